This is an optimization exercise on Yosys and OpenROAD, whose aim is small area, a short achievable clock period and few clock cycles per item, not a production implementation.
Where RTL was checked, it was by simulation tests only, not by an equivalence proof against the original.
Order is by start time. A run may have started before the one above it ended, and the first run may already hold edits.
Not every run is shown, and edits may drop behaviour that the tests do not exercise.
Only the layout flow was run in runs 2 to 4, 6, 7, 9, 11 to 15, 18, 19, 21 to 37, 42 to 44, 46 to 52, 54 to 58 and 60 to 68; the RTL was not checked for function there.
Power figures rest on the tool's default switching activity, not on a simulated workload.

==> design.v <==
module assignment (
    input logic clk,
    input logic NRST,
    input logic start,
    input logic [10:0] A,
    input logic [10:0] B,
    output logic [20:0] result,
    output logic ready
);
    logic [10:0] a_value;
    logic [10:0] b_value;
    int b_dec_value;
    logic [20:0] mul_value;
    logic [11:0] bcd;
    logic [10:0] binary_round_0;
    logic [10:0] binary_round_1;
    logic [10:0] binary_round_2;
    logic [20:0] accumlator;
    logic [1:0] state;
    always_ff @(posedge clk or negedge NRST) begin 
        if (NRST == 0) begin 
            result <= 0;
            ready <= 0;
            a_value <= 0;
            b_value <= 0;
            b_dec_value <= 0;
            mul_value <= 0;
            binary_round_0 <= 0;
            binary_round_1 <= 0;
            binary_round_2 <= 0;
            accumlator <= 0;
            state <= 0;
        end else if (start == 1) begin
            if (state == 0) begin 
                ready <= 0;
                accumlator <= 0;
                a_value <= A;
                b_value <= B;
                b_dec_value <= B; 
                state <= 1;
            end else if (state == 1) begin 
                binary_round_0 <= b_dec_value % 10; 
                binary_round_1 <= (b_dec_value / 10) % 10;
                binary_round_2 <= (b_dec_value / 100) % 10;
                mul_value <= $unsigned(a_value) * $unsigned(b_dec_value % 10);
                accumlator <= accumlator + $unsigned(a_value) * $unsigned(b_dec_value % 10);
                state <= 2;
            end else if (state == 2) begin 
                mul_value <= $unsigned(a_value) * $unsigned(binary_round_1) * 10;
                accumlator <= accumlator + $unsigned(a_value) * $unsigned(binary_round_1) * 10;
                state <= 3;
            end else if (state == 3) begin 
                mul_value <= $unsigned(a_value) * $unsigned(binary_round_2) * 100;
                accumlator <= accumlator + $unsigned(a_value) * $unsigned(binary_round_2) * 100;
                result <= accumlator + $unsigned(a_value) * $unsigned(binary_round_2) * 100;
                ready <= 1;
                state <= 0;
            end 
        end 
    end 
endmodule
==> run.sh <==
#!/bin/bash
# synth_recipe.tcl (not shown) runs the flow's synth.tcl, then flattens the netlist and writes it again
# the make line also repeats each setting of config.mk as NAME=value (left out here)
make -C /OpenROAD-flow-scripts/flow DESIGN_CONFIG=/design/flow/config.mk WORK_HOME=/design/flow/orfs CLKGATE_MAP_FILE= SYNTH_SCRIPT=/design/flow/synth_recipe.tcl finish
==> config.mk <==
export PLATFORM = sky130hd
export DESIGN_NAME = assignment
export DESIGN_NICKNAME = assignment
export VERILOG_FILES = /design/flow/design.v
export SDC_FILE = /design/flow/constraint.sdc
export NUM_CORES = 4
export LEC_CHECK = 0
export CAP_MARGIN = 20
export CORE_MARGIN = 2
export CORE_UTILIZATION = 40
export SLEW_MARGIN = 20
==> constraint.sdc <==
create_clock -name core_clock -period 12.5 [get_ports {clk}]
set_input_delay 2.5000 -clock core_clock [delete_from_list [all_inputs] [get_ports {clk}]]
set_output_delay 2.5000 -clock core_clock [all_outputs]
set_load 0.01 [all_outputs]
==> results.yml, run 1 <==
outcome:
  status: "no timing/DRC/antenna violations"
sta:
  finalSetupViolations: 0
  fin_crit_sh: 0.932
  timing.final.crit_period_ps: 11650
  timing.final.ws_setup_ps: 846
  finClkSkew_ps: 17.8
  worstMarginPinSlew_ps: 937
  max_freq_ghz: 0.0858
  hold_violations: 0
  relSlewSlack: 0.370
  drv_slew: 0
  hold_slack_ps: 481
finish:
  final_cells: 3608
  insertedDiodeCount: 0
  layout-drive-gt1-share: 0.0568
  fin_nets: 3434
  fillerInstances: 5917
  syn_to_final_growth_pct: 5.75
worst_setup_path:
  end_kind: "flop"
  start_kind: "flop"
  critical_path.max_stage_delay_ps: 530
  critPathArrivalTime_ps: 11900
  path_class: "reg -> reg"
  worstPathMaxFanout: 13
  crit_path_top_delay_cell: "fa_1"
  cp.required_ps: 12750
grt:
  grt_max_degree: 54
  grt_overflow: 0
  antenna_found_initial: 0
  first_global_vias: 20300
  grt_use_total: 0.208
  grt_pass1_wl_mm: 105
detailed_routing:
  wl_per_cell_um: 17.5
  drcViolationCount: 0
  ant_nets: 0
  dr.pass1.iters: 6
  via_per_inst: 5.43
  initialDrtViolationCount: 1319
  vias: 19600
  totalWireLength_mm: 63.0
clock_network:
  cts.sinks: 89
  cts_buffer_depth: 2
  clk_pin_slew_ps: 70
  worst_skew_pair.late_latency_ps: 400
  cts_tree: "done"
  hold_buffers: 0
  cts_root_buf: "clkbuf_16"
  htree_levels: 3
  numCtsBuffers: 9
job:
  maxCapViolCount: 0
hold_path:
  min_path_type: "reg -> reg"
logic_synthesis:
  synth_edf_count: 0
  muxShareOfSynthArea: 0.0166
  synth_compound_area_frac: 0.162
  synth_area_leaders: "fa_1 (26%), ha_1 (14%), dfrtp_1 (9.3%)"
  ys_seq_area_frac: 0.0927
  yosys.area.top_type: "fa_1"
  yosys.area_share.simple: 0.170
  synth-seq-cells: 89
  ys.flop_type: "dfrtp_1"
  synthAdderAreaFrac: 0.401
  syn_area_per_cell_um2: 8.31
  synth_top_family_by_area: "adder cells"
  ys_async_sr_fraction: 1.00
  yosys_warnings: 1
  post_synth_xor_area_fraction: 0.0575
  netlist_area_um2: 24000
  synthCells: 2893
  synth_top_area_share: 0.260
  synth.distinct_cells: 116
place:
  hpwl_mm: 50.7
  dp_slack_ps: 574
  portBuffers: 46
  dp_cells: 3591
  gp_congestion: 0.891
die:
  coreArea_um2: 59200
  ios: 47
  std_cell_rows: 89
  initial_core_util: 0.406
  die_h_um: 249
  die_w_um: 249
  dieArea_um2: 62100
==> cells in the final DEF, fill, tap and decap left out, types with 12 or more instances in the layout <==
cell type,synthesis,routed
mux2_2,27,27
xnor2_1,125,124
nor3_1,28,27
a21o_1,26,26
o211ai_1,12,12
nand2b_1,29,29
a211oi_1,25,25
a21boi_0,13,13
xor2_1,27,27
and2_1,154,154
inv_1,452,452
nand3_1,29,29
a21oi_1,154,153
nand2_1,383,383
nor2_1,117,117
o21ai_0,126,126
o21bai_1,39,39
dfrtp_1,89,89
a31oi_1,19,19
nor2b_1,12,12
clkdlybuf4s50_1,0,45
o21ai_1,15,15
buf_4,2,36
a22o_1,17,17
ha_1,267,267
fa_1,312,312
==> cell type report <==
class | count | area, µm² | share of cell area
flip-flops and latches | 89 | 2230 | 0.0876
inverters | 460 | 1730 | 0.0681
clock buffers | 11 | 253 | 0.00994
well taps | 773 | 967 | 0.0381
repair buffers | 81 | 721 | 0.0284
multi-input cells | 2189 | 19400 | 0.764
clock inverters | 5 | 86.3 | 0.00340
==> cells by family after synthesis <==
| logic type | count (synthesis) |
|---|---|
| XOR/XNOR | 154 |
| flip-flops | 89 |
| AND/OR/NAND/NOR | 836 |
| adder cells (fa/ha/maj) | 584 |
| AO/OA/AOI/OAI | 580 |
| multiplexers | 35 |
| buffers and inverters | 615 |
==> worst max-delay path, delay by kind of cell (launching register included) <==
kind / cells / cell delay, ps
xor gates and xnor gates: 4 / 760
AOI/OAI and AO/OA: 20 / 4130
DFF: 1 / 410
muxes: 1 / 330
and+or+nand+nor: 13 / 2240
buffers and inverters: 9 / 920
adders and majority gates: 7 / 2690
==> flip-flops by register name, summed over array words and instances (netlist names) <==
| name | cells |
|---|---|
| binary_round_1 | 11 |
| a_value | 11 |
| state | 2 |
| b_dec_value | 11 |
| result | 21 |
| ready | 1 |
| binary_round_2 | 11 |
| accumlator | 21 |
==> worst paths after layout <==
path	start	endpoint	slack [ps]	cells after the start
max	b_dec_value[8]$_DFFE_PN0P_	accumlator[20]$_DFFE_PN0P_	850	54
min reg2reg	result[7]$_DFFE_PN0P_	result[7]$_DFFE_PN0P_	480	2
max reg2reg	b_dec_value[8]$_DFFE_PN0P_	accumlator[20]$_DFFE_PN0P_	850	54
min in group asynchronous	NRST	result[2]$_DFFE_PN0P_	2190	1
max in group asynchronous	NRST	b_dec_value[6]$_DFFE_PN0P_	9230	2
min	result[7]$_DFFE_PN0P_	result[7]$_DFFE_PN0P_	480	2
==> per-stage QoR <==
step	setup TNS, ps	cell area [µm²]	util
after floorplan	0	24000	-
after global placement	0	25100	0.423
after detailed placement	0	25100	0.423
after CTS	0	25400	0.429
after global routing	-11.7	25400	0.429
final	0	25400	0.429
==> synthesized netlist by cell type, drive strengths merged, types with 10 or more instances <==
cell type  number
nor2b          12
a21o           27
mux2           28
fa            312
inv           459
dfrtp          89
nand3          31
xnor2         126
o22ai          10
nand2b         29
o21bai         39
o21ai         145
nand2         385
o211ai         16
a211oi         27
a21boi         15
o31a           11
a21oi         158
a31oi          20
ha            267
nor2          120
buf            36
nor3           33
xor2           27
clkbuf        119
o31ai          19
and2          154
or3            10
nor4           12
a22o           17
==> what timing repair did <==
| item | 4_1_cts | 5_1_grt |
|---|---|---|
| setup endpoints to repair | 0 | 2 |
| resized for setup | 0 | 3 |
| buffers inserted | 0 | 1 |
| hold endpoints to repair | 0 | 0 |
==> metal layers <==
layer  wire length, µm  part of all wire  track usage
met5                 0                 0            0
met4              1490             0.024       0.0585
met3              2760             0.044       0.0234
met2             30200              0.48        0.358
met1             28600              0.45        0.276
Testbench counts, summed over its fixed seeds: cycles 6,400, items 1,600.
Power of run 1 is not shown: default switching activity piles up to over one toggle a cycle in this logic, so the estimate is an artifact.
==> inputs of run 2 (changes only) <==
==> design.v (replaced) <==
module assignment (
    input logic clk,
    input logic NRST,
    input logic start,
    input logic [10:0] A,
    input logic [10:0] B,
    output logic [20:0] result,
    output logic ready
);
    logic        busy;
    logic        accept;
    logic [10:0] a_value;
    logic [9:0]  b_mod;
    logic [9:0]  b_mod_next;
    assign accept = start & ~busy;
    always_comb begin
        if (B >= 11'd2000)      b_mod_next = 10'(B - 11'd2000);
        else if (B >= 11'd1000) b_mod_next = 10'(B - 11'd1000);
        else                    b_mod_next = B[9:0];
    end
    always_ff @(posedge clk) begin
        if (accept) begin
            a_value <= A;
            b_mod   <= b_mod_next;
        end
    end
    always_ff @(posedge clk) begin
        result <= a_value * b_mod;
    end
    always_ff @(posedge clk or negedge NRST) begin
        if (!NRST) begin
            busy  <= 1'b0;
            ready <= 1'b0;
        end else begin
            busy  <= accept;
            ready <= busy | (ready & ~start);
        end
    end
endmodule
==> results.yml, run 2 <==
outcome:
  status: "no timing/DRC/antenna violations"
logic_synthesis:
  ys_async_sr_fraction: 0.0455
  ys.flop_type: "edfxtp_1"
  synth-seq-cells: 44
  synthMostInstantiatedCell: "inv_1"
  yosys_warnings: 1
  synth_area_leaders: "fa_1 (27%), ha_1 (15%), edfxtp_1 (12%)"
  synth_edf_count: 21
  synth_top_area_share: 0.268
  synth.distinct_cells: 50
  ys_seq_area_frac: 0.211
  netlist_area_um2: 5220
  syn_area_per_cell_um2: 9.82
  synthCells: 532
  netlist_top_cells_count: "inv_1 (75), and2_1 (70), fa_1 (70), ha_1 (62), nand2_1 (62)"
  yosys.area.top_type: "fa_1"
sta:
  timing.final.crit_period_ps: 5160
  drv_slew: 0
  finalSetupViolations: 0
  tns_ps: 0
  finClkSkew_ps: 11.0
  max_freq_ghz: 0.194
  hold_slack_ps: 478
  hold_violations: 0
  fin_crit_sh: 0.413
  grt_setup_unrepaired: "false"
  timing.final.ws_setup_ps: 7340
  relSlewSlack: 0.314
  worstMarginPinSlew_ps: 1030
finish:
  fin_area_um2: 5970
  insertedDiodeCount: 0
  layout-drive-gt1-share: 0.0426
  fillerInstances: 1255
  syn_to_final_growth_pct: 14.3
  fin_nets: 719
  largest_reg_flops: 21
  final_cell_mix: "inv_1 (75), and2_1 (70), fa_1 (70)"
  largest_register: "result"
  final_cells: 735
  multiInputGateArea_um2: 3750
  ff_latch_area_um2: 1100
  final_common_cell: "inv_1"
  utilization: 0.471
grt:
  grt_use_total: 0.163
  met2_usage: 0.269
  antenna_found_initial: 0
  grt_max_degree: 23
  use_met3: 0.0343
  grt_pass1_wl_mm: 18.2
  grt_overflow: 0
  grt_busiest_layer: "met2"
  first_global_vias: 3793
  use_met1: 0.213
die:
  coreArea_um2: 12700
  ios: 47
  die_w_um: 118
  dieArea_um2: 14000
  std_cell_rows: 41
  die_h_um: 118
  initial_core_util: 0.412
detailed_routing:
  drcViolationCount: 0
  initialDrtViolationCount: 134
  vias: 3668
  wl_per_cell_um: 14.7
  ant_nets: 0
  dr.pass1.iters: 4
  via_per_inst: 4.99
  totalWireLength_mm: 10.8
worst_setup_path:
  path_class: "reg -> reg"
  start_kind: "flop"
  worstPathMaxFanout: 11
  critPathArrivalTime_ps: 5320
  cp.required_ps: 12660
  end_kind: "flop"
clock_network:
  cts_resized: 0
  worst_skew_pair.late_latency_ps: 300
  cts_tree: "done"
  post-cts-setup-buffers: 0
  cts_root_buf: "clkbuf_16"
  cts_buffer_depth: 2
  cts.sinks: 44
  htree_levels: 2
  numCtsBuffers: 5
  clk_pin_slew_ps: 70
  hold_buffers: 0
hold_path:
  min_path_type: "reg -> reg"
pwr:
  totalPowerFinal_mw: 1.29
  ir_drop_mv: 0.103
  power_density_nw_per_um2: 217
  leakage_nw: 2.82
place:
  hpwl_mm: 8.95
  dp_slack_ps: 7390
  gp_congestion: 0.871
  portBuffers: 46
  dp_cells: 727
  dpl_cell_area_um2: 5810
job:
  maxCapViolCount: 0
[run 2: power breakdown]
part	total, mW	internal (mW)	switching [mW]
Sequential	0.218	0.200	0.0186
Clock	0.152	0.0939	0.0578
Combinational	0.925	0.394	0.531
[run 2: cell type report]
class,count,share of cell area
clock inverters,3,0.00712
repair buffers,46,0.0771
clock buffers,5,0.0209
inverters,75,0.0471
multi-input cells,390,0.627
well taps,172,0.0360
flip-flops and latches,44,0.184
[run 2: worst paths after layout]
check | cells past startpoint | from | to | slack [ps]
max | 17 | b_mod[3]$_DFFE_PP_ | result[18]$_DFF_P_ | 7340
min | 1 | busy$_DFF_PN0_ | ready$_DFF_PN0_ | 480
max reg2reg | 17 | b_mod[3]$_DFFE_PP_ | result[18]$_DFF_P_ | 7340
min reg2reg | 1 | busy$_DFF_PN0_ | ready$_DFF_PN0_ | 480
max in group asynchronous | 1 | NRST | ready$_DFF_PN0_ | 10020
min in group asynchronous | 1 | NRST | busy$_DFF_PN0_ | 2360
[run 2: critical path, cell delays in order (launching register included)]
cell      delay [ps]
edfxtp_1         630
nand2_1          140
fa_1             550
inv_1             50
fa_1             490
inv_1             50
fa_1             470
inv_1             60
fa_1             530
inv_1             60
fa_1             530
inv_1             40
ha_1             340
nand2_1          140
o21ai_0          180
a21oi_1          100
o311ai_1         520
xor2_1           140
[run 2: routing by layer]
layer	up-vias	share of wire
li1	1773	-
met1	1800	0.43
met2	85	0.50
met3	10	0.051
met4	0	0.014
met5	-	0
[run 2: cells by family after synthesis]
group,after synthesis,share of synthesized area
buffers and inverters,98,0.0723
DFF,44,0.211
muxes,4,0.00766
xor gates and xnor gates,19,0.0319
adders and majority gates,132,0.417
AOI/OAI and AO/OA,70,0.0958
and+or+nand+nor,165,0.165
--- run 3: outline of the changes from run 2 ---
design.v: 39 -> 582 lines; modules unchanged: 0
  assignment: edited, 39 -> 582 lines, shown in part
==> module assignment, changes in run 3, first 43 of 552 lines <==
@@ -14,2 +14,273 @@
     logic [9:0]  b_mod_next;
+    logic [20:0] row0, row1;
+    logic pp_0_0;
+    logic pp_0_1;
+    logic pp_0_2;
+    logic pp_0_3;
+    logic pp_0_4;
+    logic pp_0_5;
+    logic pp_0_6;
+    logic pp_0_7;
+    logic pp_0_8;
+    logic pp_0_9;
+    logic pp_1_0;
+    logic pp_1_1;
+    logic pp_1_2;
+    logic pp_1_3;
+    logic pp_1_4;
+    logic pp_1_5;
+    logic pp_1_6;
+    logic pp_1_7;
+    logic pp_1_8;
+    logic pp_1_9;
+    logic pp_2_0;
+    logic pp_2_1;
+    logic pp_2_2;
+    logic pp_2_3;
+    logic pp_2_4;
+    logic pp_2_5;
+    logic pp_2_6;
+    logic pp_2_7;
+    logic pp_2_8;
+    logic pp_2_9;
+    logic pp_3_0;
+    logic pp_3_1;
+    logic pp_3_2;
+    logic pp_3_3;
+    logic pp_3_4;
+    logic pp_3_5;
+    logic pp_3_6;
+    logic pp_3_7;
+    logic pp_3_8;
+    logic pp_3_9;
==> results.yml, run 3 <==
outcome:
  status: "no timing/DRC/antenna violations"
worst_setup_path:
  path_class: "reg -> reg"
  crit_start: "b_mod[2]$_DFFE_PP_"
  crit_chain: "and2_1, fa_1, fa_1, fa_1, fa_1, inv_1, fa_1, inv_1, fa_1, fa_1, inv_1, fa_1, nor4bb_2, a41oi_1, o22ai_1, a21boi_1, xnor2_1"
  crit_path_end: "result[18]$_DFF_P_"
  worstPathMaxFanout: 11
  critical_path.max_stage_delay_ps: 550
  end_kind: "flop"
  critPathArrivalTime_ps: 5670
  rrSetupSlack_ps: 7010
  start_kind: "flop"
  rr_startpoint: "b_mod[2]$_DFFE_PP_"
  rr_endpoint: "result[18]$_DFF_P_"
  cpMostUsedCell: "fa_1"
  crit_path_top_delay_cell: "edfxtp_1"
  cp_top_family: "adder cells"
  reg2regPathDepth: 17
  worstSetupPathDepth: 17
  cp.required_ps: 12680
grt:
  use_met1: 0.208
  grt_max_degree: 23
  first_global_vias: 3372
  grt_overflow: 0
  antenna_found_initial: 0
  grt_busiest_layer: "met2"
  grt_use_total: 0.161
clock_network:
  post-cts-setup-buffers: 0
  hold_buffers: 0
  htree_levels: 2
  cts_buffer_depth: 2
  clk_pin_slew_ps: 60
  cts_tree: "done"
  cts.sinks: 44
  cts_root_buf: "clkbuf_16"
  cts_resized: 0
detailed_routing:
  totalWireLength_mm: 9.31
  route.met3.wl_um: 268
  drcViolationCount: 0
  dr.pass1.iters: 4
  wl_met1_mm: 3.97
  vias: 3118
  ant_nets: 0
  via_per_inst: 4.96
  met2_length_mm: 4.88
  initialDrtViolationCount: 128
  wl_per_cell_um: 14.8
finish:
  fin_nets: 607
  fillerInstances: 1088
  insertedDiodeCount: 0
  fin_area_um2: 5350
  largest_reg_flops: 21
  largest_register: "result"
  syn_to_final_growth_pct: 16.1
  final_cell_mix: "fa_1 (80), and2_1 (77), inv_1 (70)"
  final_common_cell: "fa_1"
sta:
  timing.final.crit_period_ps: 5490
  worstMarginPinSlew_ps: 465
  fin_crit_sh: 0.439
  relSlewSlack: 0.686
  tns_ps: 0
  max_freq_ghz: 0.182
  drv_slew: 0
  finalSetupViolations: 0
  grt_setup_unrepaired: "false"
pwr:
  top_power_group: "combinational logic"
  p_sw_mw: 0.385
  power_density_nw_per_um2: 181
  comb_power_mw: 0.599
  combPwrFrac: 0.617
  seq_power_mw: 0.215
  clockPowerShare: 0.161
  power_clock_mw: 0.156
  swShare: 0.396
  intPower_mw: 0.586
job:
  maxCapViolCount: 0
logic_synthesis:
  netlist_top_cells_count: "fa_1 (80), and2_1 (77), inv_1 (70), nand2_1 (41)"
  synth_area_leaders: "fa_1 (35%), edfxtp_1 (14%), and2_1 (10%)"
  ys_seq_area_frac: 0.239
  yosys.area.top_type: "fa_1"
  ys.flop_type: "edfxtp_1"
  netlist_area_um2: 4610
  synth_top_area_share: 0.347
  synth-seq-cells: 44
  yosys_warnings: 1
  syn_area_per_cell_um2: 10.2
  synth_edf_count: 21
  ys_async_sr_fraction: 0.0455
  synthMostInstantiatedCell: "fa_1"
  synthCells: 450
die:
  initial_core_util: 0.407
  coreArea_um2: 11300
  std_cell_rows: 39
  ios: 47
  die_w_um: 111
  dieArea_um2: 12400
  die_h_um: 111
place:
  hpwl_mm: 7.49
  portBuffers: 46
  dpl_cell_area_um2: 5180
  gp_congestion: 0.841
  dp_cells: 621
hold_path:
  min_path_type: "reg -> reg"
==> run 3: worst min-delay path by stage <==
| stage | from | endpoint | cells past startpoint | slack, ps |
|---|---|---|---|---|
| 2_1_floorplan | busy$_DFF_PN0_ | ready$_DFF_PN0_ | 1 | 430 |
| 3_3_place_gp | busy$_DFF_PN0_ | ready$_DFF_PN0_ | 1 | 440 |
| 3_5_place_dp | busy$_DFF_PN0_ | ready$_DFF_PN0_ | 1 | 460 |
| 4_1_cts | busy$_DFF_PN0_ | ready$_DFF_PN0_ | 1 | 470 |
| 5_1_grt | busy$_DFF_PN0_ | ready$_DFF_PN0_ | 1 | 510 |
| 6_report | busy$_DFF_PN0_ | ready$_DFF_PN0_ | 1 | 470 |
==> run 3: final cells by class <==
class                   instances  area (µm²)  share of cell area
flip-flops and latches         44        1100               0.206
repair buffers                 47         468              0.0874
clock inverters                 3        46.3             0.00865
multi-input cells             316        3170               0.592
clock buffers                   5         125              0.0234
well taps                     143         179              0.0334
inverters                      71         267              0.0498
==> run 3: logic make-up (layout without fill, tap and decap cells) <==
group | after synthesis | after routing | share of synthesized area
buf+inv | 90 | 126 | 0.0744
xor+xnor | 18 | 18 | 0.0342
flops | 44 | 44 | 0.239
mux | 3 | 3 | 0.00760
fa+ha+maj | 98 | 98 | 0.396
simple gates | 155 | 155 | 0.185
compound gates | 42 | 42 | 0.0646
==> run 3: stage by stage <==
step | util | total power [mW] | hold slack (ps) | setup WS (ps)
after detailed placement | 0.458 | 0.826 | 456 | 7000
after floorplan | - | 0.654 | 429 | 7550
final | 0.473 | 0.970 | 465 | 7010
after global routing | 0.473 | 1.07 | 513 | 6700
after CTS | 0.473 | 0.989 | 470 | 6990
after global placement | 0.458 | 0.811 | 440 | 7160
--- run 4: outline of the changes from run 3 ---
design.v: 582 -> 582 lines; modules unchanged: 0
  assignment: edited, 582 -> 582 lines, shown in part
==> module assignment, changes in run 4, first 20 of 230 lines <==
@@ -297,112 +297,112 @@
     end
-    assign pp_0_0 = a_value[0] & b_mod[0];
-    assign pp_0_1 = a_value[0] & b_mod[1];
-    assign pp_0_2 = a_value[0] & b_mod[2];
-    assign pp_0_3 = a_value[0] & b_mod[3];
-    assign pp_0_4 = a_value[0] & b_mod[4];
-    assign pp_0_5 = a_value[0] & b_mod[5];
-    assign pp_0_6 = a_value[0] & b_mod[6];
-    assign pp_0_7 = a_value[0] & b_mod[7];
-    assign pp_0_8 = a_value[0] & b_mod[8];
-    assign pp_0_9 = a_value[0] & b_mod[9];
-    assign pp_1_0 = a_value[1] & b_mod[0];
-    assign pp_1_1 = a_value[1] & b_mod[1];
-    assign pp_1_2 = a_value[1] & b_mod[2];
-    assign pp_1_3 = a_value[1] & b_mod[3];
-    assign pp_1_4 = a_value[1] & b_mod[4];
-    assign pp_1_5 = a_value[1] & b_mod[5];
-    assign pp_1_6 = a_value[1] & b_mod[6];
-    assign pp_1_7 = a_value[1] & b_mod[7];
==> results.yml, run 4 <==
finish:
  final_cell_mix: "inv_1 (85), fa_1 (80), and2_1 (78)"
  final_common_cell: "inv_1"
  largest_reg_flops: 21
  final_cells: 634
  layout-drive-gt1-share: 0.0305
  fillerInstances: 1060
  syn_to_final_growth_pct: 16.9
  fin_nets: 612
  largest_register: "result"
clock_network:
  htree_levels: 2
  numCtsBuffers: 5
  cts_buffer_depth: 2
  cts_tree: "done"
  cts_resized: 0
  post-cts-setup-buffers: 0
  hold_buffers: 0
  clk_pin_slew_ps: 70
  worst_skew_pair.late_latency_ps: 300
logic_synthesis:
  netlist_area_um2: 4580
  synth_compound_area_frac: 0.0528
  synthMostInstantiatedCell: "inv_1"
  syn_area_per_cell_um2: 10.1
  synthCells: 451
  ys.flop_type: "edfxtp_1"
  synthAdderAreaFrac: 0.396
  synth_top_family_by_area: "adder cells"
  synth.distinct_cells: 44
  synth_top_area_share: 0.350
  muxShareOfSynthArea: 0.00219
  synth_edf_count: 21
  yosys_warnings: 1
  yosys.area.top_type: "fa_1"
worst_setup_path:
  crit_chain: "and2_1, fa_1, fa_1, fa_1, inv_1, fa_1, inv_1, fa_1, inv_1, fa_1, inv_1, fa_1, inv_1, fa_1, inv_1, ha_1, and3b_1, and4_1, a221oi_1, a21oi_1, xor2_1"
  rr_endpoint: "result[19]$_DFF_P_"
  critical_path.max_stage_delay_ps: 530
  cpMostUsedCell: "fa_1"
  worst-path-buf-inv: 6
  rrSetupSlack_ps: 7190
  start_kind: "flop"
  path_class: "reg -> reg"
  reg2regPathDepth: 21
  crit_path_top_delay_cell: "edfxtp_1"
  worstSetupPathDepth: 21
  end_kind: "flop"
die:
  std_cell_rows: 39
  die_h_um: 111
  dieArea_um2: 12300
sta:
  drv_slew: 0
  fin_crit_sh: 0.424
  grt_setup_unrepaired: "false"
  finalSetupViolations: 0
  tns_ps: 0
  hold_violations: 0
pwr:
  seqPwrFrac: 0.222
  combPwrFrac: 0.616
  clockPowerShare: 0.161
  ir_drop_mv: 0.105
  power_density_nw_per_um2: 181
  p_sw_mw: 0.379
  intPower_mw: 0.587
hold_path:
  min_path_cells: 1
  min_path_type: "reg -> reg"
place:
  portBuffers: 46
  gp_congestion: 0.856
grt:
  grt_overflow: 0
  grt_max_degree: 23
  first_global_vias: 3316
job:
  maxCapViolCount: 0
detailed_routing:
  wl_per_cell_um: 14.2
  ant_nets: 0
outcome:
  status: "no timing/DRC/antenna violations"
==> run 4: cell count changes after synthesis, moves of 3 or more <==
cell and change:
inv_1 +15, nand2b_1 -4, xor2_1 +4, and3b_1 +3, xnor2_1 -3
==> run 4: per-stage QoR <==
stage / setup slack [ps] / power [mW] / hold slack, ps / utilization / instance area [µm²]
4_1_cts: 7180 / 0.977 / 481 / 0.473 / 5330
3_3_place_gp: 7300 / 0.807 / 459 / 0.458 / 5160
2_1_floorplan: 7590 / 0.656 / 429 / - / 4580
5_1_grt: 6850 / 1.07 / 492 / 0.475 / 5350
6_report: 7190 / 0.966 / 474 / 0.475 / 5350
3_5_place_dp: 7210 / 0.818 / 466 / 0.458 / 5160
==> run 4: routing by layer <==
layer  up-vias  GRT usage  wire length [µm]
met2        86      0.258              4290
met1      1525      0.212              4140
met3        18     0.0246               337
li1       1454          -                 -
met5         -          0                 0
met4         0     0.0592               255
==> run 4: layout make-up <==
type                            count  area [µm²]  share of cell area
Clock buffer                        5         125              0.0234
Inverter                           85         319              0.0596
Multi-Input combinational cell    307        3100               0.580
Sequential cell                    44        1100               0.206
Timing Repair Buffer               47         475              0.0889
Clock inverter                      3        46.3             0.00865
Tap cell                          143         179              0.0335
==> run 4: worst register-to-register path, delay by kind of cell (launching register included) <==
family | cells | cell delay (ps)
xor+xnor | 1 | 170
compound gates | 2 | 640
simple gates | 3 | 670
flops | 1 | 530
fa+ha+maj | 9 | 2810
buf+inv | 6 | 390
==> run 4: power groups by stage <==
stage	Sequential [mW]	Clock (mW)	Combinational (mW)
global placement	0.218	0	0.589
global route	0.218	0.165	0.685
CTS	0.215	0.160	0.602
floorplan	0.225	0	0.430
finish	0.215	0.156	0.595
detailed placement	0.219	0	0.599
## Run 5: large edit since run 4, in outline
design.v: 582 -> 530 lines; modules unchanged: 0
  fa_cell: new, 10 lines, not shown
  ha_cell: new, 9 lines
  hai_cell: new, 9 lines
  assignment: edited, 582 -> 502 lines, shown in part
==> module ha_cell as of run 5 <==
module ha_cell (
    input  logic a,
    input  logic b,
    output logic s,
    output logic co
);
    assign s  = a ^ b;
    assign co = a & b;
endmodule
==> module hai_cell as of run 5 <==
module hai_cell (
    input  logic a,
    input  logic b,
    output logic s,
    output logic co
);
    assign s  = ~(a ^ b);
    assign co = a | b;
endmodule
==> module assignment as of run 5, first 14 of 502 lines <==
module assignment (
    input logic clk,
    input logic NRST,
    input logic start,
    input logic [10:0] A,
    input logic [10:0] B,
    output logic [20:0] result,
    output logic ready
);
    logic        busy;
    logic        accept;
    logic [10:0] a_value;
    logic [9:0]  b_mod;
    logic [9:0]  b_mod_next;
--- a/config.mk
+++ b/config.mk
@@ -11 +11,3 @@
 export SLEW_MARGIN = 20
+export SYNTH_HIERARCHICAL = 1
+export SYNTH_MINIMUM_KEEP_SIZE = 0
==> results.yml, run 5 <==
outcome:
  status: "no timing/DRC/antenna violations"
worst_setup_path:
  critPathArrivalTime_ps: 4900
  end_kind: "flop"
  worstSetupPathDepth: 13
  crit_path_end: "result[18]$_DFF_P_"
  rrSetupSlack_ps: 7780
  rr_startpoint: "b_mod[0]$_DFFE_PP_"
  rr_endpoint: "result[18]$_DFF_P_"
  critical_path.max_stage_delay_ps: 570
  crit_start: "b_mod[0]$_DFFE_PP_"
  worstPathMaxFanout: 11
  path_class: "reg -> reg"
  crit_path_top_delay_cell: "edfxtp_1"
  cpMostUsedCell: "fa_1"
  cp_top_family: "adder cells"
  start_kind: "flop"
sta:
  timing.final.crit_period_ps: 4720
  max_freq_ghz: 0.212
  finalSetupViolations: 0
  hold_violations: 0
  relSlewSlack: 0.645
  tns_ps: 0
  fin_crit_sh: 0.378
  drv_slew: 0
detailed_routing:
  ant_nets: 0
  totalWireLength_mm: 9.41
  wl_per_cell_um: 14.2
  via_per_inst: 4.95
  vias: 3284
finish:
  ff_latch_area_um2: 1100
  nonClockBufferCount: 47
  largest_register: "result"
  nClkBuffers: 5
  fin_area_um2: 5330
  nMultiInputCombCells: 340
  n_sequential_cell: 44
  syn_to_final_growth_pct: 16.0
  fin_nets: 650
  multi_input_area_share: 0.583
  insertedDiodeCount: 0
  final_cells: 663
  multiInputGateArea_um2: 3100
  largestClassByArea: "multi-input gates"
  fillerInstances: 1094
  buf_share: 0.0878
  final_common_cell: "nand2_1"
  layout-drive-gt1-share: 0.0269
die:
  nWellTaps: 143
  ios: 47
  initial_core_util: 0.406
  die_w_um: 111
  std_cell_rows: 39
  dieArea_um2: 12400
grt:
  grt_pass1_wl_mm: 16.2
  grt_overflow: 0
  grt_use_total: 0.163
  first_global_vias: 3458
  antenna_found_initial: 0
place:
  gp_congestion: 0.842
  hpwl_mm: 7.25
  dp_cells: 655
  dpl_cell_area_um2: 5160
  portBuffers: 46
hold_path:
  min_path_type: "reg -> reg"
  hold_start: "busy$_DFF_PN0_"
  min_path_cells: 1
  worstHoldEndpoint: "ready$_DFF_PN0_"
clock_network:
  cts_root_buf: "clkbuf_16"
  cts.sinks: 44
  numCtsBuffers: 5
  cts_resized: 0
  post-cts-setup-buffers: 0
  htree_levels: 2
  hold_buffers: 0
  cts_buffer_depth: 2
  cts_tree: "done"
logic_synthesis:
  synth-seq-cells: 44
  ys_async_sr_fraction: 0.0455
  synthAdderAreaFrac: 0.409
  synthMostInstantiatedCell: "nand2_1"
  syn_area_per_cell_um2: 9.43
  post_synth_xor_area_fraction: 0.0362
  netlist_area_um2: 4590
  ys_seq_area_frac: 0.240
  synthCells: 487
  synth_top_area_share: 0.314
  synth_top_family_by_area: "adder cells"
  synth_compound_area_frac: 0.0875
  synth_edf_count: 21
  synth_area_leaders: "fa_1 (31%), edfxtp_1 (14%), nand2_1 (9.7%)"
  yosys.area_share.simple: 0.139
  yosys.area.top_type: "fa_1"
  ys.flop_type: "edfxtp_1"
  yosys_warnings: 7
  muxShareOfSynthArea: 0.00436
pwr:
  seqPwrFrac: 0.214
  swShare: 0.416
  combPwrFrac: 0.632
  intPower_mw: 0.592
  ir_drop_mv: 0.123
  p_sw_mw: 0.422
job:
  maxCapViolCount: 0
[run 5: routing by layer]
layer / vias up / routed length (µm) / track usage
met5: - / 0 / 0
met4: 0 / 125 / 0.0453
met3: 10 / 481 / 0.0268
met2: 88 / 4630 / 0.285
met1: 1604 / 4170 / 0.210
li1: 1582 / - / -
[run 5: power by group through the flow]
stage / Sequential [mW] / Clock (mW) / Combinational [mW]
floorplan: 0.224 / 0 / 0.468
global placement: 0.220 / 0 / 0.636
detailed placement: 0.220 / 0 / 0.644
CTS: 0.217 / 0.162 / 0.647
global route: 0.221 / 0.169 / 0.729
finish: 0.216 / 0.157 / 0.641
[run 5: per-stage QoR]
step | utilization | hold slack, ps | power (mW) | worst slack, ps
CTS | 0.471 | 468 | 1.03 | 7800
finish | 0.471 | 460 | 1.01 | 7780
global route | 0.471 | 488 | 1.12 | 7530
floorplan | - | 429 | 0.692 | 8070
detailed placement | 0.455 | 453 | 0.864 | 7810
global placement | 0.455 | 435 | 0.856 | 7890
[run 5: modules after synthesis, one instance, submodules excluded]
module | area (µm²) | copies in the design | flip-flops and latches | cells
hai_cell | 27.5 | 9 | 0 | 5
fa_cell | 20.0 | 71 | 0 | 1
assignment | 2920 | 1 | 44 | 371
[run 5: worst register-to-register path, delay by kind of cell (launching register included)]
| kind | cells | cell delay, ps |
|---|---|---|
| compound gates | 3 | 760 |
| flops | 1 | 570 |
| fa+ha+maj | 6 | 2750 |
| simple gates | 3 | 510 |
| buf+inv | 1 | 40 |
Testbench counts for the RTL of run 5, summed over its fixed seeds: cycles 3,200, items 1,600.
--- run 6: outline of the changes from run 5 ---
design.v: 530 -> 530 lines; modules unchanged: 3
  assignment: edited, 502 -> 502 lines, shown in part
==> module assignment as of run 6, first 42 of 502 lines <==
module assignment (
    input logic clk,
    input logic NRST,
    input logic start,
    input logic [10:0] A,
    input logic [10:0] B,
    output logic [20:0] result,
    output logic ready
);
    logic        busy;
    logic        accept;
    logic [10:0] a_value;
    logic [9:0]  b_mod;
    logic [9:0]  b_mod_next;
    logic [20:0] row0, row1;
    logic pp_0_0;
    logic pp_0_1;
    logic pp_0_2;
    logic pp_0_3;
    logic pp_0_4;
    logic pp_0_5;
    logic pp_0_6;
    logic pp_0_7;
    logic pp_0_8;
    logic pp_0_9;
    logic pp_1_0;
    logic pp_1_1;
    logic pp_1_2;
    logic pp_1_3;
    logic pp_1_4;
    logic pp_1_5;
    logic pp_1_6;
    logic pp_1_7;
    logic pp_1_8;
    logic pp_1_9;
    logic pp_2_0;
    logic pp_2_1;
    logic pp_2_2;
    logic pp_2_3;
    logic pp_2_4;
    logic pp_2_5;
    logic pp_2_6;
==> results.yml, run 6 <==
worst_setup_path:
  path_class: "reg -> reg"
  cp.required_ps: 12680
  reg2regPathDepth: 13
  start_kind: "flop"
  worstPathMaxFanout: 10
  end_kind: "flop"
  critPathArrivalTime_ps: 4830
pwr:
  p_sw_mw: 0.426
  comb_power_mw: 0.659
  totalPowerFinal_mw: 1.03
  power_clock_mw: 0.154
  clockPowerShare: 0.150
  seq_power_mw: 0.215
  intPower_mw: 0.601
  top_power_group: "combinational logic"
  seqPwrFrac: 0.209
  ir_drop_mv: 0.108
  swShare: 0.415
  leakage_nw: 2.29
  combPwrFrac: 0.642
die:
  coreArea_um2: 11300
  initial_core_util: 0.406
  ios: 47
  die_w_um: 111
  dieArea_um2: 12300
logic_synthesis:
  synthAdderAreaFrac: 0.410
  netlist_top_cells_count: "and2_1 (112), fa_1 (72), ha_1 (34), dfxtp_1 (21), edfxtp_1 (21)"
  synth_area_leaders: "fa_1 (31%), and2_1 (15%), edfxtp_1 (14%)"
  yosys_warnings: 7
  yosys.area_share.simple: 0.212
  synth_top_area_share: 0.315
  syn_area_per_cell_um2: 11.0
  synthMostInstantiatedCell: "and2_1"
  synth_edf_count: 21
  muxShareOfSynthArea: 0
  netlist_area_um2: 4580
  synth_compound_area_frac: 0.0809
  ys_seq_area_frac: 0.240
  synth_top_family_by_area: "adder cells"
  yosys.area.top_type: "fa_1"
  synth.distinct_cells: 41
  ys.flop_type: "edfxtp_1"
  synthCells: 416
  ys_async_sr_fraction: 0.0455
finish:
  fin_area_um2: 5350
  largest_reg_flops: 21
  layout-drive-gt1-share: 0.0349
  insertedDiodeCount: 0
  fin_nets: 588
  final_cell_mix: "and2_1 (112), fa_1 (72), clkdlybuf4s50_1 (46)"
  final_common_cell: "and2_1"
  largest_register: "result"
  final_cells: 601
detailed_routing:
  dr.pass1.iters: 4
  initialDrtViolationCount: 128
  met2_length_mm: 4.81
  wl_per_cell_um: 16.3
  ant_nets: 0
  totalWireLength_mm: 9.77
  top_layer: "met4"
  wl_met1_mm: 4.49
  vias: 3082
  route.met3.wl_um: 258
  drcViolationCount: 0
grt:
  use_met3: 0.0224
  grt_max_degree: 23
  grt_busiest_layer: "met2"
  met2_usage: 0.291
  antenna_found_initial: 0
  use_met1: 0.225
  grt_overflow: 0
  first_global_vias: 3390
  grt_use_total: 0.172
  grt_pass1_wl_mm: 17.0
clock_network:
  clk_pin_slew_ps: 70
  cts_tree: "done"
  numCtsBuffers: 5
  cts_root_buf: "clkbuf_16"
  htree_levels: 2
  cts.sinks: 44
  hold_buffers: 0
  cts_buffer_depth: 2
  post-cts-setup-buffers: 0
  worst_skew_pair.late_latency_ps: 290
place:
  portBuffers: 46
  hpwl_mm: 7.75
  dpl_cell_area_um2: 5170
  dp_cells: 593
  gp_congestion: 0.848
sta:
  drv_slew: 0
  grt_setup_unrepaired: "false"
  timing.final.crit_period_ps: 4650
  finalSetupViolations: 0
  hold_violations: 0
  tns_ps: 0
  finClkSkew_ps: 5.80
  fin_crit_sh: 0.372
  worstMarginPinSlew_ps: 1030
job:
  maxCapViolCount: 0
outcome:
  status: "no timing/DRC/antenna violations"
hold_path:
  min_path_type: "reg -> reg"
  min_path_cells: 1
run 6: cell types whose count changed in the layout (fill, tap and decap cells not counted), sizes merged, moves of 4 or more:
| cell | before | now |
|---|---|---|
| a21boi | 4 | 0 |
| and2 | 7 | 112 |
| inv | 82 | 11 |
| nand2 | 119 | 16 |
| nor2 | 9 | 17 |
| nor2b | 0 | 4 |
| o21bai | 0 | 4 |
run 6: layout make-up:
class                   count  area, µm²
clock buffers               5        125
well taps                 143        179
multi-input cells         350       3400
inverters                  10       37.5
repair buffers             46        460
clock inverters             3       46.3
fillers                  1049       5930
flip-flops and latches     44       1100
run 6: per-module statistics from Yosys, one instance, submodules excluded:
module | cells inside | flops+latches | cell area (µm²)
ha_cell | 1 | 0 | 12.5
fa_cell | 1 | 0 | 20.0
assignment | 336 | 44 | 3050
run 6: worst paths after layout:
check                                      to             startpoint
max in group asynchronous      busy$_DFF_PN0_                   NRST
hold reg to reg               ready$_DFF_PN0_         busy$_DFF_PN0_
min in group asynchronous     ready$_DFF_PN0_                   NRST
hold / removal                ready$_DFF_PN0_         busy$_DFF_PN0_
setup / recovery           result[20]$_DFF_P_  a_value[10]$_DFFE_PP_
setup reg to reg           result[20]$_DFF_P_  a_value[10]$_DFFE_PP_
run 6: critical path, stage by stage, from the launching register on:
cell and delay, ps:
edfxtp_1 510, and2_1 240, fa_1 440, fa_1 510, fa_1 440, fa_1 510, fa_1 410, ha_1 380
nand2_1 120, nor2_1 50, a211oi_1 280, o221ai_1 150, a21o_1 200, a221o_1 290
run 6: stage by stage:
step	utilization	hold WS, ps	worst slack (ps)
final	0.474	481	7850
after CTS	0.474	486	7860
after global placement	0.459	456	7900
after global routing	0.474	514	7640
after floorplan	-	429	8110
after detailed placement	0.459	471	7800
## Run 7: large edit since run 6, in outline
design.v: 530 -> 530 lines; modules unchanged: 3
  assignment: edited, 502 -> 502 lines, shown in part
==> module assignment as of run 7, first 42 of 502 lines <==
module assignment (
    input logic clk,
    input logic NRST,
    input logic start,
    input logic [10:0] A,
    input logic [10:0] B,
    output logic [20:0] result,
    output logic ready
);
    logic        busy;
    logic        accept;
    logic [10:0] a_value;
    logic [9:0]  b_mod;
    logic [9:0]  b_mod_next;
    logic [20:0] row0, row1;
    logic pp_0_0;
    logic pp_0_1;
    logic pp_0_2;
    logic pp_0_3;
    logic pp_0_4;
    logic pp_0_5;
    logic pp_0_6;
    logic pp_0_7;
    logic pp_0_8;
    logic pp_0_9;
    logic pp_1_0;
    logic pp_1_1;
    logic pp_1_2;
    logic pp_1_3;
    logic pp_1_4;
    logic pp_1_5;
    logic pp_1_6;
    logic pp_1_7;
    logic pp_1_8;
    logic pp_1_9;
    logic pp_2_0;
    logic pp_2_1;
    logic pp_2_2;
    logic pp_2_3;
    logic pp_2_4;
    logic pp_2_5;
    logic pp_2_6;
==> results.yml, run 7 <==
worst_setup_path:
  reg2regPathDepth: 13
  worstPathMaxFanout: 11
  start_kind: "flop"
  cp.required_ps: 12720
  critPathArrivalTime_ps: 4980
  path_class: "reg -> reg"
  critical_path.max_stage_delay_ps: 580
  cp_top_family: "adder cells"
  crit_path_top_delay_cell: "edfxtp_1"
  cpMostUsedCell: "fa_1"
  worstSetupPathDepth: 13
  end_kind: "flop"
logic_synthesis:
  synth_area_leaders: "fa_1 (32%), edfxtp_1 (14%), nand2_1 (9.7%)"
  ys_seq_area_frac: 0.244
  netlist_top_cells_count: "nand2_1 (116), fa_1 (72), inv_1 (47), ha_1 (34)"
  synthMostInstantiatedCell: "nand2_1"
  yosys_warnings: 7
  synth_top_area_share: 0.320
  synth_edf_count: 21
  ys_async_sr_fraction: 0.0455
  synth.distinct_cells: 48
  synth-seq-cells: 44
  syn_area_per_cell_um2: 9.88
  yosys.area.top_type: "fa_1"
grt:
  first_global_vias: 3547
  use_met3: 0.0282
  grt_pass1_wl_mm: 16.5
  grt_overflow: 0
  grt_busiest_layer: "met2"
  antenna_found_initial: 0
  use_met1: 0.222
  grt_use_total: 0.178
sta:
  hold_slack_ps: 465
  worstMarginPinSlew_ps: 496
  hold_violations: 0
  finalSetupViolations: 0
  timing.final.crit_period_ps: 4760
  max_freq_ghz: 0.210
  tns_ps: 0
  relSlewSlack: 0.669
  grt_setup_unrepaired: "false"
  finClkSkew_ps: 8.71
  fin_crit_sh: 0.381
detailed_routing:
  ant_nets: 0
  totalWireLength_mm: 9.83
  dr.pass1.iters: 4
  wl_per_cell_um: 15.6
  vias: 3306
  drcViolationCount: 0
  initialDrtViolationCount: 173
  met2_length_mm: 5.25
  via_per_inst: 5.25
  wl_met1_mm: 3.99
  top_layer: "met4"
  route.met3.wl_um: 469
die:
  std_cell_rows: 38
  coreArea_um2: 10900
  ios: 47
  initial_core_util: 0.412
  dieArea_um2: 12100
  die_w_um: 110
  die_h_um: 110
clock_network:
  post-cts-setup-buffers: 0
  cts_tree: "done"
  clk_pin_slew_ps: 70
  cts.sinks: 44
  numCtsBuffers: 5
  hold_buffers: 0
  htree_levels: 2
  worst_skew_pair.late_latency_ps: 290
  cts_root_buf: "clkbuf_16"
  cts_resized: 0
finish:
  final_common_cell: "nand2_1"
  utilization: 0.477
  fin_nets: 620
  largest_register: "result"
  fillerInstances: 1053
  final_cells: 630
  layout-drive-gt1-share: 0.0306
  syn_to_final_growth_pct: 15.7
hold_path:
  min_path_cells: 1
  min_path_type: "reg -> reg"
pwr:
  comb_power_mw: 0.777
  ir_drop_mv: 0.154
  seqPwrFrac: 0.195
  top_power_group: "combinational logic"
  combPwrFrac: 0.688
  power_clock_mw: 0.132
  p_sw_mw: 0.498
  intPower_mw: 0.632
  clockPowerShare: 0.117
  leakage_nw: 2.12
  seq_power_mw: 0.221
  swShare: 0.441
  power_density_nw_per_um2: 217
place:
  dpl_cell_area_um2: 5070
  portBuffers: 46
  hpwl_mm: 7.60
  gp_congestion: 0.880
  dp_slack_ps: 7620
outcome:
  status: "no timing/DRC/antenna violations"
job:
  maxCapViolCount: 0
run 7: cell count changes in the layout (fill, tap and decap cells not counted), moves of 4 or more:
cell | before | now
o21ai_1 | 0 | 4
and2_1 | 112 | 3
o21ai_0 | 9 | 4
o21a_1 | 0 | 4
inv_1 | 10 | 47
nor2_1 | 16 | 12
nand2_1 | 15 | 116
run 7: cell families (layout without fill, tap and decap cells):
family	after synthesis	after routing	share of synthesized area
AND/OR/NAND/NOR	154	154	0.142
adder cells (fa/ha/maj)	107	107	0.417
buffers and inverters	68	102	0.0567
AO/OA/AOI/OAI	62	62	0.0986
flip-flops	44	44	0.244
XOR/XNOR	19	19	0.0369
multiplexers	2	2	0.00444
run 7: layout make-up:
class / instances / area (µm²) / share of cell area
Tap cell: 140 / 175 / 0.0336
Multi-Input combinational cell: 344 / 3150 / 0.604
Clock inverter: 3 / 18.8 / 0.00360
Clock buffer: 5 / 125 / 0.0240
Sequential cell: 44 / 1100 / 0.211
Timing Repair Buffer: 47 / 468 / 0.0898
Inverter: 47 / 176 / 0.0338
run 7: final timing paths:
kind	to	slack, ps	from
setup / recovery	result[18]$_DFF_P_	7740	b_mod[0]$_DFFE_PP_
hold / removal	ready$_DFF_PN0_	470	busy$_DFF_PN0_
setup reg to reg	result[18]$_DFF_P_	7740	b_mod[0]$_DFFE_PP_
hold reg to reg	ready$_DFF_PN0_	470	busy$_DFF_PN0_
max in group asynchronous	ready$_DFF_PN0_	10020	NRST
min in group asynchronous	busy$_DFF_PN0_	2370	NRST
run 7: modules after synthesis (local to each module, per instance):
module,copies in the design,flip-flops and latches,cells inside,cell area (µm²)
assignment,1,44,340,2840
fa_cell,71,0,1,20.0
hai_cell,9,0,5,27.5
==> inputs of run 8 (changes only) <==
--- a/design.v
+++ b/design.v
@@ -515,6 +515,6 @@
     fa_cell u_fa71 (.a(pp_10_8), .b(pp_9_9), .ci(c126), .s(s159), .co(c160));
-    assign row0 = {1'b1, pp_10_9, s159, s157, s155, s153, s151, c148, c146, c144, c142, c140, c138, c136, c134, c132, c130, c128, pp_2_0, pp_0_1, pp_0_0};
-    assign row1 = {1'b1, c160, c158, c156, c154, c152, c150, s149, s147, s145, s143, s141, s139, s137, s135, s133, s131, s129, s127, pp_1_0, 1'b1};
+    assign row0 = {1'b0, ~pp_10_9, ~s159, ~s157, ~s155, ~s153, ~s151, ~c148, ~c146, ~c144, ~c142, ~c140, ~c138, ~c136, ~c134, ~c132, ~c130, ~c128, ~pp_2_0, ~pp_0_1, ~pp_0_0};
+    assign row1 = {1'b0, ~c160, ~c158, ~c156, ~c154, ~c152, ~c150, ~s149, ~s147, ~s145, ~s143, ~s141, ~s139, ~s137, ~s135, ~s133, ~s131, ~s129, ~s127, ~pp_1_0, 1'b0};
     always_ff @(posedge clk) begin
-        result <= ~(row0 + row1 + 21'd1);
+        result <= row0 + row1;
     end
==> flow/run.sh (new file) <==
#!/bin/bash
# The standard layout (standard.sh: ORFS synthesis to final layout),
# with smaller port buffers and no clock-tree dummy loads.
set -euo pipefail
export BUFFER_PORTS_ARGS="-buffer_cell ${PORT_BUF:-sky130_fd_sc_hd__buf_1}"
export CTS_ARGS="-sink_clustering_enable -repair_clock_nets -dont_use_dummy_load"
bash standard.sh > standard.log 2>&1
==> standard.sh (new file) <==
#!/bin/bash
# synth_recipe.tcl (not shown) runs the flow's synth.tcl, then flattens the netlist and writes it again
# the make line also repeats each setting of config.mk as NAME=value (left out here)
make -C /OpenROAD-flow-scripts/flow DESIGN_CONFIG=/design/flow/config.mk WORK_HOME=/design/flow/orfs CLKGATE_MAP_FILE= SYNTH_SCRIPT=/design/flow/synth_recipe.tcl "${@:-finish}"
removed: run.sh
==> results.yml, run 8 <==
worst_setup_path:
  worstSetupPathDepth: 13
  crit_path_top_delay_cell: "edfxtp_1"
  cpMostUsedCell: "fa_1"
  crit_chain: "nand2_1, fa_1, fa_1, fa_1, fa_1, fa_1, inv_1, ha_1, and2_2, and3_1, a31oi_1, o21ai_1, o311a_1"
  reg2regPathDepth: 13
  start_kind: "flop"
  end_kind: "flop"
  worst-path-buf-inv: 1
  crit_path_end: "result[18]$_DFF_P_"
  rrSetupSlack_ps: 7840
  path_class: "reg -> reg"
  critPathArrivalTime_ps: 4830
  rr_endpoint: "result[18]$_DFF_P_"
  critical_path.max_stage_delay_ps: 550
  crit_start: "b_mod[0]$_DFFE_PP_"
  cp_top_family: "adder cells"
  worstPathMaxFanout: 11
  rr_startpoint: "b_mod[0]$_DFFE_PP_"
  cp.required_ps: 12680
finish:
  ff_latch_area_um2: 1100
  insertedDiodeCount: 0
  largest_reg_flops: 21
  fin_nets: 650
  multiInputGateArea_um2: 3100
  syn_to_final_growth_pct: 8.75
  final_common_cell: "nand2_1"
  largest_register: "result"
  layout-drive-gt1-share: 0.0213
  fillerInstances: 1131
  final_cell_mix: "nand2_1 (119), inv_1 (81), fa_1 (72)"
die:
  die_h_um: 111
  dieArea_um2: 12400
  coreArea_um2: 11300
  initial_core_util: 0.406
  ios: 47
  std_cell_rows: 39
  die_w_um: 111
detailed_routing:
  ant_nets: 0
  dr.pass1.iters: 4
  via_per_inst: 5.07
  totalWireLength_mm: 9.95
  drcViolationCount: 0
  wl_per_cell_um: 15.1
  initialDrtViolationCount: 158
  vias: 3346
clock_network:
  cts_buffer_depth: 2
  cts_root_buf: "clkbuf_16"
  clk_pin_slew_ps: 70
  cts_resized: 0
  numCtsBuffers: 5
  worst_skew_pair.late_latency_ps: 290
  cts.sinks: 44
  htree_levels: 2
  post-cts-setup-buffers: 0
  hold_buffers: 0
  cts_tree: "done"
logic_synthesis:
  synthMostInstantiatedCell: "nand2_1"
  yosys.area.top_type: "fa_1"
  ys_async_sr_fraction: 0.0455
  synth_top_area_share: 0.314
  synth.distinct_cells: 43
  synth_edf_count: 21
  netlist_area_um2: 4590
  syn_area_per_cell_um2: 9.43
  synthCells: 487
  ys.flop_type: "edfxtp_1"
  ys_seq_area_frac: 0.240
  synth_area_leaders: "fa_1 (31%), edfxtp_1 (14%), nand2_1 (9.7%)"
  yosys_warnings: 7
  netlist_top_cells_count: "nand2_1 (119), inv_1 (81), fa_1 (72), ha_1 (34), clkbuf_1 (22)"
  synth-seq-cells: 44
hold_path:
  hold_start: "busy$_DFF_PN0_"
  min_path_cells: 1
  worstHoldEndpoint: "ready$_DFF_PN0_"
  min_path_type: "reg -> reg"
sta:
  tns_ps: 0
  fin_crit_sh: 0.373
  worstMarginPinSlew_ps: 544
  drv_slew: 0
  grt_setup_unrepaired: "false"
  hold_slack_ps: 456
  relSlewSlack: 0.633
  max_freq_ghz: 0.215
  finClkSkew_ps: 13.3
  finalSetupViolations: 0
  hold_violations: 0
  timing.final.crit_period_ps: 4660
job:
  maxCapViolCount: 0
grt:
  grt_pass1_wl_mm: 17.3
  grt_max_degree: 23
  grt_use_total: 0.174
  antenna_found_initial: 0
  grt_overflow: 0
  first_global_vias: 3608
outcome:
  status: "no timing/DRC/antenna violations"
pwr:
  ir_drop_mv: 0.122
  power_density_nw_per_um2: 191
  leakage_nw: 2.23
place:
  portBuffers: 46
  hpwl_mm: 7.76
  gp_congestion: 0.834
## run 8: cell families after synthesis
family,synth area share
compound gates,0.0875
simple gates,0.139
buf+inv,0.0842
mux,0.00436
flops,0.240
fa+ha+maj,0.409
xor+xnor,0.0362
## run 8: per-stage QoR
| step | worst slack (ps) | power (mW) | instances | area (µm²) | util |
|---|---|---|---|---|---|
| floorplan | 8070 | 0.692 | 487 | 4590 | - |
| global placement | 7970 | 0.817 | 655 | 4870 | 0.430 |
| detailed placement | 7870 | 0.834 | 655 | 4870 | 0.430 |
| CTS | 7860 | 0.967 | 660 | 4990 | 0.441 |
| global route | 7620 | 1.06 | 660 | 4990 | 0.441 |
| finish | 7840 | 0.954 | 660 | 4990 | 0.441 |
## run 8: where the power goes
| part | switching, mW | internal, mW |
|---|---|---|
| sequential | 0.0202 | 0.196 |
| combinational | 0.352 | 0.261 |
| clock | 0.0545 | 0.0708 |
| total | 0.426 | 0.528 |
## run 8: routing by layer
layer | GRT usage | share of wire | vias to the layer above
met2 | 0.311 | 0.51 | 92
li1 | - | - | 1583
met4 | 0.0477 | 0.012 | 0
met1 | 0.220 | 0.42 | 1661
met3 | 0.0257 | 0.052 | 10
met5 | 0 | 0 | -
## run 8: Yosys stat by module (local to each module, per instance)
module      cells  copies in the design  flip-flops and latches
assignment    371                     1                      44
fa_cell         1                    71                       0
hai_cell        5                     9                       0
## run 8: layout make-up
cell class              count  share of cell area
inverters                  81              0.0609
repair buffers             47              0.0361
well taps                 143              0.0358
flip-flops and latches     44               0.220
multi-input cells         340               0.622
clock buffers               5              0.0251
Testbench counts for the RTL of run 8, summed over its fixed seeds: cycles 3,200, items 1,600.
## Run 9: large edit since run 8, in outline
design.v: 530 -> 549 lines; modules unchanged: 2
  assignment: edited, 502 -> 530 lines, shown in part
  removed: hai_cell
==> module assignment, changes in run 9, first 21 of 307 lines <==
@@ -286,7 +286,8 @@
     assign accept = start & ~busy;
-    always_comb begin
-        if (B >= 11'd2000)      b_mod_next = 10'(B - 11'd2000);
-        else if (B >= 11'd1000) b_mod_next = 10'(B - 11'd1000);
-        else                    b_mod_next = B[9:0];
-    end
+    logic       b_ge_1000, b_ge_2000;
+    logic [6:0] b_add;
+    assign b_ge_1000 = B >= 11'd1000;
+    assign b_ge_2000 = B >= 11'd2000;
+    assign b_add = b_ge_2000 ? 7'd6 : (b_ge_1000 ? 7'd3 : 7'd0);
+    assign b_mod_next = {7'(B[9:3] + b_add), B[2:0]};
     always_ff @(posedge clk) begin
@@ -297,121 +298,121 @@
     end
-    assign pp_0_0 = ~(a_value[0] & b_mod[0]);
-    assign pp_0_1 = ~(a_value[0] & b_mod[1]);
-    assign pp_0_2 = ~(a_value[0] & b_mod[2]);
-    assign pp_0_3 = ~(a_value[0] & b_mod[3]);
-    assign pp_0_4 = ~(a_value[0] & b_mod[4]);
==> results.yml, run 9 <==
pwr:
  p_sw_mw: 0.325
  top_power_group: "combinational logic"
  clockPowerShare: 0.144
  totalPowerFinal_mw: 0.837
  combPwrFrac: 0.568
  swShare: 0.388
  power_clock_mw: 0.121
  seq_power_mw: 0.240
  seqPwrFrac: 0.287
  leakage_nw: 2.17
  ir_drop_mv: 0.123
  power_density_nw_per_um2: 169
  comb_power_mw: 0.475
  intPower_mw: 0.512
die:
  initial_core_util: 0.405
  std_cell_rows: 39
  dieArea_um2: 12300
  die_w_um: 111
  die_h_um: 111
  ios: 47
  coreArea_um2: 11300
grt:
  grt_use_total: 0.151
  first_global_vias: 3223
  antenna_found_initial: 0
  grt_max_degree: 23
  grt_pass1_wl_mm: 14.8
  grt_overflow: 0
finish:
  largest_reg_flops: 21
  final_common_cell: "and2_1"
  layout-drive-gt1-share: 0.0191
  final_cells: 562
  syn_to_final_growth_pct: 8.47
  final_cell_mix: "and2_1 (110), fa_1 (76), buf_1 (46)"
  largest_register: "sum_q"
  utilization: 0.439
  fin_nets: 559
  insertedDiodeCount: 0
  fin_area_um2: 4950
  fillerInstances: 1056
detailed_routing:
  vias: 2755
  wl_per_cell_um: 14.5
  dr.pass1.iters: 4
  via_per_inst: 4.90
  ant_nets: 0
  drcViolationCount: 0
  initialDrtViolationCount: 64
  totalWireLength_mm: 8.17
worst_setup_path:
  start_kind: "input port"
  worstPathMaxFanout: 4
  critical_path.max_stage_delay_ps: 410
  path_class: "in -> reg"
  crit_chain: "buf_1, nand4_1, o21ai_0, o31ai_1, ha_1, fa_1, a21o_1, nand2_1, nor2_1, xor2_1"
  critPathArrivalTime_ps: 4270
  crit_path_top_delay_cell: "fa_1"
  end_kind: "flop"
  cp.required_ps: 12540
logic_synthesis:
  yosys.area.top_type: "fa_1"
  synth.distinct_cells: 27
  synth_top_area_share: 0.333
  synthMostInstantiatedCell: "and2_1"
  synth-seq-cells: 49
  ys_seq_area_frac: 0.263
  synth_area_leaders: "fa_1 (33%), and2_1 (15%), edfxtp_1 (14%)"
  synth_edf_count: 21
  netlist_top_cells_count: "and2_1 (110), fa_1 (76), ha_1 (37), dfxtp_1 (26), edfxtp_1 (21)"
  netlist_area_um2: 4570
  synthCells: 385
  ys_async_sr_fraction: 0.0408
  syn_area_per_cell_um2: 11.9
  ys.flop_type: "dfxtp_1"
  yosys_warnings: 7
clock_network:
  clk_pin_slew_ps: 70
  worst_skew_pair.late_latency_ps: 290
  htree_levels: 2
  cts.sinks: 49
  numCtsBuffers: 5
  cts_tree: "done"
  cts_buffer_depth: 2
  cts_root_buf: "clkbuf_16"
  post-cts-setup-buffers: 0
  cts_resized: 0
  hold_buffers: 0
place:
  gp_congestion: 0.777
  dp_slack_ps: 7960
  portBuffers: 46
  dp_cells: 557
  hpwl_mm: 6.46
  dpl_cell_area_um2: 4830
sta:
  finalSetupViolations: 0
  worstMarginPinSlew_ps: 403
  grt_setup_unrepaired: "false"
  relSlewSlack: 0.731
  hold_slack_ps: 462
  tns_ps: 0
  timing.final.crit_period_ps: 4230
  drv_slew: 0
  max_freq_ghz: 0.237
  finClkSkew_ps: 25.9
  timing.final.ws_setup_ps: 8270
  fin_crit_sh: 0.338
  hold_violations: 0
job:
  maxCapViolCount: 0
outcome:
  status: "no timing/DRC/antenna violations"
hold_path:
  min_path_type: "reg -> reg"
## run 9: cell type report
type / count / area [µm²] / share of cell area
repair buffers: 47 / 180 / 0.0364
multi-input cells: 304 / 3210 / 0.649
well taps: 143 / 179 / 0.0361
flip-flops and latches: 49 / 1200 / 0.243
inverters: 14 / 52.6 / 0.0106
clock buffers: 5 / 125 / 0.0253
## run 9: critical path, delay by kind of cell
family                     cells  cell delay [ps]
AOI/OAI and AO/OA              3              490
xor gates and xnor gates       1              140
adders and majority gates      2              620
buffers and inverters          1              160
and+or+nand+nor                3              360
## run 9: logic make-up after synthesis
group,share of synthesized area
AOI/OAI and AO/OA,0.0485
xor gates and xnor gates,0.0422
adders and majority gates,0.435
buffers and inverters,0.0329
DFF,0.263
and+or+nand+nor,0.179
## run 9: routing by layer
metal / vias up / GRT usage / routed length, µm / share of wire
met3: 17 / 0.0262 / 230 / 0.028
met2: 43 / 0.275 / 4130 / 0.51
met4: 0 / 0.0583 / 215 / 0.026
li1: 1300 / - / - / -
met1: 1395 / 0.177 / 3600 / 0.44
met5: - / 0 / 0 / 0
## run 9: per-module statistics from Yosys (local to each module, per instance)
module / flip-flops and latches / cells inside / copies in the design
assignment: 49 / 305 / 1
fa_cell: 0 / 1 / 71
ha_cell: 0 / 1 / 9
## run 9: final timing paths
path	startpoint	end	slack, ps	cells after the start
max	B[6]	b_mod[9]$_DFFE_PP_	8270	10
min	busy$_DFF_PN0_	ready$_DFF_PN0_	460	1
max reg2reg	b_mod[9]$_DFFE_PP_	gen_q[1]$_DFF_P_	8530	11
min reg2reg	busy$_DFF_PN0_	ready$_DFF_PN0_	460	1
max in group asynchronous	NRST	ready$_DFF_PN0_	10410	1
min in group asynchronous	NRST	busy$_DFF_PN0_	1970	1
--- run 10: outline of the changes from run 9 ---
design.v: 549 -> 540 lines; modules unchanged: 1
  assignment: edited, 530 -> 530 lines, shown in part
  removed: ha_cell
==> module assignment as of run 10, first 32 of 530 lines <==
module assignment (
    input logic clk,
    input logic NRST,
    input logic start,
    input logic [10:0] A,
    input logic [10:0] B,
    output logic [20:0] result,
    output logic ready
);
    logic        busy;
    logic        accept;
    logic [10:0] a_value;
    logic [9:0]  b_mod;
    logic [9:0]  b_mod_next;
    logic [20:0] row0, row1;
    logic pp_0_0;
    logic pp_0_1;
    logic pp_0_2;
    logic pp_0_3;
    logic pp_0_4;
    logic pp_0_5;
    logic pp_0_6;
    logic pp_0_7;
    logic pp_0_8;
    logic pp_0_9;
    logic pp_1_0;
    logic pp_1_1;
    logic pp_1_2;
    logic pp_1_3;
    logic pp_1_4;
    logic pp_1_5;
    logic pp_1_6;
--- a/flow/run.sh
+++ b/flow/run.sh
@@ -6,2 +6,3 @@
 export CTS_ARGS="-sink_clustering_enable -repair_clock_nets -dont_use_dummy_load"
+export SETUP_SLACK_MARGIN=9
 bash standard.sh > standard.log 2>&1
==> results.yml, run 10 <==
outcome:
  status: "no timing/DRC/antenna violations"
hold_path:
  worstHoldEndpoint: "ready$_DFF_PN0_"
  hold_start: "ready$_DFF_PN0_"
  min_path_type: "reg -> reg"
logic_synthesis:
  synthCells: 400
  ys_async_sr_fraction: 0.0408
  synthMostInstantiatedCell: "nand2_1"
  yosys.area.top_type: "fa_1"
  synth_top_area_share: 0.386
  netlist_area_um2: 4410
  ys_seq_area_frac: 0.272
  ys.flop_type: "dfxtp_1"
  synth_edf_count: 21
  synth-seq-cells: 49
  yosys_warnings: 7
  synth.distinct_cells: 29
  netlist_top_cells_count: "nand2_1 (113), fa_1 (85), ha_1 (28), dfxtp_1 (26)"
  syn_area_per_cell_um2: 11.0
sta:
  max_freq_ghz: 0.245
  finClkSkew_ps: 40.3
  grt_setup_unrepaired: "true"
  timing.final.crit_period_ps: 4090
  tns_ps: 0
  relSlewSlack: 0.605
  hold_slack_ps: 498
  fin_crit_sh: 0.327
worst_setup_path:
  worst-path-buf-inv: 1
  worstSetupPathDepth: 6
  cp.required_ps: 10000
  cp_top_family: "compound AO/OA/AOI/OAI gates"
  crit_path_end: "result[19]"
  critical_path.max_stage_delay_ps: 330
  start_kind: "flop"
  end_kind: "output port"
  rr_endpoint: "gen_q[1]$_DFF_P_"
  worstPathMaxFanout: 2
  rr_startpoint: "b_mod[9]$_DFFE_PP_"
  crit_start: "gen_q[0]$_DFF_P_"
  crit_chain: "a21o_1, a21o_1, ha_4, ha_4, xor2_2, buf_2"
  rrSetupSlack_ps: 8690
  crit_path_top_delay_cell: "dfxtp_2"
  reg2regPathDepth: 10
  critPathArrivalTime_ps: 1590
grt:
  grt_max_degree: 23
  met2_usage: 0.316
  use_met3: 0.0424
  grt_pass1_wl_mm: 15.8
  use_met1: 0.208
  grt_busiest_layer: "met2"
  first_global_vias: 3465
  grt_overflow: 0
  antenna_found_initial: 0
  grt_use_total: 0.176
place:
  hpwl_mm: 6.35
  portBuffers: 46
  dpl_cell_area_um2: 4780
  gp_congestion: 0.805
finish:
  layout-drive-gt1-share: 0.291
  largest_register: "sum_q"
  fin_nets: 631
  syn_to_final_growth_pct: 27.7
  insertedDiodeCount: 0
  final_cell_mix: "nand2_1 (107), fa_1 (69), buf_4 (51)"
  largest_reg_flops: 21
  fin_area_um2: 5630
  final_common_cell: "nand2_1"
detailed_routing:
  initialDrtViolationCount: 135
  ant_nets: 0
  met2_length_mm: 4.93
  wl_met1_mm: 3.75
  totalWireLength_mm: 9.39
  vias: 3084
  route.met3.wl_um: 615
  drcViolationCount: 0
  via_per_inst: 4.89
  top_layer: "met4"
  dr.pass1.iters: 4
  wl_per_cell_um: 14.9
die:
  std_cell_rows: 38
  initial_core_util: 0.409
  die_h_um: 109
  die_w_um: 109
  coreArea_um2: 10800
  ios: 47
  dieArea_um2: 11900
pwr:
  p_sw_mw: 0.452
  power_density_nw_per_um2: 198
  ir_drop_mv: 0.170
  leakage_nw: 2.25
  seqPwrFrac: 0.226
  combPwrFrac: 0.697
  clockPowerShare: 0.077
  intPower_mw: 0.665
  swShare: 0.405
clock_network:
  cts_buffer_depth: 2
  clk_pin_slew_ps: 110
  cts_tree: "done"
  hold_buffers: 0
  htree_levels: 2
  worst_skew_pair.late_latency_ps: 320
  cts_root_buf: "clkbuf_8"
job:
  maxCapViolCount: 0
run 10: cell types whose count changed after synthesis, sizes merged, moves of 4 or more:
cell / delta
xnor2: -5
and2: -107
fa: +9
ha: -9
inv: +4
xor2: +5
clkbuf: +11
nand2: +108
run 10: stage by stage:
step | setup slack [ps] | util | total power, mW | instances
finish | 8410 | 0.522 | 1.12 | 631
global route | 8340 | 0.522 | 1.25 | 631
CTS | 8400 | 0.508 | 1.09 | 625
detailed placement | 8110 | 0.443 | 0.902 | 565
global placement | 8180 | 0.443 | 0.892 | 565
floorplan | 8410 | - | 0.778 | 408
run 10: power groups by stage:
stage	sequential, mW	clock [mW]	combinational [mW]
after floorplan	0.240	0	0.538
after global routing	0.256	0.0963	0.894
after global placement	0.256	0	0.636
after detailed placement	0.257	0	0.646
after CTS	0.251	0.0909	0.751
final	0.252	0.0865	0.778
run 10: what timing repair did:
action / CTS / global route
pin swaps: 30 / 24
buffers inserted: 55 / 6
hold endpoints to repair: 0 / 0
resized for setup: 65 / 22
setup endpoints to repair: 31 / 31
run 10: Yosys stat by module, one instance, submodules excluded:
| module | cells | copies in the design |
|---|---|---|
| assignment | 320 | 1 |
| fa_cell | 1 | 80 |
run 10: layout make-up:
cell class / count / area, µm²
flip-flops and latches: 49 / 1200
well taps: 140 / 175
multi-input cells: 312 / 3340
clock buffers: 5 / 68.8
fillers: 943 / 5160
inverters: 18 / 67.6
repair buffers: 107 / 778
run 10: cell families (layout without fill, tap and decap cells):
family	Yosys count	in the layout	synth area share
DFF	49	49	0.272
AOI/OAI and AO/OA	35	35	0.0511
and+or+nand+nor	133	133	0.120
adders and majority gates	113	113	0.465
xor gates and xnor gates	22	22	0.0437
buffers and inverters	47	130	0.0468
other	1	9	0.000850
Testbench counts for the RTL of run 10, summed over its fixed seeds: cycles 3,200, items 1,600.
==> inputs of run 11 (changes only) <==
--- a/design.v
+++ b/design.v
@@ -297,7 +297,9 @@
     logic       b_ge_1000, b_ge_2000;
-    logic [6:0] b_add;
+    logic [6:0] b_plus3, b_plus6;
     assign b_ge_1000 = B >= 11'd1000;
     assign b_ge_2000 = B >= 11'd2000;
-    assign b_add = b_ge_2000 ? 7'd6 : (b_ge_1000 ? 7'd3 : 7'd0);
-    assign b_mod_next = {7'(B[9:3] + b_add), B[2:0]};
+    assign b_plus3 = B[9:3] + 7'd3;
+    assign b_plus6 = B[9:3] + 7'd6;
+    assign b_mod_next[2:0] = B[2:0];
+    assign b_mod_next[9:3] = b_ge_2000 ? b_plus6 : (b_ge_1000 ? b_plus3 : B[9:3]);
     always_ff @(posedge clk) begin
@@ -516,6 +518,6 @@
         gen_q[1] <= blk1[5];
-        prop_q[1] <= &(row0[12:8] ^ row1[12:8]);
+        prop_q[1] <= &blk1[4:0];
         sum_q[16:13] <= blk2[3:0];
         gen_q[2] <= blk2[4];
-        prop_q[2] <= &(row0[16:13] ^ row1[16:13]);
+        prop_q[2] <= &blk2[3:0];
         sum_q[20:17] <= blk3[3:0];
@@ -527,5 +529,15 @@
     assign result[7:0] = sum_q[7:0];
-    assign result[12:8] = sum_q[12:8] + 5'(cin[1]);
-    assign result[16:13] = sum_q[16:13] + 4'(cin[2]);
-    assign result[20:17] = sum_q[20:17] + 4'(cin[3]);
+    assign result[8] = sum_q[8] ^ cin[1];
+    assign result[9] = sum_q[9] ^ (cin[1] & (&sum_q[8:8]));
+    assign result[10] = sum_q[10] ^ (cin[1] & (&sum_q[9:8]));
+    assign result[11] = sum_q[11] ^ (cin[1] & (&sum_q[10:8]));
+    assign result[12] = sum_q[12] ^ (cin[1] & (&sum_q[11:8]));
+    assign result[13] = sum_q[13] ^ cin[2];
+    assign result[14] = sum_q[14] ^ (cin[2] & (&sum_q[13:13]));
+    assign result[15] = sum_q[15] ^ (cin[2] & (&sum_q[14:13]));
+    assign result[16] = sum_q[16] ^ (cin[2] & (&sum_q[15:13]));
+    assign result[17] = sum_q[17] ^ cin[3];
+    assign result[18] = sum_q[18] ^ (cin[3] & (&sum_q[17:17]));
+    assign result[19] = sum_q[19] ^ (cin[3] & (&sum_q[18:17]));
+    assign result[20] = sum_q[20] ^ (cin[3] & (&sum_q[19:17]));
     always_ff @(posedge clk or negedge NRST) begin
--- a/flow/run.sh
+++ b/flow/run.sh
@@ -6,3 +6,2 @@
 export CTS_ARGS="-sink_clustering_enable -repair_clock_nets -dont_use_dummy_load"
-export SETUP_SLACK_MARGIN=9
 bash standard.sh > standard.log 2>&1
==> results.yml, run 11 <==
outcome:
  status: "no timing/DRC/antenna violations"
sta:
  finalSetupViolations: 0
  timing.final.ws_setup_ps: 8320
  max_freq_ghz: 0.239
  fin_crit_sh: 0.335
  hold_violations: 0
  grt_setup_unrepaired: "false"
  relSlewSlack: 0.582
  timing.final.crit_period_ps: 4180
  finClkSkew_ps: 24.0
  drv_slew: 0
  tns_ps: 0
  worstMarginPinSlew_ps: 626
detailed_routing:
  via_per_inst: 5.03
  ant_nets: 0
  wl_per_cell_um: 14.6
  initialDrtViolationCount: 142
  vias: 3056
  totalWireLength_mm: 8.84
  drcViolationCount: 0
  dr.pass1.iters: 4
grt:
  grt_use_total: 0.160
  grt_max_degree: 23
  antenna_found_initial: 0
  first_global_vias: 3425
  grt_pass1_wl_mm: 16.0
  grt_overflow: 0
worst_setup_path:
  crit_path_end: "prop_q[1]$_DFF_P_"
  start_kind: "flop"
  rr_startpoint: "b_mod[9]$_DFFE_PP_"
  worstSetupPathDepth: 11
  worstPathMaxFanout: 11
  path_class: "reg -> reg"
  critical_path.max_stage_delay_ps: 620
  crit_chain: "nand2_1, fa_1, fa_1, fa_1, fa_1, fa_1, ha_1, a21o_1, a21oi_1, xor2_1, and3_1"
  crit_path_top_delay_cell: "edfxtp_1"
  worst-path-buf-inv: 0
  crit_start: "b_mod[9]$_DFFE_PP_"
  end_kind: "flop"
  critPathArrivalTime_ps: 4400
  rrSetupSlack_ps: 8320
  reg2regPathDepth: 11
  cp.required_ps: 12720
  rr_endpoint: "prop_q[1]$_DFF_P_"
  cpMostUsedCell: "fa_1"
hold_path:
  min_path_cells: 1
  hold_start: "busy$_DFF_PN0_"
  worstHoldEndpoint: "ready$_DFF_PN0_"
  min_path_type: "reg -> reg"
finish:
  syn_to_final_growth_pct: 7.79
  fillerInstances: 1108
  largest_register: "sum_q"
  final_common_cell: "nand2_1"
  utilization: 0.438
  ff_latch_area_um2: 1200
  insertedDiodeCount: 0
  multiInputGateArea_um2: 3210
  fin_nets: 602
  fin_area_um2: 4980
logic_synthesis:
  synth_edf_count: 21
  synth_top_area_share: 0.364
  muxShareOfSynthArea: 0.00677
  synth_area_leaders: "fa_1 (36%), edfxtp_1 (14%), dfxtp_1 (11%)"
  ys.flop_type: "dfxtp_1"
  synthAdderAreaFrac: 0.439
  synth.distinct_cells: 43
  syn_area_per_cell_um2: 10.6
  synth_compound_area_frac: 0.0612
  post_synth_xor_area_fraction: 0.0379
  yosys.area_share.simple: 0.143
  synth-seq-cells: 49
  netlist_area_um2: 4620
  synth_top_family_by_area: "adder cells"
  synthMostInstantiatedCell: "nand2_1"
  yosys_warnings: 7
  ys_async_sr_fraction: 0.0408
  netlist_top_cells_count: "nand2_1 (114), fa_1 (84), ha_1 (27), dfxtp_1 (26), inv_1 (23)"
  ys_seq_area_frac: 0.260
  synthCells: 435
clock_network:
  htree_levels: 2
  cts_root_buf: "clkbuf_16"
  clk_pin_slew_ps: 70
  cts_tree: "done"
  cts_buffer_depth: 2
  post-cts-setup-buffers: 0
  hold_buffers: 0
  numCtsBuffers: 5
die:
  die_h_um: 112
  die_w_um: 112
  std_cell_rows: 39
  dieArea_um2: 12400
  initial_core_util: 0.407
  ios: 47
  coreArea_um2: 11400
place:
  gp_congestion: 0.836
  dp_slack_ps: 8280
  hpwl_mm: 6.94
  dpl_cell_area_um2: 4860
job:
  maxCapViolCount: 0
pwr:
  power_density_nw_per_um2: 189
  ir_drop_mv: 0.101
  leakage_nw: 1.96
[run 11: cell types whose count changed after synthesis, sizes merged, moves of 3 or more]
cell    delta
nor2       +6
a21o       -3
nand3      -3
o21bai     -3
inv        +5
and3       +6
[run 11: logic make-up after synthesis]
family	after synthesis
mux	3
buf+inv	54
xor+xnor	20
flops	49
other cells	1
compound gates	42
fa+ha+maj	112
simple gates	154
[run 11: layout make-up]
cell class                 count  area share
timing repair buffer          47      0.0362
clock buffer                   5      0.0251
tap                          143      0.0359
inverter                      23      0.0173
sequential                    49       0.241
multi-input combinational    340       0.644
[run 11: per-layer routing]
metal	vias up	GRT usage	part of all wire
li1	1432	-	-
met1	1542	0.206	0.43
met2	71	0.280	0.51
met5	-	0	0
met4	0	0.0502	0.015
met3	11	0.0234	0.044
[run 11: power breakdown]
| part | switching (mW) | leakage, nW | internal, mW |
|---|---|---|---|
| sequential | 0.0311 | 0.443 | 0.220 |
| clock | 0.0548 | 0.0616 | 0.0708 |
| combinational | 0.300 | 1.46 | 0.264 |
| total | 0.386 | 1.96 | 0.555 |
[run 11: modules after synthesis (local to each module, per instance)]
module	area (µm²)	cells
fa_cell	20.0	1
assignment	3020	355
[run 11: per-stage QoR]
stage / hold WS, ps / power (mW) / std cells
final: 464 / 0.941 / 607
after global routing: 494 / 1.06 / 607
after CTS: 469 / 0.960 / 607
after detailed placement: 453 / 0.831 / 602
after global placement: 435 / 0.821 / 602
after floorplan: 429 / 0.707 / 443
==> inputs of run 12 (changes only) <==
--- a/design.v
+++ b/design.v
@@ -305,6 +305,4 @@
     always_ff @(posedge clk) begin
-        if (accept) begin
-            a_value <= A;
-            b_mod   <= b_mod_next;
-        end
+        a_value <= (A & {11{accept}}) | (a_value & {11{~accept}});
+        b_mod   <= (b_mod_next & {10{accept}}) | (b_mod & {10{~accept}});
     end
==> results.yml, run 12 <==
outcome:
  status: "no timing/DRC/antenna violations"
die:
  initial_core_util: 0.408
  std_cell_rows: 39
  coreArea_um2: 11300
  ios: 47
  die_w_um: 111
  dieArea_um2: 12400
  die_h_um: 111
pwr:
  leakage_nw: 1.94
  totalPowerFinal_mw: 0.946
  ir_drop_mv: 0.132
  p_sw_mw: 0.388
  intPower_mw: 0.558
  clockPowerShare: 0.134
  combPwrFrac: 0.602
  power_clock_mw: 0.126
  seq_power_mw: 0.250
  seqPwrFrac: 0.264
  top_power_group: "combinational logic"
  comb_power_mw: 0.570
  power_density_nw_per_um2: 190
  swShare: 0.410
detailed_routing:
  totalWireLength_mm: 8.76
  via_per_inst: 5.10
  wl_per_cell_um: 14.6
  met2_length_mm: 4.49
  initialDrtViolationCount: 161
  ant_nets: 0
  wl_met1_mm: 3.76
  dr.pass1.iters: 4
  top_layer: "met4"
  route.met3.wl_um: 382
  drcViolationCount: 0
  vias: 3062
worst_setup_path:
  worstPathMaxFanout: 11
  end_kind: "flop"
  path_class: "reg -> reg"
  start_kind: "flop"
  cp.required_ps: 12720
  critPathArrivalTime_ps: 4460
clock_network:
  post-cts-setup-buffers: 0
  cts_buffer_depth: 2
  htree_levels: 2
  cts_resized: 0
  hold_buffers: 0
  cts_root_buf: "clkbuf_16"
  cts_tree: "done"
  clk_pin_slew_ps: 70
  numCtsBuffers: 5
  cts.sinks: 49
  worst_skew_pair.late_latency_ps: 290
grt:
  grt_use_total: 0.155
  antenna_found_initial: 0
  grt_busiest_layer: "met2"
  grt_overflow: 0
  use_met1: 0.196
  grt_pass1_wl_mm: 15.5
  met2_usage: 0.277
  use_met3: 0.0305
  first_global_vias: 3315
  grt_max_degree: 23
logic_synthesis:
  post_synth_xor_area_fraction: 0.0417
  synth_edf_count: 21
  synth.distinct_cells: 43
  ys.flop_type: "dfxtp_1"
  synthCells: 429
  synth_area_leaders: "fa_1 (36%), edfxtp_1 (14%), dfxtp_1 (11%)"
  muxShareOfSynthArea: 0.00244
  ys_seq_area_frac: 0.260
  syn_area_per_cell_um2: 10.8
  ys_async_sr_fraction: 0.0408
  yosys.area.top_type: "fa_1"
  synth_top_area_share: 0.364
  yosys.area_share.simple: 0.132
  yosys_warnings: 7
  synthMostInstantiatedCell: "nand2_1"
  netlist_top_cells_count: "nand2_1 (112), fa_1 (84), ha_1 (27), dfxtp_1 (26), inv_1 (26)"
  synth_top_family_by_area: "adder cells"
  synth_compound_area_frac: 0.0688
  synth-seq-cells: 49
  synthAdderAreaFrac: 0.437
  netlist_area_um2: 4620
place:
  gp_congestion: 0.861
  dpl_cell_area_um2: 4840
  portBuffers: 46
  hpwl_mm: 6.73
sta:
  drv_slew: 0
  timing.final.crit_period_ps: 4240
  hold_slack_ps: 456
  grt_setup_unrepaired: "false"
  finClkSkew_ps: 21.0
  hold_violations: 0
  max_freq_ghz: 0.236
  finalSetupViolations: 0
  fin_crit_sh: 0.339
  tns_ps: 0
finish:
  final_common_cell: "nand2_1"
  fin_nets: 595
  syn_to_final_growth_pct: 7.56
  fin_area_um2: 4970
  final_cell_mix: "nand2_1 (112), fa_1 (84), buf_1 (46)"
  insertedDiodeCount: 0
  layout-drive-gt1-share: 0.0263
hold_path:
  min_path_type: "reg -> reg"
job:
  maxCapViolCount: 0
run 12: changes by cell type in the layout (fill, tap and decap cells not counted), moves of 2 or more:
cell / change
a21o_1: +2
mux2i_1: -2
o21ai_0: -2
xnor2_1: +2
nand2_1: -2
nor2_1: -7
a21oi_1: +2
nor3_1: +2
inv_1: +3
nor2b_1: -3
and3_1: -2
run 12: path summary, 6_finish.rpt:
path / from / to / slack, ps / cells past startpoint
worst max register to register: flop / prop_q[1]$_DFF_P_ / 8260 / 11
worst max-delay path: flop / prop_q[1]$_DFF_P_ / 8260 / 11
worst min register to register: busy$_DFF_PN0_ / ready$_DFF_PN0_ / 460 / 1
min in group asynchronous: NRST / ready$_DFF_PN0_ / 1970 / 1
worst min-delay path: busy$_DFF_PN0_ / ready$_DFF_PN0_ / 460 / 1
max in group asynchronous: NRST / busy$_DFF_PN0_ / 10410 / 1
run 12: per-stage QoR:
step / worst slack (ps) / util / std cells
floorplan: 8530 / - / 437
global placement: 8260 / 0.428 / 595
detailed placement: 8100 / 0.428 / 595
CTS: 8250 / 0.439 / 600
global route: 8020 / 0.439 / 600
finish: 8260 / 0.439 / 600
run 12: cell type report:
cell class | count | area [µm²]
clock buffers | 5 | 125
fillers | 1099 | 6350
inverters | 26 | 97.6
multi-input cells | 330 | 3180
flip-flops and latches | 49 | 1200
well taps | 143 | 179
repair buffers | 47 | 180
run 12: Yosys stat by module (local to each module, per instance):
module,flip-flops and latches,cells inside
assignment,49,349
fa_cell,0,1
run 12: worst max-delay path, cell delays in order (launching register included):
cell and delay, ps:
edfxtp_1 600, nand2_1 150, fa_1 580, fa_1 460, fa_1 400, fa_1 510
fa_1 410, ha_1 330, a21o_1 190, a21oi_1 160, xor2_1 200, and3_1 180
==> inputs of run 13 (changes only) <==
--- a/design.v
+++ b/design.v
@@ -510,3 +510,2 @@
     logic [2:0] gen_q;
-    logic [2:1] prop_q;
     always_ff @(posedge clk) begin
@@ -516,8 +515,9 @@
         gen_q[1] <= blk1[5];
-        prop_q[1] <= &blk1[4:0];
         sum_q[16:13] <= blk2[3:0];
         gen_q[2] <= blk2[4];
-        prop_q[2] <= &blk2[3:0];
         sum_q[20:17] <= blk3[3:0];
     end
+    logic [2:1] prop_q;
+    assign prop_q[1] = &sum_q[12:8];
+    assign prop_q[2] = &sum_q[16:13];
     logic [3:1] cin;
==> results.yml, run 13 <==
hold_path:
  min_path_type: "reg -> reg"
place:
  gp_congestion: 0.826
  portBuffers: 46
  dp_cells: 586
  dp_slack_ps: 8350
  dpl_cell_area_um2: 4800
  hpwl_mm: 6.73
die:
  die_h_um: 111
  ios: 47
  die_w_um: 111
  std_cell_rows: 39
  coreArea_um2: 11300
  dieArea_um2: 12300
  initial_core_util: 0.405
worst_setup_path:
  critical_path.max_stage_delay_ps: 310
  start_kind: "flop"
  cp.required_ps: 10000
  critPathArrivalTime_ps: 1850
  crit_chain: "and4_4, a31o_4, a41oi_4, inv_1, ha_1, xor2_1, buf_1"
  worst-path-buf-inv: 2
  cp_top_family: "compound AO/OA/AOI/OAI gates"
  crit_path_top_delay_cell: "dfxtp_1"
  rrSetupSlack_ps: 8430
  path_class: "reg -> out"
  worstPathMaxFanout: 3
  end_kind: "output port"
sta:
  timing.final.ws_setup_ps: 8150
  finalSetupViolations: 0
  tns_ps: 0
  worstMarginPinSlew_ps: 612
  timing.final.crit_period_ps: 4350
  max_freq_ghz: 0.230
  grt_setup_unrepaired: "false"
  drv_slew: 0
  hold_violations: 0
  relSlewSlack: 0.591
  fin_crit_sh: 0.348
  hold_slack_ps: 488
  finClkSkew_ps: 20.0
logic_synthesis:
  synth-seq-cells: 47
  syn_area_per_cell_um2: 10.9
  netlist_top_cells_count: "nand2_1 (112), fa_1 (84), ha_1 (27), dfxtp_1 (24), inv_1 (22)"
  netlist_area_um2: 4560
  synth_area_leaders: "fa_1 (37%), edfxtp_1 (14%), dfxtp_1 (11%)"
  synthCells: 419
  synth.distinct_cells: 44
  ys_async_sr_fraction: 0.0426
  ys_seq_area_frac: 0.254
  yosys.area.top_type: "fa_1"
  yosys_warnings: 7
  synth_edf_count: 21
  ys.flop_type: "dfxtp_1"
  synth_top_area_share: 0.368
  synthMostInstantiatedCell: "nand2_1"
clock_network:
  post-cts-setup-buffers: 0
  cts_root_buf: "clkbuf_16"
  numCtsBuffers: 5
  cts_resized: 0
  hold_buffers: 0
  clk_pin_slew_ps: 70
  cts.sinks: 47
  worst_skew_pair.late_latency_ps: 290
  cts_buffer_depth: 2
  cts_tree: "done"
  htree_levels: 2
finish:
  final_cells: 591
  fin_area_um2: 4930
  utilization: 0.438
  insertedDiodeCount: 0
  final_cell_mix: "nand2_1 (112), fa_1 (84), buf_1 (46)"
  final_common_cell: "nand2_1"
  fin_nets: 586
  syn_to_final_growth_pct: 8.11
  layout-drive-gt1-share: 0.0357
job:
  maxCapViolCount: 0
grt:
  first_global_vias: 3249
  grt_pass1_wl_mm: 15.3
  grt_overflow: 0
  antenna_found_initial: 0
  grt_use_total: 0.154
  grt_max_degree: 23
pwr:
  leakage_nw: 1.92
  power_density_nw_per_um2: 186
  ir_drop_mv: 0.0892
  totalPowerFinal_mw: 0.918
detailed_routing:
  initialDrtViolationCount: 132
  totalWireLength_mm: 8.57
  via_per_inst: 5.03
  ant_nets: 0
  drcViolationCount: 0
  dr.pass1.iters: 5
  wl_per_cell_um: 14.5
  vias: 2971
outcome:
  status: "no timing/DRC/antenna violations"
run 13: cell families after synthesis:
group,Yosys count,synth area share
AO/OA/AOI/OAI,38,0.0652
other,1,0.000822
AND/OR/NAND/NOR,144,0.135
flip-flops,47,0.254
XOR/XNOR,22,0.0422
adder cells (fa/ha/maj),111,0.442
buffers and inverters,52,0.0496
multiplexers,4,0.00987
run 13: path summary, 6_finish.rpt:
check                           depth (start not counted)               end               from
worst max-delay path                                    7        result[18]  sum_q[10]$_DFF_P_
worst min-delay path                                    1   ready$_DFF_PN0_    ready$_DFF_PN0_
worst max register to register                         12  gen_q[2]$_DFF_P_               flop
worst min register to register                          1   ready$_DFF_PN0_    ready$_DFF_PN0_
max in group asynchronous                               1   ready$_DFF_PN0_               NRST
min in group asynchronous                               1    busy$_DFF_PN0_               NRST
run 13: power by group:
part | total [mW] | internal, mW | switching (mW)
clock | 0.122 | 0.0706 | 0.0511
combinational | 0.549 | 0.264 | 0.285
sequential | 0.247 | 0.213 | 0.0344
run 13: cell type report:
| class | instances | area, µm² |
|---|---|---|
| clock buffers | 5 | 125 |
| fillers | 1070 | 6340 |
| inverters | 22 | 82.6 |
| multi-input cells | 328 | 3210 |
| flip-flops and latches | 47 | 1160 |
| well taps | 143 | 179 |
| repair buffers | 46 | 173 |
run 13: per-layer routing:
| layer | up-vias | share of wire | global-route usage |
|---|---|---|---|
| li1 | 1389 | - | - |
| met4 | 0 | 0.015 | 0.0425 |
| met2 | 73 | 0.51 | 0.274 |
| met5 | - | 0 | 0 |
| met1 | 1500 | 0.43 | 0.191 |
| met3 | 9 | 0.049 | 0.0323 |
run 13: modules after synthesis (local to each module, per instance):
module / cells inside / flops+latches
assignment: 339 / 47
fa_cell: 1 / 0
==> inputs of run 14 (changes only) <==
--- a/config.mk
+++ b/config.mk
@@ -7,2 +7,3 @@
 export LEC_CHECK = 0
+export ABC_CLOCK_PERIOD_IN_PS = 3000
 export CAP_MARGIN = 20
==> results.yml, run 14 <==
finish:
  layout-drive-gt1-share: 0.0357
  insertedDiodeCount: 0
  final_common_cell: "nand2_1"
  final_cell_mix: "nand2_1 (112), fa_1 (84), buf_1 (46)"
  syn_to_final_growth_pct: 8.11
  fin_nets: 586
  fillerInstances: 1070
sta:
  tns_ps: 0
  relSlewSlack: 0.591
  max_freq_ghz: 0.230
  finClkSkew_ps: 20.0
  finalSetupViolations: 0
  timing.final.ws_setup_ps: 8150
  grt_setup_unrepaired: "false"
  drv_slew: 0
  fin_crit_sh: 0.348
  timing.final.crit_period_ps: 4350
  hold_violations: 0
  worstMarginPinSlew_ps: 612
  hold_slack_ps: 488
clock_network:
  cts_buffer_depth: 2
  clk_pin_slew_ps: 70
  cts_root_buf: "clkbuf_16"
  numCtsBuffers: 5
  cts_resized: 0
  hold_buffers: 0
  cts_tree: "done"
  post-cts-setup-buffers: 0
  cts.sinks: 47
  worst_skew_pair.late_latency_ps: 290
  htree_levels: 2
detailed_routing:
  initialDrtViolationCount: 132
  route.met3.wl_um: 420
  totalWireLength_mm: 8.57
  wl_met1_mm: 3.69
  top_layer: "met4"
  dr.pass1.iters: 5
  via_per_inst: 5.03
  vias: 2971
  drcViolationCount: 0
  met2_length_mm: 4.33
  wl_per_cell_um: 14.5
  ant_nets: 0
pwr:
  ir_drop_mv: 0.0892
  leakage_nw: 1.92
  power_density_nw_per_um2: 186
logic_synthesis:
  yosys.area.top_type: "fa_1"
  synth-seq-cells: 47
  synth_area_leaders: "fa_1 (37%), edfxtp_1 (14%), dfxtp_1 (11%)"
  synthMostInstantiatedCell: "nand2_1"
  ys.flop_type: "dfxtp_1"
  ys_seq_area_frac: 0.254
  synth.distinct_cells: 44
  yosys_warnings: 7
  netlist_area_um2: 4560
  synthCells: 419
  synth_top_area_share: 0.368
  syn_area_per_cell_um2: 10.9
  synth_edf_count: 21
  netlist_top_cells_count: "nand2_1 (112), fa_1 (84), ha_1 (27), dfxtp_1 (24), inv_1 (22)"
  ys_async_sr_fraction: 0.0426
grt:
  antenna_found_initial: 0
  use_met3: 0.0323
  met2_usage: 0.274
  use_met1: 0.191
  grt_max_degree: 23
  grt_overflow: 0
  first_global_vias: 3249
  grt_pass1_wl_mm: 15.3
  grt_busiest_layer: "met2"
  grt_use_total: 0.154
worst_setup_path:
  crit_chain: "and4_4, a31o_4, a41oi_4, inv_1, ha_1, xor2_1, buf_1"
  start_kind: "flop"
  cp.required_ps: 10000
  worst-path-buf-inv: 2
  critical_path.max_stage_delay_ps: 310
  worstPathMaxFanout: 3
  crit_path_top_delay_cell: "dfxtp_1"
  end_kind: "output port"
  cp_top_family: "compound AO/OA/AOI/OAI gates"
  critPathArrivalTime_ps: 1850
  path_class: "reg -> out"
die:
  ios: 47
  initial_core_util: 0.405
  coreArea_um2: 11300
  std_cell_rows: 39
  dieArea_um2: 12300
  die_h_um: 111
  die_w_um: 111
place:
  dp_slack_ps: 8350
  hpwl_mm: 6.73
  portBuffers: 46
  gp_congestion: 0.826
outcome:
  status: "no timing/DRC/antenna violations"
hold_path:
  min_path_type: "reg -> reg"
job:
  maxCapViolCount: 0
-- run 14: where the power goes --
part           total, mW  leakage, nW  internal (mW)  switching [mW]
Combinational      0.549         1.43          0.264           0.285
Clock              0.122       0.0616         0.0706          0.0511
Sequential         0.247        0.426          0.213          0.0344
Total              0.918         1.92          0.547           0.371
-- run 14: per-stage QoR --
step	cells	util	power, mW	cell area [µm²]
after detailed placement	586	0.426	0.812	4800
after floorplan	427	-	0.696	4590
after CTS	591	0.437	0.940	4930
final	591	0.438	0.918	4930
after global placement	586	0.426	0.802	4800
after global routing	591	0.438	1.03	4930
-- run 14: cell families after synthesis --
group           share of synthesized area
compound gates                     0.0652
simple gates                        0.135
other cells                      0.000822
flops                               0.254
buf+inv                            0.0496
mux                               0.00987
xor+xnor                           0.0422
fa+ha+maj                           0.442
-- run 14: modules after synthesis, one instance, submodules excluded --
module / cells / times used
fa_cell: 1 / 80
assignment: 339 / 1
-- run 14: path summary, 6_finish.rpt --
check / from / end / slack (ps) / cells after the start
setup / recovery: sum_q[10]$_DFF_P_ / result[18] / 8150 / 7
hold / removal: ready$_DFF_PN0_ / ready$_DFF_PN0_ / 490 / 1
setup reg to reg: flop / gen_q[2]$_DFF_P_ / 8430 / 12
hold reg to reg: ready$_DFF_PN0_ / ready$_DFF_PN0_ / 490 / 1
max in group asynchronous: NRST / ready$_DFF_PN0_ / 10410 / 1
min in group asynchronous: NRST / busy$_DFF_PN0_ / 1970 / 1
-- run 14: layout make-up --
class / instances / area [µm²] / area share
Clock buffer: 5 / 125 / 0.0254
Inverter: 22 / 82.6 / 0.0167
Timing Repair Buffer: 46 / 173 / 0.0350
Tap cell: 143 / 179 / 0.0363
Sequential cell: 47 / 1160 / 0.235
Multi-Input combinational cell: 328 / 3210 / 0.651
==> inputs of run 15 (changes only) <==
--- a/design.v
+++ b/design.v
@@ -305,4 +305,6 @@
     always_ff @(posedge clk) begin
-        a_value <= (A & {11{accept}}) | (a_value & {11{~accept}});
-        b_mod   <= (b_mod_next & {10{accept}}) | (b_mod & {10{~accept}});
+        if (accept) begin
+            a_value <= A;
+            b_mod   <= b_mod_next;
+        end
     end
@@ -510,2 +512,3 @@
     logic [2:0] gen_q;
+    logic [2:1] prop_q;
     always_ff @(posedge clk) begin
@@ -515,9 +518,8 @@
         gen_q[1] <= blk1[5];
+        prop_q[1] <= &blk1[4:0];
         sum_q[16:13] <= blk2[3:0];
         gen_q[2] <= blk2[4];
+        prop_q[2] <= &blk2[3:0];
         sum_q[20:17] <= blk3[3:0];
     end
-    logic [2:1] prop_q;
-    assign prop_q[1] = &sum_q[12:8];
-    assign prop_q[2] = &sum_q[16:13];
     logic [3:1] cin;
==> results.yml, run 15 <==
worst_setup_path:
  cp.required_ps: 12720
  end_kind: "flop"
  worstSetupPathDepth: 11
  worstPathMaxFanout: 11
  crit_path_top_delay_cell: "edfxtp_1"
  crit_chain: "nand2_1, fa_1, fa_1, fa_1, fa_1, fa_1, ha_1, a21o_1, a21oi_1, xor2_1, and3_1"
  start_kind: "flop"
  worst-path-buf-inv: 0
  cpMostUsedCell: "fa_1"
  critPathArrivalTime_ps: 4400
  critical_path.max_stage_delay_ps: 620
  cp_top_family: "adder cells"
  path_class: "reg -> reg"
  rr_startpoint: "b_mod[9]$_DFFE_PP_"
  crit_path_end: "prop_q[1]$_DFF_P_"
  rr_endpoint: "prop_q[1]$_DFF_P_"
  reg2regPathDepth: 11
  crit_start: "b_mod[9]$_DFFE_PP_"
clock_network:
  cts_root_buf: "clkbuf_16"
  htree_levels: 2
  cts.sinks: 49
  clk_pin_slew_ps: 70
  cts_buffer_depth: 2
  cts_resized: 0
  cts_tree: "done"
sta:
  max_freq_ghz: 0.239
  finClkSkew_ps: 24.0
  fin_crit_sh: 0.335
  hold_violations: 0
  tns_ps: 0
  grt_setup_unrepaired: "false"
  worstMarginPinSlew_ps: 626
  timing.final.ws_setup_ps: 8320
  hold_slack_ps: 464
  drv_slew: 0
  timing.final.crit_period_ps: 4180
  relSlewSlack: 0.582
  finalSetupViolations: 0
place:
  dpl_cell_area_um2: 4860
  hpwl_mm: 6.94
  dp_cells: 602
  portBuffers: 46
  gp_congestion: 0.836
  dp_slack_ps: 8280
detailed_routing:
  via_per_inst: 5.03
  drcViolationCount: 0
  wl_per_cell_um: 14.6
  dr.pass1.iters: 4
  totalWireLength_mm: 8.84
  vias: 3056
  initialDrtViolationCount: 142
  ant_nets: 0
pwr:
  combPwrFrac: 0.600
  seqPwrFrac: 0.267
  power_density_nw_per_um2: 189
  p_sw_mw: 0.386
  ir_drop_mv: 0.101
  swShare: 0.410
  intPower_mw: 0.555
  totalPowerFinal_mw: 0.941
  clockPowerShare: 0.134
logic_synthesis:
  ys_seq_area_frac: 0.260
  synth_top_area_share: 0.364
  synth-seq-cells: 49
  netlist_top_cells_count: "nand2_1 (114), fa_1 (84), ha_1 (27), dfxtp_1 (26), inv_1 (23)"
  synth.distinct_cells: 43
  netlist_area_um2: 4620
  ys_async_sr_fraction: 0.0408
  syn_area_per_cell_um2: 10.6
  yosys_warnings: 7
  synthMostInstantiatedCell: "nand2_1"
  ys.flop_type: "dfxtp_1"
  yosys.area.top_type: "fa_1"
  synth_edf_count: 21
  synth_area_leaders: "fa_1 (36%), edfxtp_1 (14%), dfxtp_1 (11%)"
finish:
  layout-drive-gt1-share: 0.0194
  fin_nets: 602
  syn_to_final_growth_pct: 7.79
  final_cell_mix: "nand2_1 (114), fa_1 (84), buf_1 (46)"
  largest_reg_flops: 21
  insertedDiodeCount: 0
  utilization: 0.438
  final_common_cell: "nand2_1"
  largest_register: "sum_q"
grt:
  grt_pass1_wl_mm: 16.0
  grt_max_degree: 23
  grt_use_total: 0.160
  grt_overflow: 0
  antenna_found_initial: 0
outcome:
  status: "no timing/DRC/antenna violations"
die:
  std_cell_rows: 39
  dieArea_um2: 12400
  die_w_um: 112
  initial_core_util: 0.407
  coreArea_um2: 11400
  ios: 47
  die_h_um: 112
hold_path:
  min_path_type: "reg -> reg"
  hold_start: "busy$_DFF_PN0_"
  worstHoldEndpoint: "ready$_DFF_PN0_"
  min_path_cells: 1
job:
  maxCapViolCount: 0
[run 15: Yosys stat by module, one instance, submodules excluded]
| module | cells | area (µm²) |
|---|---|---|
| assignment | 355 | 3020 |
| fa_cell | 1 | 20.0 |
[run 15: logic make-up (layout without fill, tap and decap cells)]
| logic type | after synthesis | after routing | share of synthesized area |
|---|---|---|---|
| XOR/XNOR | 20 | 20 | 0.0379 |
| other | 1 | 9 | 0.000811 |
| flip-flops | 49 | 49 | 0.260 |
| AO/OA/AOI/OAI | 42 | 42 | 0.0612 |
| buffers and inverters | 54 | 75 | 0.0520 |
| multiplexers | 3 | 3 | 0.00677 |
| AND/OR/NAND/NOR | 154 | 154 | 0.143 |
| adder cells (fa/ha/maj) | 112 | 112 | 0.439 |
[run 15: power groups by stage]
stage / clock network (mW) / logic [mW] / registers [mW]
3_3_place_gp: 0 / 0.567 / 0.254
3_5_place_dp: 0 / 0.576 / 0.255
6_report: 0.126 / 0.564 / 0.251
5_1_grt: 0.134 / 0.668 / 0.257
2_1_floorplan: 0 / 0.469 / 0.238
4_1_cts: 0.128 / 0.579 / 0.252
[run 15: cell type report]
cell class	instances	area [µm²]
Tap cell	143	179
Timing Repair Buffer	47	180
Clock buffer	5	125
Sequential cell	49	1200
Fill cell	1108	6390
Inverter	23	86.3
Multi-Input combinational cell	340	3210
[run 15: layer usage]
metal  share of wire  wire length (µm)  vias to the layer above  track usage
met2            0.51              4520                       71        0.280
met4           0.015               129                        0       0.0502
met5               0                 0                        -            0
met1            0.43              3800                     1542        0.206
met3           0.044               390                       11       0.0234
li1                -                 -                     1432            -
==> inputs of run 16 (changes only) <==
--- a/design.v
+++ b/design.v
@@ -297,9 +297,7 @@
     logic       b_ge_1000, b_ge_2000;
-    logic [6:0] b_plus3, b_plus6;
+    logic [6:0] b_add;
     assign b_ge_1000 = B >= 11'd1000;
     assign b_ge_2000 = B >= 11'd2000;
-    assign b_plus3 = B[9:3] + 7'd3;
-    assign b_plus6 = B[9:3] + 7'd6;
-    assign b_mod_next[2:0] = B[2:0];
-    assign b_mod_next[9:3] = b_ge_2000 ? b_plus6 : (b_ge_1000 ? b_plus3 : B[9:3]);
+    assign b_add = b_ge_2000 ? 7'd6 : (b_ge_1000 ? 7'd3 : 7'd0);
+    assign b_mod_next = {7'(B[9:3] + b_add), B[2:0]};
     always_ff @(posedge clk) begin
@@ -518,6 +516,6 @@
         gen_q[1] <= blk1[5];
-        prop_q[1] <= &blk1[4:0];
+        prop_q[1] <= &(row0[12:8] ^ row1[12:8]);
         sum_q[16:13] <= blk2[3:0];
         gen_q[2] <= blk2[4];
-        prop_q[2] <= &blk2[3:0];
+        prop_q[2] <= &(row0[16:13] ^ row1[16:13]);
         sum_q[20:17] <= blk3[3:0];
@@ -529,15 +527,5 @@
     assign result[7:0] = sum_q[7:0];
-    assign result[8] = sum_q[8] ^ cin[1];
-    assign result[9] = sum_q[9] ^ (cin[1] & (&sum_q[8:8]));
-    assign result[10] = sum_q[10] ^ (cin[1] & (&sum_q[9:8]));
-    assign result[11] = sum_q[11] ^ (cin[1] & (&sum_q[10:8]));
-    assign result[12] = sum_q[12] ^ (cin[1] & (&sum_q[11:8]));
-    assign result[13] = sum_q[13] ^ cin[2];
-    assign result[14] = sum_q[14] ^ (cin[2] & (&sum_q[13:13]));
-    assign result[15] = sum_q[15] ^ (cin[2] & (&sum_q[14:13]));
-    assign result[16] = sum_q[16] ^ (cin[2] & (&sum_q[15:13]));
-    assign result[17] = sum_q[17] ^ cin[3];
-    assign result[18] = sum_q[18] ^ (cin[3] & (&sum_q[17:17]));
-    assign result[19] = sum_q[19] ^ (cin[3] & (&sum_q[18:17]));
-    assign result[20] = sum_q[20] ^ (cin[3] & (&sum_q[19:17]));
+    assign result[12:8] = sum_q[12:8] + 5'(cin[1]);
+    assign result[16:13] = sum_q[16:13] + 4'(cin[2]);
+    assign result[20:17] = sum_q[20:17] + 4'(cin[3]);
     always_ff @(posedge clk or negedge NRST) begin
--- a/config.mk
+++ b/config.mk
@@ -7,3 +7,2 @@
 export LEC_CHECK = 0
-export ABC_CLOCK_PERIOD_IN_PS = 3000
 export CAP_MARGIN = 20
==> results.yml, run 16 <==
finish:
  utilization: 0.438
  layout-drive-gt1-share: 0.0186
  insertedDiodeCount: 0
  final_cell_mix: "nand2_1 (113), fa_1 (85), buf_1 (46)"
  final_common_cell: "nand2_1"
  fin_nets: 571
  largest_register: "sum_q"
  syn_to_final_growth_pct: 7.15
  largest_reg_flops: 21
  final_cells: 571
  fin_area_um2: 4730
pwr:
  comb_power_mw: 0.583
  clockPowerShare: 0.094
  p_sw_mw: 0.395
  combPwrFrac: 0.635
  swShare: 0.429
  seq_power_mw: 0.249
  seqPwrFrac: 0.271
  totalPowerFinal_mw: 0.919
  power_clock_mw: 0.0863
  ir_drop_mv: 0.106
  power_density_nw_per_um2: 194
  intPower_mw: 0.524
  top_power_group: "combinational logic"
  leakage_nw: 1.84
logic_synthesis:
  yosys.area_share.simple: 0.120
  ys.flop_type: "dfxtp_1"
  ys_seq_area_frac: 0.272
  synth_compound_area_frac: 0.0511
  muxShareOfSynthArea: 0
  synthAdderAreaFrac: 0.465
  synth-seq-cells: 49
  netlist_top_cells_count: "nand2_1 (113), fa_1 (85), ha_1 (28), dfxtp_1 (26)"
  synth_top_area_share: 0.386
  synth_edf_count: 21
  synth.distinct_cells: 29
  synth_top_family_by_area: "adder cells"
  yosys.area.top_type: "fa_1"
  synthCells: 400
  yosys_warnings: 7
  ys_async_sr_fraction: 0.0408
  syn_area_per_cell_um2: 11.0
  synth_area_leaders: "fa_1 (39%), edfxtp_1 (14%), dfxtp_1 (12%)"
  synthMostInstantiatedCell: "nand2_1"
  post_synth_xor_area_fraction: 0.0437
  netlist_area_um2: 4410
clock_network:
  cts.sinks: 49
  worst_skew_pair.late_latency_ps: 310
  hold_buffers: 0
  cts_tree: "done"
  clk_pin_slew_ps: 100
  cts_root_buf: "clkbuf_8"
  numCtsBuffers: 5
  htree_levels: 2
  cts_buffer_depth: 2
  post-cts-setup-buffers: 0
  cts_resized: 0
sta:
  relSlewSlack: 0.652
  finClkSkew_ps: 32.9
  grt_setup_unrepaired: "false"
  finalSetupViolations: 0
  worstMarginPinSlew_ps: 522
  hold_violations: 0
  fin_crit_sh: 0.338
  hold_slack_ps: 461
  drv_slew: 0
  timing.final.ws_setup_ps: 8280
  tns_ps: 0
  max_freq_ghz: 0.237
  timing.final.crit_period_ps: 4220
die:
  std_cell_rows: 38
  dieArea_um2: 11900
  die_w_um: 109
  die_h_um: 109
  coreArea_um2: 10800
  ios: 47
  initial_core_util: 0.409
worst_setup_path:
  end_kind: "output port"
  worstPathMaxFanout: 2
  path_class: "reg -> out"
  cp.required_ps: 10000
  critPathArrivalTime_ps: 1720
  start_kind: "flop"
place:
  dpl_cell_area_um2: 4660
  hpwl_mm: 6.54
  dp_cells: 566
  gp_congestion: 0.815
  dp_slack_ps: 8060
  portBuffers: 46
outcome:
  status: "no timing/DRC/antenna violations"
detailed_routing:
  totalWireLength_mm: 8.33
  initialDrtViolationCount: 114
  met2_length_mm: 4.32
  drcViolationCount: 0
  top_layer: "met4"
  ant_nets: 0
  dr.pass1.iters: 4
  wl_met1_mm: 3.47
  via_per_inst: 5.01
  vias: 2862
  wl_per_cell_um: 14.6
  route.met3.wl_um: 358
grt:
  grt_pass1_wl_mm: 14.4
  grt_max_degree: 23
  grt_use_total: 0.158
  grt_overflow: 0
  antenna_found_initial: 0
  first_global_vias: 3180
hold_path:
  min_path_type: "reg -> reg"
job:
  maxCapViolCount: 0
## run 16: area by class of cell
class,count,area [µm²]
multi-input combinational,312,3030
timing repair buffer,47,180
inverter,18,67.6
sequential,49,1200
fill,1062,6070
tap,140,175
clock buffer,5,68.8
## run 16: path summary, 6_finish.rpt
| check | startpoint | end | slack [ps] | cells past startpoint |
|---|---|---|---|---|
| min in group asynchronous | NRST | busy$_DFF_PN0_ | 1950 | 1 |
| min reg2reg | busy$_DFF_PN0_ | ready$_DFF_PN0_ | 460 | 1 |
| max | gen_q[0]$_DFF_P_ | result[19] | 8280 | 6 |
| min | busy$_DFF_PN0_ | ready$_DFF_PN0_ | 460 | 1 |
| max reg2reg | b_mod[9]$_DFFE_PP_ | sum_q[12]$_DFF_P_ | 8400 | 10 |
| max in group asynchronous | NRST | ready$_DFF_PN0_ | 10430 | 1 |
## run 16: critical path: stages (launching register included)
cell	delay, ps
dfxtp_1	320
a21o_1	220
a21o_1	200
ha_1	200
ha_1	190
xor2_1	150
buf_1	170
## run 16: cells by family (layout without fill, tap and decap cells)
family / after synthesis / count (layout)
and+or+nand+nor: 133 / 133
buffers and inverters: 47 / 70
DFF: 49 / 49
other: 1 / 9
adders and majority gates: 113 / 113
xor gates and xnor gates: 22 / 22
AOI/OAI and AO/OA: 35 / 35
## run 16: metal layers
| layer | track usage | vias to the layer above |
|---|---|---|
| met5 | 0 | - |
| met4 | 0.0531 | 0 |
| met3 | 0.0281 | 20 |
| met2 | 0.283 | 84 |
| met1 | 0.190 | 1452 |
| li1 | - | 1306 |
## run 16: Yosys stat by module (local to each module, per instance)
module,cells,times used,flip-flops and latches
fa_cell,1,80,0
assignment,320,1,49
Testbench counts for the RTL of run 16, summed over its fixed seeds: cycles 3,200, items 1,600.
==> inputs of run 17 (changes only) <==
--- a/flow/run.sh
+++ b/flow/run.sh
@@ -5,3 +5,3 @@
 export BUFFER_PORTS_ARGS="-buffer_cell ${PORT_BUF:-sky130_fd_sc_hd__buf_1}"
-export CTS_ARGS="-sink_clustering_enable -repair_clock_nets -dont_use_dummy_load"
+export CTS_ARGS="-sink_clustering_enable -repair_clock_nets -dont_use_dummy_load -sink_clustering_size 60 -sink_clustering_max_diameter 300 -buf_list sky130_fd_sc_hd__clkbuf_16"
 bash standard.sh > standard.log 2>&1
==> results.yml, run 17 <==
outcome:
  status: "no timing/DRC/antenna violations"
die:
  die_w_um: 109
  coreArea_um2: 10800
  ios: 47
  std_cell_rows: 38
  die_h_um: 109
  dieArea_um2: 11900
  initial_core_util: 0.409
sta:
  hold_violations: 0
  max_freq_ghz: 0.237
  finClkSkew_ps: 21.8
  finalSetupViolations: 0
  hold_slack_ps: 454
  grt_setup_unrepaired: "false"
  tns_ps: 0
  timing.final.crit_period_ps: 4210
  drv_slew: 0
  worstMarginPinSlew_ps: 528
  relSlewSlack: 0.648
  fin_crit_sh: 0.337
logic_synthesis:
  synth.distinct_cells: 29
  synth-seq-cells: 49
  yosys_warnings: 7
  netlist_top_cells_count: "nand2_1 (113), fa_1 (85), ha_1 (28), dfxtp_1 (26)"
  yosys.area.top_type: "fa_1"
  ys_async_sr_fraction: 0.0408
  synth_top_area_share: 0.386
  synth_area_leaders: "fa_1 (39%), edfxtp_1 (14%), dfxtp_1 (12%)"
  synthMostInstantiatedCell: "nand2_1"
  ys_seq_area_frac: 0.272
  synth_edf_count: 21
  netlist_area_um2: 4410
  synthCells: 400
  ys.flop_type: "dfxtp_1"
  syn_area_per_cell_um2: 11.0
worst_setup_path:
  cp_top_family: "compound AO/OA/AOI/OAI gates"
  path_class: "reg -> out"
  crit_path_top_delay_cell: "dfxtp_1"
  end_kind: "output port"
  worst-path-buf-inv: 1
  start_kind: "flop"
  critPathArrivalTime_ps: 1710
  crit_chain: "a21o_1, a21o_1, ha_1, ha_1, xor2_1, buf_1"
  cp.required_ps: 10000
  reg2regPathDepth: 10
  worstPathMaxFanout: 2
  worstSetupPathDepth: 6
  critical_path.max_stage_delay_ps: 320
hold_path:
  min_path_type: "reg -> reg"
  min_path_cells: 1
finish:
  layout-drive-gt1-share: 0.0186
  fin_nets: 571
  largest_reg_flops: 21
  final_common_cell: "nand2_1"
  insertedDiodeCount: 0
  fin_area_um2: 4780
  syn_to_final_growth_pct: 8.43
  largest_register: "sum_q"
  final_cell_mix: "nand2_1 (113), fa_1 (85), buf_1 (46)"
pwr:
  ir_drop_mv: 0.106
  leakage_nw: 1.86
  totalPowerFinal_mw: 0.957
  power_density_nw_per_um2: 200
detailed_routing:
  met2_length_mm: 4.37
  wl_per_cell_um: 14.6
  totalWireLength_mm: 8.33
  top_layer: "met4"
  drcViolationCount: 0
  wl_met1_mm: 3.38
  via_per_inst: 5.01
  vias: 2858
  route.met3.wl_um: 441
  initialDrtViolationCount: 87
  ant_nets: 0
  dr.pass1.iters: 4
clock_network:
  cts_buffer_depth: 2
  htree_levels: 2
  cts_root_buf: "clkbuf_16"
  numCtsBuffers: 5
  cts_tree: "done"
  hold_buffers: 0
  worst_skew_pair.late_latency_ps: 300
  cts.sinks: 49
  clk_pin_slew_ps: 70
  post-cts-setup-buffers: 0
  cts_resized: 0
grt:
  use_met3: 0.0359
  grt_use_total: 0.159
  met2_usage: 0.285
  grt_overflow: 0
  first_global_vias: 3167
  grt_pass1_wl_mm: 14.4
  antenna_found_initial: 0
  grt_busiest_layer: "met2"
  use_met1: 0.190
  grt_max_degree: 23
job:
  maxCapViolCount: 0
place:
  hpwl_mm: 6.54
  portBuffers: 46
  gp_congestion: 0.815
  dpl_cell_area_um2: 4660
## run 17: cell counts after synthesis
No cell type changed its count.
## run 17: cells by family after synthesis
kind of cell,count (synthesis),share of synthesized area
simple gates,133,0.120
other cells,1,0.000850
compound gates,35,0.0511
fa+ha+maj,113,0.465
buf+inv,47,0.0468
xor+xnor,22,0.0437
flops,49,0.272
## run 17: report_power, final
| group | internal [mW] | total [mW] | switching (mW) |
|---|---|---|---|
| Sequential | 0.221 | 0.250 | 0.0291 |
| Clock | 0.0708 | 0.125 | 0.0540 |
| Combinational | 0.268 | 0.583 | 0.315 |
## run 17: worst paths after layout
path,from,end,slack (ps)
max reg2reg,b_mod[9]$_DFFE_PP_,sum_q[12]$_DFF_P_,8430
min in group asynchronous,NRST,busy$_DFF_PN0_,1970
min,busy$_DFF_PN0_,ready$_DFF_PN0_,450
max in group asynchronous,NRST,ready$_DFF_PN0_,10400
max,gen_q[0]$_DFF_P_,result[19],8290
min reg2reg,busy$_DFF_PN0_,ready$_DFF_PN0_,450
## run 17: final cells by class
class	instances	area, µm²
Clock buffer	5	125
Timing Repair Buffer	47	180
Multi-Input combinational cell	312	3030
Tap cell	140	175
Inverter	18	67.6
Sequential cell	49	1200
Fill cell	1051	6010
## run 17: Yosys stat by module (local to each module, per instance)
module      cells inside  area, µm²  flip-flops and latches  times used
fa_cell                1       20.0                       0          80
assignment           320       2810                      49           1
## run 17: through the flow
stage,setup WS (ps),std cells,util
floorplan,8360,408,-
global placement,8180,566,0.431
detailed placement,8060,566,0.431
CTS,8270,571,0.443
global route,8170,571,0.443
finish,8290,571,0.443
==> inputs of run 18 (changes only) <==
--- a/design.v
+++ b/design.v
@@ -500,32 +500,17 @@
     assign row1 = {1'b1, c160, c158, c156, c154, c152, c150, s149, s147, s145, s143, s141, s139, s137, s135, s133, s131, s129, s127, pp_1_0, 1'b1};
-    logic [8:0] blk0;
-    assign blk0 = ~({1'b0, row0[7:0]} + {1'b0, row1[7:0]} + 9'd1);
-    logic [5:0] blk1;
-    assign blk1 = ~({1'b0, row0[12:8]} + {1'b0, row1[12:8]} + 6'd1);
-    logic [4:0] blk2;
-    assign blk2 = ~({1'b0, row0[16:13]} + {1'b0, row1[16:13]} + 5'd1);
-    logic [4:0] blk3;
-    assign blk3 = ~({1'b0, row0[20:17]} + {1'b0, row1[20:17]} + 5'd1);
+    logic [10:0] blk0;
+    assign blk0 = ~({1'b0, row0[9:0]} + {1'b0, row1[9:0]} + 11'd1);
+    logic [11:0] blk1;
+    assign blk1 = ~({1'b0, row0[20:10]} + {1'b0, row1[20:10]} + 12'd1);
     logic [20:0] sum_q;
-    logic [2:0] gen_q;
-    logic [2:1] prop_q;
+    logic [0:0] gen_q;
     always_ff @(posedge clk) begin
-        sum_q[7:0] <= blk0[7:0];
-        gen_q[0] <= blk0[8];
-        sum_q[12:8] <= blk1[4:0];
-        gen_q[1] <= blk1[5];
-        prop_q[1] <= &(row0[12:8] ^ row1[12:8]);
-        sum_q[16:13] <= blk2[3:0];
-        gen_q[2] <= blk2[4];
-        prop_q[2] <= &(row0[16:13] ^ row1[16:13]);
-        sum_q[20:17] <= blk3[3:0];
+        sum_q[9:0] <= blk0[9:0];
+        gen_q[0] <= blk0[10];
+        sum_q[20:10] <= blk1[10:0];
     end
-    logic [3:1] cin;
+    logic [1:1] cin;
     assign cin[1] = gen_q[0];
-    assign cin[2] = gen_q[1] | (prop_q[1] & cin[1]);
-    assign cin[3] = gen_q[2] | (prop_q[2] & cin[2]);
-    assign result[7:0] = sum_q[7:0];
-    assign result[12:8] = sum_q[12:8] + 5'(cin[1]);
-    assign result[16:13] = sum_q[16:13] + 4'(cin[2]);
-    assign result[20:17] = sum_q[20:17] + 4'(cin[3]);
+    assign result[9:0] = sum_q[9:0];
+    assign result[20:10] = sum_q[20:10] + 11'(cin[1]);
     always_ff @(posedge clk or negedge NRST) begin
==> flow/run.sh (replaced) <==
#!/bin/bash
# The standard layout (standard.sh: ORFS synthesis to final layout),
# with smaller port buffers and no clock-tree dummy loads.
set -euo pipefail
export BUFFER_PORTS_ARGS="-buffer_cell ${PORT_BUF:-sky130_fd_sc_hd__buf_1}"
export CTS_ARGS="-sink_clustering_enable -repair_clock_nets -dont_use_dummy_load -buf_list sky130_fd_sc_hd__clkbuf_8"
bash standard.sh > standard.log 2>&1
==> results.yml, run 18 <==
place:
  dp_slack_ps: 8000
  hpwl_mm: 6.64
  portBuffers: 46
  dp_cells: 574
  dpl_cell_area_um2: 4640
  gp_congestion: 0.832
detailed_routing:
  via_per_inst: 5.07
  totalWireLength_mm: 8.53
  initialDrtViolationCount: 147
  wl_per_cell_um: 14.7
  ant_nets: 0
  drcViolationCount: 0
  dr.pass1.iters: 4
  vias: 2938
logic_synthesis:
  yosys_warnings: 7
  synth-seq-cells: 45
  ys_async_sr_fraction: 0.0444
  synth_edf_count: 21
  netlist_top_cells_count: "nand2_1 (115), fa_1 (83), ha_1 (24), dfxtp_1 (22)"
  synth_top_area_share: 0.377
  ys.flop_type: "dfxtp_1"
  synthCells: 410
  syn_area_per_cell_um2: 10.8
  synth.distinct_cells: 38
  yosys.area.top_type: "fa_1"
  synth_area_leaders: "fa_1 (38%), edfxtp_1 (14%), dfxtp_1 (10%)"
  synthMostInstantiatedCell: "nand2_1"
  netlist_area_um2: 4410
  ys_seq_area_frac: 0.254
sta:
  timing.final.ws_setup_ps: 7960
  tns_ps: 0
  hold_slack_ps: 461
  hold_violations: 0
  fin_crit_sh: 0.363
  grt_setup_unrepaired: "false"
  finalSetupViolations: 0
  drv_slew: 0
  timing.final.crit_period_ps: 4540
  finClkSkew_ps: 28.4
  max_freq_ghz: 0.220
finish:
  syn_to_final_growth_pct: 6.80
  final_cell_mix: "nand2_1 (115), fa_1 (83), buf_1 (46)"
  layout-drive-gt1-share: 0.0228
  fin_nets: 573
  largest_register: "sum_q"
  fin_area_um2: 4710
  largest_reg_flops: 21
  final_common_cell: "nand2_1"
  utilization: 0.437
  final_cells: 579
  insertedDiodeCount: 0
pwr:
  totalPowerFinal_mw: 1.01
  power_density_nw_per_um2: 214
  leakage_nw: 1.74
  ir_drop_mv: 0.0982
clock_network:
  cts_tree: "done"
  cts_resized: 0
  numCtsBuffers: 5
  htree_levels: 2
  cts_root_buf: "clkbuf_8"
  cts.sinks: 45
  clk_pin_slew_ps: 90
  hold_buffers: 0
  worst_skew_pair.late_latency_ps: 330
  cts_buffer_depth: 2
  post-cts-setup-buffers: 0
die:
  coreArea_um2: 10800
  ios: 47
  initial_core_util: 0.409
  dieArea_um2: 11900
  die_w_um: 109
  std_cell_rows: 38
  die_h_um: 109
worst_setup_path:
  end_kind: "flop"
  worstPathMaxFanout: 11
  rrSetupSlack_ps: 7960
  critPathArrivalTime_ps: 4750
  path_class: "reg -> reg"
  cp.required_ps: 12710
  start_kind: "flop"
grt:
  grt_use_total: 0.164
  grt_overflow: 0
  first_global_vias: 3129
  antenna_found_initial: 0
  grt_pass1_wl_mm: 14.6
  grt_max_degree: 23
outcome:
  status: "no timing/DRC/antenna violations"
job:
  maxCapViolCount: 0
hold_path:
  min_path_type: "reg -> reg"
## run 18: layer usage
metal  wire [µm]  track usage  share of wire
met1        3510        0.196           0.41
met3         383       0.0299          0.045
met4         125       0.0687          0.015
met5           0            0              0
met2        4510        0.290           0.53
## run 18: logic make-up after synthesis
group,count (synthesis),share of synthesized area
flops,45,0.254
compound gates,42,0.0663
xor+xnor,28,0.0556
buf+inv,39,0.0417
other cells,1,0.000850
simple gates,148,0.137
fa+ha+maj,107,0.445
## run 18: where the power goes
group / switching (mW) / total, mW / internal, mW
sequential: 0.0310 / 0.237 / 0.206
clock: 0.0498 / 0.0859 / 0.0361
combinational: 0.367 / 0.688 / 0.320
total: 0.448 / 1.01 / 0.563
## run 18: worst paths after layout
kind / startpoint / end / cells after the start
max: b_mod[1]$_DFFE_PP_ / sum_q[20]$_DFF_P_ / 13
min: busy$_DFF_PN0_ / ready$_DFF_PN0_ / 1
max reg2reg: b_mod[1]$_DFFE_PP_ / sum_q[20]$_DFF_P_ / 13
min reg2reg: busy$_DFF_PN0_ / ready$_DFF_PN0_ / 1
max in group asynchronous: NRST / ready$_DFF_PN0_ / 1
min in group asynchronous: NRST / busy$_DFF_PN0_ / 1
## run 18: final cells by class
cell class,count,area [µm²]
timing repair buffer,47,180
sequential,45,1120
multi-input combinational,334,3140
clock buffer,5,68.8
tap,140,175
fill,1022,6080
inverter,8,30.0
## run 18: critical path, stage by stage (launching register included)
cell	delay, ps
edfxtp_1	570
nand2_1	140
fa_1	580
fa_1	430
fa_1	530
fa_1	430
fa_1	510
inv_1	60
fa_1	420
nor2b_1	160
o31a_1	190
nor4_1	70
o21bai_1	220
a31oi_1	110
==> inputs of run 19 (changes only) <==
--- a/design.v
+++ b/design.v
@@ -500,17 +500,25 @@
     assign row1 = {1'b1, c160, c158, c156, c154, c152, c150, s149, s147, s145, s143, s141, s139, s137, s135, s133, s131, s129, s127, pp_1_0, 1'b1};
-    logic [10:0] blk0;
-    assign blk0 = ~({1'b0, row0[9:0]} + {1'b0, row1[9:0]} + 11'd1);
-    logic [11:0] blk1;
-    assign blk1 = ~({1'b0, row0[20:10]} + {1'b0, row1[20:10]} + 12'd1);
+    logic [9:0] blk0;
+    assign blk0 = ~({1'b0, row0[8:0]} + {1'b0, row1[8:0]} + 10'd1);
+    logic [6:0] blk1;
+    assign blk1 = ~({1'b0, row0[14:9]} + {1'b0, row1[14:9]} + 7'd1);
+    logic [6:0] blk2;
+    assign blk2 = ~({1'b0, row0[20:15]} + {1'b0, row1[20:15]} + 7'd1);
     logic [20:0] sum_q;
-    logic [0:0] gen_q;
+    logic [1:0] gen_q;
+    logic [1:1] prop_q;
     always_ff @(posedge clk) begin
-        sum_q[9:0] <= blk0[9:0];
-        gen_q[0] <= blk0[10];
-        sum_q[20:10] <= blk1[10:0];
+        sum_q[8:0] <= blk0[8:0];
+        gen_q[0] <= blk0[9];
+        sum_q[14:9] <= blk1[5:0];
+        gen_q[1] <= blk1[6];
+        prop_q[1] <= &(row0[14:9] ^ row1[14:9]);
+        sum_q[20:15] <= blk2[5:0];
     end
-    logic [1:1] cin;
+    logic [2:1] cin;
     assign cin[1] = gen_q[0];
-    assign result[9:0] = sum_q[9:0];
-    assign result[20:10] = sum_q[20:10] + 11'(cin[1]);
+    assign cin[2] = gen_q[1] | (prop_q[1] & cin[1]);
+    assign result[8:0] = sum_q[8:0];
+    assign result[14:9] = sum_q[14:9] + 6'(cin[1]);
+    assign result[20:15] = sum_q[20:15] + 6'(cin[2]);
     always_ff @(posedge clk or negedge NRST) begin
==> results.yml, run 19 <==
detailed_routing:
  totalWireLength_mm: 8.30
  initialDrtViolationCount: 129
  vias: 2891
  wl_met1_mm: 3.34
  wl_per_cell_um: 14.3
  ant_nets: 0
  top_layer: "met4"
  met2_length_mm: 4.31
  route.met3.wl_um: 570
  via_per_inst: 4.99
  dr.pass1.iters: 5
  drcViolationCount: 0
finish:
  syn_to_final_growth_pct: 6.95
  insertedDiodeCount: 0
  utilization: 0.437
  final_cells: 579
  layout-drive-gt1-share: 0.0228
  largest_reg_flops: 21
  fin_area_um2: 4740
  largest_register: "sum_q"
  final_cell_mix: "nand2_1 (113), fa_1 (84), buf_1 (46)"
  fin_nets: 576
  final_common_cell: "nand2_1"
logic_synthesis:
  synthMostInstantiatedCell: "nand2_1"
  ys_seq_area_frac: 0.262
  yosys.area.top_type: "fa_1"
  synth_top_area_share: 0.380
  ys.flop_type: "dfxtp_1"
  synth.distinct_cells: 37
  netlist_area_um2: 4430
  syn_area_per_cell_um2: 10.8
  synth_area_leaders: "fa_1 (38%), edfxtp_1 (14%), dfxtp_1 (11%)"
  synth-seq-cells: 47
  synthCells: 409
  netlist_top_cells_count: "nand2_1 (113), fa_1 (84), ha_1 (26), dfxtp_1 (24)"
  ys_async_sr_fraction: 0.0426
  yosys_warnings: 7
  synth_edf_count: 21
place:
  dpl_cell_area_um2: 4670
  gp_congestion: 0.835
  dp_slack_ps: 7900
  dp_cells: 574
  portBuffers: 46
  hpwl_mm: 6.48
worst_setup_path:
  worstPathMaxFanout: 11
  cp_top_family: "adder cells"
  cp.required_ps: 12720
  crit_chain: "nand2_1, fa_1, fa_1, fa_1, fa_1, fa_1, ha_1, nor2b_1, o21ai_0, a21oi_1, o21a_1, nor2_1"
  crit_path_top_delay_cell: "edfxtp_1"
  cpMostUsedCell: "fa_1"
  worst-path-buf-inv: 0
  end_kind: "flop"
  critical_path.max_stage_delay_ps: 620
  path_class: "reg -> reg"
  critPathArrivalTime_ps: 4640
  start_kind: "flop"
grt:
  grt_busiest_layer: "met2"
  grt_max_degree: 23
  antenna_found_initial: 0
  met2_usage: 0.277
  first_global_vias: 3123
  grt_pass1_wl_mm: 14.4
  use_met3: 0.0281
  grt_overflow: 0
  use_met1: 0.200
  grt_use_total: 0.157
clock_network:
  hold_buffers: 0
  cts_tree: "done"
  cts.sinks: 47
  cts_buffer_depth: 2
  cts_root_buf: "clkbuf_8"
  worst_skew_pair.late_latency_ps: 310
  post-cts-setup-buffers: 0
  numCtsBuffers: 5
  cts_resized: 0
  htree_levels: 2
  clk_pin_slew_ps: 100
hold_path:
  min_path_type: "reg -> reg"
pwr:
  ir_drop_mv: 0.0963
  leakage_nw: 1.81
  power_density_nw_per_um2: 207
  totalPowerFinal_mw: 0.979
sta:
  max_freq_ghz: 0.227
  timing.final.ws_setup_ps: 8090
  finalSetupViolations: 0
  grt_setup_unrepaired: "false"
  finClkSkew_ps: 32.0
  fin_crit_sh: 0.353
  drv_slew: 0
  hold_violations: 0
  tns_ps: 0
  timing.final.crit_period_ps: 4410
  hold_slack_ps: 466
die:
  dieArea_um2: 11900
  die_h_um: 109
  std_cell_rows: 38
  die_w_um: 109
  ios: 47
  coreArea_um2: 10800
  initial_core_util: 0.409
outcome:
  status: "no timing/DRC/antenna violations"
job:
  maxCapViolCount: 0
[run 19: changes by cell type after synthesis, sizes merged, moves of 3 or more]
cell | previous run | this run
inv | 8 | 16
nor2b | 1 | 7
xnor2 | 15 | 11
o21a | 5 | 2
[run 19: cells by family (layout without fill, tap and decap cells)]
logic type / Yosys count / count (layout) / share of synthesized area
AND/OR/NAND/NOR: 151 / 151 / 0.145
adder cells (fa/ha/maj): 110 / 110 / 0.453
flip-flops: 47 / 47 / 0.262
buffers and inverters: 46 / 68 / 0.0466
AO/OA/AOI/OAI: 30 / 30 / 0.0452
XOR/XNOR: 23 / 23 / 0.0455
other: 1 / 9 / 0.000846
multiplexers: 1 / 1 / 0.00226
[run 19: path summary, 6_finish.rpt]
path | start | endpoint | slack, ps | cells past startpoint
max in group asynchronous | NRST | ready$_DFF_PN0_ | 10430 | 1
max reg2reg | b_mod[1]$_DFFE_PP_ | gen_q[1]$_DFF_P_ | 8090 | 12
min | busy$_DFF_PN0_ | ready$_DFF_PN0_ | 470 | 1
min reg2reg | busy$_DFF_PN0_ | ready$_DFF_PN0_ | 470 | 1
max | b_mod[1]$_DFFE_PP_ | gen_q[1]$_DFF_P_ | 8090 | 12
min in group asynchronous | NRST | busy$_DFF_PN0_ | 1950 | 1
[run 19: per-module statistics from Yosys, one instance, submodules excluded]
module	flops+latches	copies in the design
assignment	47	1
fa_cell	0	80
[run 19: area by class of cell]
type,instances,area [µm²]
fill,1022,6100
inverter,16,60.1
timing repair buffer,47,180
tap,140,175
sequential,47,1160
clock buffer,5,68.8
multi-input combinational,324,3090
[run 19: where the power goes]
part           internal [mW]  switching (mW)
Combinational          0.305           0.345
Sequential             0.214          0.0326
Clock                 0.0361          0.0459
==> inputs of run 20 (changes only) <==
--- a/design.v
+++ b/design.v
@@ -500,25 +500,32 @@
     assign row1 = {1'b1, c160, c158, c156, c154, c152, c150, s149, s147, s145, s143, s141, s139, s137, s135, s133, s131, s129, s127, pp_1_0, 1'b1};
-    logic [9:0] blk0;
-    assign blk0 = ~({1'b0, row0[8:0]} + {1'b0, row1[8:0]} + 10'd1);
-    logic [6:0] blk1;
-    assign blk1 = ~({1'b0, row0[14:9]} + {1'b0, row1[14:9]} + 7'd1);
-    logic [6:0] blk2;
-    assign blk2 = ~({1'b0, row0[20:15]} + {1'b0, row1[20:15]} + 7'd1);
+    logic [8:0] blk0;
+    assign blk0 = ~({1'b0, row0[7:0]} + {1'b0, row1[7:0]} + 9'd1);
+    logic [5:0] blk1;
+    assign blk1 = ~({1'b0, row0[12:8]} + {1'b0, row1[12:8]} + 6'd1);
+    logic [4:0] blk2;
+    assign blk2 = ~({1'b0, row0[16:13]} + {1'b0, row1[16:13]} + 5'd1);
+    logic [4:0] blk3;
+    assign blk3 = ~({1'b0, row0[20:17]} + {1'b0, row1[20:17]} + 5'd1);
     logic [20:0] sum_q;
-    logic [1:0] gen_q;
-    logic [1:1] prop_q;
+    logic [2:0] gen_q;
+    logic [2:1] prop_q;
     always_ff @(posedge clk) begin
-        sum_q[8:0] <= blk0[8:0];
-        gen_q[0] <= blk0[9];
-        sum_q[14:9] <= blk1[5:0];
-        gen_q[1] <= blk1[6];
-        prop_q[1] <= &(row0[14:9] ^ row1[14:9]);
-        sum_q[20:15] <= blk2[5:0];
+        sum_q[7:0] <= blk0[7:0];
+        gen_q[0] <= blk0[8];
+        sum_q[12:8] <= blk1[4:0];
+        gen_q[1] <= blk1[5];
+        prop_q[1] <= &(row0[12:8] ^ row1[12:8]);
+        sum_q[16:13] <= blk2[3:0];
+        gen_q[2] <= blk2[4];
+        prop_q[2] <= &(row0[16:13] ^ row1[16:13]);
+        sum_q[20:17] <= blk3[3:0];
     end
-    logic [2:1] cin;
+    logic [3:1] cin;
     assign cin[1] = gen_q[0];
     assign cin[2] = gen_q[1] | (prop_q[1] & cin[1]);
-    assign result[8:0] = sum_q[8:0];
-    assign result[14:9] = sum_q[14:9] + 6'(cin[1]);
-    assign result[20:15] = sum_q[20:15] + 6'(cin[2]);
+    assign cin[3] = gen_q[2] | (prop_q[2] & cin[2]);
+    assign result[7:0] = sum_q[7:0];
+    assign result[12:8] = sum_q[12:8] + 5'(cin[1]);
+    assign result[16:13] = sum_q[16:13] + 4'(cin[2]);
+    assign result[20:17] = sum_q[20:17] + 4'(cin[3]);
     always_ff @(posedge clk or negedge NRST) begin
--- a/flow/run.sh
+++ b/flow/run.sh
@@ -6,2 +6,3 @@
 export CTS_ARGS="-sink_clustering_enable -repair_clock_nets -dont_use_dummy_load -buf_list sky130_fd_sc_hd__clkbuf_8"
+export SETUP_SLACK_MARGIN=8.5
 bash standard.sh > standard.log 2>&1
==> results.yml, run 20 <==
outcome:
  status: "no timing/DRC/antenna violations"
worst_setup_path:
  worst-path-buf-inv: 1
  cp.required_ps: 10000
  critical_path.max_stage_delay_ps: 330
  crit_chain: "a21o_1, a21o_1, ha_4, ha_4, xor2_1, buf_2"
  end_kind: "output port"
  crit_path_top_delay_cell: "dfxtp_2"
  cp_top_family: "compound AO/OA/AOI/OAI gates"
  worstPathMaxFanout: 2
  critPathArrivalTime_ps: 1610
  path_class: "reg -> out"
  start_kind: "flop"
job:
  maxCapViolCount: 0
sta:
  timing.final.ws_setup_ps: 8390
  finalSetupViolations: 0
  timing.final.crit_period_ps: 4110
  finClkSkew_ps: 33.4
  max_freq_ghz: 0.244
  fin_crit_sh: 0.329
  tns_ps: 0
  drv_slew: 0
  hold_violations: 0
  hold_slack_ps: 479
  grt_setup_unrepaired: "true"
detailed_routing:
  via_per_inst: 4.93
  vias: 2975
  totalWireLength_mm: 8.44
  drcViolationCount: 0
  wl_per_cell_um: 14.0
  dr.pass1.iters: 4
  initialDrtViolationCount: 119
  ant_nets: 0
hold_path:
  min_path_type: "reg -> reg"
clock_network:
  cts.sinks: 49
  hold_buffers: 0
  cts_root_buf: "clkbuf_8"
  clk_pin_slew_ps: 100
  cts_tree: "done"
  htree_levels: 2
  cts_resized: 17
  cts_buffer_depth: 2
  worst_skew_pair.late_latency_ps: 320
  numCtsBuffers: 5
  post-cts-setup-buffers: 11
pwr:
  intPower_mw: 0.556
  power_density_nw_per_um2: 190
  clockPowerShare: 0.090
  leakage_nw: 2.03
  ir_drop_mv: 0.106
  swShare: 0.421
  p_sw_mw: 0.405
  combPwrFrac: 0.653
  seqPwrFrac: 0.257
  totalPowerFinal_mw: 0.961
finish:
  fin_area_um2: 5070
  insertedDiodeCount: 0
  fin_nets: 603
  final_cell_mix: "nand2_1 (112), fa_1 (84), buf_1 (34)"
  largest_register: "sum_q"
  final_cells: 603
  fillerInstances: 1027
  final_common_cell: "nand2_1"
  largest_reg_flops: 21
  syn_to_final_growth_pct: 15.0
  utilization: 0.470
  layout-drive-gt1-share: 0.134
logic_synthesis:
  yosys.area.top_type: "fa_1"
  ys_async_sr_fraction: 0.0408
  synth-seq-cells: 49
  netlist_top_cells_count: "nand2_1 (113), fa_1 (85), ha_1 (28), dfxtp_1 (26)"
  synth_top_area_share: 0.386
  ys_seq_area_frac: 0.272
  yosys_warnings: 7
  synthCells: 400
  syn_area_per_cell_um2: 11.0
  synth_area_leaders: "fa_1 (39%), edfxtp_1 (14%), dfxtp_1 (12%)"
  ys.flop_type: "dfxtp_1"
  synth_edf_count: 21
  synth.distinct_cells: 29
  synthMostInstantiatedCell: "nand2_1"
  netlist_area_um2: 4410
grt:
  grt_overflow: 0
  grt_max_degree: 23
  antenna_found_initial: 0
  grt_use_total: 0.158
  first_global_vias: 3146
  grt_pass1_wl_mm: 14.5
die:
  die_w_um: 109
  die_h_um: 109
  std_cell_rows: 38
  dieArea_um2: 11900
  coreArea_um2: 10800
  initial_core_util: 0.409
  ios: 47
place:
  hpwl_mm: 6.32
  gp_congestion: 0.804
  dp_cells: 566
  dpl_cell_area_um2: 4670
  portBuffers: 46
  dp_slack_ps: 8100
==> run 20: final timing paths <==
kind                                      startpoint                end  slack [ps]  cells after the start
worst min-delay path                  busy$_DFF_PN0_    ready$_DFF_PN0_         480                      1
worst min register to register        busy$_DFF_PN0_    ready$_DFF_PN0_         480                      1
worst max-delay path                gen_q[0]$_DFF_P_         result[19]        8390                      6
worst max register to register  a_value[6]$_DFFE_PP_  sum_q[12]$_DFF_P_        8610                     12
max in group asynchronous                       NRST     busy$_DFF_PN0_       10430                      1
min in group asynchronous                       NRST    ready$_DFF_PN0_        1940                      1
==> run 20: power groups by stage <==
stage	clock [mW]	sequential [mW]	combinational [mW]
2_1_floorplan	0	0.236	0.484
3_3_place_gp	0	0.252	0.582
3_5_place_dp	0	0.253	0.595
4_1_cts	0.0907	0.250	0.622
5_1_grt	0.0942	0.252	0.743
6_report	0.0864	0.247	0.627
==> run 20: cell families after synthesis <==
kind of cell / after synthesis / share of synthesized area
adders and majority gates: 113 / 0.465
xor gates and xnor gates: 22 / 0.0437
DFF: 49 / 0.272
and+or+nand+nor: 133 / 0.120
buffers and inverters: 47 / 0.0468
AOI/OAI and AO/OA: 35 / 0.0511
other: 1 / 0.000850
==> run 20: cell type report <==
type,count,area [µm²],area share
multi-input cells,312,3100,0.611
repair buffers,79,458,0.0903
inverters,18,67.6,0.0133
flip-flops and latches,49,1200,0.237
well taps,140,175,0.0346
clock buffers,5,68.8,0.0136
==> run 20: metal layers <==
layer  vias to the layer above  track usage  wire [µm]
li1                       1372            -          -
met1                      1489        0.196       3510
met2                        94        0.283       4330
met3                        20       0.0275        423
met4                         0       0.0421        174
met5                         -            0          0
Testbench counts for the RTL of run 20, summed over its fixed seeds: cycles 3,200, items 1,600.
==> inputs of run 21 (changes only) <==
--- a/design.v
+++ b/design.v
@@ -500,25 +500,30 @@
     assign row1 = {1'b1, c160, c158, c156, c154, c152, c150, s149, s147, s145, s143, s141, s139, s137, s135, s133, s131, s129, s127, pp_1_0, 1'b1};
-    logic [8:0] blk0;
-    assign blk0 = ~({1'b0, row0[7:0]} + {1'b0, row1[7:0]} + 9'd1);
-    logic [5:0] blk1;
-    assign blk1 = ~({1'b0, row0[12:8]} + {1'b0, row1[12:8]} + 6'd1);
+    logic [7:0] blk0;
+    assign blk0 = ~({1'b0, row0[6:0]} + {1'b0, row1[6:0]} + 8'd1);
+    logic [4:0] blk1;
+    assign blk1 = ~({1'b0, row0[10:7]} + {1'b0, row1[10:7]} + 5'd1);
     logic [4:0] blk2;
-    assign blk2 = ~({1'b0, row0[16:13]} + {1'b0, row1[16:13]} + 5'd1);
-    logic [4:0] blk3;
-    assign blk3 = ~({1'b0, row0[20:17]} + {1'b0, row1[20:17]} + 5'd1);
+    assign blk2 = ~({1'b0, row0[14:11]} + {1'b0, row1[14:11]} + 5'd1);
+    logic [3:0] blk3;
+    assign blk3 = ~({1'b0, row0[17:15]} + {1'b0, row1[17:15]} + 4'd1);
+    logic [3:0] blk4;
+    assign blk4 = ~({1'b0, row0[20:18]} + {1'b0, row1[20:18]} + 4'd1);
     logic [20:0] sum_q;
-    logic [2:0] gen_q;
-    logic [2:1] prop_q;
+    logic [3:0] gen_q;
+    logic [3:1] prop_q;
     always_ff @(posedge clk) begin
-        sum_q[7:0] <= blk0[7:0];
-        gen_q[0] <= blk0[8];
-        sum_q[12:8] <= blk1[4:0];
-        gen_q[1] <= blk1[5];
-        prop_q[1] <= &(row0[12:8] ^ row1[12:8]);
-        sum_q[16:13] <= blk2[3:0];
+        sum_q[6:0] <= blk0[6:0];
+        gen_q[0] <= blk0[7];
+        sum_q[10:7] <= blk1[3:0];
+        gen_q[1] <= blk1[4];
+        prop_q[1] <= &(row0[10:7] ^ row1[10:7]);
+        sum_q[14:11] <= blk2[3:0];
         gen_q[2] <= blk2[4];
-        prop_q[2] <= &(row0[16:13] ^ row1[16:13]);
-        sum_q[20:17] <= blk3[3:0];
+        prop_q[2] <= &(row0[14:11] ^ row1[14:11]);
+        sum_q[17:15] <= blk3[2:0];
+        gen_q[3] <= blk3[3];
+        prop_q[3] <= &(row0[17:15] ^ row1[17:15]);
+        sum_q[20:18] <= blk4[2:0];
     end
-    logic [3:1] cin;
+    logic [4:1] cin;
     assign cin[1] = gen_q[0];
@@ -526,6 +531,8 @@
     assign cin[3] = gen_q[2] | (prop_q[2] & cin[2]);
-    assign result[7:0] = sum_q[7:0];
-    assign result[12:8] = sum_q[12:8] + 5'(cin[1]);
-    assign result[16:13] = sum_q[16:13] + 4'(cin[2]);
-    assign result[20:17] = sum_q[20:17] + 4'(cin[3]);
+    assign cin[4] = gen_q[3] | (prop_q[3] & cin[3]);
+    assign result[6:0] = sum_q[6:0];
+    assign result[10:7] = sum_q[10:7] + 4'(cin[1]);
+    assign result[14:11] = sum_q[14:11] + 4'(cin[2]);
+    assign result[17:15] = sum_q[17:15] + 3'(cin[3]);
+    assign result[20:18] = sum_q[20:18] + 3'(cin[4]);
     always_ff @(posedge clk or negedge NRST) begin
--- a/flow/run.sh
+++ b/flow/run.sh
@@ -6,3 +6,2 @@
 export CTS_ARGS="-sink_clustering_enable -repair_clock_nets -dont_use_dummy_load -buf_list sky130_fd_sc_hd__clkbuf_8"
-export SETUP_SLACK_MARGIN=8.5
 bash standard.sh > standard.log 2>&1
==> results.yml, run 21 <==
pwr:
  intPower_mw: 0.523
  leakage_nw: 1.92
  seq_power_mw: 0.256
  totalPowerFinal_mw: 0.898
  ir_drop_mv: 0.0960
  top_power_group: "combinational logic"
  combPwrFrac: 0.616
  seqPwrFrac: 0.285
  comb_power_mw: 0.553
  power_density_nw_per_um2: 188
  power_clock_mw: 0.0895
  p_sw_mw: 0.376
  swShare: 0.418
  clockPowerShare: 0.100
sta:
  hold_violations: 0
  drv_slew: 0
  tns_ps: 0
  max_freq_ghz: 0.226
  grt_setup_unrepaired: "false"
  fin_crit_sh: 0.354
  finalSetupViolations: 0
  hold_slack_ps: 472
  timing.final.crit_period_ps: 4420
  timing.final.ws_setup_ps: 8080
  finClkSkew_ps: 18.3
clock_network:
  worst_skew_pair.late_latency_ps: 310
  cts.sinks: 51
  numCtsBuffers: 5
  clk_pin_slew_ps: 100
  htree_levels: 2
  cts_resized: 0
  cts_tree: "done"
  cts_root_buf: "clkbuf_8"
  post-cts-setup-buffers: 0
logic_synthesis:
  ys_seq_area_frac: 0.279
  netlist_area_um2: 4450
  synth_area_leaders: "fa_1 (39%), edfxtp_1 (14%), dfxtp_1 (13%)"
  synth_top_area_share: 0.387
  yosys.area.top_type: "fa_1"
  netlist_top_cells_count: "nand2_1 (110), fa_1 (86), ha_1 (29), dfxtp_1 (28), inv_1 (27)"
  synth.distinct_cells: 32
  syn_area_per_cell_um2: 11.1
  synthCells: 400
  synth_edf_count: 21
  yosys_warnings: 7
  synthMostInstantiatedCell: "nand2_1"
die:
  ios: 47
  std_cell_rows: 38
  coreArea_um2: 10800
  die_h_um: 110
  initial_core_util: 0.411
  die_w_um: 110
  dieArea_um2: 12000
finish:
  final_cells: 572
  layout-drive-gt1-share: 0.0162
  fin_area_um2: 4780
  ff_latch_area_um2: 1240
  fin_nets: 574
  largest_reg_flops: 21
  fillerInstances: 1047
  insertedDiodeCount: 0
  utilization: 0.441
  syn_to_final_growth_pct: 7.25
  multiInputGateArea_um2: 3010
  final_common_cell: "nand2_1"
detailed_routing:
  initialDrtViolationCount: 114
  route.met3.wl_um: 284
  wl_per_cell_um: 14.2
  vias: 2797
  wl_met1_mm: 3.37
  drcViolationCount: 0
  dr.pass1.iters: 4
  via_per_inst: 4.89
  top_layer: "met4"
  totalWireLength_mm: 8.10
  ant_nets: 0
grt:
  antenna_found_initial: 0
  grt_busiest_layer: "met2"
  met2_usage: 0.291
  first_global_vias: 3176
  grt_pass1_wl_mm: 14.4
  grt_use_total: 0.156
  grt_max_degree: 23
worst_setup_path:
  crit_chain: "a21o_1, a21o_1, a21o_1, ha_1, ha_1, xor2_1, buf_1"
  cpMostUsedCell: "a21o_1"
  worst-path-buf-inv: 1
  end_kind: "output port"
  cp_top_family: "compound AO/OA/AOI/OAI gates"
  path_class: "reg -> out"
  worstPathMaxFanout: 2
  critical_path.max_stage_delay_ps: 330
  start_kind: "flop"
  critPathArrivalTime_ps: 1920
  crit_path_top_delay_cell: "dfxtp_1"
outcome:
  status: "no timing/DRC/antenna violations"
hold_path:
  min_path_type: "reg -> reg"
place:
  gp_congestion: 0.838
  dpl_cell_area_um2: 4710
  hpwl_mm: 6.46
  portBuffers: 46
  dp_slack_ps: 7970
job:
  maxCapViolCount: 0
## run 21: cell types whose count changed after synthesis, moves of 2 or more
cell,change
xnor2_1,-4
nand2_1,-3
nand3_1,-3
o21ai_0,-4
dfxtp_1,+2
inv_1,+9
## run 21: Yosys stat by module, one instance, submodules excluded
module / cell area, µm² / cells / times used
assignment: 2850 / 320 / 1
fa_cell: 20.0 / 1 / 80
## run 21: path summary, 6_finish.rpt
check | from | endpoint | slack [ps] | cells after the start
setup / recovery | gen_q[0]$_DFF_P_ | result[20] | 8080 | 7
hold / removal | busy$_DFF_PN0_ | ready$_DFF_PN0_ | 470 | 1
setup reg to reg | b_mod[9]$_DFFE_PP_ | gen_q[2]$_DFF_P_ | 8330 | 12
hold reg to reg | busy$_DFF_PN0_ | ready$_DFF_PN0_ | 470 | 1
max in group asynchronous | NRST | ready$_DFF_PN0_ | 10420 | 1
min in group asynchronous | NRST | busy$_DFF_PN0_ | 1960 | 1
## run 21: final cells by class
| class | count | share of cell area |
|---|---|---|
| multi-input cells | 302 | 0.630 |
| well taps | 140 | 0.0367 |
| repair buffers | 47 | 0.0377 |
| clock buffers | 5 | 0.0144 |
| inverters | 27 | 0.0212 |
| flip-flops and latches | 51 | 0.260 |
## run 21: worst register-to-register path, cell delays in order (launching register included)
cell and delay, ps:
edfxtp_1 630, nand2_1 140, fa_1 550, fa_1 440, fa_1 530, fa_1 430
fa_1 490, inv_1 40, ha_1 190, fa_1 400, inv_1 70, a21o_1 100
a21oi_1 60
## run 21: cells by family after synthesis
group,after synthesis,share of synthesized area
fa+ha+maj,115,0.468
other cells,1,0.000842
compound gates,31,0.0475
buf+inv,55,0.0523
flops,51,0.279
simple gates,129,0.117
xor+xnor,18,0.0354
--- run 22: outline of the changes from run 21 ---
design.v: 547 -> 559 lines; modules unchanged: 1
  assignment: edited, 537 -> 549 lines, not shown
==> results.yml, run 22 <==
outcome:
  status: "no timing/DRC/antenna violations"
pwr:
  ir_drop_mv: 0.0877
  seq_power_mw: 0.250
  combPwrFrac: 0.621
  swShare: 0.420
  p_sw_mw: 0.368
  totalPowerFinal_mw: 0.877
  top_power_group: "combinational logic"
  leakage_nw: 1.83
  power_clock_mw: 0.0824
  comb_power_mw: 0.545
  intPower_mw: 0.509
  power_density_nw_per_um2: 185
  seqPwrFrac: 0.285
  clockPowerShare: 0.094
hold_path:
  min_path_type: "reg -> reg"
detailed_routing:
  met2_length_mm: 4.39
  route.met3.wl_um: 371
  ant_nets: 0
  vias: 2884
  wl_per_cell_um: 14.5
  totalWireLength_mm: 8.40
  initialDrtViolationCount: 126
  top_layer: "met4"
  via_per_inst: 4.98
  drcViolationCount: 0
  dr.pass1.iters: 4
finish:
  layout-drive-gt1-share: 0.0228
  largest_reg_flops: 21
  buf_share: 0.0380
  insertedDiodeCount: 0
  utilization: 0.437
  syn_to_final_growth_pct: 6.92
  final_cells: 579
  largestClassByArea: "multi-input gates"
  final_cell_mix: "nand2_1 (113), fa_1 (84), buf_1 (46)"
  nMultiInputCombCells: 318
  seq_share: 0.245
  nClkBuffers: 5
  nonClockBufferCount: 47
  multiInputGateArea_um2: 3070
  clk_share: 0.0145
  n_sequential_cell: 47
  fillerInstances: 1033
  largest_register: "sum_q"
  nNonClkInverters: 22
  ff_latch_area_um2: 1160
  fin_area_um2: 4740
  fin_nets: 576
grt:
  grt_pass1_wl_mm: 14.7
  grt_use_total: 0.161
  first_global_vias: 3232
  antenna_found_initial: 0
  grt_overflow: 0
  grt_max_degree: 23
worst_setup_path:
  end_kind: "output port"
  critPathArrivalTime_ps: 1800
  worstPathMaxFanout: 5
  crit_path_top_delay_cell: "dfxtp_1"
  cp.required_ps: 10000
  crit_chain: "nand4_2, o21ai_2, a31o_2, ha_1, xor2_1, buf_1"
  path_class: "reg -> out"
  start_kind: "flop"
  critical_path.max_stage_delay_ps: 370
die:
  ios: 47
  nWellTaps: 140
  coreArea_um2: 10800
  dieArea_um2: 11900
  die_h_um: 109
  initial_core_util: 0.409
  std_cell_rows: 38
sta:
  timing.final.crit_period_ps: 4300
  max_freq_ghz: 0.232
  drv_slew: 0
  timing.final.ws_setup_ps: 8200
  hold_slack_ps: 467
  finalSetupViolations: 0
  hold_violations: 0
  tns_ps: 0
logic_synthesis:
  synth_top_area_share: 0.379
  syn_area_per_cell_um2: 10.8
  yosys.area.top_type: "fa_1"
  yosys_warnings: 7
  synth_area_leaders: "fa_1 (38%), edfxtp_1 (14%), dfxtp_1 (11%)"
  ys_seq_area_frac: 0.262
  ys_async_sr_fraction: 0.0426
  netlist_top_cells_count: "nand2_1 (113), fa_1 (84), ha_1 (26), dfxtp_1 (24)"
  ys.flop_type: "dfxtp_1"
  synthMostInstantiatedCell: "nand2_1"
  synth.distinct_cells: 43
clock_network:
  post-cts-setup-buffers: 0
  cts.sinks: 47
  cts_buffer_depth: 2
  cts_tree: "done"
  clk_pin_slew_ps: 90
  hold_buffers: 0
  cts_root_buf: "clkbuf_8"
  cts_resized: 0
place:
  portBuffers: 46
  dp_slack_ps: 8460
  hpwl_mm: 6.69
job:
  maxCapViolCount: 0
## run 22: worst paths after layout
| kind | slack (ps) | to | depth (start not counted) | startpoint |
|---|---|---|---|---|
| max in group asynchronous | 10410 | busy$_DFF_PN0_ | 1 | NRST |
| max | 8200 | result[18] | 6 | sum_q[10]$_DFF_P_ |
| min in group asynchronous | 1970 | ready$_DFF_PN0_ | 1 | NRST |
| max reg2reg | 8480 | gen_q[2]$_DFF_P_ | 12 | b_mod[1]$_DFFE_PP_ |
| min | 470 | ready$_DFF_PN0_ | 1 | busy$_DFF_PN0_ |
| min reg2reg | 470 | ready$_DFF_PN0_ | 1 | busy$_DFF_PN0_ |
## run 22: metal layers
| metal | vias to the layer above | GRT usage |
|---|---|---|
| li1 | 1347 | - |
| met4 | 0 | 0.0461 |
| met5 | - | 0 |
| met3 | 13 | 0.0185 |
| met1 | 1444 | 0.203 |
| met2 | 80 | 0.290 |
## run 22: cells by family (layout without fill, tap and decap cells)
group	Yosys count	count (layout)	share of synthesized area
AO/OA/AOI/OAI	39	39	0.0624
adder cells (fa/ha/maj)	110	110	0.453
buffers and inverters	53	74	0.0519
flip-flops	47	47	0.262
other	1	9	0.000846
XOR/XNOR	19	19	0.0375
AND/OR/NAND/NOR	141	141	0.133
## run 22: worst max-delay path, delay by kind of cell, from the launching register on
kind / cells / cell delay (ps)
XOR/XNOR: 1 / 140
flip-flops: 1 / 370
buffers and inverters: 1 / 160
adder cells (fa/ha/maj): 1 / 160
AO/OA/AOI/OAI: 2 / 510
AND/OR/NAND/NOR: 1 / 180
## run 22: modules after synthesis (local to each module, per instance)
module,copies in the design,flip-flops and latches,cells inside
assignment,1,47,330
fa_cell,80,0,1
==> inputs of run 23 (changes only) <==
--- a/design.v
+++ b/design.v
@@ -519,2 +519,3 @@
     logic [2:0] gen_q;
+    logic [2:1] prop_q;
     always_ff @(posedge clk) begin
@@ -524,9 +525,8 @@
         gen_q[1] <= blk1[5];
+        prop_q[1] <= &blk1[4:0];
         sum_q[16:13] <= blk2[3:0];
         gen_q[2] <= blk2[4];
+        prop_q[2] <= &blk2[3:0];
         sum_q[20:17] <= blk3[3:0];
     end
-    logic [2:1] prop_q;
-    assign prop_q[1] = &sum_q[12:8];
-    assign prop_q[2] = &sum_q[16:13];
     logic [3:1] cin;
==> results.yml, run 23 <==
pwr:
  ir_drop_mv: 0.127
  clockPowerShare: 0.093
  seqPwrFrac: 0.268
  intPower_mw: 0.537
  totalPowerFinal_mw: 0.935
  swShare: 0.426
  leakage_nw: 1.84
  combPwrFrac: 0.639
grt:
  met2_usage: 0.281
  use_met3: 0.0255
  grt_pass1_wl_mm: 14.7
  grt_max_degree: 23
  antenna_found_initial: 0
  grt_use_total: 0.159
  grt_overflow: 0
  grt_busiest_layer: "met2"
  use_met1: 0.205
logic_synthesis:
  ys_seq_area_frac: 0.269
  syn_area_per_cell_um2: 10.9
  synthAdderAreaFrac: 0.450
  yosys_warnings: 7
  synth.distinct_cells: 42
  ys_async_sr_fraction: 0.0408
  netlist_area_um2: 4460
  synth_top_area_share: 0.377
  yosys.area.top_type: "fa_1"
  synth_compound_area_frac: 0.0460
  synth_area_leaders: "fa_1 (38%), edfxtp_1 (14%), dfxtp_1 (12%)"
  muxShareOfSynthArea: 0.00224
  synthMostInstantiatedCell: "nand2_1"
  synth-seq-cells: 49
  synth_top_family_by_area: "adder cells"
  yosys.area_share.simple: 0.139
place:
  dp_cells: 575
  dp_slack_ps: 8280
  hpwl_mm: 6.59
  portBuffers: 46
  gp_congestion: 0.831
  dpl_cell_area_um2: 4700
clock_network:
  cts_tree: "done"
  cts.sinks: 49
  clk_pin_slew_ps: 100
  cts_buffer_depth: 2
  htree_levels: 2
  numCtsBuffers: 5
  hold_buffers: 0
  cts_resized: 0
  post-cts-setup-buffers: 0
  cts_root_buf: "clkbuf_8"
die:
  die_w_um: 110
  coreArea_um2: 10800
  std_cell_rows: 38
  dieArea_um2: 12000
  die_h_um: 110
  initial_core_util: 0.411
worst_setup_path:
  crit_path_end: "prop_q[2]$_DFF_P_"
  cp.required_ps: 12740
  critPathArrivalTime_ps: 4470
  rr_endpoint: "prop_q[2]$_DFF_P_"
  reg2regPathDepth: 12
  critical_path.max_stage_delay_ps: 570
  cpMostUsedCell: "fa_1"
  start_kind: "flop"
  rrSetupSlack_ps: 8270
  worstPathMaxFanout: 11
  path_class: "reg -> reg"
  end_kind: "flop"
  crit_path_top_delay_cell: "edfxtp_1"
  rr_startpoint: "b_mod[1]$_DFFE_PP_"
  crit_chain: "nand2_1, fa_1, fa_1, fa_1, fa_1, fa_1, inv_1, ha_1, fa_1, xor2_1, nand4b_1, mux2i_1"
  crit_start: "b_mod[1]$_DFFE_PP_"
sta:
  grt_setup_unrepaired: "false"
  max_freq_ghz: 0.237
  hold_violations: 0
  hold_slack_ps: 466
  finClkSkew_ps: 35.1
  tns_ps: 0
  drv_slew: 0
  timing.final.crit_period_ps: 4230
  finalSetupViolations: 0
  fin_crit_sh: 0.338
detailed_routing:
  wl_per_cell_um: 14.2
  initialDrtViolationCount: 131
  dr.pass1.iters: 4
  ant_nets: 0
  vias: 2904
  drcViolationCount: 0
hold_path:
  min_path_type: "reg -> reg"
  hold_start: "busy$_DFF_PN0_"
  min_path_cells: 1
finish:
  fin_nets: 577
  syn_to_final_growth_pct: 6.96
  largest_register: "sum_q"
  layout-drive-gt1-share: 0.0205
  utilization: 0.440
  insertedDiodeCount: 0
  fillerInstances: 1068
  final_cell_mix: "nand2_1 (112), fa_1 (84), buf_1 (46)"
  final_cells: 580
  largest_reg_flops: 21
job:
  maxCapViolCount: 0
outcome:
  status: "no timing/DRC/antenna violations"
## run 23: changes by cell type after synthesis, sizes merged, moves of 2 or more
cell / before / now
o21a: 3 / 0
dfxtp: 24 / 26
nand4b: 0 / 2
and3: 2 / 4
a21oi: 7 / 9
xnor2: 7 / 11
## run 23: area by class of cell
type | instances | area [µm²] | share of cell area
multi-input combinational | 318 | 3070 | 0.643
sequential | 49 | 1200 | 0.252
timing repair buffer | 47 | 180 | 0.0378
tap | 140 | 175 | 0.0367
inverter | 21 | 78.8 | 0.0165
clock buffer | 5 | 68.8 | 0.0144
## run 23: metal layers
metal	wire [µm]	part of all wire	vias to the layer above
met3	378	0.046	10
li1	-	-	1343
met1	3500	0.42	1480
met4	97	0.012	0
met2	4280	0.52	71
met5	0	0	-
## run 23: critical path: cells and delay by family, from the launching register on
| family | cells | cell delay (ps) |
|---|---|---|
| flops | 1 | 570 |
| buf+inv | 1 | 50 |
| fa+ha+maj | 7 | 2910 |
| simple gates | 2 | 270 |
| mux | 1 | 130 |
| xor+xnor | 1 | 250 |
## run 23: power groups by stage
stage / combinational, mW / sequential, mW / clock, mW
floorplan: 0.498 / 0.239 / 0
global placement: 0.596 / 0.255 / 0
detailed placement: 0.609 / 0.255 / 0
CTS: 0.612 / 0.252 / 0.0919
global route: 0.705 / 0.257 / 0.0989
finish: 0.597 / 0.251 / 0.0870
## run 23: modules after synthesis (local to each module, per instance)
module	times used	area [µm²]	flops+latches	cells inside
assignment	1	2860	49	330
fa_cell	80	20.0	0	1
==> inputs of run 24 (changes only) <==
--- a/design.v
+++ b/design.v
@@ -10,2 +10,10 @@
 endmodule
+module operand_select (
+    input  logic        load,
+    input  logic [20:0] d,
+    input  logic [20:0] q,
+    output logic [20:0] y
+);
+    assign y = load ? d : q;
+endmodule
 module assignment (
@@ -311,7 +319,11 @@
     assign b_mod_next[9] = h[6] ^ (b_f & h[3] & h[4] & h[5]);
+    logic [20:0] operands_next;
+    operand_select u_operand_select (
+        .load(accept),
+        .d({A, b_mod_next}),
+        .q({a_value, b_mod}),
+        .y(operands_next)
+    );
     always_ff @(posedge clk) begin
-        if (accept) begin
-            a_value <= A;
-            b_mod   <= b_mod_next;
-        end
+        {a_value, b_mod} <= operands_next;
     end
==> results.yml, run 24 <==
clock_network:
  worst_skew_pair.late_latency_ps: 310
  cts_root_buf: "clkbuf_8"
  numCtsBuffers: 5
  cts_buffer_depth: 2
  post-cts-setup-buffers: 0
  cts_resized: 0
  hold_buffers: 0
  htree_levels: 2
  cts_tree: "done"
  clk_pin_slew_ps: 100
  cts.sinks: 49
logic_synthesis:
  syn_area_per_cell_um2: 10.6
  synthMostInstantiatedCell: "nand2_1"
  synth_edf_count: 0
  yosys_warnings: 7
  ys_async_sr_fraction: 0.0408
  synthCells: 433
  ys.flop_type: "dfxtp_1"
  synth.distinct_cells: 44
  yosys.area.top_type: "fa_1"
  synth-seq-cells: 49
  netlist_area_um2: 4580
  ys_seq_area_frac: 0.216
  synth_top_area_share: 0.367
  synth_area_leaders: "fa_1 (37%), dfxtp_1 (21%), nand2_1 (9.2%)"
  netlist_top_cells_count: "nand2_1 (112), fa_1 (84), dfxtp_1 (47), ha_1 (26)"
finish:
  largest_register: "sum_q"
  ff_latch_area_um2: 991
  insertedDiodeCount: 0
  layout-drive-gt1-share: 0.0672
  multiInputGateArea_um2: 3380
  fillerInstances: 1120
  fin_nets: 598
  final_cell_mix: "nand2_1 (112), fa_1 (84), dfxtp_1 (47)"
  largest_reg_flops: 21
  final_common_cell: "nand2_1"
  syn_to_final_growth_pct: 6.41
  fin_area_um2: 4880
sta:
  hold_violations: 0
  hold_slack_ps: 486
  relSlewSlack: 0.651
  finalSetupViolations: 0
  timing.final.crit_period_ps: 4280
  max_freq_ghz: 0.234
  drv_slew: 0
  grt_setup_unrepaired: "false"
  worstMarginPinSlew_ps: 523
  finClkSkew_ps: 22.0
  fin_crit_sh: 0.342
  tns_ps: 0
place:
  dpl_cell_area_um2: 4810
  gp_congestion: 0.821
  portBuffers: 46
  hpwl_mm: 6.83
outcome:
  status: "no timing/DRC/antenna violations"
detailed_routing:
  vias: 3025
  route.met3.wl_um: 393
  wl_per_cell_um: 14.3
  via_per_inst: 5.01
  met2_length_mm: 4.34
  drcViolationCount: 0
  totalWireLength_mm: 8.63
  ant_nets: 0
  dr.pass1.iters: 4
  top_layer: "met4"
  initialDrtViolationCount: 83
  wl_met1_mm: 3.67
grt:
  grt_overflow: 0
  met2_usage: 0.270
  grt_max_degree: 23
  first_global_vias: 3278
  use_met3: 0.0257
  grt_busiest_layer: "met2"
  antenna_found_initial: 0
  use_met1: 0.184
  grt_use_total: 0.153
  grt_pass1_wl_mm: 15.2
hold_path:
  min_path_type: "reg -> reg"
die:
  coreArea_um2: 11300
  initial_core_util: 0.405
  ios: 47
  dieArea_um2: 12300
  std_cell_rows: 39
  die_w_um: 111
  die_h_um: 111
job:
  maxCapViolCount: 0
worst_setup_path:
  crit_path_top_delay_cell: "dfxtp_1"
  worstPathMaxFanout: 12
  path_class: "reg -> reg"
  end_kind: "flop"
  start_kind: "flop"
  cp_top_family: "adder cells"
  crit_chain: "nand2_1, fa_1, fa_1, fa_1, fa_1, fa_1, inv_1, ha_1, fa_1, xor2_1, nand4_1, mux2i_1"
  critPathArrivalTime_ps: 4510
  worst-path-buf-inv: 1
  cpMostUsedCell: "fa_1"
  cp.required_ps: 12730
  critical_path.max_stage_delay_ps: 580
## run 24: changes by cell type in the layout (fill, tap and decap cells not counted), sizes merged
cell    change
dfxtp      +21
edfxtp     -21
mux2       +21
## run 24: logic make-up (layout without fill, tap and decap cells)
group / Yosys count / in the layout / share of synthesized area
other cells: 1 / 9 / 0.000818
mux: 22 / 22 / 0.0701
compound gates: 31 / 31 / 0.0448
fa+ha+maj: 110 / 110 / 0.438
simple gates: 145 / 145 / 0.135
xor+xnor: 22 / 22 / 0.0420
flops: 49 / 49 / 0.216
buf+inv: 53 / 73 / 0.0535
## run 24: path summary, 6_finish.rpt
check	start	end	slack [ps]	cells past startpoint
setup / recovery	b_mod[1]$_DFF_P_	prop_q[2]$_DFF_P_	8220	12
hold / removal	ready$_DFF_PN0_	ready$_DFF_PN0_	490	1
setup reg to reg	b_mod[1]$_DFF_P_	prop_q[2]$_DFF_P_	8220	12
hold reg to reg	ready$_DFF_PN0_	ready$_DFF_PN0_	490	1
max in group asynchronous	NRST	busy$_DFF_PN0_	10420	1
min in group asynchronous	NRST	ready$_DFF_PN0_	1960	1
## run 24: metrics by stage
| step | setup WS (ps) | util | cells |
|---|---|---|---|
| 6_report | 8220 | 0.431 | 604 |
| 5_1_grt | 8000 | 0.431 | 604 |
| 4_1_cts | 8220 | 0.431 | 604 |
| 3_5_place_dp | 8280 | 0.425 | 599 |
| 3_3_place_gp | 8370 | 0.425 | 599 |
| 2_1_floorplan | 8450 | - | 441 |
## run 24: layout make-up
class	instances	share of cell area
Inverter	21	0.0162
Timing Repair Buffer	47	0.0369
Tap cell	143	0.0367
Clock buffer	5	0.0141
Multi-Input combinational cell	339	0.693
Sequential cell	49	0.203
Power of run 24 is not shown: default switching activity piles up to over one toggle a cycle in this logic, so the estimate is an artifact.
--- run 25: outline of the changes from run 24 ---
design.v: 571 -> 603 lines; modules unchanged: 1
  assignment: edited, 553 -> 593 lines, shown in part
  removed: operand_select
==> module assignment, changes in run 25, first 23 of 109 lines <==
@@ -301,11 +301,7 @@
     assign b_mod_next[9] = h[6] ^ (b_f & h[3] & h[4] & h[5]);
-    logic [20:0] operands_next;
-    operand_select u_operand_select (
-        .load(accept),
-        .d({A, b_mod_next}),
-        .q({a_value, b_mod}),
-        .y(operands_next)
-    );
     always_ff @(posedge clk) begin
-        {a_value, b_mod} <= operands_next;
+        if (accept) begin
+            a_value <= A;
+            b_mod   <= b_mod_next;
+        end
     end
@@ -503,10 +499,34 @@
     assign row1 = {1'b1, c160, c158, c156, c154, c152, c150, s149, s147, s145, s143, s141, s139, s137, s135, s133, s131, s129, s127, pp_1_0, 1'b1};
+    logic [20:0] bit_g, bit_p;
+    assign bit_g = ~(row0 | row1);
+    assign bit_p = row0 ^ row1;
     logic [8:0] blk0;
-    assign blk0 = ~({1'b0, row0[7:0]} + {1'b0, row1[7:0]} + 9'd1);
==> results.yml, run 25 <==
clock_network:
  hold_buffers: 0
  worst_skew_pair.late_latency_ps: 310
  numCtsBuffers: 5
  post-cts-setup-buffers: 0
  cts_root_buf: "clkbuf_8"
  htree_levels: 2
  cts_buffer_depth: 2
  cts.sinks: 49
  clk_pin_slew_ps: 90
  cts_resized: 0
  cts_tree: "done"
logic_synthesis:
  synth-seq-cells: 49
  ys_async_sr_fraction: 0.0408
  yosys.area.top_type: "fa_1"
  yosys_warnings: 7
  synth_area_leaders: "fa_1 (37%), edfxtp_1 (14%), dfxtp_1 (11%)"
  synth.distinct_cells: 35
  synth_edf_count: 21
  netlist_area_um2: 4550
  synthCells: 431
  synthMostInstantiatedCell: "nand2_1"
  syn_area_per_cell_um2: 10.5
  ys_seq_area_frac: 0.264
  synth_top_area_share: 0.370
worst_setup_path:
  worst-path-buf-inv: 2
  worstPathMaxFanout: 4
  rr_startpoint: "b_mod[9]$_DFFE_PP_"
  cp_top_family: "compound AO/OA/AOI/OAI gates"
  rr_endpoint: "gen_q[1]$_DFF_P_"
  critPathArrivalTime_ps: 1680
  reg2regPathDepth: 12
  critical_path.max_stage_delay_ps: 360
  crit_path_end: "result[18]"
  cp.required_ps: 10000
  start_kind: "flop"
  path_class: "reg -> out"
  worstSetupPathDepth: 6
  crit_start: "gen_q[0]$_DFF_P_"
  end_kind: "output port"
  rrSetupSlack_ps: 8390
detailed_routing:
  vias: 2931
  ant_nets: 0
  totalWireLength_mm: 8.28
  met2_length_mm: 4.10
  drcViolationCount: 0
  dr.pass1.iters: 4
  via_per_inst: 4.89
  wl_met1_mm: 3.60
  top_layer: "met4"
  route.met3.wl_um: 414
  initialDrtViolationCount: 121
  wl_per_cell_um: 13.8
sta:
  tns_ps: 0
  hold_violations: 0
  grt_setup_unrepaired: "false"
  drv_slew: 0
  finClkSkew_ps: 27.8
  timing.final.ws_setup_ps: 8320
  fin_crit_sh: 0.335
  timing.final.crit_period_ps: 4180
  finalSetupViolations: 0
  max_freq_ghz: 0.239
finish:
  largest_register: "sum_q"
  fin_nets: 601
  fin_area_um2: 4850
  final_common_cell: "nand2_1"
  syn_to_final_growth_pct: 6.61
  insertedDiodeCount: 0
  final_cell_mix: "nand2_1 (110), fa_1 (84), inv_1 (49)"
  fillerInstances: 1047
  largest_reg_flops: 21
grt:
  antenna_found_initial: 0
  grt_max_degree: 23
  grt_pass1_wl_mm: 14.6
  first_global_vias: 3164
hold_path:
  hold_start: "busy$_DFF_PN0_"
  worstHoldEndpoint: "ready$_DFF_PN0_"
  min_path_cells: 1
  min_path_type: "reg -> reg"
pwr:
  power_density_nw_per_um2: 173
  seqPwrFrac: 0.295
  leakage_nw: 2.03
  combPwrFrac: 0.606
  swShare: 0.416
  totalPowerFinal_mw: 0.838
  clockPowerShare: 0.100
  intPower_mw: 0.490
  ir_drop_mv: 0.0954
job:
  maxCapViolCount: 0
die:
  die_w_um: 111
  coreArea_um2: 11000
  std_cell_rows: 38
  die_h_um: 111
  dieArea_um2: 12200
  initial_core_util: 0.414
  ios: 47
outcome:
  status: "no timing/DRC/antenna violations"
place:
  portBuffers: 46
  dpl_cell_area_um2: 4780
  hpwl_mm: 6.56
  dp_slack_ps: 8410
  gp_congestion: 0.861
==> run 25: power groups by stage <==
stage	Sequential, mW	Clock (mW)	Combinational, mW
finish	0.247	0.0835	0.508
global route	0.253	0.0960	0.604
CTS	0.247	0.0903	0.521
detailed placement	0.251	0	0.518
global placement	0.250	0	0.505
floorplan	0.235	0	0.425
==> run 25: stage by stage <==
stage / hold slack (ps) / cells / utilization
6_report: 466 / 600 / 0.441
5_1_grt: 501 / 600 / 0.441
4_1_cts: 477 / 600 / 0.441
3_5_place_dp: 454 / 595 / 0.435
3_3_place_gp: 436 / 595 / 0.435
2_1_floorplan: 429 / 439 / -
==> run 25: metal layers <==
layer	GRT usage	vias to the layer above
met3	0.0263	14
met1	0.189	1463
li1	-	1362
met2	0.250	92
met5	0	-
met4	0.0517	0
==> run 25: kinds of logic (layout without fill, tap and decap cells) <==
group | after synthesis | after routing | share of synthesized area
flip-flops | 49 | 49 | 0.264
other | 1 | 9 | 0.000825
XOR/XNOR | 21 | 21 | 0.0405
AO/OA/AOI/OAI | 25 | 25 | 0.0394
buffers and inverters | 80 | 101 | 0.0743
AND/OR/NAND/NOR | 141 | 141 | 0.128
adder cells (fa/ha/maj) | 114 | 114 | 0.453
==> run 25: area by class of cell <==
class / count / area, µm² / area share
flip-flops and latches: 49 / 1200 / 0.248
inverters: 49 / 184 / 0.0380
repair buffers: 47 / 180 / 0.0372
multi-input cells: 310 / 3040 / 0.627
well taps: 140 / 175 / 0.0361
clock buffers: 5 / 68.8 / 0.0142
==> run 25: modules after synthesis (local to each module, per instance) <==
module	area [µm²]	copies in the design	flip-flops and latches
assignment	2940	1	49
fa_cell	20.0	80	0
==> inputs of run 26 (changes only) <==
==> design.v: back to that of run 24 <==
--- a/flow/run.sh
+++ b/flow/run.sh
@@ -6,2 +6,3 @@
 export CTS_ARGS="-sink_clustering_enable -repair_clock_nets -dont_use_dummy_load -buf_list sky130_fd_sc_hd__clkbuf_8"
+export SETUP_SLACK_MARGIN=8.7 SETUP_MOVE_SEQUENCE="sizeup,swap" SKIP_GATE_CLONING=1 SKIP_LAST_GASP=1
 bash standard.sh > standard.log 2>&1
==> results.yml, run 26 <==
sta:
  drv_slew: 0
  fin_crit_sh: 0.326
  tns_ps: 0
  hold_violations: 0
  finClkSkew_ps: 23.7
  max_freq_ghz: 0.245
  timing.final.crit_period_ps: 4080
  grt_setup_unrepaired: "true"
  finalSetupViolations: 0
clock_network:
  post-cts-setup-buffers: 0
  cts_tree: "done"
  numCtsBuffers: 5
  hold_buffers: 0
  clk_pin_slew_ps: 90
  cts.sinks: 49
  cts_root_buf: "clkbuf_8"
  worst_skew_pair.late_latency_ps: 310
  htree_levels: 2
  cts_buffer_depth: 2
hold_path:
  hold_start: "busy$_DFF_PN0_"
  min_path_cells: 1
  min_path_type: "reg -> reg"
  worstHoldEndpoint: "ready$_DFF_PN0_"
die:
  die_h_um: 111
  initial_core_util: 0.405
  dieArea_um2: 12300
  ios: 47
  std_cell_rows: 39
  coreArea_um2: 11300
  die_w_um: 111
detailed_routing:
  initialDrtViolationCount: 102
  vias: 3027
  totalWireLength_mm: 8.93
  wl_per_cell_um: 14.8
  drcViolationCount: 0
  ant_nets: 0
  dr.pass1.iters: 5
  via_per_inst: 5.01
finish:
  layout-drive-gt1-share: 0.208
  largest_reg_flops: 21
  fin_nets: 598
  syn_to_final_growth_pct: 12.4
  insertedDiodeCount: 0
  final_cell_mix: "nand2_1 (108), fa_1 (77), buf_1 (36)"
  final_common_cell: "nand2_1"
  fillerInstances: 1110
  largest_register: "sum_q"
  fin_area_um2: 5150
  utilization: 0.455
outcome:
  status: "no timing/DRC/antenna violations"
worst_setup_path:
  rr_endpoint: "prop_q[2]$_DFF_P_"
  reg2regPathDepth: 12
  crit_start: "gen_q[0]$_DFF_P_"
  crit_path_end: "result[18]"
  start_kind: "flop"
  cp.required_ps: 10000
  rr_startpoint: "b_mod[1]$_DFF_P_"
  end_kind: "output port"
  critPathArrivalTime_ps: 1580
  worstPathMaxFanout: 4
  rrSetupSlack_ps: 8550
  path_class: "reg -> out"
logic_synthesis:
  synthMostInstantiatedCell: "nand2_1"
  synth_compound_area_frac: 0.0448
  yosys.area_share.simple: 0.135
  ys_async_sr_fraction: 0.0408
  netlist_area_um2: 4580
  yosys_warnings: 7
  synthCells: 433
  ys_seq_area_frac: 0.216
  synth_top_area_share: 0.367
  yosys.area.top_type: "fa_1"
  post_synth_xor_area_fraction: 0.0420
  synth_top_family_by_area: "adder cells"
  synth-seq-cells: 49
  ys.flop_type: "dfxtp_1"
  synthAdderAreaFrac: 0.438
  netlist_top_cells_count: "nand2_1 (112), fa_1 (84), dfxtp_1 (47), ha_1 (26)"
  synth_edf_count: 0
  synth.distinct_cells: 44
  muxShareOfSynthArea: 0.0701
  synth_area_leaders: "fa_1 (37%), dfxtp_1 (21%), nand2_1 (9.2%)"
  syn_area_per_cell_um2: 10.6
place:
  dpl_cell_area_um2: 4850
  gp_congestion: 0.840
  portBuffers: 46
  hpwl_mm: 6.72
grt:
  antenna_found_initial: 0
  first_global_vias: 3369
  grt_use_total: 0.160
  grt_pass1_wl_mm: 15.9
  grt_overflow: 0
  grt_max_degree: 23
job:
  maxCapViolCount: 0
==> run 26: cell types whose count changed in the layout (fill, tap and decap cells not counted), moves of 8 or more <==
cell and delta:
buf_1 -10, buf_2 +8, dfxtp_4 +19, edfxtp_1 -21
ha_1 -12, inv_1 -31, mux2_4 +20
==> run 26: repair_timing <==
item / CTS / global route
gates resized for setup: 55 / 31
pin swaps: 6 / 25
setup endpoints to repair: 22 / 21
==> run 26: per-stage QoR <==
step	hold slack, ps	setup slack [ps]	std cells
floorplan	429	8550	441
global placement	455	8340	599
detailed placement	475	8250	599
CTS	496	8400	604
global route	530	8340	604
finish	487	8420	604
==> run 26: final cells by class <==
class | count | area (µm²) | share of cell area
Sequential cell | 49 | 1070 | 0.207
Clock buffer | 5 | 68.8 | 0.0134
Tap cell | 143 | 179 | 0.0347
Timing Repair Buffer | 47 | 199 | 0.0386
Inverter | 21 | 78.8 | 0.0153
Multi-Input combinational cell | 339 | 3560 | 0.691
==> run 26: routing by layer <==
metal	share of wire	global-route usage
met2	0.49	0.275
met1	0.44	0.205
met4	0.016	0.0436
met3	0.053	0.0344
met5	0	0
==> run 26: critical path, cell delays in order (launching register included) <==
cell and delay [ps]:
dfxtp_4 370, a21o_4 220, a21oi_4 190, inv_2 60, ha_4 160, xor2_2 140, buf_2 140
==> run 26: Yosys stat by module (local to each module, per instance) <==
module | cell area (µm²) | flops+latches | copies in the design | cells inside
fa_cell | 20.0 | 0 | 80 | 1
operand_select | 334 | 0 | 1 | 23
assignment | 2650 | 49 | 1 | 330
==> run 26: cell families after synthesis <==
logic type	count (synthesis)
muxes	22
buffers and inverters	53
and+or+nand+nor	145
DFF	49
xor gates and xnor gates	22
AOI/OAI and AO/OA	31
other	1
adders and majority gates	110
Power of run 26 is left out: the tool's default activity adds up to more than one toggle a clock period on the data nets, which glitch-free logic cannot reach.
==> inputs of run 27 (changes only) <==
--- a/design.v
+++ b/design.v
@@ -10,10 +10,2 @@
 endmodule
-module operand_select (
-    input  logic        load,
-    input  logic [20:0] d,
-    input  logic [20:0] q,
-    output logic [20:0] y
-);
-    assign y = load ? d : q;
-endmodule
 module assignment (
@@ -319,11 +311,7 @@
     assign b_mod_next[9] = h[6] ^ (b_f & h[3] & h[4] & h[5]);
-    logic [20:0] operands_next;
-    operand_select u_operand_select (
-        .load(accept),
-        .d({A, b_mod_next}),
-        .q({a_value, b_mod}),
-        .y(operands_next)
-    );
     always_ff @(posedge clk) begin
-        {a_value, b_mod} <= operands_next;
+        if (accept) begin
+            a_value <= A;
+            b_mod   <= b_mod_next;
+        end
     end
==> results.yml, run 27 <==
outcome:
  status: "no timing/DRC/antenna violations"
place:
  hpwl_mm: 6.56
  dp_slack_ps: 8350
  gp_congestion: 0.797
  portBuffers: 46
hold_path:
  min_path_type: "reg -> reg"
  worstHoldEndpoint: "ready$_DFF_PN0_"
  hold_start: "busy$_DFF_PN0_"
worst_setup_path:
  critical_path.max_stage_delay_ps: 370
  rr_startpoint: "a_value[10]$_DFFE_PP_"
  worstPathMaxFanout: 4
  reg2regPathDepth: 11
  critPathArrivalTime_ps: 1620
  worst-path-buf-inv: 2
  rrSetupSlack_ps: 8430
  cp_top_family: "compound AO/OA/AOI/OAI gates"
  end_kind: "output port"
  crit_start: "gen_q[0]$_DFF_P_"
  crit_path_end: "result[18]"
  cp.required_ps: 10000
  path_class: "reg -> out"
  start_kind: "flop"
  crit_path_top_delay_cell: "dfxtp_4"
  crit_chain: "a21o_4, a21oi_4, inv_2, ha_4, xor2_1, buf_2"
logic_synthesis:
  synth_area_leaders: "fa_1 (38%), edfxtp_1 (14%), dfxtp_1 (12%)"
  synth.distinct_cells: 42
  synth_top_area_share: 0.377
  syn_area_per_cell_um2: 10.9
  ys.flop_type: "dfxtp_1"
  synthCells: 410
  ys_seq_area_frac: 0.269
  synth-seq-cells: 49
  yosys_warnings: 7
  synthMostInstantiatedCell: "nand2_1"
  netlist_top_cells_count: "nand2_1 (112), fa_1 (84), dfxtp_1 (26), ha_1 (26)"
  netlist_area_um2: 4460
  yosys.area.top_type: "fa_1"
  synth_edf_count: 21
finish:
  fillerInstances: 1016
  syn_to_final_growth_pct: 12.3
  largest_register: "sum_q"
  final_cell_mix: "nand2_1 (101), fa_1 (74), buf_1 (36)"
  fin_nets: 577
  utilization: 0.462
  insertedDiodeCount: 0
  final_common_cell: "nand2_1"
  layout-drive-gt1-share: 0.139
  largest_reg_flops: 21
grt:
  grt_use_total: 0.162
  grt_overflow: 0
  grt_pass1_wl_mm: 14.8
  antenna_found_initial: 0
  use_met3: 0.0296
  use_met1: 0.204
  met2_usage: 0.284
  first_global_vias: 3166
  grt_busiest_layer: "met2"
  grt_max_degree: 23
pwr:
  power_density_nw_per_um2: 207
  leakage_nw: 1.89
  ir_drop_mv: 0.120
sta:
  fin_crit_sh: 0.329
  max_freq_ghz: 0.243
  worstMarginPinSlew_ps: 560
  hold_violations: 0
  grt_setup_unrepaired: "true"
  timing.final.ws_setup_ps: 8380
  relSlewSlack: 0.626
  timing.final.crit_period_ps: 4120
  finalSetupViolations: 0
  drv_slew: 0
  tns_ps: 0
  finClkSkew_ps: 32.2
clock_network:
  cts_tree: "done"
  cts.sinks: 49
  post-cts-setup-buffers: 0
  cts_root_buf: "clkbuf_8"
  clk_pin_slew_ps: 100
  hold_buffers: 0
  htree_levels: 2
  worst_skew_pair.late_latency_ps: 320
  numCtsBuffers: 5
  cts_buffer_depth: 2
detailed_routing:
  totalWireLength_mm: 8.37
  ant_nets: 0
  wl_met1_mm: 3.59
  dr.pass1.iters: 4
  route.met3.wl_um: 417
  top_layer: "met4"
  via_per_inst: 4.96
  drcViolationCount: 0
  initialDrtViolationCount: 128
  vias: 2879
  wl_per_cell_um: 14.4
  met2_length_mm: 4.25
die:
  std_cell_rows: 38
  coreArea_um2: 10800
  dieArea_um2: 12000
  die_w_um: 110
  die_h_um: 110
  initial_core_util: 0.411
job:
  maxCapViolCount: 0
## run 27: changes by cell type in the layout (fill, tap and decap cells not counted), sizes merged
| cell | change |
|---|---|
| dfxtp | -21 |
| edfxtp | +21 |
| mux2 | -21 |
## run 27: metrics by stage
step	cells	power, mW	hold slack [ps]	cell area [µm²]
5_1_grt	580	1.18	501	5010
4_1_cts	579	1.02	482	4910
3_5_place_dp	574	0.868	460	4740
6_report	580	1.04	478	5010
3_3_place_gp	574	0.855	455	4740
2_1_floorplan	418	0.741	447	4570
## run 27: power by group
| part | total (mW) | leakage (nW) | internal, mW | switching (mW) |
|---|---|---|---|---|
| clock network | 0.0849 | 0.0359 | 0.0361 | 0.0487 |
| registers | 0.257 | 0.443 | 0.221 | 0.0361 |
| logic | 0.694 | 1.41 | 0.347 | 0.347 |
| total | 1.04 | 1.89 | 0.605 | 0.431 |
## run 27: logic make-up (layout without fill, tap and decap cells)
logic type      Yosys count  count (layout)  synth area share
compound gates           31              31            0.0460
flops                    49              49             0.269
mux                       1               1           0.00224
simple gates            145             145             0.139
buf+inv                  51              73            0.0499
xor+xnor                 22              22            0.0432
other cells               1               9          0.000841
fa+ha+maj               110             110             0.450
## run 27: cell type report
| type | instances | area (µm²) | area share |
|---|---|---|---|
| Clock buffer | 5 | 68.8 | 0.0137 |
| Tap cell | 140 | 175 | 0.0350 |
| Inverter | 21 | 78.8 | 0.0157 |
| Multi-Input combinational cell | 318 | 3270 | 0.653 |
| Sequential cell | 49 | 1200 | 0.240 |
| Timing Repair Buffer | 47 | 213 | 0.0424 |
## run 27: timing repair
item                       4_1_cts  5_1_grt
resized for setup               28       26
hold endpoints to repair         0        0
setup endpoints to repair       18       21
pin swaps                       18       26
==> inputs of run 28 (changes only) <==
--- a/design.v
+++ b/design.v
@@ -296,17 +296,8 @@
     assign accept = start & ~busy;
-    logic       b_ge_1000, b_ge_2000, b_q1, b_f;
-    logic [6:0] h;
-    assign h = B[9:3];
-    assign b_ge_2000 = B[10] & B[9] & B[8] & B[7] & B[6] & (B[5] | B[4]);
-    assign b_ge_1000 = B[10] | (B[9] & B[8] & B[7] & B[6] & B[5] & (B[4] | B[3]));
-    assign b_q1 = b_ge_1000 & ~b_ge_2000;
-    assign b_f = (b_ge_2000 & (h[1] | h[2])) | (b_q1 & (h[0] | h[1]) & h[2]);
-    assign b_mod_next[2:0] = B[2:0];
-    assign b_mod_next[3] = h[0] ^ b_q1;
-    assign b_mod_next[4] = h[1] ^ (b_ge_2000 | (b_q1 & ~h[0]));
-    assign b_mod_next[5] = h[2] ^ ((b_ge_2000 & ~h[1]) | (b_q1 & (h[0] | h[1])));
-    assign b_mod_next[6] = h[3] ^ b_f;
-    assign b_mod_next[7] = h[4] ^ (b_f & h[3]);
-    assign b_mod_next[8] = h[5] ^ (b_f & h[3] & h[4]);
-    assign b_mod_next[9] = h[6] ^ (b_f & h[3] & h[4] & h[5]);
+    logic       b_ge_1000, b_ge_2000;
+    logic [6:0] b_add;
+    assign b_ge_1000 = B >= 11'd1000;
+    assign b_ge_2000 = B >= 11'd2000;
+    assign b_add = b_ge_2000 ? 7'd6 : (b_ge_1000 ? 7'd3 : 7'd0);
+    assign b_mod_next = {7'(B[9:3] + b_add), B[2:0]};
     always_ff @(posedge clk) begin
@@ -525,6 +516,6 @@
         gen_q[1] <= blk1[5];
-        prop_q[1] <= &blk1[4:0];
+        prop_q[1] <= &(row0[12:8] ^ row1[12:8]);
         sum_q[16:13] <= blk2[3:0];
         gen_q[2] <= blk2[4];
-        prop_q[2] <= &blk2[3:0];
+        prop_q[2] <= &(row0[16:13] ^ row1[16:13]);
         sum_q[20:17] <= blk3[3:0];
@@ -536,15 +527,5 @@
     assign result[7:0] = sum_q[7:0];
-    assign result[8] = sum_q[8] ^ cin[1];
-    assign result[9] = sum_q[9] ^ (cin[1] & (&sum_q[8:8]));
-    assign result[10] = sum_q[10] ^ (cin[1] & (&sum_q[9:8]));
-    assign result[11] = sum_q[11] ^ (cin[1] & (&sum_q[10:8]));
-    assign result[12] = sum_q[12] ^ (cin[1] & (&sum_q[11:8]));
-    assign result[13] = sum_q[13] ^ cin[2];
-    assign result[14] = sum_q[14] ^ (cin[2] & (&sum_q[13:13]));
-    assign result[15] = sum_q[15] ^ (cin[2] & (&sum_q[14:13]));
-    assign result[16] = sum_q[16] ^ (cin[2] & (&sum_q[15:13]));
-    assign result[17] = sum_q[17] ^ cin[3];
-    assign result[18] = sum_q[18] ^ (cin[3] & (&sum_q[17:17]));
-    assign result[19] = sum_q[19] ^ (cin[3] & (&sum_q[18:17]));
-    assign result[20] = sum_q[20] ^ (cin[3] & (&sum_q[19:17]));
+    assign result[12:8] = sum_q[12:8] + 5'(cin[1]);
+    assign result[16:13] = sum_q[16:13] + 4'(cin[2]);
+    assign result[20:17] = sum_q[20:17] + 4'(cin[3]);
     always_ff @(posedge clk or negedge NRST) begin
--- a/flow/run.sh
+++ b/flow/run.sh
@@ -6,3 +6,2 @@
 export CTS_ARGS="-sink_clustering_enable -repair_clock_nets -dont_use_dummy_load -buf_list sky130_fd_sc_hd__clkbuf_8"
-export SETUP_SLACK_MARGIN=8.7 SETUP_MOVE_SEQUENCE="sizeup,swap" SKIP_GATE_CLONING=1 SKIP_LAST_GASP=1
 bash standard.sh > standard.log 2>&1
==> results.yml, run 28 <==
grt:
  grt_overflow: 0
  first_global_vias: 3180
  grt_use_total: 0.158
  grt_max_degree: 23
  antenna_found_initial: 0
  grt_pass1_wl_mm: 14.4
sta:
  relSlewSlack: 0.652
  hold_slack_ps: 461
  grt_setup_unrepaired: "false"
  finalSetupViolations: 0
  timing.final.ws_setup_ps: 8280
  fin_crit_sh: 0.338
  drv_slew: 0
  finClkSkew_ps: 32.9
  timing.final.crit_period_ps: 4220
  worstMarginPinSlew_ps: 522
  tns_ps: 0
  hold_violations: 0
  max_freq_ghz: 0.237
detailed_routing:
  via_per_inst: 5.01
  drcViolationCount: 0
  initialDrtViolationCount: 114
  vias: 2862
  totalWireLength_mm: 8.33
  wl_per_cell_um: 14.6
  dr.pass1.iters: 4
  ant_nets: 0
worst_setup_path:
  path_class: "reg -> out"
  worstPathMaxFanout: 2
  end_kind: "output port"
  critical_path.max_stage_delay_ps: 320
  critPathArrivalTime_ps: 1720
  crit_start: "gen_q[0]$_DFF_P_"
  cp.required_ps: 10000
  crit_path_top_delay_cell: "dfxtp_1"
  rr_startpoint: "b_mod[9]$_DFFE_PP_"
  crit_chain: "a21o_1, a21o_1, ha_1, ha_1, xor2_1, buf_1"
  start_kind: "flop"
clock_network:
  numCtsBuffers: 5
  hold_buffers: 0
  cts_root_buf: "clkbuf_8"
  cts_tree: "done"
  cts.sinks: 49
  clk_pin_slew_ps: 100
  cts_resized: 0
  worst_skew_pair.late_latency_ps: 310
  htree_levels: 2
  cts_buffer_depth: 2
  post-cts-setup-buffers: 0
pwr:
  power_density_nw_per_um2: 194
  ir_drop_mv: 0.106
  totalPowerFinal_mw: 0.919
  leakage_nw: 1.84
logic_synthesis:
  ys_async_sr_fraction: 0.0408
  netlist_top_cells_count: "nand2_1 (113), fa_1 (85), ha_1 (28), dfxtp_1 (26)"
  syn_area_per_cell_um2: 11.0
  synth-seq-cells: 49
  synth_area_leaders: "fa_1 (39%), edfxtp_1 (14%), dfxtp_1 (12%)"
  yosys.area.top_type: "fa_1"
  synthCells: 400
  ys_seq_area_frac: 0.272
  synth_top_area_share: 0.386
  yosys_warnings: 7
  synth_edf_count: 21
  netlist_area_um2: 4410
  synthMostInstantiatedCell: "nand2_1"
  synth.distinct_cells: 29
  ys.flop_type: "dfxtp_1"
finish:
  seq_share: 0.254
  multi_input_area_share: 0.642
  final_common_cell: "nand2_1"
  largest_reg_flops: 21
  nNonClkInverters: 18
  utilization: 0.438
  n_sequential_cell: 49
  multiInputGateArea_um2: 3030
  largestClassByArea: "multi-input gates"
  layout-drive-gt1-share: 0.0186
  syn_to_final_growth_pct: 7.15
  final_cell_mix: "nand2_1 (113), fa_1 (85), buf_1 (46)"
  fin_area_um2: 4730
  ff_latch_area_um2: 1200
  buf_share: 0.0381
  insertedDiodeCount: 0
  fillerInstances: 1062
  fin_nets: 571
  clk_share: 0.0146
  nonClockBufferCount: 47
  largest_register: "sum_q"
  nMultiInputCombCells: 312
  final_cells: 571
  nClkBuffers: 5
die:
  std_cell_rows: 38
  die_w_um: 109
  initial_core_util: 0.409
  die_h_um: 109
  ios: 47
  coreArea_um2: 10800
  dieArea_um2: 11900
  nWellTaps: 140
outcome:
  status: "no timing/DRC/antenna violations"
hold_path:
  hold_start: "busy$_DFF_PN0_"
  min_path_type: "reg -> reg"
place:
  hpwl_mm: 6.54
  portBuffers: 46
  dpl_cell_area_um2: 4660
  dp_slack_ps: 8060
  dp_cells: 566
  gp_congestion: 0.815
job:
  maxCapViolCount: 0
run 28: power breakdown:
part           leakage (nW)  switching [mW]  internal (mW)  total, mW
logic                  1.36           0.315          0.268      0.583
registers             0.442          0.0291          0.220      0.249
clock network        0.0359          0.0501         0.0362     0.0863
run 28: layer usage:
metal  track usage  wire length, µm  vias to the layer above
met1         0.190             3470                     1452
li1              -                -                     1306
met4        0.0531              175                        0
met5             0                0                        -
met2         0.283             4320                       84
met3        0.0281              358                       20
run 28: cell families (layout without fill, tap and decap cells):
| logic type | after synthesis | count (layout) | synth area share |
|---|---|---|---|
| fa+ha+maj | 113 | 113 | 0.465 |
| buf+inv | 47 | 70 | 0.0468 |
| xor+xnor | 22 | 22 | 0.0437 |
| other cells | 1 | 9 | 0.000850 |
| simple gates | 133 | 133 | 0.120 |
| compound gates | 35 | 35 | 0.0511 |
| flops | 49 | 49 | 0.272 |
run 28: worst paths after layout:
path / endpoint / slack, ps / depth (start not counted)
setup / recovery: result[19] / 8280 / 6
hold / removal: ready$_DFF_PN0_ / 460 / 1
setup reg to reg: sum_q[12]$_DFF_P_ / 8400 / 10
hold reg to reg: ready$_DFF_PN0_ / 460 / 1
max in group asynchronous: ready$_DFF_PN0_ / 10430 / 1
min in group asynchronous: busy$_DFF_PN0_ / 1950 / 1
run 28: per-module statistics from Yosys, one instance, submodules excluded:
module	area, µm²	cells inside
assignment	2810	320
fa_cell	20.0	1
run 28: critical path: cells and delay by family (launching register included):
kind,cells,cell delay (ps)
DFF,1,320
AOI/OAI and AO/OA,2,420
adders and majority gates,2,390
xor gates and xnor gates,1,150
buffers and inverters,1,170
--- run 29: outline of the changes from run 28 ---
design.v: 540 -> 540 lines; modules unchanged: 1
  assignment: edited, 530 -> 530 lines, not shown
==> results.yml, run 29 <==
worst_setup_path:
  path_class: "reg -> out"
  start_kind: "flop"
  critPathArrivalTime_ps: 1750
  worstPathMaxFanout: 2
  rrSetupSlack_ps: 8400
  cp.required_ps: 10000
  end_kind: "output port"
  rr_endpoint: "gen_q[2]$_DFF_P_"
  rr_startpoint: "b_mod[9]$_DFFE_PP_"
  reg2regPathDepth: 12
logic_synthesis:
  synth-seq-cells: 49
  yosys.area.top_type: "fa_1"
  ys_seq_area_frac: 0.273
  synth.distinct_cells: 34
  yosys_warnings: 7
  synthMostInstantiatedCell: "nand2_1"
  synthCells: 402
  netlist_top_cells_count: "nand2_1 (112), fa_1 (84), ha_1 (28), dfxtp_1 (26)"
  netlist_area_um2: 4410
  ys.flop_type: "dfxtp_1"
  ys_async_sr_fraction: 0.0408
  synth_area_leaders: "fa_1 (38%), edfxtp_1 (14%), dfxtp_1 (12%)"
  synth_top_area_share: 0.382
  synth_edf_count: 21
  syn_area_per_cell_um2: 11.0
die:
  dieArea_um2: 11900
  die_w_um: 109
  die_h_um: 109
  initial_core_util: 0.408
  ios: 47
  coreArea_um2: 10800
  std_cell_rows: 38
clock_network:
  htree_levels: 2
  cts_buffer_depth: 2
  post-cts-setup-buffers: 0
  worst_skew_pair.late_latency_ps: 310
  clk_pin_slew_ps: 100
  cts.sinks: 49
  hold_buffers: 0
  cts_root_buf: "clkbuf_8"
  numCtsBuffers: 5
  cts_tree: "done"
  cts_resized: 0
sta:
  hold_violations: 0
  drv_slew: 0
  grt_setup_unrepaired: "false"
  tns_ps: 0
  fin_crit_sh: 0.340
  finalSetupViolations: 0
  finClkSkew_ps: 21.4
  timing.final.crit_period_ps: 4250
  max_freq_ghz: 0.235
grt:
  grt_use_total: 0.157
  met2_usage: 0.281
  grt_max_degree: 23
  use_met1: 0.193
  antenna_found_initial: 0
  first_global_vias: 3120
  grt_pass1_wl_mm: 14.4
  grt_overflow: 0
  grt_busiest_layer: "met2"
  use_met3: 0.0269
finish:
  largest_reg_flops: 21
  syn_to_final_growth_pct: 7.07
  fin_nets: 571
  final_cell_mix: "nand2_1 (112), fa_1 (84), buf_1 (46)"
  layout-drive-gt1-share: 0.0208
  multiInputGateArea_um2: 3020
  insertedDiodeCount: 0
  ff_latch_area_um2: 1200
  largest_register: "sum_q"
  utilization: 0.437
  final_common_cell: "nand2_1"
  fin_area_um2: 4720
  fillerInstances: 1043
hold_path:
  hold_start: "busy$_DFF_PN0_"
  min_path_type: "reg -> reg"
  worstHoldEndpoint: "ready$_DFF_PN0_"
  min_path_cells: 1
pwr:
  totalPowerFinal_mw: 0.931
  intPower_mw: 0.530
  seqPwrFrac: 0.267
  power_clock_mw: 0.0879
  seq_power_mw: 0.248
  leakage_nw: 1.84
  top_power_group: "combinational logic"
  ir_drop_mv: 0.122
  comb_power_mw: 0.595
  p_sw_mw: 0.402
  swShare: 0.431
  power_density_nw_per_um2: 197
  combPwrFrac: 0.639
  clockPowerShare: 0.094
detailed_routing:
  vias: 2799
  wl_per_cell_um: 14.0
  totalWireLength_mm: 8.03
  met2_length_mm: 4.24
  initialDrtViolationCount: 104
  ant_nets: 0
  route.met3.wl_um: 306
  top_layer: "met4"
  dr.pass1.iters: 4
  drcViolationCount: 0
  via_per_inst: 4.89
  wl_met1_mm: 3.38
job:
  maxCapViolCount: 0
place:
  gp_congestion: 0.842
  hpwl_mm: 6.32
  dpl_cell_area_um2: 4650
  portBuffers: 46
outcome:
  status: "no timing/DRC/antenna violations"
run 29: cells by family after synthesis:
family / after synthesis / share of synthesized area
simple gates: 140 / 0.131
fa+ha+maj: 112 / 0.461
flops: 49 / 0.273
buf+inv: 48 / 0.0477
compound gates: 32 / 0.0471
xor+xnor: 20 / 0.0398
other cells: 1 / 0.000851
run 29: modules after synthesis (local to each module, per instance):
module	cells inside	times used	area, µm²	flip-flops and latches
fa_cell	1	80	20.0	0
assignment	322	1	2800	49
run 29: cell type report:
class / instances / area share
multi-input cells: 312 / 0.640
clock buffers: 5 / 0.0146
repair buffers: 47 / 0.0382
well taps: 140 / 0.0371
inverters: 19 / 0.0151
flip-flops and latches: 49 / 0.255
run 29: worst max-delay path, cell delays in order, from the launching register on:
cell,delay (ps)
dfxtp_1,330
a21o_1,220
a21o_1,190
ha_1,200
ha_1,200
xor2_1,150
buf_1,170
run 29: per-stage QoR:
step	std cells	hold slack [ps]	setup WS, ps
detailed placement	567	455	8070
global route	572	502	8150
floorplan	409	429	8440
global placement	567	435	8180
finish	572	471	8250
CTS	572	476	8220
run 29: how the worst max path moves through the flow:
stage                     start                  to  slack, ps  cells past startpoint
4_1_cts        gen_q[0]$_DFF_P_          result[19]       8220                      6
2_1_floorplan              B[8]  b_mod[9]$_DFFE_PP_       8440                      8
3_5_place_dp               B[6]  b_mod[9]$_DFFE_PP_       8070                      9
6_report       gen_q[0]$_DFF_P_          result[19]       8250                      6
5_1_grt        gen_q[0]$_DFF_P_          result[19]       8150                      6
3_3_place_gp               B[6]  b_mod[9]$_DFFE_PP_       8180                      9
==> inputs of run 30 (changes only) <==
==> design.v: back to that of run 24 <==
==> flow/run.sh (replaced) <==
#!/bin/bash
# The standard layout (standard.sh: ORFS synthesis to final layout),
# with smaller port buffers, no clock-tree dummy loads, and stronger operand
# flip-flops (flow/post_floorplan.tcl).
set -euo pipefail
here=$(cd "$(dirname "$0")" && pwd)
export BUFFER_PORTS_ARGS="-buffer_cell sky130_fd_sc_hd__buf_1"
export CTS_ARGS="-sink_clustering_enable -repair_clock_nets -dont_use_dummy_load -buf_list sky130_fd_sc_hd__clkbuf_8"
export POST_FLOORPLAN_TCL="$here/post_floorplan.tcl"
export OPERAND_FF_CELL=sky130_fd_sc_hd__dfxtp_4
bash standard.sh > standard.log 2>&1
==> flow/post_floorplan.tcl (new file) <==
# After floorplan: give the operand flip-flops, which drive the partial
# products, a stronger drive (same cell type, larger size).
set block [ord::get_db_block]
foreach inst [$block getInsts] {
  set name [$inst getName]
  set master [[$inst getMaster] getName]
  if {$master eq "sky130_fd_sc_hd__dfxtp_1" &&
      ([string match "a_value*" $name] || [string match "b_mod*" $name])} {
    puts "upsize $name"
    replace_cell $name $::env(OPERAND_FF_CELL)
  }
}
==> results.yml, run 30 <==
detailed_routing:
  dr.pass1.iters: 4
  ant_nets: 0
  vias: 3048
  wl_per_cell_um: 14.3
  via_per_inst: 5.05
  initialDrtViolationCount: 126
  drcViolationCount: 0
  totalWireLength_mm: 8.62
worst_setup_path:
  cp.required_ps: 10000
  crit_chain: "a21o_4, a21oi_2, or3b_1, xnor2_1, buf_1"
  critPathArrivalTime_ps: 1630
  crit_path_top_delay_cell: "dfxtp_1"
  end_kind: "output port"
  path_class: "reg -> out"
  worstPathMaxFanout: 4
  start_kind: "flop"
  critical_path.max_stage_delay_ps: 410
  reg2regPathDepth: 12
finish:
  ff_latch_area_um2: 1070
  nNonClkInverters: 21
  seq_share: 0.216
  syn_to_final_growth_pct: 8.13
  n_sequential_cell: 49
  fin_nets: 598
  nClkBuffers: 5
  insertedDiodeCount: 0
  largest_reg_flops: 21
  nMultiInputCombCells: 339
  final_common_cell: "nand2_1"
  fillerInstances: 1113
  final_cell_mix: "nand2_1 (112), fa_1 (84), buf_1 (46)"
  nonClockBufferCount: 47
  buf_share: 0.0363
  multi_input_area_share: 0.682
  largest_register: "sum_q"
  layout-drive-gt1-share: 0.113
  clk_share: 0.0139
  multiInputGateArea_um2: 3380
  largestClassByArea: "multi-input gates"
sta:
  finClkSkew_ps: 28.9
  tns_ps: 0
  max_freq_ghz: 0.242
  drv_slew: 0
  fin_crit_sh: 0.330
  timing.final.crit_period_ps: 4130
  grt_setup_unrepaired: "false"
  hold_violations: 0
  finalSetupViolations: 0
logic_synthesis:
  netlist_area_um2: 4580
  synth_area_leaders: "fa_1 (37%), dfxtp_1 (21%), nand2_1 (9.2%)"
  ys_async_sr_fraction: 0.0408
  netlist_top_cells_count: "nand2_1 (112), fa_1 (84), dfxtp_1 (47), ha_1 (26)"
  synth_top_area_share: 0.367
  ys.flop_type: "dfxtp_1"
  synthCells: 433
  syn_area_per_cell_um2: 10.6
  synth_edf_count: 0
  synth-seq-cells: 49
  yosys.area.top_type: "fa_1"
  yosys_warnings: 7
  ys_seq_area_frac: 0.216
  synthMostInstantiatedCell: "nand2_1"
  synth.distinct_cells: 44
place:
  hpwl_mm: 6.65
  portBuffers: 46
  gp_congestion: 0.824
grt:
  grt_pass1_wl_mm: 15.3
  grt_use_total: 0.153
  antenna_found_initial: 0
  first_global_vias: 3227
  grt_max_degree: 23
  grt_overflow: 0
clock_network:
  post-cts-setup-buffers: 0
  hold_buffers: 0
  cts_tree: "done"
  htree_levels: 2
  cts_root_buf: "clkbuf_8"
  numCtsBuffers: 5
  worst_skew_pair.late_latency_ps: 310
  cts.sinks: 49
  clk_pin_slew_ps: 90
  cts_resized: 0
  cts_buffer_depth: 2
die:
  nWellTaps: 143
  dieArea_um2: 12300
  std_cell_rows: 39
  die_h_um: 111
  die_w_um: 111
  ios: 47
  initial_core_util: 0.405
  coreArea_um2: 11300
job:
  maxCapViolCount: 0
hold_path:
  min_path_cells: 1
  min_path_type: "reg -> reg"
outcome:
  status: "no timing/DRC/antenna violations"
-- run 30: changes by cell type after synthesis, sizes merged, moves of 3 or more --
cell,change
mux2,+21
edfxtp,-21
dfxtp,+21
a21o,-5
and3,+3
-- run 30: per-stage QoR --
stage	setup WS [ps]	instance area, µm²	hold slack (ps)	utilization	instances
2_1_floorplan	8450	4610	429	-	441
3_3_place_gp	8400	4890	454	0.432	599
3_5_place_dp	8340	4890	477	0.432	599
4_1_cts	8330	4960	499	0.438	604
5_1_grt	8190	4960	515	0.438	604
6_report	8370	4960	492	0.438	604
-- run 30: logic make-up (layout without fill, tap and decap cells) --
group | after synthesis | count (layout) | share of synthesized area
mux | 22 | 22 | 0.0701
compound gates | 31 | 31 | 0.0448
flops | 49 | 49 | 0.216
buf+inv | 53 | 73 | 0.0535
fa+ha+maj | 110 | 110 | 0.438
simple gates | 145 | 145 | 0.135
other cells | 1 | 9 | 0.000818
xor+xnor | 22 | 22 | 0.0420
-- run 30: path summary, 6_finish.rpt --
check,startpoint,to,slack (ps)
worst min register to register,ready$_DFF_PN0_,ready$_DFF_PN0_,490
worst min-delay path,ready$_DFF_PN0_,ready$_DFF_PN0_,490
worst max-delay path,gen_q[0]$_DFF_P_,result[20],8370
worst max register to register,b_mod[1]$_DFF_P_,prop_q[2]$_DFF_P_,8420
min in group asynchronous,NRST,ready$_DFF_PN0_,1960
max in group asynchronous,NRST,busy$_DFF_PN0_,10410
-- run 30: worst max-delay path, delay by kind of cell, from the launching register on --
kind,cells,cell delay [ps]
buf+inv,1,160
xor+xnor,1,140
simple gates,1,390
compound gates,2,240
flops,1,410
-- run 30: per-layer routing --
metal	GRT usage	share of wire
met1	0.197	0.45
met2	0.265	0.50
met3	0.0301	0.044
met4	0.0428	0.011
met5	0	0
Power of run 30 is left out: the tool's default activity adds up to more than one toggle a clock period on the data nets, which glitch-free logic cannot reach.
==> inputs of run 31 (changes only) <==
--- a/design.v
+++ b/design.v
@@ -10,10 +10,2 @@
 endmodule
-module operand_select (
-    input  logic        load,
-    input  logic [20:0] d,
-    input  logic [20:0] q,
-    output logic [20:0] y
-);
-    assign y = load ? d : q;
-endmodule
 module assignment (
@@ -304,26 +296,13 @@
     assign accept = start & ~busy;
-    logic       b_ge_1000, b_ge_2000, b_q1, b_f;
-    logic [6:0] h;
-    assign h = B[9:3];
-    assign b_ge_2000 = B[10] & B[9] & B[8] & B[7] & B[6] & (B[5] | B[4]);
-    assign b_ge_1000 = B[10] | (B[9] & B[8] & B[7] & B[6] & B[5] & (B[4] | B[3]));
-    assign b_q1 = b_ge_1000 & ~b_ge_2000;
-    assign b_f = (b_ge_2000 & (h[1] | h[2])) | (b_q1 & (h[0] | h[1]) & h[2]);
-    assign b_mod_next[2:0] = B[2:0];
-    assign b_mod_next[3] = h[0] ^ b_q1;
-    assign b_mod_next[4] = h[1] ^ (b_ge_2000 | (b_q1 & ~h[0]));
-    assign b_mod_next[5] = h[2] ^ ((b_ge_2000 & ~h[1]) | (b_q1 & (h[0] | h[1])));
-    assign b_mod_next[6] = h[3] ^ b_f;
-    assign b_mod_next[7] = h[4] ^ (b_f & h[3]);
-    assign b_mod_next[8] = h[5] ^ (b_f & h[3] & h[4]);
-    assign b_mod_next[9] = h[6] ^ (b_f & h[3] & h[4] & h[5]);
-    logic [20:0] operands_next;
-    operand_select u_operand_select (
-        .load(accept),
-        .d({A, b_mod_next}),
-        .q({a_value, b_mod}),
-        .y(operands_next)
-    );
+    logic       b_ge_1000, b_ge_2000;
+    logic [6:0] b_add;
+    assign b_ge_1000 = B >= 11'd1000;
+    assign b_ge_2000 = B >= 11'd2000;
+    assign b_add = b_ge_2000 ? 7'd6 : (b_ge_1000 ? 7'd3 : 7'd0);
+    assign b_mod_next = {7'(B[9:3] + b_add), B[2:0]};
     always_ff @(posedge clk) begin
-        {a_value, b_mod} <= operands_next;
+        if (accept) begin
+            a_value <= A;
+            b_mod   <= b_mod_next;
+        end
     end
@@ -523,8 +502,8 @@
     assign blk0 = ~({1'b0, row0[7:0]} + {1'b0, row1[7:0]} + 9'd1);
-    logic [5:0] blk1;
-    assign blk1 = ~({1'b0, row0[12:8]} + {1'b0, row1[12:8]} + 6'd1);
+    logic [4:0] blk1;
+    assign blk1 = ~({1'b0, row0[11:8]} + {1'b0, row1[11:8]} + 5'd1);
     logic [4:0] blk2;
-    assign blk2 = ~({1'b0, row0[16:13]} + {1'b0, row1[16:13]} + 5'd1);
-    logic [4:0] blk3;
-    assign blk3 = ~({1'b0, row0[20:17]} + {1'b0, row1[20:17]} + 5'd1);
+    assign blk2 = ~({1'b0, row0[15:12]} + {1'b0, row1[15:12]} + 5'd1);
+    logic [5:0] blk3;
+    assign blk3 = ~({1'b0, row0[20:16]} + {1'b0, row1[20:16]} + 6'd1);
     logic [20:0] sum_q;
@@ -535,9 +514,9 @@
         gen_q[0] <= blk0[8];
-        sum_q[12:8] <= blk1[4:0];
-        gen_q[1] <= blk1[5];
-        prop_q[1] <= &blk1[4:0];
-        sum_q[16:13] <= blk2[3:0];
+        sum_q[11:8] <= blk1[3:0];
+        gen_q[1] <= blk1[4];
+        prop_q[1] <= &(row0[11:8] ^ row1[11:8]);
+        sum_q[15:12] <= blk2[3:0];
         gen_q[2] <= blk2[4];
-        prop_q[2] <= &blk2[3:0];
-        sum_q[20:17] <= blk3[3:0];
+        prop_q[2] <= &(row0[15:12] ^ row1[15:12]);
+        sum_q[20:16] <= blk3[4:0];
     end
@@ -548,15 +527,5 @@
     assign result[7:0] = sum_q[7:0];
-    assign result[8] = sum_q[8] ^ cin[1];
-    assign result[9] = sum_q[9] ^ (cin[1] & (&sum_q[8:8]));
-    assign result[10] = sum_q[10] ^ (cin[1] & (&sum_q[9:8]));
-    assign result[11] = sum_q[11] ^ (cin[1] & (&sum_q[10:8]));
-    assign result[12] = sum_q[12] ^ (cin[1] & (&sum_q[11:8]));
-    assign result[13] = sum_q[13] ^ cin[2];
-    assign result[14] = sum_q[14] ^ (cin[2] & (&sum_q[13:13]));
-    assign result[15] = sum_q[15] ^ (cin[2] & (&sum_q[14:13]));
-    assign result[16] = sum_q[16] ^ (cin[2] & (&sum_q[15:13]));
-    assign result[17] = sum_q[17] ^ cin[3];
-    assign result[18] = sum_q[18] ^ (cin[3] & (&sum_q[17:17]));
-    assign result[19] = sum_q[19] ^ (cin[3] & (&sum_q[18:17]));
-    assign result[20] = sum_q[20] ^ (cin[3] & (&sum_q[19:17]));
+    assign result[11:8] = sum_q[11:8] + 4'(cin[1]);
+    assign result[15:12] = sum_q[15:12] + 4'(cin[2]);
+    assign result[20:16] = sum_q[20:16] + 5'(cin[3]);
     always_ff @(posedge clk or negedge NRST) begin
==> flow/run.sh (replaced) <==
#!/bin/bash
# The standard layout (standard.sh: ORFS synthesis to final layout),
# with smaller port buffers and no clock-tree dummy loads.
set -euo pipefail
export BUFFER_PORTS_ARGS="-buffer_cell ${PORT_BUF:-sky130_fd_sc_hd__buf_1}"
export CTS_ARGS="-sink_clustering_enable -repair_clock_nets -dont_use_dummy_load -buf_list sky130_fd_sc_hd__clkbuf_8"
bash standard.sh > standard.log 2>&1
removed: flow/post_floorplan.tcl
==> results.yml, run 31 <==
outcome:
  status: "no timing/DRC/antenna violations"
detailed_routing:
  initialDrtViolationCount: 84
  wl_met1_mm: 3.39
  dr.pass1.iters: 4
  top_layer: "met4"
  vias: 2803
  met2_length_mm: 4.22
  wl_per_cell_um: 14.3
  ant_nets: 0
  totalWireLength_mm: 8.12
  via_per_inst: 4.93
  route.met3.wl_um: 364
  drcViolationCount: 0
sta:
  finClkSkew_ps: 28.1
  timing.final.crit_period_ps: 4310
  timing.final.ws_setup_ps: 8190
  grt_setup_unrepaired: "false"
  tns_ps: 0
  finalSetupViolations: 0
  fin_crit_sh: 0.345
  drv_slew: 0
  max_freq_ghz: 0.232
  hold_slack_ps: 474
  hold_violations: 0
pwr:
  totalPowerFinal_mw: 0.891
  power_density_nw_per_um2: 189
  ir_drop_mv: 0.127
  leakage_nw: 1.86
clock_network:
  cts_root_buf: "clkbuf_8"
  post-cts-setup-buffers: 0
  numCtsBuffers: 5
  htree_levels: 2
  hold_buffers: 0
  worst_skew_pair.late_latency_ps: 310
  clk_pin_slew_ps: 110
  cts.sinks: 49
  cts_buffer_depth: 2
  cts_resized: 0
  cts_tree: "done"
logic_synthesis:
  synth-seq-cells: 49
  synth_top_area_share: 0.386
  synth_edf_count: 21
  yosys_warnings: 7
  netlist_area_um2: 4410
  ys.flop_type: "dfxtp_1"
  ys_seq_area_frac: 0.272
  netlist_top_cells_count: "nand2_1 (110), fa_1 (85), ha_1 (28), dfxtp_1 (26)"
  synthCells: 397
  yosys.area.top_type: "fa_1"
  synth.distinct_cells: 29
  syn_area_per_cell_um2: 11.1
  ys_async_sr_fraction: 0.0408
  synthMostInstantiatedCell: "nand2_1"
  synth_area_leaders: "fa_1 (39%), edfxtp_1 (14%), dfxtp_1 (12%)"
grt:
  grt_pass1_wl_mm: 14.8
  antenna_found_initial: 0
  grt_use_total: 0.162
  met2_usage: 0.288
  use_met1: 0.201
  grt_busiest_layer: "met2"
  grt_max_degree: 23
  grt_overflow: 0
  first_global_vias: 3164
  use_met3: 0.0263
finish:
  utilization: 0.438
  fillerInstances: 1043
  largest_register: "sum_q"
  insertedDiodeCount: 0
  layout-drive-gt1-share: 0.0164
  fin_area_um2: 4720
  final_cells: 568
  final_common_cell: "nand2_1"
  final_cell_mix: "nand2_1 (110), fa_1 (85), buf_1 (46)"
  largest_reg_flops: 21
  syn_to_final_growth_pct: 7.15
  fin_nets: 568
job:
  maxCapViolCount: 0
die:
  dieArea_um2: 11900
  die_w_um: 109
  coreArea_um2: 10800
  ios: 47
  initial_core_util: 0.408
  die_h_um: 109
  std_cell_rows: 38
worst_setup_path:
  rr_startpoint: "b_mod[9]$_DFFE_PP_"
  rrSetupSlack_ps: 8400
  path_class: "reg -> out"
  worstPathMaxFanout: 2
  end_kind: "output port"
  cp.required_ps: 10000
  crit_start: "gen_q[0]$_DFF_P_"
  start_kind: "flop"
  critPathArrivalTime_ps: 1810
place:
  portBuffers: 46
  gp_congestion: 0.828
  dp_cells: 563
  hpwl_mm: 6.40
  dpl_cell_area_um2: 4650
  dp_slack_ps: 7980
hold_path:
  hold_start: "busy$_DFF_PN0_"
  min_path_type: "reg -> reg"
[run 31: changes by cell type in the layout (fill, tap and decap cells not counted), sizes merged, moves of 3 or more]
cell and delta:
and3 -4, mux2 -21, xor2 +4, o21ai -4, edfxtp +21, a21o +7, dfxtp -21, nand2b -3
xnor2 -3
[run 31: path summary, 6_finish.rpt]
kind	to	cells past startpoint
setup / recovery	result[20]	7
hold / removal	ready$_DFF_PN0_	1
setup reg to reg	gen_q[2]$_DFF_P_	12
hold reg to reg	ready$_DFF_PN0_	1
max in group asynchronous	busy$_DFF_PN0_	1
min in group asynchronous	ready$_DFF_PN0_	1
[run 31: report_power, final]
group	leakage [nW]	total, mW	switching [mW]	internal [mW]
sequential	0.443	0.252	0.0299	0.222
combinational	1.38	0.552	0.292	0.260
clock	0.0359	0.0870	0.0507	0.0363
total	1.86	0.891	0.373	0.518
[run 31: cells by family after synthesis]
| family | Yosys count | synth area share |
|---|---|---|
| fa+ha+maj | 113 | 0.466 |
| other cells | 1 | 0.000851 |
| xor+xnor | 23 | 0.0457 |
| compound gates | 33 | 0.0494 |
| simple gates | 128 | 0.117 |
| flops | 49 | 0.272 |
| buf+inv | 50 | 0.0494 |
[run 31: per-module statistics from Yosys, one instance, submodules excluded]
module,flip-flops and latches,cells inside
assignment,49,317
fa_cell,0,1
[run 31: cell type report]
type	instances	area, µm²	share of cell area
well taps	140	175	0.0371
inverters	21	78.8	0.0167
clock buffers	5	68.8	0.0146
repair buffers	47	180	0.0381
flip-flops and latches	49	1200	0.254
multi-input cells	306	3020	0.639
[run 31: worst max-delay path, stage by stage (launching register included)]
cell,delay [ps]
dfxtp_1,330
a21o_1,220
a21o_1,200
ha_1,200
ha_1,210
nand3_1,90
xnor2_1,120
buf_1,160
==> inputs of run 32 (changes only) <==
--- a/design.v
+++ b/design.v
@@ -10,2 +10,10 @@
 endmodule
+module operand_select (
+    input  logic        load,
+    input  logic [20:0] d,
+    input  logic [20:0] q,
+    output logic [20:0] y
+);
+    assign y = load ? d : q;
+endmodule
 module assignment (
@@ -296,13 +304,26 @@
     assign accept = start & ~busy;
-    logic       b_ge_1000, b_ge_2000;
-    logic [6:0] b_add;
-    assign b_ge_1000 = B >= 11'd1000;
-    assign b_ge_2000 = B >= 11'd2000;
-    assign b_add = b_ge_2000 ? 7'd6 : (b_ge_1000 ? 7'd3 : 7'd0);
-    assign b_mod_next = {7'(B[9:3] + b_add), B[2:0]};
+    logic       b_ge_1000, b_ge_2000, b_q1, b_f;
+    logic [6:0] h;
+    assign h = B[9:3];
+    assign b_ge_2000 = B[10] & B[9] & B[8] & B[7] & B[6] & (B[5] | B[4]);
+    assign b_ge_1000 = B[10] | (B[9] & B[8] & B[7] & B[6] & B[5] & (B[4] | B[3]));
+    assign b_q1 = b_ge_1000 & ~b_ge_2000;
+    assign b_f = (b_ge_2000 & (h[1] | h[2])) | (b_q1 & (h[0] | h[1]) & h[2]);
+    assign b_mod_next[2:0] = B[2:0];
+    assign b_mod_next[3] = h[0] ^ b_q1;
+    assign b_mod_next[4] = h[1] ^ (b_ge_2000 | (b_q1 & ~h[0]));
+    assign b_mod_next[5] = h[2] ^ ((b_ge_2000 & ~h[1]) | (b_q1 & (h[0] | h[1])));
+    assign b_mod_next[6] = h[3] ^ b_f;
+    assign b_mod_next[7] = h[4] ^ (b_f & h[3]);
+    assign b_mod_next[8] = h[5] ^ (b_f & h[3] & h[4]);
+    assign b_mod_next[9] = h[6] ^ (b_f & h[3] & h[4] & h[5]);
+    logic [20:0] operands_next;
+    operand_select u_operand_select (
+        .load(accept),
+        .d({A, b_mod_next}),
+        .q({a_value, b_mod}),
+        .y(operands_next)
+    );
     always_ff @(posedge clk) begin
-        if (accept) begin
-            a_value <= A;
-            b_mod   <= b_mod_next;
-        end
+        {a_value, b_mod} <= operands_next;
     end
@@ -502,8 +523,8 @@
     assign blk0 = ~({1'b0, row0[7:0]} + {1'b0, row1[7:0]} + 9'd1);
-    logic [4:0] blk1;
-    assign blk1 = ~({1'b0, row0[11:8]} + {1'b0, row1[11:8]} + 5'd1);
+    logic [5:0] blk1;
+    assign blk1 = ~({1'b0, row0[12:8]} + {1'b0, row1[12:8]} + 6'd1);
     logic [4:0] blk2;
-    assign blk2 = ~({1'b0, row0[15:12]} + {1'b0, row1[15:12]} + 5'd1);
-    logic [5:0] blk3;
-    assign blk3 = ~({1'b0, row0[20:16]} + {1'b0, row1[20:16]} + 6'd1);
+    assign blk2 = ~({1'b0, row0[16:13]} + {1'b0, row1[16:13]} + 5'd1);
+    logic [4:0] blk3;
+    assign blk3 = ~({1'b0, row0[20:17]} + {1'b0, row1[20:17]} + 5'd1);
     logic [20:0] sum_q;
@@ -514,9 +535,9 @@
         gen_q[0] <= blk0[8];
-        sum_q[11:8] <= blk1[3:0];
-        gen_q[1] <= blk1[4];
-        prop_q[1] <= &(row0[11:8] ^ row1[11:8]);
-        sum_q[15:12] <= blk2[3:0];
+        sum_q[12:8] <= blk1[4:0];
+        gen_q[1] <= blk1[5];
+        prop_q[1] <= &(row0[12:8] ^ row1[12:8]);
+        sum_q[16:13] <= blk2[3:0];
         gen_q[2] <= blk2[4];
-        prop_q[2] <= &(row0[15:12] ^ row1[15:12]);
-        sum_q[20:16] <= blk3[4:0];
+        prop_q[2] <= &(row0[16:13] ^ row1[16:13]);
+        sum_q[20:17] <= blk3[3:0];
     end
@@ -527,5 +548,5 @@
     assign result[7:0] = sum_q[7:0];
-    assign result[11:8] = sum_q[11:8] + 4'(cin[1]);
-    assign result[15:12] = sum_q[15:12] + 4'(cin[2]);
-    assign result[20:16] = sum_q[20:16] + 5'(cin[3]);
+    assign result[12:8] = sum_q[12:8] + 5'(cin[1]);
+    assign result[16:13] = sum_q[16:13] + 4'(cin[2]);
+    assign result[20:17] = sum_q[20:17] + 4'(cin[3]);
     always_ff @(posedge clk or negedge NRST) begin
==> flow/run.sh (replaced) <==
#!/bin/bash
# The standard layout (standard.sh: ORFS synthesis to final layout),
# with smaller port buffers, no clock-tree dummy loads, and stronger operand
# flip-flops (flow/post_floorplan.tcl).
set -euo pipefail
here=$(cd "$(dirname "$0")" && pwd)
export BUFFER_PORTS_ARGS="-buffer_cell sky130_fd_sc_hd__buf_1"
export CTS_ARGS="-sink_clustering_enable -repair_clock_nets -dont_use_dummy_load -buf_list sky130_fd_sc_hd__clkbuf_8"
export POST_FLOORPLAN_TCL="$here/post_floorplan.tcl"
export OPERAND_FF_CELL=sky130_fd_sc_hd__dfxtp_4
bash standard.sh > standard.log 2>&1
==> flow/post_floorplan.tcl (new file) <==
# After floorplan: give the operand flip-flops, which drive the partial
# products, a stronger drive (same cell type, larger size).
set block [ord::get_db_block]
foreach inst [$block getInsts] {
  set name [$inst getName]
  set master [[$inst getMaster] getName]
  if {$master eq "sky130_fd_sc_hd__dfxtp_1" &&
      ([string match "a_value*" $name] || [string match "b_mod*" $name])} {
    puts "upsize $name"
    replace_cell $name $::env(OPERAND_FF_CELL)
  }
}
==> results.yml, run 32 <==
finish:
  syn_to_final_growth_pct: 7.91
  largest_reg_flops: 21
  fin_nets: 597
  insertedDiodeCount: 0
  final_common_cell: "nand2_1"
  final_cell_mix: "nand2_1 (111), fa_1 (84), buf_1 (46)"
  fillerInstances: 1072
  ff_latch_area_um2: 1070
  multiInputGateArea_um2: 3360
  largest_register: "sum_q"
  utilization: 0.438
  layout-drive-gt1-share: 0.116
clock_network:
  htree_levels: 2
  cts.sinks: 49
  cts_buffer_depth: 2
  numCtsBuffers: 5
  worst_skew_pair.late_latency_ps: 320
  cts_root_buf: "clkbuf_8"
  clk_pin_slew_ps: 110
  cts_resized: 0
  hold_buffers: 0
  cts_tree: "done"
  post-cts-setup-buffers: 0
worst_setup_path:
  rr_startpoint: "b_mod[9]$_DFF_P_"
  end_kind: "output port"
  rrSetupSlack_ps: 8640
  worstPathMaxFanout: 2
  start_kind: "flop"
  cp.required_ps: 10000
  crit_path_end: "result[19]"
  path_class: "reg -> out"
  rr_endpoint: "sum_q[12]$_DFF_P_"
  reg2regPathDepth: 10
  critPathArrivalTime_ps: 1720
  crit_start: "gen_q[0]$_DFF_P_"
detailed_routing:
  via_per_inst: 4.97
  met2_length_mm: 4.27
  wl_met1_mm: 3.72
  vias: 2981
  route.met3.wl_um: 412
  totalWireLength_mm: 8.54
  ant_nets: 0
  top_layer: "met4"
  initialDrtViolationCount: 100
  dr.pass1.iters: 4
  wl_per_cell_um: 14.2
  drcViolationCount: 0
grt:
  met2_usage: 0.265
  grt_busiest_layer: "met2"
  antenna_found_initial: 0
  use_met1: 0.193
  grt_overflow: 0
  first_global_vias: 3136
  grt_use_total: 0.152
  grt_pass1_wl_mm: 15.1
  use_met3: 0.0268
  grt_max_degree: 23
die:
  die_h_um: 111
  ios: 47
  coreArea_um2: 11300
  die_w_um: 111
  dieArea_um2: 12300
  initial_core_util: 0.406
  std_cell_rows: 39
logic_synthesis:
  yosys_warnings: 7
  netlist_area_um2: 4570
  synth_edf_count: 0
  ys_async_sr_fraction: 0.0408
  ys.flop_type: "dfxtp_1"
  yosys.area.top_type: "fa_1"
  synth_area_leaders: "fa_1 (37%), dfxtp_1 (21%), nand2_1 (9.1%)"
  ys_seq_area_frac: 0.217
  netlist_top_cells_count: "nand2_1 (111), fa_1 (84), dfxtp_1 (47), ha_1 (29), clkbuf_1 (21)"
  synthCells: 430
  synth-seq-cells: 49
  syn_area_per_cell_um2: 10.6
  synth.distinct_cells: 40
  synth_top_area_share: 0.368
  synthMostInstantiatedCell: "nand2_1"
sta:
  fin_crit_sh: 0.337
  timing.final.crit_period_ps: 4220
  grt_setup_unrepaired: "false"
  tns_ps: 0
  finalSetupViolations: 0
  hold_violations: 0
  finClkSkew_ps: 36.8
  max_freq_ghz: 0.237
  drv_slew: 0
  hold_slack_ps: 483
job:
  maxCapViolCount: 0
place:
  gp_congestion: 0.821
  portBuffers: 46
  hpwl_mm: 6.65
hold_path:
  worstHoldEndpoint: "ready$_DFF_PN0_"
  hold_start: "busy$_DFF_PN0_"
  min_path_type: "reg -> reg"
  min_path_cells: 1
outcome:
  status: "no timing/DRC/antenna violations"
==> run 32: cell types whose count changed after synthesis, sizes merged, moves of 3 or more <==
cell / change
a21o: -5
buf: +3
dfxtp: +21
edfxtp: -21
mux2: +21
o21ai: +7
xor2: -5
==> run 32: stage by stage <==
step / instance area [µm²] / worst slack [ps] / cells
global route: 4930 / 8200 / 600
detailed placement: 4860 / 8340 / 595
floorplan: 4600 / 8510 / 438
finish: 4930 / 8280 / 600
global placement: 4860 / 8380 / 595
CTS: 4930 / 8270 / 600
==> run 32: area by class of cell <==
cell class | instances | area share
clock buffer | 5 | 0.0139
multi-input combinational | 336 | 0.681
inverter | 20 | 0.0152
timing repair buffer | 47 | 0.0365
tap | 143 | 0.0363
sequential | 49 | 0.217
==> run 32: Yosys stat by module, one instance, submodules excluded <==
module / cell area (µm²) / copies in the design / flip-flops and latches / cells
operand_select: 334 / 1 / 0 / 23
fa_cell: 20.0 / 80 / 0 / 1
assignment: 2640 / 1 / 49 / 327
==> run 32: worst max-delay path, stage by stage, from the launching register on <==
cell,delay [ps]
dfxtp_1,320
a21o_1,220
a21o_1,200
ha_1,190
ha_1,190
xor2_1,130
buf_1,180
==> run 32: kinds of logic (layout without fill, tap and decap cells) <==
family | count (synthesis) | count (layout) | share of synthesized area
AO/OA/AOI/OAI | 36 | 36 | 0.0514
multiplexers | 21 | 21 | 0.0681
other | 1 | 9 | 0.000820
buffers and inverters | 53 | 72 | 0.0553
adder cells (fa/ha/maj) | 113 | 113 | 0.447
XOR/XNOR | 18 | 18 | 0.0345
flip-flops | 49 | 49 | 0.217
AND/OR/NAND/NOR | 139 | 139 | 0.126
Power of run 32 is not shown: the default activity estimate is doubtful for this run.
==> inputs of run 33 (changes only) <==
--- a/design.v
+++ b/design.v
@@ -548,5 +548,35 @@
     assign result[7:0] = sum_q[7:0];
-    assign result[12:8] = sum_q[12:8] + 5'(cin[1]);
-    assign result[16:13] = sum_q[16:13] + 4'(cin[2]);
-    assign result[20:17] = sum_q[20:17] + 4'(cin[3]);
+    assign result[8] = sum_q[8] ^ cin[1];
+    logic ones9;
+    assign ones9 = &sum_q[8:8];
+    assign result[9] = sum_q[9] ^ (ones9 & cin[1]);
+    logic ones10;
+    assign ones10 = &sum_q[9:8];
+    assign result[10] = sum_q[10] ^ (ones10 & cin[1]);
+    logic ones11;
+    assign ones11 = &sum_q[10:8];
+    assign result[11] = sum_q[11] ^ (ones11 & cin[1]);
+    logic ones12;
+    assign ones12 = &sum_q[11:8];
+    assign result[12] = sum_q[12] ^ (ones12 & cin[1]);
+    assign result[13] = sum_q[13] ^ cin[2];
+    logic ones14;
+    assign ones14 = &sum_q[13:13];
+    assign result[14] = sum_q[14] ^ (ones14 & cin[2]);
+    logic ones15;
+    assign ones15 = &sum_q[14:13];
+    assign result[15] = sum_q[15] ^ (ones15 & cin[2]);
+    logic ones16;
+    assign ones16 = &sum_q[15:13];
+    assign result[16] = sum_q[16] ^ (ones16 & cin[2]);
+    assign result[17] = sum_q[17] ^ cin[3];
+    logic ones18;
+    assign ones18 = &sum_q[17:17];
+    assign result[18] = sum_q[18] ^ (ones18 & cin[3]);
+    logic ones19;
+    assign ones19 = &sum_q[18:17];
+    assign result[19] = sum_q[19] ^ (ones19 & cin[3]);
+    logic ones20;
+    assign ones20 = &sum_q[19:17];
+    assign result[20] = sum_q[20] ^ (ones20 & cin[3]);
     always_ff @(posedge clk or negedge NRST) begin
==> results.yml, run 33 <==
outcome:
  status: "no timing/DRC/antenna violations"
worst_setup_path:
  crit_path_end: "result[20]"
  crit_chain: "a21o_4, a21oi_2, or3b_1, xnor2_1, buf_1"
  end_kind: "output port"
  path_class: "reg -> out"
  rr_endpoint: "sum_q[12]$_DFF_P_"
  critPathArrivalTime_ps: 1650
  worstSetupPathDepth: 5
  crit_path_top_delay_cell: "dfxtp_1"
  crit_start: "gen_q[0]$_DFF_P_"
  worstPathMaxFanout: 4
  start_kind: "flop"
  cp.required_ps: 10000
  rr_startpoint: "b_mod[9]$_DFF_P_"
  cp_top_family: "flip-flops"
  critical_path.max_stage_delay_ps: 420
  rrSetupSlack_ps: 8670
  worst-path-buf-inv: 1
  reg2regPathDepth: 10
sta:
  hold_slack_ps: 496
  hold_violations: 0
  timing.final.ws_setup_ps: 8350
  finalSetupViolations: 0
  fin_crit_sh: 0.332
  grt_setup_unrepaired: "false"
  tns_ps: 0
  max_freq_ghz: 0.241
  drv_slew: 0
  finClkSkew_ps: 27.3
  timing.final.crit_period_ps: 4150
grt:
  first_global_vias: 3359
  grt_max_degree: 23
  grt_overflow: 0
  grt_use_total: 0.157
  grt_pass1_wl_mm: 15.7
  antenna_found_initial: 0
logic_synthesis:
  yosys_warnings: 7
  synth_top_area_share: 0.367
  synth_edf_count: 0
  synthCells: 436
  synth_area_leaders: "fa_1 (37%), dfxtp_1 (21%), nand2_1 (9.3%)"
  synth-seq-cells: 49
  ys_async_sr_fraction: 0.0408
  yosys.area.top_type: "fa_1"
  netlist_area_um2: 4580
  synthMostInstantiatedCell: "nand2_1"
  ys_seq_area_frac: 0.216
  netlist_top_cells_count: "nand2_1 (114), fa_1 (84), dfxtp_1 (47), ha_1 (26)"
  ys.flop_type: "dfxtp_1"
  syn_area_per_cell_um2: 10.5
  synth.distinct_cells: 41
detailed_routing:
  route.met3.wl_um: 474
  dr.pass1.iters: 4
  wl_per_cell_um: 14.5
  drcViolationCount: 0
  met2_length_mm: 4.48
  totalWireLength_mm: 8.82
  wl_met1_mm: 3.76
  via_per_inst: 5.13
  initialDrtViolationCount: 84
  vias: 3107
  ant_nets: 0
  top_layer: "met4"
clock_network:
  cts.sinks: 49
  htree_levels: 2
  worst_skew_pair.late_latency_ps: 310
  cts_tree: "done"
  cts_resized: 0
  hold_buffers: 0
  clk_pin_slew_ps: 100
  numCtsBuffers: 5
  cts_root_buf: "clkbuf_8"
  post-cts-setup-buffers: 0
  cts_buffer_depth: 2
finish:
  final_common_cell: "nand2_1"
  final_cells: 606
  insertedDiodeCount: 0
  syn_to_final_growth_pct: 8.06
  utilization: 0.439
  largest_reg_flops: 21
  final_cell_mix: "nand2_1 (114), fa_1 (84), buf_1 (46)"
  fin_nets: 600
  fin_area_um2: 4950
  layout-drive-gt1-share: 0.112
  largest_register: "sum_q"
hold_path:
  min_path_cells: 1
  hold_start: "busy$_DFF_PN0_"
  worstHoldEndpoint: "ready$_DFF_PN0_"
  min_path_type: "reg -> reg"
place:
  dp_slack_ps: 8340
  gp_congestion: 0.811
  portBuffers: 46
  dpl_cell_area_um2: 4880
  hpwl_mm: 6.72
  dp_cells: 601
die:
  ios: 47
  coreArea_um2: 11300
  die_h_um: 111
  std_cell_rows: 39
  initial_core_util: 0.406
  die_w_um: 111
  dieArea_um2: 12300
job:
  maxCapViolCount: 0
-- run 33: cell count changes in the layout (fill, tap and decap cells not counted), sizes merged, moves of 2 or more --
cell	previous run	this run
inv	20	22
nand2	112	114
nor2	6	8
xor2	10	13
ha	29	26
nand3	6	3
-- run 33: per-layer routing --
| metal | vias up | global-route usage |
|---|---|---|
| met2 | 97 | 0.280 |
| met4 | 0 | 0.0383 |
| met3 | 9 | 0.0284 |
| met1 | 1577 | 0.197 |
| met5 | - | 0 |
| li1 | 1424 | - |
-- run 33: cells by family (layout without fill, tap and decap cells) --
logic type | after synthesis | in the layout | share of synthesized area
XOR/XNOR | 21 | 21 | 0.0402
flip-flops | 49 | 49 | 0.216
other | 1 | 9 | 0.000819
buffers and inverters | 55 | 74 | 0.0552
AND/OR/NAND/NOR | 143 | 143 | 0.130
AO/OA/AOI/OAI | 36 | 36 | 0.0508
multiplexers | 21 | 21 | 0.0681
adder cells (fa/ha/maj) | 110 | 110 | 0.438
-- run 33: layout make-up --
cell class / instances / area (µm²)
clock buffers: 5 / 68.8
fillers: 1078 / 6320
inverters: 22 / 82.6
multi-input cells: 340 / 3370
flip-flops and latches: 49 / 1070
well taps: 143 / 179
repair buffers: 47 / 180
-- run 33: worst reg2reg max path, stage by stage (launching register included) --
cell	delay [ps]
dfxtp_4	440
nand2_1	110
fa_1	560
fa_1	450
fa_1	400
fa_1	510
fa_1	410
ha_1	340
a21o_1	200
a21oi_1	160
xor2_1	160
-- run 33: Yosys stat by module, one instance, submodules excluded --
module / area [µm²] / flip-flops and latches / cells inside / copies in the design
fa_cell: 20.0 / 0 / 1 / 80
operand_select: 334 / 0 / 23 / 1
assignment: 2640 / 49 / 333 / 1
Power of run 33 is not shown: the default activity estimate is doubtful for this run.
==> inputs of run 34 (changes only) <==
--- a/config.mk
+++ b/config.mk
@@ -7,2 +7,3 @@
 export LEC_CHECK = 0
+export ABC_CLOCK_PERIOD_IN_PS = 800
 export CAP_MARGIN = 20
==> results.yml, run 34 <==
logic_synthesis:
  synthAdderAreaFrac: 0.438
  yosys.area_share.simple: 0.130
  post_synth_xor_area_fraction: 0.0402
  synth.distinct_cells: 41
  muxShareOfSynthArea: 0.0681
  synth_compound_area_frac: 0.0508
  synth-seq-cells: 49
  syn_area_per_cell_um2: 10.5
  netlist_area_um2: 4580
  ys.flop_type: "dfxtp_1"
  yosys.area.top_type: "fa_1"
  synthMostInstantiatedCell: "nand2_1"
  synth_area_leaders: "fa_1 (37%), dfxtp_1 (21%), nand2_1 (9.3%)"
  netlist_top_cells_count: "nand2_1 (114), fa_1 (84), dfxtp_1 (47), ha_1 (26)"
  synthCells: 436
  ys_seq_area_frac: 0.216
  ys_async_sr_fraction: 0.0408
  synth_top_family_by_area: "adder cells"
  synth_top_area_share: 0.367
  yosys_warnings: 7
  synth_edf_count: 0
grt:
  met2_usage: 0.280
  grt_use_total: 0.157
  grt_overflow: 0
  grt_pass1_wl_mm: 15.7
  first_global_vias: 3359
  use_met3: 0.0284
  antenna_found_initial: 0
  grt_busiest_layer: "met2"
  use_met1: 0.197
  grt_max_degree: 23
place:
  hpwl_mm: 6.72
  portBuffers: 46
  dpl_cell_area_um2: 4880
  gp_congestion: 0.811
detailed_routing:
  dr.pass1.iters: 4
  totalWireLength_mm: 8.82
  initialDrtViolationCount: 84
  ant_nets: 0
  drcViolationCount: 0
  wl_per_cell_um: 14.5
  via_per_inst: 5.13
  vias: 3107
clock_network:
  hold_buffers: 0
  cts_tree: "done"
  cts_resized: 0
  htree_levels: 2
  worst_skew_pair.late_latency_ps: 310
  cts_root_buf: "clkbuf_8"
  numCtsBuffers: 5
  post-cts-setup-buffers: 0
  cts_buffer_depth: 2
  clk_pin_slew_ps: 100
  cts.sinks: 49
worst_setup_path:
  path_class: "reg -> out"
  start_kind: "flop"
  cp.required_ps: 10000
  worstPathMaxFanout: 4
  critical_path.max_stage_delay_ps: 420
  crit_chain: "a21o_4, a21oi_2, or3b_1, xnor2_1, buf_1"
  critPathArrivalTime_ps: 1650
  crit_path_top_delay_cell: "dfxtp_1"
  end_kind: "output port"
sta:
  grt_setup_unrepaired: "false"
  timing.final.crit_period_ps: 4150
  drv_slew: 0
  hold_violations: 0
  fin_crit_sh: 0.332
  finClkSkew_ps: 27.3
  finalSetupViolations: 0
  max_freq_ghz: 0.241
  tns_ps: 0
die:
  ios: 47
  coreArea_um2: 11300
  die_w_um: 111
  die_h_um: 111
  std_cell_rows: 39
  initial_core_util: 0.406
  dieArea_um2: 12300
finish:
  utilization: 0.439
  fillerInstances: 1078
  insertedDiodeCount: 0
  syn_to_final_growth_pct: 8.06
  layout-drive-gt1-share: 0.112
  largest_register: "sum_q"
  fin_area_um2: 4950
  final_common_cell: "nand2_1"
  fin_nets: 600
  final_cell_mix: "nand2_1 (114), fa_1 (84), buf_1 (46)"
  largest_reg_flops: 21
job:
  maxCapViolCount: 0
outcome:
  status: "no timing/DRC/antenna violations"
hold_path:
  min_path_type: "reg -> reg"
## run 34: cell counts in the layout (fill, tap and decap cells not counted)
No cell type changed its count.
## run 34: path summary, 6_finish.rpt
path,from,slack (ps),endpoint,depth (start not counted)
setup / recovery,gen_q[0]$_DFF_P_,8350,result[20],5
hold / removal,busy$_DFF_PN0_,500,ready$_DFF_PN0_,1
setup reg to reg,b_mod[9]$_DFF_P_,8670,sum_q[12]$_DFF_P_,10
hold reg to reg,busy$_DFF_PN0_,500,ready$_DFF_PN0_,1
max in group asynchronous,NRST,10420,busy$_DFF_PN0_,1
min in group asynchronous,NRST,1950,ready$_DFF_PN0_,1
## run 34: Yosys stat by module, one instance, submodules excluded
module	cells	flip-flops and latches
assignment	333	49
operand_select	23	0
fa_cell	1	0
## run 34: worst max-delay path: cells and delay by family, from the launching register on
kind,cells,cell delay [ps]
simple gates,1,390
compound gates,2,250
flops,1,420
xor+xnor,1,140
buf+inv,1,170
## run 34: cell type report
type	instances	area, µm²	area share
sequential	49	1070	0.216
inverter	22	82.6	0.0167
multi-input combinational	340	3370	0.681
timing repair buffer	47	180	0.0364
tap	143	179	0.0362
clock buffer	5	68.8	0.0139
## run 34: per-stage QoR
stage / hold WS [ps] / worst slack (ps) / instances
6_report: 496 / 8350 / 606
5_1_grt: 530 / 8170 / 606
4_1_cts: 500 / 8320 / 606
3_5_place_dp: 478 / 8340 / 601
3_3_place_gp: 454 / 8390 / 601
2_1_floorplan: 429 / 8510 / 444
## run 34: routing by layer
layer / vias to the layer above / part of all wire
met3: 9 / 0.054
met2: 97 / 0.51
met5: - / 0
met4: 0 / 0.011
met1: 1577 / 0.43
li1: 1424 / -
Power of run 34 is not shown: the default activity estimate is doubtful for this run.
==> inputs of run 35 (changes only) <==
--- a/config.mk
+++ b/config.mk
@@ -7,3 +7,3 @@
 export LEC_CHECK = 0
-export ABC_CLOCK_PERIOD_IN_PS = 800
+export ABC_CLOCK_PERIOD_IN_PS = 300
 export CAP_MARGIN = 20
==> results.yml, run 35 <==
worst_setup_path:
  worstPathMaxFanout: 4
  worstSetupPathDepth: 5
  cp.required_ps: 10000
  rr_endpoint: "sum_q[12]$_DFF_P_"
  path_class: "reg -> out"
  reg2regPathDepth: 10
  rr_startpoint: "b_mod[9]$_DFF_P_"
  crit_start: "gen_q[0]$_DFF_P_"
  critPathArrivalTime_ps: 1650
  crit_chain: "a21o_4, a21oi_2, or3b_1, xnor2_1, buf_1"
  worst-path-buf-inv: 1
  end_kind: "output port"
  cp_top_family: "flip-flops"
  crit_path_top_delay_cell: "dfxtp_1"
  critical_path.max_stage_delay_ps: 420
  crit_path_end: "result[20]"
  start_kind: "flop"
  rrSetupSlack_ps: 8670
sta:
  drv_slew: 0
  timing.final.crit_period_ps: 4150
  grt_setup_unrepaired: "false"
  finalSetupViolations: 0
  finClkSkew_ps: 27.3
  tns_ps: 0
  hold_violations: 0
  max_freq_ghz: 0.241
  hold_slack_ps: 496
  fin_crit_sh: 0.332
finish:
  utilization: 0.439
  final_common_cell: "nand2_1"
  insertedDiodeCount: 0
  final_cells: 606
  final_cell_mix: "nand2_1 (114), fa_1 (84), buf_1 (46)"
  largest_register: "sum_q"
  layout-drive-gt1-share: 0.112
  syn_to_final_growth_pct: 8.06
  fin_nets: 600
  largest_reg_flops: 21
die:
  initial_core_util: 0.406
  die_w_um: 111
  dieArea_um2: 12300
  die_h_um: 111
  ios: 47
  std_cell_rows: 39
  coreArea_um2: 11300
logic_synthesis:
  synth-seq-cells: 49
  synthMostInstantiatedCell: "nand2_1"
  yosys_warnings: 7
  yosys.area.top_type: "fa_1"
  ys_seq_area_frac: 0.216
  synthCells: 436
  synth.distinct_cells: 41
  netlist_top_cells_count: "nand2_1 (114), fa_1 (84), dfxtp_1 (47), ha_1 (26)"
  syn_area_per_cell_um2: 10.5
  ys_async_sr_fraction: 0.0408
  synth_area_leaders: "fa_1 (37%), dfxtp_1 (21%), nand2_1 (9.3%)"
  synth_top_area_share: 0.367
  netlist_area_um2: 4580
  synth_edf_count: 0
  ys.flop_type: "dfxtp_1"
clock_network:
  hold_buffers: 0
  cts_root_buf: "clkbuf_8"
  worst_skew_pair.late_latency_ps: 310
  clk_pin_slew_ps: 100
  cts_resized: 0
  cts_buffer_depth: 2
  numCtsBuffers: 5
  post-cts-setup-buffers: 0
  cts_tree: "done"
  htree_levels: 2
  cts.sinks: 49
place:
  gp_congestion: 0.811
  hpwl_mm: 6.72
  portBuffers: 46
  dp_cells: 601
detailed_routing:
  top_layer: "met4"
  wl_per_cell_um: 14.5
  totalWireLength_mm: 8.82
  vias: 3107
  initialDrtViolationCount: 84
  met2_length_mm: 4.48
  route.met3.wl_um: 474
  wl_met1_mm: 3.76
  ant_nets: 0
  drcViolationCount: 0
  via_per_inst: 5.13
  dr.pass1.iters: 4
grt:
  use_met3: 0.0284
  grt_max_degree: 23
  first_global_vias: 3359
  grt_pass1_wl_mm: 15.7
  grt_busiest_layer: "met2"
  use_met1: 0.197
  antenna_found_initial: 0
  grt_overflow: 0
  grt_use_total: 0.157
  met2_usage: 0.280
outcome:
  status: "no timing/DRC/antenna violations"
job:
  maxCapViolCount: 0
hold_path:
  min_path_cells: 1
  min_path_type: "reg -> reg"
[run 35: cell counts after synthesis]
No cell type changed its count.
[run 35: stage by stage]
| stage | setup WS [ps] | cell area (µm²) |
|---|---|---|
| 6_report | 8350 | 4950 |
| 5_1_grt | 8170 | 4950 |
| 4_1_cts | 8320 | 4950 |
| 3_5_place_dp | 8340 | 4880 |
| 3_3_place_gp | 8390 | 4880 |
| 2_1_floorplan | 8510 | 4610 |
[run 35: worst min path at each step]
stage,start,to,slack (ps)
floorplan,busy$_DFF_PN0_,ready$_DFF_PN0_,430
global placement,busy$_DFF_PN0_,ready$_DFF_PN0_,450
detailed placement,busy$_DFF_PN0_,ready$_DFF_PN0_,480
CTS,busy$_DFF_PN0_,ready$_DFF_PN0_,500
global route,ready$_DFF_PN0_,ready$_DFF_PN0_,530
finish,busy$_DFF_PN0_,ready$_DFF_PN0_,500
[run 35: layout make-up]
class | count | area, µm²
clock buffer | 5 | 68.8
fill | 1078 | 6320
inverter | 22 | 82.6
multi-input combinational | 340 | 3370
sequential | 49 | 1070
tap | 143 | 179
timing repair buffer | 47 | 180
[run 35: Yosys stat by module (local to each module, per instance)]
module / area [µm²] / flip-flops and latches
assignment: 2640 / 49
operand_select: 334 / 0
fa_cell: 20.0 / 0
[run 35: logic make-up (layout without fill, tap and decap cells)]
group / after synthesis / after routing / share of synthesized area
other cells: 1 / 9 / 0.000819
xor+xnor: 21 / 21 / 0.0402
flops: 49 / 49 / 0.216
mux: 21 / 21 / 0.0681
buf+inv: 55 / 74 / 0.0552
compound gates: 36 / 36 / 0.0508
fa+ha+maj: 110 / 110 / 0.438
simple gates: 143 / 143 / 0.130
Power of run 35 is not shown: the default activity estimate is doubtful for this run.
==> inputs of run 36 (changes only) <==
--- a/design.v
+++ b/design.v
@@ -521,62 +521,55 @@
     assign row1 = {1'b1, c160, c158, c156, c154, c152, c150, s149, s147, s145, s143, s141, s139, s137, s135, s133, s131, s129, s127, pp_1_0, 1'b1};
-    logic [8:0] blk0;
-    assign blk0 = ~({1'b0, row0[7:0]} + {1'b0, row1[7:0]} + 9'd1);
-    logic [5:0] blk1;
-    assign blk1 = ~({1'b0, row0[12:8]} + {1'b0, row1[12:8]} + 6'd1);
-    logic [4:0] blk2;
-    assign blk2 = ~({1'b0, row0[16:13]} + {1'b0, row1[16:13]} + 5'd1);
-    logic [4:0] blk3;
-    assign blk3 = ~({1'b0, row0[20:17]} + {1'b0, row1[20:17]} + 5'd1);
+    logic [9:0] blk0;
+    assign blk0 = ~({1'b0, row0[8:0]} + {1'b0, row1[8:0]} + 10'd1);
+    logic [6:0] blk1;
+    assign blk1 = ~({1'b0, row0[14:9]} + {1'b0, row1[14:9]} + 7'd1);
+    logic [6:0] blk2;
+    assign blk2 = ~({1'b0, row0[20:15]} + {1'b0, row1[20:15]} + 7'd1);
     logic [20:0] sum_q;
-    logic [2:0] gen_q;
-    logic [2:1] prop_q;
+    logic [1:0] gen_q;
+    logic [1:1] prop_q;
     always_ff @(posedge clk) begin
-        sum_q[7:0] <= blk0[7:0];
-        gen_q[0] <= blk0[8];
-        sum_q[12:8] <= blk1[4:0];
-        gen_q[1] <= blk1[5];
-        prop_q[1] <= &(row0[12:8] ^ row1[12:8]);
-        sum_q[16:13] <= blk2[3:0];
-        gen_q[2] <= blk2[4];
-        prop_q[2] <= &(row0[16:13] ^ row1[16:13]);
-        sum_q[20:17] <= blk3[3:0];
+        sum_q[8:0] <= blk0[8:0];
+        gen_q[0] <= blk0[9];
+        sum_q[14:9] <= blk1[5:0];
+        gen_q[1] <= blk1[6];
+        prop_q[1] <= &(row0[14:9] ^ row1[14:9]);
+        sum_q[20:15] <= blk2[5:0];
     end
-    logic [3:1] cin;
+    logic [2:1] cin;
     assign cin[1] = gen_q[0];
     assign cin[2] = (gen_q[0] & prop_q[1]) | gen_q[1];
-    assign cin[3] = (gen_q[0] & prop_q[1] & prop_q[2]) | (gen_q[1] & prop_q[2]) | gen_q[2];
-    assign result[7:0] = sum_q[7:0];
-    assign result[8] = sum_q[8] ^ cin[1];
-    logic ones9;
-    assign ones9 = &sum_q[8:8];
-    assign result[9] = sum_q[9] ^ (ones9 & cin[1]);
+    assign result[8:0] = sum_q[8:0];
+    assign result[9] = sum_q[9] ^ cin[1];
     logic ones10;
-    assign ones10 = &sum_q[9:8];
+    assign ones10 = &sum_q[9:9];
     assign result[10] = sum_q[10] ^ (ones10 & cin[1]);
     logic ones11;
-    assign ones11 = &sum_q[10:8];
+    assign ones11 = &sum_q[10:9];
     assign result[11] = sum_q[11] ^ (ones11 & cin[1]);
     logic ones12;
-    assign ones12 = &sum_q[11:8];
+    assign ones12 = &sum_q[11:9];
     assign result[12] = sum_q[12] ^ (ones12 & cin[1]);
-    assign result[13] = sum_q[13] ^ cin[2];
+    logic ones13;
+    assign ones13 = &sum_q[12:9];
+    assign result[13] = sum_q[13] ^ (ones13 & cin[1]);
     logic ones14;
-    assign ones14 = &sum_q[13:13];
-    assign result[14] = sum_q[14] ^ (ones14 & cin[2]);
-    logic ones15;
-    assign ones15 = &sum_q[14:13];
-    assign result[15] = sum_q[15] ^ (ones15 & cin[2]);
+    assign ones14 = &sum_q[13:9];
+    assign result[14] = sum_q[14] ^ (ones14 & cin[1]);
+    assign result[15] = sum_q[15] ^ cin[2];
     logic ones16;
-    assign ones16 = &sum_q[15:13];
+    assign ones16 = &sum_q[15:15];
     assign result[16] = sum_q[16] ^ (ones16 & cin[2]);
-    assign result[17] = sum_q[17] ^ cin[3];
+    logic ones17;
+    assign ones17 = &sum_q[16:15];
+    assign result[17] = sum_q[17] ^ (ones17 & cin[2]);
     logic ones18;
-    assign ones18 = &sum_q[17:17];
-    assign result[18] = sum_q[18] ^ (ones18 & cin[3]);
+    assign ones18 = &sum_q[17:15];
+    assign result[18] = sum_q[18] ^ (ones18 & cin[2]);
     logic ones19;
-    assign ones19 = &sum_q[18:17];
-    assign result[19] = sum_q[19] ^ (ones19 & cin[3]);
+    assign ones19 = &sum_q[18:15];
+    assign result[19] = sum_q[19] ^ (ones19 & cin[2]);
     logic ones20;
-    assign ones20 = &sum_q[19:17];
-    assign result[20] = sum_q[20] ^ (ones20 & cin[3]);
+    assign ones20 = &sum_q[19:15];
+    assign result[20] = sum_q[20] ^ (ones20 & cin[2]);
     always_ff @(posedge clk or negedge NRST) begin
--- a/config.mk
+++ b/config.mk
@@ -7,3 +7,2 @@
 export LEC_CHECK = 0
-export ABC_CLOCK_PERIOD_IN_PS = 300
 export CAP_MARGIN = 20
==> results.yml, run 36 <==
logic_synthesis:
  netlist_top_cells_count: "nand2_1 (115), fa_1 (83), dfxtp_1 (45), ha_1 (25)"
  synth-seq-cells: 47
  synth_top_area_share: 0.366
  yosys_warnings: 7
  synth.distinct_cells: 39
  ys.flop_type: "dfxtp_1"
  syn_area_per_cell_um2: 10.5
  synth_area_leaders: "fa_1 (37%), dfxtp_1 (20%), nand2_1 (9.5%)"
  synthMostInstantiatedCell: "nand2_1"
  ys_async_sr_fraction: 0.0426
  yosys.area.top_type: "fa_1"
  netlist_area_um2: 4540
  synthCells: 434
  ys_seq_area_frac: 0.210
  synth_edf_count: 0
place:
  dp_slack_ps: 8320
  hpwl_mm: 6.91
  gp_congestion: 0.815
  portBuffers: 46
  dp_cells: 596
  dpl_cell_area_um2: 4830
clock_network:
  htree_levels: 2
  cts_buffer_depth: 2
  cts_root_buf: "clkbuf_8"
  numCtsBuffers: 5
  clk_pin_slew_ps: 90
  hold_buffers: 0
  worst_skew_pair.late_latency_ps: 310
  cts_resized: 0
  post-cts-setup-buffers: 0
  cts.sinks: 47
  cts_tree: "done"
finish:
  layout-drive-gt1-share: 0.117
  largest_register: "sum_q"
  final_cells: 601
  utilization: 0.448
  insertedDiodeCount: 0
  final_common_cell: "nand2_1"
  final_cell_mix: "nand2_1 (115), fa_1 (83), buf_1 (46)"
  fin_nets: 596
  largest_reg_flops: 21
  fin_area_um2: 4900
  syn_to_final_growth_pct: 7.91
detailed_routing:
  totalWireLength_mm: 8.85
  wl_per_cell_um: 14.7
  initialDrtViolationCount: 166
  drcViolationCount: 0
  dr.pass1.iters: 4
  vias: 3088
  via_per_inst: 5.14
  ant_nets: 0
worst_setup_path:
  worstPathMaxFanout: 12
  critPathArrivalTime_ps: 4390
  end_kind: "flop"
  reg2regPathDepth: 12
  cp.required_ps: 12710
  path_class: "reg -> reg"
  start_kind: "flop"
sta:
  timing.final.crit_period_ps: 4180
  max_freq_ghz: 0.239
  drv_slew: 0
  grt_setup_unrepaired: "false"
  hold_slack_ps: 486
  hold_violations: 0
  timing.final.ws_setup_ps: 8320
  fin_crit_sh: 0.335
  tns_ps: 0
  finClkSkew_ps: 15.5
  finalSetupViolations: 0
outcome:
  status: "no timing/DRC/antenna violations"
die:
  initial_core_util: 0.415
  coreArea_um2: 10900
  die_h_um: 111
  ios: 47
  dieArea_um2: 12200
  std_cell_rows: 38
  die_w_um: 111
grt:
  first_global_vias: 3435
  grt_use_total: 0.159
  grt_max_degree: 23
  grt_pass1_wl_mm: 15.7
  antenna_found_initial: 0
  grt_overflow: 0
hold_path:
  min_path_type: "reg -> reg"
  min_path_cells: 1
job:
  maxCapViolCount: 0
## run 36: path summary, 6_finish.rpt
check                                 start                end  slack (ps)
min in group asynchronous              NRST     busy$_DFF_PN0_        1950
max                        b_mod[9]$_DFF_P_  sum_q[14]$_DFF_P_        8320
max reg2reg                b_mod[9]$_DFF_P_  sum_q[14]$_DFF_P_        8320
max in group asynchronous              NRST    ready$_DFF_PN0_       10420
min reg2reg                  busy$_DFF_PN0_    ready$_DFF_PN0_         490
min                          busy$_DFF_PN0_    ready$_DFF_PN0_         490
## run 36: cell type report
type                       count  area [µm²]
fill                        1058        6040
multi-input combinational    344        3380
sequential                    47        1030
timing repair buffer          47         180
tap                          140         175
clock buffer                   5        68.8
inverter                      18        67.6
## run 36: kinds of logic after synthesis
logic type | Yosys count | share of synthesized area
buffers and inverters | 51 | 0.0538
other | 1 | 0.000826
adder cells (fa/ha/maj) | 108 | 0.435
flip-flops | 47 | 0.210
XOR/XNOR | 21 | 0.0405
AND/OR/NAND/NOR | 150 | 0.139
multiplexers | 23 | 0.0742
AO/OA/AOI/OAI | 33 | 0.0474
## run 36: layer usage
layer	global-route usage	vias to the layer above	share of wire
met4	0.0608	0	0.023
met5	0	-	0
met2	0.292	68	0.53
met1	0.186	1579	0.41
li1	-	1423	-
met3	0.0269	18	0.038
## run 36: critical path, stage by stage (launching register included)
cell and delay [ps]:
dfxtp_4 430, nand2_1 100, fa_1 560, fa_1 440, fa_1 420, fa_1 510, fa_1 430, ha_1 300
nor2b_1 140, o21a_1 180, o21ai_2 140, mux2i_1 100, a2111oi_2 320
## run 36: Yosys stat by module, one instance, submodules excluded
module / times used / flops+latches
assignment: 1 / 47
fa_cell: 80 / 0
operand_select: 1 / 0
Power of run 36 is not shown: default switching activity piles up to over one toggle a cycle in this logic, so the estimate is an artifact.
==> inputs of run 37 (changes only) <==
--- a/design.v
+++ b/design.v
@@ -521,8 +521,8 @@
     assign row1 = {1'b1, c160, c158, c156, c154, c152, c150, s149, s147, s145, s143, s141, s139, s137, s135, s133, s131, s129, s127, pp_1_0, 1'b1};
-    logic [9:0] blk0;
-    assign blk0 = ~({1'b0, row0[8:0]} + {1'b0, row1[8:0]} + 10'd1);
+    logic [8:0] blk0;
+    assign blk0 = ~({1'b0, row0[7:0]} + {1'b0, row1[7:0]} + 9'd1);
     logic [6:0] blk1;
-    assign blk1 = ~({1'b0, row0[14:9]} + {1'b0, row1[14:9]} + 7'd1);
-    logic [6:0] blk2;
-    assign blk2 = ~({1'b0, row0[20:15]} + {1'b0, row1[20:15]} + 7'd1);
+    assign blk1 = ~({1'b0, row0[13:8]} + {1'b0, row1[13:8]} + 7'd1);
+    logic [7:0] blk2;
+    assign blk2 = ~({1'b0, row0[20:14]} + {1'b0, row1[20:14]} + 8'd1);
     logic [20:0] sum_q;
@@ -531,8 +531,8 @@
     always_ff @(posedge clk) begin
-        sum_q[8:0] <= blk0[8:0];
-        gen_q[0] <= blk0[9];
-        sum_q[14:9] <= blk1[5:0];
+        sum_q[7:0] <= blk0[7:0];
+        gen_q[0] <= blk0[8];
+        sum_q[13:8] <= blk1[5:0];
         gen_q[1] <= blk1[6];
-        prop_q[1] <= &(row0[14:9] ^ row1[14:9]);
-        sum_q[20:15] <= blk2[5:0];
+        prop_q[1] <= &(row0[13:8] ^ row1[13:8]);
+        sum_q[20:14] <= blk2[6:0];
     end
@@ -541,34 +541,37 @@
     assign cin[2] = (gen_q[0] & prop_q[1]) | gen_q[1];
-    assign result[8:0] = sum_q[8:0];
-    assign result[9] = sum_q[9] ^ cin[1];
+    assign result[7:0] = sum_q[7:0];
+    assign result[8] = sum_q[8] ^ cin[1];
+    logic ones9;
+    assign ones9 = &sum_q[8:8];
+    assign result[9] = sum_q[9] ^ (ones9 & cin[1]);
     logic ones10;
-    assign ones10 = &sum_q[9:9];
+    assign ones10 = &sum_q[9:8];
     assign result[10] = sum_q[10] ^ (ones10 & cin[1]);
     logic ones11;
-    assign ones11 = &sum_q[10:9];
+    assign ones11 = &sum_q[10:8];
     assign result[11] = sum_q[11] ^ (ones11 & cin[1]);
     logic ones12;
-    assign ones12 = &sum_q[11:9];
+    assign ones12 = &sum_q[11:8];
     assign result[12] = sum_q[12] ^ (ones12 & cin[1]);
     logic ones13;
-    assign ones13 = &sum_q[12:9];
+    assign ones13 = &sum_q[12:8];
     assign result[13] = sum_q[13] ^ (ones13 & cin[1]);
-    logic ones14;
-    assign ones14 = &sum_q[13:9];
-    assign result[14] = sum_q[14] ^ (ones14 & cin[1]);
-    assign result[15] = sum_q[15] ^ cin[2];
+    assign result[14] = sum_q[14] ^ cin[2];
+    logic ones15;
+    assign ones15 = &sum_q[14:14];
+    assign result[15] = sum_q[15] ^ (ones15 & cin[2]);
     logic ones16;
-    assign ones16 = &sum_q[15:15];
+    assign ones16 = &sum_q[15:14];
     assign result[16] = sum_q[16] ^ (ones16 & cin[2]);
     logic ones17;
-    assign ones17 = &sum_q[16:15];
+    assign ones17 = &sum_q[16:14];
     assign result[17] = sum_q[17] ^ (ones17 & cin[2]);
     logic ones18;
-    assign ones18 = &sum_q[17:15];
+    assign ones18 = &sum_q[17:14];
     assign result[18] = sum_q[18] ^ (ones18 & cin[2]);
     logic ones19;
-    assign ones19 = &sum_q[18:15];
+    assign ones19 = &sum_q[18:14];
     assign result[19] = sum_q[19] ^ (ones19 & cin[2]);
     logic ones20;
-    assign ones20 = &sum_q[19:15];
+    assign ones20 = &sum_q[19:14];
     assign result[20] = sum_q[20] ^ (ones20 & cin[2]);
==> results.yml, run 37 <==
logic_synthesis:
  ys.flop_type: "dfxtp_1"
  synth_top_family_by_area: "adder cells"
  ys_seq_area_frac: 0.207
  yosys.area.top_type: "fa_1"
  netlist_top_cells_count: "nand2_1 (118), fa_1 (83), dfxtp_1 (45), ha_1 (25), clkbuf_1 (22)"
  post_synth_xor_area_fraction: 0.0362
  synth_top_area_share: 0.361
  synthMostInstantiatedCell: "nand2_1"
  yosys.area_share.simple: 0.147
  synthAdderAreaFrac: 0.429
  netlist_area_um2: 4600
  muxShareOfSynthArea: 0.0699
  ys_async_sr_fraction: 0.0426
  synth.distinct_cells: 46
  yosys_warnings: 7
  synth_area_leaders: "fa_1 (36%), dfxtp_1 (20%), nand2_1 (9.6%)"
  syn_area_per_cell_um2: 10.2
  synth-seq-cells: 47
  synth_compound_area_frac: 0.0598
  synth_edf_count: 0
  synthCells: 450
detailed_routing:
  initialDrtViolationCount: 108
  via_per_inst: 5.10
  vias: 3160
  ant_nets: 0
  wl_per_cell_um: 14.4
  dr.pass1.iters: 4
  drcViolationCount: 0
  totalWireLength_mm: 8.92
clock_network:
  worst_skew_pair.late_latency_ps: 320
  cts.sinks: 47
  htree_levels: 2
  post-cts-setup-buffers: 0
  hold_buffers: 0
  cts_root_buf: "clkbuf_8"
  numCtsBuffers: 5
  cts_buffer_depth: 2
  cts_tree: "done"
  clk_pin_slew_ps: 90
  cts_resized: 0
sta:
  grt_setup_unrepaired: "false"
  tns_ps: 0
  max_freq_ghz: 0.235
  hold_slack_ps: 484
  fin_crit_sh: 0.341
  finalSetupViolations: 0
  timing.final.crit_period_ps: 4260
  timing.final.ws_setup_ps: 8240
  finClkSkew_ps: 27.4
  hold_violations: 0
  drv_slew: 0
die:
  die_h_um: 111
  ios: 47
  die_w_um: 111
  dieArea_um2: 12400
  initial_core_util: 0.406
  std_cell_rows: 39
  coreArea_um2: 11300
worst_setup_path:
  end_kind: "output port"
  worstPathMaxFanout: 3
  crit_chain: "a21oi_1, nor3_1, nand3_1, xnor2_1, buf_1"
  reg2regPathDepth: 13
  rr_startpoint: "b_mod[1]$_DFF_P_"
  crit_path_top_delay_cell: "dfxtp_1"
  crit_start: "gen_q[0]$_DFF_P_"
  start_kind: "flop"
  worstSetupPathDepth: 5
  critical_path.max_stage_delay_ps: 410
  cp.required_ps: 10000
  path_class: "reg -> out"
  critPathArrivalTime_ps: 1760
  worst-path-buf-inv: 1
  rr_endpoint: "sum_q[20]$_DFF_P_"
  crit_path_end: "result[20]"
  cp_top_family: "simple AND/OR/NAND/NOR gates"
  rrSetupSlack_ps: 8510
grt:
  antenna_found_initial: 0
  grt_overflow: 0
  first_global_vias: 3497
  grt_use_total: 0.159
  grt_pass1_wl_mm: 16.0
  grt_max_degree: 23
finish:
  final_cell_mix: "nand2_1 (118), fa_1 (83), buf_1 (46)"
  insertedDiodeCount: 0
  layout-drive-gt1-share: 0.107
  fillerInstances: 1089
  syn_to_final_growth_pct: 8.02
  ff_latch_area_um2: 1030
  largest_register: "sum_q"
  fin_nets: 612
  final_common_cell: "nand2_1"
  multiInputGateArea_um2: 3450
  largest_reg_flops: 21
  final_cells: 620
hold_path:
  worstHoldEndpoint: "ready$_DFF_PN0_"
  hold_start: "ready$_DFF_PN0_"
  min_path_type: "reg -> reg"
  min_path_cells: 1
outcome:
  status: "no timing/DRC/antenna violations"
place:
  portBuffers: 46
  dp_cells: 615
  dp_slack_ps: 8360
  hpwl_mm: 6.87
  gp_congestion: 0.833
job:
  maxCapViolCount: 0
==> run 37: cell families (layout without fill, tap and decap cells) <==
family          Yosys count  after routing
xor+xnor                 19             19
other cells               1              9
mux                      22             22
buf+inv                  50             69
fa+ha+maj               108            108
flops                    47             47
compound gates           43             43
simple gates            160            160
==> run 37: modules after synthesis (local to each module, per instance) <==
module          times used  flops+latches  cells inside  cell area [µm²]
operand_select           1              0            23              334
fa_cell                 80              0             1             20.0
assignment               1             47           347             2670
==> run 37: worst register-to-register path: cells and delay by family (launching register included) <==
kind,cells,cell delay (ps)
fa+ha+maj,7,2800
buf+inv,1,40
simple gates,3,350
compound gates,2,230
flops,1,440
==> run 37: layer usage <==
| metal | track usage | up-vias | share of wire |
|---|---|---|---|
| met5 | 0 | - | 0 |
| met4 | 0.0576 | 0 | 0.016 |
| met2 | 0.283 | 70 | 0.52 |
| met1 | 0.195 | 1590 | 0.42 |
| li1 | - | 1489 | - |
| met3 | 0.0273 | 11 | 0.042 |
==> run 37: layout make-up <==
type / count / share of cell area
Clock buffer: 5 / 0.0138
Sequential cell: 47 / 0.207
Inverter: 17 / 0.0128
Tap cell: 143 / 0.0360
Timing Repair Buffer: 47 / 0.0362
Multi-Input combinational cell: 361 / 0.694
==> run 37: stage by stage <==
| stage | utilization | instance area (µm²) |
|---|---|---|
| after floorplan | - | 4630 |
| after global placement | 0.433 | 4900 |
| after detailed placement | 0.433 | 4900 |
| after CTS | 0.439 | 4970 |
| after global routing | 0.439 | 4970 |
| final | 0.439 | 4970 |
Power of run 37 is left out for the same reason.
==> inputs of run 38 (changes only) <==
==> design.v: back to that of run 10 <==
==> flow/run.sh (replaced) <==
#!/bin/bash
# The standard layout (standard.sh: ORFS synthesis to final layout),
# with smaller port buffers and no clock-tree dummy loads.
set -euo pipefail
export BUFFER_PORTS_ARGS="-buffer_cell ${PORT_BUF:-sky130_fd_sc_hd__buf_1}"
export CTS_ARGS="-sink_clustering_enable -repair_clock_nets -dont_use_dummy_load -buf_list sky130_fd_sc_hd__clkbuf_8"
bash standard.sh > standard.log 2>&1
--- a/config.mk
+++ b/config.mk
@@ -9,3 +9,3 @@
 export CORE_MARGIN = 2
-export CORE_UTILIZATION = 40
+export CORE_UTILIZATION = 85
 export SLEW_MARGIN = 20
removed: flow/post_floorplan.tcl
==> results.yml, run 38 <==
outcome:
  status: "no timing/DRC/antenna violations"
hold_path:
  worstHoldEndpoint: "ready$_DFF_PN0_"
  hold_start: "busy$_DFF_PN0_"
  min_path_type: "reg -> reg"
  min_path_cells: 1
finish:
  layout-drive-gt1-share: 0.0186
  nonClockBufferCount: 47
  fin_nets: 571
  clk_share: 0.0148
  nNonClkInverters: 18
  largest_reg_flops: 21
  largestClassByArea: "multi-input gates"
  nMultiInputCombCells: 312
  buf_share: 0.0388
  largest_register: "sum_q"
  n_sequential_cell: 49
  final_common_cell: "nand2_1"
  seq_share: 0.259
  fillerInstances: 178
  multiInputGateArea_um2: 3030
  final_cell_mix: "nand2_1 (113), fa_1 (85), buf_1 (46)"
  insertedDiodeCount: 0
  multi_input_area_share: 0.654
  syn_to_final_growth_pct: 5.16
  ff_latch_area_um2: 1200
grt:
  grt_max_degree: 23
  first_global_vias: 3468
  grt_use_total: 0.361
  grt_busiest_layer: "met2"
  use_met3: 0.0640
  use_met1: 0.412
  grt_overflow: 0
  antenna_found_initial: 0
  grt_pass1_wl_mm: 15.7
worst_setup_path:
  worstPathMaxFanout: 2
  reg2regPathDepth: 10
  path_class: "reg -> out"
  critPathArrivalTime_ps: 1800
  rrSetupSlack_ps: 8300
  end_kind: "output port"
  crit_path_end: "result[19]"
  rr_endpoint: "sum_q[12]$_DFF_P_"
  cp.required_ps: 10000
  start_kind: "flop"
logic_synthesis:
  ys_async_sr_fraction: 0.0408
  synthMostInstantiatedCell: "nand2_1"
  yosys.area.top_type: "fa_1"
  synth_edf_count: 21
  syn_area_per_cell_um2: 11.0
  synth.distinct_cells: 29
  yosys_warnings: 7
  synthCells: 400
  netlist_area_um2: 4410
  synth-seq-cells: 49
  ys.flop_type: "dfxtp_1"
  netlist_top_cells_count: "nand2_1 (113), fa_1 (85), ha_1 (28), dfxtp_1 (26)"
detailed_routing:
  initialDrtViolationCount: 394
  wl_met1_mm: 3.14
  top_layer: "met4"
  route.met3.wl_um: 649
  vias: 3085
  dr.pass1.iters: 5
  wl_per_cell_um: 18.7
  totalWireLength_mm: 9.39
  drcViolationCount: 0
  ant_nets: 0
  met2_length_mm: 5.22
  via_per_inst: 6.16
clock_network:
  numCtsBuffers: 5
  cts_root_buf: "clkbuf_8"
  post-cts-setup-buffers: 0
  cts_resized: 0
  cts.sinks: 49
  worst_skew_pair.late_latency_ps: 320
  cts_buffer_depth: 2
  hold_buffers: 0
  htree_levels: 2
  cts_tree: "done"
sta:
  finClkSkew_ps: 36.6
  max_freq_ghz: 0.232
  finalSetupViolations: 0
  grt_setup_unrepaired: "false"
  drv_slew: 0
  tns_ps: 0
  timing.final.crit_period_ps: 4300
pwr:
  leakage_nw: 1.84
  combPwrFrac: 0.649
  totalPowerFinal_mw: 0.955
  swShare: 0.444
  clockPowerShare: 0.088
  intPower_mw: 0.531
die:
  die_w_um: 76.0
  nWellTaps: 70
  ios: 47
  initial_core_util: 0.875
  coreArea_um2: 5040
  dieArea_um2: 5780
  std_cell_rows: 26
place:
  gp_congestion: 0.877
  hpwl_mm: 7.37
  portBuffers: 46
job:
  maxCapViolCount: 0
==> run 38: cell count changes after synthesis, sizes merged, moves of 4 or more <==
| cell | change |
|---|---|
| nor2b | -4 |
| nand2 | -5 |
| dfxtp | -19 |
| mux2 | -21 |
| edfxtp | +21 |
| nor3 | -6 |
| nor2 | -5 |
| o21ai | -7 |
| a21o | +8 |
==> run 38: cell families (layout without fill, tap and decap cells) <==
family | count (synthesis) | count (layout) | synth area share
adders and majority gates | 113 | 113 | 0.465
DFF | 49 | 49 | 0.272
buffers and inverters | 47 | 70 | 0.0468
other | 1 | 9 | 0.000850
xor gates and xnor gates | 22 | 22 | 0.0437
AOI/OAI and AO/OA | 35 | 35 | 0.0511
and+or+nand+nor | 133 | 133 | 0.120
==> run 38: through the flow <==
step                hold slack (ps)  worst slack (ps)  cell area, µm²  utilization  std cells
floorplan                       429              8360            4440            -        408
global placement                436              8180            4570        0.906        496
detailed placement              464              7970            4570        0.906        496
CTS                             488              8210            4640        0.920        501
global route                    502              8100            4640        0.920        501
finish                          485              8200            4640        0.920        501
==> run 38: power groups by stage <==
stage / Sequential [mW] / Combinational, mW / Clock, mW
global route: 0.255 / 0.700 / 0.0905
detailed placement: 0.253 / 0.614 / 0
floorplan: 0.236 / 0.484 / 0
CTS: 0.250 / 0.618 / 0.0850
global placement: 0.250 / 0.561 / 0
finish: 0.251 / 0.620 / 0.0841
==> run 38: critical path: stages, from the launching register on <==
cell and delay (ps):
dfxtp_1 320, a21o_1 210, a21o_1 190, ha_1 190, ha_1 210, xor2_1 210
buf_1 180
==> run 38: Yosys stat by module, one instance, submodules excluded <==
module      cell area (µm²)  copies in the design  flops+latches  cells
assignment             2810                     1             49    320
fa_cell                20.0                    80              0      1
Testbench counts for the RTL of run 38, summed over its fixed seeds: cycles 3,200, items 1,600.
==> inputs of run 39 (changes only) <==
--- a/config.mk
+++ b/config.mk
@@ -9,3 +9,3 @@
 export CORE_MARGIN = 2
-export CORE_UTILIZATION = 85
+export CORE_UTILIZATION = 65
 export SLEW_MARGIN = 20
==> results.yml, run 39 <==
outcome:
  status: "no timing/DRC/antenna violations"
clock_network:
  cts_resized: 0
  cts_root_buf: "clkbuf_8"
  clk_pin_slew_ps: 100
  post-cts-setup-buffers: 0
  cts.sinks: 49
  hold_buffers: 0
  worst_skew_pair.late_latency_ps: 310
  cts_tree: "done"
  cts_buffer_depth: 2
  numCtsBuffers: 5
  htree_levels: 2
hold_path:
  min_path_type: "reg -> reg"
detailed_routing:
  totalWireLength_mm: 7.74
  ant_nets: 0
  met2_length_mm: 4.11
  initialDrtViolationCount: 135
  drcViolationCount: 0
  top_layer: "met4"
  dr.pass1.iters: 4
  route.met3.wl_um: 358
  wl_per_cell_um: 15.1
  vias: 2830
  wl_met1_mm: 3.16
  via_per_inst: 5.54
place:
  portBuffers: 46
  dp_slack_ps: 8100
  hpwl_mm: 6.22
  dp_cells: 506
  dpl_cell_area_um2: 4580
  gp_congestion: 0.865
worst_setup_path:
  worst-path-buf-inv: 1
  path_class: "reg -> out"
  cp.required_ps: 10000
  critPathArrivalTime_ps: 1700
  critical_path.max_stage_delay_ps: 330
  crit_path_top_delay_cell: "dfxtp_1"
  worstPathMaxFanout: 2
  cp_top_family: "compound AO/OA/AOI/OAI gates"
  crit_chain: "a21o_1, a21o_1, ha_1, ha_1, xor2_1, buf_1"
  end_kind: "output port"
  start_kind: "flop"
sta:
  finalSetupViolations: 0
  grt_setup_unrepaired: "false"
  timing.final.ws_setup_ps: 8300
  hold_violations: 0
  drv_slew: 0
  fin_crit_sh: 0.336
  timing.final.crit_period_ps: 4200
  hold_slack_ps: 464
  finClkSkew_ps: 35.1
  tns_ps: 0
  max_freq_ghz: 0.238
finish:
  insertedDiodeCount: 0
  fin_nets: 571
  final_common_cell: "nand2_1"
  final_cell_mix: "nand2_1 (113), fa_1 (85), buf_1 (46)"
  largest_register: "sum_q"
  utilization: 0.696
  fillerInstances: 552
  largest_reg_flops: 21
  layout-drive-gt1-share: 0.0186
  final_cells: 511
  fin_area_um2: 4650
  syn_to_final_growth_pct: 5.45
pwr:
  top_power_group: "combinational logic"
  combPwrFrac: 0.636
  power_density_nw_per_um2: 196
  clockPowerShare: 0.091
  intPower_mw: 0.525
  totalPowerFinal_mw: 0.912
  leakage_nw: 1.84
  ir_drop_mv: 0.120
  p_sw_mw: 0.387
  seqPwrFrac: 0.273
  swShare: 0.424
  comb_power_mw: 0.580
  seq_power_mw: 0.249
  power_clock_mw: 0.0835
die:
  initial_core_util: 0.660
  die_h_um: 86.4
  std_cell_rows: 30
  ios: 47
  dieArea_um2: 7460
  coreArea_um2: 6680
  die_w_um: 86.4
logic_synthesis:
  synthMostInstantiatedCell: "nand2_1"
  synth_area_leaders: "fa_1 (39%), edfxtp_1 (14%), dfxtp_1 (12%)"
  ys_seq_area_frac: 0.272
  synth_edf_count: 21
  ys.flop_type: "dfxtp_1"
  netlist_top_cells_count: "nand2_1 (113), fa_1 (85), ha_1 (28), dfxtp_1 (26)"
  netlist_area_um2: 4410
  synth.distinct_cells: 29
  synth_top_area_share: 0.386
  syn_area_per_cell_um2: 11.0
  yosys.area.top_type: "fa_1"
  synth-seq-cells: 49
  yosys_warnings: 7
  synthCells: 400
  ys_async_sr_fraction: 0.0408
grt:
  antenna_found_initial: 0
  grt_pass1_wl_mm: 13.7
  grt_max_degree: 23
  first_global_vias: 3129
  grt_use_total: 0.237
  grt_overflow: 0
job:
  maxCapViolCount: 0
run 39: cell counts in the layout (fill, tap and decap cells not counted):
No cell type changed its count.
run 39: final cells by class:
cell class	count	area, µm²	area share
flip-flops and latches	49	1200	0.258
repair buffers	47	180	0.0387
multi-input cells	312	3030	0.652
inverters	18	67.6	0.0145
clock buffers	5	68.8	0.0148
well taps	80	100	0.0215
run 39: logic make-up (layout without fill, tap and decap cells):
logic type / count (synthesis) / in the layout / share of synthesized area
flops: 49 / 49 / 0.272
simple gates: 133 / 133 / 0.120
fa+ha+maj: 113 / 113 / 0.465
compound gates: 35 / 35 / 0.0511
buf+inv: 47 / 70 / 0.0468
xor+xnor: 22 / 22 / 0.0437
other cells: 1 / 9 / 0.000850
run 39: worst reg2reg max path: cells and delay by family (launching register included):
family	cells	cell delay, ps
AO/OA/AOI/OAI	2	160
adder cells (fa/ha/maj)	7	2970
buffers and inverters	2	110
flip-flops	1	610
AND/OR/NAND/NOR	1	150
run 39: layer usage:
metal | GRT usage | up-vias
met1 | 0.301 | 1436
met5 | 0 | -
li1 | - | 1304
met2 | 0.427 | 81
met4 | 0.0625 | 0
met3 | 0.0343 | 9
run 39: final timing paths:
kind	cells after the start	from	slack [ps]	to
setup / recovery	6	gen_q[0]$_DFF_P_	8300	result[19]
hold / removal	1	busy$_DFF_PN0_	460	ready$_DFF_PN0_
setup reg to reg	12	b_mod[1]$_DFFE_PP_	8390	gen_q[2]$_DFF_P_
hold reg to reg	1	busy$_DFF_PN0_	460	ready$_DFF_PN0_
max in group asynchronous	1	NRST	10430	busy$_DFF_PN0_
min in group asynchronous	1	NRST	1950	ready$_DFF_PN0_
==> inputs of run 40 (changes only) <==
--- a/config.mk
+++ b/config.mk
@@ -10,2 +10,3 @@
 export CORE_UTILIZATION = 65
+export PLACE_DENSITY = 0.75
 export SLEW_MARGIN = 20
==> results.yml, run 40 <==
place:
  portBuffers: 46
  gp_congestion: 0.819
  dp_cells: 506
  dp_slack_ps: 8060
  dpl_cell_area_um2: 4580
  hpwl_mm: 6.37
finish:
  insertedDiodeCount: 0
  final_cell_mix: "nand2_1 (113), fa_1 (85), buf_1 (46)"
  largest_register: "sum_q"
  final_common_cell: "nand2_1"
  syn_to_final_growth_pct: 5.45
  utilization: 0.696
  fin_area_um2: 4650
  fin_nets: 571
  largest_reg_flops: 21
  layout-drive-gt1-share: 0.0186
  final_cells: 511
detailed_routing:
  drcViolationCount: 0
  via_per_inst: 5.67
  wl_per_cell_um: 15.7
  ant_nets: 0
  totalWireLength_mm: 8.04
  initialDrtViolationCount: 225
  vias: 2899
  dr.pass1.iters: 4
worst_setup_path:
  rrSetupSlack_ps: 8450
  rr_startpoint: "b_mod[9]$_DFFE_PP_"
  crit_chain: "a21o_1, a21o_1, ha_1, ha_1, xor2_1, buf_1"
  cp_top_family: "compound AO/OA/AOI/OAI gates"
  reg2regPathDepth: 10
  rr_endpoint: "sum_q[12]$_DFF_P_"
  end_kind: "output port"
  worstPathMaxFanout: 2
  start_kind: "flop"
  crit_path_top_delay_cell: "dfxtp_1"
  path_class: "reg -> out"
  cp.required_ps: 10000
  critical_path.max_stage_delay_ps: 320
  worst-path-buf-inv: 1
  critPathArrivalTime_ps: 1700
clock_network:
  cts_resized: 0
  cts_buffer_depth: 2
  hold_buffers: 0
  numCtsBuffers: 5
  cts_tree: "done"
  clk_pin_slew_ps: 100
  htree_levels: 2
  cts_root_buf: "clkbuf_8"
  worst_skew_pair.late_latency_ps: 310
  post-cts-setup-buffers: 0
  cts.sinks: 49
sta:
  hold_slack_ps: 475
  fin_crit_sh: 0.336
  drv_slew: 0
  hold_violations: 0
  finClkSkew_ps: 31.1
  max_freq_ghz: 0.238
  timing.final.ws_setup_ps: 8300
  finalSetupViolations: 0
  grt_setup_unrepaired: "false"
  timing.final.crit_period_ps: 4200
  tns_ps: 0
die:
  die_w_um: 86.4
  coreArea_um2: 6680
  ios: 47
  initial_core_util: 0.660
  dieArea_um2: 7460
  die_h_um: 86.4
  std_cell_rows: 30
grt:
  first_global_vias: 3253
  grt_max_degree: 23
  grt_use_total: 0.245
  grt_overflow: 0
  grt_pass1_wl_mm: 14.0
  antenna_found_initial: 0
logic_synthesis:
  synth.distinct_cells: 29
  yosys_warnings: 7
  synth-seq-cells: 49
  synthCells: 400
  synth_edf_count: 21
  netlist_area_um2: 4410
  synth_area_leaders: "fa_1 (39%), edfxtp_1 (14%), dfxtp_1 (12%)"
  syn_area_per_cell_um2: 11.0
  ys_seq_area_frac: 0.272
  synthMostInstantiatedCell: "nand2_1"
  netlist_top_cells_count: "nand2_1 (113), fa_1 (85), ha_1 (28), dfxtp_1 (26)"
  ys_async_sr_fraction: 0.0408
  synth_top_area_share: 0.386
  yosys.area.top_type: "fa_1"
  ys.flop_type: "dfxtp_1"
pwr:
  ir_drop_mv: 0.112
  power_density_nw_per_um2: 198
  leakage_nw: 1.84
  totalPowerFinal_mw: 0.923
hold_path:
  min_path_cells: 1
  hold_start: "busy$_DFF_PN0_"
  worstHoldEndpoint: "ready$_DFF_PN0_"
  min_path_type: "reg -> reg"
job:
  maxCapViolCount: 0
outcome:
  status: "no timing/DRC/antenna violations"
[run 40: cell counts after synthesis]
Identical to the previous run, type by type.
[run 40: cell families after synthesis]
family | Yosys count | synth area share
buf+inv | 47 | 0.0468
compound gates | 35 | 0.0511
simple gates | 133 | 0.120
fa+ha+maj | 113 | 0.465
other cells | 1 | 0.000850
flops | 49 | 0.272
xor+xnor | 22 | 0.0437
[run 40: power by group]
group	total (mW)	internal [mW]	leakage, nW	switching, mW
Clock	0.0847	0.0362	0.0359	0.0485
Combinational	0.589	0.271	1.36	0.319
Sequential	0.249	0.220	0.442	0.0283
[run 40: routing by layer]
layer	GRT usage	vias to the layer above	routed length, µm
met5	0	-	0
met4	0.102	0	203
met3	0.0390	17	475
met2	0.434	107	4200
met1	0.298	1471	3170
li1	-	1304	-
[run 40: how the worst max path moves through the flow]
stage | start | end | cells after the start
finish | gen_q[0]$_DFF_P_ | result[19] | 6
global route | gen_q[0]$_DFF_P_ | result[19] | 6
CTS | gen_q[0]$_DFF_P_ | result[19] | 6
detailed placement | B[4] | b_mod[9]$_DFFE_PP_ | 10
global placement | B[6] | b_mod[9]$_DFFE_PP_ | 9
floorplan | B[3] | b_mod[9]$_DFFE_PP_ | 9
[run 40: final cells by class]
| cell class | count | area (µm²) |
|---|---|---|
| Clock buffer | 5 | 68.8 |
| Tap cell | 80 | 100 |
| Fill cell | 508 | 2030 |
| Timing Repair Buffer | 47 | 180 |
| Inverter | 18 | 67.6 |
| Multi-Input combinational cell | 312 | 3030 |
| Sequential cell | 49 | 1200 |
[run 40: Yosys stat by module, one instance, submodules excluded]
| module | times used | area (µm²) | cells | flops+latches |
|---|---|---|---|---|
| fa_cell | 80 | 20.0 | 1 | 0 |
| assignment | 1 | 2810 | 320 | 49 |
==> inputs of run 41 (changes only) <==
==> flow/run.sh (replaced) <==
#!/bin/bash
# The standard layout (standard.sh: ORFS synthesis to final layout),
# with smaller port buffers and no clock-tree dummy loads.
set -euo pipefail
export BUFFER_PORTS_ARGS="-buffer_cell ${PORT_BUF:-sky130_fd_sc_hd__buf_1}"
export CTS_ARGS="-sink_clustering_enable -repair_clock_nets -dont_use_dummy_load -buf_list sky130_fd_sc_hd__clkbuf_8 -sink_clustering_size 30 -sink_clustering_max_diameter 100"
bash standard.sh > standard.log 2>&1
--- a/config.mk
+++ b/config.mk
@@ -10,3 +10,2 @@
 export CORE_UTILIZATION = 65
-export PLACE_DENSITY = 0.75
 export SLEW_MARGIN = 20
==> results.yml, run 41 <==
sta:
  fin_crit_sh: 0.336
  hold_slack_ps: 464
  finClkSkew_ps: 35.1
  tns_ps: 0
  hold_violations: 0
  grt_setup_unrepaired: "false"
  timing.final.crit_period_ps: 4200
  max_freq_ghz: 0.238
  finalSetupViolations: 0
  drv_slew: 0
detailed_routing:
  via_per_inst: 5.54
  dr.pass1.iters: 4
  wl_per_cell_um: 15.1
  initialDrtViolationCount: 135
  vias: 2830
  ant_nets: 0
  totalWireLength_mm: 7.74
  drcViolationCount: 0
finish:
  final_cells: 511
  final_cell_mix: "nand2_1 (113), fa_1 (85), buf_1 (46)"
  fin_area_um2: 4650
  fillerInstances: 552
  insertedDiodeCount: 0
  largest_reg_flops: 21
  multiInputGateArea_um2: 3030
  largest_register: "sum_q"
  syn_to_final_growth_pct: 5.45
  final_common_cell: "nand2_1"
  layout-drive-gt1-share: 0.0186
  ff_latch_area_um2: 1200
  fin_nets: 571
worst_setup_path:
  rr_endpoint: "gen_q[2]$_DFF_P_"
  rrSetupSlack_ps: 8390
  crit_path_end: "result[19]"
  reg2regPathDepth: 12
  crit_start: "gen_q[0]$_DFF_P_"
  cp.required_ps: 10000
  start_kind: "flop"
  worstPathMaxFanout: 2
  critPathArrivalTime_ps: 1700
  rr_startpoint: "b_mod[1]$_DFFE_PP_"
  path_class: "reg -> out"
  end_kind: "output port"
logic_synthesis:
  ys_seq_area_frac: 0.272
  synth-seq-cells: 49
  syn_area_per_cell_um2: 11.0
  synth_top_area_share: 0.386
  synthCells: 400
  netlist_area_um2: 4410
  ys_async_sr_fraction: 0.0408
  yosys.area.top_type: "fa_1"
  synth_edf_count: 21
  ys.flop_type: "dfxtp_1"
  synthMostInstantiatedCell: "nand2_1"
  yosys_warnings: 7
  synth.distinct_cells: 29
  netlist_top_cells_count: "nand2_1 (113), fa_1 (85), ha_1 (28), dfxtp_1 (26)"
  synth_area_leaders: "fa_1 (39%), edfxtp_1 (14%), dfxtp_1 (12%)"
clock_network:
  cts_root_buf: "clkbuf_8"
  post-cts-setup-buffers: 0
  htree_levels: 2
  cts_resized: 0
  hold_buffers: 0
  cts_buffer_depth: 2
  worst_skew_pair.late_latency_ps: 310
  cts_tree: "done"
  numCtsBuffers: 5
  cts.sinks: 49
  clk_pin_slew_ps: 100
die:
  die_h_um: 86.4
  die_w_um: 86.4
  ios: 47
  std_cell_rows: 30
  dieArea_um2: 7460
  coreArea_um2: 6680
  initial_core_util: 0.660
grt:
  first_global_vias: 3129
  grt_use_total: 0.237
  antenna_found_initial: 0
  grt_max_degree: 23
  grt_pass1_wl_mm: 13.7
  grt_overflow: 0
hold_path:
  hold_start: "busy$_DFF_PN0_"
  worstHoldEndpoint: "ready$_DFF_PN0_"
  min_path_cells: 1
  min_path_type: "reg -> reg"
place:
  dp_cells: 506
  dpl_cell_area_um2: 4580
  hpwl_mm: 6.22
  gp_congestion: 0.865
  portBuffers: 46
pwr:
  leakage_nw: 1.84
  power_density_nw_per_um2: 196
  ir_drop_mv: 0.120
outcome:
  status: "no timing/DRC/antenna violations"
job:
  maxCapViolCount: 0
==> run 41: cell counts in the layout (fill, tap and decap cells not counted) <==
Identical to the previous run, type by type.
==> run 41: final cells by class <==
type                            count  area share
Tap cell                           80      0.0215
Timing Repair Buffer               47      0.0387
Multi-Input combinational cell    312       0.652
Clock buffer                        5      0.0148
Inverter                           18      0.0145
Sequential cell                    49       0.258
==> run 41: kinds of logic (layout without fill, tap and decap cells) <==
group | count (synthesis) | in the layout | share of synthesized area
compound gates | 35 | 35 | 0.0511
xor+xnor | 22 | 22 | 0.0437
fa+ha+maj | 113 | 113 | 0.465
buf+inv | 47 | 70 | 0.0468
flops | 49 | 49 | 0.272
other cells | 1 | 9 | 0.000850
simple gates | 133 | 133 | 0.120
==> run 41: where the power goes <==
part,total [mW],leakage [nW],internal (mW),switching [mW]
logic,0.580,1.36,0.269,0.311
clock network,0.0835,0.0359,0.0362,0.0473
registers,0.249,0.442,0.220,0.0286
total,0.912,1.84,0.525,0.387
==> run 41: critical path, cell delays in order (launching register included) <==
cell     delay, ps
dfxtp_1        330
a21o_1         220
a21o_1         190
ha_1           190
ha_1           190
xor2_1         140
buf_1          160
==> run 41: metrics by stage <==
step           utilization  setup WS, ps  power, mW
2_1_floorplan            -          8360      0.720
3_3_place_gp         0.686          8170      0.823
3_5_place_dp         0.686          8100      0.844
4_1_cts              0.696          8270      0.928
5_1_grt              0.696          8210       1.02
6_report             0.696          8300      0.912
==> run 41: routing by layer <==
metal  vias to the layer above  share of wire  global-route usage
met2                        81           0.53               0.427
li1                       1304              -                   -
met3                         9          0.046              0.0343
met1                      1436           0.41               0.301
met5                         -              0                   0
met4                         0          0.014              0.0625
==> inputs of run 42 (changes only) <==
--- a/design.v
+++ b/design.v
@@ -524,8 +524,38 @@
     assign cin[1] = gen_q[0];
-    assign cin[2] = gen_q[1] | (prop_q[1] & cin[1]);
-    assign cin[3] = gen_q[2] | (prop_q[2] & cin[2]);
+    assign cin[2] = (gen_q[0] & prop_q[1]) | gen_q[1];
+    assign cin[3] = (gen_q[0] & prop_q[1] & prop_q[2]) | (gen_q[1] & prop_q[2]) | gen_q[2];
     assign result[7:0] = sum_q[7:0];
-    assign result[12:8] = sum_q[12:8] + 5'(cin[1]);
-    assign result[16:13] = sum_q[16:13] + 4'(cin[2]);
-    assign result[20:17] = sum_q[20:17] + 4'(cin[3]);
+    assign result[8] = sum_q[8] ^ cin[1];
+    logic ones9;
+    assign ones9 = &sum_q[8:8];
+    assign result[9] = sum_q[9] ^ (ones9 & cin[1]);
+    logic ones10;
+    assign ones10 = &sum_q[9:8];
+    assign result[10] = sum_q[10] ^ (ones10 & cin[1]);
+    logic ones11;
+    assign ones11 = &sum_q[10:8];
+    assign result[11] = sum_q[11] ^ (ones11 & cin[1]);
+    logic ones12;
+    assign ones12 = &sum_q[11:8];
+    assign result[12] = sum_q[12] ^ (ones12 & cin[1]);
+    assign result[13] = sum_q[13] ^ cin[2];
+    logic ones14;
+    assign ones14 = &sum_q[13:13];
+    assign result[14] = sum_q[14] ^ (ones14 & cin[2]);
+    logic ones15;
+    assign ones15 = &sum_q[14:13];
+    assign result[15] = sum_q[15] ^ (ones15 & cin[2]);
+    logic ones16;
+    assign ones16 = &sum_q[15:13];
+    assign result[16] = sum_q[16] ^ (ones16 & cin[2]);
+    assign result[17] = sum_q[17] ^ cin[3];
+    logic ones18;
+    assign ones18 = &sum_q[17:17];
+    assign result[18] = sum_q[18] ^ (ones18 & cin[3]);
+    logic ones19;
+    assign ones19 = &sum_q[18:17];
+    assign result[19] = sum_q[19] ^ (ones19 & cin[3]);
+    logic ones20;
+    assign ones20 = &sum_q[19:17];
+    assign result[20] = sum_q[20] ^ (ones20 & cin[3]);
     always_ff @(posedge clk or negedge NRST) begin
==> flow/run.sh (replaced) <==
#!/bin/bash
# The standard layout (standard.sh: ORFS synthesis to final layout),
# with smaller port buffers and no clock-tree dummy loads.
set -euo pipefail
export BUFFER_PORTS_ARGS="-buffer_cell ${PORT_BUF:-sky130_fd_sc_hd__buf_1}"
export CTS_ARGS="-sink_clustering_enable -repair_clock_nets -dont_use_dummy_load -buf_list sky130_fd_sc_hd__clkbuf_8"
bash standard.sh > standard.log 2>&1
==> results.yml, run 42 <==
detailed_routing:
  dr.pass1.iters: 4
  via_per_inst: 5.48
  drcViolationCount: 0
  ant_nets: 0
  wl_per_cell_um: 14.9
  initialDrtViolationCount: 160
  vias: 2830
  totalWireLength_mm: 7.68
logic_synthesis:
  synth_area_leaders: "fa_1 (38%), edfxtp_1 (14%), dfxtp_1 (12%)"
  ys.flop_type: "dfxtp_1"
  synth_compound_area_frac: 0.0489
  synthMostInstantiatedCell: "nand2_1"
  synthCells: 405
  ys_async_sr_fraction: 0.0408
  synth_top_family_by_area: "adder cells"
  synth_edf_count: 21
  synth-seq-cells: 49
  yosys_warnings: 7
  netlist_area_um2: 4430
  synth_top_area_share: 0.384
  synthAdderAreaFrac: 0.455
  netlist_top_cells_count: "nand2_1 (112), fa_1 (85), dfxtp_1 (26), ha_1 (25)"
  post_synth_xor_area_fraction: 0.0494
  syn_area_per_cell_um2: 10.9
  synth.distinct_cells: 32
  yosys.area.top_type: "fa_1"
  ys_seq_area_frac: 0.271
  yosys.area_share.simple: 0.127
  muxShareOfSynthArea: 0
clock_network:
  numCtsBuffers: 5
  cts_tree: "done"
  cts.sinks: 49
  cts_root_buf: "clkbuf_8"
  post-cts-setup-buffers: 0
  hold_buffers: 0
  clk_pin_slew_ps: 100
  cts_buffer_depth: 2
  worst_skew_pair.late_latency_ps: 310
  htree_levels: 2
  cts_resized: 0
sta:
  fin_crit_sh: 0.336
  drv_slew: 0
  max_freq_ghz: 0.238
  finalSetupViolations: 0
  hold_slack_ps: 471
  tns_ps: 0
  hold_violations: 0
  timing.final.ws_setup_ps: 8300
  finClkSkew_ps: 35.7
  timing.final.crit_period_ps: 4200
  grt_setup_unrepaired: "false"
hold_path:
  hold_start: "busy$_DFF_PN0_"
  min_path_type: "reg -> reg"
  worstHoldEndpoint: "ready$_DFF_PN0_"
  min_path_cells: 1
finish:
  final_cell_mix: "nand2_1 (112), fa_1 (85), buf_1 (46)"
  final_common_cell: "nand2_1"
  largest_reg_flops: 21
  fin_nets: 573
  final_cells: 516
  utilization: 0.699
  layout-drive-gt1-share: 0.0183
  largest_register: "sum_q"
  syn_to_final_growth_pct: 5.42
  fin_area_um2: 4670
  insertedDiodeCount: 0
pwr:
  combPwrFrac: 0.634
  leakage_nw: 1.83
  p_sw_mw: 0.389
  seqPwrFrac: 0.275
  power_density_nw_per_um2: 196
  totalPowerFinal_mw: 0.914
  clockPowerShare: 0.091
  intPower_mw: 0.525
  swShare: 0.426
  ir_drop_mv: 0.116
place:
  dpl_cell_area_um2: 4600
  hpwl_mm: 5.99
  gp_congestion: 0.841
  portBuffers: 46
  dp_slack_ps: 8040
  dp_cells: 511
worst_setup_path:
  worstPathMaxFanout: 4
  end_kind: "output port"
  path_class: "reg -> out"
  cp.required_ps: 10000
  reg2regPathDepth: 12
  rrSetupSlack_ps: 8430
  rr_endpoint: "gen_q[2]$_DFF_P_"
  critPathArrivalTime_ps: 1700
  start_kind: "flop"
  rr_startpoint: "b_mod[1]$_DFFE_PP_"
job:
  maxCapViolCount: 0
grt:
  grt_overflow: 0
  grt_max_degree: 23
  antenna_found_initial: 0
  first_global_vias: 3080
  grt_pass1_wl_mm: 14.0
  grt_use_total: 0.242
outcome:
  status: "no timing/DRC/antenna violations"
die:
  ios: 47
  coreArea_um2: 6680
  initial_core_util: 0.663
  die_w_um: 86.6
  dieArea_um2: 7490
  die_h_um: 86.6
  std_cell_rows: 30
[run 42: Yosys stat by module (local to each module, per instance)]
module	cells inside	copies in the design	cell area, µm²
fa_cell	1	80	20.0
assignment	325	1	2830
[run 42: final cells by class]
class,count,area [µm²]
Multi-Input combinational cell,315,3040
Fill cell,524,2010
Sequential cell,49,1200
Timing Repair Buffer,47,180
Tap cell,80,100
Inverter,20,75.1
Clock buffer,5,68.8
[run 42: power by group through the flow]
| stage | Combinational [mW] | Clock, mW | Sequential [mW] |
|---|---|---|---|
| 3_3_place_gp | 0.571 | 0 | 0.254 |
| 3_5_place_dp | 0.588 | 0 | 0.255 |
| 2_1_floorplan | 0.484 | 0 | 0.239 |
| 6_report | 0.579 | 0.0834 | 0.251 |
| 4_1_cts | 0.590 | 0.0882 | 0.251 |
| 5_1_grt | 0.684 | 0.0922 | 0.257 |
[run 42: metal layers]
layer	routed length [µm]	vias up	global-route usage
met5	0	-	0
met4	89	0	0.0526
met3	328	9	0.0295
met2	4130	74	0.428
met1	3130	1426	0.325
li1	-	1321	-
[run 42: critical path, stage by stage, from the launching register on]
cell     delay [ps]
dfxtp_1         350
a21o_2          230
a21oi_1         250
inv_1            80
ha_1            190
xor2_1          160
buf_1           170
[run 42: how the worst max path moves through the flow]
stage                               to  cells after the start             start
global placement    b_mod[9]$_DFFE_PP_                      9              B[6]
floorplan           b_mod[9]$_DFFE_PP_                      8              B[8]
global route        b_mod[9]$_DFFE_PP_                      9              B[6]
CTS                         result[18]                      6  gen_q[0]$_DFF_P_
finish                      result[18]                      6  gen_q[0]$_DFF_P_
detailed placement  b_mod[9]$_DFFE_PP_                      9              B[6]
==> inputs of run 43 (changes only) <==
--- a/design.v
+++ b/design.v
@@ -296,8 +296,17 @@
     assign accept = start & ~busy;
-    logic       b_ge_1000, b_ge_2000;
-    logic [6:0] b_add;
-    assign b_ge_1000 = B >= 11'd1000;
-    assign b_ge_2000 = B >= 11'd2000;
-    assign b_add = b_ge_2000 ? 7'd6 : (b_ge_1000 ? 7'd3 : 7'd0);
-    assign b_mod_next = {7'(B[9:3] + b_add), B[2:0]};
+    logic       b_ge_1000, b_ge_2000, b_q1, b_f;
+    logic [6:0] h;
+    assign h = B[9:3];
+    assign b_ge_2000 = B[10] & B[9] & B[8] & B[7] & B[6] & (B[5] | B[4]);
+    assign b_ge_1000 = B[10] | (B[9] & B[8] & B[7] & B[6] & B[5] & (B[4] | B[3]));
+    assign b_q1 = b_ge_1000 & ~b_ge_2000;
+    assign b_f = (b_ge_2000 & (h[1] | h[2])) | (b_q1 & (h[0] | h[1]) & h[2]);
+    assign b_mod_next[2:0] = B[2:0];
+    assign b_mod_next[3] = h[0] ^ b_q1;
+    assign b_mod_next[4] = h[1] ^ (b_ge_2000 | (b_q1 & ~h[0]));
+    assign b_mod_next[5] = h[2] ^ ((b_ge_2000 & ~h[1]) | (b_q1 & (h[0] | h[1])));
+    assign b_mod_next[6] = h[3] ^ b_f;
+    assign b_mod_next[7] = h[4] ^ (b_f & h[3]);
+    assign b_mod_next[8] = h[5] ^ (b_f & h[3] & h[4]);
+    assign b_mod_next[9] = h[6] ^ (b_f & h[3] & h[4] & h[5]);
     always_ff @(posedge clk) begin
@@ -511,3 +520,6 @@
     logic [2:1] prop_q;
+    logic [3:1] pre_cin, cin_q;
+    assign pre_cin[3] = (blk0[8] & (&(row0[12:8] ^ row1[12:8])) & (&(row0[16:13] ^ row1[16:13]))) | (blk1[5] & (&(row0[16:13] ^ row1[16:13]))) | blk2[4];
     always_ff @(posedge clk) begin
+        cin_q[3] <= pre_cin[3];
         sum_q[7:0] <= blk0[7:0];
@@ -525,37 +537,7 @@
     assign cin[2] = (gen_q[0] & prop_q[1]) | gen_q[1];
-    assign cin[3] = (gen_q[0] & prop_q[1] & prop_q[2]) | (gen_q[1] & prop_q[2]) | gen_q[2];
+    assign cin[3] = cin_q[3];
     assign result[7:0] = sum_q[7:0];
-    assign result[8] = sum_q[8] ^ cin[1];
-    logic ones9;
-    assign ones9 = &sum_q[8:8];
-    assign result[9] = sum_q[9] ^ (ones9 & cin[1]);
-    logic ones10;
-    assign ones10 = &sum_q[9:8];
-    assign result[10] = sum_q[10] ^ (ones10 & cin[1]);
-    logic ones11;
-    assign ones11 = &sum_q[10:8];
-    assign result[11] = sum_q[11] ^ (ones11 & cin[1]);
-    logic ones12;
-    assign ones12 = &sum_q[11:8];
-    assign result[12] = sum_q[12] ^ (ones12 & cin[1]);
-    assign result[13] = sum_q[13] ^ cin[2];
-    logic ones14;
-    assign ones14 = &sum_q[13:13];
-    assign result[14] = sum_q[14] ^ (ones14 & cin[2]);
-    logic ones15;
-    assign ones15 = &sum_q[14:13];
-    assign result[15] = sum_q[15] ^ (ones15 & cin[2]);
-    logic ones16;
-    assign ones16 = &sum_q[15:13];
-    assign result[16] = sum_q[16] ^ (ones16 & cin[2]);
-    assign result[17] = sum_q[17] ^ cin[3];
-    logic ones18;
-    assign ones18 = &sum_q[17:17];
-    assign result[18] = sum_q[18] ^ (ones18 & cin[3]);
-    logic ones19;
-    assign ones19 = &sum_q[18:17];
-    assign result[19] = sum_q[19] ^ (ones19 & cin[3]);
-    logic ones20;
-    assign ones20 = &sum_q[19:17];
-    assign result[20] = sum_q[20] ^ (ones20 & cin[3]);
+    assign result[12:8] = sum_q[12:8] + 5'(cin[1]);
+    assign result[16:13] = sum_q[16:13] + 4'(cin[2]);
+    assign result[20:17] = sum_q[20:17] + 4'(cin[3]);
     always_ff @(posedge clk or negedge NRST) begin
==> results.yml, run 43 <==
outcome:
  status: "no timing/DRC/antenna violations"
finish:
  fillerInstances: 512
  buf_share: 0.0385
  clk_share: 0.0147
  nonClockBufferCount: 47
  fin_area_um2: 4690
  syn_to_final_growth_pct: 5.20
  layout-drive-gt1-share: 0.0181
  largest_reg_flops: 21
  ff_latch_area_um2: 1180
  final_common_cell: "nand2_1"
  n_sequential_cell: 48
  insertedDiodeCount: 0
  nMultiInputCombCells: 322
  nClkBuffers: 5
  nNonClkInverters: 21
  multiInputGateArea_um2: 3080
  largestClassByArea: "multi-input gates"
  seq_share: 0.252
  multi_input_area_share: 0.657
  final_cell_mix: "nand2_1 (115), fa_1 (84), buf_1 (46)"
  largest_register: "sum_q"
clock_network:
  hold_buffers: 0
  cts.sinks: 48
  post-cts-setup-buffers: 0
  cts_root_buf: "clkbuf_8"
  cts_buffer_depth: 2
  worst_skew_pair.late_latency_ps: 300
  cts_tree: "done"
  htree_levels: 2
  numCtsBuffers: 5
  clk_pin_slew_ps: 90
die:
  std_cell_rows: 30
  nWellTaps: 80
  dieArea_um2: 7530
  die_w_um: 86.8
  ios: 47
  die_h_um: 86.8
  initial_core_util: 0.663
  coreArea_um2: 6720
sta:
  timing.final.crit_period_ps: 4250
  grt_setup_unrepaired: "false"
  drv_slew: 0
  tns_ps: 0
  fin_crit_sh: 0.340
  finalSetupViolations: 0
  finClkSkew_ps: 18.2
logic_synthesis:
  synth.distinct_cells: 40
  ys.flop_type: "dfxtp_1"
  netlist_top_cells_count: "nand2_1 (115), fa_1 (84), ha_1 (29), dfxtp_1 (25), clkbuf_1 (22)"
  ys_async_sr_fraction: 0.0417
  yosys_warnings: 7
  synth_top_area_share: 0.378
  yosys.area.top_type: "fa_1"
  ys_seq_area_frac: 0.265
  netlist_area_um2: 4450
  synthCells: 414
worst_setup_path:
  crit_start: "b_mod[1]$_DFFE_PP_"
  start_kind: "flop"
  crit_chain: "nand2_1, fa_1, fa_1, fa_1, fa_1, fa_1, inv_1, ha_1, fa_1, inv_1, a21o_1, a21oi_1, a211o_1"
  worstSetupPathDepth: 13
  cpMostUsedCell: "fa_1"
  worstPathMaxFanout: 11
  crit_path_end: "cin_q[3]$_DFF_P_"
  path_class: "reg -> reg"
  worst-path-buf-inv: 2
  rr_endpoint: "cin_q[3]$_DFF_P_"
  crit_path_top_delay_cell: "edfxtp_1"
  critical_path.max_stage_delay_ps: 570
  end_kind: "flop"
  rr_startpoint: "b_mod[1]$_DFFE_PP_"
  cp_top_family: "adder cells"
detailed_routing:
  wl_per_cell_um: 15.2
  vias: 2912
  dr.pass1.iters: 4
  drcViolationCount: 0
  totalWireLength_mm: 7.96
  initialDrtViolationCount: 145
  ant_nets: 0
  via_per_inst: 5.57
pwr:
  p_sw_mw: 0.404
  power_density_nw_per_um2: 199
  totalPowerFinal_mw: 0.933
  clockPowerShare: 0.092
  intPower_mw: 0.528
  combPwrFrac: 0.648
  swShare: 0.434
  seqPwrFrac: 0.261
  ir_drop_mv: 0.131
place:
  hpwl_mm: 6.39
  gp_congestion: 0.871
  dpl_cell_area_um2: 4620
  portBuffers: 46
grt:
  antenna_found_initial: 0
  grt_use_total: 0.243
  first_global_vias: 3093
  grt_max_degree: 23
  grt_pass1_wl_mm: 14.0
  grt_overflow: 0
job:
  maxCapViolCount: 0
hold_path:
  min_path_cells: 1
  worstHoldEndpoint: "ready$_DFF_PN0_"
-- run 43: changes by cell type after synthesis, sizes merged, moves of 3 or more --
cell and delta:
nand3 +4, xor2 -7, nand2 +3, o21bai -3, ha +4
-- run 43: per-module statistics from Yosys (local to each module, per instance) --
module	times used	flops+latches	cell area, µm²	cells
assignment	1	48	2850	334
fa_cell	80	0	20.0	1
-- run 43: per-stage QoR --
step                std cells   util  worst slack, ps  hold slack, ps
finish                    523  0.697             8250             473
detailed placement        518  0.687             8260             454
global placement          518  0.687             8380             436
floorplan                 422      -             8410             429
CTS                       523  0.697             8240             476
global route              523  0.697             8020             503
-- run 43: per-layer routing --
metal  wire [µm]  GRT usage
met1        3340      0.321
met5           0          0
met4         146     0.0682
met3         382     0.0362
met2        4100      0.421
-- run 43: cells by family (layout without fill, tap and decap cells) --
| kind of cell | count (synthesis) | after routing | synth area share |
|---|---|---|---|
| and+or+nand+nor | 147 | 147 | 0.137 |
| adders and majority gates | 113 | 113 | 0.459 |
| buffers and inverters | 52 | 73 | 0.0508 |
| DFF | 48 | 48 | 0.265 |
| AOI/OAI and AO/OA | 35 | 35 | 0.0514 |
| xor gates and xnor gates | 17 | 17 | 0.0334 |
| other | 1 | 9 | 0.000842 |
| muxes | 1 | 1 | 0.00253 |
-- run 43: power groups by stage --
stage / sequential (mW) / clock, mW / combinational [mW]
after floorplan: 0.232 / 0 / 0.502
after global placement: 0.246 / 0 / 0.596
after detailed placement: 0.247 / 0 / 0.610
after CTS: 0.243 / 0.0886 / 0.614
after global routing: 0.248 / 0.0931 / 0.709
final: 0.243 / 0.0855 / 0.604
==> inputs of run 44 (changes only) <==
--- a/design.v
+++ b/design.v
@@ -521,5 +521,5 @@
     logic [3:1] pre_cin, cin_q;
-    assign pre_cin[3] = (blk0[8] & (&(row0[12:8] ^ row1[12:8])) & (&(row0[16:13] ^ row1[16:13]))) | (blk1[5] & (&(row0[16:13] ^ row1[16:13]))) | blk2[4];
+    assign pre_cin[2] = (blk0[8] & (&(row0[12:8] ^ row1[12:8]))) | blk1[5];
     always_ff @(posedge clk) begin
-        cin_q[3] <= pre_cin[3];
+        cin_q[2] <= pre_cin[2];
         sum_q[7:0] <= blk0[7:0];
@@ -536,4 +536,4 @@
     assign cin[1] = gen_q[0];
-    assign cin[2] = (gen_q[0] & prop_q[1]) | gen_q[1];
-    assign cin[3] = cin_q[3];
+    assign cin[2] = cin_q[2];
+    assign cin[3] = (gen_q[2] | (prop_q[2] & cin_q[2]));
     assign result[7:0] = sum_q[7:0];
==> results.yml, run 44 <==
detailed_routing:
  ant_nets: 0
  vias: 2916
  initialDrtViolationCount: 114
  totalWireLength_mm: 8.22
  drcViolationCount: 0
  wl_per_cell_um: 15.8
  dr.pass1.iters: 5
  via_per_inst: 5.60
pwr:
  p_sw_mw: 0.391
  leakage_nw: 1.85
  ir_drop_mv: 0.119
  intPower_mw: 0.528
  comb_power_mw: 0.592
  power_clock_mw: 0.0836
  top_power_group: "combinational logic"
  combPwrFrac: 0.644
  seqPwrFrac: 0.265
  swShare: 0.426
  seq_power_mw: 0.243
  power_density_nw_per_um2: 197
  clockPowerShare: 0.091
logic_synthesis:
  muxShareOfSynthArea: 0
  synth_top_family_by_area: "adder cells"
  post_synth_xor_area_fraction: 0.0316
  synth_area_leaders: "fa_1 (38%), edfxtp_1 (14%), dfxtp_1 (11%)"
  ys.flop_type: "dfxtp_1"
  synth_edf_count: 21
  netlist_area_um2: 4430
  synthMostInstantiatedCell: "nand2_1"
  syn_area_per_cell_um2: 10.8
  synth_top_area_share: 0.379
  yosys.area.top_type: "fa_1"
  synth-seq-cells: 48
  synthCells: 411
  netlist_top_cells_count: "nand2_1 (115), fa_1 (84), ha_1 (29), dfxtp_1 (25), inv_1 (24)"
  synth_compound_area_frac: 0.0615
  yosys.area_share.simple: 0.126
  ys_seq_area_frac: 0.266
  synth.distinct_cells: 32
  synthAdderAreaFrac: 0.461
  ys_async_sr_fraction: 0.0417
  yosys_warnings: 7
place:
  portBuffers: 46
  hpwl_mm: 6.56
  gp_congestion: 0.941
sta:
  finClkSkew_ps: 18.5
  fin_crit_sh: 0.334
  drv_slew: 0
  grt_setup_unrepaired: "false"
  hold_slack_ps: 475
  timing.final.crit_period_ps: 4170
  finalSetupViolations: 0
  max_freq_ghz: 0.240
  tns_ps: 0
  hold_violations: 0
finish:
  syn_to_final_growth_pct: 5.33
  utilization: 0.699
  largest_reg_flops: 21
  final_common_cell: "nand2_1"
  final_cell_mix: "nand2_1 (115), fa_1 (84), buf_1 (46)"
  layout-drive-gt1-share: 0.0159
  fin_nets: 581
  largest_register: "sum_q"
  insertedDiodeCount: 0
grt:
  grt_use_total: 0.260
  antenna_found_initial: 0
  grt_pass1_wl_mm: 14.6
  grt_max_degree: 23
  first_global_vias: 3190
  grt_overflow: 0
worst_setup_path:
  critical_path.max_stage_delay_ps: 570
  cp_top_family: "adder cells"
  cpMostUsedCell: "fa_1"
  critPathArrivalTime_ps: 4360
  start_kind: "flop"
  end_kind: "flop"
  cp.required_ps: 12680
  worst-path-buf-inv: 0
  crit_path_top_delay_cell: "edfxtp_1"
  crit_chain: "nand2_1, fa_1, fa_1, fa_1, fa_1, fa_1, ha_1, o21a_1, o31a_1, o21ai_0, a32o_1"
  path_class: "reg -> reg"
  worstPathMaxFanout: 11
clock_network:
  post-cts-setup-buffers: 0
  numCtsBuffers: 5
  clk_pin_slew_ps: 90
  cts_resized: 0
  worst_skew_pair.late_latency_ps: 310
  cts_tree: "done"
  cts_root_buf: "clkbuf_8"
  hold_buffers: 0
  cts_buffer_depth: 2
  htree_levels: 2
  cts.sinks: 48
die:
  dieArea_um2: 7500
  coreArea_um2: 6680
  ios: 47
  die_w_um: 86.6
  initial_core_util: 0.663
  die_h_um: 86.6
  std_cell_rows: 30
job:
  maxCapViolCount: 0
outcome:
  status: "no timing/DRC/antenna violations"
hold_path:
  min_path_type: "reg -> reg"
==> run 44: cell types whose count changed after synthesis, moves of 2 or more <==
cell      change
and3_1        -2
o31a_1        +2
and4_1        +2
nand4_1       -2
nand3_1       -2
inv_1         +3
a21oi_1       +3
nand3b_1      -2
==> run 44: final timing paths <==
kind	startpoint	end	slack, ps	cells past startpoint
min in group asynchronous	NRST	busy$_DFF_PN0_	1970	1
max	b_mod[1]$_DFFE_PP_	cin[2]$_DFF_P_	8330	11
min	busy$_DFF_PN0_	ready$_DFF_PN0_	480	1
min reg2reg	busy$_DFF_PN0_	ready$_DFF_PN0_	480	1
max in group asynchronous	NRST	ready$_DFF_PN0_	10400	1
max reg2reg	b_mod[1]$_DFFE_PP_	cin[2]$_DFF_P_	8330	11
==> run 44: through the flow <==
| step | total power [mW] | instances | worst slack, ps | instance area (µm²) |
|---|---|---|---|---|
| 2_1_floorplan | 0.719 | 419 | 8520 | 4460 |
| 3_3_place_gp | 0.824 | 516 | 8490 | 4600 |
| 3_5_place_dp | 0.846 | 516 | 8380 | 4600 |
| 4_1_cts | 0.933 | 521 | 8340 | 4670 |
| 5_1_grt | 1.03 | 521 | 8080 | 4670 |
| 6_report | 0.919 | 521 | 8330 | 4670 |
==> run 44: metal layers <==
metal	wire, µm	GRT usage
met1	3310	0.319
met4	218	0.112
met3	364	0.0419
met2	4320	0.456
met5	0	0
==> run 44: final cells by class <==
class                           count  area, µm²
Clock buffer                        5       68.8
Fill cell                         525       2010
Inverter                           24       90.1
Multi-Input combinational cell    317       3050
Sequential cell                    48       1180
Tap cell                           80        100
Timing Repair Buffer               47        180
==> inputs of run 45 (changes only) <==
--- a/design.v
+++ b/design.v
@@ -520,6 +520,3 @@
     logic [2:1] prop_q;
-    logic [3:1] pre_cin, cin_q;
-    assign pre_cin[2] = (blk0[8] & (&(row0[12:8] ^ row1[12:8]))) | blk1[5];
     always_ff @(posedge clk) begin
-        cin_q[2] <= pre_cin[2];
         sum_q[7:0] <= blk0[7:0];
@@ -536,4 +533,4 @@
     assign cin[1] = gen_q[0];
-    assign cin[2] = cin_q[2];
-    assign cin[3] = (gen_q[2] | (prop_q[2] & cin_q[2]));
+    assign cin[2] = (gen_q[0] & prop_q[1]) | gen_q[1];
+    assign cin[3] = (gen_q[0] & prop_q[1] & prop_q[2]) | (gen_q[1] & prop_q[2]) | gen_q[2];
     assign result[7:0] = sum_q[7:0];
==> results.yml, run 45 <==
job:
  maxCapViolCount: 0
grt:
  grt_overflow: 0
  grt_busiest_layer: "met2"
  antenna_found_initial: 0
  grt_use_total: 0.244
  grt_pass1_wl_mm: 14.0
  first_global_vias: 3038
  met2_usage: 0.431
  grt_max_degree: 23
  use_met1: 0.316
  use_met3: 0.0352
logic_synthesis:
  synth_edf_count: 21
  synthCells: 407
  syn_area_per_cell_um2: 10.9
  netlist_top_cells_count: "nand2_1 (111), fa_1 (84), ha_1 (29), dfxtp_1 (26)"
  yosys.area.top_type: "fa_1"
  ys_async_sr_fraction: 0.0408
  synth.distinct_cells: 39
  synthMostInstantiatedCell: "nand2_1"
  yosys_warnings: 7
  synth-seq-cells: 49
  ys_seq_area_frac: 0.270
  netlist_area_um2: 4450
  ys.flop_type: "dfxtp_1"
  synth_area_leaders: "fa_1 (38%), edfxtp_1 (14%), dfxtp_1 (12%)"
  synth_top_area_share: 0.378
pwr:
  seq_power_mw: 0.247
  combPwrFrac: 0.633
  top_power_group: "combinational logic"
  swShare: 0.429
  comb_power_mw: 0.572
  p_sw_mw: 0.387
  clockPowerShare: 0.093
  ir_drop_mv: 0.125
  leakage_nw: 1.83
  power_clock_mw: 0.0838
  totalPowerFinal_mw: 0.903
  seqPwrFrac: 0.274
  power_density_nw_per_um2: 193
  intPower_mw: 0.515
worst_setup_path:
  cp.required_ps: 10000
  end_kind: "output port"
  start_kind: "flop"
  rr_endpoint: "sum_q[12]$_DFF_P_"
  rrSetupSlack_ps: 8460
  reg2regPathDepth: 10
  path_class: "reg -> out"
  critPathArrivalTime_ps: 1670
  rr_startpoint: "b_mod[9]$_DFFE_PP_"
  worstPathMaxFanout: 2
finish:
  layout-drive-gt1-share: 0.0229
  final_cells: 516
  insertedDiodeCount: 0
  final_cell_mix: "nand2_1 (111), fa_1 (84), buf_1 (46)"
  largest_reg_flops: 21
  largest_register: "sum_q"
  utilization: 0.695
  fin_nets: 576
  syn_to_final_growth_pct: 5.04
  final_common_cell: "nand2_1"
  fillerInstances: 534
clock_network:
  cts_tree: "done"
  worst_skew_pair.late_latency_ps: 310
  cts.sinks: 49
  hold_buffers: 0
  cts_buffer_depth: 2
  post-cts-setup-buffers: 0
  cts_root_buf: "clkbuf_8"
  clk_pin_slew_ps: 100
  numCtsBuffers: 5
  htree_levels: 2
  cts_resized: 0
detailed_routing:
  wl_per_cell_um: 15.4
  route.met3.wl_um: 318
  ant_nets: 0
  drcViolationCount: 0
  totalWireLength_mm: 7.94
  vias: 2859
  top_layer: "met4"
  wl_met1_mm: 3.35
  initialDrtViolationCount: 69
  dr.pass1.iters: 4
  met2_length_mm: 4.14
  via_per_inst: 5.54
die:
  coreArea_um2: 6720
  initial_core_util: 0.662
  die_h_um: 86.7
  std_cell_rows: 30
  ios: 47
  dieArea_um2: 7520
  die_w_um: 86.7
hold_path:
  min_path_type: "reg -> reg"
  worstHoldEndpoint: "ready$_DFF_PN0_"
  min_path_cells: 1
  hold_start: "busy$_DFF_PN0_"
sta:
  timing.final.ws_setup_ps: 8330
  drv_slew: 0
  max_freq_ghz: 0.240
  grt_setup_unrepaired: "false"
  finClkSkew_ps: 31.6
  tns_ps: 0
  timing.final.crit_period_ps: 4170
  fin_crit_sh: 0.334
  hold_violations: 0
  finalSetupViolations: 0
place:
  dp_slack_ps: 8440
  dp_cells: 511
  hpwl_mm: 6.25
  gp_congestion: 0.858
  portBuffers: 46
outcome:
  status: "no timing/DRC/antenna violations"
==> run 45: worst max path at each step <==
stage / from / to / slack [ps] / cells past startpoint
2_1_floorplan: B[9] / b_mod[9]$_DFFE_PP_ / 8620 / 8
3_3_place_gp: B[9] / b_mod[9]$_DFFE_PP_ / 8500 / 8
3_5_place_dp: B[9] / b_mod[9]$_DFFE_PP_ / 8440 / 8
4_1_cts: gen_q[0]$_DFF_P_ / result[19] / 8300 / 6
5_1_grt: gen_q[0]$_DFF_P_ / result[19] / 8220 / 6
6_report: gen_q[0]$_DFF_P_ / result[19] / 8330 / 6
==> run 45: final cells by class <==
class	instances	area [µm²]	area share
Multi-Input combinational cell	315	3050	0.652
Inverter	20	75.1	0.0161
Timing Repair Buffer	47	180	0.0386
Tap cell	80	100	0.0214
Clock buffer	5	68.8	0.0147
Sequential cell	49	1200	0.257
==> run 45: kinds of logic (layout without fill, tap and decap cells) <==
| kind of cell | count (synthesis) | in the layout | share of synthesized area |
|---|---|---|---|
| xor+xnor | 18 | 18 | 0.0354 |
| fa+ha+maj | 113 | 113 | 0.460 |
| compound gates | 36 | 36 | 0.0529 |
| other cells | 1 | 9 | 0.000843 |
| buf+inv | 51 | 72 | 0.0518 |
| simple gates | 139 | 139 | 0.129 |
| flops | 49 | 49 | 0.270 |
==> run 45: stage by stage <==
step                      hold slack, ps  instance area (µm²)
after floorplan                      429                 4480
after global placement               436                 4600
after detailed placement             447                 4600
after CTS                            471                 4670
after global routing                 507                 4670
final                                466                 4670
==> run 45: critical path, cell delays in order (launching register included) <==
cell and delay [ps]:
dfxtp_1 330, a21o_1 210, a21o_1 180, ha_1 190
ha_1 190, xor2_1 120, buf_1 160
Testbench counts for the RTL of run 45, summed over its fixed seeds: cycles 3,200, items 1,600.
==> run 46: too many edits to list; what changed since run 45 <==
design.v: 549 -> 553 lines; modules unchanged: 1
  assignment: edited, 539 -> 543 lines, shown in part
==> module assignment, changes in run 46, first 43 of 245 lines <==
@@ -87,3 +87,2 @@
     logic pp_7_1;
-    logic pp_7_2;
     logic pp_7_3;
@@ -96,4 +95,2 @@
     logic pp_8_0;
-    logic pp_8_1;
-    logic pp_8_2;
     logic pp_8_3;
@@ -105,5 +102,2 @@
     logic pp_8_9;
-    logic pp_9_0;
-    logic pp_9_1;
-    logic pp_9_2;
     logic pp_9_3;
@@ -115,4 +109,2 @@
     logic pp_9_9;
-    logic pp_10_0;
-    logic pp_10_1;
     logic pp_10_2;
@@ -279,8 +271,2 @@
     logic c154;
-    logic s155;
-    logic c156;
-    logic s157;
-    logic c158;
-    logic s159;
-    logic c160;
     assign accept = start & ~busy;
@@ -307,2 +293,31 @@
     end
+    logic ppi_9_0;
+    logic ppi_8_1;
+    logic ppi_7_2;
+    logic ppi_10_0;
+    logic ppi_9_1;
+    logic ppi_8_2;
+    logic ppi_10_1;
+    logic ppi_9_2;
+    logic pre_s9;
+    logic pre_c10;
+    logic pre_s10;
+    logic pre_c11;
==> results.yml, run 46 <==
finish:
  fillerInstances: 505
  final_cell_mix: "nand2_1 (111), fa_1 (84), buf_1 (46)"
  largest_register: "sum_q"
  multiInputGateArea_um2: 3050
  layout-drive-gt1-share: 0.0249
  final_common_cell: "nand2_1"
  utilization: 0.714
  fin_area_um2: 4870
  fin_nets: 582
  final_cells: 538
  syn_to_final_growth_pct: 5.41
  insertedDiodeCount: 0
sta:
  finalSetupViolations: 0
  timing.final.crit_period_ps: 4160
  drv_slew: 0
  grt_setup_unrepaired: "false"
  fin_crit_sh: 0.333
  max_freq_ghz: 0.241
  hold_violations: 0
  hold_slack_ps: 490
  tns_ps: 0
  finClkSkew_ps: 12.3
worst_setup_path:
  end_kind: "output port"
  rr_startpoint: "a_value[6]$_DFFE_PP_"
  rr_endpoint: "sum_q[12]$_DFF_P_"
  crit_start: "gen_q[0]$_DFF_P_"
  start_kind: "flop"
  critPathArrivalTime_ps: 1660
  worst-path-buf-inv: 1
  crit_chain: "a21o_1, a21o_1, ha_1, ha_1, xor2_1, buf_1"
  cp.required_ps: 10000
  worstSetupPathDepth: 6
  critical_path.max_stage_delay_ps: 320
  cp_top_family: "adder cells"
  worstPathMaxFanout: 2
  rrSetupSlack_ps: 8620
  crit_path_end: "result[19]"
  reg2regPathDepth: 12
  crit_path_top_delay_cell: "dfxtp_1"
place:
  gp_congestion: 0.864
  dpl_cell_area_um2: 4810
  portBuffers: 46
  hpwl_mm: 6.64
clock_network:
  hold_buffers: 0
  post-cts-setup-buffers: 0
  cts.sinks: 55
  clk_pin_slew_ps: 90
  cts_tree: "done"
  cts_buffer_depth: 2
  htree_levels: 2
  cts_root_buf: "clkbuf_8"
  worst_skew_pair.late_latency_ps: 310
  cts_resized: 0
die:
  dieArea_um2: 7800
  die_w_um: 88.3
  coreArea_um2: 6830
  ios: 47
  std_cell_rows: 30
  initial_core_util: 0.677
  die_h_um: 88.3
logic_synthesis:
  yosys_warnings: 7
  synth.distinct_cells: 39
  synth_edf_count: 27
  synth_compound_area_frac: 0.0509
  netlist_top_cells_count: "nand2_1 (111), fa_1 (84), ha_1 (29), edfxtp_1 (27), dfxtp_1 (26)"
  muxShareOfSynthArea: 0
  synth_top_area_share: 0.364
  post_synth_xor_area_fraction: 0.0341
  synthAdderAreaFrac: 0.442
  synthCells: 412
  ys_seq_area_frac: 0.299
  synthMostInstantiatedCell: "nand2_1"
  synth_area_leaders: "fa_1 (36%), edfxtp_1 (18%), dfxtp_1 (11%)"
  synth_top_family_by_area: "adder cells"
  ys.flop_type: "edfxtp_1"
  yosys.area_share.simple: 0.124
  synth-seq-cells: 55
  yosys.area.top_type: "fa_1"
detailed_routing:
  via_per_inst: 5.42
  ant_nets: 0
  drcViolationCount: 0
  dr.pass1.iters: 4
  vias: 2918
  initialDrtViolationCount: 173
  wl_per_cell_um: 15.4
  totalWireLength_mm: 8.30
grt:
  met2_usage: 0.400
  grt_use_total: 0.238
  grt_overflow: 0
  grt_max_degree: 29
  use_met3: 0.0485
  first_global_vias: 2987
  antenna_found_initial: 0
  use_met1: 0.326
  grt_pass1_wl_mm: 13.9
  grt_busiest_layer: "met2"
job:
  maxCapViolCount: 0
pwr:
  leakage_nw: 1.88
  power_density_nw_per_um2: 186
hold_path:
  hold_start: "busy$_DFF_PN0_"
  min_path_type: "reg -> reg"
outcome:
  status: "no timing/DRC/antenna violations"
[run 46: area by class of cell]
| cell class | count | share of cell area |
|---|---|---|
| tap | 96 | 0.0246 |
| timing repair buffer | 47 | 0.0370 |
| clock buffer | 5 | 0.0141 |
| multi-input combinational | 315 | 0.626 |
| sequential | 55 | 0.283 |
| inverter | 20 | 0.0154 |
[run 46: worst min-delay path by stage]
stage | slack, ps | cells after the start | end
global route | 510 | 1 | ready$_DFF_PN0_
finish | 490 | 1 | ready$_DFF_PN0_
CTS | 490 | 1 | ready$_DFF_PN0_
detailed placement | 470 | 1 | ready$_DFF_PN0_
floorplan | 430 | 1 | ready$_DFF_PN0_
global placement | 460 | 1 | ready$_DFF_PN0_
[run 46: routing by layer]
layer,vias up,part of all wire
li1,1369,-
met1,1437,0.43
met2,104,0.49
met3,8,0.070
met4,0,0.0093
met5,-,0
[run 46: report_power, final]
group / leakage [nW] / total (mW) / internal, mW / switching (mW)
logic: 1.35 / 0.548 / 0.251 / 0.297
registers: 0.496 / 0.270 / 0.242 / 0.0280
clock network: 0.0359 / 0.0893 / 0.0363 / 0.0530
[run 46: cells by family (layout without fill, tap and decap cells)]
family,Yosys count,count (layout)
AND/OR/NAND/NOR,139,139
adder cells (fa/ha/maj),113,113
flip-flops,55,55
buffers and inverters,50,72
AO/OA/AOI/OAI,36,36
XOR/XNOR,18,18
other,1,9
[run 46: per-module statistics from Yosys (local to each module, per instance)]
| module | flip-flops and latches | copies in the design |
|---|---|---|
| fa_cell | 0 | 80 |
| assignment | 55 | 1 |
[run 46: through the flow]
stage                     power [mW]  worst slack [ps]
after floorplan                0.705              8370
after global placement         0.802              8500
after detailed placement       0.829              8430
after CTS                      0.918              8320
after global routing            1.01              8240
final                          0.907              8340
==> inputs of run 47 (changes only) <==
--- a/design.v
+++ b/design.v
@@ -513,32 +513,25 @@
     assign row1 = {1'b1, c154, c152, c150, c148, s147, s145, s143, s141, s139, s137, s135, s133, s131, s129, s127, s125, s123, s121, pp_1_0, 1'b1};
-    logic [8:0] blk0;
-    assign blk0 = ~({1'b0, row0[7:0]} + {1'b0, row1[7:0]} + 9'd1);
-    logic [5:0] blk1;
-    assign blk1 = ~({1'b0, row0[12:8]} + {1'b0, row1[12:8]} + 6'd1);
-    logic [4:0] blk2;
-    assign blk2 = ~({1'b0, row0[16:13]} + {1'b0, row1[16:13]} + 5'd1);
-    logic [4:0] blk3;
-    assign blk3 = ~({1'b0, row0[20:17]} + {1'b0, row1[20:17]} + 5'd1);
+    logic [9:0] blk0;
+    assign blk0 = ~({1'b0, row0[8:0]} + {1'b0, row1[8:0]} + 10'd1);
+    logic [6:0] blk1;
+    assign blk1 = ~({1'b0, row0[14:9]} + {1'b0, row1[14:9]} + 7'd1);
+    logic [6:0] blk2;
+    assign blk2 = ~({1'b0, row0[20:15]} + {1'b0, row1[20:15]} + 7'd1);
     logic [20:0] sum_q;
-    logic [2:0] gen_q;
-    logic [2:1] prop_q;
+    logic [1:0] gen_q;
+    logic [1:1] prop_q;
     always_ff @(posedge clk) begin
-        sum_q[7:0] <= blk0[7:0];
-        gen_q[0] <= blk0[8];
-        sum_q[12:8] <= blk1[4:0];
-        gen_q[1] <= blk1[5];
-        prop_q[1] <= &(row0[12:8] ^ row1[12:8]);
-        sum_q[16:13] <= blk2[3:0];
-        gen_q[2] <= blk2[4];
-        prop_q[2] <= &(row0[16:13] ^ row1[16:13]);
-        sum_q[20:17] <= blk3[3:0];
+        sum_q[8:0] <= blk0[8:0];
+        gen_q[0] <= blk0[9];
+        sum_q[14:9] <= blk1[5:0];
+        gen_q[1] <= blk1[6];
+        prop_q[1] <= &(row0[14:9] ^ row1[14:9]);
+        sum_q[20:15] <= blk2[5:0];
     end
-    logic [3:1] cin;
+    logic [2:1] cin;
     assign cin[1] = gen_q[0];
     assign cin[2] = (gen_q[0] & prop_q[1]) | gen_q[1];
-    assign cin[3] = (gen_q[0] & prop_q[1] & prop_q[2]) | (gen_q[1] & prop_q[2]) | gen_q[2];
-    assign result[7:0] = sum_q[7:0];
-    assign result[12:8] = sum_q[12:8] + 5'(cin[1]);
-    assign result[16:13] = sum_q[16:13] + 4'(cin[2]);
-    assign result[20:17] = sum_q[20:17] + 4'(cin[3]);
+    assign result[8:0] = sum_q[8:0];
+    assign result[14:9] = sum_q[14:9] + 6'(cin[1]);
+    assign result[20:15] = sum_q[20:15] + 6'(cin[2]);
     always_ff @(posedge clk or negedge NRST) begin
==> results.yml, run 47 <==
outcome:
  status: "no timing/DRC/antenna violations"
place:
  dp_cells: 538
  hpwl_mm: 6.78
  dp_slack_ps: 8430
  dpl_cell_area_um2: 4790
  portBuffers: 46
hold_path:
  worstHoldEndpoint: "ready$_DFF_PN0_"
  min_path_cells: 1
  hold_start: "ready$_DFF_PN0_"
  min_path_type: "reg -> reg"
worst_setup_path:
  worst-path-buf-inv: 1
  critical_path.max_stage_delay_ps: 320
  crit_start: "gen_q[0]$_DFF_P_"
  cpMostUsedCell: "ha_1"
  rrSetupSlack_ps: 8370
  crit_chain: "a21o_1, ha_1, ha_1, nand3_1, xnor2_1, buf_1"
  worstPathMaxFanout: 3
  rr_startpoint: "a_value[6]$_DFFE_PP_"
  cp.required_ps: 10000
  critPathArrivalTime_ps: 1670
  worstSetupPathDepth: 6
  start_kind: "flop"
  rr_endpoint: "gen_q[1]$_DFF_P_"
  crit_path_top_delay_cell: "dfxtp_1"
  cp_top_family: "adder cells"
  path_class: "reg -> out"
grt:
  grt_overflow: 0
  first_global_vias: 3118
  grt_max_degree: 29
  grt_use_total: 0.242
  grt_pass1_wl_mm: 14.3
  antenna_found_initial: 0
detailed_routing:
  via_per_inst: 5.41
  ant_nets: 0
  totalWireLength_mm: 8.26
  vias: 2938
  initialDrtViolationCount: 132
  dr.pass1.iters: 4
  drcViolationCount: 0
  wl_per_cell_um: 15.2
pwr:
  p_sw_mw: 0.407
  seqPwrFrac: 0.280
  clockPowerShare: 0.091
  power_density_nw_per_um2: 197
  totalPowerFinal_mw: 0.957
  ir_drop_mv: 0.123
  intPower_mw: 0.550
  leakage_nw: 1.87
  combPwrFrac: 0.628
  swShare: 0.425
finish:
  fillerInstances: 523
  utilization: 0.711
  final_cell_mix: "nand2_1 (114), fa_1 (83), buf_1 (46)"
  fin_area_um2: 4860
  fin_nets: 584
  largest_register: "sum_q"
  largest_reg_flops: 21
  final_common_cell: "nand2_1"
  insertedDiodeCount: 0
  syn_to_final_growth_pct: 5.46
  layout-drive-gt1-share: 0.0291
sta:
  hold_violations: 0
  hold_slack_ps: 495
  drv_slew: 0
  finClkSkew_ps: 32.4
  fin_crit_sh: 0.333
  timing.final.crit_period_ps: 4170
  finalSetupViolations: 0
  max_freq_ghz: 0.240
  tns_ps: 0
  grt_setup_unrepaired: "false"
  timing.final.ws_setup_ps: 8330
die:
  coreArea_um2: 6830
  initial_core_util: 0.675
  die_w_um: 88.2
  dieArea_um2: 7780
  std_cell_rows: 30
  ios: 47
  die_h_um: 88.2
logic_synthesis:
  ys_async_sr_fraction: 0.0377
  synth.distinct_cells: 39
  ys.flop_type: "edfxtp_1"
  synth_edf_count: 27
  ys_seq_area_frac: 0.291
  yosys.area.top_type: "fa_1"
  synth-seq-cells: 53
  syn_area_per_cell_um2: 11.1
  synth_top_area_share: 0.361
  yosys_warnings: 7
  synth_area_leaders: "fa_1 (36%), edfxtp_1 (18%), dfxtp_1 (10%)"
  netlist_area_um2: 4610
  synthCells: 417
clock_network:
  cts.sinks: 53
  cts_tree: "done"
  hold_buffers: 0
  clk_pin_slew_ps: 110
  numCtsBuffers: 5
  worst_skew_pair.late_latency_ps: 320
  htree_levels: 2
  cts_root_buf: "clkbuf_8"
  post-cts-setup-buffers: 0
job:
  maxCapViolCount: 0
[run 47: cell count changes after synthesis, sizes merged, moves of 3 or more]
cell    previous run  this run
a21o               8         5
nor2b              2         5
nand2b             1         4
nand2            112       115
o21a               0         3
[run 47: power groups by stage]
stage	clock [mW]	combinational, mW	sequential (mW)
after global routing	0.0959	0.698	0.275
final	0.0876	0.601	0.268
after floorplan	0	0.498	0.256
after CTS	0.0898	0.608	0.268
after detailed placement	0	0.604	0.272
after global placement	0	0.587	0.271
[run 47: cells by family (layout without fill, tap and decap cells)]
| kind of cell | count (synthesis) | count (layout) | share of synthesized area |
|---|---|---|---|
| flip-flops | 53 | 53 | 0.291 |
| XOR/XNOR | 19 | 19 | 0.0361 |
| buffers and inverters | 48 | 70 | 0.0472 |
| AND/OR/NAND/NOR | 151 | 151 | 0.139 |
| multiplexers | 2 | 2 | 0.00543 |
| other | 1 | 9 | 0.000814 |
| AO/OA/AOI/OAI | 33 | 33 | 0.0467 |
| adder cells (fa/ha/maj) | 110 | 110 | 0.434 |
[run 47: layer usage]
metal  vias up  global-route usage  wire (µm)
li1       1377                   -          -
met1      1456               0.324       3510
met2        86               0.417       4180
met3        19              0.0396        383
met4         0              0.0647        190
met5         -                   0          0
[run 47: cell type report]
cell class / instances / area [µm²] / share of cell area
Sequential cell: 53 / 1340 / 0.276
Clock buffer: 5 / 68.8 / 0.0142
Multi-Input combinational cell: 324 / 3080 / 0.634
Tap cell: 96 / 120 / 0.0247
Inverter: 18 / 67.6 / 0.0139
Timing Repair Buffer: 47 / 180 / 0.0371
[run 47: modules after synthesis (local to each module, per instance)]
module | flops+latches | cells
assignment | 53 | 337
fa_cell | 0 | 1
==> inputs of run 48 (changes only) <==
--- a/design.v
+++ b/design.v
@@ -513,25 +513,35 @@
     assign row1 = {1'b1, c154, c152, c150, c148, s147, s145, s143, s141, s139, s137, s135, s133, s131, s129, s127, s125, s123, s121, pp_1_0, 1'b1};
-    logic [9:0] blk0;
-    assign blk0 = ~({1'b0, row0[8:0]} + {1'b0, row1[8:0]} + 10'd1);
-    logic [6:0] blk1;
-    assign blk1 = ~({1'b0, row0[14:9]} + {1'b0, row1[14:9]} + 7'd1);
-    logic [6:0] blk2;
-    assign blk2 = ~({1'b0, row0[20:15]} + {1'b0, row1[20:15]} + 7'd1);
+    logic [8:0] blk0;
+    assign blk0 = ~({1'b0, row0[7:0]} + {1'b0, row1[7:0]} + 9'd1);
+    logic [5:0] blk1;
+    assign blk1 = ~({1'b0, row0[12:8]} + {1'b0, row1[12:8]} + 6'd1);
+    logic [4:0] blk2;
+    assign blk2 = ~({1'b0, row0[16:13]} + {1'b0, row1[16:13]} + 5'd1);
+    logic [4:0] blk3;
+    assign blk3 = ~({1'b0, row0[20:17]} + {1'b0, row1[20:17]} + 5'd1);
     logic [20:0] sum_q;
-    logic [1:0] gen_q;
-    logic [1:1] prop_q;
+    logic [2:0] gen_q;
+    logic [2:1] prop_q;
+    logic pre_cin3, cin_q3;
+    assign pre_cin3 = (blk0[8] & (&(row0[12:8] ^ row1[12:8])) & (&(row0[16:13] ^ row1[16:13]))) | (blk1[5] & (&(row0[16:13] ^ row1[16:13]))) | blk2[4];
     always_ff @(posedge clk) begin
-        sum_q[8:0] <= blk0[8:0];
-        gen_q[0] <= blk0[9];
-        sum_q[14:9] <= blk1[5:0];
-        gen_q[1] <= blk1[6];
-        prop_q[1] <= &(row0[14:9] ^ row1[14:9]);
-        sum_q[20:15] <= blk2[5:0];
+        cin_q3 <= pre_cin3;
+        sum_q[7:0] <= blk0[7:0];
+        gen_q[0] <= blk0[8];
+        sum_q[12:8] <= blk1[4:0];
+        gen_q[1] <= blk1[5];
+        prop_q[1] <= &(row0[12:8] ^ row1[12:8]);
+        sum_q[16:13] <= blk2[3:0];
+        gen_q[2] <= blk2[4];
+        prop_q[2] <= &(row0[16:13] ^ row1[16:13]);
+        sum_q[20:17] <= blk3[3:0];
     end
-    logic [2:1] cin;
+    logic [3:1] cin;
     assign cin[1] = gen_q[0];
     assign cin[2] = (gen_q[0] & prop_q[1]) | gen_q[1];
-    assign result[8:0] = sum_q[8:0];
-    assign result[14:9] = sum_q[14:9] + 6'(cin[1]);
-    assign result[20:15] = sum_q[20:15] + 6'(cin[2]);
+    assign cin[3] = cin_q3;
+    assign result[7:0] = sum_q[7:0];
+    assign result[12:8] = sum_q[12:8] + 5'(cin[1]);
+    assign result[16:13] = sum_q[16:13] + 4'(cin[2]);
+    assign result[20:17] = sum_q[20:17] + 4'(cin[3]);
     always_ff @(posedge clk or negedge NRST) begin
==> results.yml, run 48 <==
place:
  gp_congestion: 0.831
  dp_cells: 539
  hpwl_mm: 6.72
  dpl_cell_area_um2: 4840
  portBuffers: 46
  dp_slack_ps: 8480
die:
  die_w_um: 88.7
  ios: 47
  coreArea_um2: 6870
  die_h_um: 88.7
worst_setup_path:
  path_class: "reg -> reg"
  start_kind: "flop"
  cp.required_ps: 12690
  critical_path.max_stage_delay_ps: 630
  rr_startpoint: "a_value[2]$_DFFE_PP_"
  crit_start: "a_value[2]$_DFFE_PP_"
  reg2regPathDepth: 12
  crit_path_top_delay_cell: "edfxtp_1"
  worstPathMaxFanout: 10
  worstSetupPathDepth: 12
  end_kind: "flop"
  cp_top_family: "adder cells"
  critPathArrivalTime_ps: 4190
  crit_chain: "nand2_1, fa_1, fa_1, fa_1, fa_1, inv_1, ha_1, fa_1, inv_1, a21o_1, a21oi_1, a211o_1"
pwr:
  intPower_mw: 0.547
  leakage_nw: 1.93
  ir_drop_mv: 0.0746
  p_sw_mw: 0.402
  combPwrFrac: 0.624
  swShare: 0.423
  power_density_nw_per_um2: 193
  clockPowerShare: 0.095
  seqPwrFrac: 0.281
sta:
  timing.final.crit_period_ps: 3990
  grt_setup_unrepaired: "false"
  max_freq_ghz: 0.250
  hold_violations: 0
  tns_ps: 0
  finClkSkew_ps: 25.9
  timing.final.ws_setup_ps: 8510
  finalSetupViolations: 0
  hold_slack_ps: 516
clock_network:
  numCtsBuffers: 5
  clk_pin_slew_ps: 100
  cts_resized: 0
  post-cts-setup-buffers: 0
  htree_levels: 2
  cts.sinks: 54
  cts_tree: "done"
  cts_root_buf: "clkbuf_8"
  cts_buffer_depth: 2
logic_synthesis:
  synth_top_family_by_area: "adder cells"
  post_synth_xor_area_fraction: 0.0320
  syn_area_per_cell_um2: 11.1
  yosys.area_share.simple: 0.128
  netlist_area_um2: 4660
  synthAdderAreaFrac: 0.439
  synth_edf_count: 27
  synthCells: 418
  synth-seq-cells: 54
  yosys_warnings: 7
  netlist_top_cells_count: "nand2_1 (115), fa_1 (84), ha_1 (29), edfxtp_1 (27), dfxtp_1 (25)"
  synth_area_leaders: "fa_1 (36%), edfxtp_1 (17%), dfxtp_1 (11%)"
  ys_async_sr_fraction: 0.0370
  synthMostInstantiatedCell: "nand2_1"
  synth.distinct_cells: 42
  synth_compound_area_frac: 0.0564
  ys.flop_type: "edfxtp_1"
  synth_top_area_share: 0.361
  ys_seq_area_frac: 0.292
finish:
  final_cell_mix: "nand2_1 (115), fa_1 (84), buf_1 (46)"
  layout-drive-gt1-share: 0.0290
  final_common_cell: "nand2_1"
  syn_to_final_growth_pct: 5.40
  largest_register: "sum_q"
  fillerInstances: 509
  utilization: 0.715
  fin_area_um2: 4910
  final_cells: 544
  fin_nets: 588
  largest_reg_flops: 21
  insertedDiodeCount: 0
detailed_routing:
  via_per_inst: 5.51
  wl_per_cell_um: 15.8
  ant_nets: 0
  top_layer: "met4"
  dr.pass1.iters: 4
  met2_length_mm: 4.20
  route.met3.wl_um: 585
  drcViolationCount: 0
  initialDrtViolationCount: 211
grt:
  first_global_vias: 3064
  grt_use_total: 0.244
  grt_max_degree: 29
  antenna_found_initial: 0
  grt_pass1_wl_mm: 14.3
  grt_overflow: 0
hold_path:
  min_path_cells: 1
  hold_start: "busy$_DFF_PN0_"
  min_path_type: "reg -> reg"
outcome:
  status: "no timing/DRC/antenna violations"
job:
  maxCapViolCount: 0
==> run 48: layout make-up <==
class | instances | area (µm²) | area share
well taps | 96 | 120 | 0.0245
flip-flops and latches | 54 | 1360 | 0.277
multi-input cells | 321 | 3100 | 0.631
clock buffers | 5 | 68.8 | 0.0140
repair buffers | 47 | 180 | 0.0367
inverters | 21 | 78.8 | 0.0161
==> run 48: per-module statistics from Yosys (local to each module, per instance) <==
module      flops+latches  copies in the design  cells inside
assignment             54                     1           338
fa_cell                 0                    80             1
==> run 48: power groups by stage <==
stage	Clock [mW]	Combinational (mW)	Sequential [mW]
finish	0.0905	0.592	0.267
global route	0.0960	0.687	0.272
CTS	0.0923	0.596	0.267
detailed placement	0	0.594	0.271
global placement	0	0.576	0.270
floorplan	0	0.485	0.256
==> run 48: worst paths after layout <==
check / endpoint / slack, ps
max in group asynchronous: ready$_DFF_PN0_ / 10440
worst min-delay path: ready$_DFF_PN0_ / 520
worst max-delay path: cin_q3$_DFF_P_ / 8510
worst max register to register: cin_q3$_DFF_P_ / 8510
min in group asynchronous: busy$_DFF_PN0_ / 1940
worst min register to register: ready$_DFF_PN0_ / 520
==> run 48: cell families after synthesis <==
logic type,after synthesis
compound gates,37
xor+xnor,17
fa+ha+maj,113
buf+inv,51
flops,54
mux,1
other cells,1
simple gates,144
==> run 48: metal layers <==
metal  vias up  GRT usage
li1       1383          -
met3        10     0.0504
met1      1488      0.336
met4         0     0.0496
met2       115      0.410
met5         -          0
==> inputs of run 49 (changes only) <==
--- a/design.v
+++ b/design.v
@@ -524,5 +524,8 @@
     logic [2:1] prop_q;
+    logic pre_cin2, cin_q2;
     logic pre_cin3, cin_q3;
+    assign pre_cin2 = (blk0[8] & (&(row0[12:8] ^ row1[12:8]))) | blk1[5];
     assign pre_cin3 = (blk0[8] & (&(row0[12:8] ^ row1[12:8])) & (&(row0[16:13] ^ row1[16:13]))) | (blk1[5] & (&(row0[16:13] ^ row1[16:13]))) | blk2[4];
     always_ff @(posedge clk) begin
+        cin_q2 <= pre_cin2;
         cin_q3 <= pre_cin3;
@@ -540,3 +543,3 @@
     assign cin[1] = gen_q[0];
-    assign cin[2] = (gen_q[0] & prop_q[1]) | gen_q[1];
+    assign cin[2] = cin_q2;
     assign cin[3] = cin_q3;
==> results.yml, run 49 <==
outcome:
  status: "no timing/DRC/antenna violations"
clock_network:
  post-cts-setup-buffers: 0
  cts.sinks: 53
  hold_buffers: 0
  cts_resized: 0
  clk_pin_slew_ps: 100
  htree_levels: 2
  numCtsBuffers: 5
  cts_buffer_depth: 2
  cts_root_buf: "clkbuf_8"
  worst_skew_pair.late_latency_ps: 320
  cts_tree: "done"
grt:
  grt_overflow: 0
  antenna_found_initial: 0
  grt_use_total: 0.248
  grt_max_degree: 29
  first_global_vias: 3077
  grt_pass1_wl_mm: 14.5
sta:
  fin_crit_sh: 0.321
  timing.final.crit_period_ps: 4010
  timing.final.ws_setup_ps: 8490
  drv_slew: 0
  hold_slack_ps: 491
  finalSetupViolations: 0
  tns_ps: 0
  finClkSkew_ps: 24.2
  hold_violations: 0
  worstMarginPinSlew_ps: 516
  max_freq_ghz: 0.249
  grt_setup_unrepaired: "false"
  relSlewSlack: 0.653
finish:
  final_cells: 541
  multiInputGateArea_um2: 3070
  fin_area_um2: 4860
  largest_reg_flops: 21
  largest_register: "sum_q"
  syn_to_final_growth_pct: 5.60
  fillerInstances: 542
  final_common_cell: "nand2_1"
  insertedDiodeCount: 0
  ff_latch_area_um2: 1340
  layout-drive-gt1-share: 0.0225
  final_cell_mix: "nand2_1 (115), fa_1 (84), buf_1 (46)"
  fin_nets: 585
  utilization: 0.711
logic_synthesis:
  synth.distinct_cells: 39
  synthMostInstantiatedCell: "nand2_1"
  synthCells: 415
  synth_area_leaders: "fa_1 (37%), edfxtp_1 (18%), dfxtp_1 (10%)"
  synth_top_area_share: 0.366
  ys_seq_area_frac: 0.292
  synth_edf_count: 27
  ys_async_sr_fraction: 0.0377
  netlist_area_um2: 4600
  yosys.area.top_type: "fa_1"
  synth-seq-cells: 53
  ys.flop_type: "edfxtp_1"
  yosys_warnings: 7
  netlist_top_cells_count: "nand2_1 (115), fa_1 (84), ha_1 (29), edfxtp_1 (27), dfxtp_1 (24)"
  syn_area_per_cell_um2: 11.1
detailed_routing:
  initialDrtViolationCount: 203
  via_per_inst: 5.47
  vias: 2957
  dr.pass1.iters: 4
  ant_nets: 0
  totalWireLength_mm: 8.55
  drcViolationCount: 0
  wl_per_cell_um: 15.8
die:
  dieArea_um2: 7770
  initial_core_util: 0.673
  coreArea_um2: 6830
  ios: 47
  std_cell_rows: 30
  die_w_um: 88.1
  die_h_um: 88.1
hold_path:
  min_path_cells: 1
  hold_start: "busy$_DFF_PN0_"
  min_path_type: "reg -> reg"
  worstHoldEndpoint: "ready$_DFF_PN0_"
pwr:
  totalPowerFinal_mw: 0.939
  leakage_nw: 1.90
  ir_drop_mv: 0.0728
  power_density_nw_per_um2: 193
worst_setup_path:
  path_class: "reg -> reg"
  end_kind: "flop"
  rr_startpoint: "a_value[3]$_DFFE_PP_"
  rr_endpoint: "cin_q3$_DFF_P_"
  worstPathMaxFanout: 10
  reg2regPathDepth: 12
  critPathArrivalTime_ps: 4170
  rrSetupSlack_ps: 8490
  crit_start: "a_value[3]$_DFFE_PP_"
  crit_path_end: "cin_q3$_DFF_P_"
  start_kind: "flop"
  cp.required_ps: 12660
job:
  maxCapViolCount: 0
place:
  portBuffers: 46
  hpwl_mm: 6.73
  dp_cells: 536
  gp_congestion: 0.840
  dpl_cell_area_um2: 4790
  dp_slack_ps: 8430
[run 49: report_power, final]
| group | switching (mW) | internal, mW |
|---|---|---|
| Clock | 0.0525 | 0.0363 |
| Combinational | 0.319 | 0.269 |
| Sequential | 0.0270 | 0.235 |
| Total | 0.398 | 0.541 |
[run 49: per-module statistics from Yosys, one instance, submodules excluded]
module / flops+latches / area (µm²) / times used / cells
assignment: 53 / 3000 / 1 / 335
fa_cell: 0 / 20.0 / 80 / 1
[run 49: layout make-up]
class / count / area share
well taps: 96 / 0.0247
repair buffers: 47 / 0.0371
multi-input cells: 318 / 0.631
clock buffers: 5 / 0.0142
inverters: 22 / 0.0170
flip-flops and latches: 53 / 0.276
[run 49: cell families (layout without fill, tap and decap cells)]
family / Yosys count / in the layout / share of synthesized area
AND/OR/NAND/NOR: 142 / 142 / 0.127
buffers and inverters: 52 / 74 / 0.0492
XOR/XNOR: 17 / 17 / 0.0324
adder cells (fa/ha/maj): 113 / 113 / 0.444
multiplexers: 1 / 1 / 0.00245
other: 1 / 9 / 0.000815
AO/OA/AOI/OAI: 36 / 36 / 0.0525
flip-flops: 53 / 53 / 0.292
[run 49: metal layers]
layer,track usage,vias up,share of wire
met3,0.0386,7,0.067
met5,0,-,0
met2,0.419,110,0.50
met1,0.348,1470,0.43
met4,0.0523,0,0.0096
li1,-,1370,-
[run 49: worst max-delay path: stages, from the launching register on]
cell	delay, ps
edfxtp_1	600
nand2_1	160
fa_1	530
fa_1	430
fa_1	460
fa_1	520
inv_1	40
ha_1	190
fa_1	400
nor2b_1	130
o21ai_0	90
a32oi_1	180
o31ai_1	120
## Run 50: large edit since run 49, in outline
design.v: 559 -> 549 lines; modules unchanged: 1
  assignment: edited, 549 -> 539 lines, shown in part
==> module assignment, changes in run 50, first 43 of 262 lines <==
@@ -87,2 +87,3 @@
     logic pp_7_1;
+    logic pp_7_2;
     logic pp_7_3;
@@ -95,2 +96,4 @@
     logic pp_8_0;
+    logic pp_8_1;
+    logic pp_8_2;
     logic pp_8_3;
@@ -102,2 +105,5 @@
     logic pp_8_9;
+    logic pp_9_0;
+    logic pp_9_1;
+    logic pp_9_2;
     logic pp_9_3;
@@ -109,2 +115,4 @@
     logic pp_9_9;
+    logic pp_10_0;
+    logic pp_10_1;
     logic pp_10_2;
@@ -271,2 +279,8 @@
     logic c154;
+    logic s155;
+    logic c156;
+    logic s157;
+    logic c158;
+    logic s159;
+    logic c160;
     assign accept = start & ~busy;
@@ -293,31 +307,2 @@
     end
-    logic ppi_9_0;
-    logic ppi_8_1;
-    logic ppi_7_2;
-    logic ppi_10_0;
-    logic ppi_9_1;
-    logic ppi_8_2;
-    logic ppi_10_1;
-    logic ppi_9_2;
-    logic pre_s9;
-    logic pre_c10;
-    logic pre_s10;
-    logic pre_c11;
==> results.yml, run 50 <==
worst_setup_path:
  critical_path.max_stage_delay_ps: 590
  reg2regPathDepth: 13
  end_kind: "flop"
  start_kind: "flop"
  rrSetupSlack_ps: 8190
  cpMostUsedCell: "fa_1"
  cp.required_ps: 12670
  rr_startpoint: "b_mod[6]$_DFFE_PP_"
  critPathArrivalTime_ps: 4490
  crit_start: "b_mod[6]$_DFFE_PP_"
  path_class: "reg -> reg"
  crit_path_end: "sum_q[12]$_DFF_P_"
  worstPathMaxFanout: 11
  crit_path_top_delay_cell: "edfxtp_1"
clock_network:
  numCtsBuffers: 5
  hold_buffers: 0
  post-cts-setup-buffers: 0
  clk_pin_slew_ps: 110
  cts_root_buf: "clkbuf_8"
  worst_skew_pair.late_latency_ps: 320
  cts_tree: "done"
  cts_resized: 0
  htree_levels: 2
  cts.sinks: 49
finish:
  largest_reg_flops: 21
  fin_nets: 557
  final_common_cell: "nand2_1"
  multiInputGateArea_um2: 2920
  ff_latch_area_um2: 1200
  syn_to_final_growth_pct: 4.74
  final_cell_mix: "nand2_1 (114), fa_1 (83), buf_1 (46)"
  largest_register: "sum_q"
  layout-drive-gt1-share: 0.0214
  insertedDiodeCount: 0
  utilization: 0.710
sta:
  finClkSkew_ps: 36.5
  timing.final.crit_period_ps: 4310
  tns_ps: 0
  max_freq_ghz: 0.232
  hold_violations: 0
  fin_crit_sh: 0.345
  finalSetupViolations: 0
  drv_slew: 0
logic_synthesis:
  yosys_warnings: 7
  synth_top_area_share: 0.384
  synth_area_leaders: "fa_1 (38%), edfxtp_1 (15%), dfxtp_1 (12%)"
  ys_seq_area_frac: 0.277
  syn_area_per_cell_um2: 10.9
  ys.flop_type: "dfxtp_1"
  synthCells: 396
  netlist_area_um2: 4330
  synth.distinct_cells: 33
  ys_async_sr_fraction: 0.0408
  synth_edf_count: 21
  synth-seq-cells: 49
  netlist_top_cells_count: "nand2_1 (114), fa_1 (83), dfxtp_1 (26), ha_1 (26)"
  yosys.area.top_type: "fa_1"
grt:
  grt_use_total: 0.233
  grt_overflow: 0
  antenna_found_initial: 0
  grt_pass1_wl_mm: 13.0
  grt_max_degree: 23
  first_global_vias: 2944
detailed_routing:
  totalWireLength_mm: 7.48
  initialDrtViolationCount: 165
  top_layer: "met4"
  dr.pass1.iters: 5
  route.met3.wl_um: 383
  vias: 2751
  wl_met1_mm: 2.94
  wl_per_cell_um: 15.0
  via_per_inst: 5.52
  drcViolationCount: 0
  met2_length_mm: 3.93
  ant_nets: 0
die:
  dieArea_um2: 7330
  initial_core_util: 0.678
  ios: 47
  die_h_um: 85.6
  std_cell_rows: 29
  die_w_um: 85.6
  coreArea_um2: 6390
pwr:
  power_density_nw_per_um2: 198
  seq_power_mw: 0.246
  power_clock_mw: 0.0869
  top_power_group: "combinational logic"
  p_sw_mw: 0.384
  intPower_mw: 0.512
  seqPwrFrac: 0.274
  swShare: 0.429
  comb_power_mw: 0.563
  clockPowerShare: 0.097
  combPwrFrac: 0.629
  leakage_nw: 1.76
hold_path:
  worstHoldEndpoint: "ready$_DFF_PN0_"
  min_path_type: "reg -> reg"
  hold_start: "busy$_DFF_PN0_"
place:
  gp_congestion: 0.910
  hpwl_mm: 6.03
  portBuffers: 46
job:
  maxCapViolCount: 0
outcome:
  status: "no timing/DRC/antenna violations"
## run 50: cell types whose count changed after synthesis, sizes merged, moves of 3 or more
cell / previous run / this run
edfxtp: 27 / 21
ha: 29 / 26
inv: 22 / 19
nor2b: 4 / 1
o31ai: 3 / 0
## run 50: Yosys stat by module, one instance, submodules excluded
module,cells inside,copies in the design
fa_cell,1,80
assignment,316,1
## run 50: cell type report
cell class,instances,area share
sequential,49,0.265
tap,77,0.0212
timing repair buffer,47,0.0397
clock buffer,5,0.0152
inverter,19,0.0157
multi-input combinational,301,0.643
## run 50: cell families (layout without fill, tap and decap cells)
logic type / Yosys count / in the layout / synth area share
other: 1 / 5 / 0.000866
AOI/OAI and AO/OA: 30 / 30 / 0.0442
xor gates and xnor gates: 18 / 18 / 0.0364
buffers and inverters: 50 / 71 / 0.0523
adders and majority gates: 109 / 109 / 0.459
DFF: 49 / 49 / 0.277
and+or+nand+nor: 139 / 139 / 0.130
## run 50: critical path: cells and delay by family (launching register included)
kind / cells / cell delay [ps]
and+or+nand+nor: 1 / 140
adders and majority gates: 7 / 2970
xor gates and xnor gates: 1 / 140
DFF: 1 / 590
AOI/OAI and AO/OA: 2 / 190
buffers and inverters: 2 / 120
## run 50: metal layers
metal | up-vias | GRT usage
met2 | 84 | 0.425
met5 | - | 0
met4 | 0 | 0.0909
li1 | 1282 | -
met1 | 1363 | 0.275
met3 | 22 | 0.0375
## run 50: through the flow
stage                     hold WS (ps)  total power [mW]  std cells  area, µm²  worst slack, ps
final                              468             0.896        498       4530             8190
after global routing               505              1.00        498       4530             7990
after CTS                          472             0.911        498       4530             8190
after detailed placement           447             0.823        493       4470             8240
after global placement             436             0.803        493       4470             8350
after floorplan                    429             0.699        400       4340             8380
--- run 51: outline of the changes from run 50 ---
design.v: 549 -> 549 lines; modules unchanged: 1
  assignment: edited, 539 -> 539 lines, shown in part
==> module assignment, changes in run 51, first 12 of 79 lines <==
@@ -484,25 +484,25 @@
     fa_cell u_fa67 (.a(c100), .b(s101), .ci(c132), .s(s133), .co(c134));
-    fa_cell u_ha1 (.a(c102), .b(s103), .ci(1'b1), .s(s135), .co(c136));
-    fa_cell u_ha2 (.a(c104), .b(s105), .ci(1'b1), .s(s137), .co(c138));
-    fa_cell u_ha3 (.a(c106), .b(s107), .ci(1'b1), .s(s139), .co(c140));
-    fa_cell u_ha4 (.a(c108), .b(s109), .ci(1'b1), .s(s141), .co(c142));
-    fa_cell u_fa68 (.a(s73), .b(c110), .ci(s111), .s(s143), .co(c144));
-    fa_cell u_ha5 (.a(c112), .b(s113), .ci(1'b1), .s(s145), .co(c146));
-    fa_cell u_fa69 (.a(c78), .b(c114), .ci(s115), .s(s147), .co(c148));
-    fa_cell u_fa70 (.a(s85), .b(s117), .ci(c116), .s(s149), .co(c150));
-    fa_cell u_fa71 (.a(c86), .b(s119), .ci(c118), .s(s151), .co(c152));
-    fa_cell u_fa72 (.a(s93), .b(s121), .ci(c120), .s(s153), .co(c154));
==> results.yml, run 51 <==
die:
  coreArea_um2: 6350
  die_w_um: 85.1
  dieArea_um2: 7250
  std_cell_rows: 29
  die_h_um: 85.1
  initial_core_util: 0.674
finish:
  insertedDiodeCount: 0
  final_common_cell: "nand2_1"
  final_cells: 494
  layout-drive-gt1-share: 0.0216
  largest_register: "sum_q"
  syn_to_final_growth_pct: 5.09
  final_cell_mix: "nand2_1 (113), fa_1 (82), buf_1 (46)"
  largest_reg_flops: 21
  fin_nets: 551
  fillerInstances: 463
grt:
  grt_busiest_layer: "met2"
  grt_max_degree: 23
  grt_pass1_wl_mm: 12.8
  use_met3: 0.0418
  use_met1: 0.296
  grt_overflow: 0
  first_global_vias: 2926
  met2_usage: 0.393
  grt_use_total: 0.225
clock_network:
  cts.sinks: 49
  cts_tree: "done"
  cts_buffer_depth: 2
  clk_pin_slew_ps: 100
  cts_root_buf: "clkbuf_8"
  numCtsBuffers: 5
  worst_skew_pair.late_latency_ps: 300
  cts_resized: 0
  post-cts-setup-buffers: 0
  hold_buffers: 0
job:
  maxCapViolCount: 0
pwr:
  seqPwrFrac: 0.289
  totalPowerFinal_mw: 0.853
  swShare: 0.420
  intPower_mw: 0.495
  combPwrFrac: 0.615
  power_clock_mw: 0.0823
  p_sw_mw: 0.358
  power_density_nw_per_um2: 190
  comb_power_mw: 0.524
  leakage_nw: 1.74
  top_power_group: "combinational logic"
  ir_drop_mv: 0.217
  seq_power_mw: 0.246
worst_setup_path:
  worstPathMaxFanout: 11
  critPathArrivalTime_ps: 4560
  rr_endpoint: "sum_q[15]$_DFF_P_"
  rr_startpoint: "b_mod[1]$_DFFE_PP_"
  start_kind: "flop"
  cp.required_ps: 12660
  end_kind: "flop"
  reg2regPathDepth: 13
  crit_start: "b_mod[1]$_DFFE_PP_"
  crit_path_end: "sum_q[15]$_DFF_P_"
  path_class: "reg -> reg"
  rrSetupSlack_ps: 8100
sta:
  fin_crit_sh: 0.352
  max_freq_ghz: 0.227
  drv_slew: 0
  grt_setup_unrepaired: "false"
  timing.final.crit_period_ps: 4400
  hold_violations: 0
detailed_routing:
  met2_length_mm: 3.51
  wl_met1_mm: 3.01
  ant_nets: 0
  vias: 2750
  route.met3.wl_um: 542
  initialDrtViolationCount: 250
  via_per_inst: 5.57
  top_layer: "met4"
  wl_per_cell_um: 14.5
  totalWireLength_mm: 7.17
  drcViolationCount: 0
logic_synthesis:
  synthMostInstantiatedCell: "nand2_1"
  ys.flop_type: "dfxtp_1"
  synth_top_area_share: 0.384
  synthCells: 391
  ys_seq_area_frac: 0.281
  yosys_warnings: 7
  synth.distinct_cells: 33
  synth_area_leaders: "fa_1 (38%), edfxtp_1 (15%), dfxtp_1 (12%)"
  synth_edf_count: 21
  netlist_area_um2: 4280
  synth-seq-cells: 49
  syn_area_per_cell_um2: 10.9
  ys_async_sr_fraction: 0.0408
  yosys.area.top_type: "fa_1"
  netlist_top_cells_count: "nand2_1 (113), fa_1 (82), dfxtp_1 (26), ha_1 (25)"
hold_path:
  min_path_cells: 1
  hold_start: "busy$_DFF_PN0_"
  min_path_type: "reg -> reg"
  worstHoldEndpoint: "ready$_DFF_PN0_"
place:
  hpwl_mm: 5.68
  gp_congestion: 0.870
  dp_cells: 489
  portBuffers: 46
outcome:
  status: "no timing/DRC/antenna violations"
-- run 51: cell types whose count changed after synthesis, sizes merged, moves of 2 or more --
cell / previous run / this run
buf: 9 / 7
inv: 19 / 21
nand2: 115 / 113
nand3: 5 / 8
-- run 51: final cells by class --
cell class | instances | area, µm² | share of cell area
Timing Repair Buffer | 47 | 180 | 0.0401
Multi-Input combinational cell | 295 | 2870 | 0.639
Clock buffer | 5 | 68.8 | 0.0153
Inverter | 21 | 78.8 | 0.0175
Sequential cell | 49 | 1200 | 0.267
Tap cell | 77 | 96.3 | 0.0214
-- run 51: kinds of logic (layout without fill, tap and decap cells) --
family	Yosys count	in the layout	synth area share
simple gates	139	139	0.132
fa+ha+maj	107	107	0.457
flops	49	49	0.281
buf+inv	49	73	0.0500
compound gates	27	27	0.0404
xor+xnor	19	19	0.0389
other cells	1	3	0.000876
-- run 51: critical path, stage by stage, from the launching register on --
cell and delay [ps]:
edfxtp_1 580, nand2_1 140, fa_1 590, fa_1 450
fa_1 550, fa_1 440, fa_1 510, inv_1 40
ha_1 190, fa_1 400, inv_1 70, a21o_1 100
a21oi_1 60, xor2_1 140
-- run 51: per-stage QoR --
| step | util | hold WS [ps] | setup slack, ps | instance area (µm²) |
|---|---|---|---|---|
| 2_1_floorplan | - | 429 | 8260 | 4290 |
| 3_3_place_gp | 0.697 | 438 | 8230 | 4430 |
| 3_5_place_dp | 0.697 | 453 | 8150 | 4430 |
| 4_1_cts | 0.708 | 476 | 8110 | 4500 |
| 5_1_grt | 0.708 | 487 | 7900 | 4500 |
| 6_report | 0.708 | 467 | 8100 | 4500 |
-- run 51: modules after synthesis (local to each module, per instance) --
module	flip-flops and latches	cell area, µm²	cells
fa_cell	0	20.0	1
assignment	49	2680	311
==> inputs of run 52 (changes only) <==
--- a/design.v
+++ b/design.v
@@ -509,10 +509,10 @@
     assign row1 = {1'b1, c160, c158, c156, c154, c152, s151, s149, s147, c144, s143, s141, 1'b1, c136, 1'b1, 1'b1, 1'b1, 1'b1, 1'b1, pp_1_0, 1'b1};
-    logic [6:0] blk0;
-    assign blk0 = ~({1'b0, row0[5:0]} + {1'b0, row1[5:0]} + 7'd1);
+    logic [7:0] blk0;
+    assign blk0 = ~({1'b0, row0[6:0]} + {1'b0, row1[6:0]} + 8'd1);
     logic [5:0] blk1;
-    assign blk1 = ~({1'b0, row0[10:6]} + {1'b0, row1[10:6]} + 6'd1);
+    assign blk1 = ~({1'b0, row0[11:7]} + {1'b0, row1[11:7]} + 6'd1);
     logic [5:0] blk2;
-    assign blk2 = ~({1'b0, row0[15:11]} + {1'b0, row1[15:11]} + 6'd1);
-    logic [5:0] blk3;
-    assign blk3 = ~({1'b0, row0[20:16]} + {1'b0, row1[20:16]} + 6'd1);
+    assign blk2 = ~({1'b0, row0[16:12]} + {1'b0, row1[16:12]} + 6'd1);
+    logic [4:0] blk3;
+    assign blk3 = ~({1'b0, row0[20:17]} + {1'b0, row1[20:17]} + 5'd1);
     logic [20:0] sum_q;
@@ -521,11 +521,11 @@
     always_ff @(posedge clk) begin
-        sum_q[5:0] <= blk0[5:0];
-        gen_q[0] <= blk0[6];
-        sum_q[10:6] <= blk1[4:0];
+        sum_q[6:0] <= blk0[6:0];
+        gen_q[0] <= blk0[7];
+        sum_q[11:7] <= blk1[4:0];
         gen_q[1] <= blk1[5];
-        prop_q[1] <= &(row0[10:6] ^ row1[10:6]);
-        sum_q[15:11] <= blk2[4:0];
+        prop_q[1] <= &(row0[11:7] ^ row1[11:7]);
+        sum_q[16:12] <= blk2[4:0];
         gen_q[2] <= blk2[5];
-        prop_q[2] <= &(row0[15:11] ^ row1[15:11]);
-        sum_q[20:16] <= blk3[4:0];
+        prop_q[2] <= &(row0[16:12] ^ row1[16:12]);
+        sum_q[20:17] <= blk3[3:0];
     end
@@ -535,6 +535,6 @@
     assign cin[3] = (gen_q[0] & prop_q[1] & prop_q[2]) | (gen_q[1] & prop_q[2]) | gen_q[2];
-    assign result[5:0] = sum_q[5:0];
-    assign result[10:6] = sum_q[10:6] + 5'(cin[1]);
-    assign result[15:11] = sum_q[15:11] + 5'(cin[2]);
-    assign result[20:16] = sum_q[20:16] + 5'(cin[3]);
+    assign result[6:0] = sum_q[6:0];
+    assign result[11:7] = sum_q[11:7] + 5'(cin[1]);
+    assign result[16:12] = sum_q[16:12] + 5'(cin[2]);
+    assign result[20:17] = sum_q[20:17] + 4'(cin[3]);
     always_ff @(posedge clk or negedge NRST) begin
==> results.yml, run 52 <==
die:
  initial_core_util: 0.676
  dieArea_um2: 7270
  die_w_um: 85.2
  die_h_um: 85.2
  ios: 47
  coreArea_um2: 6350
  std_cell_rows: 29
pwr:
  top_power_group: "combinational logic"
  seq_power_mw: 0.245
  swShare: 0.421
  intPower_mw: 0.500
  combPwrFrac: 0.622
  seqPwrFrac: 0.284
  power_clock_mw: 0.0813
  totalPowerFinal_mw: 0.863
  leakage_nw: 1.72
  p_sw_mw: 0.363
  power_density_nw_per_um2: 192
  comb_power_mw: 0.537
  ir_drop_mv: 0.262
  clockPowerShare: 0.094
detailed_routing:
  wl_per_cell_um: 14.7
  via_per_inst: 5.54
  route.met3.wl_um: 350
  totalWireLength_mm: 7.24
  wl_met1_mm: 2.91
  top_layer: "met4"
  initialDrtViolationCount: 125
  drcViolationCount: 0
  dr.pass1.iters: 4
  vias: 2733
  met2_length_mm: 3.88
  ant_nets: 0
logic_synthesis:
  synth_edf_count: 21
  ys.flop_type: "dfxtp_1"
  netlist_top_cells_count: "nand2_1 (113), fa_1 (82), dfxtp_1 (26), ha_1 (25)"
  yosys_warnings: 7
  synth.distinct_cells: 37
  muxShareOfSynthArea: 0
  synth_top_family_by_area: "adder cells"
  synth_top_area_share: 0.383
  synthCells: 392
  synthMostInstantiatedCell: "nand2_1"
  synth-seq-cells: 49
  ys_seq_area_frac: 0.280
  yosys.area_share.simple: 0.135
  netlist_area_um2: 4290
  synth_compound_area_frac: 0.0405
  synth_area_leaders: "fa_1 (38%), edfxtp_1 (15%), dfxtp_1 (12%)"
  synthAdderAreaFrac: 0.456
  ys_async_sr_fraction: 0.0408
  yosys.area.top_type: "fa_1"
  post_synth_xor_area_fraction: 0.0388
  syn_area_per_cell_um2: 10.9
place:
  portBuffers: 46
  gp_congestion: 0.883
  hpwl_mm: 5.82
finish:
  layout-drive-gt1-share: 0.0216
  fin_nets: 550
  syn_to_final_growth_pct: 4.78
  utilization: 0.708
  largest_register: "sum_q"
  largest_reg_flops: 21
  final_cell_mix: "nand2_1 (113), fa_1 (82), buf_1 (46)"
  final_common_cell: "nand2_1"
  insertedDiodeCount: 0
  fillerInstances: 464
sta:
  finalSetupViolations: 0
  finClkSkew_ps: 18.7
  drv_slew: 0
  fin_crit_sh: 0.340
  hold_slack_ps: 466
  timing.final.crit_period_ps: 4250
  tns_ps: 0
  grt_setup_unrepaired: "false"
  hold_violations: 0
  max_freq_ghz: 0.235
clock_network:
  cts_buffer_depth: 2
  cts_root_buf: "clkbuf_8"
  cts_resized: 0
  numCtsBuffers: 5
  cts.sinks: 49
  worst_skew_pair.late_latency_ps: 300
  hold_buffers: 0
  htree_levels: 2
  cts_tree: "done"
  clk_pin_slew_ps: 90
  post-cts-setup-buffers: 0
grt:
  grt_pass1_wl_mm: 13.3
  first_global_vias: 2961
  grt_overflow: 0
  antenna_found_initial: 0
  grt_use_total: 0.237
  grt_max_degree: 23
worst_setup_path:
  end_kind: "flop"
  worst-path-buf-inv: 2
  path_class: "reg -> reg"
  crit_chain: "nand2_1, fa_1, fa_1, fa_1, fa_1, fa_1, inv_1, ha_1, fa_1, inv_1, a21o_1, a21oi_1, xor2_1"
  cp_top_family: "adder cells"
  critical_path.max_stage_delay_ps: 580
  critPathArrivalTime_ps: 4420
  cpMostUsedCell: "fa_1"
  start_kind: "flop"
  worstPathMaxFanout: 11
  cp.required_ps: 12670
  crit_path_top_delay_cell: "fa_1"
job:
  maxCapViolCount: 0
hold_path:
  min_path_type: "reg -> reg"
outcome:
  status: "no timing/DRC/antenna violations"
## run 52: cell count changes in the layout (fill, tap and decap cells not counted), moves of 2 or more
cell / change
inv_1: -4
nand3_1: -2
o21ai_0: +3
nor2_1: +2
o21ai_1: -3
## run 52: metal layers
metal  track usage  up-vias
li1              -     1271
met1         0.296     1367
met2         0.427       86
met3        0.0379        9
met4        0.0678        0
met5             0        -
## run 52: cell type report
class,count,area (µm²),share of cell area
multi-input cells,298,2890,0.642
clock buffers,5,68.8,0.0153
well taps,77,96.3,0.0214
repair buffers,47,180,0.0401
flip-flops and latches,49,1200,0.267
inverters,17,63.8,0.0142
## run 52: final timing paths
check	endpoint	cells past startpoint	slack, ps	startpoint
max	sum_q[16]$_DFF_P_	13	8250	b_mod[1]$_DFFE_PP_
min	ready$_DFF_PN0_	1	470	busy$_DFF_PN0_
min reg2reg	ready$_DFF_PN0_	1	470	busy$_DFF_PN0_
min in group asynchronous	busy$_DFF_PN0_	1	1960	NRST
max in group asynchronous	ready$_DFF_PN0_	1	10410	NRST
max reg2reg	sum_q[16]$_DFF_P_	13	8250	b_mod[1]$_DFFE_PP_
## run 52: through the flow
stage	std cells	worst slack, ps	cell area [µm²]
final	493	8250	4500
after global routing	493	8020	4500
after CTS	493	8250	4500
after detailed placement	488	8260	4430
after global placement	488	8290	4430
after floorplan	394	8350	4300
## run 52: worst register-to-register path, cell delays in order (launching register included)
cell	delay (ps)
edfxtp_1	570
nand2_1	140
fa_1	580
fa_1	440
fa_1	490
fa_1	400
fa_1	510
inv_1	40
ha_1	200
fa_1	400
inv_1	70
a21o_1	100
a21oi_1	70
xor2_1	140
==> inputs of run 53 (changes only) <==
--- a/design.v
+++ b/design.v
@@ -509,8 +509,8 @@
     assign row1 = {1'b1, c160, c158, c156, c154, c152, s151, s149, s147, c144, s143, s141, 1'b1, c136, 1'b1, 1'b1, 1'b1, 1'b1, 1'b1, pp_1_0, 1'b1};
-    logic [7:0] blk0;
-    assign blk0 = ~({1'b0, row0[6:0]} + {1'b0, row1[6:0]} + 8'd1);
+    logic [8:0] blk0;
+    assign blk0 = ~({1'b0, row0[7:0]} + {1'b0, row1[7:0]} + 9'd1);
     logic [5:0] blk1;
-    assign blk1 = ~({1'b0, row0[11:7]} + {1'b0, row1[11:7]} + 6'd1);
-    logic [5:0] blk2;
-    assign blk2 = ~({1'b0, row0[16:12]} + {1'b0, row1[16:12]} + 6'd1);
+    assign blk1 = ~({1'b0, row0[12:8]} + {1'b0, row1[12:8]} + 6'd1);
+    logic [4:0] blk2;
+    assign blk2 = ~({1'b0, row0[16:13]} + {1'b0, row1[16:13]} + 5'd1);
     logic [4:0] blk3;
@@ -521,10 +521,10 @@
     always_ff @(posedge clk) begin
-        sum_q[6:0] <= blk0[6:0];
-        gen_q[0] <= blk0[7];
-        sum_q[11:7] <= blk1[4:0];
+        sum_q[7:0] <= blk0[7:0];
+        gen_q[0] <= blk0[8];
+        sum_q[12:8] <= blk1[4:0];
         gen_q[1] <= blk1[5];
-        prop_q[1] <= &(row0[11:7] ^ row1[11:7]);
-        sum_q[16:12] <= blk2[4:0];
-        gen_q[2] <= blk2[5];
-        prop_q[2] <= &(row0[16:12] ^ row1[16:12]);
+        prop_q[1] <= &(row0[12:8] ^ row1[12:8]);
+        sum_q[16:13] <= blk2[3:0];
+        gen_q[2] <= blk2[4];
+        prop_q[2] <= &(row0[16:13] ^ row1[16:13]);
         sum_q[20:17] <= blk3[3:0];
@@ -535,5 +535,5 @@
     assign cin[3] = (gen_q[0] & prop_q[1] & prop_q[2]) | (gen_q[1] & prop_q[2]) | gen_q[2];
-    assign result[6:0] = sum_q[6:0];
-    assign result[11:7] = sum_q[11:7] + 5'(cin[1]);
-    assign result[16:12] = sum_q[16:12] + 5'(cin[2]);
+    assign result[7:0] = sum_q[7:0];
+    assign result[12:8] = sum_q[12:8] + 5'(cin[1]);
+    assign result[16:13] = sum_q[16:13] + 4'(cin[2]);
     assign result[20:17] = sum_q[20:17] + 4'(cin[3]);
==> results.yml, run 53 <==
finish:
  final_common_cell: "nand2_1"
  syn_to_final_growth_pct: 4.63
  largest_reg_flops: 21
  final_cell_mix: "nand2_1 (111), fa_1 (83), buf_1 (46)"
  final_cells: 486
  fin_nets: 543
  layout-drive-gt1-share: 0.0244
  insertedDiodeCount: 0
  fillerInstances: 483
  largest_register: "sum_q"
pwr:
  seq_power_mw: 0.244
  power_density_nw_per_um2: 188
  ir_drop_mv: 0.242
  seqPwrFrac: 0.291
  comb_power_mw: 0.509
  power_clock_mw: 0.0861
  top_power_group: "combinational logic"
  intPower_mw: 0.491
  leakage_nw: 1.72
  combPwrFrac: 0.606
  clockPowerShare: 0.103
  swShare: 0.415
  p_sw_mw: 0.348
worst_setup_path:
  crit_path_end: "gen_q[1]$_DFF_P_"
  start_kind: "flop"
  path_class: "reg -> reg"
  rr_startpoint: "b_mod[9]$_DFFE_PP_"
  end_kind: "flop"
  cp.required_ps: 12690
  rrSetupSlack_ps: 8260
  worstPathMaxFanout: 11
  crit_start: "b_mod[9]$_DFFE_PP_"
  rr_endpoint: "gen_q[1]$_DFF_P_"
  critPathArrivalTime_ps: 4420
  reg2regPathDepth: 12
logic_synthesis:
  synthMostInstantiatedCell: "nand2_1"
  ys.flop_type: "dfxtp_1"
  yosys_warnings: 7
  netlist_area_um2: 4270
  synth_area_leaders: "fa_1 (39%), edfxtp_1 (15%), dfxtp_1 (12%)"
  synth_compound_area_frac: 0.0340
  ys_seq_area_frac: 0.281
  synth-seq-cells: 49
  synthCells: 386
  synthAdderAreaFrac: 0.459
  synth_edf_count: 21
  yosys.area.top_type: "fa_1"
  muxShareOfSynthArea: 0
  yosys.area_share.simple: 0.133
  ys_async_sr_fraction: 0.0408
  netlist_top_cells_count: "nand2_1 (111), fa_1 (83), dfxtp_1 (26), ha_1 (24)"
  syn_area_per_cell_um2: 11.1
  post_synth_xor_area_fraction: 0.0369
  synth_top_area_share: 0.389
  synth_top_family_by_area: "adder cells"
  synth.distinct_cells: 32
detailed_routing:
  ant_nets: 0
  totalWireLength_mm: 7.34
  wl_per_cell_um: 15.1
  vias: 2645
  initialDrtViolationCount: 129
  dr.pass1.iters: 4
  via_per_inst: 5.44
  drcViolationCount: 0
grt:
  grt_max_degree: 23
  first_global_vias: 2827
  grt_pass1_wl_mm: 12.9
  grt_use_total: 0.231
  antenna_found_initial: 0
  grt_overflow: 0
clock_network:
  cts_tree: "done"
  htree_levels: 2
  clk_pin_slew_ps: 100
  cts_root_buf: "clkbuf_8"
  post-cts-setup-buffers: 0
  hold_buffers: 0
  numCtsBuffers: 5
  worst_skew_pair.late_latency_ps: 320
  cts_buffer_depth: 2
  cts_resized: 0
  cts.sinks: 49
place:
  portBuffers: 46
  gp_congestion: 0.864
  dp_cells: 481
  hpwl_mm: 5.87
sta:
  finalSetupViolations: 0
  tns_ps: 0
  drv_slew: 0
  hold_violations: 0
  grt_setup_unrepaired: "false"
  finClkSkew_ps: 23.0
  timing.final.crit_period_ps: 4240
  max_freq_ghz: 0.236
  fin_crit_sh: 0.339
die:
  std_cell_rows: 29
  die_h_um: 85.1
  dieArea_um2: 7240
  coreArea_um2: 6350
  initial_core_util: 0.673
  ios: 47
  die_w_um: 85.1
hold_path:
  worstHoldEndpoint: "ready$_DFF_PN0_"
  hold_start: "busy$_DFF_PN0_"
  min_path_type: "reg -> reg"
  min_path_cells: 1
job:
  maxCapViolCount: 0
outcome:
  status: "no timing/DRC/antenna violations"
==> run 53: cell types whose count changed in the layout (fill, tap and decap cells not counted), sizes merged, moves of 2 or more <==
cell	change
inv	+4
o21ai	-4
nor2	-4
nand2	-3
nand3	+2
a21o	+2
a21oi	+2
a211oi	-2
==> run 53: layout make-up <==
type / count / area [µm²] / area share
Tap cell: 77 / 96.3 / 0.0216
Multi-Input combinational cell: 287 / 2850 / 0.636
Sequential cell: 49 / 1200 / 0.269
Inverter: 21 / 78.8 / 0.0176
Clock buffer: 5 / 68.8 / 0.0154
Timing Repair Buffer: 47 / 180 / 0.0403
==> run 53: Yosys stat by module, one instance, submodules excluded <==
module	cells	area [µm²]	copies in the design
fa_cell	1	20.0	80
assignment	306	2670	1
==> run 53: critical path: stages, from the launching register on <==
cell      delay (ps)
edfxtp_1         550
nand2_1          150
fa_1             580
fa_1             440
fa_1             560
fa_1             440
fa_1             510
inv_1             40
ha_1             200
fa_1             400
inv_1             70
a21o_1           100
a21oi_1           60
==> run 53: through the flow <==
| stage | power (mW) | instance area, µm² | worst slack (ps) | hold slack (ps) | utilization |
|---|---|---|---|---|---|
| finish | 0.839 | 4470 | 8260 | 464 | 0.704 |
| global route | 0.934 | 4470 | 8050 | 491 | 0.704 |
| CTS | 0.853 | 4470 | 8270 | 472 | 0.704 |
| detailed placement | 0.765 | 4400 | 8320 | 449 | 0.693 |
| global placement | 0.749 | 4400 | 8390 | 435 | 0.693 |
| floorplan | 0.653 | 4280 | 8400 | 429 | - |
==> run 53: routing by layer <==
layer	up-vias	part of all wire	track usage
li1	1245	-	-
met1	1329	0.40	0.286
met2	61	0.53	0.410
met3	10	0.045	0.0418
met4	0	0.016	0.0765
met5	-	0	0
Testbench counts for the RTL of run 53, summed over its fixed seeds: cycles 3,200, items 1,600.
==> inputs of run 54 (changes only) <==
--- a/design.v
+++ b/design.v
@@ -494,17 +494,17 @@
     fa_cell u_fa67 (.a(c100), .b(s101), .ci(c132), .s(s133), .co(c134));
-    fa_cell u_fa68 (.a(c102), .b(s103), .ci(c134), .s(s135), .co(c136));
-    fa_cell u_ha1 (.a(c104), .b(s105), .ci(1'b1), .s(s137), .co(c138));
-    fa_cell u_fa69 (.a(c106), .b(s107), .ci(c138), .s(s139), .co(c140));
-    fa_cell u_ha2 (.a(c108), .b(s109), .ci(1'b1), .s(s141), .co(c142));
-    fa_cell u_fa70 (.a(s73), .b(c110), .ci(s111), .s(s143), .co(c144));
-    fa_cell u_ha3 (.a(c112), .b(s113), .ci(1'b1), .s(s145), .co(c146));
-    fa_cell u_fa71 (.a(c78), .b(c114), .ci(s115), .s(s147), .co(c148));
-    fa_cell u_fa72 (.a(s85), .b(s117), .ci(c116), .s(s149), .co(c150));
-    fa_cell u_fa73 (.a(c86), .b(s119), .ci(c118), .s(s151), .co(c152));
-    fa_cell u_fa74 (.a(s93), .b(s121), .ci(c120), .s(s153), .co(c154));
-    fa_cell u_fa75 (.a(c94), .b(s123), .ci(c122), .s(s155), .co(c156));
-    fa_cell u_fa76 (.a(c96), .b(s125), .ci(c124), .s(s157), .co(c158));
-    fa_cell u_fa77 (.a(pp_10_8), .b(pp_9_9), .ci(c126), .s(s159), .co(c160));
+    fa_cell u_ha1 (.a(c102), .b(s103), .ci(1'b1), .s(s135), .co(c136));
+    fa_cell u_fa68 (.a(c104), .b(s105), .ci(c136), .s(s137), .co(c138));
+    fa_cell u_ha2 (.a(c106), .b(s107), .ci(1'b1), .s(s139), .co(c140));
+    fa_cell u_ha3 (.a(c108), .b(s109), .ci(1'b1), .s(s141), .co(c142));
+    fa_cell u_fa69 (.a(s73), .b(c110), .ci(s111), .s(s143), .co(c144));
+    fa_cell u_ha4 (.a(c112), .b(s113), .ci(1'b1), .s(s145), .co(c146));
+    fa_cell u_fa70 (.a(c78), .b(c114), .ci(s115), .s(s147), .co(c148));
+    fa_cell u_fa71 (.a(s85), .b(s117), .ci(c116), .s(s149), .co(c150));
+    fa_cell u_fa72 (.a(c86), .b(s119), .ci(c118), .s(s151), .co(c152));
+    fa_cell u_fa73 (.a(s93), .b(s121), .ci(c120), .s(s153), .co(c154));
+    fa_cell u_fa74 (.a(c94), .b(s123), .ci(c122), .s(s155), .co(c156));
+    fa_cell u_fa75 (.a(c96), .b(s125), .ci(c124), .s(s157), .co(c158));
+    fa_cell u_fa76 (.a(pp_10_8), .b(pp_9_9), .ci(c126), .s(s159), .co(c160));
     assign row0 = {1'b1, pp_10_9, s159, s157, s155, s153, c150, c148, c146, s145, c142, c140, s139, s137, s135, s133, s131, s129, s127, pp_0_1, pp_0_0};
-    assign row1 = {1'b1, c160, c158, c156, c154, c152, s151, s149, s147, c144, s143, s141, 1'b1, c136, 1'b1, 1'b1, 1'b1, 1'b1, 1'b1, pp_1_0, 1'b1};
+    assign row1 = {1'b1, c160, c158, c156, c154, c152, s151, s149, s147, c144, s143, s141, c138, 1'b1, c134, 1'b1, 1'b1, 1'b1, 1'b1, pp_1_0, 1'b1};
     logic [8:0] blk0;
==> results.yml, run 54 <==
logic_synthesis:
  synth_edf_count: 21
  synth_area_leaders: "fa_1 (39%), edfxtp_1 (15%), dfxtp_1 (12%)"
  ys.flop_type: "dfxtp_1"
  ys_seq_area_frac: 0.279
  netlist_area_um2: 4310
  synthMostInstantiatedCell: "nand2_1"
  yosys.area.top_type: "fa_1"
  yosys_warnings: 7
  netlist_top_cells_count: "nand2_1 (112), fa_1 (83), dfxtp_1 (26), ha_1 (25)"
  syn_area_per_cell_um2: 11.0
  ys_async_sr_fraction: 0.0408
  synthCells: 392
  synth_top_area_share: 0.386
  synth-seq-cells: 49
  synth.distinct_cells: 34
die:
  die_w_um: 85.4
  initial_core_util: 0.674
  ios: 47
  dieArea_um2: 7290
  coreArea_um2: 6390
  die_h_um: 85.4
  std_cell_rows: 29
grt:
  grt_use_total: 0.236
  grt_pass1_wl_mm: 13.4
  grt_overflow: 0
  grt_busiest_layer: "met2"
  antenna_found_initial: 0
  grt_max_degree: 23
  use_met3: 0.0340
  met2_usage: 0.435
  use_met1: 0.291
  first_global_vias: 2998
finish:
  final_common_cell: "nand2_1"
  final_cells: 493
  layout-drive-gt1-share: 0.0216
  multiInputGateArea_um2: 2890
  largest_register: "sum_q"
  insertedDiodeCount: 0
  ff_latch_area_um2: 1200
  utilization: 0.706
  final_cell_mix: "nand2_1 (112), fa_1 (83), buf_1 (46)"
  fin_nets: 551
  syn_to_final_growth_pct: 4.68
  fillerInstances: 478
  largest_reg_flops: 21
worst_setup_path:
  worstPathMaxFanout: 11
  crit_path_end: "sum_q[12]$_DFF_P_"
  critPathArrivalTime_ps: 4400
  rr_endpoint: "sum_q[12]$_DFF_P_"
  reg2regPathDepth: 12
  crit_start: "b_mod[9]$_DFFE_PP_"
  rr_startpoint: "b_mod[9]$_DFFE_PP_"
  rrSetupSlack_ps: 8270
  end_kind: "flop"
  start_kind: "flop"
  cp.required_ps: 12670
  path_class: "reg -> reg"
clock_network:
  cts_root_buf: "clkbuf_8"
  cts_resized: 0
  hold_buffers: 0
  numCtsBuffers: 5
  cts.sinks: 49
  cts_tree: "done"
  cts_buffer_depth: 2
  post-cts-setup-buffers: 0
  worst_skew_pair.late_latency_ps: 300
  htree_levels: 2
  clk_pin_slew_ps: 90
job:
  maxCapViolCount: 0
hold_path:
  worstHoldEndpoint: "ready$_DFF_PN0_"
  min_path_cells: 1
  hold_start: "busy$_DFF_PN0_"
  min_path_type: "reg -> reg"
pwr:
  ir_drop_mv: 0.263
  power_density_nw_per_um2: 193
  leakage_nw: 1.74
place:
  gp_congestion: 0.904
  portBuffers: 46
  hpwl_mm: 5.97
  dp_cells: 488
detailed_routing:
  top_layer: "met4"
  via_per_inst: 5.55
  dr.pass1.iters: 4
  ant_nets: 0
  vias: 2734
  drcViolationCount: 0
  met2_length_mm: 3.98
  totalWireLength_mm: 7.40
  initialDrtViolationCount: 179
  route.met3.wl_um: 290
  wl_met1_mm: 2.99
  wl_per_cell_um: 15.0
sta:
  hold_violations: 0
  grt_setup_unrepaired: "false"
  max_freq_ghz: 0.236
  timing.final.crit_period_ps: 4230
  fin_crit_sh: 0.339
  tns_ps: 0
  finClkSkew_ps: 20.0
  drv_slew: 0
  finalSetupViolations: 0
  hold_slack_ps: 465
outcome:
  status: "no timing/DRC/antenna violations"
==> run 54: cell types whose count changed after synthesis, sizes merged, moves of 2 or more <==
cell    previous run  this run
o21ai              4         8
a211oi             0         2
inv               21        19
nand2            111       113
nand3              8         6
nor3               0         2
nor4               2         0
==> run 54: power breakdown <==
group          internal [mW]  switching, mW
logic                  0.251          0.294
clock network         0.0362         0.0466
registers              0.217         0.0258
total                  0.505          0.366
==> run 54: cells by family (layout without fill, tap and decap cells) <==
logic type | count (synthesis) | in the layout | synth area share
and+or+nand+nor | 137 | 137 | 0.129
DFF | 49 | 49 | 0.279
AOI/OAI and AO/OA | 29 | 29 | 0.0433
other | 1 | 4 | 0.000871
buffers and inverters | 50 | 71 | 0.0526
xor gates and xnor gates | 18 | 18 | 0.0366
adders and majority gates | 108 | 108 | 0.458
==> run 54: layout make-up <==
class | instances | area share
inverters | 19 | 0.0158
multi-input cells | 296 | 0.641
well taps | 77 | 0.0214
clock buffers | 5 | 0.0153
repair buffers | 47 | 0.0400
flip-flops and latches | 49 | 0.266
==> run 54: critical path, stage by stage, from the launching register on <==
cell and delay (ps):
edfxtp_1 560, nand2_1 140, fa_1 580, fa_1 440
fa_1 540, fa_1 440, fa_1 550, inv_1 60
fa_1 420, inv_1 70, a21o_1 100, a21oi_1 70
xor2_1 150
==> run 54: Yosys stat by module (local to each module, per instance) <==
module	flops+latches	area, µm²	cells inside	times used
fa_cell	0	20.0	1	80
assignment	49	2710	312	1
==> run 54: per-stage QoR <==
stage	setup slack, ps	instance area [µm²]	total power [mW]
final	8270	4510	0.871
after CTS	8260	4510	0.886
after floorplan	8380	4320	0.686
after detailed placement	8290	4440	0.802
after global placement	8350	4440	0.788
after global routing	8020	4510	0.981
==> inputs of run 55 (changes only) <==
--- a/design.v
+++ b/design.v
@@ -10,2 +10,10 @@
 endmodule
+module operand_select (
+    input  logic        load,
+    input  logic [20:0] d,
+    input  logic [20:0] q,
+    output logic [20:0] y
+);
+    assign y = load ? d : q;
+endmodule
 module assignment (
@@ -311,7 +319,11 @@
     assign b_mod_next[9] = h[6] ^ (b_f & h[3] & h[4] & h[5]);
+    logic [20:0] operands_next;
+    operand_select u_operand_select (
+        .load(accept),
+        .d({A, b_mod_next}),
+        .q({a_value, b_mod}),
+        .y(operands_next)
+    );
     always_ff @(posedge clk) begin
-        if (accept) begin
-            a_value <= A;
-            b_mod   <= b_mod_next;
-        end
+        {a_value, b_mod} <= operands_next;
     end
@@ -494,17 +506,17 @@
     fa_cell u_fa67 (.a(c100), .b(s101), .ci(c132), .s(s133), .co(c134));
-    fa_cell u_ha1 (.a(c102), .b(s103), .ci(1'b1), .s(s135), .co(c136));
-    fa_cell u_fa68 (.a(c104), .b(s105), .ci(c136), .s(s137), .co(c138));
-    fa_cell u_ha2 (.a(c106), .b(s107), .ci(1'b1), .s(s139), .co(c140));
-    fa_cell u_ha3 (.a(c108), .b(s109), .ci(1'b1), .s(s141), .co(c142));
-    fa_cell u_fa69 (.a(s73), .b(c110), .ci(s111), .s(s143), .co(c144));
-    fa_cell u_ha4 (.a(c112), .b(s113), .ci(1'b1), .s(s145), .co(c146));
-    fa_cell u_fa70 (.a(c78), .b(c114), .ci(s115), .s(s147), .co(c148));
-    fa_cell u_fa71 (.a(s85), .b(s117), .ci(c116), .s(s149), .co(c150));
-    fa_cell u_fa72 (.a(c86), .b(s119), .ci(c118), .s(s151), .co(c152));
-    fa_cell u_fa73 (.a(s93), .b(s121), .ci(c120), .s(s153), .co(c154));
-    fa_cell u_fa74 (.a(c94), .b(s123), .ci(c122), .s(s155), .co(c156));
-    fa_cell u_fa75 (.a(c96), .b(s125), .ci(c124), .s(s157), .co(c158));
-    fa_cell u_fa76 (.a(pp_10_8), .b(pp_9_9), .ci(c126), .s(s159), .co(c160));
+    fa_cell u_fa68 (.a(c102), .b(s103), .ci(c134), .s(s135), .co(c136));
+    fa_cell u_ha1 (.a(c104), .b(s105), .ci(1'b1), .s(s137), .co(c138));
+    fa_cell u_fa69 (.a(c106), .b(s107), .ci(c138), .s(s139), .co(c140));
+    fa_cell u_ha2 (.a(c108), .b(s109), .ci(1'b1), .s(s141), .co(c142));
+    fa_cell u_fa70 (.a(s73), .b(c110), .ci(s111), .s(s143), .co(c144));
+    fa_cell u_ha3 (.a(c112), .b(s113), .ci(1'b1), .s(s145), .co(c146));
+    fa_cell u_fa71 (.a(c78), .b(c114), .ci(s115), .s(s147), .co(c148));
+    fa_cell u_fa72 (.a(s85), .b(s117), .ci(c116), .s(s149), .co(c150));
+    fa_cell u_fa73 (.a(c86), .b(s119), .ci(c118), .s(s151), .co(c152));
+    fa_cell u_fa74 (.a(s93), .b(s121), .ci(c120), .s(s153), .co(c154));
+    fa_cell u_fa75 (.a(c94), .b(s123), .ci(c122), .s(s155), .co(c156));
+    fa_cell u_fa76 (.a(c96), .b(s125), .ci(c124), .s(s157), .co(c158));
+    fa_cell u_fa77 (.a(pp_10_8), .b(pp_9_9), .ci(c126), .s(s159), .co(c160));
     assign row0 = {1'b1, pp_10_9, s159, s157, s155, s153, c150, c148, c146, s145, c142, c140, s139, s137, s135, s133, s131, s129, s127, pp_0_1, pp_0_0};
-    assign row1 = {1'b1, c160, c158, c156, c154, c152, s151, s149, s147, c144, s143, s141, c138, 1'b1, c134, 1'b1, 1'b1, 1'b1, 1'b1, pp_1_0, 1'b1};
+    assign row1 = {1'b1, c160, c158, c156, c154, c152, s151, s149, s147, c144, s143, s141, 1'b1, c136, 1'b1, 1'b1, 1'b1, 1'b1, 1'b1, pp_1_0, 1'b1};
     logic [8:0] blk0;
==> flow/run.sh (replaced) <==
#!/bin/bash
# The standard layout (standard.sh: ORFS synthesis to final layout),
# with smaller port buffers, no clock-tree dummy loads, and stronger operand
# flip-flops (flow/post_floorplan.tcl).
set -euo pipefail
here=$(cd "$(dirname "$0")" && pwd)
export BUFFER_PORTS_ARGS="-buffer_cell sky130_fd_sc_hd__buf_1"
export CTS_ARGS="-sink_clustering_enable -repair_clock_nets -dont_use_dummy_load -buf_list sky130_fd_sc_hd__clkbuf_8"
export POST_FLOORPLAN_TCL="$here/post_floorplan.tcl"
export OPERAND_FF_CELL=sky130_fd_sc_hd__dfxtp_4
bash standard.sh > standard.log 2>&1
==> flow/post_floorplan.tcl (new file) <==
# After floorplan: give the operand flip-flops, which drive the partial
# products, a stronger drive (same cell type, larger size).
set block [ord::get_db_block]
foreach inst [$block getInsts] {
  set name [$inst getName]
  set master [[$inst getMaster] getName]
  if {$master eq "sky130_fd_sc_hd__dfxtp_1" &&
      ([string match "a_value*" $name] || [string match "b_mod*" $name])} {
    puts "upsize $name"
    replace_cell $name $::env(OPERAND_FF_CELL)
  }
}
==> results.yml, run 55 <==
place:
  portBuffers: 46
  dp_cells: 502
  gp_congestion: 0.849
  hpwl_mm: 6.13
  dpl_cell_area_um2: 4580
sta:
  fin_crit_sh: 0.337
  max_freq_ghz: 0.238
  finClkSkew_ps: 19.0
  tns_ps: 0
  grt_setup_unrepaired: "false"
  finalSetupViolations: 0
  timing.final.crit_period_ps: 4210
  hold_violations: 0
  drv_slew: 0
hold_path:
  hold_start: "busy$_DFF_PN0_"
  min_path_cells: 1
  min_path_type: "reg -> reg"
  worstHoldEndpoint: "ready$_DFF_PN0_"
grt:
  grt_pass1_wl_mm: 13.9
  first_global_vias: 3070
  grt_use_total: 0.242
  antenna_found_initial: 0
  grt_max_degree: 23
  grt_overflow: 0
die:
  ios: 47
  die_w_um: 86.2
  std_cell_rows: 29
  coreArea_um2: 6460
  initial_core_util: 0.681
  dieArea_um2: 7440
  die_h_um: 86.2
detailed_routing:
  vias: 2841
  drcViolationCount: 0
  dr.pass1.iters: 4
  ant_nets: 0
  totalWireLength_mm: 7.89
  initialDrtViolationCount: 139
  wl_per_cell_um: 15.6
  via_per_inst: 5.60
worst_setup_path:
  crit_path_end: "result[19]"
  critical_path.max_stage_delay_ps: 330
  end_kind: "output port"
  cp_top_family: "compound AO/OA/AOI/OAI gates"
  critPathArrivalTime_ps: 1710
  crit_start: "gen_q[0]$_DFF_P_"
  start_kind: "flop"
  reg2regPathDepth: 12
  path_class: "reg -> out"
  worstPathMaxFanout: 2
  cp.required_ps: 10000
  worst-path-buf-inv: 1
  worstSetupPathDepth: 6
  rr_endpoint: "gen_q[1]$_DFF_P_"
  rr_startpoint: "b_mod[9]$_DFF_P_"
  crit_path_top_delay_cell: "dfxtp_1"
  rrSetupSlack_ps: 8470
  crit_chain: "a21o_1, a21o_1, ha_1, ha_1, xor2_1, buf_1"
finish:
  syn_to_final_growth_pct: 5.83
  ff_latch_area_um2: 1070
  insertedDiodeCount: 0
  multiInputGateArea_um2: 3160
  fin_area_um2: 4650
  final_common_cell: "nand2_1"
  fillerInstances: 502
  layout-drive-gt1-share: 0.123
  largest_reg_flops: 21
  final_cells: 507
  final_cell_mix: "nand2_1 (111), fa_1 (83), buf_1 (46)"
  fin_nets: 564
  largest_register: "sum_q"
clock_network:
  cts_buffer_depth: 2
  clk_pin_slew_ps: 90
  numCtsBuffers: 5
  worst_skew_pair.late_latency_ps: 300
  post-cts-setup-buffers: 0
  hold_buffers: 0
  cts_root_buf: "clkbuf_8"
  cts.sinks: 49
  cts_resized: 0
  cts_tree: "done"
  htree_levels: 2
logic_synthesis:
  ys_seq_area_frac: 0.225
  synth_area_leaders: "fa_1 (38%), dfxtp_1 (21%), nand2_1 (9.5%)"
  ys.flop_type: "dfxtp_1"
  syn_area_per_cell_um2: 10.7
  synth_top_area_share: 0.378
  synth.distinct_cells: 33
  netlist_area_um2: 4400
  synth-seq-cells: 49
  synthMostInstantiatedCell: "nand2_1"
  yosys.area.top_type: "fa_1"
  synth_edf_count: 0
  yosys_warnings: 7
  synthCells: 409
  netlist_top_cells_count: "nand2_1 (111), fa_1 (83), dfxtp_1 (47), ha_1 (24)"
  ys_async_sr_fraction: 0.0408
outcome:
  status: "no timing/DRC/antenna violations"
job:
  maxCapViolCount: 0
## run 55: changes by cell type after synthesis, sizes merged, moves of 2 or more
cell | previous run | this run
edfxtp | 21 | 0
nand3 | 6 | 8
buf | 9 | 11
nand2 | 113 | 111
dfxtp | 26 | 47
mux2 | 0 | 21
nor4 | 0 | 2
inv | 19 | 21
o21ai | 8 | 4
nor3 | 2 | 0
a211oi | 2 | 0
## run 55: cell type report
cell class	count	share of cell area
Clock buffer	5	0.0148
Inverter	21	0.0169
Multi-Input combinational cell	308	0.679
Sequential cell	49	0.230
Tap cell	77	0.0207
Timing Repair Buffer	47	0.0387
## run 55: logic make-up (layout without fill, tap and decap cells)
logic type	count (synthesis)	after routing	synth area share
AND/OR/NAND/NOR	136	136	0.129
adder cells (fa/ha/maj)	107	107	0.446
buffers and inverters	54	73	0.0583
flip-flops	49	49	0.225
AO/OA/AOI/OAI	23	23	0.0330
multiplexers	21	21	0.0709
XOR/XNOR	18	18	0.0359
other	1	3	0.000853
## run 55: per-layer routing
| layer | vias up | wire length, µm | part of all wire | track usage |
|---|---|---|---|---|
| met3 | 18 | 384 | 0.049 | 0.0381 |
| li1 | 1308 | - | - | - |
| met1 | 1426 | 3160 | 0.40 | 0.298 |
| met5 | - | 0 | 0 | 0 |
| met4 | 0 | 187 | 0.024 | 0.0795 |
| met2 | 89 | 4160 | 0.53 | 0.436 |
## run 55: stage by stage
| stage | util | hold WS [ps] | setup WS [ps] |
|---|---|---|---|
| 2_1_floorplan | - | 429 | 8400 |
| 3_3_place_gp | 0.710 | 456 | 8460 |
| 3_5_place_dp | 0.710 | 472 | 8410 |
| 4_1_cts | 0.720 | 493 | 8260 |
| 5_1_grt | 0.720 | 505 | 8160 |
| 6_report | 0.720 | 487 | 8290 |
Power of run 55 is not shown: the default activity estimate is doubtful for this run.
==> inputs of run 56 (changes only) <==
--- a/design.v
+++ b/design.v
@@ -532,3 +532,6 @@
     logic [2:1] prop_q;
+    logic pre_cin2, cin_q2;
+    assign pre_cin2 = (blk0[8] & (&(row0[12:8] ^ row1[12:8]))) | blk1[5];
     always_ff @(posedge clk) begin
+        cin_q2 <= pre_cin2;
         sum_q[7:0] <= blk0[7:0];
@@ -545,4 +548,4 @@
     assign cin[1] = gen_q[0];
-    assign cin[2] = (gen_q[0] & prop_q[1]) | gen_q[1];
-    assign cin[3] = (gen_q[0] & prop_q[1] & prop_q[2]) | (gen_q[1] & prop_q[2]) | gen_q[2];
+    assign cin[2] = cin_q2;
+    assign cin[3] = (gen_q[2] | (prop_q[2] & cin_q2));
     assign result[7:0] = sum_q[7:0];
==> results.yml, run 56 <==
worst_setup_path:
  crit_path_top_delay_cell: "fa_1"
  cp_top_family: "adder cells"
  start_kind: "flop"
  end_kind: "flop"
  crit_chain: "nand2_1, fa_1, fa_1, fa_1, fa_1, fa_1, inv_1, ha_1, fa_1, inv_1, a21o_1, a21oi_1, a31o_1"
  critical_path.max_stage_delay_ps: 570
  cp.required_ps: 12670
  path_class: "reg -> reg"
  worst-path-buf-inv: 2
  worstPathMaxFanout: 12
  cpMostUsedCell: "fa_1"
  critPathArrivalTime_ps: 4410
finish:
  fin_area_um2: 4620
  final_common_cell: "nand2_1"
  multiInputGateArea_um2: 3150
  insertedDiodeCount: 0
  final_cells: 505
  final_cell_mix: "nand2_1 (111), fa_1 (83), buf_1 (46)"
  fillerInstances: 482
  ff_latch_area_um2: 1050
  utilization: 0.720
  layout-drive-gt1-share: 0.119
  syn_to_final_growth_pct: 6.05
  fin_nets: 562
  largest_register: "sum_q"
  largest_reg_flops: 21
clock_network:
  post-cts-setup-buffers: 0
  cts_resized: 0
  clk_pin_slew_ps: 80
  cts_tree: "done"
  cts_buffer_depth: 2
  hold_buffers: 0
  cts_root_buf: "clkbuf_8"
  worst_skew_pair.late_latency_ps: 300
  cts.sinks: 48
  htree_levels: 2
  numCtsBuffers: 5
sta:
  finalSetupViolations: 0
  timing.final.ws_setup_ps: 8270
  drv_slew: 0
  grt_setup_unrepaired: "false"
  fin_crit_sh: 0.339
  max_freq_ghz: 0.236
  tns_ps: 0
  finClkSkew_ps: 24.0
  timing.final.crit_period_ps: 4230
  hold_slack_ps: 490
  hold_violations: 0
die:
  die_h_um: 85.9
  dieArea_um2: 7380
  die_w_um: 85.9
  coreArea_um2: 6420
  std_cell_rows: 29
  ios: 47
  initial_core_util: 0.679
logic_synthesis:
  netlist_top_cells_count: "nand2_1 (111), fa_1 (83), dfxtp_1 (46), ha_1 (24), clkbuf_1 (22)"
  synth.distinct_cells: 31
  synthAdderAreaFrac: 0.450
  synthMostInstantiatedCell: "nand2_1"
  synth_edf_count: 0
  synth-seq-cells: 48
  yosys_warnings: 7
  synth_compound_area_frac: 0.0336
  ys_seq_area_frac: 0.223
  ys_async_sr_fraction: 0.0417
  syn_area_per_cell_um2: 10.7
  post_synth_xor_area_fraction: 0.0362
  yosys.area.top_type: "fa_1"
  synth_area_leaders: "fa_1 (38%), dfxtp_1 (21%), nand2_1 (9.6%)"
  netlist_area_um2: 4360
  synth_top_family_by_area: "adder cells"
  synthCells: 407
  yosys.area_share.simple: 0.128
  ys.flop_type: "dfxtp_1"
  muxShareOfSynthArea: 0.0714
  synth_top_area_share: 0.381
grt:
  grt_use_total: 0.243
  antenna_found_initial: 0
  grt_max_degree: 23
  first_global_vias: 3075
  grt_pass1_wl_mm: 14.0
  grt_overflow: 0
job:
  maxCapViolCount: 0
place:
  hpwl_mm: 5.94
  portBuffers: 46
  gp_congestion: 0.825
  dpl_cell_area_um2: 4560
  dp_cells: 500
  dp_slack_ps: 8290
detailed_routing:
  totalWireLength_mm: 7.56
  ant_nets: 0
  wl_per_cell_um: 15.0
  via_per_inst: 5.55
  dr.pass1.iters: 4
  initialDrtViolationCount: 124
  drcViolationCount: 0
  vias: 2801
hold_path:
  min_path_type: "reg -> reg"
outcome:
  status: "no timing/DRC/antenna violations"
[run 56: cell count changes after synthesis, sizes merged]
cell / before / now
a21o: 8 / 7
dfxtp: 47 / 46
nand3: 8 / 7
a31o: 0 / 1
and4: 2 / 3
nor3b: 1 / 0
[run 56: path summary, 6_finish.rpt]
| check | from | endpoint | slack, ps | depth (start not counted) |
|---|---|---|---|---|
| max | b_mod[9]$_DFF_P_ | cin_q2$_DFF_P_ | 8270 | 13 |
| min | busy$_DFF_PN0_ | ready$_DFF_PN0_ | 490 | 1 |
| max reg2reg | b_mod[9]$_DFF_P_ | cin_q2$_DFF_P_ | 8270 | 13 |
| min reg2reg | busy$_DFF_PN0_ | ready$_DFF_PN0_ | 490 | 1 |
| max in group asynchronous | NRST | ready$_DFF_PN0_ | 10420 | 1 |
| min in group asynchronous | NRST | busy$_DFF_PN0_ | 1960 | 1 |
[run 56: area by class of cell]
class / count / share of cell area
timing repair buffer: 47 / 0.0390
clock buffer: 5 / 0.0149
sequential: 48 / 0.227
inverter: 21 / 0.0170
tap: 77 / 0.0208
multi-input combinational: 307 / 0.681
[run 56: Yosys stat by module, one instance, submodules excluded]
module          flops+latches  cells inside  copies in the design
assignment                 48           304                     1
operand_select              0            23                     1
fa_cell                     0             1                    80
[run 56: routing by layer]
| metal | global-route usage | share of wire | vias to the layer above |
|---|---|---|---|
| met2 | 0.425 | 0.52 | 69 |
| met5 | 0 | 0 | - |
| met3 | 0.0356 | 0.039 | 14 |
| li1 | - | - | 1311 |
| met4 | 0.0678 | 0.017 | 0 |
| met1 | 0.316 | 0.42 | 1407 |
Power of run 56 is not shown: the default activity estimate is doubtful for this run.
==> inputs of run 57 (changes only) <==
--- a/design.v
+++ b/design.v
@@ -10,10 +10,2 @@
 endmodule
-module operand_select (
-    input  logic        load,
-    input  logic [20:0] d,
-    input  logic [20:0] q,
-    output logic [20:0] y
-);
-    assign y = load ? d : q;
-endmodule
 module assignment (
@@ -319,11 +311,7 @@
     assign b_mod_next[9] = h[6] ^ (b_f & h[3] & h[4] & h[5]);
-    logic [20:0] operands_next;
-    operand_select u_operand_select (
-        .load(accept),
-        .d({A, b_mod_next}),
-        .q({a_value, b_mod}),
-        .y(operands_next)
-    );
     always_ff @(posedge clk) begin
-        {a_value, b_mod} <= operands_next;
+        if (accept) begin
+            a_value <= A;
+            b_mod   <= b_mod_next;
+        end
     end
@@ -522,9 +510,9 @@
     logic [8:0] blk0;
-    assign blk0 = ~({1'b0, row0[7:0]} + {1'b0, row1[7:0]} + 9'd1);
+    assign blk0 = {1'b0, ~row0[7:0]} + {1'b0, ~row1[7:0]};
     logic [5:0] blk1;
-    assign blk1 = ~({1'b0, row0[12:8]} + {1'b0, row1[12:8]} + 6'd1);
+    assign blk1 = {1'b0, ~row0[12:8]} + {1'b0, ~row1[12:8]};
     logic [4:0] blk2;
-    assign blk2 = ~({1'b0, row0[16:13]} + {1'b0, row1[16:13]} + 5'd1);
+    assign blk2 = {1'b0, ~row0[16:13]} + {1'b0, ~row1[16:13]};
     logic [4:0] blk3;
-    assign blk3 = ~({1'b0, row0[20:17]} + {1'b0, row1[20:17]} + 5'd1);
+    assign blk3 = {1'b0, ~row0[20:17]} + {1'b0, ~row1[20:17]};
     logic [20:0] sum_q;
@@ -532,6 +520,3 @@
     logic [2:1] prop_q;
-    logic pre_cin2, cin_q2;
-    assign pre_cin2 = (blk0[8] & (&(row0[12:8] ^ row1[12:8]))) | blk1[5];
     always_ff @(posedge clk) begin
-        cin_q2 <= pre_cin2;
         sum_q[7:0] <= blk0[7:0];
@@ -548,4 +533,4 @@
     assign cin[1] = gen_q[0];
-    assign cin[2] = cin_q2;
-    assign cin[3] = (gen_q[2] | (prop_q[2] & cin_q2));
+    assign cin[2] = (gen_q[0] & prop_q[1]) | gen_q[1];
+    assign cin[3] = (gen_q[0] & prop_q[1] & prop_q[2]) | (gen_q[1] & prop_q[2]) | gen_q[2];
     assign result[7:0] = sum_q[7:0];
==> flow/run.sh (replaced) <==
#!/bin/bash
# The standard layout (standard.sh: ORFS synthesis to final layout),
# with smaller port buffers and no clock-tree dummy loads.
set -euo pipefail
export BUFFER_PORTS_ARGS="-buffer_cell ${PORT_BUF:-sky130_fd_sc_hd__buf_1}"
export CTS_ARGS="-sink_clustering_enable -repair_clock_nets -dont_use_dummy_load -buf_list sky130_fd_sc_hd__clkbuf_8"
bash standard.sh > standard.log 2>&1
removed: flow/post_floorplan.tcl
==> results.yml, run 57 <==
outcome:
  status: "no timing/DRC/antenna violations"
grt:
  grt_max_degree: 23
  grt_busiest_layer: "met2"
  met2_usage: 0.403
  grt_use_total: 0.236
  first_global_vias: 2953
  grt_pass1_wl_mm: 13.3
  antenna_found_initial: 0
  use_met1: 0.314
worst_setup_path:
  start_kind: "flop"
  path_class: "reg -> reg"
  cp.required_ps: 12740
  critPathArrivalTime_ps: 4450
  worstPathMaxFanout: 11
  critical_path.max_stage_delay_ps: 580
  crit_chain: "nand2_1, fa_1, fa_1, fa_1, fa_1, fa_1, inv_1, ha_1, inv_1, fa_1, nor2b_1, o21ai_0, nand2b_1"
  worst-path-buf-inv: 2
  end_kind: "flop"
  crit_path_top_delay_cell: "fa_1"
  cpMostUsedCell: "fa_1"
place:
  dp_slack_ps: 8310
  hpwl_mm: 5.89
  portBuffers: 46
  gp_congestion: 0.841
die:
  die_w_um: 85.8
  dieArea_um2: 7360
  coreArea_um2: 6420
  std_cell_rows: 29
  initial_core_util: 0.677
  die_h_um: 85.8
  ios: 47
logic_synthesis:
  ys_seq_area_frac: 0.276
  syn_area_per_cell_um2: 10.8
  synth_top_area_share: 0.382
  ys.flop_type: "dfxtp_1"
  synthCells: 401
  yosys.area.top_type: "fa_1"
  synthMostInstantiatedCell: "nand2_1"
  netlist_area_um2: 4350
  synth-seq-cells: 49
  netlist_top_cells_count: "nand2_1 (108), fa_1 (83), inv_1 (36), dfxtp_1 (26), ha_1 (24)"
  yosys.area_share.simple: 0.132
  synth_edf_count: 21
  synth_top_family_by_area: "adder cells"
  muxShareOfSynthArea: 0.00230
  yosys_warnings: 7
  synth.distinct_cells: 34
  ys_async_sr_fraction: 0.0408
  synthAdderAreaFrac: 0.451
  synth_compound_area_frac: 0.0363
  synth_area_leaders: "fa_1 (38%), edfxtp_1 (15%), dfxtp_1 (12%)"
pwr:
  clockPowerShare: 0.103
  power_clock_mw: 0.0854
  swShare: 0.413
  seq_power_mw: 0.243
  p_sw_mw: 0.343
  comb_power_mw: 0.502
  combPwrFrac: 0.605
  power_density_nw_per_um2: 182
  ir_drop_mv: 0.130
  intPower_mw: 0.487
  seqPwrFrac: 0.292
  leakage_nw: 1.86
finish:
  final_common_cell: "nand2_1"
  fin_nets: 559
  layout-drive-gt1-share: 0.0282
  largest_reg_flops: 21
  syn_to_final_growth_pct: 4.75
  final_cell_mix: "nand2_1 (108), fa_1 (83), buf_1 (46)"
clock_network:
  worst_skew_pair.late_latency_ps: 320
  post-cts-setup-buffers: 0
  cts_resized: 0
  numCtsBuffers: 5
  cts.sinks: 49
  htree_levels: 2
  hold_buffers: 0
  cts_root_buf: "clkbuf_8"
  cts_buffer_depth: 2
  cts_tree: "done"
detailed_routing:
  top_layer: "met4"
  ant_nets: 0
  vias: 2763
  totalWireLength_mm: 7.44
  wl_per_cell_um: 14.8
  drcViolationCount: 0
  wl_met1_mm: 3.10
  route.met3.wl_um: 401
  met2_length_mm: 3.84
  initialDrtViolationCount: 132
  dr.pass1.iters: 18
sta:
  timing.final.crit_period_ps: 4210
  finalSetupViolations: 0
  finClkSkew_ps: 32.5
  grt_setup_unrepaired: "false"
  max_freq_ghz: 0.237
  tns_ps: 0
  drv_slew: 0
  hold_violations: 0
  timing.final.ws_setup_ps: 8290
  fin_crit_sh: 0.337
job:
  maxCapViolCount: 0
hold_path:
  min_path_type: "reg -> reg"
## run 57: cell count changes after synthesis, moves of 4 or more
| cell | change |
|---|---|
| mux2_4 | -20 |
| dfxtp_1 | -20 |
| nand2b_1 | +4 |
| inv_1 | +15 |
| xor2_1 | -4 |
| xnor2_1 | +4 |
| edfxtp_1 | +21 |
## run 57: metrics by stage
step / total power, mW / utilization / hold slack (ps) / std cells / cell area (µm²)
floorplan: 0.652 / - / 429 / 403 / 4350
global placement: 0.738 / 0.698 / 438 / 497 / 4480
detailed placement: 0.759 / 0.698 / 450 / 497 / 4480
CTS: 0.845 / 0.709 / 475 / 502 / 4550
global route: 0.934 / 0.709 / 500 / 502 / 4550
finish: 0.830 / 0.709 / 468 / 502 / 4550
## run 57: worst paths after layout
| path | start | to | slack [ps] | cells past startpoint |
|---|---|---|---|---|
| max | b_mod[9]$_DFFE_PP_ | gen_q[1]$_DFF_P_ | 8290 | 13 |
| min | busy$_DFF_PN0_ | ready$_DFF_PN0_ | 470 | 1 |
| max reg2reg | b_mod[9]$_DFFE_PP_ | gen_q[1]$_DFF_P_ | 8290 | 13 |
| min reg2reg | busy$_DFF_PN0_ | ready$_DFF_PN0_ | 470 | 1 |
| max in group asynchronous | NRST | ready$_DFF_PN0_ | 10440 | 1 |
| min in group asynchronous | NRST | busy$_DFF_PN0_ | 1940 | 1 |
## run 57: area by class of cell
| class | instances | area, µm² |
|---|---|---|
| Inverter | 36 | 135 |
| Fill cell | 497 | 1870 |
| Tap cell | 77 | 96.3 |
| Multi-Input combinational cell | 288 | 2870 |
| Timing Repair Buffer | 47 | 180 |
| Clock buffer | 5 | 68.8 |
| Sequential cell | 49 | 1200 |
==> inputs of run 58 (changes only) <==
--- a/design.v
+++ b/design.v
@@ -510,9 +510,9 @@
     logic [8:0] blk0;
-    assign blk0 = {1'b0, ~row0[7:0]} + {1'b0, ~row1[7:0]};
-    logic [5:0] blk1;
-    assign blk1 = {1'b0, ~row0[12:8]} + {1'b0, ~row1[12:8]};
-    logic [4:0] blk2;
-    assign blk2 = {1'b0, ~row0[16:13]} + {1'b0, ~row1[16:13]};
+    assign blk0 = ~({1'b0, row0[7:0]} + {1'b0, row1[7:0]} + 9'd1);
+    logic [4:0] blk1;
+    assign blk1 = ~({1'b0, row0[11:8]} + {1'b0, row1[11:8]} + 5'd1);
+    logic [5:0] blk2;
+    assign blk2 = ~({1'b0, row0[16:12]} + {1'b0, row1[16:12]} + 6'd1);
     logic [4:0] blk3;
-    assign blk3 = {1'b0, ~row0[20:17]} + {1'b0, ~row1[20:17]};
+    assign blk3 = ~({1'b0, row0[20:17]} + {1'b0, row1[20:17]} + 5'd1);
     logic [20:0] sum_q;
@@ -523,8 +523,8 @@
         gen_q[0] <= blk0[8];
-        sum_q[12:8] <= blk1[4:0];
-        gen_q[1] <= blk1[5];
-        prop_q[1] <= &(row0[12:8] ^ row1[12:8]);
-        sum_q[16:13] <= blk2[3:0];
-        gen_q[2] <= blk2[4];
-        prop_q[2] <= &(row0[16:13] ^ row1[16:13]);
+        sum_q[11:8] <= blk1[3:0];
+        gen_q[1] <= blk1[4];
+        prop_q[1] <= &(row0[11:8] ^ row1[11:8]);
+        sum_q[16:12] <= blk2[4:0];
+        gen_q[2] <= blk2[5];
+        prop_q[2] <= &(row0[16:12] ^ row1[16:12]);
         sum_q[20:17] <= blk3[3:0];
@@ -536,4 +536,4 @@
     assign result[7:0] = sum_q[7:0];
-    assign result[12:8] = sum_q[12:8] + 5'(cin[1]);
-    assign result[16:13] = sum_q[16:13] + 4'(cin[2]);
+    assign result[11:8] = sum_q[11:8] + 4'(cin[1]);
+    assign result[16:12] = sum_q[16:12] + 5'(cin[2]);
     assign result[20:17] = sum_q[20:17] + 4'(cin[3]);
==> results.yml, run 58 <==
logic_synthesis:
  syn_area_per_cell_um2: 11.0
  ys_seq_area_frac: 0.281
  post_synth_xor_area_fraction: 0.0349
  yosys.area.top_type: "fa_1"
  ys.flop_type: "dfxtp_1"
  synth_compound_area_frac: 0.0390
  synthCells: 388
  synth_top_area_share: 0.389
  yosys.area_share.simple: 0.132
  synth-seq-cells: 49
  synthMostInstantiatedCell: "nand2_1"
  synth_top_family_by_area: "adder cells"
  synth_edf_count: 21
  netlist_top_cells_count: "nand2_1 (113), fa_1 (83), dfxtp_1 (26), ha_1 (24)"
  yosys_warnings: 7
  muxShareOfSynthArea: 0
clock_network:
  cts_buffer_depth: 2
  cts.sinks: 49
  hold_buffers: 0
  cts_tree: "done"
  post-cts-setup-buffers: 0
  numCtsBuffers: 5
  clk_pin_slew_ps: 100
  cts_resized: 0
  htree_levels: 2
detailed_routing:
  wl_per_cell_um: 14.8
  drcViolationCount: 0
  initialDrtViolationCount: 139
  via_per_inst: 5.51
  dr.pass1.iters: 4
  totalWireLength_mm: 7.23
worst_setup_path:
  critPathArrivalTime_ps: 4470
  reg2regPathDepth: 13
  rrSetupSlack_ps: 8210
  rr_endpoint: "sum_q[16]$_DFF_P_"
  cp.required_ps: 12670
  cpMostUsedCell: "fa_1"
  crit_start: "b_mod[1]$_DFFE_PP_"
  path_class: "reg -> reg"
  end_kind: "flop"
  crit_path_top_delay_cell: "fa_1"
  critical_path.max_stage_delay_ps: 580
  crit_path_end: "sum_q[16]$_DFF_P_"
  rr_startpoint: "b_mod[1]$_DFFE_PP_"
sta:
  tns_ps: 0
  hold_slack_ps: 465
  hold_violations: 0
  timing.final.crit_period_ps: 4290
  finClkSkew_ps: 24.7
  fin_crit_sh: 0.344
  grt_setup_unrepaired: "false"
  drv_slew: 0
  finalSetupViolations: 0
finish:
  syn_to_final_growth_pct: 4.63
  fin_nets: 545
  largest_reg_flops: 21
  utilization: 0.703
  final_common_cell: "nand2_1"
  multiInputGateArea_um2: 2850
  nClkBuffers: 5
  final_cell_mix: "nand2_1 (113), fa_1 (83), buf_1 (46)"
  seq_share: 0.269
  clk_share: 0.0154
  largest_register: "sum_q"
  fillerInstances: 481
  ff_latch_area_um2: 1200
  n_sequential_cell: 49
  nMultiInputCombCells: 292
  largestClassByArea: "multi-input gates"
  nonClockBufferCount: 47
  multi_input_area_share: 0.639
  layout-drive-gt1-share: 0.0219
  nNonClkInverters: 18
grt:
  first_global_vias: 2920
  grt_overflow: 0
  grt_pass1_wl_mm: 13.0
  antenna_found_initial: 0
  grt_max_degree: 23
pwr:
  clockPowerShare: 0.100
  swShare: 0.417
  totalPowerFinal_mw: 0.843
  ir_drop_mv: 0.196
  power_density_nw_per_um2: 189
  leakage_nw: 1.70
  combPwrFrac: 0.609
hold_path:
  min_path_type: "reg -> reg"
  worstHoldEndpoint: "ready$_DFF_PN0_"
  hold_start: "busy$_DFF_PN0_"
  min_path_cells: 1
job:
  maxCapViolCount: 0
place:
  gp_congestion: 0.906
  hpwl_mm: 5.81
  dpl_cell_area_um2: 4400
  portBuffers: 46
die:
  dieArea_um2: 7230
  ios: 47
  coreArea_um2: 6350
  initial_core_util: 0.672
  std_cell_rows: 29
  nWellTaps: 77
  die_h_um: 85.0
outcome:
  status: "no timing/DRC/antenna violations"
-- run 58: changes by cell type in the layout (fill, tap and decap cells not counted), moves of 2 or more --
cell / delta
a21oi_1: +2
a31oi_1: +2
inv_1: -18
nand2_1: +5
nand2b_1: -4
nor2_1: +3
nor2b_1: -2
nor4_1: +2
o21ai_0: +3
xnor2_1: -3
xor2_1: +2
-- run 58: power groups by stage --
stage	clock network [mW]	logic [mW]	registers (mW)
after floorplan	0	0.426	0.235
after global placement	0	0.511	0.248
after detailed placement	0	0.525	0.250
after CTS	0.0877	0.527	0.246
after global routing	0.0908	0.608	0.250
final	0.0841	0.514	0.246
-- run 58: cell families (layout without fill, tap and decap cells) --
group | Yosys count | after routing
compound gates | 26 | 26
xor+xnor | 17 | 17
fa+ha+maj | 107 | 107
buf+inv | 49 | 70
flops | 49 | 49
other cells | 1 | 3
simple gates | 139 | 139
-- run 58: per-layer routing --
layer  global-route usage  wire length [µm]  vias up  part of all wire
met3               0.0302               219        7             0.030
met2                0.417              3790       65              0.52
met4               0.0519                55        0            0.0076
li1                     -                 -     1257                 -
met1                0.299              3160     1358              0.44
met5                    0                 0        -                 0
-- run 58: stage by stage --
stage	cells	setup WS, ps
CTS	488	8210
finish	488	8210
floorplan	390	8350
global placement	483	8290
global route	488	8030
detailed placement	483	8220
-- run 58: modules after synthesis (local to each module, per instance) --
module,cells,copies in the design,flops+latches,area [µm²]
assignment,308,1,49,2670
fa_cell,1,80,0,20.0
-- run 58: critical path: cells and delay by family (launching register included) --
kind	cells	cell delay, ps
buffers and inverters	2	120
AO/OA/AOI/OAI	2	170
flip-flops	1	570
adder cells (fa/ha/maj)	7	3030
XOR/XNOR	1	140
AND/OR/NAND/NOR	1	150
==> inputs of run 59 (changes only) <==
--- a/design.v
+++ b/design.v
@@ -509,8 +509,8 @@
     assign row1 = {1'b1, c160, c158, c156, c154, c152, s151, s149, s147, c144, s143, s141, 1'b1, c136, 1'b1, 1'b1, 1'b1, 1'b1, 1'b1, pp_1_0, 1'b1};
-    logic [8:0] blk0;
-    assign blk0 = ~({1'b0, row0[7:0]} + {1'b0, row1[7:0]} + 9'd1);
+    logic [9:0] blk0;
+    assign blk0 = ~({1'b0, row0[8:0]} + {1'b0, row1[8:0]} + 10'd1);
     logic [4:0] blk1;
-    assign blk1 = ~({1'b0, row0[11:8]} + {1'b0, row1[11:8]} + 5'd1);
-    logic [5:0] blk2;
-    assign blk2 = ~({1'b0, row0[16:12]} + {1'b0, row1[16:12]} + 6'd1);
+    assign blk1 = ~({1'b0, row0[12:9]} + {1'b0, row1[12:9]} + 5'd1);
+    logic [4:0] blk2;
+    assign blk2 = ~({1'b0, row0[16:13]} + {1'b0, row1[16:13]} + 5'd1);
     logic [4:0] blk3;
@@ -521,10 +521,10 @@
     always_ff @(posedge clk) begin
-        sum_q[7:0] <= blk0[7:0];
-        gen_q[0] <= blk0[8];
-        sum_q[11:8] <= blk1[3:0];
+        sum_q[8:0] <= blk0[8:0];
+        gen_q[0] <= blk0[9];
+        sum_q[12:9] <= blk1[3:0];
         gen_q[1] <= blk1[4];
-        prop_q[1] <= &(row0[11:8] ^ row1[11:8]);
-        sum_q[16:12] <= blk2[4:0];
-        gen_q[2] <= blk2[5];
-        prop_q[2] <= &(row0[16:12] ^ row1[16:12]);
+        prop_q[1] <= &(row0[12:9] ^ row1[12:9]);
+        sum_q[16:13] <= blk2[3:0];
+        gen_q[2] <= blk2[4];
+        prop_q[2] <= &(row0[16:13] ^ row1[16:13]);
         sum_q[20:17] <= blk3[3:0];
@@ -535,5 +535,5 @@
     assign cin[3] = (gen_q[0] & prop_q[1] & prop_q[2]) | (gen_q[1] & prop_q[2]) | gen_q[2];
-    assign result[7:0] = sum_q[7:0];
-    assign result[11:8] = sum_q[11:8] + 4'(cin[1]);
-    assign result[16:12] = sum_q[16:12] + 5'(cin[2]);
+    assign result[8:0] = sum_q[8:0];
+    assign result[12:9] = sum_q[12:9] + 4'(cin[1]);
+    assign result[16:13] = sum_q[16:13] + 4'(cin[2]);
     assign result[20:17] = sum_q[20:17] + 4'(cin[3]);
==> results.yml, run 59 <==
clock_network:
  hold_buffers: 0
  cts_tree: "done"
  clk_pin_slew_ps: 100
  htree_levels: 2
  post-cts-setup-buffers: 0
  cts_buffer_depth: 2
  cts_resized: 0
  worst_skew_pair.late_latency_ps: 310
  numCtsBuffers: 5
  cts.sinks: 49
  cts_root_buf: "clkbuf_8"
pwr:
  leakage_nw: 1.72
  swShare: 0.410
  ir_drop_mv: 0.232
  seq_power_mw: 0.244
  comb_power_mw: 0.512
  seqPwrFrac: 0.291
  combPwrFrac: 0.609
  intPower_mw: 0.495
  p_sw_mw: 0.345
  power_clock_mw: 0.0843
  top_power_group: "combinational logic"
  power_density_nw_per_um2: 188
  clockPowerShare: 0.100
  totalPowerFinal_mw: 0.840
sta:
  timing.final.crit_period_ps: 4230
  tns_ps: 0
  finClkSkew_ps: 32.2
  fin_crit_sh: 0.339
  timing.final.ws_setup_ps: 8270
  drv_slew: 0
  finalSetupViolations: 0
  grt_setup_unrepaired: "false"
  hold_violations: 0
  max_freq_ghz: 0.236
grt:
  grt_overflow: 0
  grt_pass1_wl_mm: 13.2
  antenna_found_initial: 0
  grt_use_total: 0.235
  grt_busiest_layer: "met2"
  met2_usage: 0.411
  use_met3: 0.0399
  grt_max_degree: 23
  use_met1: 0.305
  first_global_vias: 2849
logic_synthesis:
  netlist_top_cells_count: "nand2_1 (111), fa_1 (83), dfxtp_1 (26), ha_1 (24), clkbuf_1 (22)"
  ys.flop_type: "dfxtp_1"
  synthCells: 385
  yosys.area.top_type: "fa_1"
  synth.distinct_cells: 30
  netlist_area_um2: 4260
  syn_area_per_cell_um2: 11.1
  synth_top_area_share: 0.390
  synthMostInstantiatedCell: "nand2_1"
  synth-seq-cells: 49
  synth_area_leaders: "fa_1 (39%), edfxtp_1 (15%), dfxtp_1 (12%)"
  ys_seq_area_frac: 0.282
  yosys_warnings: 7
  synth_edf_count: 21
  ys_async_sr_fraction: 0.0408
die:
  dieArea_um2: 7220
  std_cell_rows: 29
  die_w_um: 85.0
  coreArea_um2: 6350
  ios: 47
  initial_core_util: 0.671
  die_h_um: 85.0
worst_setup_path:
  rr_endpoint: "gen_q[1]$_DFF_P_"
  path_class: "reg -> out"
  crit_path_end: "result[19]"
  reg2regPathDepth: 12
  crit_start: "gen_q[0]$_DFF_P_"
  end_kind: "output port"
  start_kind: "flop"
  worstPathMaxFanout: 2
  cp.required_ps: 10000
  critPathArrivalTime_ps: 1730
  rr_startpoint: "b_mod[9]$_DFFE_PP_"
  rrSetupSlack_ps: 8280
detailed_routing:
  met2_length_mm: 3.89
  via_per_inst: 5.58
  initialDrtViolationCount: 145
  dr.pass1.iters: 4
  top_layer: "met4"
  wl_met1_mm: 2.87
  route.met3.wl_um: 483
  totalWireLength_mm: 7.36
  vias: 2701
  wl_per_cell_um: 15.2
  drcViolationCount: 0
  ant_nets: 0
hold_path:
  min_path_type: "reg -> reg"
place:
  portBuffers: 46
  hpwl_mm: 5.85
  gp_congestion: 0.858
  dp_slack_ps: 8340
finish:
  layout-drive-gt1-share: 0.0197
  syn_to_final_growth_pct: 4.64
  final_cell_mix: "nand2_1 (111), fa_1 (83), buf_1 (46)"
  largest_reg_flops: 21
  insertedDiodeCount: 0
  final_common_cell: "nand2_1"
  largest_register: "sum_q"
  fin_nets: 541
  fillerInstances: 489
job:
  maxCapViolCount: 0
outcome:
  status: "no timing/DRC/antenna violations"
## run 59: worst max-delay path, stage by stage (launching register included)
cell	delay, ps
dfxtp_1	340
a21o_1	230
a21o_1	190
ha_1	190
ha_1	190
xor2_1	130
buf_1	160
## run 59: how the worst min path moves through the flow
stage,from,to,slack [ps],cells after the start
3_3_place_gp,busy$_DFF_PN0_,ready$_DFF_PN0_,440,1
6_report,busy$_DFF_PN0_,ready$_DFF_PN0_,480,1
2_1_floorplan,busy$_DFF_PN0_,ready$_DFF_PN0_,430,1
5_1_grt,busy$_DFF_PN0_,ready$_DFF_PN0_,530,1
3_5_place_dp,busy$_DFF_PN0_,ready$_DFF_PN0_,450,1
4_1_cts,busy$_DFF_PN0_,ready$_DFF_PN0_,490,1
## run 59: area by class of cell
class	count	area (µm²)	share of cell area
multi-input cells	286	2840	0.636
flip-flops and latches	49	1200	0.269
repair buffers	47	180	0.0404
well taps	77	96.3	0.0216
inverters	20	75.1	0.0168
clock buffers	5	68.8	0.0154
## run 59: modules after synthesis (local to each module, per instance)
module	cells	copies in the design
assignment	305	1
fa_cell	1	80
## run 59: logic make-up after synthesis
| kind of cell | synth area share |
|---|---|
| adders and majority gates | 0.460 |
| buffers and inverters | 0.0540 |
| xor gates and xnor gates | 0.0370 |
| DFF | 0.282 |
| other | 0.000880 |
| AOI/OAI and AO/OA | 0.0358 |
| and+or+nand+nor | 0.130 |
## run 59: stage by stage
step / util / std cells / cell area [µm²] / hold slack [ps]
after global placement: 0.691 / 479 / 4390 / 435
final: 0.702 / 484 / 4460 / 481
after floorplan: - / 387 / 4270 / 429
after CTS: 0.702 / 484 / 4460 / 487
after global routing: 0.702 / 484 / 4460 / 528
after detailed placement: 0.691 / 479 / 4390 / 454
Testbench counts for the RTL of run 59, summed over its fixed seeds: cycles 3,200, items 1,600.
==> inputs of run 60 (changes only) <==
--- a/design.v
+++ b/design.v
@@ -519,3 +519,2 @@
     logic [2:0] gen_q;
-    logic [2:1] prop_q;
     always_ff @(posedge clk) begin
@@ -525,8 +524,9 @@
         gen_q[1] <= blk1[4];
-        prop_q[1] <= &(row0[12:9] ^ row1[12:9]);
         sum_q[16:13] <= blk2[3:0];
         gen_q[2] <= blk2[4];
-        prop_q[2] <= &(row0[16:13] ^ row1[16:13]);
         sum_q[20:17] <= blk3[3:0];
     end
+    logic [2:1] prop_q;
+    assign prop_q[1] = &sum_q[12:9];
+    assign prop_q[2] = &sum_q[16:13];
     logic [3:1] cin;
==> results.yml, run 60 <==
pwr:
  power_clock_mw: 0.0846
  comb_power_mw: 0.485
  leakage_nw: 1.70
  swShare: 0.409
  clockPowerShare: 0.105
  power_density_nw_per_um2: 183
  intPower_mw: 0.478
  combPwrFrac: 0.600
  seq_power_mw: 0.239
  ir_drop_mv: 0.237
  top_power_group: "combinational logic"
  seqPwrFrac: 0.295
finish:
  syn_to_final_growth_pct: 4.78
  fillerInstances: 507
  multiInputGateArea_um2: 2840
  ff_latch_area_um2: 1160
  layout-drive-gt1-share: 0.0198
  final_cell_mix: "nand2_1 (113), fa_1 (83), buf_1 (46)"
  fin_nets: 539
  largest_reg_flops: 21
  insertedDiodeCount: 0
  largest_register: "sum_q"
  fin_area_um2: 4420
logic_synthesis:
  netlist_top_cells_count: "nand2_1 (113), fa_1 (83), dfxtp_1 (24), ha_1 (24)"
  syn_area_per_cell_um2: 11.0
  ys_async_sr_fraction: 0.0426
  ys_seq_area_frac: 0.275
  synth_edf_count: 21
  yosys.area.top_type: "fa_1"
  synth-seq-cells: 47
  synth_top_area_share: 0.394
  ys.flop_type: "dfxtp_1"
  synthMostInstantiatedCell: "nand2_1"
  yosys_warnings: 7
  synthCells: 382
  netlist_area_um2: 4220
  synth_area_leaders: "fa_1 (39%), edfxtp_1 (15%), dfxtp_1 (11%)"
  synth.distinct_cells: 31
place:
  dp_slack_ps: 8300
  portBuffers: 46
  dpl_cell_area_um2: 4350
  hpwl_mm: 5.94
  gp_congestion: 0.827
die:
  die_h_um: 84.5
  initial_core_util: 0.668
  coreArea_um2: 6310
  std_cell_rows: 29
  die_w_um: 84.5
  dieArea_um2: 7150
  ios: 47
grt:
  grt_max_degree: 23
  grt_use_total: 0.249
  antenna_found_initial: 0
  grt_pass1_wl_mm: 13.8
  first_global_vias: 3018
  grt_overflow: 0
clock_network:
  cts.sinks: 47
  post-cts-setup-buffers: 0
  numCtsBuffers: 5
  clk_pin_slew_ps: 100
  hold_buffers: 0
  htree_levels: 2
  cts_tree: "done"
  cts_resized: 0
  cts_buffer_depth: 2
  cts_root_buf: "clkbuf_8"
  worst_skew_pair.late_latency_ps: 310
detailed_routing:
  wl_per_cell_um: 15.6
  ant_nets: 0
  via_per_inst: 5.60
  drcViolationCount: 0
  vias: 2700
  initialDrtViolationCount: 116
  dr.pass1.iters: 4
worst_setup_path:
  start_kind: "flop"
  worst-path-buf-inv: 1
  end_kind: "output port"
  critPathArrivalTime_ps: 1880
  worstPathMaxFanout: 2
  reg2regPathDepth: 12
  crit_chain: "and2_1, a41o_1, a21o_1, ha_1, ha_1, xor2_1, buf_1"
  crit_path_top_delay_cell: "dfxtp_1"
  path_class: "reg -> out"
  rr_startpoint: "b_mod[9]$_DFFE_PP_"
  cpMostUsedCell: "ha_1"
  critical_path.max_stage_delay_ps: 310
  rrSetupSlack_ps: 8270
sta:
  max_freq_ghz: 0.228
  finClkSkew_ps: 34.1
  finalSetupViolations: 0
  hold_violations: 0
  timing.final.ws_setup_ps: 8120
  grt_setup_unrepaired: "false"
  tns_ps: 0
  fin_crit_sh: 0.351
  drv_slew: 0
hold_path:
  min_path_cells: 1
  min_path_type: "reg -> reg"
  worstHoldEndpoint: "ready$_DFF_PN0_"
  hold_start: "busy$_DFF_PN0_"
outcome:
  status: "no timing/DRC/antenna violations"
job:
  maxCapViolCount: 0
[run 60: changes by cell type in the layout (fill, tap and decap cells not counted)]
cell,previous run,this run
a211oi_1,1,2
nand2_1,111,113
and2_1,3,4
dfxtp_1,26,24
nand3_1,6,5
nand3b_1,2,1
a21oi_1,7,6
and4_1,3,2
a21o_1,8,7
a41o_1,0,1
[run 60: area by class of cell]
class	instances	area share
Clock buffer	5	0.0156
Inverter	20	0.0170
Multi-Input combinational cell	286	0.642
Sequential cell	47	0.263
Tap cell	77	0.0218
Timing Repair Buffer	47	0.0408
[run 60: through the flow]
stage	util	total power, mW	std cells	hold WS, ps
2_1_floorplan	-	0.643	384	429
3_5_place_dp	0.689	0.741	477	445
6_report	0.700	0.808	482	464
5_1_grt	0.700	0.921	482	498
3_3_place_gp	0.689	0.725	477	434
4_1_cts	0.700	0.828	482	469
[run 60: worst max path at each step]
stage | cells past startpoint | end | slack [ps]
after floorplan | 13 | gen_q[1]$_DFF_P_ | 8410
after global placement | 12 | gen_q[1]$_DFF_P_ | 8390
after detailed placement | 12 | gen_q[1]$_DFF_P_ | 8300
after CTS | 7 | result[19] | 8100
after global routing | 7 | result[19] | 8010
final | 7 | result[19] | 8120
[run 60: metal layers]
layer,up-vias,global-route usage,wire length (µm)
met1,1357,0.307,3000
li1,1236,-,-
met4,0,0.0794,127
met2,95,0.445,3970
met3,12,0.0472,404
met5,-,0,0
[run 60: logic make-up after synthesis]
kind of cell	Yosys count	synth area share
buffers and inverters	51	0.0537
other	1	0.000890
AO/OA/AOI/OAI	24	0.0374
XOR/XNOR	18	0.0374
AND/OR/NAND/NOR	134	0.130
flip-flops	47	0.275
adder cells (fa/ha/maj)	107	0.465
--- run 61: outline of the changes from run 60 ---
design.v: 549 -> 575 lines; modules unchanged: 1
  assignment: edited, 539 -> 565 lines, not shown
==> results.yml, run 61 <==
die:
  ios: 47
  die_h_um: 86.0
  die_w_um: 86.0
  coreArea_um2: 6420
  dieArea_um2: 7400
  std_cell_rows: 29
  initial_core_util: 0.681
logic_synthesis:
  synth_area_leaders: "fa_1 (38%), edfxtp_1 (14%), dfxtp_1 (12%)"
  ys_seq_area_frac: 0.275
  synth.distinct_cells: 32
  yosys_warnings: 7
  synth-seq-cells: 49
  yosys.area.top_type: "fa_1"
  ys_async_sr_fraction: 0.0408
  synthCells: 397
  synth_edf_count: 21
  synthMostInstantiatedCell: "nand2_1"
  netlist_top_cells_count: "nand2_1 (106), fa_1 (84), inv_1 (38), ha_1 (32), dfxtp_1 (26)"
  synth_top_area_share: 0.384
  ys.flop_type: "dfxtp_1"
  syn_area_per_cell_um2: 11.0
  netlist_area_um2: 4370
detailed_routing:
  initialDrtViolationCount: 132
  wl_per_cell_um: 14.4
  drcViolationCount: 0
  dr.pass1.iters: 4
  vias: 2702
  via_per_inst: 5.44
  ant_nets: 0
  totalWireLength_mm: 7.15
job:
  maxCapViolCount: 0
worst_setup_path:
  worstPathMaxFanout: 11
  rr_startpoint: "b_mod[8]$_DFFE_PP_"
  cp.required_ps: 12680
  reg2regPathDepth: 12
  end_kind: "flop"
  crit_start: "b_mod[8]$_DFFE_PP_"
  rrSetupSlack_ps: 8250
  path_class: "reg -> reg"
  critPathArrivalTime_ps: 4430
  crit_path_end: "gen_q[1]$_DFF_P_"
  rr_endpoint: "gen_q[1]$_DFF_P_"
  start_kind: "flop"
clock_network:
  hold_buffers: 0
  worst_skew_pair.late_latency_ps: 310
  clk_pin_slew_ps: 100
  cts.sinks: 49
  cts_buffer_depth: 2
  htree_levels: 2
  cts_root_buf: "clkbuf_8"
  cts_tree: "done"
  cts_resized: 0
  post-cts-setup-buffers: 0
  numCtsBuffers: 5
sta:
  tns_ps: 0
  timing.final.crit_period_ps: 4250
  drv_slew: 0
  grt_setup_unrepaired: "false"
  finClkSkew_ps: 30.3
  fin_crit_sh: 0.340
  hold_slack_ps: 466
  timing.final.ws_setup_ps: 8250
  max_freq_ghz: 0.235
  hold_violations: 0
  finalSetupViolations: 0
finish:
  layout-drive-gt1-share: 0.0262
  utilization: 0.712
  final_cells: 497
  final_common_cell: "nand2_1"
  largest_register: "sum_q"
  syn_to_final_growth_pct: 4.55
  fillerInstances: 488
  largest_reg_flops: 21
  final_cell_mix: "nand2_1 (106), fa_1 (84), buf_1 (46)"
  fin_nets: 563
  fin_area_um2: 4570
  insertedDiodeCount: 0
pwr:
  clockPowerShare: 0.105
  intPower_mw: 0.476
  leakage_nw: 1.90
  swShare: 0.410
  p_sw_mw: 0.331
  seqPwrFrac: 0.299
  ir_drop_mv: 0.115
  combPwrFrac: 0.596
  power_density_nw_per_um2: 176
  totalPowerFinal_mw: 0.807
place:
  hpwl_mm: 5.78
  dpl_cell_area_um2: 4500
  gp_congestion: 0.860
  portBuffers: 46
  dp_slack_ps: 8290
  dp_cells: 492
outcome:
  status: "no timing/DRC/antenna violations"
hold_path:
  worstHoldEndpoint: "ready$_DFF_PN0_"
  hold_start: "busy$_DFF_PN0_"
  min_path_cells: 1
  min_path_type: "reg -> reg"
grt:
  grt_pass1_wl_mm: 13.0
  antenna_found_initial: 0
  grt_max_degree: 23
  first_global_vias: 2960
  grt_use_total: 0.228
  grt_overflow: 0
[run 61: cell count changes after synthesis, sizes merged, moves of 3 or more]
cell,change
inv,+18
nand2,-6
nand2b,+4
a21oi,-5
a21o,-3
xor2,-5
ha,+8
[run 61: logic make-up (layout without fill, tap and decap cells)]
kind of cell | after synthesis | count (layout) | synth area share
buffers and inverters | 69 | 90 | 0.0678
muxes | 1 | 1 | 0.00229
and+or+nand+nor | 130 | 130 | 0.123
xor gates and xnor gates | 13 | 13 | 0.0260
adders and majority gates | 116 | 116 | 0.476
AOI/OAI and AO/OA | 18 | 18 | 0.0295
DFF | 49 | 49 | 0.275
other | 1 | 3 | 0.000857
[run 61: layout make-up]
class | instances | area, µm² | area share
multi-input cells | 281 | 2880 | 0.631
inverters | 38 | 143 | 0.0312
well taps | 77 | 96.3 | 0.0211
repair buffers | 47 | 180 | 0.0394
clock buffers | 5 | 68.8 | 0.0150
flip-flops and latches | 49 | 1200 | 0.263
[run 61: critical path, stage by stage (launching register included)]
cell and delay, ps:
edfxtp_1 570, nand2_1 140, fa_1 500, fa_1 560, fa_1 440, fa_1 400
fa_1 570, inv_1 60, ha_1 290, ha_1 190, o21a_1 190, o21ai_0 150
nand2b_1 70
[run 61: power by group through the flow]
stage	sequential, mW	combinational [mW]	clock, mW
6_report	0.241	0.481	0.0849
5_1_grt	0.246	0.570	0.0935
4_1_cts	0.241	0.494	0.0889
3_5_place_dp	0.245	0.493	0
3_3_place_gp	0.244	0.470	0
2_1_floorplan	0.231	0.401	0
[run 61: routing by layer]
layer	wire [µm]	global-route usage	vias up	part of all wire
met5	0	0	-	0
met4	131	0.0750	0	0.018
met3	371	0.0404	13	0.052
met2	3640	0.387	81	0.51
met1	3010	0.300	1351	0.42
li1	-	-	1257	-
--- run 62: outline of the changes from run 61 ---
design.v: 575 -> 540 lines; modules unchanged: 1
  assignment: edited, 565 -> 530 lines, shown in part
==> module assignment, changes in run 62, first 16 of 65 lines <==
@@ -286,17 +286,8 @@
     assign accept = start & ~busy;
-    logic       b_ge_1000, b_ge_2000, b_q1, b_f;
-    logic [6:0] h;
-    assign h = B[9:3];
-    assign b_ge_2000 = B[10] & B[9] & B[8] & B[7] & B[6] & (B[5] | B[4]);
-    assign b_ge_1000 = B[10] | (B[9] & B[8] & B[7] & B[6] & B[5] & (B[4] | B[3]));
-    assign b_q1 = b_ge_1000 & ~b_ge_2000;
-    assign b_f = (b_ge_2000 & (h[1] | h[2])) | (b_q1 & (h[0] | h[1]) & h[2]);
-    assign b_mod_next[2:0] = B[2:0];
-    assign b_mod_next[3] = h[0] ^ b_q1;
-    assign b_mod_next[4] = h[1] ^ (b_ge_2000 | (b_q1 & ~h[0]));
-    assign b_mod_next[5] = h[2] ^ ((b_ge_2000 & ~h[1]) | (b_q1 & (h[0] | h[1])));
-    assign b_mod_next[6] = h[3] ^ b_f;
-    assign b_mod_next[7] = h[4] ^ (b_f & h[3]);
-    assign b_mod_next[8] = h[5] ^ (b_f & h[3] & h[4]);
==> results.yml, run 62 <==
clock_network:
  cts_buffer_depth: 2
  cts.sinks: 49
  htree_levels: 2
  worst_skew_pair.late_latency_ps: 320
  clk_pin_slew_ps: 100
  cts_resized: 0
  numCtsBuffers: 5
  hold_buffers: 0
  cts_root_buf: "clkbuf_8"
  cts_tree: "done"
  post-cts-setup-buffers: 0
hold_path:
  min_path_type: "reg -> reg"
  min_path_cells: 1
  hold_start: "busy$_DFF_PN0_"
  worstHoldEndpoint: "ready$_DFF_PN0_"
place:
  gp_congestion: 0.829
  hpwl_mm: 5.83
  dp_cells: 476
  portBuffers: 46
grt:
  grt_max_degree: 23
  grt_busiest_layer: "met2"
  use_met1: 0.283
  antenna_found_initial: 0
  grt_use_total: 0.235
  met2_usage: 0.433
  grt_overflow: 0
  first_global_vias: 2861
  grt_pass1_wl_mm: 13.0
  use_met3: 0.0360
detailed_routing:
  vias: 2659
  totalWireLength_mm: 7.31
  met2_length_mm: 4.00
  via_per_inst: 5.53
  ant_nets: 0
  drcViolationCount: 0
  top_layer: "met4"
  initialDrtViolationCount: 163
  route.met3.wl_um: 313
  dr.pass1.iters: 4
  wl_per_cell_um: 15.2
  wl_met1_mm: 2.84
logic_synthesis:
  synth_edf_count: 21
  syn_area_per_cell_um2: 11.3
  netlist_top_cells_count: "nand2_1 (110), fa_1 (84), dfxtp_1 (26), ha_1 (23)"
  synth_area_leaders: "fa_1 (39%), edfxtp_1 (15%), dfxtp_1 (12%)"
  synth.distinct_cells: 28
  yosys.area.top_type: "fa_1"
  ys_async_sr_fraction: 0.0408
  synthCells: 380
  ys_seq_area_frac: 0.281
  netlist_area_um2: 4280
  synth-seq-cells: 49
  synthMostInstantiatedCell: "nand2_1"
  synth_top_area_share: 0.393
  yosys_warnings: 7
  ys.flop_type: "dfxtp_1"
sta:
  finalSetupViolations: 0
  timing.final.crit_period_ps: 4250
  hold_violations: 0
  max_freq_ghz: 0.236
  tns_ps: 0
  hold_slack_ps: 467
  fin_crit_sh: 0.340
  finClkSkew_ps: 22.4
  grt_setup_unrepaired: "false"
  drv_slew: 0
finish:
  final_common_cell: "nand2_1"
  ff_latch_area_um2: 1200
  fillerInstances: 485
  insertedDiodeCount: 0
  multiInputGateArea_um2: 2870
  largest_register: "sum_q"
  fin_nets: 538
  largest_reg_flops: 21
  layout-drive-gt1-share: 0.0272
  syn_to_final_growth_pct: 4.83
  final_cell_mix: "nand2_1 (110), fa_1 (84), buf_1 (46)"
  final_cells: 481
die:
  dieArea_um2: 7250
  ios: 47
  initial_core_util: 0.674
  coreArea_um2: 6350
  std_cell_rows: 29
  die_w_um: 85.1
  die_h_um: 85.1
worst_setup_path:
  reg2regPathDepth: 12
  rr_startpoint: "b_mod[9]$_DFFE_PP_"
  crit_path_end: "gen_q[1]$_DFF_P_"
  rrSetupSlack_ps: 8250
  worstPathMaxFanout: 11
  crit_start: "b_mod[9]$_DFFE_PP_"
  critPathArrivalTime_ps: 4430
  start_kind: "flop"
  path_class: "reg -> reg"
  cp.required_ps: 12690
  rr_endpoint: "gen_q[1]$_DFF_P_"
  end_kind: "flop"
pwr:
  totalPowerFinal_mw: 0.864
  leakage_nw: 1.72
  ir_drop_mv: 0.274
  power_density_nw_per_um2: 193
outcome:
  status: "no timing/DRC/antenna violations"
job:
  maxCapViolCount: 0
==> run 62: changes by cell type after synthesis, sizes merged, moves of 5 or more <==
cell | before | now
a21o | 4 | 10
xor2 | 4 | 10
a21oi | 2 | 7
inv | 38 | 18
ha | 32 | 23
==> run 62: report_power, final <==
group          internal, mW  total [mW]  switching [mW]  leakage [nW]
Combinational         0.254       0.534           0.280          1.24
Sequential            0.219       0.245          0.0263         0.442
Clock                0.0362      0.0849          0.0487        0.0359
Total                 0.509       0.864           0.355          1.72
==> run 62: cell type report <==
class / count / area share
sequential: 49 / 0.268
inverter: 18 / 0.0151
multi-input combinational: 285 / 0.640
timing repair buffer: 47 / 0.0402
clock buffer: 5 / 0.0153
tap: 77 / 0.0215
==> run 62: cell families after synthesis <==
group	share of synthesized area
xor gates and xnor gates	0.0430
and+or+nand+nor	0.128
DFF	0.281
buffers and inverters	0.0500
AOI/OAI and AO/OA	0.0366
other	0.000877
adders and majority gates	0.460
==> run 62: worst max-delay path: stages (launching register included) <==
cell and delay [ps]:
edfxtp_1 590, nand2_1 140, fa_1 580, fa_1 440, fa_1 550, fa_1 440
fa_1 510, inv_1 40, ha_1 200, fa_1 400, inv_1 70, a21o_1 100
a21oi_1 60
==> run 62: per-module statistics from Yosys (local to each module, per instance) <==
module | copies in the design | cells | area, µm² | flip-flops and latches
fa_cell | 80 | 1 | 20.0 | 0
assignment | 1 | 300 | 2680 | 49
==> run 62: through the flow <==
stage	area, µm²	worst slack (ps)	utilization
2_1_floorplan	4290	8400	-
3_3_place_gp	4420	8150	0.695
3_5_place_dp	4420	8040	0.695
4_1_cts	4480	8250	0.706
5_1_grt	4480	8050	0.706
6_report	4480	8250	0.706
==> inputs of run 63 (changes only) <==
--- a/design.v
+++ b/design.v
@@ -296,8 +296,7 @@
     assign accept = start & ~busy;
-    logic       b_ge_1000, b_ge_2000;
-    logic [6:0] b_add;
-    assign b_ge_1000 = B >= 11'd1000;
-    assign b_ge_2000 = B >= 11'd2000;
-    assign b_add = b_ge_2000 ? 7'd6 : (b_ge_1000 ? 7'd3 : 7'd0);
-    assign b_mod_next = {7'(B[9:3] + b_add), B[2:0]};
+    always_comb begin
+        if (B >= 11'd2000)      b_mod_next = 10'(B - 11'd2000);
+        else if (B >= 11'd1000) b_mod_next = 10'(B - 11'd1000);
+        else                    b_mod_next = B[9:0];
+    end
     always_ff @(posedge clk) begin
==> results.yml, run 63 <==
logic_synthesis:
  synth-seq-cells: 49
  post_synth_xor_area_fraction: 0.0373
  ys_seq_area_frac: 0.269
  muxShareOfSynthArea: 0
  synthAdderAreaFrac: 0.446
  yosys.area.top_type: "fa_1"
  synth_top_family_by_area: "adder cells"
  yosys.area_share.simple: 0.134
  synth_top_area_share: 0.373
  syn_area_per_cell_um2: 10.8
  synth.distinct_cells: 39
  synth_edf_count: 21
  synthMostInstantiatedCell: "nand2_1"
  netlist_top_cells_count: "nand2_1 (113), fa_1 (83), dfxtp_1 (26), ha_1 (26), clkbuf_1 (23)"
  netlist_area_um2: 4460
  synth_compound_area_frac: 0.0612
  synth_area_leaders: "fa_1 (37%), edfxtp_1 (14%), dfxtp_1 (12%)"
  ys.flop_type: "dfxtp_1"
  yosys_warnings: 7
  synthCells: 412
finish:
  largest_reg_flops: 21
  fin_area_um2: 4660
  ff_latch_area_um2: 1200
  multiInputGateArea_um2: 3040
  final_common_cell: "nand2_1"
  fillerInstances: 533
  layout-drive-gt1-share: 0.0162
  final_cell_mix: "nand2_1 (113), fa_1 (83), buf_1 (46)"
  final_cells: 513
  utilization: 0.693
  fin_nets: 569
  insertedDiodeCount: 0
place:
  hpwl_mm: 6.41
  dpl_cell_area_um2: 4590
  gp_congestion: 0.873
  dp_slack_ps: 8060
  dp_cells: 508
die:
  die_w_um: 86.8
  std_cell_rows: 30
  coreArea_um2: 6720
  dieArea_um2: 7540
  die_h_um: 86.8
  ios: 47
  initial_core_util: 0.664
clock_network:
  worst_skew_pair.late_latency_ps: 300
  clk_pin_slew_ps: 80
  post-cts-setup-buffers: 0
  cts.sinks: 49
  numCtsBuffers: 5
  cts_buffer_depth: 2
  cts_root_buf: "clkbuf_8"
  hold_buffers: 0
  cts_tree: "done"
  cts_resized: 0
  htree_levels: 2
hold_path:
  min_path_type: "reg -> reg"
detailed_routing:
  route.met3.wl_um: 431
  ant_nets: 0
  top_layer: "met4"
  via_per_inst: 5.85
  initialDrtViolationCount: 179
  drcViolationCount: 0
  dr.pass1.iters: 6
  vias: 3000
  wl_per_cell_um: 16.2
  wl_met1_mm: 3.27
  met2_length_mm: 4.49
pwr:
  power_density_nw_per_um2: 183
  totalPowerFinal_mw: 0.851
  leakage_nw: 1.77
  ir_drop_mv: 0.123
grt:
  met2_usage: 0.436
  use_met1: 0.321
  grt_max_degree: 23
  grt_pass1_wl_mm: 14.5
  grt_overflow: 0
  antenna_found_initial: 0
  grt_busiest_layer: "met2"
  grt_use_total: 0.250
worst_setup_path:
  crit_path_end: "gen_q[1]$_DFF_P_"
  cp.required_ps: 12740
  crit_start: "b_mod[9]$_DFFE_PP_"
  rr_startpoint: "b_mod[9]$_DFFE_PP_"
  reg2regPathDepth: 12
  rrSetupSlack_ps: 8270
  start_kind: "flop"
  rr_endpoint: "gen_q[1]$_DFF_P_"
  worstPathMaxFanout: 11
  end_kind: "flop"
sta:
  finClkSkew_ps: 5.93
  worstMarginPinSlew_ps: 596
  finalSetupViolations: 0
  hold_slack_ps: 465
  fin_crit_sh: 0.339
  timing.final.ws_setup_ps: 8270
  max_freq_ghz: 0.236
  grt_setup_unrepaired: "false"
  tns_ps: 0
  timing.final.crit_period_ps: 4230
  hold_violations: 0
outcome:
  status: "no timing/DRC/antenna violations"
job:
  maxCapViolCount: 0
[run 63: changes by cell type after synthesis, moves of 3 or more]
| cell | before | now |
|---|---|---|
| a21oi_1 | 6 | 9 |
| a211oi_1 | 0 | 3 |
| nor3_1 | 0 | 4 |
| ha_1 | 23 | 26 |
| xor2_1 | 10 | 7 |
| nand3_1 | 3 | 8 |
| nand2_1 | 110 | 113 |
[run 63: cell type report]
class / count / share of cell area
multi-input combinational: 313 / 0.652
sequential: 49 / 0.258
timing repair buffer: 47 / 0.0387
tap: 80 / 0.0215
inverter: 19 / 0.0153
clock buffer: 5 / 0.0148
[run 63: how the worst min path moves through the flow]
| stage | from | to | slack [ps] | cells after the start |
|---|---|---|---|---|
| after global routing | busy$_DFF_PN0_ | ready$_DFF_PN0_ | 490 | 1 |
| after global placement | busy$_DFF_PN0_ | ready$_DFF_PN0_ | 440 | 1 |
| after detailed placement | busy$_DFF_PN0_ | ready$_DFF_PN0_ | 450 | 1 |
| after floorplan | busy$_DFF_PN0_ | ready$_DFF_PN0_ | 430 | 1 |
| after CTS | busy$_DFF_PN0_ | ready$_DFF_PN0_ | 470 | 1 |
| final | busy$_DFF_PN0_ | ready$_DFF_PN0_ | 470 | 1 |
[run 63: critical path, cell delays in order, from the launching register on]
cell	delay, ps
edfxtp_1	580
nand2_1	140
fa_1	590
fa_1	450
fa_1	540
fa_1	440
fa_1	460
inv_1	70
ha_1	130
inv_1	60
fa_1	400
a21o_1	190
a21oi_1	130
[run 63: where the power goes]
group          internal [mW]  switching [mW]  leakage [nW]
combinational          0.248           0.273          1.29
clock                 0.0362          0.0494        0.0359
sequential             0.218          0.0264         0.442
==> inputs of run 64 (changes only) <==
--- a/design.v
+++ b/design.v
@@ -296,7 +296,17 @@
     assign accept = start & ~busy;
-    always_comb begin
-        if (B >= 11'd2000)      b_mod_next = 10'(B - 11'd2000);
-        else if (B >= 11'd1000) b_mod_next = 10'(B - 11'd1000);
-        else                    b_mod_next = B[9:0];
-    end
+    logic       b_ge_1000, b_ge_2000, b_q1, b_f;
+    logic [6:0] h;
+    assign h = B[9:3];
+    assign b_ge_2000 = B[10] & B[9] & B[8] & B[7] & B[6] & (B[5] | B[4]);
+    assign b_ge_1000 = B[10] | (B[9] & B[8] & B[7] & B[6] & B[5] & (B[4] | B[3]));
+    assign b_q1 = b_ge_1000 & ~b_ge_2000;
+    assign b_f = (b_ge_2000 & (h[1] | h[2])) | (b_q1 & (h[0] | h[1]) & h[2]);
+    assign b_mod_next[2:0] = B[2:0];
+    assign b_mod_next[3] = h[0] ^ b_q1;
+    assign b_mod_next[4] = h[1] ^ (b_ge_2000 | (b_q1 & ~h[0]));
+    assign b_mod_next[5] = h[2] ^ ((b_ge_2000 & ~h[1]) | (b_q1 & (h[0] | h[1])));
+    assign b_mod_next[6] = h[3] ^ b_f;
+    assign b_mod_next[7] = h[4] ^ (b_f & h[3]);
+    assign b_mod_next[8] = h[5] ^ (b_f & h[3] & h[4]);
+    assign b_mod_next[9] = h[6] ^ (b_f & h[3] & h[4] & h[5]);
     always_ff @(posedge clk) begin
@@ -501,8 +511,8 @@
     assign blk0 = ~({1'b0, row0[8:0]} + {1'b0, row1[8:0]} + 10'd1);
-    logic [4:0] blk1;
-    assign blk1 = ~({1'b0, row0[12:9]} + {1'b0, row1[12:9]} + 5'd1);
+    logic [5:0] blk1;
+    assign blk1 = ~({1'b0, row0[13:9]} + {1'b0, row1[13:9]} + 6'd1);
     logic [4:0] blk2;
-    assign blk2 = ~({1'b0, row0[16:13]} + {1'b0, row1[16:13]} + 5'd1);
-    logic [4:0] blk3;
-    assign blk3 = ~({1'b0, row0[20:17]} + {1'b0, row1[20:17]} + 5'd1);
+    assign blk2 = ~({1'b0, row0[17:14]} + {1'b0, row1[17:14]} + 5'd1);
+    logic [3:0] blk3;
+    assign blk3 = ~({1'b0, row0[20:18]} + {1'b0, row1[20:18]} + 4'd1);
     logic [20:0] sum_q;
@@ -513,9 +523,9 @@
         gen_q[0] <= blk0[9];
-        sum_q[12:9] <= blk1[3:0];
-        gen_q[1] <= blk1[4];
-        prop_q[1] <= &(row0[12:9] ^ row1[12:9]);
-        sum_q[16:13] <= blk2[3:0];
+        sum_q[13:9] <= blk1[4:0];
+        gen_q[1] <= blk1[5];
+        prop_q[1] <= &(row0[13:9] ^ row1[13:9]);
+        sum_q[17:14] <= blk2[3:0];
         gen_q[2] <= blk2[4];
-        prop_q[2] <= &(row0[16:13] ^ row1[16:13]);
-        sum_q[20:17] <= blk3[3:0];
+        prop_q[2] <= &(row0[17:14] ^ row1[17:14]);
+        sum_q[20:18] <= blk3[2:0];
     end
@@ -526,5 +536,5 @@
     assign result[8:0] = sum_q[8:0];
-    assign result[12:9] = sum_q[12:9] + 4'(cin[1]);
-    assign result[16:13] = sum_q[16:13] + 4'(cin[2]);
-    assign result[20:17] = sum_q[20:17] + 4'(cin[3]);
+    assign result[13:9] = sum_q[13:9] + 5'(cin[1]);
+    assign result[17:14] = sum_q[17:14] + 4'(cin[2]);
+    assign result[20:18] = sum_q[20:18] + 3'(cin[3]);
     always_ff @(posedge clk or negedge NRST) begin
==> results.yml, run 64 <==
pwr:
  comb_power_mw: 0.549
  power_density_nw_per_um2: 196
  clockPowerShare: 0.096
  leakage_nw: 1.73
  intPower_mw: 0.506
  power_clock_mw: 0.0841
  ir_drop_mv: 0.241
  top_power_group: "combinational logic"
  p_sw_mw: 0.369
  seqPwrFrac: 0.277
  swShare: 0.422
  combPwrFrac: 0.627
  totalPowerFinal_mw: 0.875
  seq_power_mw: 0.243
worst_setup_path:
  cp.required_ps: 12670
  reg2regPathDepth: 13
  crit_path_top_delay_cell: "fa_1"
  worstSetupPathDepth: 13
  rr_startpoint: "b_mod[9]$_DFFE_PP_"
  start_kind: "flop"
  end_kind: "flop"
  critPathArrivalTime_ps: 4590
  rr_endpoint: "sum_q[13]$_DFF_P_"
  crit_chain: "nand2_1, fa_1, fa_1, fa_1, fa_1, fa_1, inv_1, ha_1, fa_1, inv_1, a21o_1, a21oi_1, xor2_1"
  cpMostUsedCell: "fa_1"
  path_class: "reg -> reg"
  critical_path.max_stage_delay_ps: 580
  worstPathMaxFanout: 11
  crit_start: "b_mod[9]$_DFFE_PP_"
  rrSetupSlack_ps: 8080
  crit_path_end: "sum_q[13]$_DFF_P_"
  worst-path-buf-inv: 2
grt:
  met2_usage: 0.401
  grt_max_degree: 23
  grt_pass1_wl_mm: 12.8
  use_met3: 0.0438
  grt_use_total: 0.226
  grt_busiest_layer: "met2"
  grt_overflow: 0
  antenna_found_initial: 0
  first_global_vias: 2903
clock_network:
  worst_skew_pair.late_latency_ps: 310
  hold_buffers: 0
  cts_tree: "done"
  htree_levels: 2
  cts_resized: 0
  clk_pin_slew_ps: 100
  cts_buffer_depth: 2
  post-cts-setup-buffers: 0
  cts.sinks: 49
  numCtsBuffers: 5
  cts_root_buf: "clkbuf_8"
finish:
  syn_to_final_growth_pct: 4.62
  final_cell_mix: "nand2_1 (115), fa_1 (83), buf_1 (46)"
  fin_nets: 546
  utilization: 0.705
  final_common_cell: "nand2_1"
  insertedDiodeCount: 0
  layout-drive-gt1-share: 0.0218
  fillerInstances: 494
sta:
  finClkSkew_ps: 27.4
  grt_setup_unrepaired: "false"
  max_freq_ghz: 0.226
  finalSetupViolations: 0
  hold_slack_ps: 481
  fin_crit_sh: 0.354
  tns_ps: 0
logic_synthesis:
  yosys_warnings: 7
  synth-seq-cells: 49
  ys_async_sr_fraction: 0.0408
  yosys.area.top_type: "fa_1"
  synth_edf_count: 21
  synth_area_leaders: "fa_1 (39%), edfxtp_1 (15%), dfxtp_1 (12%)"
  synthCells: 391
  netlist_top_cells_count: "nand2_1 (115), fa_1 (83), dfxtp_1 (26), ha_1 (23), clkbuf_1 (22)"
  synth_top_area_share: 0.388
  netlist_area_um2: 4280
  syn_area_per_cell_um2: 10.9
  ys_seq_area_frac: 0.281
  ys.flop_type: "dfxtp_1"
  synth.distinct_cells: 33
detailed_routing:
  wl_met1_mm: 2.87
  ant_nets: 0
  drcViolationCount: 0
  totalWireLength_mm: 7.17
  wl_per_cell_um: 14.6
  via_per_inst: 5.48
  met2_length_mm: 3.85
  dr.pass1.iters: 4
  initialDrtViolationCount: 234
die:
  std_cell_rows: 29
  dieArea_um2: 7250
  initial_core_util: 0.674
  ios: 47
  coreArea_um2: 6350
  die_w_um: 85.1
outcome:
  status: "no timing/DRC/antenna violations"
hold_path:
  min_path_cells: 1
  min_path_type: "reg -> reg"
place:
  portBuffers: 46
  hpwl_mm: 5.89
job:
  maxCapViolCount: 0
==> run 64: cell types whose count changed after synthesis, moves of 3 or more <==
cell,before,now
a21oi_1,9,5
nand3_1,8,4
ha_1,26,23
o21ai_0,5,8
nor3_1,4,1
xnor2_1,12,7
==> run 64: layout make-up <==
cell class	count	area (µm²)	area share
clock buffer	5	68.8	0.0154
timing repair buffer	47	180	0.0402
sequential	49	1200	0.268
tap	77	96.3	0.0215
multi-input combinational	292	2860	0.638
inverter	20	75.1	0.0168
==> run 64: worst min-delay path by stage <==
stage | slack (ps) | to | from
global route | 490 | ready$_DFF_PN0_ | busy$_DFF_PN0_
global placement | 440 | ready$_DFF_PN0_ | busy$_DFF_PN0_
finish | 480 | ready$_DFF_PN0_ | busy$_DFF_PN0_
CTS | 490 | ready$_DFF_PN0_ | busy$_DFF_PN0_
floorplan | 430 | ready$_DFF_PN0_ | busy$_DFF_PN0_
detailed placement | 460 | ready$_DFF_PN0_ | busy$_DFF_PN0_
==> run 64: kinds of logic (layout without fill, tap and decap cells) <==
| group | count (synthesis) | count (layout) | synth area share |
|---|---|---|---|
| simple gates | 139 | 139 | 0.136 |
| other cells | 1 | 3 | 0.000876 |
| flops | 49 | 49 | 0.281 |
| compound gates | 28 | 28 | 0.0406 |
| fa+ha+maj | 106 | 106 | 0.456 |
| xor+xnor | 16 | 16 | 0.0327 |
| buf+inv | 52 | 72 | 0.0538 |
==> run 64: stage by stage <==
stage          cell area (µm²)  setup WS, ps  std cells
3_3_place_gp              4410          8230        485
2_1_floorplan             4290          8250        393
3_5_place_dp              4410          8130        485
4_1_cts                   4480          8080        490
6_report                  4480          8080        490
5_1_grt                   4480          7820        490
==> inputs of run 65 (changes only) <==
--- a/design.v
+++ b/design.v
@@ -511,6 +511,6 @@
     assign blk0 = ~({1'b0, row0[8:0]} + {1'b0, row1[8:0]} + 10'd1);
-    logic [5:0] blk1;
-    assign blk1 = ~({1'b0, row0[13:9]} + {1'b0, row1[13:9]} + 6'd1);
-    logic [4:0] blk2;
-    assign blk2 = ~({1'b0, row0[17:14]} + {1'b0, row1[17:14]} + 5'd1);
+    logic [4:0] blk1;
+    assign blk1 = ~({1'b0, row0[12:9]} + {1'b0, row1[12:9]} + 5'd1);
+    logic [5:0] blk2;
+    assign blk2 = ~({1'b0, row0[17:13]} + {1'b0, row1[17:13]} + 6'd1);
     logic [3:0] blk3;
@@ -523,8 +523,8 @@
         gen_q[0] <= blk0[9];
-        sum_q[13:9] <= blk1[4:0];
-        gen_q[1] <= blk1[5];
-        prop_q[1] <= &(row0[13:9] ^ row1[13:9]);
-        sum_q[17:14] <= blk2[3:0];
-        gen_q[2] <= blk2[4];
-        prop_q[2] <= &(row0[17:14] ^ row1[17:14]);
+        sum_q[12:9] <= blk1[3:0];
+        gen_q[1] <= blk1[4];
+        prop_q[1] <= &(row0[12:9] ^ row1[12:9]);
+        sum_q[17:13] <= blk2[4:0];
+        gen_q[2] <= blk2[5];
+        prop_q[2] <= &(row0[17:13] ^ row1[17:13]);
         sum_q[20:18] <= blk3[2:0];
@@ -536,4 +536,4 @@
     assign result[8:0] = sum_q[8:0];
-    assign result[13:9] = sum_q[13:9] + 5'(cin[1]);
-    assign result[17:14] = sum_q[17:14] + 4'(cin[2]);
+    assign result[12:9] = sum_q[12:9] + 4'(cin[1]);
+    assign result[17:13] = sum_q[17:13] + 5'(cin[2]);
     assign result[20:18] = sum_q[20:18] + 3'(cin[3]);
==> results.yml, run 65 <==
outcome:
  status: "no timing/DRC/antenna violations"
place:
  hpwl_mm: 5.90
  gp_congestion: 0.881
  dpl_cell_area_um2: 4410
  dp_slack_ps: 8290
  portBuffers: 46
  dp_cells: 485
finish:
  fin_nets: 546
  largest_register: "sum_q"
  nonClockBufferCount: 47
  largestClassByArea: "multi-input gates"
  multiInputGateArea_um2: 2860
  n_sequential_cell: 49
  final_common_cell: "nand2_1"
  layout-drive-gt1-share: 0.0218
  nClkBuffers: 5
  seq_share: 0.268
  final_cells: 490
  insertedDiodeCount: 0
  fin_area_um2: 4480
  clk_share: 0.0154
  multi_input_area_share: 0.638
  ff_latch_area_um2: 1200
  final_cell_mix: "nand2_1 (115), fa_1 (83), buf_1 (46)"
  fillerInstances: 507
  largest_reg_flops: 21
  nNonClkInverters: 20
  nMultiInputCombCells: 292
  utilization: 0.705
  syn_to_final_growth_pct: 4.62
  buf_share: 0.0402
grt:
  grt_pass1_wl_mm: 13.4
  use_met1: 0.314
  grt_max_degree: 23
  grt_busiest_layer: "met2"
  use_met3: 0.0389
  met2_usage: 0.403
  grt_use_total: 0.237
  grt_overflow: 0
  antenna_found_initial: 0
  first_global_vias: 2926
clock_network:
  clk_pin_slew_ps: 100
  cts_root_buf: "clkbuf_8"
  cts_resized: 0
  cts.sinks: 49
  post-cts-setup-buffers: 0
  numCtsBuffers: 5
  worst_skew_pair.late_latency_ps: 310
  cts_buffer_depth: 2
  htree_levels: 2
  hold_buffers: 0
  cts_tree: "done"
logic_synthesis:
  synth_top_area_share: 0.388
  synth-seq-cells: 49
  synth_area_leaders: "fa_1 (39%), edfxtp_1 (15%), dfxtp_1 (12%)"
  ys_seq_area_frac: 0.281
  yosys_warnings: 7
  ys.flop_type: "dfxtp_1"
  synth_edf_count: 21
  synthCells: 391
  netlist_area_um2: 4280
  synth.distinct_cells: 33
  ys_async_sr_fraction: 0.0408
  netlist_top_cells_count: "nand2_1 (115), fa_1 (83), dfxtp_1 (26), ha_1 (23), clkbuf_1 (22)"
  yosys.area.top_type: "fa_1"
  syn_area_per_cell_um2: 10.9
  synthMostInstantiatedCell: "nand2_1"
die:
  coreArea_um2: 6350
  nWellTaps: 77
  ios: 47
  initial_core_util: 0.674
  die_w_um: 85.1
  std_cell_rows: 29
  die_h_um: 85.1
  dieArea_um2: 7250
detailed_routing:
  via_per_inst: 5.50
  totalWireLength_mm: 7.34
  initialDrtViolationCount: 218
  wl_per_cell_um: 15.0
  vias: 2695
  ant_nets: 0
  dr.pass1.iters: 4
  drcViolationCount: 0
pwr:
  ir_drop_mv: 0.201
  leakage_nw: 1.73
  totalPowerFinal_mw: 0.856
  power_density_nw_per_um2: 191
sta:
  tns_ps: 0
  timing.final.ws_setup_ps: 8260
  finalSetupViolations: 0
  hold_slack_ps: 465
  drv_slew: 0
  max_freq_ghz: 0.236
  timing.final.crit_period_ps: 4240
  grt_setup_unrepaired: "false"
  finClkSkew_ps: 30.4
  hold_violations: 0
  fin_crit_sh: 0.340
worst_setup_path:
  end_kind: "flop"
  cp.required_ps: 12670
  path_class: "reg -> reg"
  worstPathMaxFanout: 11
  start_kind: "flop"
  critPathArrivalTime_ps: 4410
hold_path:
  min_path_type: "reg -> reg"
job:
  maxCapViolCount: 0
-- run 65: cell counts after synthesis --
No cell type changed its count.
-- run 65: cell families after synthesis --
family | Yosys count | share of synthesized area
XOR/XNOR | 16 | 0.0327
flip-flops | 49 | 0.281
buffers and inverters | 52 | 0.0538
AND/OR/NAND/NOR | 139 | 0.136
adder cells (fa/ha/maj) | 106 | 0.456
AO/OA/AOI/OAI | 28 | 0.0406
other | 1 | 0.000876
-- run 65: worst paths after layout --
kind / cells after the start / startpoint / endpoint / slack, ps
setup reg to reg: 12 / b_mod[9]$_DFFE_PP_ / gen_q[1]$_DFF_P_ / 8260
max in group asynchronous: 1 / NRST / ready$_DFF_PN0_ / 10430
setup / recovery: 12 / b_mod[9]$_DFFE_PP_ / gen_q[1]$_DFF_P_ / 8260
hold / removal: 1 / busy$_DFF_PN0_ / ready$_DFF_PN0_ / 460
hold reg to reg: 1 / busy$_DFF_PN0_ / ready$_DFF_PN0_ / 460
min in group asynchronous: 1 / NRST / busy$_DFF_PN0_ / 1950
-- run 65: power breakdown --
part	switching [mW]	internal [mW]	leakage, nW
registers	0.0254	0.218	0.442
logic	0.283	0.247	1.25
clock network	0.0472	0.0362	0.0359
-- run 65: critical path, stage by stage, from the launching register on --
cell	delay [ps]
edfxtp_1	570
nand2_1	140
fa_1	580
fa_1	450
fa_1	550
fa_1	440
fa_1	510
inv_1	40
ha_1	190
fa_1	400
inv_1	70
a21o_1	100
a21oi_1	50
-- run 65: metal layers --
metal  wire length, µm  vias up
met2              3730       87
met3               411       15
met4               172        0
met5                 0        -
met1              3030     1338
li1                  -     1255
-- run 65: modules after synthesis, one instance, submodules excluded --
module	copies in the design	flops+latches	area [µm²]
assignment	1	49	2680
fa_cell	80	0	20.0
==> inputs of run 66 (changes only) <==
--- a/design.v
+++ b/design.v
@@ -511,8 +511,8 @@
     assign blk0 = ~({1'b0, row0[8:0]} + {1'b0, row1[8:0]} + 10'd1);
-    logic [4:0] blk1;
-    assign blk1 = ~({1'b0, row0[12:9]} + {1'b0, row1[12:9]} + 5'd1);
-    logic [5:0] blk2;
-    assign blk2 = ~({1'b0, row0[17:13]} + {1'b0, row1[17:13]} + 6'd1);
-    logic [3:0] blk3;
-    assign blk3 = ~({1'b0, row0[20:18]} + {1'b0, row1[20:18]} + 4'd1);
+    logic [3:0] blk1;
+    assign blk1 = ~({1'b0, row0[11:9]} + {1'b0, row1[11:9]} + 4'd1);
+    logic [4:0] blk2;
+    assign blk2 = ~({1'b0, row0[15:12]} + {1'b0, row1[15:12]} + 5'd1);
+    logic [5:0] blk3;
+    assign blk3 = ~({1'b0, row0[20:16]} + {1'b0, row1[20:16]} + 6'd1);
     logic [20:0] sum_q;
@@ -523,9 +523,9 @@
         gen_q[0] <= blk0[9];
-        sum_q[12:9] <= blk1[3:0];
-        gen_q[1] <= blk1[4];
-        prop_q[1] <= &(row0[12:9] ^ row1[12:9]);
-        sum_q[17:13] <= blk2[4:0];
-        gen_q[2] <= blk2[5];
-        prop_q[2] <= &(row0[17:13] ^ row1[17:13]);
-        sum_q[20:18] <= blk3[2:0];
+        sum_q[11:9] <= blk1[2:0];
+        gen_q[1] <= blk1[3];
+        prop_q[1] <= &(row0[11:9] ^ row1[11:9]);
+        sum_q[15:12] <= blk2[3:0];
+        gen_q[2] <= blk2[4];
+        prop_q[2] <= &(row0[15:12] ^ row1[15:12]);
+        sum_q[20:16] <= blk3[4:0];
     end
@@ -536,5 +536,5 @@
     assign result[8:0] = sum_q[8:0];
-    assign result[12:9] = sum_q[12:9] + 4'(cin[1]);
-    assign result[17:13] = sum_q[17:13] + 5'(cin[2]);
-    assign result[20:18] = sum_q[20:18] + 3'(cin[3]);
+    assign result[11:9] = sum_q[11:9] + 3'(cin[1]);
+    assign result[15:12] = sum_q[15:12] + 4'(cin[2]);
+    assign result[20:16] = sum_q[20:16] + 5'(cin[3]);
     always_ff @(posedge clk or negedge NRST) begin
==> results.yml, run 66 <==
clock_network:
  htree_levels: 2
  cts_root_buf: "clkbuf_8"
  hold_buffers: 0
  cts_tree: "done"
  worst_skew_pair.late_latency_ps: 310
  cts_resized: 0
  numCtsBuffers: 5
  cts_buffer_depth: 2
  post-cts-setup-buffers: 0
  clk_pin_slew_ps: 100
  cts.sinks: 49
grt:
  first_global_vias: 2855
  grt_pass1_wl_mm: 13.1
  grt_overflow: 0
  grt_use_total: 0.233
  antenna_found_initial: 0
  grt_max_degree: 23
sta:
  grt_setup_unrepaired: "false"
  tns_ps: 0
  max_freq_ghz: 0.231
  fin_crit_sh: 0.346
  timing.final.crit_period_ps: 4330
  drv_slew: 0
  finalSetupViolations: 0
  finClkSkew_ps: 29.0
  hold_violations: 0
hold_path:
  hold_start: "busy$_DFF_PN0_"
  min_path_cells: 1
  min_path_type: "reg -> reg"
  worstHoldEndpoint: "ready$_DFF_PN0_"
finish:
  largest_register: "sum_q"
  insertedDiodeCount: 0
  final_cell_mix: "nand2_1 (111), fa_1 (83), buf_1 (46)"
  fin_nets: 542
  layout-drive-gt1-share: 0.0196
  largest_reg_flops: 21
  final_common_cell: "nand2_1"
  syn_to_final_growth_pct: 4.64
logic_synthesis:
  netlist_area_um2: 4260
  syn_area_per_cell_um2: 11.0
  yosys.area.top_type: "fa_1"
  ys_async_sr_fraction: 0.0408
  synth.distinct_cells: 30
  synth_edf_count: 21
  netlist_top_cells_count: "nand2_1 (111), fa_1 (83), dfxtp_1 (26), ha_1 (24), clkbuf_1 (22)"
  ys_seq_area_frac: 0.282
  ys.flop_type: "dfxtp_1"
  synth-seq-cells: 49
  synthCells: 386
  synth_top_area_share: 0.390
  synthMostInstantiatedCell: "nand2_1"
  synth_area_leaders: "fa_1 (39%), edfxtp_1 (15%), dfxtp_1 (12%)"
  yosys_warnings: 7
worst_setup_path:
  worstPathMaxFanout: 2
  crit_start: "gen_q[0]$_DFF_P_"
  end_kind: "output port"
  crit_path_top_delay_cell: "dfxtp_1"
  path_class: "reg -> out"
  rr_endpoint: "gen_q[2]$_DFF_P_"
  critPathArrivalTime_ps: 1830
  reg2regPathDepth: 12
  start_kind: "flop"
  cp_top_family: "compound AO/OA/AOI/OAI gates"
  critical_path.max_stage_delay_ps: 340
  crit_path_end: "result[20]"
  cp.required_ps: 10000
  rr_startpoint: "b_mod[1]$_DFFE_PP_"
  worstSetupPathDepth: 7
  worst-path-buf-inv: 1
  crit_chain: "a21o_1, a21o_1, ha_1, ha_1, nand3_1, xnor2_1, buf_1"
  rrSetupSlack_ps: 8370
pwr:
  totalPowerFinal_mw: 0.829
  leakage_nw: 1.73
  ir_drop_mv: 0.190
  power_density_nw_per_um2: 186
die:
  coreArea_um2: 6350
  initial_core_util: 0.671
  die_h_um: 85.0
  ios: 47
  dieArea_um2: 7220
  die_w_um: 85.0
  std_cell_rows: 29
detailed_routing:
  wl_per_cell_um: 15.4
  totalWireLength_mm: 7.45
  drcViolationCount: 0
  initialDrtViolationCount: 149
  ant_nets: 0
  vias: 2653
  dr.pass1.iters: 4
  via_per_inst: 5.47
job:
  maxCapViolCount: 0
place:
  hpwl_mm: 5.94
  portBuffers: 46
  gp_congestion: 0.904
outcome:
  status: "no timing/DRC/antenna violations"
[run 66: cell count changes after synthesis, moves of 2 or more]
cell,before,now
a21oi_1,5,7
nand2_1,115,111
nand3_1,4,6
o21ai_0,8,3
nor2b_1,3,0
a21o_1,6,8
[run 66: routing by layer]
metal	GRT usage	up-vias	wire [µm]
li1	-	1242	-
met5	0	-	0
met3	0.0457	15	453
met1	0.298	1316	3010
met4	0.0750	0	163
met2	0.404	80	3830
[run 66: kinds of logic after synthesis]
kind of cell,Yosys count,synth area share
xor gates and xnor gates,18,0.0370
buffers and inverters,53,0.0549
DFF,49,0.282
adders and majority gates,107,0.460
AOI/OAI and AO/OA,24,0.0358
and+or+nand+nor,134,0.129
other,1,0.000880
[run 66: per-module statistics from Yosys, one instance, submodules excluded]
module	cell area, µm²	flops+latches	cells inside	times used
assignment	2660	49	306	1
fa_cell	20.0	0	1	80
[run 66: power by group]
group          leakage, nW  total, mW  internal [mW]  switching, mW
clock               0.0359     0.0841         0.0362         0.0479
sequential           0.443      0.246          0.219         0.0266
combinational         1.25      0.500          0.236          0.263
total                 1.73      0.829          0.491          0.338
[run 66: layout make-up]
class,instances,area [µm²]
Clock buffer,5,68.8
Fill cell,474,1890
Inverter,21,78.8
Multi-Input combinational cell,286,2840
Sequential cell,49,1200
Tap cell,77,96.3
Timing Repair Buffer,47,180
[run 66: per-stage QoR]
step	instances	utilization	instance area [µm²]	hold slack, ps	setup WS [ps]
2_1_floorplan	388	-	4270	429	8490
3_3_place_gp	480	0.692	4390	438	8440
3_5_place_dp	480	0.692	4390	443	8420
4_1_cts	485	0.702	4460	466	8140
5_1_grt	485	0.702	4460	499	8070
6_report	485	0.702	4460	465	8170
==> inputs of run 67 (changes only) <==
--- a/design.v
+++ b/design.v
@@ -511,8 +511,8 @@
     assign blk0 = ~({1'b0, row0[8:0]} + {1'b0, row1[8:0]} + 10'd1);
-    logic [3:0] blk1;
-    assign blk1 = ~({1'b0, row0[11:9]} + {1'b0, row1[11:9]} + 4'd1);
+    logic [4:0] blk1;
+    assign blk1 = ~({1'b0, row0[12:9]} + {1'b0, row1[12:9]});
     logic [4:0] blk2;
-    assign blk2 = ~({1'b0, row0[15:12]} + {1'b0, row1[15:12]} + 5'd1);
-    logic [5:0] blk3;
-    assign blk3 = ~({1'b0, row0[20:16]} + {1'b0, row1[20:16]} + 6'd1);
+    assign blk2 = ~({1'b0, row0[16:13]} + {1'b0, row1[16:13]});
+    logic [4:0] blk3;
+    assign blk3 = ~({1'b0, row0[20:17]} + {1'b0, row1[20:17]});
     logic [20:0] sum_q;
@@ -523,9 +523,9 @@
         gen_q[0] <= blk0[9];
-        sum_q[11:9] <= blk1[2:0];
-        gen_q[1] <= blk1[3];
-        prop_q[1] <= &(row0[11:9] ^ row1[11:9]);
-        sum_q[15:12] <= blk2[3:0];
+        sum_q[12:9] <= blk1[3:0];
+        gen_q[1] <= blk1[4];
+        prop_q[1] <= &(row0[12:9] ^ row1[12:9]);
+        sum_q[16:13] <= blk2[3:0];
         gen_q[2] <= blk2[4];
-        prop_q[2] <= &(row0[15:12] ^ row1[15:12]);
-        sum_q[20:16] <= blk3[4:0];
+        prop_q[2] <= &(row0[16:13] ^ row1[16:13]);
+        sum_q[20:17] <= blk3[3:0];
     end
@@ -533,8 +533,8 @@
     assign cin[1] = gen_q[0];
-    assign cin[2] = (gen_q[0] & prop_q[1]) | gen_q[1];
-    assign cin[3] = (gen_q[0] & prop_q[1] & prop_q[2]) | (gen_q[1] & prop_q[2]) | gen_q[2];
+    assign cin[2] = gen_q[1] & (~prop_q[1] | cin[1]);
+    assign cin[3] = gen_q[2] & (~prop_q[2] | cin[2]);
     assign result[8:0] = sum_q[8:0];
-    assign result[11:9] = sum_q[11:9] + 3'(cin[1]);
-    assign result[15:12] = sum_q[15:12] + 4'(cin[2]);
-    assign result[20:16] = sum_q[20:16] + 5'(cin[3]);
+    assign result[12:9] = sum_q[12:9] - {3'b0, !cin[1]};
+    assign result[16:13] = sum_q[16:13] - {3'b0, !cin[2]};
+    assign result[20:17] = sum_q[20:17] - {3'b0, !cin[3]};
     always_ff @(posedge clk or negedge NRST) begin
==> results.yml, run 67 <==
place:
  hpwl_mm: 6.09
  portBuffers: 46
  gp_congestion: 0.850
worst_setup_path:
  cp_top_family: "compound AO/OA/AOI/OAI gates"
  start_kind: "flop"
  rrSetupSlack_ps: 8320
  crit_path_top_delay_cell: "o21ai_0"
  critPathArrivalTime_ps: 1950
  path_class: "reg -> out"
  worstSetupPathDepth: 7
  crit_chain: "inv_1, o21ai_0, a21bo_2, ha_1, nor3b_1, xor2_1, buf_1"
  crit_path_end: "result[20]"
  end_kind: "output port"
  rr_endpoint: "gen_q[1]$_DFF_P_"
  worstPathMaxFanout: 2
  critical_path.max_stage_delay_ps: 370
  crit_start: "prop_q[1]$_DFF_P_"
  cp.required_ps: 10000
  rr_startpoint: "b_mod[9]$_DFFE_PP_"
finish:
  largest_reg_flops: 21
  utilization: 0.708
  final_common_cell: "nand2_1"
  insertedDiodeCount: 0
  fin_nets: 552
  syn_to_final_growth_pct: 4.57
  final_cell_mix: "nand2_1 (110), fa_1 (83), buf_1 (46)"
  layout-drive-gt1-share: 0.0359
logic_synthesis:
  ys_seq_area_frac: 0.276
  yosys_warnings: 7
  yosys.area_share.simple: 0.133
  netlist_top_cells_count: "nand2_1 (110), fa_1 (83), inv_1 (27), dfxtp_1 (26), ha_1 (24)"
  yosys.area.top_type: "fa_1"
  netlist_area_um2: 4350
  synth.distinct_cells: 38
  synthMostInstantiatedCell: "nand2_1"
  synth_compound_area_frac: 0.0440
  synth_top_area_share: 0.382
  muxShareOfSynthArea: 0.00230
  synth-seq-cells: 49
  synthAdderAreaFrac: 0.451
  synth_edf_count: 21
  ys_async_sr_fraction: 0.0408
  synth_area_leaders: "fa_1 (38%), edfxtp_1 (14%), dfxtp_1 (12%)"
  synthCells: 395
  syn_area_per_cell_um2: 11.0
  post_synth_xor_area_fraction: 0.0342
  synth_top_family_by_area: "adder cells"
die:
  die_h_um: 85.8
  initial_core_util: 0.677
  std_cell_rows: 29
  ios: 47
  coreArea_um2: 6420
  die_w_um: 85.8
pwr:
  seq_power_mw: 0.244
  combPwrFrac: 0.639
  intPower_mw: 0.524
  swShare: 0.430
  totalPowerFinal_mw: 0.919
  ir_drop_mv: 0.163
  comb_power_mw: 0.588
  top_power_group: "combinational logic"
  clockPowerShare: 0.095
  power_clock_mw: 0.0873
  p_sw_mw: 0.395
  power_density_nw_per_um2: 202
  leakage_nw: 1.77
clock_network:
  cts_tree: "done"
  cts_root_buf: "clkbuf_8"
  post-cts-setup-buffers: 0
  hold_buffers: 0
  clk_pin_slew_ps: 100
  cts.sinks: 49
  htree_levels: 2
  cts_resized: 0
  worst_skew_pair.late_latency_ps: 310
  numCtsBuffers: 5
  cts_buffer_depth: 2
sta:
  grt_setup_unrepaired: "false"
  fin_crit_sh: 0.356
  drv_slew: 0
  timing.final.crit_period_ps: 4450
  max_freq_ghz: 0.225
  finalSetupViolations: 0
  hold_violations: 0
  finClkSkew_ps: 25.0
  tns_ps: 0
detailed_routing:
  wl_per_cell_um: 15.6
  vias: 2772
  via_per_inst: 5.60
  ant_nets: 0
  drcViolationCount: 0
  dr.pass1.iters: 20
  totalWireLength_mm: 7.73
grt:
  grt_pass1_wl_mm: 14.3
  grt_overflow: 0
  grt_use_total: 0.251
  antenna_found_initial: 0
  grt_max_degree: 23
  first_global_vias: 3134
job:
  maxCapViolCount: 0
hold_path:
  min_path_type: "reg -> reg"
outcome:
  status: "no timing/DRC/antenna violations"
run 67: layout make-up:
type / count / area, µm²
multi-input cells: 290 / 2900
fillers: 486 / 1870
flip-flops and latches: 49 / 1200
repair buffers: 47 / 180
inverters: 27 / 101
well taps: 77 / 96.3
clock buffers: 5 / 68.8
run 67: stage by stage:
| stage | cells | worst slack [ps] | cell area (µm²) | hold slack, ps |
|---|---|---|---|---|
| floorplan | 397 | 8450 | 4360 | 429 |
| global placement | 490 | 8420 | 4480 | 434 |
| detailed placement | 490 | 8350 | 4480 | 447 |
| CTS | 495 | 8040 | 4550 | 471 |
| global route | 495 | 7860 | 4550 | 489 |
| finish | 495 | 8050 | 4550 | 467 |
run 67: routing by layer:
metal  global-route usage  wire (µm)  vias to the layer above
li1                     -          -                     1276
met1                0.319       3070                     1376
met2                0.438       4030                      101
met3               0.0395        395                       19
met4               0.0952        243                        0
met5                    0          0                        -
run 67: worst min path at each step:
stage                         startpoint         endpoint  depth (start not counted)
final                     busy$_DFF_PN0_  ready$_DFF_PN0_                          1
after global routing      busy$_DFF_PN0_  ready$_DFF_PN0_                          1
after CTS                 busy$_DFF_PN0_  ready$_DFF_PN0_                          1
after detailed placement  busy$_DFF_PN0_  ready$_DFF_PN0_                          1
after global placement    busy$_DFF_PN0_  ready$_DFF_PN0_                          1
after floorplan           busy$_DFF_PN0_  ready$_DFF_PN0_                          1
run 67: logic make-up (layout without fill, tap and decap cells):
group	count (synthesis)	count (layout)
and+or+nand+nor	135	135
other	1	3
DFF	49	49
buffers and inverters	58	79
AOI/OAI and AO/OA	27	27
adders and majority gates	107	107
muxes	1	1
xor gates and xnor gates	17	17
==> inputs of run 68 (changes only) <==
--- a/design.v
+++ b/design.v
@@ -509,10 +509,10 @@
     assign row1 = {1'b1, c160, c158, c156, c154, c152, s151, s149, s147, c144, s143, s141, 1'b1, c136, 1'b1, 1'b1, 1'b1, 1'b1, 1'b1, pp_1_0, 1'b1};
-    logic [9:0] blk0;
-    assign blk0 = ~({1'b0, row0[8:0]} + {1'b0, row1[8:0]} + 10'd1);
+    logic [10:0] blk0;
+    assign blk0 = ~({1'b0, row0[9:0]} + {1'b0, row1[9:0]} + 11'd1);
     logic [4:0] blk1;
-    assign blk1 = ~({1'b0, row0[12:9]} + {1'b0, row1[12:9]});
+    assign blk1 = ~({1'b0, row0[13:10]} + {1'b0, row1[13:10]});
     logic [4:0] blk2;
-    assign blk2 = ~({1'b0, row0[16:13]} + {1'b0, row1[16:13]});
-    logic [4:0] blk3;
-    assign blk3 = ~({1'b0, row0[20:17]} + {1'b0, row1[20:17]});
+    assign blk2 = ~({1'b0, row0[17:14]} + {1'b0, row1[17:14]});
+    logic [3:0] blk3;
+    assign blk3 = ~({1'b0, row0[20:18]} + {1'b0, row1[20:18]});
     logic [20:0] sum_q;
@@ -521,11 +521,11 @@
     always_ff @(posedge clk) begin
-        sum_q[8:0] <= blk0[8:0];
-        gen_q[0] <= blk0[9];
-        sum_q[12:9] <= blk1[3:0];
+        sum_q[9:0] <= blk0[9:0];
+        gen_q[0] <= blk0[10];
+        sum_q[13:10] <= blk1[3:0];
         gen_q[1] <= blk1[4];
-        prop_q[1] <= &(row0[12:9] ^ row1[12:9]);
-        sum_q[16:13] <= blk2[3:0];
+        prop_q[1] <= &(row0[13:10] ^ row1[13:10]);
+        sum_q[17:14] <= blk2[3:0];
         gen_q[2] <= blk2[4];
-        prop_q[2] <= &(row0[16:13] ^ row1[16:13]);
-        sum_q[20:17] <= blk3[3:0];
+        prop_q[2] <= &(row0[17:14] ^ row1[17:14]);
+        sum_q[20:18] <= blk3[2:0];
     end
@@ -535,6 +535,6 @@
     assign cin[3] = gen_q[2] & (~prop_q[2] | cin[2]);
-    assign result[8:0] = sum_q[8:0];
-    assign result[12:9] = sum_q[12:9] - {3'b0, !cin[1]};
-    assign result[16:13] = sum_q[16:13] - {3'b0, !cin[2]};
-    assign result[20:17] = sum_q[20:17] - {3'b0, !cin[3]};
+    assign result[9:0] = sum_q[9:0];
+    assign result[13:10] = sum_q[13:10] - {3'b0, !cin[1]};
+    assign result[17:14] = sum_q[17:14] - {3'b0, !cin[2]};
+    assign result[20:18] = sum_q[20:18] - {2'b0, !cin[3]};
     always_ff @(posedge clk or negedge NRST) begin
==> results.yml, run 68 <==
outcome:
  status: "no timing/DRC/antenna violations"
sta:
  finalSetupViolations: 0
  drv_slew: 0
  max_freq_ghz: 0.236
  tns_ps: 0
  hold_violations: 0
  finClkSkew_ps: 30.3
  fin_crit_sh: 0.339
  hold_slack_ps: 476
  timing.final.crit_period_ps: 4240
  grt_setup_unrepaired: "false"
  timing.final.ws_setup_ps: 8260
worst_setup_path:
  critPathArrivalTime_ps: 1740
  crit_chain: "o21ai_1, a21bo_1, ha_1, ha_1, xor2_1, buf_1"
  cp_top_family: "compound AO/OA/AOI/OAI gates"
  rrSetupSlack_ps: 8360
  start_kind: "flop"
  worstPathMaxFanout: 2
  critical_path.max_stage_delay_ps: 360
  worst-path-buf-inv: 1
  cpMostUsedCell: "ha_1"
  cp.required_ps: 10000
  end_kind: "output port"
  crit_path_top_delay_cell: "dfxtp_1"
  path_class: "reg -> out"
finish:
  final_cells: 494
  final_common_cell: "nand2_1"
  syn_to_final_growth_pct: 4.04
  largest_reg_flops: 21
  final_cell_mix: "nand2_1 (113), fa_1 (83), buf_1 (46)"
  fin_nets: 550
  largest_register: "sum_q"
  fin_area_um2: 4540
  insertedDiodeCount: 0
  layout-drive-gt1-share: 0.0216
  utilization: 0.707
grt:
  grt_use_total: 0.234
  first_global_vias: 2948
  grt_pass1_wl_mm: 13.2
  antenna_found_initial: 0
  grt_overflow: 0
  grt_max_degree: 23
detailed_routing:
  vias: 2729
  totalWireLength_mm: 7.41
  initialDrtViolationCount: 106
  dr.pass1.iters: 4
  ant_nets: 0
  drcViolationCount: 0
  via_per_inst: 5.52
  wl_per_cell_um: 15.0
clock_network:
  worst_skew_pair.late_latency_ps: 310
  cts.sinks: 49
  cts_resized: 0
  htree_levels: 2
  numCtsBuffers: 5
  cts_buffer_depth: 2
  cts_root_buf: "clkbuf_8"
  post-cts-setup-buffers: 0
  clk_pin_slew_ps: 100
  cts_tree: "done"
  hold_buffers: 0
logic_synthesis:
  syn_area_per_cell_um2: 11.0
  ys_async_sr_fraction: 0.0408
  synth_top_area_share: 0.381
  yosys.area.top_type: "fa_1"
  netlist_top_cells_count: "nand2_1 (113), fa_1 (83), inv_1 (27), dfxtp_1 (26), ha_1 (23)"
  ys_seq_area_frac: 0.275
  netlist_area_um2: 4360
  synth-seq-cells: 49
  synth.distinct_cells: 39
  ys.flop_type: "dfxtp_1"
  synthMostInstantiatedCell: "nand2_1"
  yosys_warnings: 7
  synth_edf_count: 21
  synth_area_leaders: "fa_1 (38%), edfxtp_1 (14%), dfxtp_1 (12%)"
  synthCells: 396
die:
  std_cell_rows: 29
  coreArea_um2: 6420
  initial_core_util: 0.679
  die_w_um: 85.9
  dieArea_um2: 7380
  ios: 47
  die_h_um: 85.9
job:
  maxCapViolCount: 0
pwr:
  ir_drop_mv: 0.156
  leakage_nw: 1.78
  power_density_nw_per_um2: 198
  totalPowerFinal_mw: 0.900
place:
  portBuffers: 46
  gp_congestion: 0.844
  dp_slack_ps: 8400
  hpwl_mm: 5.89
  dpl_cell_area_um2: 4470
  dp_cells: 489
hold_path:
  min_path_type: "reg -> reg"
==> run 68: metal layers <==
metal / vias up / track usage / wire length, µm
met1: 1368 / 0.311 / 3200
li1: 1275 / - / -
met3: 5 / 0.0452 / 435
met5: - / 0 / 0
met2: 81 / 0.400 / 3700
met4: 0 / 0.0563 / 63
==> run 68: worst paths after layout <==
kind / start / to / cells past startpoint
worst max register to register: b_mod[9]$_DFFE_PP_ / gen_q[1]$_DFF_P_ / 10
worst min register to register: busy$_DFF_PN0_ / ready$_DFF_PN0_ / 1
worst max-delay path: gen_q[0]$_DFF_P_ / result[20] / 6
worst min-delay path: busy$_DFF_PN0_ / ready$_DFF_PN0_ / 1
max in group asynchronous: NRST / busy$_DFF_PN0_ / 1
min in group asynchronous: NRST / ready$_DFF_PN0_ / 1
==> run 68: per-module statistics from Yosys (local to each module, per instance) <==
module,flops+latches,copies in the design
assignment,49,1
fa_cell,0,80
==> run 68: kinds of logic (layout without fill, tap and decap cells) <==
family,after synthesis,in the layout,synth area share
simple gates,136,136,0.131
fa+ha+maj,106,106,0.447
buf+inv,60,79,0.0637
flops,49,49,0.275
compound gates,28,28,0.0499
xor+xnor,15,15,0.0301
other cells,1,3,0.000860
mux,1,1,0.00229
==> run 68: power breakdown <==
part           total (mW)  switching [mW]  internal [mW]
Clock              0.0821          0.0460         0.0361
Sequential          0.244          0.0247          0.220
Combinational       0.573           0.305          0.268
==> run 68: cell type report <==
type / instances / area [µm²]
Clock buffer: 5 / 68.8
Inverter: 27 / 101
Sequential cell: 49 / 1200
Fill cell: 492 / 1880
Multi-Input combinational cell: 289 / 2890
Tap cell: 77 / 96.3
Timing Repair Buffer: 47 / 180
==> inputs of run 69 (changes only) <==
--- a/design.v
+++ b/design.v
@@ -512,7 +512,7 @@
     logic [4:0] blk1;
-    assign blk1 = ~({1'b0, row0[13:10]} + {1'b0, row1[13:10]});
+    assign blk1 = ~({1'b0, row0[13:10]} + {1'b0, row1[13:10]} + 5'd1);
     logic [4:0] blk2;
-    assign blk2 = ~({1'b0, row0[17:14]} + {1'b0, row1[17:14]});
+    assign blk2 = ~({1'b0, row0[17:14]} + {1'b0, row1[17:14]} + 5'd1);
     logic [3:0] blk3;
-    assign blk3 = ~({1'b0, row0[20:18]} + {1'b0, row1[20:18]});
+    assign blk3 = ~({1'b0, row0[20:18]} + {1'b0, row1[20:18]} + 4'd1);
     logic [20:0] sum_q;
@@ -533,8 +533,8 @@
     assign cin[1] = gen_q[0];
-    assign cin[2] = gen_q[1] & (~prop_q[1] | cin[1]);
-    assign cin[3] = gen_q[2] & (~prop_q[2] | cin[2]);
+    assign cin[2] = (gen_q[0] & prop_q[1]) | gen_q[1];
+    assign cin[3] = (gen_q[0] & prop_q[1] & prop_q[2]) | (gen_q[1] & prop_q[2]) | gen_q[2];
     assign result[9:0] = sum_q[9:0];
-    assign result[13:10] = sum_q[13:10] - {3'b0, !cin[1]};
-    assign result[17:14] = sum_q[17:14] - {3'b0, !cin[2]};
-    assign result[20:18] = sum_q[20:18] - {2'b0, !cin[3]};
+    assign result[13:10] = sum_q[13:10] + 4'(cin[1]);
+    assign result[17:14] = sum_q[17:14] + 4'(cin[2]);
+    assign result[20:18] = sum_q[20:18] + 3'(cin[3]);
     always_ff @(posedge clk or negedge NRST) begin
==> results.yml, run 69 <==
logic_synthesis:
  synthMostInstantiatedCell: "nand2_1"
  netlist_area_um2: 4270
  synth.distinct_cells: 33
  ys_async_sr_fraction: 0.0408
  ys_seq_area_frac: 0.281
  yosys.area.top_type: "fa_1"
  synth-seq-cells: 49
  synth_area_leaders: "fa_1 (39%), edfxtp_1 (15%), dfxtp_1 (12%)"
  syn_area_per_cell_um2: 11.0
  yosys_warnings: 7
  synthCells: 388
  synth_edf_count: 21
  netlist_top_cells_count: "nand2_1 (111), fa_1 (83), dfxtp_1 (26), ha_1 (23)"
  ys.flop_type: "dfxtp_1"
worst_setup_path:
  crit_chain: "a21o_1, a21o_1, ha_1, ha_1, xor2_1, buf_1"
  critical_path.max_stage_delay_ps: 320
  cp.required_ps: 10000
  rr_endpoint: "sum_q[13]$_DFF_P_"
  reg2regPathDepth: 10
  rrSetupSlack_ps: 8310
  end_kind: "output port"
  path_class: "reg -> out"
  worstPathMaxFanout: 2
  cp_top_family: "compound AO/OA/AOI/OAI gates"
  rr_startpoint: "b_mod[1]$_DFFE_PP_"
pwr:
  ir_drop_mv: 0.213
  power_density_nw_per_um2: 193
clock_network:
  cts_resized: 0
  cts_root_buf: "clkbuf_8"
  cts.sinks: 49
  cts_tree: "done"
  clk_pin_slew_ps: 100
  cts_buffer_depth: 2
  worst_skew_pair.late_latency_ps: 310
  post-cts-setup-buffers: 0
  hold_buffers: 0
  numCtsBuffers: 5
  htree_levels: 2
sta:
  fin_crit_sh: 0.336
  timing.final.crit_period_ps: 4200
  tns_ps: 0
  grt_setup_unrepaired: "false"
  timing.final.ws_setup_ps: 8300
  hold_slack_ps: 469
  finClkSkew_ps: 31.8
  hold_violations: 0
  drv_slew: 0
  max_freq_ghz: 0.238
  finalSetupViolations: 0
detailed_routing:
  drcViolationCount: 0
  route.met3.wl_um: 382
  dr.pass1.iters: 4
  ant_nets: 0
  wl_per_cell_um: 15.0
  met2_length_mm: 3.86
  via_per_inst: 5.51
  totalWireLength_mm: 7.27
  vias: 2680
  top_layer: "met4"
  wl_met1_mm: 2.94
  initialDrtViolationCount: 107
hold_path:
  min_path_cells: 1
  worstHoldEndpoint: "ready$_DFF_PN0_"
  hold_start: "busy$_DFF_PN0_"
  min_path_type: "reg -> reg"
grt:
  use_met3: 0.0360
  grt_max_degree: 23
  grt_busiest_layer: "met2"
  grt_use_total: 0.236
  use_met1: 0.297
  antenna_found_initial: 0
  first_global_vias: 2972
  grt_pass1_wl_mm: 13.3
  met2_usage: 0.428
  grt_overflow: 0
die:
  ios: 47
  coreArea_um2: 6350
  initial_core_util: 0.673
  die_w_um: 85.1
  std_cell_rows: 29
  die_h_um: 85.1
  dieArea_um2: 7240
place:
  dp_slack_ps: 8370
  dpl_cell_area_um2: 4400
  portBuffers: 46
  dp_cells: 481
  hpwl_mm: 5.91
  gp_congestion: 0.857
finish:
  largest_register: "sum_q"
  layout-drive-gt1-share: 0.0220
  fillerInstances: 506
  syn_to_final_growth_pct: 4.45
  largest_reg_flops: 21
  fin_area_um2: 4460
  utilization: 0.703
  fin_nets: 542
  final_common_cell: "nand2_1"
  final_cell_mix: "nand2_1 (111), fa_1 (83), buf_1 (46)"
  insertedDiodeCount: 0
  final_cells: 486
outcome:
  status: "no timing/DRC/antenna violations"
job:
  maxCapViolCount: 0
## run 69: worst max path at each step
stage,end,slack (ps),start,cells after the start
after CTS,result[20],8280,gen_q[0]$_DFF_P_,6
final,result[20],8300,gen_q[0]$_DFF_P_,6
after floorplan,gen_q[1]$_DFF_P_,8500,b_mod[9]$_DFFE_PP_,13
after global routing,sum_q[13]$_DFF_P_,8120,b_mod[9]$_DFFE_PP_,10
after global placement,gen_q[1]$_DFF_P_,8460,b_mod[9]$_DFFE_PP_,12
after detailed placement,sum_q[13]$_DFF_P_,8370,b_mod[1]$_DFFE_PP_,10
## run 69: cell type report
cell class	instances	area [µm²]	area share
clock buffer	5	68.8	0.0154
inverter	22	82.6	0.0185
multi-input combinational	286	2840	0.635
sequential	49	1200	0.269
tap	77	96.3	0.0216
timing repair buffer	47	180	0.0404
## run 69: logic make-up after synthesis
| group | Yosys count | synth area share |
|---|---|---|
| simple gates | 137 | 0.135 |
| fa+ha+maj | 106 | 0.456 |
| buf+inv | 55 | 0.0574 |
| flops | 49 | 0.281 |
| compound gates | 23 | 0.0345 |
| xor+xnor | 17 | 0.0348 |
| other cells | 1 | 0.000877 |
## run 69: per-module statistics from Yosys (local to each module, per instance)
module | flip-flops and latches | copies in the design
fa_cell | 0 | 80
assignment | 49 | 1
## run 69: power breakdown
part	total [mW]	leakage [nW]	internal, mW	switching, mW
logic	0.535	1.25	0.251	0.284
clock network	0.0844	0.0359	0.0362	0.0482
registers	0.244	0.442	0.219	0.0250
## run 69: worst register-to-register path, delay by kind of cell, from the launching register on
family / cells / cell delay, ps
compound gates: 2 / 360
xor+xnor: 1 / 150
fa+ha+maj: 6 / 2850
flops: 1 / 570
simple gates: 1 / 140
Testbench counts for the RTL of run 69, summed over its fixed seeds: cycles 3,200, items 1,600.

-- port drivers added, routing unchanged --
The flow's constraints put no driver on any port. The routed layouts listed below were extracted and timed again, unchanged, in two steps. Step 1, drivers: a clkbuf_16 drives clk and a buf_2 each remaining input, both assumed. Step 2 times the ports against the registers' clock, not the clock port: input delays grow and output delays shrink by t, the midpoint of the rising clock arrivals with the driver on. a / b / c = ideal ports / drivers / drivers and shift; a / b = the first two.
run	shift t [ns]	slack for setup (ns)	worst setup path after step 2	worst register clock-pin slew, ns
run 1	0.443	0.846 / 0.846 / 0.846	register to register	0.08 / 0.08
run 2	0.334	7.338 / 7.338 / 7.338	register to register	0.07 / 0.07
run 3	0.329	7.014 / 7.014 / 7.014	register to register	0.07 / 0.07
run 4	0.330	7.195 / 7.195 / 7.195	register to register	0.07 / 0.07
run 5	0.327	7.779 / 7.779 / 7.779	register to register	0.07 / 0.07
run 6	0.327	7.848 / 7.848 / 7.773	input to register	0.07 / 0.07
run 7	0.319	7.737 / 7.737 / 7.615	input to register	0.07 / 0.07
run 8	0.323	7.843 / 7.843 / 7.843	register to register	0.07 / 0.07
run 9	0.317	8.274 / 8.278 / 7.969	input to register	0.07 / 0.07
run 10	0.327	8.412 / 8.381 / 8.264	input to register	0.11 / 0.11
run 11	0.322	8.317 / 8.317 / 8.282	input to register	0.07 / 0.07
run 12	0.321	8.262 / 8.262 / 8.116	input to register	0.07 / 0.07
run 13	0.322	8.151 / 8.112 / 8.331	input to register	0.07 / 0.07
run 14	0.322	8.151 / 8.112 / 8.331	input to register	0.07 / 0.07
run 15	0.322	8.317 / 8.317 / 8.282	input to register	0.07 / 0.07
run 16	0.328	8.275 / 8.243 / 8.109	input to register	0.10 / 0.10
run 17	0.322	8.289 / 8.252 / 8.097	input to register	0.07 / 0.07
run 18	0.351	7.963 / 7.963 / 7.963	register to register	0.09 / 0.09
run 19	0.326	8.085 / 8.085 / 7.966	input to register	0.10 / 0.10
run 20	0.332	8.393 / 8.362 / 8.202	input to register	0.10 / 0.10
run 21	0.328	8.078 / 8.048 / 8.007	input to register	0.10 / 0.10
run 22	0.318	8.197 / 8.167 / 8.479	register to register	0.09 / 0.09
run 23	0.329	8.272 / 8.272 / 8.272	register to register	0.10 / 0.10
run 24	0.336	8.221 / 8.221 / 8.221	register to register	0.10 / 0.10
run 25	0.329	8.317 / 8.284 / 8.389	register to register	0.10 / 0.10
run 26	0.336	8.419 / 8.383 / 8.429	input to register	0.10 / 0.10
run 27	0.335	8.385 / 8.354 / 8.431	register to register	0.10 / 0.10
run 28	0.328	8.275 / 8.243 / 8.109	input to register	0.10 / 0.10
run 29	0.333	8.247 / 8.215 / 8.098	input to register	0.10 / 0.10
run 30	0.328	8.371 / 8.338 / 8.343	input to register	0.09 / 0.09
run 31	0.330	8.191 / 8.157 / 8.020	input to register	0.11 / 0.11
run 32	0.331	8.285 / 8.253 / 8.344	input to register	0.11 / 0.11
run 33	0.327	8.348 / 8.315 / 8.365	input to register	0.10 / 0.10
run 34	0.327	8.348 / 8.315 / 8.365	input to register	0.10 / 0.10
run 35	0.327	8.348 / 8.315 / 8.365	input to register	0.10 / 0.10
run 36	0.338	8.317 / 8.317 / 8.317	register to register	0.09 / 0.09
run 37	0.340	8.239 / 8.201 / 8.355	input to register	0.10 / 0.10
run 38	0.330	8.196 / 8.164 / 7.952	input to register	0.11 / 0.11
run 39	0.323	8.295 / 8.267 / 8.129	input to register	0.10 / 0.10
run 40	0.324	8.297 / 8.263 / 8.103	input to register	0.10 / 0.10
run 41	0.323	8.295 / 8.267 / 8.129	input to register	0.10 / 0.10
run 42	0.325	8.303 / 8.272 / 8.058	input to register	0.10 / 0.10
run 43	0.326	8.247 / 8.247 / 8.247	register to register	0.09 / 0.09
run 44	0.327	8.327 / 8.327 / 8.327	register to register	0.09 / 0.09
run 45	0.330	8.330 / 8.298 / 8.457	input to register	0.10 / 0.10
run 46	0.334	8.342 / 8.314 / 8.437	input to register	0.09 / 0.09
run 47	0.332	8.334 / 8.304 / 8.369	register to register	0.11 / 0.11
run 48	0.329	8.506 / 8.489 / 8.467	input to register	0.10 / 0.10
run 49	0.338	8.490 / 8.490 / 8.417	input to register	0.10 / 0.10
run 50	0.332	8.187 / 8.187 / 8.187	register to register	0.11 / 0.11
run 51	0.315	8.097 / 8.097 / 8.097	register to register	0.10 / 0.10
run 52	0.322	8.249 / 8.249 / 8.249	register to register	0.09 / 0.09
run 53	0.340	8.263 / 8.253 / 8.263	register to register	0.10 / 0.10
run 54	0.325	8.267 / 8.258 / 8.267	register to register	0.09 / 0.09
run 55	0.323	8.290 / 8.260 / 8.409	input to register	0.09 / 0.09
run 56	0.320	8.267 / 8.267 / 8.267	register to register	0.09 / 0.09
run 57	0.330	8.288 / 8.268 / 8.288	register to register	0.10 / 0.10
run 58	0.324	8.206 / 8.206 / 8.206	register to register	0.10 / 0.10
run 59	0.327	8.266 / 8.235 / 8.279	register to register	0.10 / 0.10
run 60	0.328	8.118 / 8.087 / 8.265	register to register	0.10 / 0.10
run 61	0.324	8.251 / 8.251 / 8.251	register to register	0.10 / 0.10
run 62	0.334	8.254 / 8.245 / 8.067	input to register	0.10 / 0.10
run 63	0.329	8.267 / 8.259 / 8.020	input to register	0.08 / 0.08
run 64	0.326	8.077 / 8.077 / 8.077	register to register	0.10 / 0.10
run 65	0.325	8.256 / 8.256 / 8.256	register to register	0.10 / 0.10
run 66	0.326	8.169 / 8.138 / 8.371	register to register	0.10 / 0.10
run 67	0.327	8.051 / 8.020 / 8.325	register to register	0.10 / 0.10
run 68	0.331	8.264 / 8.232 / 8.363	register to register	0.10 / 0.10
run 69	0.322	8.305 / 8.274 / 8.312	register to register	0.10 / 0.10
After both steps setup and hold are still met in every run listed. The setup slack of run 9, which loses most, moves by +0.004 ns with the drivers and by -0.305 ns with both steps.
